This design comes from an exercise in tuning for small area, a short achievable clock period and few clock cycles per item on the open sky130 flow, not from production work.
Where RTL was checked, it was by simulation tests only, not by an equivalence proof against the original.
Runs are listed by start time; runs that overlapped did not see each other's results, and the first one shown may already differ from the original design.
The series may have gaps, and a smaller design here may also do less where the tests do not look.
The RTL of runs 2 to 7, 11 to 14, 28, 29, 36, 39, 40 and 42 was laid out without a check of its function.

## flow/config.mk

```make
export PLATFORM = sky130hd
export DESIGN_NAME = top
export DESIGN_NICKNAME = top
export VERILOG_FILES = /design/flow/design.v
export SDC_FILE = /design/flow/constraint.sdc
export NUM_CORES = 4
export LEC_CHECK = 0
export CAP_MARGIN = 20
export CORE_MARGIN = 2
export CORE_UTILIZATION = 40
export SLEW_MARGIN = 20
```

## flow/constraint.sdc

```tcl
create_clock -name core_clock -period 6.0 [get_ports {clk}]
set_input_delay 1.2000 -clock core_clock [delete_from_list [all_inputs] [get_ports {clk}]]
set_output_delay 1.2000 -clock core_clock [all_outputs]
set_load 0.01 [all_outputs]
```

## flow/design.v

```verilog
module processor(
input   clk,
input   rst,
input   inst_valid,
input   [63:0] p_rdata,
output  reg [31:0] p_wdata,
output  reg done
    );
parameter IDLE = 0;
parameter INST = 1;
parameter ADD  = 2;
parameter SUB  = 3;
parameter MUL  = 4;
parameter TRAN = 5;
parameter DET  = 6;
parameter DONE = 7;
reg [2:0] state,n_state;
reg [4:0] inst;
reg  [6:0] A_0,A_1,A_2,A_3,B_0,B_1,B_2,B_3;
always@(posedge clk or posedge rst) begin
    if(rst) begin
        state <= 0;
    end
    else begin
        state <= n_state;
    end
end
always@(*) begin
    case(state)
    IDLE:begin
        n_state =(inst_valid == 1)? INST : IDLE; 
    end
    INST:begin
        case(inst)
            5'b00001:   n_state = ADD;
            5'b00010:   n_state = SUB;
            5'b00100:   n_state = MUL;
            5'b01000:   n_state = TRAN;
            5'b10000:   n_state = DET;
            default:     n_state = IDLE;
        endcase
    end
    ADD:begin
        n_state = DONE;
    end
    SUB:begin
        n_state = DONE;
    end
    MUL:begin
        n_state = DONE;
    end
    TRAN:begin
        n_state = DONE;
    end
    DET:begin
        n_state = DONE;
    end
    DONE:begin
        n_state = IDLE;
    end
    default:begin
        n_state = IDLE;
    end
    endcase
end
always@(posedge clk) begin
    case(state)
    IDLE:begin
         p_wdata <= 0;
         done    <= 0;
         inst <= (inst_valid == 1)? p_rdata[60:56] : 5'd0;
         A_0  <= (inst_valid == 1)? p_rdata[6:0] : 7'd0;
         A_1  <= (inst_valid == 1)? p_rdata[13:7] : 7'd0;
         A_2  <= (inst_valid == 1)? p_rdata[20:14] : 7'd0;
         A_3  <= (inst_valid == 1)? p_rdata[27:21] : 7'd0;
         B_0  <= (inst_valid == 1)? p_rdata[34:28] : 7'd0;
         B_1  <= (inst_valid == 1)? p_rdata[41:35] : 7'd0;
         B_2  <= (inst_valid == 1)? p_rdata[48:42] : 7'd0;
         B_3  <= (inst_valid == 1)? p_rdata[55:49] : 7'd0;
    end
    INST:begin
    end
    ADD:begin
        p_wdata[6:0]   <= A_0 + B_0;
        p_wdata[13:7]  <= A_1 + B_1;
        p_wdata[20:14] <= A_2 + B_2;
        p_wdata[27:21] <= A_3 + B_3;
        p_wdata[31:28] <= 4'd0;
        done <= 1;
    end
    SUB:begin
        p_wdata[6:0]   <= A_0 - B_0;
        p_wdata[13:7]  <= A_1 - B_1;
        p_wdata[20:14] <= A_2 - B_2;
        p_wdata[27:21] <= A_3 - B_3;
        p_wdata[31:28] <= 4'd0;
        done <= 1;
    end
    MUL:begin
        p_wdata[6:0]     <= (A_0 * B_0) + (A_1 * B_2);
        p_wdata[13:7]    <= (A_0 * B_1) + (A_1 * B_3);
        p_wdata[20:14]   <= (A_2 * B_0) + (A_3 * B_2);
        p_wdata[27:21]   <= (A_2 * B_1) + (A_3 * B_3);
        p_wdata[31:28] <= 4'd0;
        done <= 1;
    end
    TRAN:begin
        p_wdata[6:0]     <= A_0;
        p_wdata[13:7]    <= A_2;
        p_wdata[20:14]   <= A_1;
        p_wdata[27:21]   <= A_3; 
        p_wdata[31:28] <= 4'd0;
        done <= 1;
    end
    DET:begin
        p_wdata[6:0]     <= (A_0 * A_3) - (A_1 * A_2);
        p_wdata[31:6] <= 25'd0;
        done <= 1;
    end
    DONE:begin
        done <= 0;
    end
    default:begin
        p_wdata <= 0;
        done    <= 0;
    end
    endcase
end
endmodule
module controller(
input clk,
input rst,
input done,
input  [31:0] p_wdata,
input  [31:0] b_rdata,
output reg [31:0] b_wdata,
output [63:0] p_rdata,
output reg [31:0] addr,
output reg inst_valid,
output reg [3:0] we,
output reg en
    );
parameter bram_base_addr   = 32'h00000000;  
parameter result_base_addr   =  32'h00000000 ; 
parameter RESET_1     = 0;
parameter RESET_2     = 1;
parameter IDLE      = 2;
parameter R_BEGIN_1 = 3;
parameter R_BEGIN_2 = 4;
parameter READ_1    = 5;
parameter READ_2    = 6;
parameter READ_3    = 7;
parameter READ_4    = 8;
parameter WAIT      = 9;
parameter WRITE_1   = 10;
parameter WRITE_2   = 11;
reg [31:0] data1,data2;
reg start;
reg [3:0]  state,n_state;
reg [31:0] counter_r,counter_w;
reg [31:0] count,count_goal;
assign   p_rdata = {data2,data1};
always@(posedge clk or posedge rst) begin
    if(rst) begin
        state <= RESET_1;
    end
    else begin
        state <= n_state;
    end
end
always@(*) begin
    case(state)
        RESET_1:begin
            n_state = RESET_2;
        end
        RESET_2:begin
            n_state = (count == count_goal)? IDLE : RESET_2;
        end
        IDLE:begin
            n_state = (start)? READ_1 : R_BEGIN_1;
        end
        R_BEGIN_1:begin
             n_state = R_BEGIN_2;
        end
        R_BEGIN_2:begin
             n_state = IDLE;
        end
        READ_1:begin
            n_state = READ_2;
        end
        READ_2:begin
            n_state = READ_3;
        end
        READ_3:begin
            n_state = READ_4;
        end
        READ_4:begin
            n_state = WAIT;
        end
        WAIT:begin
            n_state = (done)? WRITE_1 : WAIT;
        end
        WRITE_1:begin
            n_state = WRITE_2;
        end
        WRITE_2:begin
            n_state = IDLE;
        end 
        default: begin
            n_state = IDLE;
        end 
    endcase
end
always@(posedge clk) begin
    case(state)
        RESET_1:begin
            inst_valid <= 0;
            counter_r    <= 32'd4;
            counter_w    <= 32'd40;
            addr       <= 0;
            we         <= 4'h0;
            en         <= 0;
            start      <= 0;
            data1      <= 0;
            data2      <= 0;
            count      <= 0;
            count_goal <=15; 
            b_wdata    <= 0;
        end 
        RESET_2:begin
            en         <= (count == count_goal)? 1:0;
            count      <= (count == count_goal)? 0 : count +1;
        end
        IDLE:begin
            addr <= (start)? bram_base_addr + counter_r : bram_base_addr;
            we   <= 0;
        end
        R_BEGIN_1:begin
             addr <= addr;
        end
        R_BEGIN_2:begin
              start <= (b_rdata[31] == 1)? 1:0;
        end
        READ_1:begin
            addr <= addr;
            counter_r <= counter_r + 32'd4;
        end
        READ_2:begin
            data1  <= b_rdata;
            addr <= bram_base_addr + counter_r;
        end
        READ_3:begin
            addr <= addr;
            counter_r <= counter_r + 32'd4;
        end
        READ_4:begin
            data2  <= b_rdata;
            counter_r <= counter_r + 32'd4;
        end
        WAIT:begin
            inst_valid <= 1;
            b_wdata    <= (done == 1)? p_wdata : 0;
        end
        WRITE_1:begin
            inst_valid <= 0;
            addr <= result_base_addr + counter_w;
            we   <= 4'hf;
        end
        WRITE_2:begin
            counter_w    <= counter_w + 32'd4;
            we   <= 4'hf;
            start <= 0;
        end 
        default: begin
            inst_valid <= 0;
            counter_r    <= 32'd4;
            counter_w    <= 32'd40;
            addr       <= 0;
            we         <= 4'h0;
            en         <= 0;
            start      <= 0;
            data1      <= 0;
            data2      <= 0;
            count      <= 0;
            count_goal <=15; 
            b_wdata    <= 0;
        end 
    endcase
end
endmodule
`timescale 1ns / 1ps
module top(
input clk,
input rst,
input  [31:0] b_rdata,
output [31:0] b_wdata,
output [31:0] addr,
output [3:0] we,
output en,
output rstout
    );
wire inst_valid;
wire [63:0] p_rdata;
wire [31:0] p_wdata;
wire done;
assign rstout = ~rst;
processor po(
        .clk(clk),
        .rst(rstout),
        .inst_valid(inst_valid),
        .p_rdata(p_rdata),
        .p_wdata(p_wdata),
        .done(done)
    );
controller co(
        .clk(clk),
        .rst(rstout),
        .done(done),
        .p_wdata(p_wdata),
        .b_rdata(b_rdata),
        .b_wdata(b_wdata),   
        .p_rdata(p_rdata),
        .addr(addr),
        .inst_valid(inst_valid),
        .we(we),
        .en(en)
    );
endmodule
```

## flow/run.sh

```bash
#!/bin/bash
# synth_recipe.tcl (not shown) runs the flow's synth.tcl, then flattens the netlist and writes it again
# the make line also repeats each setting of config.mk as NAME=value (left out here)
make -C /OpenROAD-flow-scripts/flow DESIGN_CONFIG=/design/flow/config.mk WORK_HOME=/design/flow/orfs CLKGATE_MAP_FILE= SYNTH_SCRIPT=/design/flow/synth_recipe.tcl finish
```

==> impl_metrics.ini, run 1 <==
[status]
status = no timing/DRC/antenna violations

[grt]
grt_use_met1 = 0.2732
grt.met3_usage = 0.03708
overflow = 0
busiest_layer = met2
grt_pass1_vias = 15760
met2_usage = 0.3349
grt_start_max_net_pins = 63
grt_util_all_layers = 0.2048
grt_pass1_wl_um = 89910
antenna_found_initial = 1

[yosys]
ys_seq_area_frac = 0.4192
syn-instance-count = 2093
synth_seq_cells = 312
synth_top_cell_by_area = edfxtp_1
async_reset_ff_frac = 0.02244
synth_area_per_cell_um2 = 10.64
ys.flop_type = edfxtp_1
synth_mux_area_frac = 0.006744
yosysWarnings = 2
synthAdderAreaFrac = 0.1823
synth_area_leaders = edfxtp_1 (41%), ha_1 (9.1%), fa_1 (9.1%)
netlist_area_um2 = 22260
synth_common_cells = edfxtp_1 (305), and2_1 (278), nand2_1 (171)
synth_edf_count = 305
synth_top_family_by_area = adder cells
yosys.cell_types.count = 59
yosys.area_share.simple = 0.1770
synth_compound_area_frac = 0.06755
synth.most_common_cell = edfxtp_1
synthXorXnorAreaFrac = 0.09880
synth_top_area_frac = 0.4114

[flow_run]
drv_cap = 0

[final_layout]
nNetsFinal = 2496
diodes = 0
drive_above_1_share = 0.06424
area_delta_synth_final_pct = 15.07
fill_cells = 5084
multi_input_area_um2 = 11970
seqCellArea_um2 = 9335

[critical_path]
reg2reg_slack_ps = 320
path_cells = and2_1 > fa_1 > inv_1 > fa_1 > inv_1 > fa_1 > inv_1 > fa_1 > inv_1 > fa_1 > fa_1 > ha_1 > o211ai_1 > a21oi_1 > xnor3_1 > xnor2_1 > nor3_1 > a221o_1
endpoint_kind = flop
critPathLaunchType = flop
worstPathRequired_ps = 6300
crit_path_top_delay_cell = fa_1
ff2ff_path_depth = 18
reg2reg_to = po.p_wdata[6]
r2r-start = po.B_0[3]
worstSetupStartpoint = po.B_0[3]
worstPathArrival_ps = 5980
cp_max_fo = 7
crit_path_frequent_cell = fa_1
crit_path_max_incr_delay_ps = 530
crit_type = reg -> reg

[routing]
drtPass1Iterations = 5
post-route-drc-count = 0
wl_um = 57470
ant_nets = 0
dr_total_vias = 15330
drt-initial-drc-count = 1117
wl_per_cell_um = 19.32
routed_via_density = 5.156

[timing]
fin_crit_sh = 0.9468
worst_pin_slew_ps = 1000
fmax_mhz = 176.0
layout_min_cycle_time_ps = 5681
rsz0062_at_grt = false
setup-violations-final = 0
finalMaxSlewViolations = 0
max_slew_margin = 0.3317
fin_skew_ps = 52.72
fin_tns_setup_ps = 0
finalHoldViolations = 0

[floorplanning]
die_w_um = 239.9
io_pins = 104
rows = 86
core-area_um2 = 55090
start_util = 0.4041
die_h_um = 239.9
die-area_um2 = 57560

[cts]
numCtsBuffers = 38
cts.path.max_buffers = 3
cts_setup_buffers = 0
cts_tree = yes
postCtsResizedCells = 0
clk_pin_slew_ps = 60
htreeDepth = 2
cts.sinks = 312
cts_hold_buf = 0
clock_latency_ps = 600
clockRootBuffer = clkbuf_16

[placement]
gp_congestion = 0.9222
numPortBuffers = 97
hpwl_um = 42900

[worst_hold_path]
worstHoldStart = po.p_wdata[18]
hold_path_depth = 1
hold_path.class = reg -> reg
whs_endpoint = co.b_wdata[18]
layer usage:
metal	routed length [um]	part of all wire
met1	25170	0.44
met4	1809	0.031
met5	0	0
met2	27150	0.47
met3	3342	0.058
stage by stage:
| step | setup slack, ps | util | cell area (um^2) | std cells | hold WS, ps |
|---|---|---|---|---|---|
| after floorplan | 299.6 | - | 22280 | 2098 | 496.7 |
| after global placement | 355.2 | 0.4419 | 24350 | 2907 | 506.4 |
| after detailed placement | 296.9 | 0.4420 | 24350 | 2907 | 507.0 |
| after CTS | 304.3 | 0.4650 | 25620 | 2974 | 494.5 |
| after global routing | 36.36 | 0.4650 | 25620 | 2974 | 524.1 |
| final | 319.0 | 0.4650 | 25620 | 2974 | 492.5 |
cell type report:
cell class | instances | area share
Clock buffer | 46 | 0.03829
Clock inverter | 21 | 0.01114
Inverter | 169 | 0.02476
Multi-Input combinational cell | 1513 | 0.4671
Sequential cell | 312 | 0.3644
Tap cell | 748 | 0.03653
Timing Repair Buffer | 165 | 0.05783
registers in the layout (all words and copies together), names as in the netlist, 28 cells and up:
name / cells
co.addr: 30
co.counter_w: 30
co.count: 32
co.counter_r: 30
po.p_wdata: 28
co.data1: 32
co.data2: 29
co.b_wdata: 28
placed cells by master (no fill, tap or decap), drive strengths merged, types with 17 or more instances in the layout:
| cell type | count |
|---|---|
| edfxtp | 305 |
| and2 | 278 |
| nand2 | 171 |
| inv | 170 |
| nor2 | 163 |
| ha | 162 |
| xnor2 | 146 |
| fa | 101 |
| clkdlybuf4s50 | 97 |
| xor2 | 82 |
| buf | 68 |
| a21oi | 65 |
| clkbuf | 46 |
| o21ai | 39 |
| nand3 | 33 |
| a22o | 32 |
| a21o | 25 |
| o22ai | 24 |
| and3 | 17 |
| or3 | 17 |
| nand4 | 17 |
cells by family (layout without fill, tap and decap cells):
kind of cell | after synthesis | in the layout
simple gates | 761 | 761
flops | 312 | 312
buf+inv | 273 | 401
fa+ha+maj | 264 | 264
xor+xnor | 237 | 237
compound gates | 230 | 230
mux | 15 | 15
other cells | 1 | 6
critical path, delay by kind of cell, from the launching register on:
family | cells | cell delay [ps]
XOR/XNOR | 2 | 560
AND/OR/NAND/NOR | 2 | 290
AO/OA/AOI/OAI | 3 | 550
flip-flops | 1 | 520
adder cells (fa/ha/maj) | 7 | 3290
buffers and inverters | 4 | 210
worst max path at each step:
stage                     cells past startpoint  slack, ps              to
after floorplan                              20        300  po.p_wdata[20]
after detailed placement                     19        300  po.p_wdata[13]
after CTS                                    18        300   po.p_wdata[6]
after global placement                       18        360   po.p_wdata[6]
final                                        18        320   po.p_wdata[6]
after global routing                         18         40   po.p_wdata[6]
Testbench counts, summed over its fixed seeds: cycles 20,160, items 960.
Power of run 1 is not shown: the default activity estimate is doubtful for this run.
==> run 2: changes to the inputs <==
==> flow/design.v (replaced) <==
module processor(
input   clk,
input   [31:0] b_rdata,
output  [31:0] b_wdata
    );
reg [31:0] w1;
always @(posedge clk) w1 <= b_rdata;
wire [63:0] p = {b_rdata, w1};
wire [6:0] a0 = p[6:0],   a1 = p[13:7],  a2 = p[20:14], a3 = p[27:21];
wire [6:0] b0 = p[34:28], b1 = p[41:35], b2 = p[48:42], b3 = p[55:49];
wire [4:0] op = p[60:56];
wire [6:0] m0 = a0 * b0 + a1 * b2;
wire [6:0] m1 = a0 * b1 + a1 * b3;
wire [6:0] m2 = a2 * b0 + a3 * b2;
wire [6:0] m3 = a2 * b1 + a3 * b3;
wire [6:0] d  = a0 * a3 - a1 * a2;
wire       sub = op[1];
wire [6:0] s0 = a0 + (b0 ^ {7{sub}}) + {6'd0, sub};
wire [6:0] s1 = a1 + (b1 ^ {7{sub}}) + {6'd0, sub};
wire [6:0] s2 = a2 + (b2 ^ {7{sub}}) + {6'd0, sub};
wire [6:0] s3 = a3 + (b3 ^ {7{sub}}) + {6'd0, sub};
wire as = op[0] | op[1];
assign b_wdata = ({32{as}}    & {4'd0, s3, s2, s1, s0})
               | ({32{op[2]}} & {4'd0, m3, m2, m1, m0})
               | ({32{op[3]}} & {4'd0, a3, a1, a2, a0})
               | ({32{op[4]}} & {26'd0, d[5:0]});
endmodule
module controller(
input clk,
input rst,                
input  [31:0] b_rdata,
output [31:0] addr,
output [3:0] we,
output en
    );
localparam F  = 2'd0;
localparam R1 = 2'd1;
localparam R2 = 2'd2;
localparam WR = 2'd3;
reg [1:0] ph;
reg [1:0] k;        
reg [3:0] widx;     
reg       wr;
reg [1:0] n_ph;
reg [1:0] n_k;
reg [3:0] n_widx;
always @(*) begin
    n_ph = ph;
    n_k  = k;
    case (ph)
        F:  n_ph = (k == 2'd3) ? F : R1;
        R1: n_ph = b_rdata[31] ? R2 : F;
        R2: n_ph = WR;
        WR: begin
            n_ph = F;
            n_k  = k + 2'd1;
        end
    endcase
    case (n_ph)
        F:  n_widx = 4'd0;
        R1: n_widx = {n_k, 2'b00} - {2'b00, n_k} + 4'd1;    
        R2: n_widx = {n_k, 2'b00} - {2'b00, n_k} + 4'd2;    
        default: n_widx = 4'd10 + {2'b00, n_k};
    endcase
end
always @(posedge clk or negedge rst) begin
    if (!rst) begin
        ph   <= F;
        k    <= 2'd0;
        widx <= 4'd0;
        wr   <= 1'b0;
    end else begin
        ph   <= n_ph;
        k    <= n_k;
        widx <= n_widx;
        wr   <= (n_ph == WR);
    end
end
assign en   = 1'b1;
assign we   = {4{wr}};
assign addr = {26'd0, widx, 2'b00};
endmodule
module top(
input clk,
input rst,
input  [31:0] b_rdata,
output [31:0] b_wdata,
output [31:0] addr,
output [3:0] we,
output en,
output rstout
    );
wire [31:0] p_rdata_d;
assign rstout = ~rst;
processor po(
        .clk(clk),
        .b_rdata(b_rdata),
        .b_wdata(b_wdata)
    );
controller co(
        .clk(clk),
        .rst(rst),
        .b_rdata(b_rdata),
        .addr(addr),
        .we(we),
        .en(en)
    );
endmodule
==> run 2 against run 1 <==
  * Now fails the layout checks on negative setup slack
  * Via count decreased by 46%
  * Non-clock buffer count grew 76
  * Fmax is 20% lower
  * First-iteration DRC count fell by 50%
  * Design area decreased by 49%
  * Sequential share of layout area is 30 points lower
  * Clock skew down 51 ps
  * Critical path depth grew 2
  * Sequential cell count shrank 271
  * Largest cell class unchanged
==> impl_metrics.ini, run 2 <==
[status]
status = finished with violations
failed_checks = negative setup slack

[yosys]
yosys.area_share.simple = 0.1502
netlist_area_um2 = 9839
yosys.cell_types.count = 44
synth_top_family_by_area = adder cells
synth_top_cell_by_area = fa_1
synth_mux_area_frac = 0.007375
ys.flop_type = dfxtp_1
synth.most_common_cell = inv_1
yosysWarnings = 2
synth_seq_cells = 41
synth_top_area_frac = 0.2035
synth_compound_area_frac = 0.07757
synth_area_leaders = fa_1 (20%), ha_1 (19%), xnor2_1 (12%)
async_reset_ff_frac = 0.2195
synth_area_per_cell_um2 = 8.497
synthXorXnorAreaFrac = 0.1676
synth_common_cells = inv_1 (166), ha_1 (148), nand2_1 (144)
synthAdderAreaFrac = 0.3917
syn-instance-count = 1158
synth_edf_count = 0
ys_seq_area_frac = 0.08800

[timing]
fin_skew_ps = 1.669
setup_slack_ps = -1106
max_slew_margin = 0.2664
finalHoldViolations = 0
fmax_mhz = 140.7
layout_min_cycle_time_ps = 7106
whs_ps = 589.2
fin_tns_setup_ps = -10170
finalMaxSlewViolations = 0
setup-violations-final = 12
rsz0062_at_grt = true
fin_crit_sh = 1.184
worst_pin_slew_ps = 1097

[worst_hold_path]
whs_endpoint = co.widx[2]
hold_path.class = reg -> reg
worstHoldStart = co.k[1]
hold_path_depth = 2

[cts]
htreeDepth = 2
clockRootBuffer = clkbuf_16
cts_tree = yes
clk_pin_slew_ps = 70
cts.path.max_buffers = 2
clock_latency_ps = 300
numCtsBuffers = 5
cts_hold_buf = 0
cts.sinks = 41

[final_layout]
nNetsFinal = 1625
multi_input_area_um2 = 8797
top_register = po.w1
seqCellArea_um2 = 865.8
fill_cells = 2257
largest_reg_flops = 32
utilization = 0.5382
area_delta_synth_final_pct = 32.64
drive_above_1_share = 0.2455
layout_common_cells = inv_1 (148), buf_4 (134), nand2_1 (130)
biggestRegsByFlops = po.w1 x32, co.widx x4
mostFrequentLayoutCell = inv_1

[critical_path]
worstPathArrival_ps = 5910
ff2ff_path_depth = 6
r2r-start = co.k[0]
critPathLaunchType = input port
crit_type = in -> out
cp_max_fo = 6
reg2reg_to = co.widx[2]
reg2reg_slack_ps = 4160
worstPathRequired_ps = 4800
endpoint_kind = output pin

[routing]
drt-initial-drc-count = 555
ant_nets = 0
drtPass1Iterations = 5
dr_total_vias = 8291
routed_via_density = 4.968
wl_per_cell_um = 18.85
post-route-drc-count = 0
wl_um = 31470

[floorplanning]
start_util = 0.4058
die_w_um = 160.8
core-area_um2 = 24250
rows = 57
io_pins = 104
die_h_um = 160.8
die-area_um2 = 25870

[grt]
grt_util_all_layers = 0.2438
grt_pass1_vias = 8523
grt_pass1_wl_um = 48270
overflow = 0
grt_start_max_net_pins = 23
antenna_found_initial = 1

[placement]
numPortBuffers = 70
dp_worst_setup_slack_ps = -1916
gp_congestion = 0.9319
hpwl_um = 25100

[flow_run]
drv_cap = 0
run 2: changes by cell type after synthesis, moves of 30 or more:
| cell | before | now |
|---|---|---|
| dfxtp_1 | 0 | 32 |
| and2_1 | 278 | 134 |
| xor2_1 | 82 | 52 |
| nor2_1 | 163 | 7 |
| clkbuf_1 | 83 | 34 |
| nand3_1 | 33 | 3 |
| a21oi_1 | 65 | 32 |
| a22o_1 | 32 | 1 |
| edfxtp_1 | 305 | 0 |
run 2: repair_timing:
action                                  CTS  global route
buffers inserted                         20            13
cloned                                    0             0
resized for setup                       207            76
pin swaps                                85            80
endpoints found under the setup margin   20            19
run 2: routing by layer:
layer / up-vias / track usage / routed length (um)
met2: 307 / 0.4038 / 14510
met5: - / 0 / 0
met3: 57 / 0.02686 / 2226
met4: 0 / 0.06615 / 950
li1: 3900 / - / -
met1: 4027 / 0.3385 / 13780
run 2: area by class of cell:
type,count,share of cell area
Antenna cell,1,0.0001917
Clock inverter,3,0.005273
Sequential cell,41,0.06634
Clock buffer,5,0.009587
Inverter,166,0.04774
Timing Repair Buffer,241,0.1658
Multi-Input combinational cell,888,0.6740
Tap cell,324,0.03106
run 2: cell families after synthesis:
kind of cell | Yosys count
DFF | 41
other | 2
adders and majority gates | 248
buffers and inverters | 260
and+or+nand+nor | 297
xor gates and xnor gates | 185
muxes | 7
AOI/OAI and AO/OA | 118
run 2: worst max-delay path by stage:
stage | from | to | slack, ps | cells after the start
after floorplan | b_rdata[7] | b_wdata[27] | -660 | 18
after global placement | b_rdata[5] | b_wdata[13] | -1910 | 21
after detailed placement | b_rdata[5] | b_wdata[13] | -1920 | 21
after CTS | b_rdata[5] | b_wdata[13] | -1110 | 20
after global routing | b_rdata[7] | b_wdata[13] | -1210 | 20
final | b_rdata[7] | b_wdata[13] | -1110 | 20
run 2: metrics by stage:
step,std cells,instance area [um^2]
after CTS,1666,12750
after floorplan,1189,10190
after global routing,1668,13050
final,1669,13050
after detailed placement,1640,12010
after global placement,1640,12010
run 2: critical path: stages:
cell,delay [ps]
buf_12,100
buf_6,100
nand2_2,50
fa_1,540
fa_1,430
fa_1,520
inv_2,50
fa_1,520
inv_1,50
fa_1,460
fa_1,510
inv_2,50
ha_4,260
inv_2,40
o21bai_4,120
a21oi_4,70
xnor2_2,150
xnor2_2,320
o221ai_2,170
buf_2,170
Power of run 2 is not shown: the default activity estimate is doubtful for this run.
--- run 3: outline of the changes from run 2 ---
flow/design.v: 108 -> 711 lines; modules unchanged: 2
  processor: edited, 27 -> 630 lines, shown in part
==> module processor, changes in run 3, first 36 of 636 lines <==
@@ -11,17 +11,620 @@
 wire [4:0] op = p[60:56];
-wire [6:0] m0 = a0 * b0 + a1 * b2;
-wire [6:0] m1 = a0 * b1 + a1 * b3;
-wire [6:0] m2 = a2 * b0 + a3 * b2;
-wire [6:0] m3 = a2 * b1 + a3 * b3;
-wire [6:0] d  = a0 * a3 - a1 * a2;
-wire       sub = op[1];
-wire [6:0] s0 = a0 + (b0 ^ {7{sub}}) + {6'd0, sub};
-wire [6:0] s1 = a1 + (b1 ^ {7{sub}}) + {6'd0, sub};
-wire [6:0] s2 = a2 + (b2 ^ {7{sub}}) + {6'd0, sub};
-wire [6:0] s3 = a3 + (b3 ^ {7{sub}}) + {6'd0, sub};
-wire as = op[0] | op[1];
-assign b_wdata = ({32{as}}    & {4'd0, s3, s2, s1, s0})
-               | ({32{op[2]}} & {4'd0, m3, m2, m1, m0})
-               | ({32{op[3]}} & {4'd0, a3, a1, a2, a0})
-               | ({32{op[4]}} & {26'd0, d[5:0]});
+wire is_add = op[0], is_sub = op[1], is_mul = op[2], is_tra = op[3], is_det = op[4];
+wire is_as = is_add | is_sub;
+wire [6:0] a0x3 = a0 + {a0[5:0], 1'b0};
+wire [6:0] a1x3 = a1 + {a1[5:0], 1'b0};
+wire [6:0] a2x3 = a2 + {a2[5:0], 1'b0};
+wire [6:0] a3x3 = a3 + {a3[5:0], 1'b0};
+wire [6:0] na2 = ~a2 + 7'd1;
+wire [6:0] d0a = is_det ? a3 : b0;
+wire [6:0] d0b = is_det ? na2 : b2;
+wire l0a0_1 = (((is_mul | is_det) & d0a[0] & ~d0a[1]) | is_as);
+wire l0a0_2 = (is_mul | is_det) & ~d0a[0] & d0a[1];
+wire l0a0_3 = (is_mul | is_det) & d0a[0] & d0a[1];
+wire l0a0_r0 = (l0a0_1 & a0[0]) | (l0a0_3 & a0x3[0]);
+wire l0a0_r1 = (l0a0_1 & a0[1]) | (l0a0_2 & a0[0]) | (l0a0_3 & a0x3[1]);
+wire l0a0_r2 = (l0a0_1 & a0[2]) | (l0a0_2 & a0[1]) | (l0a0_3 & a0x3[2]);
+wire l0a0_r3 = (l0a0_1 & a0[3]) | (l0a0_2 & a0[2]) | (l0a0_3 & a0x3[3]);
+wire l0a0_r4 = (l0a0_1 & a0[4]) | (l0a0_2 & a0[3]) | (l0a0_3 & a0x3[4]);
+wire l0a0_r5 = (l0a0_1 & a0[5]) | (l0a0_2 & a0[4]) | (l0a0_3 & a0x3[5]);
+wire l0a0_r6 = (l0a0_1 & a0[6]) | (l0a0_2 & a0[5]) | (l0a0_3 & a0x3[6]);
==> run 3 against run 2 <==
  * Still fails the layout checks on negative setup slack
  * Cell count is 5.4% lower
  * Register-to-register slack worse by 30 ps
  * Global-route usage is 1.5 points higher
  * Critical path depth is 3 lower
  * First-iteration DRC count is 42% higher
  * Die area is 13% lower
  * Core utilization is 2.7 points higher
  * Critical endpoint is now b_wdata[6]
==> impl_metrics.ini, run 3 <==
[yosys]
synth_area_leaders = fa_1 (15%), ha_1 (11%), xnor2_1 (7.6%)
yosysWarnings = 2
ys_seq_area_frac = 0.1016
syn-instance-count = 1058
netlist_area_um2 = 8524
synth_top_cell_by_area = fa_1
synth.most_common_cell = nand2_1
synth_area_per_cell_um2 = 8.057
synth_seq_cells = 41
ys.flop_type = dfxtp_1
synth_common_cells = nand2_1 (111), inv_1 (86), ha_1 (78)
async_reset_ff_frac = 0.2195
yosys.cell_types.count = 64
synth_top_area_frac = 0.1503
synth_edf_count = 0

[critical_path]
critPathLaunchType = input port
cp_max_fo = 4
worstPathRequired_ps = 4800
crit_type = in -> out
endpoint_kind = output pin
reg2reg_slack_ps = 4130
worstPathArrival_ps = 5410

[timing]
setup-violations-final = 4
fin_crit_sh = 1.102
max_slew_margin = 0.5851
fmax_mhz = 151.2
setup_slack_ps = -612.4
fin_skew_ps = 1.073
finalHoldViolations = 0
worst_pin_slew_ps = 615.9
rsz0062_at_grt = true
layout_min_cycle_time_ps = 6612
whs_ps = 539.5
finalMaxSlewViolations = 0

[final_layout]
diodes = 0
fill_cells = 1928
biggestRegsByFlops = po.w1 x32, co.widx x4
nNetsFinal = 1479
drive_above_1_share = 0.3252
mostFrequentLayoutCell = buf_4
area_delta_synth_final_pct = 39.01
largest_reg_flops = 32
layout_common_cells = buf_4 (217), nand2_1 (107), inv_1 (78)
top_register = po.w1

[floorplanning]
rows = 53
io_pins = 104
die_h_um = 150.0
start_util = 0.4068
die-area_um2 = 22500
core-area_um2 = 20960
die_w_um = 150.0

[grt]
grt_start_max_net_pins = 37
antenna_found_initial = 0
overflow = 0
grt_pass1_wl_um = 44620
grt_pass1_vias = 8227
grt_util_all_layers = 0.2590

[cts]
numCtsBuffers = 5
clockRootBuffer = clkbuf_16
htreeDepth = 2
cts.sinks = 41
cts.path.max_buffers = 2
cts_tree = yes
clk_pin_slew_ps = 80
clock_latency_ps = 300
cts_hold_buf = 0

[placement]
hpwl_um = 23090
numPortBuffers = 70
gp_congestion = 0.9483

[routing]
drt-initial-drc-count = 788
post-route-drc-count = 0
met2_length_um = 13750
wl_per_cell_um = 18.81
maxUsedRoutingLayer = met4
ant_nets = 0
wl_met3_um = 1984
wl_um = 29700
drtPass1Iterations = 7
dr_total_vias = 8553
routed_via_density = 5.417
wl_met1_um = 12930

[worst_hold_path]
hold_path.class = reg -> reg

[flow_run]
drv_cap = 0

[status]
status = finished with violations
failed_checks = negative setup slack
-- run 3: metrics by stage --
| stage | utilization | worst slack [ps] | setup TNS (ps) | cells | instance area (um^2) |
|---|---|---|---|---|---|
| 6_report | 0.5655 | -612.4 | -1422 | 1579 | 11850 |
| 3_5_place_dp | 0.5174 | -1258 | -12000 | 1540 | 10840 |
| 4_1_cts | 0.5475 | -759.5 | -1673 | 1568 | 11470 |
| 2_1_floorplan | - | -356.8 | -356.8 | 1089 | 8745 |
| 5_1_grt | 0.5655 | -808.4 | -2293 | 1579 | 11850 |
| 3_3_place_gp | 0.5174 | -1209 | -11020 | 1540 | 10840 |
-- run 3: cell families after synthesis --
kind of cell	Yosys count	share of synthesized area
mux	54	0.06781
other cells	2	0.0008810
xor+xnor	96	0.1036
buf+inv	199	0.1057
flops	41	0.1016
simple gates	265	0.1512
fa+ha+maj	142	0.2648
compound gates	259	0.2045
-- run 3: critical path: stages --
cell and delay (ps):
clkdlybuf4s15_1 250, mux2i_4 250, buf_6 130, and3b_1 180, o21ai_2 150, fa_1 460, fa_1 510, fa_2 410
xor2_2 150, xnor2_1 170, xnor2_1 110, xnor2_1 240, xnor2_2 150, xnor3_1 380, buf_4 150, a2111o_1 350
buf_2 140
-- run 3: metal layers --
| layer | up-vias | track usage |
|---|---|---|
| met2 | 370 | 0.4299 |
| met5 | - | 0 |
| li1 | 4050 | - |
| met3 | 60 | 0.02866 |
| met1 | 4073 | 0.3526 |
| met4 | 0 | 0.08208 |
-- run 3: path summary, 6_finish.rpt --
| check | start | depth (start not counted) | to |
|---|---|---|---|
| worst max register to register | co.k[0] | 6 | co.widx[1] |
| worst min register to register | co.k[1] | 1 | co.widx[1] |
| min in group asynchronous | rst | 1 | co.widx[3] |
| max in group asynchronous | rst | 1 | co.wr |
| worst max-delay path | b_rdata[14] | 17 | b_wdata[6] |
| worst min-delay path | co.k[1] | 1 | co.widx[1] |
-- run 3: area by class of cell --
| class | instances | area, um^2 | area share |
|---|---|---|---|
| Clock buffer | 5 | 125.1 | 0.01056 |
| Tap cell | 275 | 344.1 | 0.02904 |
| Sequential cell | 41 | 877.1 | 0.07402 |
| Inverter | 87 | 326.6 | 0.02756 |
| Timing Repair Buffer | 319 | 2728 | 0.2302 |
| Clock inverter | 3 | 28.78 | 0.002428 |
| Multi-Input combinational cell | 849 | 7421 | 0.6262 |
-- run 3: what timing repair did --
item | CTS | global route
pin swaps | 72 | 85
cloned | 2 | 0
resized for setup | 166 | 90
setup buffers | 20 | 12
setup endpoints to repair | 20 | 14
Power of run 3 is not shown: the default activity estimate is doubtful for this run.
==> run 4: changes to the inputs <==
==> flow/design.v (replaced) <==
module processor(
input   clk,
input   ld_a,
input   [3:0] l,
input   [31:0] b_rdata,
output  [31:0] b_wdata
    );
reg [31:0] w1;
always @(posedge clk) if (ld_a) w1 <= b_rdata;
wire [63:0] p = {b_rdata, w1};
wire [6:0] a0 = p[6:0],   a1 = p[13:7],  a2 = p[20:14], a3 = p[27:21];
wire [6:0] b0 = p[34:28], b1 = p[41:35], b2 = p[48:42], b3 = p[55:49];
wire [4:0] op = p[60:56];
wire is_add = op[0], is_sub = op[1], is_mul = op[2], is_tra = op[3], is_det = op[4];
wire is_as = is_add | is_sub;
wire sel01 = l[0] | l[1];
wire sel02 = l[0] | l[2];
wire det0 = is_det & l[0];
wire [6:0] ma = sel01 ? a0 : a2;
wire [6:0] mb = sel01 ? a1 : a3;
wire [6:0] max3 = ma + {ma[5:0], 1'b0};
wire [6:0] mbx3 = mb + {mb[5:0], 1'b0};
wire [6:0] na2 = ~a2 + 7'd1;
wire [6:0] da = det0 ? a3 : (sel02 ? b0 : b1);
wire [6:0] db = det0 ? na2 : (sel02 ? b2 : b3);
wire mulen = is_mul | det0;
wire adda = is_as & sel02;
wire addb = is_as & ~sel02;
wire [6:0] bl = ({7{l[0]}} & b0) | ({7{l[1]}} & b1) | ({7{l[2]}} & b2) | ({7{l[3]}} & b3);
wire [6:0] tl = ({7{l[0]}} & a0) | ({7{l[1]}} & a2) | ({7{l[2]}} & a1) | ({7{l[3]}} & a3);
wire [6:0] x = ({7{is_as}} & (bl ^ {7{is_sub}})) | ({7{is_tra}} & tl);
wire pa0_1 = ((mulen & da[0] & ~da[1]) | adda);
wire pa0_2 = mulen & ~da[0] & da[1];
wire pa0_3 = mulen & da[0] & da[1];
wire pa0_r0 = (pa0_1 & ma[0]) | (pa0_3 & max3[0]);
wire pa0_r1 = (pa0_1 & ma[1]) | (pa0_2 & ma[0]) | (pa0_3 & max3[1]);
wire pa0_r2 = (pa0_1 & ma[2]) | (pa0_2 & ma[1]) | (pa0_3 & max3[2]);
wire pa0_r3 = (pa0_1 & ma[3]) | (pa0_2 & ma[2]) | (pa0_3 & max3[3]);
wire pa0_r4 = (pa0_1 & ma[4]) | (pa0_2 & ma[3]) | (pa0_3 & max3[4]);
wire pa0_r5 = (pa0_1 & ma[5]) | (pa0_2 & ma[4]) | (pa0_3 & max3[5]);
wire pa0_r6 = (pa0_1 & ma[6]) | (pa0_2 & ma[5]) | (pa0_3 & max3[6]);
wire pa1_1 = (mulen & da[2] & ~da[3]);
wire pa1_2 = mulen & ~da[2] & da[3];
wire pa1_3 = mulen & da[2] & da[3];
wire pa1_r2 = (pa1_1 & ma[0]) | (pa1_3 & max3[0]);
wire pa1_r3 = (pa1_1 & ma[1]) | (pa1_2 & ma[0]) | (pa1_3 & max3[1]);
wire pa1_r4 = (pa1_1 & ma[2]) | (pa1_2 & ma[1]) | (pa1_3 & max3[2]);
wire pa1_r5 = (pa1_1 & ma[3]) | (pa1_2 & ma[2]) | (pa1_3 & max3[3]);
wire pa1_r6 = (pa1_1 & ma[4]) | (pa1_2 & ma[3]) | (pa1_3 & max3[4]);
wire pa2_1 = (mulen & da[4] & ~da[5]);
wire pa2_2 = mulen & ~da[4] & da[5];
wire pa2_3 = mulen & da[4] & da[5];
wire pa2_r4 = (pa2_1 & ma[0]) | (pa2_3 & max3[0]);
wire pa2_r5 = (pa2_1 & ma[1]) | (pa2_2 & ma[0]) | (pa2_3 & max3[1]);
wire pa2_r6 = (pa2_1 & ma[2]) | (pa2_2 & ma[1]) | (pa2_3 & max3[2]);
wire pa3_1 = (mulen & da[6] & ~1'b0);
wire pa3_2 = mulen & ~da[6] & 1'b0;
wire pa3_3 = mulen & da[6] & 1'b0;
wire pa3_r6 = (pa3_1 & ma[0]) | (pa3_3 & max3[0]);
wire pb0_1 = ((mulen & db[0] & ~db[1]) | addb);
wire pb0_2 = mulen & ~db[0] & db[1];
wire pb0_3 = mulen & db[0] & db[1];
wire pb0_r0 = (pb0_1 & mb[0]) | (pb0_3 & mbx3[0]);
wire pb0_r1 = (pb0_1 & mb[1]) | (pb0_2 & mb[0]) | (pb0_3 & mbx3[1]);
wire pb0_r2 = (pb0_1 & mb[2]) | (pb0_2 & mb[1]) | (pb0_3 & mbx3[2]);
wire pb0_r3 = (pb0_1 & mb[3]) | (pb0_2 & mb[2]) | (pb0_3 & mbx3[3]);
wire pb0_r4 = (pb0_1 & mb[4]) | (pb0_2 & mb[3]) | (pb0_3 & mbx3[4]);
wire pb0_r5 = (pb0_1 & mb[5]) | (pb0_2 & mb[4]) | (pb0_3 & mbx3[5]);
wire pb0_r6 = (pb0_1 & mb[6]) | (pb0_2 & mb[5]) | (pb0_3 & mbx3[6]);
wire pb1_1 = (mulen & db[2] & ~db[3]);
wire pb1_2 = mulen & ~db[2] & db[3];
wire pb1_3 = mulen & db[2] & db[3];
wire pb1_r2 = (pb1_1 & mb[0]) | (pb1_3 & mbx3[0]);
wire pb1_r3 = (pb1_1 & mb[1]) | (pb1_2 & mb[0]) | (pb1_3 & mbx3[1]);
wire pb1_r4 = (pb1_1 & mb[2]) | (pb1_2 & mb[1]) | (pb1_3 & mbx3[2]);
wire pb1_r5 = (pb1_1 & mb[3]) | (pb1_2 & mb[2]) | (pb1_3 & mbx3[3]);
wire pb1_r6 = (pb1_1 & mb[4]) | (pb1_2 & mb[3]) | (pb1_3 & mbx3[4]);
wire pb2_1 = (mulen & db[4] & ~db[5]);
wire pb2_2 = mulen & ~db[4] & db[5];
wire pb2_3 = mulen & db[4] & db[5];
wire pb2_r4 = (pb2_1 & mb[0]) | (pb2_3 & mbx3[0]);
wire pb2_r5 = (pb2_1 & mb[1]) | (pb2_2 & mb[0]) | (pb2_3 & mbx3[1]);
wire pb2_r6 = (pb2_1 & mb[2]) | (pb2_2 & mb[1]) | (pb2_3 & mbx3[2]);
wire pb3_1 = (mulen & db[6] & ~1'b0);
wire pb3_2 = mulen & ~db[6] & 1'b0;
wire pb3_3 = mulen & db[6] & 1'b0;
wire pb3_r6 = (pb3_1 & mb[0]) | (pb3_3 & mbx3[0]);
wire t_s1;
wire t_c2;
wire t_s3;
wire t_c4;
wire t_s5;
wire t_s6;
assign t_s1 = pa0_r4 ^ pa1_r4;
assign t_c2 = pa0_r4 & pa1_r4;
assign t_s3 = pa0_r5 ^ pa1_r5 ^ pa2_r5;
assign t_c4 = (pa0_r5 & pa1_r5) | (pa0_r5 & pa2_r5) | (pa1_r5 & pa2_r5);
assign t_s5 = pa0_r6 ^ pa1_r6 ^ pa2_r6;
assign t_s6 = pa3_r6 ^ pb0_r6 ^ pb1_r6;
reg [34:0] s1;
reg s1_det;
always @(posedge clk) begin
    s1 <= {t_s6, t_s5, t_c4, x[6], pb3_r6, pb2_r6, t_s3, t_c2, x[5], pb2_r5, pb1_r5, pb0_r5, t_s1, x[4], pb2_r4, pb1_r4, pb0_r4, pa2_r4, x[3], pb1_r3, pb0_r3, pa1_r3, pa0_r3, x[2], pb1_r2, pb0_r2, pa1_r2, pa0_r2, x[1], pb0_r1, pa0_r1, is_sub, x[0], pb0_r0, pa0_r0};
    s1_det <= det0;
end
wire u_s1;
wire u_c2;
wire u_s3;
wire u_c4;
wire u_s5;
wire u_c6;
wire u_s7;
wire u_c8;
wire u_s9;
wire u_c10;
wire u_s11;
wire u_c12;
wire u_s13;
wire u_s14;
wire u_s15;
wire u_c16;
wire u_s17;
wire u_c18;
wire u_s19;
wire u_c20;
wire u_s21;
wire u_c22;
wire u_s23;
wire u_c24;
wire u_s25;
wire u_c26;
wire u_s27;
wire u_s28;
wire u_c29;
wire u_s30;
wire u_c31;
wire u_s32;
wire u_c33;
wire u_s34;
wire u_c35;
wire u_s36;
wire u_c37;
wire u_s38;
wire u_c39;
wire u_s40;
assign u_s1 = s1[7] ^ s1[8];
assign u_c2 = s1[7] & s1[8];
assign u_s3 = s1[12] ^ s1[13] ^ s1[14];
assign u_c4 = (s1[12] & s1[13]) | (s1[12] & s1[14]) | (s1[13] & s1[14]);
assign u_s5 = s1[17] ^ s1[18] ^ s1[19];
assign u_c6 = (s1[17] & s1[18]) | (s1[17] & s1[19]) | (s1[18] & s1[19]);
assign u_s7 = s1[20] ^ s1[21];
assign u_c8 = s1[20] & s1[21];
assign u_s9 = s1[23] ^ s1[24] ^ s1[25];
assign u_c10 = (s1[23] & s1[24]) | (s1[23] & s1[25]) | (s1[24] & s1[25]);
assign u_s11 = s1[26] ^ s1[27] ^ s1[28];
assign u_c12 = (s1[26] & s1[27]) | (s1[26] & s1[28]) | (s1[27] & s1[28]);
assign u_s13 = s1[29] ^ s1[30] ^ s1[31];
assign u_s14 = s1[32] ^ s1[33] ^ s1[34];
assign u_s15 = s1[0] ^ s1[1];
assign u_c16 = s1[0] & s1[1];
assign u_s17 = s1[4] ^ s1[5];
assign u_c18 = s1[4] & s1[5];
assign u_s19 = s1[9] ^ s1[10] ^ s1[11];
assign u_c20 = (s1[9] & s1[10]) | (s1[9] & s1[11]) | (s1[10] & s1[11]);
assign u_s21 = s1[15] ^ s1[16] ^ u_c2;
assign u_c22 = (s1[15] & s1[16]) | (s1[15] & u_c2) | (s1[16] & u_c2);
assign u_s23 = s1[22] ^ u_c4 ^ u_s5;
assign u_c24 = (s1[22] & u_c4) | (s1[22] & u_s5) | (u_c4 & u_s5);
assign u_s25 = u_c6 ^ u_c8 ^ u_s9;
assign u_c26 = (u_c6 & u_c8) | (u_c6 & u_s9) | (u_c8 & u_s9);
assign u_s27 = u_c10 ^ u_c12 ^ u_s13;
assign u_s28 = s1[2] ^ s1[3];
assign u_c29 = s1[2] & s1[3];
assign u_s30 = s1[6] ^ u_c16 ^ u_s17;
assign u_c31 = (s1[6] & u_c16) | (s1[6] & u_s17) | (u_c16 & u_s17);
assign u_s32 = u_s1 ^ u_c18 ^ u_s19;
assign u_c33 = (u_s1 & u_c18) | (u_s1 & u_s19) | (u_c18 & u_s19);
assign u_s34 = u_s3 ^ u_c20 ^ u_s21;
assign u_c35 = (u_s3 & u_c20) | (u_s3 & u_s21) | (u_c20 & u_s21);
assign u_s36 = u_s7 ^ u_c22 ^ u_s23;
assign u_c37 = (u_s7 & u_c22) | (u_s7 & u_s23) | (u_c22 & u_s23);
assign u_s38 = u_s11 ^ u_c24 ^ u_s25;
assign u_c39 = (u_s11 & u_c24) | (u_s11 & u_s25) | (u_c24 & u_s25);
assign u_s40 = u_s14 ^ u_c26 ^ u_s27;
wire [6:0] ra = {u_c39, u_c37, u_c35, u_c33, u_c31, u_c29, u_s15};
wire [6:0] rb = {u_s40, u_s38, u_s36, u_s34, u_s32, u_s30, u_s28};
wire [6:0] r = ra + rb;
reg [27:0] res;
always @(posedge clk) res <= {r[6] & ~s1_det, r[5:0], res[27:7]};
assign b_wdata = {4'd0, res};
endmodule
module controller(
input clk,
input rst,                
input  [31:0] b_rdata,
output [31:0] addr,
output [3:0] we,
output en,
output ld_a,
output [3:0] l
    );
localparam F  = 4'd0;
localparam R1 = 4'd1;
localparam R2 = 4'd2;
localparam C0 = 4'd3;
localparam C1 = 4'd4;
localparam C2 = 4'd5;
localparam C3 = 4'd6;
localparam C4 = 4'd7;
localparam WR = 4'd8;
reg [3:0] ph;
reg [1:0] k;
always @(posedge clk or negedge rst) begin
    if (!rst) begin
        ph <= F;
        k  <= 2'd0;
    end else begin
        case (ph)
            F:  ph <= (k == 2'd3) ? F : R1;
            R1: ph <= b_rdata[31] ? R2 : F;
            WR: begin
                ph <= F;
                k  <= k + 2'd1;
            end
            default: ph <= ph + 4'd1;
        endcase
    end
end
wire [3:0] k3 = {k, 2'b00} - {2'b00, k};
reg  [3:0] widx;
always @(*) begin
    case (ph)
        F:  widx = 4'd0;
        R1: widx = k3 + 4'd1;
        R2: widx = k3 + 4'd2;
        default: widx = 4'd10 + {2'b00, k};
    endcase
end
assign en   = (ph == F) ? (k != 2'd3) : (ph == R1 || ph == R2 || ph == WR);
assign we   = {4{ph == WR}};
assign addr = {26'd0, widx, 2'b00};
assign ld_a = (ph == R2);
assign l    = {ph == C3, ph == C2, ph == C1, ph == C0};
endmodule
module top(
input clk,
input rst,
input  [31:0] b_rdata,
output [31:0] b_wdata,
output [31:0] addr,
output [3:0] we,
output en,
output rstout
    );
wire       ld_a;
wire [3:0] l;
assign rstout = ~rst;
processor po(
        .clk(clk),
        .ld_a(ld_a),
        .l(l),
        .b_rdata(b_rdata),
        .b_wdata(b_wdata)
    );
controller co(
        .clk(clk),
        .rst(rst),
        .b_rdata(b_rdata),
        .addr(addr),
        .we(we),
        .en(en),
        .ld_a(ld_a),
        .l(l)
    );
endmodule
==> run 4 against run 3 <==
  * Now clean on timing, DRC and antenna
  * Clock skew is 7.6 ps higher
  * Global-route usage is 4.3 points lower
  * Hold slack worse by 190 ps
  * Design area is 41% lower
  * Non-clock buffer count is 242 lower
  * First-iteration DRC count is 64% lower
  * Critical path type is now reg -> reg
  * Critical endpoint is now po.s1[34]
  * Highest routed layer unchanged
==> impl_metrics.ini, run 4 <==
[critical_path]
cp_max_fo = 13
worstPathRequired_ps = 6240
critPathLaunchType = flop
worstPathArrival_ps = 4720
crit_path_max_incr_delay_ps = 540
cpLargestDelayFamily = adder cells
crit_type = reg -> reg
path_cells = inv_1 > ha_1 > mux2_2 > nand2_1 > mux2i_1 > inv_1 > ha_1 > nor4bb_1 > nor4_1 > a32oi_1 > maj3_1 > a21oi_1 > xnor2_1 > a221oi_2 > xnor2_1
cp.buffers_inverters = 2
endpoint_kind = flop
crit_path_top_delay_cell = nand2_1

[grt]
grt_util_all_layers = 0.2159
antenna_found_initial = 0
grt_start_max_net_pins = 34
grt_pass1_vias = 4495
grt_pass1_wl_um = 26150
overflow = 0

[final_layout]
nNetsFinal = 763
top_register = po.s1
area_delta_synth_final_pct = 16.99
fill_cells = 1372
biggestRegsByFlops = po.s1 x35, po.w1 x32, po.res x28
layout_common_cells = clkdlybuf4s50_1 (71), dfxtp_1 (64), inv_1 (55)
utilization = 0.4825
mostFrequentLayoutCell = clkdlybuf4s50_1
largest_reg_flops = 35
drive_above_1_share = 0.04928
stdcell_area_um2 = 7039
diodes = 0

[routing]
drtPass1Iterations = 5
wl_um = 17210
dr_total_vias = 4830
ant_nets = 0
routed_via_density = 5.526
post-route-drc-count = 0
wl_per_cell_um = 19.70
drt-initial-drc-count = 283

[cts]
postCtsResizedCells = 0
cts.path.max_buffers = 2
cts_tree = yes
clockRootBuffer = clkbuf_16
numCtsBuffers = 9
clock_latency_ps = 360
cts_hold_buf = 0
clk_pin_slew_ps = 70
cts_setup_buffers = 0
htreeDepth = 3
cts.sinks = 102

[flow_run]
drv_cap = 0

[yosys]
synth_seq_cells = 102
ys.flop_type = dfxtp_1
synth.most_common_cell = dfxtp_1
yosys.cell_types.count = 70
synth_edf_count = 32
ys_seq_area_frac = 0.3976
synth_common_cells = dfxtp_1 (64), inv_1 (55), nand2_1 (48)
yosysWarnings = 2
synth_top_cell_by_area = dfxtp_1
synth_area_leaders = dfxtp_1 (21%), edfxtp_1 (16%), ha_1 (6.0%)
netlist_area_um2 = 6017
synth_top_area_frac = 0.2129
synth_area_per_cell_um2 = 9.627
syn-instance-count = 625
async_reset_ff_frac = 0.05882

[timing]
rsz0062_at_grt = false
fmax_mhz = 223.6
worst_pin_slew_ps = 836.1
fin_crit_sh = 0.7455
finalMaxSlewViolations = 0
max_slew_margin = 0.4423
layout_min_cycle_time_ps = 4473
whs_ps = 349.1
finalHoldViolations = 0
setup-violations-final = 0
fin_tns_setup_ps = 0
fin_skew_ps = 8.666

[floorplanning]
die_h_um = 126.7
start_util = 0.4124
core-area_um2 = 14590
die_w_um = 126.7
io_pins = 104
rows = 44
die-area_um2 = 16040

[placement]
numPortBuffers = 71
gp_congestion = 0.9744
hpwl_um = 13400
placedInstanceArea_um2 = 6759

[status]
status = no timing/DRC/antenna violations

[worst_hold_path]
hold_path.class = reg -> reg
==> run 4: changes by cell type after synthesis, moves of 20 or more <==
cell	change
nand2_1	-63
nor2b_1	-55
fa_1	-49
ha_1	-49
clkbuf_1	-48
xnor2_1	-47
a21oi_1	-35
dfxtp_1	+32
edfxtp_1	+32
inv_1	-31
o21ai_0	-29
mux2_2	-25
a222oi_1	-20
==> run 4: layer usage <==
metal | global-route usage | part of all wire
met1 | 0.2813 | 0.44
met2 | 0.3718 | 0.49
met5 | 0 | 0
met4 | 0.05495 | 0.013
met3 | 0.03838 | 0.056
==> run 4: stage by stage <==
stage / instances / setup WS, ps
floorplan: 656 / 2309
global placement: 858 / 1616
detailed placement: 858 / 1522
CTS: 874 / 1570
global route: 874 / 1149
finish: 874 / 1527
==> run 4: cell type report <==
type                    instances  area [um^2]  area share
clock buffers                   9        225.2     0.03199
clock inverters                 7        55.05    0.007821
flip-flops and latches        102         2392      0.3399
well taps                     184        230.2     0.03271
inverters                      58        217.7     0.03093
repair buffers                 77        755.7      0.1074
multi-input cells             437         3163      0.4493
==> run 4: final timing paths <==
kind	start	to	slack, ps	cells after the start
min reg2reg	po.res[17]	po.res[10]	350	0
max in group asynchronous	rst	co.ph[0]	4610	1
max reg2reg	co.ph[0]	po.s1[34]	1530	15
min	po.res[17]	po.res[10]	350	0
min in group asynchronous	rst	co.ph[3]	1120	1
max	co.ph[0]	po.s1[34]	1530	15
==> run 4: worst reg2reg max path: stages, from the launching register on <==
cell and delay, ps:
dfrtp_1 420, inv_1 80, ha_1 330, mux2_2 360, nand2_1 540, mux2i_1 540, inv_1 150, ha_1 280
nor4bb_1 160, nor4_1 200, a32oi_1 210, maj3_1 450, a21oi_1 180, xnor2_1 100, a221oi_2 250, xnor2_1 100
==> run 4: cell families after synthesis <==
kind of cell	count (synthesis)	share of synthesized area
AO/OA/AOI/OAI	167	0.1928
AND/OR/NAND/NOR	135	0.1096
buffers and inverters	117	0.09607
flip-flops	102	0.3976
adder cells (fa/ha/maj)	45	0.1119
XOR/XNOR	36	0.05240
multiplexers	22	0.03909
other	1	0.0006232
Power of run 4 is not shown: the default activity estimate is doubtful for this run.
==> run 5: changes to the inputs <==
--- a/flow/design.v
+++ b/flow/design.v
@@ -93,2 +93,16 @@
 wire t_s6;
+wire t_s7;
+wire t_c8;
+wire t_s9;
+wire t_c10;
+wire t_s11;
+wire t_c12;
+wire t_s13;
+wire t_c14;
+wire t_s15;
+wire t_c16;
+wire t_s17;
+wire t_c18;
+wire t_s19;
+wire t_s20;
 assign t_s1 = pa0_r4 ^ pa1_r4;
@@ -99,6 +113,20 @@
 assign t_s6 = pa3_r6 ^ pb0_r6 ^ pb1_r6;
-reg [34:0] s1;
+assign t_s7 = pa0_r2 ^ pa1_r2;
+assign t_c8 = pa0_r2 & pa1_r2;
+assign t_s9 = pa0_r3 ^ pa1_r3 ^ pb0_r3;
+assign t_c10 = (pa0_r3 & pa1_r3) | (pa0_r3 & pb0_r3) | (pa1_r3 & pb0_r3);
+assign t_s11 = pa2_r4 ^ pb0_r4 ^ pb1_r4;
+assign t_c12 = (pa2_r4 & pb0_r4) | (pa2_r4 & pb1_r4) | (pb0_r4 & pb1_r4);
+assign t_s13 = pb2_r4 ^ x[4];
+assign t_c14 = pb2_r4 & x[4];
+assign t_s15 = pb0_r5 ^ pb1_r5 ^ pb2_r5;
+assign t_c16 = (pb0_r5 & pb1_r5) | (pb0_r5 & pb2_r5) | (pb1_r5 & pb2_r5);
+assign t_s17 = x[5] ^ t_c2 ^ t_s3;
+assign t_c18 = (x[5] & t_c2) | (x[5] & t_s3) | (t_c2 & t_s3);
+assign t_s19 = pb2_r6 ^ pb3_r6 ^ x[6];
+assign t_s20 = t_c4 ^ t_s5 ^ t_s6;
+reg [26:0] s1;
 reg s1_det;
 always @(posedge clk) begin
-    s1 <= {t_s6, t_s5, t_c4, x[6], pb3_r6, pb2_r6, t_s3, t_c2, x[5], pb2_r5, pb1_r5, pb0_r5, t_s1, x[4], pb2_r4, pb1_r4, pb0_r4, pa2_r4, x[3], pb1_r3, pb0_r3, pa1_r3, pa0_r3, x[2], pb1_r2, pb0_r2, pa1_r2, pa0_r2, x[1], pb0_r1, pa0_r1, is_sub, x[0], pb0_r0, pa0_r0};
+    s1 <= {t_s20, t_s19, t_c18, t_c16, t_s17, t_s15, t_c14, t_c12, t_s13, t_s11, t_c10, t_s1, t_s9, t_c8, x[3], pb1_r3, t_s7, x[2], pb1_r2, pb0_r2, x[1], pb0_r1, pa0_r1, is_sub, x[0], pb0_r0, pa0_r0};
     s1_det <= det0;
@@ -119,70 +147,42 @@
 wire u_s14;
-wire u_s15;
-wire u_c16;
-wire u_s17;
-wire u_c18;
-wire u_s19;
-wire u_c20;
-wire u_s21;
-wire u_c22;
-wire u_s23;
-wire u_c24;
-wire u_s25;
-wire u_c26;
-wire u_s27;
-wire u_s28;
-wire u_c29;
-wire u_s30;
-wire u_c31;
-wire u_s32;
-wire u_c33;
-wire u_s34;
-wire u_c35;
-wire u_s36;
-wire u_c37;
-wire u_s38;
-wire u_c39;
-wire u_s40;
-assign u_s1 = s1[7] ^ s1[8];
-assign u_c2 = s1[7] & s1[8];
-assign u_s3 = s1[12] ^ s1[13] ^ s1[14];
-assign u_c4 = (s1[12] & s1[13]) | (s1[12] & s1[14]) | (s1[13] & s1[14]);
-assign u_s5 = s1[17] ^ s1[18] ^ s1[19];
-assign u_c6 = (s1[17] & s1[18]) | (s1[17] & s1[19]) | (s1[18] & s1[19]);
-assign u_s7 = s1[20] ^ s1[21];
-assign u_c8 = s1[20] & s1[21];
-assign u_s9 = s1[23] ^ s1[24] ^ s1[25];
-assign u_c10 = (s1[23] & s1[24]) | (s1[23] & s1[25]) | (s1[24] & s1[25]);
-assign u_s11 = s1[26] ^ s1[27] ^ s1[28];
-assign u_c12 = (s1[26] & s1[27]) | (s1[26] & s1[28]) | (s1[27] & s1[28]);
-assign u_s13 = s1[29] ^ s1[30] ^ s1[31];
-assign u_s14 = s1[32] ^ s1[33] ^ s1[34];
-assign u_s15 = s1[0] ^ s1[1];
-assign u_c16 = s1[0] & s1[1];
-assign u_s17 = s1[4] ^ s1[5];
-assign u_c18 = s1[4] & s1[5];
-assign u_s19 = s1[9] ^ s1[10] ^ s1[11];
-assign u_c20 = (s1[9] & s1[10]) | (s1[9] & s1[11]) | (s1[10] & s1[11]);
-assign u_s21 = s1[15] ^ s1[16] ^ u_c2;
-assign u_c22 = (s1[15] & s1[16]) | (s1[15] & u_c2) | (s1[16] & u_c2);
-assign u_s23 = s1[22] ^ u_c4 ^ u_s5;
-assign u_c24 = (s1[22] & u_c4) | (s1[22] & u_s5) | (u_c4 & u_s5);
-assign u_s25 = u_c6 ^ u_c8 ^ u_s9;
-assign u_c26 = (u_c6 & u_c8) | (u_c6 & u_s9) | (u_c8 & u_s9);
-assign u_s27 = u_c10 ^ u_c12 ^ u_s13;
-assign u_s28 = s1[2] ^ s1[3];
-assign u_c29 = s1[2] & s1[3];
-assign u_s30 = s1[6] ^ u_c16 ^ u_s17;
-assign u_c31 = (s1[6] & u_c16) | (s1[6] & u_s17) | (u_c16 & u_s17);
-assign u_s32 = u_s1 ^ u_c18 ^ u_s19;
-assign u_c33 = (u_s1 & u_c18) | (u_s1 & u_s19) | (u_c18 & u_s19);
-assign u_s34 = u_s3 ^ u_c20 ^ u_s21;
-assign u_c35 = (u_s3 & u_c20) | (u_s3 & u_s21) | (u_c20 & u_s21);
-assign u_s36 = u_s7 ^ u_c22 ^ u_s23;
-assign u_c37 = (u_s7 & u_c22) | (u_s7 & u_s23) | (u_c22 & u_s23);
-assign u_s38 = u_s11 ^ u_c24 ^ u_s25;
-assign u_c39 = (u_s11 & u_c24) | (u_s11 & u_s25) | (u_c24 & u_s25);
-assign u_s40 = u_s14 ^ u_c26 ^ u_s27;
-wire [6:0] ra = {u_c39, u_c37, u_c35, u_c33, u_c31, u_c29, u_s15};
-wire [6:0] rb = {u_s40, u_s38, u_s36, u_s34, u_s32, u_s30, u_s28};
+wire u_c15;
+wire u_s16;
+wire u_c17;
+wire u_s18;
+wire u_c19;
+wire u_s20;
+wire u_c21;
+wire u_s22;
+wire u_c23;
+wire u_s24;
+wire u_c25;
+wire u_s26;
+assign u_s1 = s1[0] ^ s1[1];
+assign u_c2 = s1[0] & s1[1];
+assign u_s3 = s1[4] ^ s1[5];
+assign u_c4 = s1[4] & s1[5];
+assign u_s5 = s1[7] ^ s1[8] ^ s1[9];
+assign u_c6 = (s1[7] & s1[8]) | (s1[7] & s1[9]) | (s1[8] & s1[9]);
+assign u_s7 = s1[11] ^ s1[12] ^ s1[13];
+assign u_c8 = (s1[11] & s1[12]) | (s1[11] & s1[13]) | (s1[12] & s1[13]);
+assign u_s9 = s1[15] ^ s1[16] ^ s1[17];
+assign u_c10 = (s1[15] & s1[16]) | (s1[15] & s1[17]) | (s1[16] & s1[17]);
+assign u_s11 = s1[19] ^ s1[20] ^ s1[21];
+assign u_c12 = (s1[19] & s1[20]) | (s1[19] & s1[21]) | (s1[20] & s1[21]);
+assign u_s13 = s1[23] ^ s1[24] ^ s1[25];
+assign u_s14 = s1[2] ^ s1[3];
+assign u_c15 = s1[2] & s1[3];
+assign u_s16 = s1[6] ^ u_c2 ^ u_s3;
+assign u_c17 = (s1[6] & u_c2) | (s1[6] & u_s3) | (u_c2 & u_s3);
+assign u_s18 = s1[10] ^ u_c4 ^ u_s5;
+assign u_c19 = (s1[10] & u_c4) | (s1[10] & u_s5) | (u_c4 & u_s5);
+assign u_s20 = s1[14] ^ u_c6 ^ u_s7;
+assign u_c21 = (s1[14] & u_c6) | (s1[14] & u_s7) | (u_c6 & u_s7);
+assign u_s22 = s1[18] ^ u_c8 ^ u_s9;
+assign u_c23 = (s1[18] & u_c8) | (s1[18] & u_s9) | (u_c8 & u_s9);
+assign u_s24 = s1[22] ^ u_c10 ^ u_s11;
+assign u_c25 = (s1[22] & u_c10) | (s1[22] & u_s11) | (u_c10 & u_s11);
+assign u_s26 = s1[26] ^ u_c12 ^ u_s13;
+wire [6:0] ra = {u_c25, u_c23, u_c21, u_c19, u_c17, u_c15, u_s1};
+wire [6:0] rb = {u_s26, u_s24, u_s22, u_s20, u_s18, u_s16, u_s14};
 wire [6:0] r = ra + rb;
==> run 5 against run 4 <==
  * Setup slack lost 460 ps
  * Largest cell class unchanged
  * Global-route usage shrank 1.5 points
  * Critical path depth grew 1
  * Sequential share of layout area shrank 1.5 points
  * Still clean on timing, DRC and antenna
  * Clock-buffer cell count grew 1
==> impl_metrics.ini, run 5 <==
[yosys]
synth_area_per_cell_um2 = 10.13
synth_top_cell_by_area = dfxtp_1
synth_edf_count = 32
yosysWarnings = 2
synth.most_common_cell = dfxtp_1
synth_seq_cells = 94
synth_top_area_frac = 0.1905
yosys.cell_types.count = 75
async_reset_ff_frac = 0.06383
netlist_area_um2 = 5884
synth_area_leaders = dfxtp_1 (19%), edfxtp_1 (16%), ha_1 (6.4%)
ys.flop_type = dfxtp_1
ys_seq_area_frac = 0.3793
syn-instance-count = 581
synth_common_cells = dfxtp_1 (56), inv_1 (44), nand2_1 (38)

[timing]
fmax_mhz = 202.9
fin_crit_sh = 0.8215
setup-violations-final = 0
worst_pin_slew_ps = 826.8
max_slew_margin = 0.4455
fin_skew_ps = 10.43
finalHoldViolations = 0
fin_tns_setup_ps = 0
rsz0062_at_grt = false
layout_min_cycle_time_ps = 4929
finalMaxSlewViolations = 0

[final_layout]
fill_cells = 1402
area_delta_synth_final_pct = 16.63
diodes = 0
nNetsFinal = 724
biggestRegsByFlops = po.w1 x32, po.res x28, po.s1 x27
layout_common_cells = clkdlybuf4s50_1 (71), dfxtp_1 (56), inv_1 (44)
mostFrequentLayoutCell = clkdlybuf4s50_1
drive_above_1_share = 0.07858
largest_reg_flops = 32
top_register = po.w1

[grt]
antenna_found_initial = 1
overflow = 0
grt_pass1_vias = 4354
grt_use_met1 = 0.2572
grt_util_all_layers = 0.2013
grt_start_max_net_pins = 26
busiest_layer = met2
grt_pass1_wl_um = 23990
met2_usage = 0.3270
grt.met3_usage = 0.04365

[cts]
clk_pin_slew_ps = 70
numCtsBuffers = 9
cts.path.max_buffers = 2
postCtsResizedCells = 0
htreeDepth = 3
cts_setup_buffers = 0
clock_latency_ps = 360
clockRootBuffer = clkbuf_16
cts_hold_buf = 0
cts_tree = yes
cts.sinks = 94

[status]
status = no timing/DRC/antenna violations

[placement]
gp_congestion = 0.8942
numPortBuffers = 71
hpwl_um = 12160

[critical_path]
worstPathArrival_ps = 5170
critPathLaunchType = flop
crit_type = reg -> reg
endpoint_kind = flop
cp_max_fo = 10
worstPathRequired_ps = 6240

[routing]
drt-initial-drc-count = 336
drtPass1Iterations = 5
dr_total_vias = 4500
wl_per_cell_um = 18.63
post-route-drc-count = 0
ant_nets = 0
routed_via_density = 5.402
wl_um = 15520

[floorplanning]
die-area_um2 = 15700
core-area_um2 = 14480
start_util = 0.4064
die_w_um = 125.3
die_h_um = 125.3
rows = 44
io_pins = 104

[flow_run]
drv_cap = 0

[worst_hold_path]
hold_path.class = reg -> reg
-- run 5: cells by family (layout without fill, tap and decap cells) --
family | after synthesis | after routing | synth area share
buffers and inverters | 101 | 138 | 0.09866
AO/OA/AOI/OAI | 156 | 156 | 0.1878
adder cells (fa/ha/maj) | 46 | 46 | 0.1182
other | 1 | 32 | 0.0006373
XOR/XNOR | 33 | 33 | 0.05507
AND/OR/NAND/NOR | 115 | 115 | 0.09718
flip-flops | 94 | 94 | 0.3793
multiplexers | 35 | 35 | 0.06315
-- run 5: final timing paths --
kind                       startpoint  slack, ps  cells past startpoint   endpoint
setup / recovery             co.ph[0]       1070                     16  po.s1[26]
setup reg to reg             co.ph[0]       1070                     16  po.s1[26]
hold / removal             po.res[15]        350                      0  po.res[8]
max in group asynchronous         rst       4660                      1   co.ph[3]
min in group asynchronous         rst       1090                      1   co.ph[2]
hold reg to reg            po.res[15]        350                      0  po.res[8]
-- run 5: metal layers --
| layer | routed length, um | vias up |
|---|---|---|
| met3 | 1006 | 31 |
| met1 | 6671 | 2145 |
| met4 | 510 | 0 |
| met2 | 7332 | 195 |
| li1 | - | 2129 |
| met5 | 0 | - |
-- run 5: per-stage QoR --
step / instance area [um^2] / worst slack (ps) / util / hold slack [ps] / instances
after detailed placement: 6575 / 1026 / 0.4541 / 336.5 / 817
after CTS: 6863 / 1119 / 0.4740 / 349.6 / 833
final: 6863 / 1071 / 0.4740 / 350.2 / 833
after floorplan: 6001 / 1864 / - / 367.4 / 612
after global placement: 6575 / 1142 / 0.4541 / 330.0 / 817
after global routing: 6863 / 701.6 / 0.4740 / 356.0 / 833
-- run 5: layout make-up --
type	count	area, um^2	area share
timing repair buffer	77	755.7	0.1101
inverter	45	168.9	0.02461
multi-input combinational	417	3188	0.4645
clock buffer	10	239.0	0.03482
clock inverter	6	48.80	0.007110
sequential	94	2232	0.3253
tap	184	230.2	0.03355
-- run 5: critical path, stage by stage (launching register included) --
cell,delay (ps)
dfrtp_1,420
inv_1,100
ha_1,330
nand2_1,110
a21oi_2,500
mux2i_1,710
inv_1,110
ha_1,230
ha_1,210
nor3_1,190
a21oi_1,110
o31ai_1,270
a21oi_1,130
fa_1,440
xnor2_1,180
xnor3_1,420
xnor3_1,330
Power of run 5 is not shown: the default activity estimate is doubtful for this run.
==> run 6: changes to the inputs <==
==> flow/design.v: back to that of run 4 <==
--- a/flow/config.mk
+++ b/flow/config.mk
@@ -7,2 +7,3 @@
 export LEC_CHECK = 0
+export ABC_CLOCK_PERIOD_IN_PS = 2800
 export CAP_MARGIN = 20
==> run 6 against run 5 <==
  * Synthesized cell count is 7.6% higher
  * Cell count is 4.9% higher
  * First-iteration DRC count shrank 16%
  * Core utilization increased by 0.85 points
  * Area after synthesis increased by 2.3%
  * Non-clock buffer count unchanged
  * Largest cell class unchanged
==> impl_metrics.ini, run 6 <==
[cts]
htreeDepth = 3
clockRootBuffer = clkbuf_16
cts_hold_buf = 0
cts_tree = yes
numCtsBuffers = 9
cts_setup_buffers = 0
clock_latency_ps = 360
postCtsResizedCells = 0
cts.sinks = 102
cts.path.max_buffers = 2
clk_pin_slew_ps = 70

[critical_path]
cp_max_fo = 13
cp.buffers_inverters = 2
endpoint_kind = flop
crit_path_max_incr_delay_ps = 540
worstPathRequired_ps = 6240
crit_path_top_delay_cell = nand2_1
cpLargestDelayFamily = adder cells
crit_type = reg -> reg
critPathLaunchType = flop
worstPathArrival_ps = 4720
path_cells = inv_1 > ha_1 > mux2_2 > nand2_1 > mux2i_1 > inv_1 > ha_1 > nor4bb_1 > nor4_1 > a32oi_1 > maj3_1 > a21oi_1 > xnor2_1 > a221oi_2 > xnor2_1

[final_layout]
fill_cells = 1372
multi_input_area_um2 = 3163
area_delta_synth_final_pct = 16.99
biggestRegsByFlops = po.s1 x35, po.w1 x32, po.res x28
mostFrequentLayoutCell = clkdlybuf4s50_1
drive_above_1_share = 0.04928
seqCellArea_um2 = 2392
layout_common_cells = clkdlybuf4s50_1 (71), dfxtp_1 (64), inv_1 (55)
largest_reg_flops = 35
nNetsFinal = 763
diodes = 0
top_register = po.s1

[floorplanning]
die_h_um = 126.7
start_util = 0.4124
rows = 44
die_w_um = 126.7
io_pins = 104
die-area_um2 = 16040
core-area_um2 = 14590

[timing]
max_slew_margin = 0.4423
fin_skew_ps = 8.666
setup-violations-final = 0
finalHoldViolations = 0
layout_min_cycle_time_ps = 4473
fmax_mhz = 223.6
worst_pin_slew_ps = 836.1
rsz0062_at_grt = false
finalMaxSlewViolations = 0
fin_crit_sh = 0.7455
fin_tns_setup_ps = 0

[yosys]
syn-instance-count = 625
ys_seq_area_frac = 0.3976
ys.flop_type = dfxtp_1
async_reset_ff_frac = 0.05882
yosys.cell_types.count = 70
synth_area_leaders = dfxtp_1 (21%), edfxtp_1 (16%), ha_1 (6.0%)
synth_edf_count = 32
synth_area_per_cell_um2 = 9.627
netlist_area_um2 = 6017
yosysWarnings = 2
synth_top_area_frac = 0.2129
synth_seq_cells = 102
synth_common_cells = dfxtp_1 (64), inv_1 (55), nand2_1 (48)
synth.most_common_cell = dfxtp_1
synth_top_cell_by_area = dfxtp_1

[grt]
grt_pass1_vias = 4495
grt_util_all_layers = 0.2159
overflow = 0
grt_pass1_wl_um = 26150
antenna_found_initial = 0
grt_start_max_net_pins = 34

[routing]
routed_via_density = 5.526
dr_total_vias = 4830
post-route-drc-count = 0
drt-initial-drc-count = 283
drtPass1Iterations = 5
ant_nets = 0
wl_per_cell_um = 19.70
wl_um = 17210

[flow_run]
drv_cap = 0

[placement]
hpwl_um = 13400
numPortBuffers = 71
gp_congestion = 0.9744

[worst_hold_path]
hold_path.class = reg -> reg

[status]
status = no timing/DRC/antenna violations
==> run 6: routing by layer <==
metal  wire length [um]  up-vias  track usage
met5                  0        -            0
met4                227        0      0.05495
met3                969       19      0.03838
met2               8467      201       0.3718
met1               7549     2330       0.2813
li1                   -     2280            -
==> run 6: path summary, 6_finish.rpt <==
path	startpoint	end	slack [ps]	cells after the start
setup reg to reg	co.ph[0]	po.s1[34]	1530	15
min in group asynchronous	rst	co.ph[3]	1120	1
max in group asynchronous	rst	co.ph[0]	4610	1
hold reg to reg	po.res[17]	po.res[10]	350	0
setup / recovery	co.ph[0]	po.s1[34]	1530	15
hold / removal	po.res[17]	po.res[10]	350	0
==> run 6: layout make-up <==
| class | count | area share |
|---|---|---|
| Clock inverter | 7 | 0.007821 |
| Multi-Input combinational cell | 437 | 0.4493 |
| Inverter | 58 | 0.03093 |
| Clock buffer | 9 | 0.03199 |
| Sequential cell | 102 | 0.3399 |
| Tap cell | 184 | 0.03271 |
| Timing Repair Buffer | 77 | 0.1074 |
==> run 6: cells by family after synthesis <==
kind of cell    share of synthesized area
xor+xnor                          0.05240
flops                              0.3976
mux                               0.03909
compound gates                     0.1928
fa+ha+maj                          0.1119
simple gates                       0.1096
other cells                     0.0006232
buf+inv                           0.09607
==> run 6: through the flow <==
| step | hold slack (ps) | cell area [um^2] | util | instances | setup slack [ps] |
|---|---|---|---|---|---|
| after detailed placement | 336.2 | 6759 | 0.4633 | 858 | 1522 |
| after CTS | 351.7 | 7039 | 0.4825 | 874 | 1570 |
| after global placement | 335.8 | 6759 | 0.4633 | 858 | 1616 |
| final | 349.1 | 7039 | 0.4825 | 874 | 1527 |
| after floorplan | 367.4 | 6133 | - | 656 | 2309 |
| after global routing | 358.6 | 7039 | 0.4825 | 874 | 1149 |
Power of run 6 is not shown: the default activity estimate is doubtful for this run.
==> run 7: changes to the inputs <==
--- a/flow/config.mk
+++ b/flow/config.mk
@@ -11,2 +11,3 @@
 export CORE_UTILIZATION = 40
+export SETUP_SLACK_MARGIN = 3.1
 export SLEW_MARGIN = 20
==> run 7 against run 6 <==
  * Sequential share of layout area down 5.2 points
  * Routed wire length grew 11%
  * Clock skew is 2.4 ps lower
  * Die area did not move
  * Core utilization up 8.9 points
  * Design area is 19% higher
  * Cell count up 9.4%
  * Via count up 10%
  * Critical path depth decreased by 1
  * Global-route usage rose by 1.4 points
  * Hold slack gained 2.0 ps
  * Critical path type unchanged
  * Setup slack better by 1000 ps
==> impl_metrics.ini, run 7 <==
[status]
status = no timing/DRC/antenna violations

[cts]
clock_latency_ps = 360
numCtsBuffers = 9
cts_tree = yes
clk_pin_slew_ps = 70
cts.sinks = 102
clockRootBuffer = clkbuf_16
htreeDepth = 3
cts.path.max_buffers = 2

[final_layout]
nNetsFinal = 845
layout_common_cells = buf_4 (78), dfxtp_1 (63), clkdlybuf4s50_1 (58)
fill_cells = 1215
top_register = po.s1
largest_reg_flops = 35
mostFrequentLayoutCell = buf_4
stdcell_area_um2 = 8343
drive_above_1_share = 0.2733
diodes = 0
instances_no_fill = 956
area_delta_synth_final_pct = 38.66
biggestRegsByFlops = po.s1 x35, po.w1 x32, po.res x28

[timing]
finalHoldViolations = 0
fin_crit_sh = 0.5724
fin_skew_ps = 6.216
layout_min_cycle_time_ps = 3435
max_slew_margin = 0.3662
setup_slack_ps = 2565
setup-violations-final = 0
fmax_mhz = 291.2
finalMaxSlewViolations = 0
worst_pin_slew_ps = 950.2
rsz0062_at_grt = true
fin_tns_setup_ps = 0

[grt]
grt_pass1_vias = 5014
grt_pass1_wl_um = 28000
antenna_found_initial = 0
overflow = 0
grt_start_max_net_pins = 19
grt_util_all_layers = 0.2298

[yosys]
yosys.cell_types.count = 70
ys.flop_type = dfxtp_1
synth_seq_cells = 102
synth_common_cells = dfxtp_1 (64), inv_1 (55), nand2_1 (48)
async_reset_ff_frac = 0.05882
synth_top_area_frac = 0.2129
synth_top_cell_by_area = dfxtp_1
netlist_area_um2 = 6017
synth.most_common_cell = dfxtp_1
synth_area_leaders = dfxtp_1 (21%), edfxtp_1 (16%), ha_1 (6.0%)
syn-instance-count = 625
ys_seq_area_frac = 0.3976
synth_area_per_cell_um2 = 9.627
synth_edf_count = 32
yosysWarnings = 2

[critical_path]
crit_type = reg -> reg
endpoint_kind = flop
worstPathRequired_ps = 6290
worstPathArrival_ps = 3720
cp_max_fo = 6
critPathLaunchType = flop

[placement]
placedInstanceArea_um2 = 6840
dp.cells = 857
hpwl_um = 13510
dp_worst_setup_slack_ps = 1713
gp_congestion = 0.9454
numPortBuffers = 71

[routing]
drt-initial-drc-count = 393
post-route-drc-count = 0
wl_per_cell_um = 19.93
ant_nets = 0
dr_total_vias = 5316
drtPass1Iterations = 4
routed_via_density = 5.561
wl_um = 19060

[floorplanning]
core-area_um2 = 14590
die_h_um = 126.7
io_pins = 104
start_util = 0.4124
rows = 44
die-area_um2 = 16040
die_w_um = 126.7

[flow_run]
drv_cap = 0

[worst_hold_path]
hold_path.class = reg -> reg
[run 7: cell counts after synthesis]
Identical to the previous run, type by type.
[run 7: repair_timing]
item / CTS / global route
cloned: 1 / 1
buffers inserted: 43 / 38
hold buffers: 0 / 0
gates resized for setup: 123 / 51
endpoints found under the setup margin: 32 / 19
pin swaps: 23 / 48
[run 7: critical path, stage by stage, from the launching register on]
cell and delay, ps:
dfrtp_2 450, inv_4 50, ha_4 180, mux2_4 300
nand2_8 130, mux2_4 330, ha_4 180, nor4bb_4 170
nor4_4 390, a32oi_4 130, maj3_2 350, a21oi_2 150
xnor2_1 90, a221oi_2 320, xnor2_1 150
[run 7: layout make-up]
class | count | area (um^2) | area share
inverters | 58 | 230.2 | 0.02759
flip-flops and latches | 102 | 2400 | 0.2876
well taps | 184 | 230.2 | 0.02759
repair buffers | 158 | 1378 | 0.1651
clock buffers | 10 | 239.0 | 0.02864
clock inverters | 6 | 80.08 | 0.009598
multi-input cells | 438 | 3786 | 0.4538
[run 7: final timing paths]
check / from / end / slack (ps) / depth (start not counted)
max reg2reg: co.ph[1] / po.s1[34] / 2570 / 14
min: po.res[10] / po.res[3] / 350 / 0
max in group asynchronous: rst / co.ph[3] / 5240 / 1
min in group asynchronous: rst / co.ph[2] / 630 / 1
min reg2reg: po.res[10] / po.res[3] / 350 / 0
max: co.ph[1] / po.s1[34] / 2570 / 14
[run 7: stage by stage]
stage	hold WS, ps	utilization
after floorplan	367.4	-
after global placement	337.0	0.4689
after detailed placement	337.8	0.4689
after CTS	353.1	0.5369
after global routing	361.3	0.5719
final	351.1	0.5719
[run 7: logic make-up after synthesis]
| kind of cell | Yosys count | share of synthesized area |
|---|---|---|
| AO/OA/AOI/OAI | 167 | 0.1928 |
| XOR/XNOR | 36 | 0.05240 |
| adder cells (fa/ha/maj) | 45 | 0.1119 |
| buffers and inverters | 117 | 0.09607 |
| flip-flops | 102 | 0.3976 |
| multiplexers | 22 | 0.03909 |
| other | 1 | 0.0006232 |
| AND/OR/NAND/NOR | 135 | 0.1096 |
[run 7: routing by layer]
metal | track usage | part of all wire | vias to the layer above
met4 | 0.09955 | 0.040 | 0
met1 | 0.2816 | 0.40 | 2516
met2 | 0.3838 | 0.48 | 293
li1 | - | - | 2456
met3 | 0.05778 | 0.076 | 51
met5 | 0 | 0 | -
Power of run 7 is not shown: the default activity estimate is doubtful for this run.
==> run 8: changes to the inputs <==
--- a/flow/design.v
+++ b/flow/design.v
@@ -202,44 +202,43 @@
     );
-localparam F  = 4'd0;
-localparam R1 = 4'd1;
-localparam R2 = 4'd2;
-localparam C0 = 4'd3;
-localparam C1 = 4'd4;
-localparam C2 = 4'd5;
-localparam C3 = 4'd6;
-localparam C4 = 4'd7;
-localparam WR = 4'd8;
-reg [3:0] ph;
+reg r1, r2, c0, c1, c2, c3, c4, wr;
 reg [1:0] k;
+wire f = ~(r1 | r2 | c0 | c1 | c2 | c3 | c4 | wr);
+wire done = k[1] & k[0];
 always @(posedge clk or negedge rst) begin
     if (!rst) begin
-        ph <= F;
+        r1 <= 1'b0;
+        r2 <= 1'b0;
+        c0 <= 1'b0;
+        c1 <= 1'b0;
+        c2 <= 1'b0;
+        c3 <= 1'b0;
+        c4 <= 1'b0;
+        wr <= 1'b0;
         k  <= 2'd0;
     end else begin
-        case (ph)
-            F:  ph <= (k == 2'd3) ? F : R1;
-            R1: ph <= b_rdata[31] ? R2 : F;
-            WR: begin
-                ph <= F;
-                k  <= k + 2'd1;
-            end
-            default: ph <= ph + 4'd1;
-        endcase
+        r1 <= f & ~done;
+        r2 <= r1 & b_rdata[31];
+        c0 <= r2;
+        c1 <= c0;
+        c2 <= c1;
+        c3 <= c2;
+        c4 <= c3;
+        wr <= c4;
+        if (wr) k <= k + 2'd1;
     end
 end
-wire [3:0] k3 = {k, 2'b00} - {2'b00, k};
-reg  [3:0] widx;
+reg [3:0] widx;
 always @(*) begin
-    case (ph)
-        F:  widx = 4'd0;
-        R1: widx = k3 + 4'd1;
-        R2: widx = k3 + 4'd2;
-        default: widx = 4'd10 + {2'b00, k};
+    case (k)
+        2'd0: widx = r1 ? 4'd1 : r2 ? 4'd2 : 4'd10;
+        2'd1: widx = r1 ? 4'd4 : r2 ? 4'd5 : 4'd11;
+        default: widx = r1 ? 4'd7 : r2 ? 4'd8 : 4'd12;
     endcase
+    if (f) widx = 4'd0;
 end
-assign en   = (ph == F) ? (k != 2'd3) : (ph == R1 || ph == R2 || ph == WR);
-assign we   = {4{ph == WR}};
+assign en   = (f & ~done) | r1 | r2 | wr;
+assign we   = {4{wr}};
 assign addr = {26'd0, widx, 2'b00};
-assign ld_a = (ph == R2);
-assign l    = {ph == C3, ph == C2, ph == C1, ph == C0};
+assign ld_a = r2;
+assign l    = {c3, c2, c1, c0};
 endmodule
--- a/flow/config.mk
+++ b/flow/config.mk
@@ -7,3 +7,2 @@
 export LEC_CHECK = 0
-export ABC_CLOCK_PERIOD_IN_PS = 2800
 export CAP_MARGIN = 20
@@ -11,3 +10,3 @@
 export CORE_UTILIZATION = 40
-export SETUP_SLACK_MARGIN = 3.1
+export SETUP_SLACK_MARGIN = 2.5
 export SLEW_MARGIN = 20
==> run 8 against run 7 <==
  * Via count is 19% lower
  * Synthesized cell count is 11% lower
  * Routed wire length is 24% lower
  * Sequential cell count is 4 higher
  * Global-route usage is 4.3 points lower
  * Critical path depth is 8 lower
  * Fmax hardly changed
  * Sequential share of layout area is 7.0 points higher
  * Area after synthesis is 2.8% lower
  * Setup slack hardly changed
  * Die area is 2.7% lower
==> impl_metrics.ini, run 8 <==
[critical_path]
worstPathArrival_ps = 2230
reg2reg_slack_ps = 2630
worstSetupStartpoint = co.c0
reg2reg_to = po.s1[34]
critPathLaunchType = flop
crit_type = reg -> out
worstPathRequired_ps = 4800
r2r-start = co.c0
cp_max_fo = 38
ff2ff_path_depth = 14
endpoint_kind = output pin
cp-endpoint = addr[5]

[final_layout]
area_delta_synth_final_pct = 19.10
biggestRegsByFlops = po.s1 x35, po.w1 x32, po.res x28
layout_common_cells = clkdlybuf4s50_1 (69), dfxtp_1 (64), inv_1 (50)
mostFrequentLayoutCell = clkdlybuf4s50_1
fill_cells = 1341
nNetsFinal = 706
utilization = 0.4831
diodes = 0
top_register = po.s1
largest_reg_flops = 35
drive_above_1_share = 0.08202
instances_no_fill = 818

[yosys]
netlist_area_um2 = 5851
ys_seq_area_frac = 0.4260
synth_top_area_frac = 0.2190
syn-instance-count = 557
synth.most_common_cell = dfxtp_1
synth_common_cells = dfxtp_1 (64), inv_1 (50), buf_4 (38)
synth_area_per_cell_um2 = 10.50
synth_seq_cells = 106
yosys.cell_types.count = 58
synth_top_cell_by_area = dfxtp_1
ys.flop_type = dfxtp_1
synth_edf_count = 32
synth_area_leaders = dfxtp_1 (22%), edfxtp_1 (16%), mux2i_1 (6.0%)
yosysWarnings = 2
async_reset_ff_frac = 0.09434

[placement]
hpwl_um = 11020
gp_congestion = 0.9030
numPortBuffers = 71
dp.cells = 795

[timing]
fin_skew_ps = 7.867
rsz0062_at_grt = true
layout_min_cycle_time_ps = 3434
finalMaxSlewViolations = 0
setup-violations-final = 0
fmax_mhz = 291.2
finalHoldViolations = 0
max_slew_margin = 0.5047
fin_tns_setup_ps = 0
worst_pin_slew_ps = 724.3
fin_crit_sh = 0.5724

[cts]
cts.path.max_buffers = 2
cts_tree = yes
htreeDepth = 3
clockRootBuffer = clkbuf_16
clock_latency_ps = 360
cts.sinks = 106
clk_pin_slew_ps = 70
numCtsBuffers = 9
cts_hold_buf = 0

[floorplanning]
io_pins = 104
die_w_um = 124.9
rows = 44
die_h_um = 124.9
core-area_um2 = 14420
start_util = 0.4056
die-area_um2 = 15610

[status]
status = no timing/DRC/antenna violations

[routing]
drt-initial-drc-count = 211
wl_um = 14440
dr_total_vias = 4287
wl_per_cell_um = 17.65
ant_nets = 0
post-route-drc-count = 0
routed_via_density = 5.241
drtPass1Iterations = 4

[grt]
overflow = 0
grt_start_max_net_pins = 39
grt_util_all_layers = 0.1867
antenna_found_initial = 0
grt_pass1_wl_um = 22650
grt_pass1_vias = 4170

[flow_run]
drv_cap = 0

[worst_hold_path]
hold_path.class = reg -> reg
-- run 8: cell count changes in the layout (fill, tap and decap cells not counted), sizes merged, moves of 7 or more --
cell           before  now
a21oi              34   26
mux2i              20   36
o22ai              11    4
mux2                2   11
inv                60   52
nand2              48   26
clkdlybuf4s50      58   69
buf                97   10
-- run 8: kinds of logic (layout without fill, tap and decap cells) --
family,Yosys count,after routing,synth area share
and+or+nand+nor,100,100,0.08319
adders and majority gates,43,43,0.1138
AOI/OAI and AO/OA,123,123,0.1444
buffers and inverters,102,148,0.09345
xor gates and xnor gates,35,35,0.05240
other,1,32,0.0006410
muxes,47,47,0.08619
DFF,106,106,0.4260
-- run 8: layer usage --
metal	up-vias	share of wire	wire length, um	track usage
li1	2043	-	-	-
met4	0	0.019	278	0.06209
met5	-	0	0	0
met3	20	0.049	713	0.04108
met1	2060	0.45	6566	0.2452
met2	164	0.48	6881	0.3079
-- run 8: layout make-up --
cell class	instances	area, um^2	share of cell area
sequential	106	2495	0.3581
clock buffer	11	252.7	0.03627
multi-input combinational	380	2945	0.4227
timing repair buffer	81	805.8	0.1156
clock inverter	5	47.55	0.006823
inverter	51	191.4	0.02747
tap	184	230.2	0.03304
-- run 8: worst min path at each step --
| stage | cells after the start | slack, ps | from | endpoint |
|---|---|---|---|---|
| final | 0 | 350 | po.res[13] | po.res[6] |
| after global routing | 0 | 360 | po.res[18] | po.res[11] |
| after CTS | 0 | 350 | po.res[13] | po.res[6] |
| after detailed placement | 0 | 340 | po.res[13] | po.res[6] |
| after global placement | 0 | 340 | po.res[25] | po.res[18] |
| after floorplan | 0 | 350 | co.c1 | co.c2 |
-- run 8: critical path: stages (launching register included) --
cell	delay, ps
dfrtp_1	360
buf_8	280
nor2_4	100
buf_4	160
and3_1	180
a211oi_1	220
clkdlybuf4s50_1	580
-- run 8: repair_timing --
| item | 4_1_cts | 5_1_grt |
|---|---|---|
| setup buffers | 6 | 1 |
| endpoints found under the setup margin | 17 | 9 |
| pin swaps | 1 | 1 |
| gates resized for setup | 8 | 5 |
-- run 8: per-stage QoR --
stage	instance area (um^2)	hold WS (ps)	worst slack, ps
final	6968	350.3	2566
after global routing	6968	360.7	2359
after CTS	6932	353.4	2505
after detailed placement	6575	339.6	1706
after global placement	6575	335.9	1808
after floorplan	5967	348.7	2893
Testbench counts for the RTL of run 8, summed over its fixed seeds: cycles 8,960, items 960.
Power of run 8 is not shown: the default activity estimate is doubtful for this run.
==> run 9: changes to the inputs <==
--- a/flow/config.mk
+++ b/flow/config.mk
@@ -10,3 +10,3 @@
 export CORE_UTILIZATION = 40
-export SETUP_SLACK_MARGIN = 2.5
+export SETUP_SLACK_MARGIN = 3.1
 export SLEW_MARGIN = 20
==> run 9 against run 8 <==
  * Critical path type is now reg -> reg
  * Clock skew increased by 0.83 ps
  * Highest routed layer unchanged
  * Critical path depth is 9 higher
  * Cell count grew 2.8%
==> impl_metrics.ini, run 9 <==
[final_layout]
stdcell_area_um2 = 7502
largest_reg_flops = 35
top_register = po.s1
layout_common_cells = dfxtp_1 (64), clkdlybuf4s50_1 (62), inv_1 (42)
mostFrequentLayoutCell = dfxtp_1
area_delta_synth_final_pct = 28.23
diodes = 0
nNetsFinal = 729
biggestRegsByFlops = po.s1 x35, po.w1 x32, po.res x28
drive_above_1_share = 0.1963

[yosys]
synth_seq_cells = 106
synth_common_cells = dfxtp_1 (64), inv_1 (50), buf_4 (38)
synth_area_per_cell_um2 = 10.50
yosysWarnings = 2
synth_area_leaders = dfxtp_1 (22%), edfxtp_1 (16%), mux2i_1 (6.0%)
async_reset_ff_frac = 0.09434
synth_top_cell_by_area = dfxtp_1
ys.flop_type = dfxtp_1
synth_top_area_frac = 0.2190
yosys.cell_types.count = 58
netlist_area_um2 = 5851
ys_seq_area_frac = 0.4260
synth_edf_count = 32
syn-instance-count = 557
synth.most_common_cell = dfxtp_1

[floorplanning]
die_h_um = 124.9
die-area_um2 = 15610
core-area_um2 = 14420
start_util = 0.4056
rows = 44
die_w_um = 124.9
io_pins = 104

[critical_path]
crit_path_top_delay_cell = fa_1
crit_type = reg -> reg
cpLargestDelayFamily = adder cells
path_cells = buf_12 > nor2_4 > buf_12 > buf_8 > mux2_4 > ha_4 > inv_2 > fa_2 > inv_2 > a21o_1 > a21oi_2 > xnor2_1 > nand2_1 > o221ai_2 > fa_1
worstPathArrival_ps = 3250
cp_max_fo = 6
worstPathRequired_ps = 6240
r2r-start = co.c0
reg2reg_slack_ps = 2980
endpoint_kind = flop
critPathLaunchType = flop
cp.buffers_inverters = 5
reg2reg_to = po.s1[28]
crit_path_max_incr_delay_ps = 490
ff2ff_path_depth = 15

[routing]
wl_met3_um = 1047
dr_total_vias = 4447
post-route-drc-count = 0
drtPass1Iterations = 4
wl_met1_um = 6440
wl_um = 15200
drt-initial-drc-count = 230
wl_per_cell_um = 18.08
ant_nets = 0
maxUsedRoutingLayer = met4
routed_via_density = 5.288
met2_length_um = 7386

[grt]
overflow = 0
grt_pass1_wl_um = 23360
grt_util_all_layers = 0.1938
grt_pass1_vias = 4322
antenna_found_initial = 0
grt_start_max_net_pins = 32

[cts]
clock_latency_ps = 360
cts.path.max_buffers = 2
clockRootBuffer = clkbuf_16
htreeDepth = 3
cts.sinks = 106
cts_hold_buf = 0
numCtsBuffers = 9
clk_pin_slew_ps = 70
cts_tree = yes

[timing]
fin_tns_setup_ps = 0
max_slew_margin = 0.5463
fmax_mhz = 331.6
finalMaxSlewViolations = 0
finalHoldViolations = 0
setup-violations-final = 0
fin_skew_ps = 8.698
layout_min_cycle_time_ps = 3016
fin_crit_sh = 0.5026
worst_pin_slew_ps = 663.4
rsz0062_at_grt = true

[worst_hold_path]
hold_path.class = reg -> reg
whs_endpoint = po.res[14]
hold_path_depth = 0
worstHoldStart = po.res[21]

[placement]
hpwl_um = 10890
numPortBuffers = 71
gp_congestion = 0.9475
placedInstanceArea_um2 = 6581

[flow_run]
drv_cap = 0

[status]
status = no timing/DRC/antenna violations
[run 9: cell counts after synthesis]
Identical to the previous run, type by type.
[run 9: final cells by class]
type                       instances  area (um^2)
sequential                       106         2502
fill                            1269         6922
multi-input combinational        380         3263
inverter                          51        195.2
tap                              184        230.2
clock inverter                     4        31.28
timing repair buffer             104         1022
clock buffer                      12        257.7
[run 9: through the flow]
step	util	setup slack (ps)	instances	hold WS [ps]
detailed placement	0.4563	1753	794	338.6
global placement	0.4563	1878	794	335.8
CTS	0.5039	2996	834	353.0
floorplan	-	3056	588	348.7
finish	0.5201	2984	841	349.9
global route	0.5201	2893	841	357.4
[run 9: kinds of logic (layout without fill, tap and decap cells)]
kind of cell	after synthesis	in the layout	share of synthesized area
flip-flops	106	106	0.4260
buffers and inverters	102	171	0.09345
XOR/XNOR	35	35	0.05240
multiplexers	47	47	0.08619
AO/OA/AOI/OAI	123	123	0.1444
AND/OR/NAND/NOR	100	100	0.08319
other	1	32	0.0006410
adder cells (fa/ha/maj)	43	43	0.1138
[run 9: what timing repair did]
action                                  in CTS  in global routing
pin swaps                                   11                 20
gates resized for setup                     69                 47
endpoints found under the setup margin      29                 17
buffers inserted                            23                  7
cloned                                       1                  0
[run 9: worst max-delay path by stage]
stage | startpoint | end | slack [ps] | cells past startpoint
final | co.c0 | po.s1[28] | 2980 | 15
after global routing | co.c0 | po.s1[28] | 2890 | 15
after CTS | b_rdata[3] | po.s1[28] | 3000 | 7
after detailed placement | b_rdata[28] | po.s1[28] | 1750 | 7
after global placement | b_rdata[28] | po.s1[28] | 1880 | 7
after floorplan | co.c1 | po.s1[28] | 3060 | 15
[run 9: metal layers]
layer | track usage | up-vias
met3 | 0.04750 | 26
met2 | 0.3269 | 190
met1 | 0.2427 | 2142
li1 | - | 2089
met4 | 0.07059 | 0
met5 | 0 | -
[run 9: worst reg2reg max path: stages, from the launching register on]
cell and delay [ps]:
dfrtp_1 410, buf_12 140, nor2_4 120, buf_12 150, buf_8 130, mux2_4 350
ha_4 180, inv_2 50, fa_2 240, inv_2 40, a21o_1 160, a21oi_2 170
xnor2_1 90, nand2_1 90, o221ai_2 100, fa_1 490
Power of run 9 is not shown: the default activity estimate is doubtful for this run.
==> run 10: changes to the inputs <==
==> flow/flow/run.sh (new file) <==
#!/bin/bash
set -e
export BUFFER_PORTS_ARGS="-buffer_cell sky130_fd_sc_hd__buf_2"
bash standard.sh > standard.log 2>&1
==> flow/standard.sh (new file) <==
#!/bin/bash
# synth_recipe.tcl (not shown) runs the flow's synth.tcl, then flattens the netlist and writes it again
# the make line also repeats each setting of config.mk as NAME=value (left out here)
make -C /OpenROAD-flow-scripts/flow DESIGN_CONFIG=/design/flow/config.mk WORK_HOME=/design/flow/orfs CLKGATE_MAP_FILE= SYNTH_SCRIPT=/design/flow/synth_recipe.tcl "${@:-finish}"
removed: flow/run.sh
==> run 10 against run 9 <==
  * Non-clock buffer count shrank 1
  * Die area unchanged
  * Register-to-register slack better by 200 ps
  * Design area down 4.5%
  * Largest cell class unchanged
  * Sequential share of layout area rose by 1.5 points
  * Synthesized cell count unchanged
  * First-iteration DRC count grew 2.2%
  * Clock skew fell by 0.91 ps
  * Hold slack worse by 2.6 ps
==> impl_metrics.ini, run 10 <==
[final_layout]
area_delta_synth_final_pct = 22.50
layout_common_cells = buf_2 (69), dfxtp_1 (62), inv_1 (42)
mostFrequentLayoutCell = buf_2
multi_input_area_um2 = 3219
fill_cells = 1349
drive_above_1_share = 0.2851
nNetsFinal = 728
diodes = 0
top_register = po.s1
biggestRegsByFlops = po.s1 x35, po.w1 x32, po.res x28
largest_reg_flops = 35
seqCellArea_um2 = 2501

[yosys]
netlist_area_um2 = 5851
synth_top_cell_by_area = dfxtp_1
synth_area_leaders = dfxtp_1 (22%), edfxtp_1 (16%), mux2i_1 (6.0%)
async_reset_ff_frac = 0.09434
ys_seq_area_frac = 0.4260
yosysWarnings = 2
synth_area_per_cell_um2 = 10.50
synth.most_common_cell = dfxtp_1
ys.flop_type = dfxtp_1
synth_seq_cells = 106
synth_edf_count = 32
syn-instance-count = 557
yosys.cell_types.count = 58
synth_common_cells = dfxtp_1 (64), inv_1 (50), buf_4 (38)
synth_top_area_frac = 0.2190

[critical_path]
ff2ff_path_depth = 14
cp-endpoint = addr[3]
crit_path_top_delay_cell = dfrtp_1
path_cells = buf_12 > nor2_4 > buf_12 > buf_12 > and3_4 > a211oi_2 > buf_2
r2r-start = co.c0
reg2reg_to = po.s1[28]
cp.buffers_inverters = 4
worstPathArrival_ps = 1720
worstSetupStartpoint = co.c0
cpLargestDelayFamily = buffers and inverters
reg2reg_slack_ps = 3180
crit_path_max_incr_delay_ps = 410
cp_max_fo = 5
crit_type = reg -> out
crit_path_frequent_cell = buf_12
critPathLaunchType = flop
worstPathRequired_ps = 4800
endpoint_kind = output pin
cp.depth = 7

[routing]
ant_nets = 0
wl_per_cell_um = 17.94
post-route-drc-count = 0
routed_via_density = 5.286
wl_um = 15070
dr_total_vias = 4440
drtPass1Iterations = 5
drt-initial-drc-count = 235

[timing]
fmax_mhz = 341.9
finalMaxSlewViolations = 0
fin_crit_sh = 0.4875
fin_skew_ps = 7.784
fin_tns_setup_ps = 0
max_slew_margin = 0.4455
setup-violations-final = 0
finalHoldViolations = 0
worst_pin_slew_ps = 810.7
layout_min_cycle_time_ps = 2925
rsz0062_at_grt = true

[floorplanning]
start_util = 0.4056
core-area_um2 = 14420
die-area_um2 = 15610
die_w_um = 124.9
io_pins = 104
die_h_um = 124.9
rows = 44

[cts]
cts.sinks = 106
htreeDepth = 3
clockRootBuffer = clkbuf_16
cts_tree = yes
clock_latency_ps = 360
cts.path.max_buffers = 2
numCtsBuffers = 9
cts_hold_buf = 0
clk_pin_slew_ps = 80

[grt]
overflow = 0
grt_pass1_vias = 4216
grt_start_max_net_pins = 33
grt_util_all_layers = 0.1913
grt_pass1_wl_um = 23120
antenna_found_initial = 0

[placement]
gp_congestion = 0.8405
hpwl_um = 10990
numPortBuffers = 71

[status]
status = no timing/DRC/antenna violations

[worst_hold_path]
hold_path.class = reg -> reg

[flow_run]
drv_cap = 0
==> run 10: changes by cell type in the layout (fill, tap and decap cells not counted), sizes merged <==
| cell | before | now |
|---|---|---|
| clkbuf | 13 | 9 |
| bufinv | 0 | 1 |
| clkdlybuf4s15 | 1 | 0 |
| dlymetal6s2s | 1 | 0 |
| buf | 38 | 102 |
| clkdlybuf4s50 | 62 | 0 |
| inv | 53 | 55 |
| clkinvlp | 2 | 1 |
| clkinv | 0 | 1 |
==> run 10: final cells by class <==
cell class              instances  area share
flip-flops and latches        106      0.3490
repair buffers                103     0.09637
clock inverters                 7     0.01432
well taps                     184     0.03212
multi-input cells             380      0.4492
clock buffers                   9     0.03142
inverters                      51     0.02758
==> run 10: kinds of logic (layout without fill, tap and decap cells) <==
kind of cell,after synthesis,count (layout),synth area share
buffers and inverters,102,170,0.09345
muxes,47,47,0.08619
and+or+nand+nor,100,100,0.08319
adders and majority gates,43,43,0.1138
AOI/OAI and AO/OA,123,123,0.1444
other,1,32,0.0006410
DFF,106,106,0.4260
xor gates and xnor gates,35,35,0.05240
==> run 10: how the worst min path moves through the flow <==
stage / startpoint / end / slack, ps / cells after the start
floorplan: co.c1 / co.c2 / 350 / 0
global route: po.res[19] / po.res[12] / 350 / 0
CTS: po.res[12] / po.res[5] / 350 / 0
finish: po.res[20] / po.res[13] / 350 / 0
detailed placement: po.res[20] / po.res[13] / 330 / 0
global placement: po.res[25] / po.res[18] / 330 / 0
==> run 10: worst reg2reg max path: stages (launching register included) <==
cell,delay (ps)
dfrtp_1,410
buf_12,140
nor2_4,140
buf_6,150
mux2_4,340
ha_4,180
inv_2,60
fa_2,210
inv_1,50
a21o_1,160
a21oi_2,130
xnor2_1,130
nand2_1,80
o221ai_2,80
fa_1,450
==> run 10: repair_timing <==
item,in CTS,in global routing
setup endpoints to repair,22,13
cloned,1,0
gates resized for setup,30,42
buffers inserted,13,15
pin swaps,8,24
==> run 10: metrics by stage <==
stage	instances	utilization	hold WS, ps	setup WS [ps]	cell area, um^2
2_1_floorplan	588	-	348.7	3056	5984
3_3_place_gp	795	0.4322	330.6	2456	6233
3_5_place_dp	795	0.4322	331.1	2338	6233
4_1_cts	825	0.4740	346.3	3050	6837
5_1_grt	840	0.4969	354.7	3003	7167
6_report	840	0.4969	347.4	3075	7167
==> run 10: per-layer routing <==
metal	wire, um	GRT usage
met1	6360	0.2464
met2	7109	0.3128
met3	1166	0.04878
met4	432	0.07124
met5	0	0
Power of run 10 is not shown: the default activity estimate is doubtful for this run.
==> run 11: changes to the inputs <==
--- a/flow/design.v
+++ b/flow/design.v
@@ -4,2 +4,3 @@
 input   [3:0] l,
+input   [3:0] wb,
 input   [31:0] b_rdata,
@@ -8,3 +9,12 @@
 reg [31:0] w1;
-always @(posedge clk) if (ld_a) w1 <= b_rdata;
+wire [6:0] rm;
+always @(posedge clk) begin
+    if (ld_a) w1 <= b_rdata;
+    else begin
+        if (wb[0]) w1[6:0]   <= rm;
+        if (wb[1]) w1[13:7]  <= rm;
+        if (wb[2]) w1[20:14] <= rm;
+        if (wb[3]) w1[27:21] <= rm;
+    end
+end
 wire [63:0] p = {b_rdata, w1};
@@ -188,5 +198,4 @@
 wire [6:0] r = ra + rb;
-reg [27:0] res;
-always @(posedge clk) res <= {r[6] & ~s1_det, r[5:0], res[27:7]};
-assign b_wdata = {4'd0, res};
+assign rm = {r[6] & ~s1_det, r[5:0]};
+assign b_wdata = {4'd0, w1[27:0]};
 endmodule
@@ -200,3 +209,4 @@
 output ld_a,
-output [3:0] l
+output [3:0] l,
+output [3:0] wb
     );
@@ -204,4 +214,19 @@
 reg [1:0] k;
-wire f = ~(r1 | r2 | c0 | c1 | c2 | c3 | c4 | wr);
+reg [3:0] widx;     
+reg       en_q, we_q;
+wire f    = ~(r1 | r2 | c0 | c1 | c2 | c3 | c4 | wr);
 wire done = k[1] & k[0];
+wire n_r1 = f & ~done;
+wire n_r2 = r1 & b_rdata[31];
+wire [1:0] n_k = wr ? k + 2'd1 : k;
+wire n_f  = ~(n_r1 | n_r2 | r2 | c0 | c1 | c2 | c3 | c4);
+reg [3:0] n_widx;
+always @(*) begin
+    case (k)
+        2'd0: n_widx = n_r1 ? 4'd1 : n_r2 ? 4'd2 : 4'd10;
+        2'd1: n_widx = n_r1 ? 4'd4 : n_r2 ? 4'd5 : 4'd11;
+        default: n_widx = n_r1 ? 4'd7 : n_r2 ? 4'd8 : 4'd12;
+    endcase
+    if (n_f) n_widx = 4'd0;
+end
 always @(posedge clk or negedge rst) begin
@@ -217,5 +242,8 @@
         k  <= 2'd0;
+        widx <= 4'd0;
+        en_q <= 1'b1;
+        we_q <= 1'b0;
     end else begin
-        r1 <= f & ~done;
-        r2 <= r1 & b_rdata[31];
+        r1 <= n_r1;
+        r2 <= n_r2;
         c0 <= r2;
@@ -226,16 +254,10 @@
         wr <= c4;
-        if (wr) k <= k + 2'd1;
+        k  <= n_k;
+        widx <= n_widx;
+        en_q <= (n_f & ~(n_k[1] & n_k[0])) | n_r1 | n_r2 | c4;
+        we_q <= c4;
     end
 end
-reg [3:0] widx;
-always @(*) begin
-    case (k)
-        2'd0: widx = r1 ? 4'd1 : r2 ? 4'd2 : 4'd10;
-        2'd1: widx = r1 ? 4'd4 : r2 ? 4'd5 : 4'd11;
-        default: widx = r1 ? 4'd7 : r2 ? 4'd8 : 4'd12;
-    endcase
-    if (f) widx = 4'd0;
-end
-assign en   = (f & ~done) | r1 | r2 | wr;
-assign we   = {4{wr}};
+assign en   = en_q;
+assign we   = {4{we_q}};
 assign addr = {26'd0, widx, 2'b00};
@@ -243,2 +265,3 @@
 assign l    = {c3, c2, c1, c0};
+assign wb   = {c4, c3, c2, c1};
 endmodule
@@ -256,2 +279,3 @@
 wire [3:0] l;
+wire [3:0] wb;
 assign rstout = ~rst;
@@ -261,2 +285,3 @@
         .l(l),
+        .wb(wb),
         .b_rdata(b_rdata),
@@ -272,3 +297,4 @@
         .ld_a(ld_a),
-        .l(l)
+        .l(l),
+        .wb(wb)
     );
==> run 11 against run 10 <==
  * Sequential cell count decreased by 23
  * Highest routed layer unchanged
  * Critical path depth increased by 5
  * Non-clock buffer count increased by 7
  * Fmax decreased by 11%
  * First-iteration DRC count increased by 31%
  * Cell count increased by 4.8%
  * Critical path type is now reg -> reg
  * Sequential share of layout area decreased by 5.6 points
==> impl_metrics.ini, run 11 <==
[grt]
antenna_found_initial = 0
grt_util_all_layers = 0.2378
grt_pass1_wl_um = 26930
overflow = 0
grt_pass1_vias = 4774
grt_start_max_net_pins = 45

[routing]
drtPass1Iterations = 5
post-route-drc-count = 0
dr_total_vias = 4819
met2_length_um = 8537
drt-initial-drc-count = 309
wl_per_cell_um = 20.20
wl_met3_um = 1117
ant_nets = 0
routed_via_density = 5.476
wl_met1_um = 7451
wl_um = 17780
maxUsedRoutingLayer = met4

[critical_path]
crit_path_max_incr_delay_ps = 560
cp_max_fo = 4
critPathLaunchType = flop
crit_path_top_delay_cell = fa_1
ff2ff_path_depth = 12
endpoint_kind = flop
cpLargestDelayFamily = adder cells
worstPathArrival_ps = 3490
path_cells = inv_2 > fa_1 > fa_1 > fa_1 > inv_2 > ha_4 > inv_2 > o21bai_1 > a21oi_2 > xnor2_2 > or3_4 > nand2_1
cp.depth = 12
crit_type = reg -> reg
cp.buffers_inverters = 3
worstPathRequired_ps = 6210
reg2reg_slack_ps = 2720

[final_layout]
instances_no_fill = 880
fill_cells = 1312
largest_reg_flops = 35
biggestRegsByFlops = po.s1 x35, po.w1 x32, co.widx x4
diodes = 0
mostFrequentLayoutCell = nand2_1
drive_above_1_share = 0.2971
layout_common_cells = nand2_1 (74), buf_2 (70), inv_1 (43)
area_delta_synth_final_pct = 21.89
nNetsFinal = 772
top_register = po.s1

[cts]
cts.sinks = 83
clock_latency_ps = 350
clk_pin_slew_ps = 70
clockRootBuffer = clkbuf_16
cts.path.max_buffers = 2
numCtsBuffers = 9
cts_tree = yes
htreeDepth = 3

[timing]
worst_pin_slew_ps = 648.7
max_slew_margin = 0.5675
fmax_mhz = 305.2
rsz0062_at_grt = true
layout_min_cycle_time_ps = 3276
fin_tns_setup_ps = 0
finalMaxSlewViolations = 0
fin_crit_sh = 0.5460
finalHoldViolations = 0
fin_skew_ps = 8.075
setup-violations-final = 0
whs_ps = 452.9

[yosys]
synth_seq_cells = 83
synth_common_cells = nand2_1 (81), inv_1 (51), buf_4 (37), mux2i_1 (37), dfxtp_1 (36)
ys.flop_type = dfxtp_1
synth_top_cell_by_area = edfxtp_1
yosys.area_share.simple = 0.1178
synth_top_family_by_area = compound AO/OA/AOI/OAI gates
synthAdderAreaFrac = 0.1152
synth_area_leaders = edfxtp_1 (17%), dfxtp_1 (12%), mux2i_1 (6.4%)
ys_seq_area_frac = 0.3562
synthXorXnorAreaFrac = 0.04851
yosys.cell_types.count = 64
yosysWarnings = 2
netlist_area_um2 = 5778
synth_mux_area_frac = 0.09809
async_reset_ff_frac = 0.1807
synth_area_per_cell_um2 = 9.614
synth_edf_count = 32
synth.most_common_cell = nand2_1
synth_top_area_frac = 0.1663
synth_compound_area_frac = 0.1568
syn-instance-count = 601

[flow_run]
drv_cap = 0

[placement]
dp.cells = 828
gp_congestion = 0.9334
hpwl_um = 13300
numPortBuffers = 71

[worst_hold_path]
hold_path_depth = 0
hold_path.class = reg -> reg

[floorplanning]
start_util = 0.4131
die_w_um = 124.2
core-area_um2 = 13990
rows = 43
die-area_um2 = 15420
io_pins = 104
die_h_um = 124.2

[status]
status = no timing/DRC/antenna violations
[run 11: final cells by class]
type | instances | area [um^2] | share of cell area
inverter | 54 | 210.2 | 0.02985
sequential | 83 | 2063 | 0.2929
timing repair buffer | 110 | 693.2 | 0.09842
clock buffer | 9 | 225.2 | 0.03198
tap | 180 | 225.2 | 0.03198
multi-input combinational | 437 | 3560 | 0.5054
clock inverter | 7 | 66.31 | 0.009416
[run 11: repair_timing]
| action | CTS | global route |
|---|---|---|
| pin swaps | 3 | 22 |
| endpoints found under the hold margin | 0 | 0 |
| gates resized for setup | 34 | 42 |
| hold buffers | 0 | 0 |
| setup endpoints to repair | 26 | 18 |
| setup buffers | 16 | 20 |
[run 11: routing by layer]
| layer | global-route usage | up-vias |
|---|---|---|
| met5 | 0 | - |
| met4 | 0.1117 | 0 |
| met3 | 0.04853 | 46 |
| met2 | 0.3774 | 196 |
| met1 | 0.3104 | 2361 |
| li1 | - | 2216 |
[run 11: worst reg2reg max path: stages, from the launching register on]
cell	delay, ps
dfxtp_2	330
inv_2	30
fa_1	560
fa_1	440
fa_1	520
inv_2	50
ha_4	260
inv_2	30
o21bai_1	170
a21oi_2	90
xnor2_2	150
or3_4	410
nand2_1	100
[run 11: through the flow]
stage          setup WS, ps  area, um^2  utilization
4_1_cts                2725        6675       0.4772
6_report               2724        7043       0.5035
3_3_place_gp           2495        6117       0.4373
2_1_floorplan          3002        5932            -
3_5_place_dp           2397        6117       0.4373
5_1_grt                2590        7043       0.5035
[run 11: final timing paths]
check | start | endpoint
worst min register to register | co.c4 | co.we_q
worst min-delay path | co.c4 | co.we_q
worst max register to register | po.s1[19] | po.w1[13]
min in group asynchronous | rst | co.widx[3]
max in group asynchronous | rst | co.en_q
worst max-delay path | po.s1[19] | po.w1[13]
[run 11: logic make-up (layout without fill, tap and decap cells)]
logic type / count (synthesis) / in the layout
and+or+nand+nor: 150 / 150
muxes: 50 / 50
other: 1 / 32
DFF: 83 / 83
buffers and inverters: 112 / 180
AOI/OAI and AO/OA: 130 / 130
adders and majority gates: 43 / 43
xor gates and xnor gates: 32 / 32
Power of run 11 is not shown: default switching activity piles up to over one toggle a cycle in this logic, so the estimate is an artifact.
==> run 12: changes to the inputs <==
--- a/flow/config.mk
+++ b/flow/config.mk
@@ -10,3 +10,3 @@
 export CORE_UTILIZATION = 40
-export SETUP_SLACK_MARGIN = 3.1
+export SETUP_SLACK_MARGIN = 3.4
 export SLEW_MARGIN = 20
==> run 12 against run 11 <==
  * Still clean
  * Clock-buffer cell count is the same
  * Sequential cell count is the same
  * Synthesized cell count unchanged
  * Area after synthesis stayed put
  * Register-to-register slack improved by 110 ps
  * Core utilization up 0.62 points
  * Design area grew 1.2%
  * Critical path type unchanged
==> impl_metrics.ini, run 12 <==
[timing]
rsz0062_at_grt = true
setup_slack_ps = 2833
fin_skew_ps = 7.145
finalHoldViolations = 0
setup-violations-final = 0
fmax_mhz = 315.8
fin_crit_sh = 0.5278
layout_min_cycle_time_ps = 3167
worst_pin_slew_ps = 655.7
max_slew_margin = 0.5629
fin_tns_setup_ps = 0
finalMaxSlewViolations = 0

[placement]
placedInstanceArea_um2 = 6202
dp.cells = 828
gp_congestion = 0.9279
hpwl_um = 13260
numPortBuffers = 71
dp_worst_setup_slack_ps = 2404

[routing]
ant_nets = 0
drtPass1Iterations = 5
wl_um = 17680
routed_via_density = 5.428
post-route-drc-count = 0
dr_total_vias = 4744
wl_per_cell_um = 20.23
drt-initial-drc-count = 336

[cts]
clock_latency_ps = 350
htreeDepth = 3
clk_pin_slew_ps = 70
clockRootBuffer = clkbuf_16
cts_tree = yes
cts.sinks = 83
cts_hold_buf = 0
numCtsBuffers = 9
cts.path.max_buffers = 2

[floorplanning]
rows = 43
die_h_um = 124.2
start_util = 0.4131
core-area_um2 = 13990
die_w_um = 124.2
io_pins = 104
die-area_um2 = 15420

[critical_path]
cpLargestDelayFamily = adder cells
cp_max_fo = 4
cp.buffers_inverters = 3
worstPathRequired_ps = 6220
path_cells = inv_2 > fa_1 > fa_1 > fa_1 > inv_2 > ha_4 > inv_2 > o21bai_2 > a21oi_2 > xnor2_1 > or3_4 > nand2_2
critPathLaunchType = flop
crit_type = reg -> reg
crit_path_max_incr_delay_ps = 540
endpoint_kind = flop
worstPathArrival_ps = 3390
crit_path_top_delay_cell = fa_1

[final_layout]
layout_common_cells = nand2_1 (76), buf_2 (68), inv_1 (41)
area_delta_synth_final_pct = 23.39
largest_reg_flops = 35
instances_no_fill = 874
top_register = po.s1
biggestRegsByFlops = po.s1 x35, po.w1 x32, co.widx x4
diodes = 0
stdcell_area_um2 = 7129
drive_above_1_share = 0.3112
nNetsFinal = 766
mostFrequentLayoutCell = nand2_1

[yosys]
yosys.cell_types.count = 64
ys.flop_type = dfxtp_1
synth_top_area_frac = 0.1663
netlist_area_um2 = 5778
syn-instance-count = 601
ys_seq_area_frac = 0.3562
synth.most_common_cell = nand2_1
synth_area_leaders = edfxtp_1 (17%), dfxtp_1 (12%), mux2i_1 (6.4%)
synth_area_per_cell_um2 = 9.614
synth_top_cell_by_area = edfxtp_1
yosysWarnings = 2
synth_edf_count = 32
synth_seq_cells = 83
synth_common_cells = nand2_1 (81), inv_1 (51), buf_4 (37), mux2i_1 (37), dfxtp_1 (36)
async_reset_ff_frac = 0.1807

[grt]
grt.met3_usage = 0.04899
grt_util_all_layers = 0.2392
grt_pass1_wl_um = 26560
antenna_found_initial = 0
grt_pass1_vias = 4575
met2_usage = 0.3726
overflow = 0
busiest_layer = met2
grt_start_max_net_pins = 45
grt_use_met1 = 0.3195

[status]
status = no timing/DRC/antenna violations

[worst_hold_path]
hold_path.class = reg -> reg

[flow_run]
drv_cap = 0
-- run 12: layout make-up --
class / count / area [um^2]
Tap cell: 180 / 225.2
Fill cell: 1287 / 6859
Clock buffer: 9 / 225.2
Multi-Input combinational cell: 437 / 3608
Timing Repair Buffer: 104 / 715.7
Sequential cell: 83 / 2063
Inverter: 54 / 210.2
Clock inverter: 7 / 81.33
-- run 12: layer usage --
| metal | part of all wire | vias up | wire length [um] |
|---|---|---|---|
| met3 | 0.064 | 33 | 1125 |
| li1 | - | 2213 | - |
| met2 | 0.48 | 205 | 8410 |
| met1 | 0.43 | 2293 | 7578 |
| met4 | 0.032 | 0 | 569 |
| met5 | 0 | - | 0 |
-- run 12: path summary, 6_finish.rpt --
kind / from / endpoint / slack [ps] / cells after the start
setup / recovery: po.s1[19] / po.w1[20] / 2830 / 12
hold / removal: co.c4 / co.we_q / 440 / 0
setup reg to reg: po.s1[19] / po.w1[20] / 2830 / 12
hold reg to reg: co.c4 / co.we_q / 440 / 0
max in group asynchronous: rst / co.en_q / 4950 / 2
min in group asynchronous: rst / co.widx[3] / 790 / 2
-- run 12: logic make-up after synthesis --
| kind of cell | after synthesis | synth area share |
|---|---|---|
| simple gates | 150 | 0.1178 |
| flops | 83 | 0.3562 |
| compound gates | 130 | 0.1568 |
| buf+inv | 112 | 0.1068 |
| xor+xnor | 32 | 0.04851 |
| fa+ha+maj | 43 | 0.1152 |
| mux | 50 | 0.09809 |
| other cells | 1 | 0.0006490 |
-- run 12: metrics by stage --
stage / utilization / hold slack (ps)
6_report: 0.5097 / 440.8
2_1_floorplan: - / 351.9
5_1_grt: 0.5097 / 464.2
3_3_place_gp: 0.4434 / 439.3
3_5_place_dp: 0.4434 / 434.8
4_1_cts: 0.5008 / 449.9
-- run 12: timing repair --
| action | 4_1_cts | 5_1_grt |
|---|---|---|
| endpoints found under the setup margin | 33 | 34 |
| resized for setup | 61 | 20 |
| setup buffers | 24 | 5 |
| pin swaps | 14 | 19 |
| cloned | 1 | 0 |
| endpoints found under the hold margin | 0 | 0 |
Power of run 12 is left out for the same reason.
==> run 13: changes to the inputs <==
--- a/flow/design.v
+++ b/flow/design.v
@@ -103,2 +103,16 @@
 wire t_s6;
+wire t_s7;
+wire t_c8;
+wire t_s9;
+wire t_c10;
+wire t_s11;
+wire t_c12;
+wire t_s13;
+wire t_c14;
+wire t_s15;
+wire t_c16;
+wire t_s17;
+wire t_c18;
+wire t_s19;
+wire t_s20;
 assign t_s1 = pa0_r4 ^ pa1_r4;
@@ -109,6 +123,20 @@
 assign t_s6 = pa3_r6 ^ pb0_r6 ^ pb1_r6;
-reg [34:0] s1;
+assign t_s7 = pa0_r2 ^ pa1_r2;
+assign t_c8 = pa0_r2 & pa1_r2;
+assign t_s9 = pa0_r3 ^ pa1_r3 ^ pb0_r3;
+assign t_c10 = (pa0_r3 & pa1_r3) | (pa0_r3 & pb0_r3) | (pa1_r3 & pb0_r3);
+assign t_s11 = pa2_r4 ^ pb0_r4 ^ pb1_r4;
+assign t_c12 = (pa2_r4 & pb0_r4) | (pa2_r4 & pb1_r4) | (pb0_r4 & pb1_r4);
+assign t_s13 = pb2_r4 ^ x[4];
+assign t_c14 = pb2_r4 & x[4];
+assign t_s15 = pb0_r5 ^ pb1_r5 ^ pb2_r5;
+assign t_c16 = (pb0_r5 & pb1_r5) | (pb0_r5 & pb2_r5) | (pb1_r5 & pb2_r5);
+assign t_s17 = x[5] ^ t_c2 ^ t_s3;
+assign t_c18 = (x[5] & t_c2) | (x[5] & t_s3) | (t_c2 & t_s3);
+assign t_s19 = pb2_r6 ^ pb3_r6 ^ x[6];
+assign t_s20 = t_c4 ^ t_s5 ^ t_s6;
+reg [26:0] s1;
 reg s1_det;
 always @(posedge clk) begin
-    s1 <= {t_s6, t_s5, t_c4, x[6], pb3_r6, pb2_r6, t_s3, t_c2, x[5], pb2_r5, pb1_r5, pb0_r5, t_s1, x[4], pb2_r4, pb1_r4, pb0_r4, pa2_r4, x[3], pb1_r3, pb0_r3, pa1_r3, pa0_r3, x[2], pb1_r2, pb0_r2, pa1_r2, pa0_r2, x[1], pb0_r1, pa0_r1, is_sub, x[0], pb0_r0, pa0_r0};
+    s1 <= {t_s20, t_s19, t_c18, t_c16, t_s17, t_s15, t_c14, t_c12, t_s13, t_s11, t_c10, t_s1, t_s9, t_c8, x[3], pb1_r3, t_s7, x[2], pb1_r2, pb0_r2, x[1], pb0_r1, pa0_r1, is_sub, x[0], pb0_r0, pa0_r0};
     s1_det <= det0;
@@ -129,70 +157,42 @@
 wire u_s14;
-wire u_s15;
-wire u_c16;
-wire u_s17;
-wire u_c18;
-wire u_s19;
-wire u_c20;
-wire u_s21;
-wire u_c22;
-wire u_s23;
-wire u_c24;
-wire u_s25;
-wire u_c26;
-wire u_s27;
-wire u_s28;
-wire u_c29;
-wire u_s30;
-wire u_c31;
-wire u_s32;
-wire u_c33;
-wire u_s34;
-wire u_c35;
-wire u_s36;
-wire u_c37;
-wire u_s38;
-wire u_c39;
-wire u_s40;
-assign u_s1 = s1[7] ^ s1[8];
-assign u_c2 = s1[7] & s1[8];
-assign u_s3 = s1[12] ^ s1[13] ^ s1[14];
-assign u_c4 = (s1[12] & s1[13]) | (s1[12] & s1[14]) | (s1[13] & s1[14]);
-assign u_s5 = s1[17] ^ s1[18] ^ s1[19];
-assign u_c6 = (s1[17] & s1[18]) | (s1[17] & s1[19]) | (s1[18] & s1[19]);
-assign u_s7 = s1[20] ^ s1[21];
-assign u_c8 = s1[20] & s1[21];
-assign u_s9 = s1[23] ^ s1[24] ^ s1[25];
-assign u_c10 = (s1[23] & s1[24]) | (s1[23] & s1[25]) | (s1[24] & s1[25]);
-assign u_s11 = s1[26] ^ s1[27] ^ s1[28];
-assign u_c12 = (s1[26] & s1[27]) | (s1[26] & s1[28]) | (s1[27] & s1[28]);
-assign u_s13 = s1[29] ^ s1[30] ^ s1[31];
-assign u_s14 = s1[32] ^ s1[33] ^ s1[34];
-assign u_s15 = s1[0] ^ s1[1];
-assign u_c16 = s1[0] & s1[1];
-assign u_s17 = s1[4] ^ s1[5];
-assign u_c18 = s1[4] & s1[5];
-assign u_s19 = s1[9] ^ s1[10] ^ s1[11];
-assign u_c20 = (s1[9] & s1[10]) | (s1[9] & s1[11]) | (s1[10] & s1[11]);
-assign u_s21 = s1[15] ^ s1[16] ^ u_c2;
-assign u_c22 = (s1[15] & s1[16]) | (s1[15] & u_c2) | (s1[16] & u_c2);
-assign u_s23 = s1[22] ^ u_c4 ^ u_s5;
-assign u_c24 = (s1[22] & u_c4) | (s1[22] & u_s5) | (u_c4 & u_s5);
-assign u_s25 = u_c6 ^ u_c8 ^ u_s9;
-assign u_c26 = (u_c6 & u_c8) | (u_c6 & u_s9) | (u_c8 & u_s9);
-assign u_s27 = u_c10 ^ u_c12 ^ u_s13;
-assign u_s28 = s1[2] ^ s1[3];
-assign u_c29 = s1[2] & s1[3];
-assign u_s30 = s1[6] ^ u_c16 ^ u_s17;
-assign u_c31 = (s1[6] & u_c16) | (s1[6] & u_s17) | (u_c16 & u_s17);
-assign u_s32 = u_s1 ^ u_c18 ^ u_s19;
-assign u_c33 = (u_s1 & u_c18) | (u_s1 & u_s19) | (u_c18 & u_s19);
-assign u_s34 = u_s3 ^ u_c20 ^ u_s21;
-assign u_c35 = (u_s3 & u_c20) | (u_s3 & u_s21) | (u_c20 & u_s21);
-assign u_s36 = u_s7 ^ u_c22 ^ u_s23;
-assign u_c37 = (u_s7 & u_c22) | (u_s7 & u_s23) | (u_c22 & u_s23);
-assign u_s38 = u_s11 ^ u_c24 ^ u_s25;
-assign u_c39 = (u_s11 & u_c24) | (u_s11 & u_s25) | (u_c24 & u_s25);
-assign u_s40 = u_s14 ^ u_c26 ^ u_s27;
-wire [6:0] ra = {u_c39, u_c37, u_c35, u_c33, u_c31, u_c29, u_s15};
-wire [6:0] rb = {u_s40, u_s38, u_s36, u_s34, u_s32, u_s30, u_s28};
+wire u_c15;
+wire u_s16;
+wire u_c17;
+wire u_s18;
+wire u_c19;
+wire u_s20;
+wire u_c21;
+wire u_s22;
+wire u_c23;
+wire u_s24;
+wire u_c25;
+wire u_s26;
+assign u_s1 = s1[0] ^ s1[1];
+assign u_c2 = s1[0] & s1[1];
+assign u_s3 = s1[4] ^ s1[5];
+assign u_c4 = s1[4] & s1[5];
+assign u_s5 = s1[7] ^ s1[8] ^ s1[9];
+assign u_c6 = (s1[7] & s1[8]) | (s1[7] & s1[9]) | (s1[8] & s1[9]);
+assign u_s7 = s1[11] ^ s1[12] ^ s1[13];
+assign u_c8 = (s1[11] & s1[12]) | (s1[11] & s1[13]) | (s1[12] & s1[13]);
+assign u_s9 = s1[15] ^ s1[16] ^ s1[17];
+assign u_c10 = (s1[15] & s1[16]) | (s1[15] & s1[17]) | (s1[16] & s1[17]);
+assign u_s11 = s1[19] ^ s1[20] ^ s1[21];
+assign u_c12 = (s1[19] & s1[20]) | (s1[19] & s1[21]) | (s1[20] & s1[21]);
+assign u_s13 = s1[23] ^ s1[24] ^ s1[25];
+assign u_s14 = s1[2] ^ s1[3];
+assign u_c15 = s1[2] & s1[3];
+assign u_s16 = s1[6] ^ u_c2 ^ u_s3;
+assign u_c17 = (s1[6] & u_c2) | (s1[6] & u_s3) | (u_c2 & u_s3);
+assign u_s18 = s1[10] ^ u_c4 ^ u_s5;
+assign u_c19 = (s1[10] & u_c4) | (s1[10] & u_s5) | (u_c4 & u_s5);
+assign u_s20 = s1[14] ^ u_c6 ^ u_s7;
+assign u_c21 = (s1[14] & u_c6) | (s1[14] & u_s7) | (u_c6 & u_s7);
+assign u_s22 = s1[18] ^ u_c8 ^ u_s9;
+assign u_c23 = (s1[18] & u_c8) | (s1[18] & u_s9) | (u_c8 & u_s9);
+assign u_s24 = s1[22] ^ u_c10 ^ u_s11;
+assign u_c25 = (s1[22] & u_c10) | (s1[22] & u_s11) | (u_c10 & u_s11);
+assign u_s26 = s1[26] ^ u_c12 ^ u_s13;
+wire [6:0] ra = {u_c25, u_c23, u_c21, u_c19, u_c17, u_c15, u_s1};
+wire [6:0] rb = {u_s26, u_s24, u_s22, u_s20, u_s18, u_s16, u_s14};
 wire [6:0] r = ra + rb;
--- a/flow/config.mk
+++ b/flow/config.mk
@@ -10,3 +10,3 @@
 export CORE_UTILIZATION = 40
-export SETUP_SLACK_MARGIN = 3.4
+export SETUP_SLACK_MARGIN = 3.1
 export SLEW_MARGIN = 20
==> run 13 against run 12 <==
  * Fmax down 9.9%
  * Routed wire length down 0.67%
  * Setup slack worse by 350 ps
  * Design area down 7.2%
  * Via count down 1.7%
  * Cell count down 3.5%
  * Die area down 3.4%
  * Register-to-register slack worse by 350 ps
  * Highest routed layer unchanged
  * Global-route usage up 0.42 points
  * Still clean on timing, DRC and antenna
  * Critical path depth up 1
==> impl_metrics.ini, run 13 <==
[timing]
layout_min_cycle_time_ps = 3513
fmax_mhz = 284.7
max_slew_margin = 0.5417
finalMaxSlewViolations = 0
fin_tns_setup_ps = 0
setup_slack_ps = 2487
worst_pin_slew_ps = 680.2
fin_crit_sh = 0.5855
finalHoldViolations = 0
setup-violations-final = 0
fin_skew_ps = 8.873
rsz0062_at_grt = true

[final_layout]
mostFrequentLayoutCell = nand2_1
largest_reg_flops = 32
instances_no_fill = 843
layout_common_cells = nand2_1 (79), buf_2 (69), inv_1 (35)
biggestRegsByFlops = po.w1 x32, po.s1 x27, co.widx x4
diodes = 0
drive_above_1_share = 0.2685
nNetsFinal = 735
top_register = po.w1
area_delta_synth_final_pct = 18.74

[cts]
cts.path.max_buffers = 2
clock_latency_ps = 350
clk_pin_slew_ps = 60
cts.sinks = 75
htreeDepth = 3
numCtsBuffers = 9
clockRootBuffer = clkbuf_16
cts_tree = yes

[grt]
overflow = 0
grt_start_max_net_pins = 44
grt_pass1_wl_um = 26680
grt_util_all_layers = 0.2433
grt_pass1_vias = 4524
antenna_found_initial = 0

[critical_path]
crit_path_max_incr_delay_ps = 510
endpoint_kind = flop
worstPathArrival_ps = 3740
worstPathRequired_ps = 6230
path_cells = buf_12 > nor2_8 > mux2i_4 > inv_2 > ha_4 > fa_2 > a21o_1 > a21oi_2 > xnor2_1 > a221oi_2 > fa_2 > inv_2 > fa_2
crit_type = reg -> reg
cp_max_fo = 7
crit_path_frequent_cell = fa_2
crit_path_top_delay_cell = fa_2
critPathLaunchType = flop
cp.buffers_inverters = 3
cpLargestDelayFamily = adder cells

[floorplanning]
die_h_um = 122.0
start_util = 0.4063
io_pins = 104
core-area_um2 = 13720
die-area_um2 = 14900
die_w_um = 122.0
rows = 43

[yosys]
synth_top_area_frac = 0.1724
yosysWarnings = 2
synth_area_per_cell_um2 = 9.611
netlist_area_um2 = 5574
ys_seq_area_frac = 0.3405
synth_seq_cells = 75
synth_area_leaders = edfxtp_1 (17%), dfxtp_1 (10%), mux2i_1 (7.4%)
synth_edf_count = 32
ys.flop_type = edfxtp_1
yosys.cell_types.count = 68
synth_common_cells = nand2_1 (81), inv_1 (41), mux2i_1 (41)
synth_top_cell_by_area = edfxtp_1
syn-instance-count = 580
synth.most_common_cell = nand2_1
async_reset_ff_frac = 0.2000

[routing]
dr_total_vias = 4662
post-route-drc-count = 0
ant_nets = 0
wl_um = 17570
routed_via_density = 5.530
drtPass1Iterations = 5
wl_per_cell_um = 20.84
drt-initial-drc-count = 406

[status]
status = no timing/DRC/antenna violations

[worst_hold_path]
hold_path.class = reg -> reg

[placement]
gp_congestion = 0.9834
numPortBuffers = 71
dp_worst_setup_slack_ps = 1944
dp.cells = 810
hpwl_um = 13300

[flow_run]
drv_cap = 0
[run 13: worst paths after layout]
kind | start | end | slack (ps) | depth (start not counted)
worst max-delay path | co.c0 | po.s1[22] | 2490 | 13
worst min register to register | co.c4 | co.we_q | 420 | 0
worst min-delay path | co.c4 | co.we_q | 420 | 0
min in group asynchronous | rst | co.widx[0] | 690 | 1
worst max register to register | co.c0 | po.s1[22] | 2490 | 13
max in group asynchronous | rst | co.en_q | 5060 | 1
[run 13: layout make-up]
class / instances / area, um^2
Fill cell: 1319 / 7101
Tap cell: 180 / 225.2
Timing Repair Buffer: 92 / 579.3
Inverter: 42 / 157.7
Multi-Input combinational cell: 438 / 3470
Sequential cell: 75 / 1906
Clock buffer: 9 / 225.2
Clock inverter: 7 / 56.30
[run 13: worst reg2reg max path, delay by kind of cell, from the launching register on]
| family | cells | cell delay (ps) |
|---|---|---|
| AOI/OAI and AO/OA | 3 | 640 |
| xor gates and xnor gates | 1 | 90 |
| adders and majority gates | 4 | 1430 |
| buffers and inverters | 3 | 300 |
| DFF | 1 | 410 |
| muxes | 1 | 300 |
| and+or+nand+nor | 1 | 210 |
[run 13: what timing repair did]
item | 4_1_cts | 5_1_grt
setup buffers | 13 | 3
setup endpoints to repair | 18 | 19
hold endpoints to repair | 0 | 0
hold buffers | 0 | 0
pin swaps | 14 | 12
cloned | 1 | 0
gates resized for setup | 24 | 7
[run 13: logic make-up (layout without fill, tap and decap cells)]
| group | count (synthesis) | in the layout | synth area share |
|---|---|---|---|
| xor gates and xnor gates | 33 | 33 | 0.05432 |
| AOI/OAI and AO/OA | 132 | 132 | 0.1679 |
| adders and majority gates | 43 | 43 | 0.1194 |
| buffers and inverters | 98 | 150 | 0.09585 |
| DFF | 75 | 75 | 0.3405 |
| muxes | 53 | 53 | 0.1030 |
| other | 1 | 32 | 0.0006728 |
| and+or+nand+nor | 145 | 145 | 0.1183 |
[run 13: metrics by stage]
step                hold slack (ps)  utilization  cell area [um^2]
floorplan                     351.9            -              5838
global placement              398.5       0.4409              6048
detailed placement            405.0       0.4409              6048
CTS                           425.8       0.4786              6566
global route                  448.6       0.4824              6619
finish                        424.5       0.4824              6619
[run 13: layer usage]
layer	GRT usage	part of all wire	up-vias
met5	0	0	-
met4	0.09195	0.033	0
met3	0.06882	0.062	33
met2	0.3781	0.46	175
met1	0.3220	0.44	2322
li1	-	-	2132
Power of run 13 is not shown: the default activity estimate is doubtful for this run.
==> run 14: changes to the inputs <==
--- a/flow/design.v
+++ b/flow/design.v
@@ -4,3 +4,2 @@
 input   [3:0] l,
-input   [3:0] wb,
 input   [31:0] b_rdata,
@@ -9,12 +8,3 @@
 reg [31:0] w1;
-wire [6:0] rm;
-always @(posedge clk) begin
-    if (ld_a) w1 <= b_rdata;
-    else begin
-        if (wb[0]) w1[6:0]   <= rm;
-        if (wb[1]) w1[13:7]  <= rm;
-        if (wb[2]) w1[20:14] <= rm;
-        if (wb[3]) w1[27:21] <= rm;
-    end
-end
+always @(posedge clk) if (ld_a) w1 <= b_rdata;
 wire [63:0] p = {b_rdata, w1};
@@ -103,16 +93,2 @@
 wire t_s6;
-wire t_s7;
-wire t_c8;
-wire t_s9;
-wire t_c10;
-wire t_s11;
-wire t_c12;
-wire t_s13;
-wire t_c14;
-wire t_s15;
-wire t_c16;
-wire t_s17;
-wire t_c18;
-wire t_s19;
-wire t_s20;
 assign t_s1 = pa0_r4 ^ pa1_r4;
@@ -123,20 +99,6 @@
 assign t_s6 = pa3_r6 ^ pb0_r6 ^ pb1_r6;
-assign t_s7 = pa0_r2 ^ pa1_r2;
-assign t_c8 = pa0_r2 & pa1_r2;
-assign t_s9 = pa0_r3 ^ pa1_r3 ^ pb0_r3;
-assign t_c10 = (pa0_r3 & pa1_r3) | (pa0_r3 & pb0_r3) | (pa1_r3 & pb0_r3);
-assign t_s11 = pa2_r4 ^ pb0_r4 ^ pb1_r4;
-assign t_c12 = (pa2_r4 & pb0_r4) | (pa2_r4 & pb1_r4) | (pb0_r4 & pb1_r4);
-assign t_s13 = pb2_r4 ^ x[4];
-assign t_c14 = pb2_r4 & x[4];
-assign t_s15 = pb0_r5 ^ pb1_r5 ^ pb2_r5;
-assign t_c16 = (pb0_r5 & pb1_r5) | (pb0_r5 & pb2_r5) | (pb1_r5 & pb2_r5);
-assign t_s17 = x[5] ^ t_c2 ^ t_s3;
-assign t_c18 = (x[5] & t_c2) | (x[5] & t_s3) | (t_c2 & t_s3);
-assign t_s19 = pb2_r6 ^ pb3_r6 ^ x[6];
-assign t_s20 = t_c4 ^ t_s5 ^ t_s6;
-reg [26:0] s1;
+reg [34:0] s1;
 reg s1_det;
 always @(posedge clk) begin
-    s1 <= {t_s20, t_s19, t_c18, t_c16, t_s17, t_s15, t_c14, t_c12, t_s13, t_s11, t_c10, t_s1, t_s9, t_c8, x[3], pb1_r3, t_s7, x[2], pb1_r2, pb0_r2, x[1], pb0_r1, pa0_r1, is_sub, x[0], pb0_r0, pa0_r0};
+    s1 <= {t_s6, t_s5, t_c4, x[6], pb3_r6, pb2_r6, t_s3, t_c2, x[5], pb2_r5, pb1_r5, pb0_r5, t_s1, x[4], pb2_r4, pb1_r4, pb0_r4, pa2_r4, x[3], pb1_r3, pb0_r3, pa1_r3, pa0_r3, x[2], pb1_r2, pb0_r2, pa1_r2, pa0_r2, x[1], pb0_r1, pa0_r1, is_sub, x[0], pb0_r0, pa0_r0};
     s1_det <= det0;
@@ -157,45 +119,74 @@
 wire u_s14;
-wire u_c15;
-wire u_s16;
-wire u_c17;
-wire u_s18;
-wire u_c19;
-wire u_s20;
-wire u_c21;
-wire u_s22;
-wire u_c23;
-wire u_s24;
-wire u_c25;
-wire u_s26;
-assign u_s1 = s1[0] ^ s1[1];
-assign u_c2 = s1[0] & s1[1];
-assign u_s3 = s1[4] ^ s1[5];
-assign u_c4 = s1[4] & s1[5];
-assign u_s5 = s1[7] ^ s1[8] ^ s1[9];
-assign u_c6 = (s1[7] & s1[8]) | (s1[7] & s1[9]) | (s1[8] & s1[9]);
-assign u_s7 = s1[11] ^ s1[12] ^ s1[13];
-assign u_c8 = (s1[11] & s1[12]) | (s1[11] & s1[13]) | (s1[12] & s1[13]);
-assign u_s9 = s1[15] ^ s1[16] ^ s1[17];
-assign u_c10 = (s1[15] & s1[16]) | (s1[15] & s1[17]) | (s1[16] & s1[17]);
-assign u_s11 = s1[19] ^ s1[20] ^ s1[21];
-assign u_c12 = (s1[19] & s1[20]) | (s1[19] & s1[21]) | (s1[20] & s1[21]);
-assign u_s13 = s1[23] ^ s1[24] ^ s1[25];
-assign u_s14 = s1[2] ^ s1[3];
-assign u_c15 = s1[2] & s1[3];
-assign u_s16 = s1[6] ^ u_c2 ^ u_s3;
-assign u_c17 = (s1[6] & u_c2) | (s1[6] & u_s3) | (u_c2 & u_s3);
-assign u_s18 = s1[10] ^ u_c4 ^ u_s5;
-assign u_c19 = (s1[10] & u_c4) | (s1[10] & u_s5) | (u_c4 & u_s5);
-assign u_s20 = s1[14] ^ u_c6 ^ u_s7;
-assign u_c21 = (s1[14] & u_c6) | (s1[14] & u_s7) | (u_c6 & u_s7);
-assign u_s22 = s1[18] ^ u_c8 ^ u_s9;
-assign u_c23 = (s1[18] & u_c8) | (s1[18] & u_s9) | (u_c8 & u_s9);
-assign u_s24 = s1[22] ^ u_c10 ^ u_s11;
-assign u_c25 = (s1[22] & u_c10) | (s1[22] & u_s11) | (u_c10 & u_s11);
-assign u_s26 = s1[26] ^ u_c12 ^ u_s13;
-wire [6:0] ra = {u_c25, u_c23, u_c21, u_c19, u_c17, u_c15, u_s1};
-wire [6:0] rb = {u_s26, u_s24, u_s22, u_s20, u_s18, u_s16, u_s14};
+wire u_s15;
+wire u_c16;
+wire u_s17;
+wire u_c18;
+wire u_s19;
+wire u_c20;
+wire u_s21;
+wire u_c22;
+wire u_s23;
+wire u_c24;
+wire u_s25;
+wire u_c26;
+wire u_s27;
+wire u_s28;
+wire u_c29;
+wire u_s30;
+wire u_c31;
+wire u_s32;
+wire u_c33;
+wire u_s34;
+wire u_c35;
+wire u_s36;
+wire u_c37;
+wire u_s38;
+wire u_c39;
+wire u_s40;
+assign u_s1 = s1[7] ^ s1[8];
+assign u_c2 = s1[7] & s1[8];
+assign u_s3 = s1[12] ^ s1[13] ^ s1[14];
+assign u_c4 = (s1[12] & s1[13]) | (s1[12] & s1[14]) | (s1[13] & s1[14]);
+assign u_s5 = s1[17] ^ s1[18] ^ s1[19];
+assign u_c6 = (s1[17] & s1[18]) | (s1[17] & s1[19]) | (s1[18] & s1[19]);
+assign u_s7 = s1[20] ^ s1[21];
+assign u_c8 = s1[20] & s1[21];
+assign u_s9 = s1[23] ^ s1[24] ^ s1[25];
+assign u_c10 = (s1[23] & s1[24]) | (s1[23] & s1[25]) | (s1[24] & s1[25]);
+assign u_s11 = s1[26] ^ s1[27] ^ s1[28];
+assign u_c12 = (s1[26] & s1[27]) | (s1[26] & s1[28]) | (s1[27] & s1[28]);
+assign u_s13 = s1[29] ^ s1[30] ^ s1[31];
+assign u_s14 = s1[32] ^ s1[33] ^ s1[34];
+assign u_s15 = s1[0] ^ s1[1];
+assign u_c16 = s1[0] & s1[1];
+assign u_s17 = s1[4] ^ s1[5];
+assign u_c18 = s1[4] & s1[5];
+assign u_s19 = s1[9] ^ s1[10] ^ s1[11];
+assign u_c20 = (s1[9] & s1[10]) | (s1[9] & s1[11]) | (s1[10] & s1[11]);
+assign u_s21 = s1[15] ^ s1[16] ^ u_c2;
+assign u_c22 = (s1[15] & s1[16]) | (s1[15] & u_c2) | (s1[16] & u_c2);
+assign u_s23 = s1[22] ^ u_c4 ^ u_s5;
+assign u_c24 = (s1[22] & u_c4) | (s1[22] & u_s5) | (u_c4 & u_s5);
+assign u_s25 = u_c6 ^ u_c8 ^ u_s9;
+assign u_c26 = (u_c6 & u_c8) | (u_c6 & u_s9) | (u_c8 & u_s9);
+assign u_s27 = u_c10 ^ u_c12 ^ u_s13;
+assign u_s28 = s1[2] ^ s1[3];
+assign u_c29 = s1[2] & s1[3];
+assign u_s30 = s1[6] ^ u_c16 ^ u_s17;
+assign u_c31 = (s1[6] & u_c16) | (s1[6] & u_s17) | (u_c16 & u_s17);
+assign u_s32 = u_s1 ^ u_c18 ^ u_s19;
+assign u_c33 = (u_s1 & u_c18) | (u_s1 & u_s19) | (u_c18 & u_s19);
+assign u_s34 = u_s3 ^ u_c20 ^ u_s21;
+assign u_c35 = (u_s3 & u_c20) | (u_s3 & u_s21) | (u_c20 & u_s21);
+assign u_s36 = u_s7 ^ u_c22 ^ u_s23;
+assign u_c37 = (u_s7 & u_c22) | (u_s7 & u_s23) | (u_c22 & u_s23);
+assign u_s38 = u_s11 ^ u_c24 ^ u_s25;
+assign u_c39 = (u_s11 & u_c24) | (u_s11 & u_s25) | (u_c24 & u_s25);
+assign u_s40 = u_s14 ^ u_c26 ^ u_s27;
+wire [6:0] ra = {u_c39, u_c37, u_c35, u_c33, u_c31, u_c29, u_s15};
+wire [6:0] rb = {u_s40, u_s38, u_s36, u_s34, u_s32, u_s30, u_s28};
 wire [6:0] r = ra + rb;
-assign rm = {r[6] & ~s1_det, r[5:0]};
-assign b_wdata = {4'd0, w1[27:0]};
+reg [27:0] res;
+always @(posedge clk) res <= {r[6] & ~s1_det, r[5:0], res[27:7]};
+assign b_wdata = {4'd0, res};
 endmodule
@@ -209,4 +200,3 @@
 output ld_a,
-output [3:0] l,
-output [3:0] wb
+output [3:0] l
     );
@@ -265,3 +255,2 @@
 assign l    = {c3, c2, c1, c0};
-assign wb   = {c4, c3, c2, c1};
 endmodule
@@ -279,3 +268,2 @@
 wire [3:0] l;
-wire [3:0] wb;
 assign rstout = ~rst;
@@ -285,3 +273,2 @@
         .l(l),
-        .wb(wb),
         .b_rdata(b_rdata),
@@ -297,4 +284,3 @@
         .ld_a(ld_a),
-        .l(l),
-        .wb(wb)
+        .l(l)
     );
==> run 14 against run 13 <==
  * Fmax is 19% higher
  * Largest cell class unchanged
  * Critical path type is now in -> reg
  * Global-route usage is 5.8 points lower
  * Clock skew is 1.4 ps higher
  * Critical endpoint is now po.s1[28]
  * Area after synthesis is 8.3% higher
  * Core utilization is 0.16 points higher
  * Design area is 7.1% higher
  * Sequential share of layout area is 8.2 points higher
  * Via count is 5.1% lower
==> impl_metrics.ini, run 14 <==
[floorplanning]
die_w_um = 126.9
start_util = 0.4123
io_pins = 104
die-area_um2 = 16090
core-area_um2 = 14640
rows = 44
die_h_um = 126.9

[routing]
routed_via_density = 5.362
drt-initial-drc-count = 352
wl_um = 14780
dr_total_vias = 4424
wl_per_cell_um = 17.91
drtPass1Iterations = 6
ant_nets = 0
post-route-drc-count = 0

[critical_path]
critPathLaunchType = input port
worstPathArrival_ps = 3180
reg2reg_to = po.s1[33]
crit_path_frequent_cell = nor2_1
worstPathRequired_ps = 6230
reg2reg_slack_ps = 3140
endpoint_kind = flop
ff2ff_path_depth = 12
path_cells = buf_4 > mux2i_1 > mux2_2 > nor2_1 > a211oi_1 > a31oi_1 > nor2_1 > fa_1
crit_path_max_incr_delay_ps = 440
cp.buffers_inverters = 1
crit_type = in -> reg
crit_path_top_delay_cell = fa_1
r2r-start = co.c1
cp_max_fo = 14
cpLargestDelayFamily = multiplexers

[cts]
htreeDepth = 3
clock_latency_ps = 360
cts.sinks = 111
numCtsBuffers = 9
cts_tree = yes
clockRootBuffer = clkbuf_16
clk_pin_slew_ps = 70
cts.path.max_buffers = 2

[final_layout]
layout_common_cells = buf_2 (69), dfxtp_1 (64), inv_1 (37), mux2i_1 (37)
seqCellArea_um2 = 2621
fill_cells = 1374
area_delta_synth_final_pct = 17.41
diodes = 0
multi_input_area_um2 = 3233
nNetsFinal = 713
mostFrequentLayoutCell = buf_2
drive_above_1_share = 0.2668
biggestRegsByFlops = po.s1 x35, po.w1 x32, po.res x28
top_register = po.s1
largest_reg_flops = 35

[yosys]
async_reset_ff_frac = 0.1351
syn-instance-count = 558
synthXorXnorAreaFrac = 0.04207
synth.most_common_cell = dfxtp_1
netlist_area_um2 = 6037
ys_seq_area_frac = 0.4338
synth_seq_cells = 111
synth_area_per_cell_um2 = 10.82
synth_top_cell_by_area = dfxtp_1
synth_common_cells = dfxtp_1 (64), mux2i_1 (46), inv_1 (44)
synth_compound_area_frac = 0.1366
synthAdderAreaFrac = 0.1103
ys.flop_type = dfxtp_1
synth_mux_area_frac = 0.1024
yosys.area_share.simple = 0.08394
yosys.cell_types.count = 60
synth_area_leaders = dfxtp_1 (21%), edfxtp_1 (16%), mux2i_1 (7.6%)
yosysWarnings = 2
synth_top_family_by_area = compound AO/OA/AOI/OAI gates
synth_top_area_frac = 0.2122
synth_edf_count = 32

[timing]
setup-violations-final = 0
layout_min_cycle_time_ps = 2951
max_slew_margin = 0.4190
finalMaxSlewViolations = 0
fmax_mhz = 338.8
fin_skew_ps = 10.30
finalHoldViolations = 0
worst_pin_slew_ps = 866.3
fin_tns_setup_ps = 0
rsz0062_at_grt = true
fin_crit_sh = 0.4919

[grt]
antenna_found_initial = 0
grt_pass1_vias = 4369
grt_start_max_net_pins = 35
grt_util_all_layers = 0.1852
grt_pass1_wl_um = 23150
overflow = 0

[worst_hold_path]
hold_path_depth = 0
whs_endpoint = po.res[16]
hold_path.class = reg -> reg
worstHoldStart = po.res[23]

[status]
status = no timing/DRC/antenna violations

[placement]
hpwl_um = 11190
numPortBuffers = 71
gp_congestion = 0.9319

[flow_run]
drv_cap = 0
[run 14: changes by cell type in the layout (fill, tap and decap cells not counted), moves of 4 or more]
cell	previous run	this run
a21o_1	6	2
a22oi_1	11	2
and3_1	1	6
dfxtp_1	26	64
nand2_1	79	30
nand2b_1	6	2
nor3_1	2	7
o21ai_0	28	16
o221ai_1	1	9
or2_2	4	0
[run 14: area by class of cell]
| type | count | area share |
|---|---|---|
| multi-input combinational | 380 | 0.4561 |
| clock buffer | 11 | 0.03725 |
| tap | 184 | 0.03248 |
| sequential | 111 | 0.3698 |
| clock inverter | 5 | 0.007237 |
| inverter | 44 | 0.02330 |
| timing repair buffer | 90 | 0.07379 |
[run 14: worst max-delay path by stage]
stage                start         to  slack [ps]  cells past startpoint
2_1_floorplan        co.c0  po.s1[33]        3030                     12
3_3_place_gp         co.c1  po.s1[24]        2280                      9
3_5_place_dp         co.c1  po.s1[24]        2250                      9
4_1_cts              co.c0  po.s1[24]        3070                     10
5_1_grt        b_rdata[28]  po.s1[28]        3020                      8
6_report       b_rdata[28]  po.s1[28]        3050                      8
[run 14: cell families after synthesis]
group,Yosys count
compound gates,114
xor+xnor,29
fa+ha+maj,43
buf+inv,98
flops,111
mux,59
other cells,1
simple gates,103
[run 14: per-layer routing]
layer | share of wire | track usage | routed length, um
met5 | 0 | 0 | 0
met4 | 0.027 | 0.05171 | 399
met3 | 0.063 | 0.04302 | 938
met2 | 0.47 | 0.3121 | 6874
met1 | 0.44 | 0.2396 | 6563
[run 14: stage by stage]
step	hold WS, ps	setup slack (ps)	utilization	cells	area [um^2]
floorplan	367.4	3027	-	589	6192
global placement	330.2	2281	0.4381	793	6416
detailed placement	329.8	2249	0.4381	793	6416
CTS	346.3	3067	0.4690	816	6868
global route	356.0	3016	0.4840	825	7088
finish	345.3	3049	0.4840	825	7088
[run 14: worst register-to-register path, stage by stage (launching register included)]
cell and delay (ps):
dfrtp_2 430, nor2_4 160, buf_8 160, mux2i_4 260, inv_2 70, ha_2 190
fa_2 450, or2_4 250, o22ai_2 170, a211oi_2 50, or3_1 300, mux2i_1 170
xnor2_1 90
[run 14: repair_timing]
| item | in CTS | in global routing |
|---|---|---|
| resized for setup | 19 | 33 |
| setup endpoints to repair | 17 | 9 |
| pin swaps | 1 | 9 |
| hold buffers | 0 | 0 |
| setup buffers | 7 | 9 |
Power of run 14 is not shown: the default activity estimate is doubtful for this run.
==> run 15: changes to the inputs <==
--- a/flow/design.v
+++ b/flow/design.v
@@ -4,2 +4,4 @@
 input   [3:0] l,
+input   sel01,
+input   sel02,
 input   [31:0] b_rdata,
@@ -15,5 +17,5 @@
 wire is_as = is_add | is_sub;
-wire sel01 = l[0] | l[1];
-wire sel02 = l[0] | l[2];
-wire det0 = is_det & l[0];
+reg det_r;
+always @(posedge clk) det_r <= b_rdata[28];
+wire det0 = det_r & l[0];
 wire [6:0] ma = sel01 ? a0 : a2;
@@ -190,3 +192,3 @@
 always @(posedge clk) res <= {r[6] & ~s1_det, r[5:0], res[27:7]};
-assign b_wdata = {4'd0, res};
+assign b_wdata = {4'd0, res[20:14], res[27:21], res[6:0], res[13:7]};
 endmodule
@@ -200,3 +202,5 @@
 output ld_a,
-output [3:0] l
+output [3:0] l,
+output sel01,
+output sel02
     );
@@ -206,2 +210,3 @@
 reg       en_q, we_q;
+reg       s01, s02;    
 wire f    = ~(r1 | r2 | c0 | c1 | c2 | c3 | c4 | wr);
@@ -235,2 +240,4 @@
         we_q <= 1'b0;
+        s01  <= 1'b0;
+        s02  <= 1'b0;
     end else begin
@@ -248,2 +255,4 @@
         we_q <= c4;
+        s01  <= r2 | c0;
+        s02  <= c0 | c2;
     end
@@ -254,3 +263,5 @@
 assign ld_a = r2;
-assign l    = {c3, c2, c1, c0};
+assign l    = {c2, c3, c0, c1};
+assign sel01 = s01;
+assign sel02 = s02;
 endmodule
@@ -268,2 +279,3 @@
 wire [3:0] l;
+wire       sel01, sel02;
 assign rstout = ~rst;
@@ -273,2 +285,4 @@
         .l(l),
+        .sel01(sel01),
+        .sel02(sel02),
         .b_rdata(b_rdata),
@@ -284,3 +298,5 @@
         .ld_a(ld_a),
-        .l(l)
+        .l(l),
+        .sel01(sel01),
+        .sel02(sel02)
     );
==> run 15 against run 14 <==
  * Hold slack got worse by 3.5 ps
  * Cell count fell by 1.3%
  * Clock skew increased by 1.5 ps
  * Area after synthesis shrank 1.4%
  * Critical path type is now reg -> reg
  * Clock-buffer cell count is 14 higher
  * Global-route usage shrank 0.87 points
  * First-iteration DRC count down 23%
  * Setup slack better by 190 ps
  * Die area is 1.4% lower
  * Sequential share of layout area grew 1.4 points
==> impl_metrics.ini, run 15 <==
[status]
status = no timing/DRC/antenna violations

[timing]
whs_ps = 341.8
finalHoldViolations = 0
setup_slack_ps = 3238
fmax_mhz = 362.1
worst_pin_slew_ps = 594.2
fin_tns_setup_ps = 0
setup-violations-final = 0
rsz0062_at_grt = false
fin_skew_ps = 11.83
layout_min_cycle_time_ps = 2762
finalMaxSlewViolations = 0
fin_crit_sh = 0.4603
max_slew_margin = 0.5997

[cts]
clk_pin_slew_ps = 50
cts_hold_buf = 0
htreeDepth = 4
cts.sinks = 114
cts.path.max_buffers = 2
clockRootBuffer = clkbuf_16
cts_tree = yes
clock_latency_ps = 420
numCtsBuffers = 17

[critical_path]
worstSetupStartpoint = po.w1[14]
cp-endpoint = po.s1[28]
crit_path_top_delay_cell = fa_1
reg2reg_slack_ps = 3240
path_cells = inv_1 > o21a_4 > inv_1 > ha_1 > fa_2 > a21o_1 > a21oi_1 > xnor2_1 > nand2_1 > o221ai_1 > fa_1
cp_max_fo = 7
endpoint_kind = flop
worstPathArrival_ps = 3050
crit_path_frequent_cell = inv_1
crit_path_max_incr_delay_ps = 510
reg2reg_to = po.s1[28]
ff2ff_path_depth = 11
critPathLaunchType = flop
worstPathRequired_ps = 6280
r2r-start = po.w1[14]
crit_type = reg -> reg

[final_layout]
mostFrequentLayoutCell = buf_2
fill_cells = 1357
largest_reg_flops = 35
nNetsFinal = 694
stdcell_area_um2 = 7019
layout_common_cells = buf_2 (70), dfxtp_1 (65), inv_1 (36)
diodes = 0
area_delta_synth_final_pct = 17.96
biggestRegsByFlops = po.s1 x35, po.w1 x32, po.res x28
drive_above_1_share = 0.2397
top_register = po.s1

[yosys]
synth_area_leaders = dfxtp_1 (22%), edfxtp_1 (16%), dfrtp_1 (6.7%)
ys_seq_area_frac = 0.4519
netlist_area_um2 = 5951
synth_area_per_cell_um2 = 11.04
synth_seq_cells = 114
synth_top_area_frac = 0.2187
yosys.cell_types.count = 62
synth.most_common_cell = dfxtp_1
syn-instance-count = 539
synth_edf_count = 32
async_reset_ff_frac = 0.1491
yosysWarnings = 2
synth_top_cell_by_area = dfxtp_1
ys.flop_type = dfxtp_1
synth_common_cells = dfxtp_1 (65), buf_4 (38), inv_1 (38)

[worst_hold_path]
hold_path.class = reg -> reg

[grt]
grt_start_max_net_pins = 35
busiest_layer = met2
overflow = 0
met2_usage = 0.2748
grt.met3_usage = 0.04843
grt_util_all_layers = 0.1766
grt_pass1_vias = 4086
grt_pass1_wl_um = 21530
grt_use_met1 = 0.2283
antenna_found_initial = 0

[floorplanning]
die-area_um2 = 15870
rows = 44
core-area_um2 = 14530
die_h_um = 126.0
io_pins = 104
die_w_um = 126.0
start_util = 0.4094

[routing]
wl_per_cell_um = 16.79
wl_um = 13670
dr_total_vias = 4228
routed_via_density = 5.194
drtPass1Iterations = 5
ant_nets = 0
drt-initial-drc-count = 270
post-route-drc-count = 0

[placement]
numPortBuffers = 71
dp_worst_setup_slack_ps = 2707
placedInstanceArea_um2 = 6300
hpwl_um = 10330
gp_congestion = 0.8847

[flow_run]
drv_cap = 0
-- run 15: changes by cell type after synthesis, moves of 4 or more --
cell and delta:
inv_1 -6, a21oi_1 -5, a22oi_1 +4, o221ai_1 -5, nor2_1 +6, and3_1 -5
mux2i_1 -13, nand3_1 +4, or3_1 -5
-- run 15: through the flow --
| step | std cells | util |
|---|---|---|
| floorplan | 570 | - |
| global route | 814 | 0.4830 |
| finish | 814 | 0.4830 |
| detailed placement | 777 | 0.4335 |
| global placement | 777 | 0.4335 |
| CTS | 809 | 0.4750 |
-- run 15: worst min path at each step --
stage | slack (ps) | end | depth (start not counted) | from
detailed placement | 330 | po.res[11] | 0 | po.res[18]
CTS | 340 | po.res[13] | 0 | po.res[20]
floorplan | 370 | po.res[27] | 1 | po.s1_det
global placement | 330 | po.res[0] | 0 | po.res[7]
finish | 340 | po.res[13] | 0 | po.res[20]
global route | 350 | po.res[3] | 0 | po.res[10]
-- run 15: cell families (layout without fill, tap and decap cells) --
logic type | count (synthesis) | in the layout | share of synthesized area
AND/OR/NAND/NOR | 101 | 101 | 0.08200
flip-flops | 114 | 114 | 0.4519
buffers and inverters | 88 | 148 | 0.08558
AO/OA/AOI/OAI | 113 | 113 | 0.1379
XOR/XNOR | 34 | 34 | 0.05004
adder cells (fa/ha/maj) | 43 | 43 | 0.1119
multiplexers | 45 | 45 | 0.08011
other | 1 | 32 | 0.0006302
-- run 15: layer usage --
| metal | vias up | wire length [um] |
|---|---|---|
| met5 | - | 0 |
| met4 | 0 | 479 |
| met3 | 40 | 972 |
| met2 | 188 | 6250 |
| met1 | 2003 | 5964 |
| li1 | 1997 | - |
-- run 15: cell type report --
type	instances	area [um^2]	area share
clock buffers	25	525.5	0.07487
clock inverters	7	70.07	0.009982
inverters	39	148.9	0.02121
multi-input cells	368	2927	0.4169
flip-flops and latches	114	2695	0.3840
well taps	184	230.2	0.03280
repair buffers	77	422.9	0.06025
-- run 15: what timing repair did --
action                     CTS  global route
pin swaps                    0             3
buffers inserted             0             5
cloned                       0             0
setup endpoints to repair    8             8
resized for setup            5            17
-- run 15: critical path, delay by kind of cell, from the launching register on --
| family | cells | cell delay [ps] |
|---|---|---|
| DFF | 1 | 490 |
| adders and majority gates | 3 | 1090 |
| and+or+nand+nor | 1 | 60 |
| AOI/OAI and AO/OA | 4 | 670 |
| xor gates and xnor gates | 1 | 80 |
| buffers and inverters | 2 | 240 |
Testbench counts for the RTL of run 15, summed over its fixed seeds: cycles 8,960, items 960.
Power of run 15 is not shown: the default activity estimate is doubtful for this run.
==> run 16: changes to the inputs <==
--- a/flow/config.mk
+++ b/flow/config.mk
@@ -10,3 +10,3 @@
 export CORE_UTILIZATION = 40
-export SETUP_SLACK_MARGIN = 3.1
+export SETUP_SLACK_MARGIN = 3.3
 export SLEW_MARGIN = 20
==> run 16 against run 15 <==
  * Hold slack improved by 1.2 ps
  * Critical path depth is the same
  * Die area unchanged
  * Cell count up 0.86%
  * Core utilization up 1.3 points
  * Sequential cell count unchanged
  * Highest routed layer unchanged
==> impl_metrics.ini, run 16 <==
[final_layout]
mostFrequentLayoutCell = buf_2
drive_above_1_share = 0.2732
instances_no_fill = 821
nNetsFinal = 701
layout_common_cells = buf_2 (70), dfxtp_1 (63), nor2_1 (33)
diodes = 0
utilization = 0.4956
biggestRegsByFlops = po.s1 x35, po.w1 x32, po.res x28
largest_reg_flops = 35
top_register = po.s1
area_delta_synth_final_pct = 21.05

[flow_run]
drv_cap = 0

[yosys]
synth_top_area_frac = 0.2187
synth_common_cells = dfxtp_1 (65), buf_4 (38), inv_1 (38)
ys_seq_area_frac = 0.4519
async_reset_ff_frac = 0.1491
synth_area_leaders = dfxtp_1 (22%), edfxtp_1 (16%), dfrtp_1 (6.7%)
yosysWarnings = 2
netlist_area_um2 = 5951
synth.most_common_cell = dfxtp_1
synth_area_per_cell_um2 = 11.04
syn-instance-count = 539
synth_top_cell_by_area = dfxtp_1
synth_seq_cells = 114
ys.flop_type = dfxtp_1
synth_edf_count = 32
yosys.cell_types.count = 62

[cts]
clock_latency_ps = 410
cts_tree = yes
cts_hold_buf = 0
clk_pin_slew_ps = 50
htreeDepth = 4
cts.sinks = 114
numCtsBuffers = 17
cts.path.max_buffers = 2
clockRootBuffer = clkbuf_16

[timing]
fin_crit_sh = 0.4593
fin_skew_ps = 8.707
worst_pin_slew_ps = 643.2
fmax_mhz = 362.9
fin_tns_setup_ps = 0
setup-violations-final = 0
max_slew_margin = 0.5712
rsz0062_at_grt = true
finalMaxSlewViolations = 0
finalHoldViolations = 0
setup_slack_ps = 3244
layout_min_cycle_time_ps = 2756

[routing]
drtPass1Iterations = 4
ant_nets = 0
drt-initial-drc-count = 295
routed_via_density = 5.129
dr_total_vias = 4211
post-route-drc-count = 0
wl_per_cell_um = 17.07
wl_um = 14020

[critical_path]
critPathLaunchType = flop
cp-endpoint = po.res[27]
worstSetupStartpoint = po.s1[17]
cp.buffers_inverters = 3
ff2ff_path_depth = 11
worstPathRequired_ps = 6300
cp.depth = 11
reg2reg_slack_ps = 3240
crit_path_frequent_cell = fa_1
crit_type = reg -> reg
cpLargestDelayFamily = adder cells
endpoint_kind = flop
worstPathArrival_ps = 3060
path_cells = fa_1 > fa_1 > inv_1 > fa_1 > inv_2 > ha_4 > inv_2 > o21bai_1 > a21oi_1 > xnor2_1 > nor2_1
reg2reg_to = po.res[27]
cp_max_fo = 2
crit_path_max_incr_delay_ps = 530
crit_path_top_delay_cell = fa_1
r2r-start = po.s1[17]

[grt]
grt_util_all_layers = 0.1816
overflow = 0
grt_pass1_vias = 4126
antenna_found_initial = 0
grt_start_max_net_pins = 35
grt_pass1_wl_um = 22070

[floorplanning]
die_h_um = 126.0
io_pins = 104
core-area_um2 = 14530
die_w_um = 126.0
rows = 44
die-area_um2 = 15870
start_util = 0.4094

[placement]
dp.cells = 777
numPortBuffers = 71
gp_congestion = 0.8901
hpwl_um = 10470
dp_worst_setup_slack_ps = 2757

[worst_hold_path]
hold_path.class = reg -> reg

[status]
status = no timing/DRC/antenna violations
-- run 16: worst min-delay path by stage --
stage | from | end | slack (ps) | cells past startpoint
final | po.res[20] | po.res[13] | 340 | 0
after CTS | po.res[20] | po.res[13] | 350 | 0
after global placement | po.res[7] | po.res[0] | 330 | 0
after detailed placement | po.res[19] | po.res[12] | 330 | 0
after floorplan | po.s1_det | po.res[27] | 370 | 1
after global routing | po.res[19] | po.res[12] | 350 | 0
-- run 16: kinds of logic (layout without fill, tap and decap cells) --
logic type,after synthesis,in the layout,share of synthesized area
and+or+nand+nor,101,101,0.08200
muxes,45,45,0.08011
xor gates and xnor gates,34,34,0.05004
AOI/OAI and AO/OA,113,113,0.1379
buffers and inverters,88,155,0.08558
other,1,32,0.0006302
adders and majority gates,43,43,0.1119
DFF,114,114,0.4519
-- run 16: metal layers --
metal | GRT usage | up-vias | part of all wire
li1 | - | 2008 | -
met1 | 0.2415 | 2019 | 0.45
met2 | 0.2770 | 157 | 0.47
met3 | 0.04970 | 27 | 0.058
met4 | 0.08274 | 0 | 0.027
met5 | 0 | - | 0
-- run 16: area by class of cell --
type	instances	area [um^2]
Tap cell	184	230.2
Multi-Input combinational cell	368	3002
Clock inverter	10	151.4
Inverter	39	151.4
Clock buffer	22	485.5
Timing Repair Buffer	84	483.0
Sequential cell	114	2700
Fill cell	1320	7331
-- run 16: repair_timing --
item                                   in CTS  in global routing
gates resized for setup                    20                 27
endpoints found under the hold margin       0                  0
setup endpoints to repair                  11                  8
buffers inserted                            5                  7
pin swaps                                   9                 12
-- run 16: through the flow --
| step | area, um^2 | hold slack [ps] |
|---|---|---|
| 3_3_place_gp | 6322 | 326.7 |
| 3_5_place_dp | 6322 | 329.8 |
| 5_1_grt | 7203 | 349.3 |
| 4_1_cts | 7063 | 347.3 |
| 6_report | 7203 | 343.0 |
| 2_1_floorplan | 6096 | 367.4 |
Power of run 16 is not shown: the default activity estimate is doubtful for this run.
==> run 17: changes to the inputs <==
==> flow/flow/run.sh (replaced) <==
#!/bin/bash
set -e
export BUFFER_PORTS_ARGS="-buffer_cell sky130_fd_sc_hd__buf_2"
export CTS_ARGS="-sink_clustering_enable -repair_clock_nets -dont_use_dummy_load -buf_list {sky130_fd_sc_hd__clkbuf_4 sky130_fd_sc_hd__clkbuf_8}"
bash standard.sh > standard.log 2>&1
--- a/flow/config.mk
+++ b/flow/config.mk
@@ -10,3 +10,3 @@
 export CORE_UTILIZATION = 40
-export SETUP_SLACK_MARGIN = 3.3
+export SETUP_SLACK_MARGIN = 2.9
 export SLEW_MARGIN = 20
==> run 17 against run 16 <==
  * Still clean on timing, DRC and antenna
  * Clock-buffer cell count is 5 lower
  * Die area stayed put
  * Sequential share of layout area is 3.6 points higher
  * First-iteration DRC count is 3.7% lower
  * Sequential cell count stayed put
  * Register-to-register slack worse by 180 ps
  * Fmax is 6.2% lower
  * Via count is 1.8% lower
  * Critical path type unchanged
==> impl_metrics.ini, run 17 <==
[status]
status = no timing/DRC/antenna violations

[cts]
cts.sinks = 114
htreeDepth = 4
clk_pin_slew_ps = 60
clock_latency_ps = 430
cts_tree = yes
clockRootBuffer = clkbuf_8
numCtsBuffers = 17
cts.path.max_buffers = 2

[yosys]
syn-instance-count = 539
synth_seq_cells = 114
netlist_area_um2 = 5951
synth_top_area_frac = 0.2187
yosys.cell_types.count = 62
ys.flop_type = dfxtp_1
synth_area_per_cell_um2 = 11.04
ys_seq_area_frac = 0.4519
synth.most_common_cell = dfxtp_1
yosysWarnings = 2
synth_top_cell_by_area = dfxtp_1
synth_area_leaders = dfxtp_1 (22%), edfxtp_1 (16%), dfrtp_1 (6.7%)
synth_edf_count = 32
synth_common_cells = dfxtp_1 (65), buf_4 (38), inv_1 (38)
async_reset_ff_frac = 0.1491

[routing]
drt-initial-drc-count = 284
wl_um = 13410
dr_total_vias = 4134
ant_nets = 0
wl_per_cell_um = 16.89
routed_via_density = 5.207
drtPass1Iterations = 6
post-route-drc-count = 0

[placement]
hpwl_um = 10330
dp_worst_setup_slack_ps = 2707
numPortBuffers = 71
gp_congestion = 0.8847

[critical_path]
crit_type = reg -> reg
critPathLaunchType = flop
cp_max_fo = 16
reg2reg_slack_ps = 3060
path_cells = mux2i_2 > inv_1 > fa_1 > a21o_1 > a21oi_1 > xnor2_1 > nand2_1 > o221ai_1 > fa_1
endpoint_kind = flop
worstPathRequired_ps = 6300
worstPathArrival_ps = 3240
crit_path_max_incr_delay_ps = 610
cpLargestDelayFamily = adder cells
cp.buffers_inverters = 1
crit_path_frequent_cell = fa_1
crit_path_top_delay_cell = dfrtp_2

[timing]
finalHoldViolations = 0
fin_tns_setup_ps = 0
layout_min_cycle_time_ps = 2939
max_slew_margin = 0.4354
fin_skew_ps = 27.47
worst_pin_slew_ps = 846.8
rsz0062_at_grt = false
fmax_mhz = 340.2
setup_slack_ps = 3061
finalMaxSlewViolations = 0
fin_crit_sh = 0.4899
setup-violations-final = 0

[grt]
grt_pass1_wl_um = 21340
overflow = 0
grt_pass1_vias = 4094
grt_util_all_layers = 0.1734
grt_start_max_net_pins = 35
antenna_found_initial = 0

[final_layout]
area_delta_synth_final_pct = 9.903
top_register = po.s1
nNetsFinal = 689
drive_above_1_share = 0.1984
diodes = 0
mostFrequentLayoutCell = buf_2
biggestRegsByFlops = po.s1 x35, po.w1 x32, po.res x28
fill_cells = 1404
layout_common_cells = buf_2 (71), dfxtp_1 (65), inv_1 (38)
largest_reg_flops = 35

[floorplanning]
start_util = 0.4094
die_h_um = 126.0
io_pins = 104
rows = 44
die-area_um2 = 15870
die_w_um = 126.0
core-area_um2 = 14530

[flow_run]
drv_cap = 0

[worst_hold_path]
hold_path.class = reg -> reg
==> run 17: cell counts after synthesis <==
Identical to the previous run, type by type.
==> run 17: kinds of logic after synthesis <==
group | synth area share
xor gates and xnor gates | 0.05004
DFF | 0.4519
other | 0.0006302
muxes | 0.08011
AOI/OAI and AO/OA | 0.1379
and+or+nand+nor | 0.08200
adders and majority gates | 0.1119
buffers and inverters | 0.08558
==> run 17: layout make-up <==
cell class                      count  area, um^2  area share
Clock buffer                       17       234.0     0.03578
Tap cell                          184       230.2     0.03520
Timing Repair Buffer               72       362.8     0.05548
Multi-Input combinational cell    368        2874      0.4394
Sequential cell                   114        2690      0.4113
Inverter                           39       148.9     0.02277
==> run 17: path summary, 6_finish.rpt <==
path	start	end	cells past startpoint
setup / recovery	co.s01	po.s1[28]	9
hold / removal	po.res[20]	po.res[13]	0
setup reg to reg	co.s01	po.s1[28]	9
hold reg to reg	po.res[20]	po.res[13]	0
max in group asynchronous	rst	co.en_q	1
min in group asynchronous	rst	co.c2	1
==> run 17: per-stage QoR <==
| stage | instances | instance area [um^2] | utilization | hold WS, ps |
|---|---|---|---|---|
| 2_1_floorplan | 570 | 6067 | - | 367.4 |
| 3_3_place_gp | 777 | 6300 | 0.4335 | 327.7 |
| 3_5_place_dp | 777 | 6300 | 0.4335 | 331.5 |
| 4_1_cts | 794 | 6535 | 0.4496 | 343.4 |
| 5_1_grt | 794 | 6540 | 0.4500 | 351.3 |
| 6_report | 794 | 6540 | 0.4500 | 342.3 |
==> run 17: timing repair <==
item | 4_1_cts | 5_1_grt
hold buffers | 0 | 0
setup endpoints to repair | 3 | 3
resized for setup | 1 | 3
setup buffers | 0 | 0
==> run 17: metal layers <==
layer | vias up | share of wire | wire [um] | GRT usage
li1 | 1966 | - | - | -
met1 | 1974 | 0.44 | 5898 | 0.2251
met2 | 168 | 0.46 | 6228 | 0.2736
met3 | 26 | 0.070 | 933 | 0.04885
met4 | 0 | 0.026 | 354 | 0.07111
met5 | - | 0 | 0 | 0
Power of run 17 is not shown: the default activity estimate is doubtful for this run.
==> run 18: changes to the inputs <==
--- a/flow/config.mk
+++ b/flow/config.mk
@@ -10,3 +10,3 @@
 export CORE_UTILIZATION = 40
-export SETUP_SLACK_MARGIN = 2.9
+export SETUP_SLACK_MARGIN = 3.1
 export SLEW_MARGIN = 20
==> run 18 against run 17 <==
  * Area after synthesis unchanged
  * Setup slack better by 130 ps
  * Sequential share of layout area down 0.49 points
  * Clock-buffer cell count unchanged
  * Register-to-register slack better by 130 ps
  * Design area up 1.4%
  * Fmax up 4.5%
  * First-iteration DRC count unchanged
  * Critical path type is now in -> out
  * Largest cell class unchanged
==> impl_metrics.ini, run 18 <==
[final_layout]
top_register = po.s1
fill_cells = 1394
mostFrequentLayoutCell = buf_2
largest_reg_flops = 35
nNetsFinal = 694
utilization = 0.4563
layout_common_cells = buf_2 (70), dfxtp_1 (65), inv_1 (37)
area_delta_synth_final_pct = 11.44
diodes = 0
drive_above_1_share = 0.2179
biggestRegsByFlops = po.s1 x35, po.w1 x32, po.res x28

[cts]
cts_hold_buf = 0
clock_latency_ps = 440
htreeDepth = 4
numCtsBuffers = 17
clk_pin_slew_ps = 50
cts.sinks = 114
cts.path.max_buffers = 2
cts_tree = yes
clockRootBuffer = clkbuf_8

[floorplanning]
die_w_um = 126.0
rows = 44
io_pins = 104
start_util = 0.4094
die-area_um2 = 15870
die_h_um = 126.0
core-area_um2 = 14530

[grt]
grt_start_max_net_pins = 35
grt_pass1_vias = 4094
grt_util_all_layers = 0.1734
antenna_found_initial = 0
overflow = 0
grt_pass1_wl_um = 21340

[timing]
fin_skew_ps = 28.80
whs_ps = 342.4
rsz0062_at_grt = true
fmax_mhz = 355.5
finalMaxSlewViolations = 0
layout_min_cycle_time_ps = 2813
fin_crit_sh = 0.4689
max_slew_margin = 0.5816
fin_tns_setup_ps = 0
finalHoldViolations = 0
setup-violations-final = 0
worst_pin_slew_ps = 621.0

[yosys]
ys.flop_type = dfxtp_1
synth_area_leaders = dfxtp_1 (22%), edfxtp_1 (16%), dfrtp_1 (6.7%)
synth_common_cells = dfxtp_1 (65), buf_4 (38), inv_1 (38)
ys_seq_area_frac = 0.4519
async_reset_ff_frac = 0.1491
synth_top_cell_by_area = dfxtp_1
synth_seq_cells = 114
synth_top_area_frac = 0.2187
synth_area_per_cell_um2 = 11.04
netlist_area_um2 = 5951
yosysWarnings = 2
synth_edf_count = 32
syn-instance-count = 539
yosys.cell_types.count = 62
synth.most_common_cell = dfxtp_1

[routing]
drt-initial-drc-count = 284
wl_um = 13520
drtPass1Iterations = 5
routed_via_density = 5.199
dr_total_vias = 4154
wl_per_cell_um = 16.92
ant_nets = 0
post-route-drc-count = 0

[critical_path]
critPathLaunchType = input port
cp_max_fo = 18
crit_type = in -> out
endpoint_kind = output pin
worstPathArrival_ps = 1610
worstPathRequired_ps = 4800

[placement]
hpwl_um = 10330
gp_congestion = 0.8847
numPortBuffers = 71

[status]
status = no timing/DRC/antenna violations

[worst_hold_path]
hold_path.class = reg -> reg

[flow_run]
drv_cap = 0
-- run 18: area by class of cell --
type,instances,area (um^2),share of cell area
Clock buffer,17,234.0,0.03528
Inverter,39,148.9,0.02245
Multi-Input combinational cell,368,2920,0.4404
Sequential cell,114,2695,0.4064
Tap cell,184,230.2,0.03472
Timing Repair Buffer,77,402.9,0.06075
-- run 18: timing repair --
action                     in CTS  in global routing
resized for setup               4                 13
pin swaps                       0                  3
buffers inserted                0                  5
setup endpoints to repair       8                  7
-- run 18: worst paths after layout --
check,end,startpoint,cells past startpoint,slack [ps]
max,rstout,rst,3,3190
min,po.res[13],po.res[20],0,340
max reg2reg,po.s1[28],co.s01,11,3190
min reg2reg,po.res[13],po.res[20],0,340
max in group asynchronous,co.en_q,rst,1,5120
min in group asynchronous,co.c2,rst,1,620
-- run 18: cells by family (layout without fill, tap and decap cells) --
logic type,count (synthesis),after routing,synth area share
compound gates,113,113,0.1379
xor+xnor,34,34,0.05004
fa+ha+maj,43,43,0.1119
buf+inv,88,133,0.08558
flops,114,114,0.4519
mux,45,45,0.08011
other cells,1,32,0.0006302
simple gates,101,101,0.08200
-- run 18: through the flow --
stage / instances / instance area [um^2] / setup WS [ps]
4_1_cts: 794 / 6541 / 3042
3_3_place_gp: 777 / 6300 / 2786
2_1_floorplan: 570 / 6067 / 3147
5_1_grt: 799 / 6631 / 3060
6_report: 799 / 6631 / 3187
3_5_place_dp: 777 / 6300 / 2707
-- run 18: metal layers --
layer / up-vias / part of all wire / wire length, um / track usage
met1: 1965 / 0.44 / 5916 / 0.2251
met4: 0 / 0.029 / 387 / 0.07111
met3: 32 / 0.072 / 978 / 0.04885
met2: 183 / 0.46 / 6239 / 0.2736
li1: 1974 / - / - / -
met5: - / 0 / 0 / 0
-- run 18: critical path, stage by stage --
cell and delay, ps:
buf_4 220, inv_1 60, buf_2 140
Power of run 18 is not shown: the default activity estimate is doubtful for this run.
==> run 19: changes to the inputs <==
==> flow/flow/run.sh (replaced) <==
#!/bin/bash
set -e
export BUFFER_PORTS_ARGS="-buffer_cell sky130_fd_sc_hd__buf_2"
export CTS_ARGS="-sink_clustering_enable -repair_clock_nets -dont_use_dummy_load -sink_clustering_size 40 -sink_clustering_max_diameter 80 -buf_list {sky130_fd_sc_hd__clkbuf_4 sky130_fd_sc_hd__clkbuf_8}"
bash standard.sh > standard.log 2>&1
==> run 19 against run 18 <==
  * Still clean on timing, DRC and antenna
  * Register-to-register slack about the same
  * First-iteration DRC count stayed put
  * Synthesized cell count did not move
  * Clock skew stayed put
  * Clock-buffer cell count stayed put
  * Via count is the same
  * Die area unchanged
  * Cell count stayed put
  * Setup slack unchanged
  * Sequential share of layout area is the same
  * Critical path depth is the same
  * Global-route usage stayed put
==> impl_metrics.ini, run 19 <==
[flow_run]
drv_cap = 0

[routing]
wl_met3_um = 978
ant_nets = 0
routed_via_density = 5.199
wl_um = 13520
met2_length_um = 6239
drtPass1Iterations = 5
post-route-drc-count = 0
maxUsedRoutingLayer = met4
dr_total_vias = 4154
wl_met1_um = 5916
wl_per_cell_um = 16.92
drt-initial-drc-count = 284

[yosys]
synth.most_common_cell = dfxtp_1
ys_seq_area_frac = 0.4519
synth_top_cell_by_area = dfxtp_1
synth_area_per_cell_um2 = 11.04
synth_area_leaders = dfxtp_1 (22%), edfxtp_1 (16%), dfrtp_1 (6.7%)
synth_top_area_frac = 0.2187
synth_seq_cells = 114
synth_edf_count = 32
yosys.cell_types.count = 62
syn-instance-count = 539
async_reset_ff_frac = 0.1491
synth_common_cells = dfxtp_1 (65), buf_4 (38), inv_1 (38)
yosysWarnings = 2
ys.flop_type = dfxtp_1
netlist_area_um2 = 5951

[cts]
numCtsBuffers = 17
htreeDepth = 4
clock_latency_ps = 440
clk_pin_slew_ps = 50
clockRootBuffer = clkbuf_8
cts_hold_buf = 0
cts_tree = yes
cts.path.max_buffers = 2
cts.sinks = 114

[worst_hold_path]
hold_path_depth = 0
whs_endpoint = po.res[13]
hold_path.class = reg -> reg
worstHoldStart = po.res[20]

[final_layout]
nNetsFinal = 694
layout_common_cells = buf_2 (70), dfxtp_1 (65), inv_1 (37)
fill_cells = 1394
top_register = po.s1
largest_reg_flops = 35
biggestRegsByFlops = po.s1 x35, po.w1 x32, po.res x28
mostFrequentLayoutCell = buf_2
diodes = 0
utilization = 0.4563
drive_above_1_share = 0.2179
area_delta_synth_final_pct = 11.44
instances_no_fill = 799

[floorplanning]
rows = 44
start_util = 0.4094
io_pins = 104
die_h_um = 126.0
die-area_um2 = 15870
core-area_um2 = 14530
die_w_um = 126.0

[timing]
max_slew_margin = 0.5816
fmax_mhz = 355.5
setup_slack_ps = 3187
fin_crit_sh = 0.4689
rsz0062_at_grt = true
worst_pin_slew_ps = 621.0
finalMaxSlewViolations = 0
fin_tns_setup_ps = 0
fin_skew_ps = 28.80
setup-violations-final = 0
finalHoldViolations = 0
layout_min_cycle_time_ps = 2813

[critical_path]
ff2ff_path_depth = 11
cp_max_fo = 18
crit_path_top_delay_cell = buf_4
cpLargestDelayFamily = buffers and inverters
cp.buffers_inverters = 3
path_cells = buf_4 > inv_1 > buf_2
worstPathArrival_ps = 1610
endpoint_kind = output pin
reg2reg_to = po.s1[28]
worstPathRequired_ps = 4800
crit_path_max_incr_delay_ps = 220
crit_type = in -> out
r2r-start = co.s01
reg2reg_slack_ps = 3190
critPathLaunchType = input port

[grt]
antenna_found_initial = 0
overflow = 0
grt_pass1_wl_um = 21340
grt_start_max_net_pins = 35
grt_pass1_vias = 4094
grt_util_all_layers = 0.1734

[placement]
dp_worst_setup_slack_ps = 2707
gp_congestion = 0.8847
numPortBuffers = 71
dp.cells = 777
hpwl_um = 10330

[status]
status = no timing/DRC/antenna violations
[run 19: cell counts after synthesis]
No cell type changed its count.
[run 19: worst max-delay path by stage]
stage          startpoint   endpoint  slack (ps)  cells past startpoint
2_1_floorplan      co.s01  po.s1[28]        3150                     11
3_3_place_gp       co.s01  po.s1[28]        2790                      9
3_5_place_dp       co.s01  po.s1[28]        2710                      9
4_1_cts            co.s01  po.s1[28]        3040                     11
5_1_grt            co.s01  po.s1[28]        3060                     11
6_report              rst     rstout        3190                      3
[run 19: layout make-up]
type                       instances  area (um^2)  area share
sequential                       114         2695      0.4064
clock buffer                      17        234.0     0.03528
tap                              184        230.2     0.03472
multi-input combinational        368         2920      0.4404
timing repair buffer              77        402.9     0.06075
inverter                          39        148.9     0.02245
[run 19: worst reg2reg max path, stage by stage, from the launching register on]
cell      delay (ps)
dfrtp_4          460
buf_4            210
o21a_4           190
inv_1             80
ha_1             210
fa_1             410
a21o_1           170
a21oi_1          180
xnor2_1           80
nand2_1           60
o221ai_1         130
fa_1             510
[run 19: cells by family after synthesis]
group | share of synthesized area
flip-flops | 0.4519
AO/OA/AOI/OAI | 0.1379
AND/OR/NAND/NOR | 0.08200
buffers and inverters | 0.08558
multiplexers | 0.08011
adder cells (fa/ha/maj) | 0.1119
XOR/XNOR | 0.05004
other | 0.0006302
[run 19: metal layers]
metal / GRT usage / up-vias
li1: - / 1974
met2: 0.2736 / 183
met5: 0 / -
met1: 0.2251 / 1965
met3: 0.04885 / 32
met4: 0.07111 / 0
[run 19: per-stage QoR]
step,hold slack [ps],area (um^2)
after floorplan,367.4,6067
after global placement,327.7,6300
after detailed placement,331.5,6300
after CTS,343.4,6541
after global routing,351.3,6631
final,342.4,6631
[run 19: timing repair]
action / 4_1_cts / 5_1_grt
resized for setup: 4 / 13
setup buffers: 0 / 5
endpoints found under the setup margin: 8 / 7
pin swaps: 0 / 3
Power of run 19 is not shown: the default activity estimate is doubtful for this run.
==> run 20: changes to the inputs <==
==> flow/flow/run.sh (replaced) <==
#!/bin/bash
set -e
export BUFFER_PORTS_ARGS="-buffer_cell sky130_fd_sc_hd__buf_2"
export CTS_ARGS="-sink_clustering_enable -repair_clock_nets -dont_use_dummy_load -sink_clustering_size 30 -sink_clustering_max_diameter 150 -sink_buffer_max_cap_derate 1.0 -buf_list {sky130_fd_sc_hd__clkbuf_8 sky130_fd_sc_hd__clkbuf_16}"
bash standard.sh > standard.log 2>&1
==> run 20 against run 19 <==
  * Critical path type unchanged
  * Critical path depth unchanged
  * Routed wire length increased by 1.0%
  * Still clean on timing, DRC and antenna
  * Global-route usage increased by 0.31 points
  * Largest cell class unchanged
  * Fmax decreased by 0.14%
  * Cell count unchanged
==> impl_metrics.ini, run 20 <==
[status]
status = no timing/DRC/antenna violations

[yosys]
synth.most_common_cell = dfxtp_1
ys.flop_type = dfxtp_1
synth_area_per_cell_um2 = 11.04
synth_seq_cells = 114
syn-instance-count = 539
synth_common_cells = dfxtp_1 (65), buf_4 (38), inv_1 (38)
synth_top_area_frac = 0.2187
synth_area_leaders = dfxtp_1 (22%), edfxtp_1 (16%), dfrtp_1 (6.7%)
yosysWarnings = 2
async_reset_ff_frac = 0.1491
yosys.cell_types.count = 62
synth_edf_count = 32
netlist_area_um2 = 5951
ys_seq_area_frac = 0.4519
synth_top_cell_by_area = dfxtp_1

[final_layout]
largest_reg_flops = 35
biggestRegsByFlops = po.s1 x35, po.w1 x32, po.res x28
drive_above_1_share = 0.2244
layout_common_cells = buf_2 (70), dfxtp_1 (65), inv_1 (35)
mostFrequentLayoutCell = buf_2
nNetsFinal = 694
diodes = 0
area_delta_synth_final_pct = 14.84
stdcell_area_um2 = 6834
top_register = po.s1

[critical_path]
crit_path_max_incr_delay_ps = 220
crit_path_top_delay_cell = buf_4
reg2reg_slack_ps = 3240
worstPathRequired_ps = 4800
cp-endpoint = rstout
cp_max_fo = 18
r2r-start = po.s1[19]
critPathLaunchType = input port
worstSetupStartpoint = rst
ff2ff_path_depth = 11
crit_type = in -> out
reg2reg_to = po.res[27]
endpoint_kind = output pin
worstPathArrival_ps = 1620
path_cells = buf_4 > inv_1 > buf_2

[cts]
numCtsBuffers = 17
cts_hold_buf = 0
htreeDepth = 4
clockRootBuffer = clkbuf_8
cts.sinks = 114
clk_pin_slew_ps = 40
clock_latency_ps = 530
cts.path.max_buffers = 2
cts_tree = yes

[worst_hold_path]
worstHoldStart = po.res[20]
hold_path.class = reg -> reg

[routing]
wl_um = 13660
drtPass1Iterations = 4
dr_total_vias = 4143
wl_per_cell_um = 17.10
ant_nets = 0
post-route-drc-count = 0
routed_via_density = 5.185
drt-initial-drc-count = 249

[timing]
setup_slack_ps = 3183
max_slew_margin = 0.5834
finalHoldViolations = 0
fmax_mhz = 355.0
fin_skew_ps = 20.33
worst_pin_slew_ps = 618.4
layout_min_cycle_time_ps = 2817
finalMaxSlewViolations = 0
fin_tns_setup_ps = 0
rsz0062_at_grt = false
fin_crit_sh = 0.4695
setup-violations-final = 0

[placement]
gp_congestion = 0.8847
dp_worst_setup_slack_ps = 2707
hpwl_um = 10330
placedInstanceArea_um2 = 6300
numPortBuffers = 71

[grt]
overflow = 0
grt_util_all_layers = 0.1764
grt_pass1_wl_um = 21550
antenna_found_initial = 0
grt_start_max_net_pins = 35
grt_pass1_vias = 4114

[floorplanning]
start_util = 0.4094
core-area_um2 = 14530
rows = 44
die_w_um = 126.0
io_pins = 104
die_h_um = 126.0
die-area_um2 = 15870

[flow_run]
drv_cap = 0
run 20: cell counts after synthesis:
No cell type changed its count.
run 20: cell type report:
cell class / count / area (um^2)
fill: 1374 / 7700
multi-input combinational: 368 / 2927
sequential: 114 / 2695
timing repair buffer: 77 / 419.2
clock buffer: 17 / 414.1
tap: 184 / 230.2
inverter: 39 / 148.9
run 20: kinds of logic (layout without fill, tap and decap cells):
| kind of cell | count (synthesis) | count (layout) | share of synthesized area |
|---|---|---|---|
| DFF | 114 | 114 | 0.4519 |
| AOI/OAI and AO/OA | 113 | 113 | 0.1379 |
| and+or+nand+nor | 101 | 101 | 0.08200 |
| buffers and inverters | 88 | 133 | 0.08558 |
| muxes | 45 | 45 | 0.08011 |
| adders and majority gates | 43 | 43 | 0.1119 |
| xor gates and xnor gates | 34 | 34 | 0.05004 |
| other | 1 | 32 | 0.0006302 |
run 20: metrics by stage:
stage	cells	util	hold WS, ps
floorplan	570	-	367.4
global placement	777	0.4335	327.7
detailed placement	777	0.4335	331.5
finish	799	0.4702	341.3
CTS	794	0.4625	343.8
global route	799	0.4702	350.3
run 20: per-layer routing:
layer,global-route usage,up-vias,part of all wire,wire length (um)
met5,0,-,0,0
met4,0.08468,0,0.031,430
met3,0.04885,30,0.067,918
met2,0.2758,177,0.46,6327
met1,0.2268,1956,0.44,5985
li1,-,1980,-,-
run 20: worst min-delay path by stage:
stage                     cells after the start          to  slack [ps]
after global routing                          0   po.res[3]         350
after floorplan                               1  po.res[27]         370
after CTS                                     0  po.res[13]         340
after global placement                        0   po.res[0]         330
after detailed placement                      0  po.res[11]         330
final                                         0  po.res[13]         340
run 20: what timing repair did:
item                                    CTS  global route
setup buffers                             0             5
endpoints found under the hold margin     0             0
pin swaps                                 0             3
endpoints found under the setup margin    8             7
resized for setup                         4            18
run 20: worst max-delay path: cells and delay by family:
kind	cells	cell delay [ps]
buf+inv	3	420
Power of run 20 is not shown: the default activity estimate is doubtful for this run.
==> run 21: changes to the inputs <==
==> flow/flow/run.sh (replaced) <==
#!/bin/bash
set -e
export BUFFER_PORTS_ARGS="-buffer_cell sky130_fd_sc_hd__buf_2"
export SKIP_REPAIR_TIE_FANOUT=1
export CTS_ARGS="-sink_clustering_enable -repair_clock_nets -dont_use_dummy_load -sink_clustering_size 40 -sink_clustering_max_diameter 80 -buf_list {sky130_fd_sc_hd__clkbuf_4 sky130_fd_sc_hd__clkbuf_8}"
bash standard.sh > standard.log 2>&1
==> run 21 against run 20 <==
  * Critical path depth stayed put
  * Cell count decreased by 3.6%
  * Setup slack better by 12 ps
  * Design area down 4.0%
  * Register-to-register slack got worse by 50 ps
  * Fmax rose by 0.43%
  * Highest routed layer unchanged
==> impl_metrics.ini, run 21 <==
[critical_path]
path_cells = buf_4 > inv_1 > buf_2
worstPathArrival_ps = 1610
critPathLaunchType = input port
crit_type = in -> out
worstPathRequired_ps = 4800
cp.buffers_inverters = 3
crit_path_max_incr_delay_ps = 210
endpoint_kind = output pin
cpLargestDelayFamily = buffers and inverters
crit_path_top_delay_cell = buf_4
cp_max_fo = 18

[placement]
gp_congestion = 0.8726
dp_worst_setup_slack_ps = 2722
numPortBuffers = 71
hpwl_um = 10160

[final_layout]
top_register = po.s1
mostFrequentLayoutCell = buf_2
area_delta_synth_final_pct = 10.26
nNetsFinal = 665
largest_reg_flops = 35
diodes = 0
drive_above_1_share = 0.2457
layout_common_cells = buf_2 (70), dfxtp_1 (64), nor2_1 (33)
utilization = 0.4514
biggestRegsByFlops = po.s1 x35, po.w1 x32, po.res x28

[yosys]
syn-instance-count = 539
synth_common_cells = dfxtp_1 (65), buf_4 (38), inv_1 (38)
synth_area_leaders = dfxtp_1 (22%), edfxtp_1 (16%), dfrtp_1 (6.7%)
synth_area_per_cell_um2 = 11.04
synth_top_cell_by_area = dfxtp_1
synth_edf_count = 32
ys_seq_area_frac = 0.4519
netlist_area_um2 = 5951
synth.most_common_cell = dfxtp_1
synth_seq_cells = 114
ys.flop_type = dfxtp_1
yosys.cell_types.count = 62
yosysWarnings = 2
synth_top_area_frac = 0.2187
async_reset_ff_frac = 0.1491

[grt]
grt_util_all_layers = 0.1706
grt_pass1_wl_um = 20930
antenna_found_initial = 0
grt_start_max_net_pins = 35
grt_pass1_vias = 3873
overflow = 0

[timing]
setup-violations-final = 0
layout_min_cycle_time_ps = 2805
fin_crit_sh = 0.4675
setup_slack_ps = 3195
finalMaxSlewViolations = 0
fin_tns_setup_ps = 0
max_slew_margin = 0.4825
worst_pin_slew_ps = 776.2
rsz0062_at_grt = true
finalHoldViolations = 0
whs_ps = 338.2
fmax_mhz = 356.5
fin_skew_ps = 29.47

[routing]
dr_total_vias = 4064
drtPass1Iterations = 7
wl_per_cell_um = 17.41
post-route-drc-count = 0
wl_um = 13400
routed_via_density = 5.278
ant_nets = 0
drt-initial-drc-count = 313

[flow_run]
drv_cap = 0

[cts]
htreeDepth = 4
numCtsBuffers = 17
clk_pin_slew_ps = 60
cts_tree = yes
cts.sinks = 114
cts.path.max_buffers = 2
clockRootBuffer = clkbuf_8
clock_latency_ps = 430

[floorplanning]
die-area_um2 = 15870
die_h_um = 126.0
io_pins = 104
start_util = 0.4094
core-area_um2 = 14530
die_w_um = 126.0
rows = 44

[worst_hold_path]
hold_path.class = reg -> reg

[status]
status = no timing/DRC/antenna violations
-- run 21: cell counts after synthesis --
Identical to the previous run, type by type.
-- run 21: layout make-up --
cell class	count	area (um^2)
fill	1383	7973
multi-input combinational	337	2819
sequential	114	2695
timing repair buffer	79	434.2
clock buffer	17	234.0
tap	184	230.2
inverter	39	148.9
-- run 21: timing repair --
item	4_1_cts	5_1_grt
setup buffers	0	7
resized for setup	6	22
pin swaps	3	9
endpoints found under the setup margin	8	6
hold buffers	0	0
-- run 21: logic make-up after synthesis --
kind of cell,after synthesis,share of synthesized area
other,1,0.0006302
adders and majority gates,43,0.1119
muxes,45,0.08011
DFF,114,0.4519
buffers and inverters,88,0.08558
xor gates and xnor gates,34,0.05004
and+or+nand+nor,101,0.08200
AOI/OAI and AO/OA,113,0.1379
-- run 21: per-stage QoR --
step | cells | cell area (um^2)
after floorplan | 539 | 5951
after global placement | 746 | 6183
after detailed placement | 746 | 6183
after CTS | 763 | 6430
after global routing | 770 | 6561
final | 770 | 6561
-- run 21: path summary, 6_finish.rpt --
| kind | cells past startpoint | from | slack (ps) | endpoint |
|---|---|---|---|---|
| hold reg to reg | 0 | po.res[17] | 340 | po.res[10] |
| hold / removal | 0 | po.res[17] | 340 | po.res[10] |
| setup reg to reg | 11 | po.s1[17] | 3190 | po.res[27] |
| min in group asynchronous | 1 | rst | 610 | co.c0 |
| setup / recovery | 3 | rst | 3190 | rstout |
| max in group asynchronous | 1 | rst | 5140 | co.en_q |
-- run 21: layer usage --
layer	vias up	track usage	part of all wire
met5	-	0	0
met4	0	0.05430	0.018
met3	17	0.04843	0.071
met2	151	0.2698	0.46
met1	1943	0.2275	0.45
li1	1953	-	-
Power of run 21 is not shown: the default activity estimate is doubtful for this run.
==> run 22: changes to the inputs <==
--- a/flow/design.v
+++ b/flow/design.v
@@ -3,5 +3,3 @@
 input   ld_a,
-input   [3:0] l,
-input   sel01,
-input   sel02,
+input   [3:0] c,         
 input   [31:0] b_rdata,
@@ -17,18 +15,26 @@
 wire is_as = is_add | is_sub;
-reg det_r;
-always @(posedge clk) det_r <= b_rdata[28];
-wire det0 = det_r & l[0];
-wire [6:0] ma = sel01 ? a0 : a2;
-wire [6:0] mb = sel01 ? a1 : a3;
+wire l3 = c[0], l0 = c[1], l1 = c[2], l2 = c[3];
+reg tra_r;    
+reg det0;     
+reg sa;       
+reg sb;       
+reg sd;       
+always @(posedge clk) begin
+    tra_r <= b_rdata[27];
+    det0  <= c[0] & b_rdata[28];
+    sa    <= c[0] | (c[1] & ~tra_r);
+    sb    <= c[0] | c[1] | (c[2] & tra_r);
+    sd    <= c[0] | c[2];
+end
+wire [6:0] ma = sa ? a0 : a2;    
+wire [6:0] mb = sb ? a1 : a3;    
 wire [6:0] max3 = ma + {ma[5:0], 1'b0};
 wire [6:0] mbx3 = mb + {mb[5:0], 1'b0};
-wire [6:0] na2 = ~a2 + 7'd1;
-wire [6:0] da = det0 ? a3 : (sel02 ? b0 : b1);
-wire [6:0] db = det0 ? na2 : (sel02 ? b2 : b3);
+wire [6:0] da = det0 ? a3 : (sd ? b0 : b1);
+wire [6:0] db = det0 ? ~a2 : (sd ? b2 : b3);
 wire mulen = is_mul | det0;
-wire adda = is_as & sel02;
-wire addb = is_as & ~sel02;
-wire [6:0] bl = ({7{l[0]}} & b0) | ({7{l[1]}} & b1) | ({7{l[2]}} & b2) | ({7{l[3]}} & b3);
-wire [6:0] tl = ({7{l[0]}} & a0) | ({7{l[1]}} & a2) | ({7{l[2]}} & a1) | ({7{l[3]}} & a3);
-wire [6:0] x = ({7{is_as}} & (bl ^ {7{is_sub}})) | ({7{is_tra}} & tl);
+wire adda = (is_as & (l0 | l2)) | (is_tra & (l0 | l1));
+wire addb = (is_as & (l1 | l3)) | (is_tra & (l2 | l3));
+wire [6:0] bl = ({7{l0}} & b0) | ({7{l1}} & b1) | ({7{l2}} & b2) | ({7{l3}} & b3);
+wire [6:0] x = ({7{is_as}} & (bl ^ {7{is_sub}})) | ({7{det0}} & a1);
 wire pa0_1 = ((mulen & da[0] & ~da[1]) | adda);
@@ -192,3 +198,3 @@
 always @(posedge clk) res <= {r[6] & ~s1_det, r[5:0], res[27:7]};
-assign b_wdata = {4'd0, res[20:14], res[27:21], res[6:0], res[13:7]};
+assign b_wdata = {4'd0, res[6:0], res[27:21], res[20:14], res[13:7]};
 endmodule
@@ -202,5 +208,3 @@
 output ld_a,
-output [3:0] l,
-output sel01,
-output sel02
+output [3:0] c
     );
@@ -210,3 +214,2 @@
 reg       en_q, we_q;
-reg       s01, s02;    
 wire f    = ~(r1 | r2 | c0 | c1 | c2 | c3 | c4 | wr);
@@ -240,4 +243,2 @@
         we_q <= 1'b0;
-        s01  <= 1'b0;
-        s02  <= 1'b0;
     end else begin
@@ -255,4 +256,2 @@
         we_q <= c4;
-        s01  <= r2 | c0;
-        s02  <= c0 | c2;
     end
@@ -263,5 +262,3 @@
 assign ld_a = r2;
-assign l    = {c2, c3, c0, c1};
-assign sel01 = s01;
-assign sel02 = s02;
+assign c    = {c3, c2, c1, c0};
 endmodule
@@ -278,4 +275,3 @@
 wire       ld_a;
-wire [3:0] l;
-wire       sel01, sel02;
+wire [3:0] c;
 assign rstout = ~rst;
@@ -284,5 +280,3 @@
         .ld_a(ld_a),
-        .l(l),
-        .sel01(sel01),
-        .sel02(sel02),
+        .c(c),
         .b_rdata(b_rdata),
@@ -298,5 +292,3 @@
         .ld_a(ld_a),
-        .l(l),
-        .sel01(sel01),
-        .sel02(sel02)
+        .c(c)
     );
--- a/flow/config.mk
+++ b/flow/config.mk
@@ -10,3 +10,3 @@
 export CORE_UTILIZATION = 40
-export SETUP_SLACK_MARGIN = 3.1
+export SETUP_SLACK_MARGIN = 3.0
 export SLEW_MARGIN = 20
==> run 22 against run 21 <==
  * Critical path type unchanged
  * Sequential cell count grew 2
  * Hold slack gained 1.8 ps
  * Largest cell class is now registers
  * Fmax shrank 3.4%
  * Non-clock buffer count shrank 2
  * Critical path depth is the same
  * Area after synthesis shrank 1.2%
  * Global-route usage grew 0.94 points
  * First-iteration DRC count shrank 32%
  * Setup slack lost 98 ps
==> impl_metrics.ini, run 22 <==
[final_layout]
nNetsFinal = 655
drive_above_1_share = 0.2253
fill_cells = 1393
stdcell_area_um2 = 6442
top_register = po.s1
area_delta_synth_final_pct = 9.577
diodes = 0
biggestRegsByFlops = po.s1 x35, po.w1 x32, po.res x28
mostFrequentLayoutCell = buf_2
layout_common_cells = buf_2 (71), dfxtp_1 (68), nand2_1 (38)
largest_reg_flops = 35

[critical_path]
cp_max_fo = 16
crit_type = in -> out
reg2reg_slack_ps = 3130
cp.depth = 3
r2r-start = po.sa
crit_path_max_incr_delay_ps = 290
worstPathArrival_ps = 1700
worstSetupStartpoint = rst
endpoint_kind = output pin
cp.buffers_inverters = 3
critPathLaunchType = input port
reg2reg_to = po.s1[33]
crit_path_top_delay_cell = buf_2
path_cells = buf_2 > inv_1 > buf_2
worstPathRequired_ps = 4800
cp-endpoint = rstout
cpLargestDelayFamily = buffers and inverters
ff2ff_path_depth = 9
crit_path_frequent_cell = buf_2

[yosys]
synth_top_cell_by_area = dfxtp_1
synth_area_leaders = dfxtp_1 (23%), edfxtp_1 (16%), dfrtp_1 (6.0%)
yosys.cell_types.count = 59
synth_edf_count = 32
netlist_area_um2 = 5879
synth_area_per_cell_um2 = 11.05
ys_seq_area_frac = 0.4624
synth_seq_cells = 116
synth_top_area_frac = 0.2349
ys.flop_type = dfxtp_1
synth.most_common_cell = dfxtp_1
syn-instance-count = 532
yosysWarnings = 2
async_reset_ff_frac = 0.1293
synth_common_cells = dfxtp_1 (69), nand2_1 (38), buf_4 (37)

[grt]
overflow = 0
grt_start_max_net_pins = 35
grt_pass1_wl_um = 21680
antenna_found_initial = 0
grt_util_all_layers = 0.1800
grt_pass1_vias = 4096

[timing]
finalMaxSlewViolations = 0
setup-violations-final = 0
worst_pin_slew_ps = 811.2
max_slew_margin = 0.4584
fin_skew_ps = 24.07
fin_crit_sh = 0.4839
finalHoldViolations = 0
layout_min_cycle_time_ps = 2903
fin_tns_setup_ps = 0
rsz0062_at_grt = false
fmax_mhz = 344.5

[placement]
hpwl_um = 10600
numPortBuffers = 71
gp_congestion = 0.8905
placedInstanceArea_um2 = 6140

[worst_hold_path]
hold_path_depth = 0
hold_path.class = reg -> reg

[routing]
dr_total_vias = 4069
routed_via_density = 5.347
post-route-drc-count = 0
drtPass1Iterations = 5
drt-initial-drc-count = 214
ant_nets = 0
wl_per_cell_um = 18.10
wl_um = 13770

[floorplanning]
start_util = 0.4076
die_w_um = 125.2
die-area_um2 = 15680
io_pins = 104
core-area_um2 = 14420
die_h_um = 125.2
rows = 44

[cts]
clk_pin_slew_ps = 50
cts_hold_buf = 0
numCtsBuffers = 17
clockRootBuffer = clkbuf_8
clock_latency_ps = 440
cts.path.max_buffers = 2
cts_tree = yes
htreeDepth = 4
cts.sinks = 116

[flow_run]
drv_cap = 0

[status]
status = no timing/DRC/antenna violations
## run 22: how the worst min path moves through the flow
stage                    start         end  slack (ps)
global placement    po.res[20]  po.res[13]         330
CTS                 po.res[24]  po.res[17]         340
detailed placement  po.res[19]  po.res[12]         330
floorplan                co.c3       co.c4         350
finish              po.res[19]  po.res[12]         340
global route        po.res[24]  po.res[17]         340
## run 22: kinds of logic after synthesis
kind of cell               Yosys count  share of synthesized area
buffers and inverters               85                    0.08087
xor gates and xnor gates            28                    0.04171
adders and majority gates           42                     0.1111
DFF                                116                     0.4624
muxes                               42                    0.07704
AOI/OAI and AO/OA                  117                     0.1436
and+or+nand+nor                    101                    0.08257
other                                1                  0.0006378
## run 22: layout make-up
cell class              count  area [um^2]  area share
multi-input cells         331         2720      0.4222
repair buffers             77        400.4     0.06215
clock buffers              17        234.0     0.03632
inverters                  36        135.1     0.02098
flip-flops and latches    116         2723      0.4226
well taps                 184        230.2     0.03574
## run 22: stage by stage
| stage | setup WS (ps) | util | hold slack (ps) | cells |
|---|---|---|---|---|
| finish | 3097 | 0.4467 | 340.1 | 761 |
| detailed placement | 2670 | 0.4257 | 335.0 | 740 |
| floorplan | 3082 | - | 351.9 | 532 |
| global route | 3011 | 0.4467 | 340.3 | 761 |
| global placement | 2746 | 0.4257 | 333.1 | 740 |
| CTS | 3018 | 0.4444 | 338.7 | 758 |
## run 22: what timing repair did
action	CTS	global route
setup buffers	1	3
pin swaps	0	1
cloned	0	0
setup endpoints to repair	3	4
hold endpoints to repair	0	0
resized for setup	6	4
## run 22: metal layers
layer,vias up,part of all wire,GRT usage
li1,1938,-,-
met1,1952,0.44,0.2261
met2,160,0.48,0.3027
met3,19,0.055,0.04835
met4,0,0.018,0.05752
met5,-,0,0
Testbench counts for the RTL of run 22, summed over its fixed seeds: cycles 8,960, items 960.
Power of run 22 is not shown: the default activity estimate is doubtful for this run.
==> run 23: changes to the inputs <==
--- a/flow/config.mk
+++ b/flow/config.mk
@@ -9,4 +9,5 @@
 export CORE_MARGIN = 2
-export CORE_UTILIZATION = 40
-export SETUP_SLACK_MARGIN = 3.0
+export CORE_UTILIZATION = 65
+export PLACE_DENSITY = 0.75
+export SETUP_SLACK_MARGIN = 3.1
 export SLEW_MARGIN = 20
==> run 23 against run 22 <==
  * Global-route usage increased by 10 points
  * Core utilization is 29 points higher
  * Register-to-register slack better by 40 ps
  * Area after synthesis is the same
  * Clock-buffer cell count did not move
  * Synthesized cell count unchanged
  * Non-clock buffer count grew 5
  * Via count is 4.0% higher
  * Design area grew 0.16%
  * Sequential share of layout area about the same
  * Critical path depth increased by 6
  * Clock skew is 2.6 ps higher
  * Highest routed layer unchanged
==> impl_metrics.ini, run 23 <==
[final_layout]
biggestRegsByFlops = po.s1 x35, po.w1 x32, po.res x28
largest_reg_flops = 35
top_register = po.s1
area_delta_synth_final_pct = 9.747
instances_no_fill = 690
mostFrequentLayoutCell = buf_2
nNetsFinal = 660
fill_cells = 637
stdcell_area_um2 = 6452
drive_above_1_share = 0.2509
layout_common_cells = buf_2 (70), dfxtp_1 (66), nand2_1 (38)
diodes = 0

[cts]
clk_pin_slew_ps = 70
cts_tree = yes
cts_hold_buf = 0
cts.sinks = 116
numCtsBuffers = 17
htreeDepth = 4
clock_latency_ps = 420
clockRootBuffer = clkbuf_8
cts.path.max_buffers = 2

[yosys]
netlist_area_um2 = 5879
synth_top_area_frac = 0.2349
synth_edf_count = 32
ys.flop_type = dfxtp_1
synth_common_cells = dfxtp_1 (69), nand2_1 (38), buf_4 (37)
synth_area_leaders = dfxtp_1 (23%), edfxtp_1 (16%), dfrtp_1 (6.0%)
async_reset_ff_frac = 0.1293
synth_top_cell_by_area = dfxtp_1
syn-instance-count = 532
yosysWarnings = 2
yosys.cell_types.count = 59
synth_seq_cells = 116
ys_seq_area_frac = 0.4624
synth_area_per_cell_um2 = 11.05
synth.most_common_cell = dfxtp_1

[timing]
setup_slack_ps = 3165
finalHoldViolations = 0
worst_pin_slew_ps = 769.4
layout_min_cycle_time_ps = 2835
fin_skew_ps = 26.71
fin_tns_setup_ps = 0
max_slew_margin = 0.4870
finalMaxSlewViolations = 0
rsz0062_at_grt = true
setup-violations-final = 0
fin_crit_sh = 0.4725
fmax_mhz = 352.8

[critical_path]
endpoint_kind = flop
crit_path_top_delay_cell = or4_4
reg2reg_slack_ps = 3170
cp_max_fo = 7
cpLargestDelayFamily = compound AO/OA/AOI/OAI gates
worstPathArrival_ps = 3160
cp.buffers_inverters = 1
crit_path_max_incr_delay_ps = 520
path_cells = buf_4 > mux2_2 > ha_1 > o21ai_0 > o21a_1 > or4_4 > a31o_1 > a32oi_1 > xnor2_1
crit_type = reg -> reg
worstPathRequired_ps = 6330
critPathLaunchType = flop

[placement]
gp_congestion = 0.9076
dp.cells = 664
hpwl_um = 10110
numPortBuffers = 71
dp_worst_setup_slack_ps = 2797
placedInstanceArea_um2 = 6052

[routing]
wl_um = 13520
maxUsedRoutingLayer = met4
wl_met1_um = 5626
routed_via_density = 6.132
wl_per_cell_um = 19.59
wl_met3_um = 897
dr_total_vias = 4231
drtPass1Iterations = 5
post-route-drc-count = 0
ant_nets = 0
drt-initial-drc-count = 290
met2_length_um = 6658

[floorplanning]
die_w_um = 99.11
die-area_um2 = 9822
die_h_um = 99.11
rows = 34
io_pins = 104
core-area_um2 = 8763
start_util = 0.6709

[grt]
grt_start_max_net_pins = 35
grt_util_all_layers = 0.2846
grt_pass1_vias = 4128
overflow = 0
antenna_found_initial = 0
grt_pass1_wl_um = 21250

[worst_hold_path]
hold_path.class = reg -> reg

[status]
status = no timing/DRC/antenna violations

[flow_run]
drv_cap = 0
-- run 23: final cells by class --
cell class                 count  area (um^2)  share of cell area
timing repair buffer          82        440.4             0.06826
inverter                      36        135.1             0.02094
sequential                   116         2725              0.4223
multi-input combinational    331         2783              0.4313
clock buffer                  17        234.0             0.03626
tap                          108        135.1             0.02094
-- run 23: repair_timing --
item | 4_1_cts | 5_1_grt
setup buffers | 3 | 6
gates resized for setup | 7 | 15
pin swaps | 2 | 11
hold endpoints to repair | 0 | 0
endpoints found under the setup margin | 6 | 4
-- run 23: per-layer routing --
metal,GRT usage,vias up
li1,-,1955
met1,0.3715,2033
met2,0.4714,215
met3,0.06465,28
met4,0.09800,0
met5,0,-
-- run 23: metrics by stage --
stage,utilization,hold slack [ps]
final,0.7363,331.0
after global routing,0.7363,341.6
after CTS,0.7230,333.0
after detailed placement,0.6906,331.8
after global placement,0.6906,327.0
after floorplan,-,351.9
-- run 23: logic make-up after synthesis --
kind of cell | count (synthesis) | share of synthesized area
AOI/OAI and AO/OA | 117 | 0.1436
DFF | 116 | 0.4624
and+or+nand+nor | 101 | 0.08257
buffers and inverters | 85 | 0.08087
adders and majority gates | 42 | 0.1111
muxes | 42 | 0.07704
xor gates and xnor gates | 28 | 0.04171
other | 1 | 0.0006378
-- run 23: final timing paths --
check	start	endpoint	cells past startpoint
max in group asynchronous	rst	co.en_q	1
min in group asynchronous	rst	co.r1	1
hold / removal	po.res[11]	po.res[4]	0
hold reg to reg	po.res[11]	po.res[4]	0
setup / recovery	po.sa	po.s1[33]	9
setup reg to reg	po.sa	po.s1[33]	9
-- run 23: worst reg2reg max path, cell delays in order, from the launching register on --
cell and delay, ps:
dfxtp_4 430, buf_4 150, mux2_2 420, ha_1 380, o21ai_0 140, o21a_1 210
or4_4 520, a31o_1 190, a32oi_1 190, xnor2_1 140
Power of run 23 is not shown: the default activity estimate is doubtful for this run.
==> run 24: changes to the inputs <==
--- a/flow/config.mk
+++ b/flow/config.mk
@@ -9,4 +9,4 @@
 export CORE_MARGIN = 2
-export CORE_UTILIZATION = 65
-export PLACE_DENSITY = 0.75
+export CORE_UTILIZATION = 80
+export PLACE_DENSITY = 0.88
 export SETUP_SLACK_MARGIN = 3.1
==> run 24 against run 23 <==
  * Critical endpoint is now po.res[27]
  * Sequential cell count unchanged
  * Global-route usage increased by 7.8 points
  * Clock-buffer cell count unchanged
  * Non-clock buffer count increased by 1
  * Still clean on timing, DRC and antenna
  * Setup slack got worse by 26 ps
  * Core utilization increased by 16 points
  * Routed wire length increased by 8.7%
  * Clock skew increased by 4.5 ps
  * Area after synthesis unchanged
==> impl_metrics.ini, run 24 <==
[yosys]
syn-instance-count = 532
async_reset_ff_frac = 0.1293
yosysWarnings = 2
synth_top_area_frac = 0.2349
synth_seq_cells = 116
synth_edf_count = 32
synth_common_cells = dfxtp_1 (69), nand2_1 (38), buf_4 (37)
synth.most_common_cell = dfxtp_1
ys.flop_type = dfxtp_1
yosys.cell_types.count = 59
synth_area_per_cell_um2 = 11.05
synth_top_cell_by_area = dfxtp_1
ys_seq_area_frac = 0.4624
netlist_area_um2 = 5879
synth_area_leaders = dfxtp_1 (23%), edfxtp_1 (16%), dfrtp_1 (6.0%)

[critical_path]
crit_path_max_incr_delay_ps = 510
crit_type = reg -> reg
cp_max_fo = 2
crit_path_top_delay_cell = fa_1
critPathLaunchType = flop
worstPathArrival_ps = 3170
worstPathRequired_ps = 6310
cp.buffers_inverters = 3
path_cells = fa_1 > fa_1 > inv_1 > fa_1 > inv_2 > ha_4 > inv_1 > o21bai_1 > a21oi_1 > xnor2_1 > nor2_1
endpoint_kind = flop
cpLargestDelayFamily = adder cells
crit_path_frequent_cell = fa_1

[timing]
setup_slack_ps = 3139
worst_pin_slew_ps = 763.8
setup-violations-final = 0
fin_tns_setup_ps = 0
finalHoldViolations = 0
fmax_mhz = 349.6
rsz0062_at_grt = true
fin_skew_ps = 31.24
layout_min_cycle_time_ps = 2861
fin_crit_sh = 0.4768
finalMaxSlewViolations = 0
max_slew_margin = 0.4901

[final_layout]
drive_above_1_share = 0.2436
mostFrequentLayoutCell = buf_2
fill_cells = 319
diodes = 0
stdcell_area_um2 = 6426
area_delta_synth_final_pct = 9.300
nNetsFinal = 661
largest_reg_flops = 35
layout_common_cells = buf_2 (70), dfxtp_1 (67), nand2_1 (38)
biggestRegsByFlops = po.s1 x35, po.w1 x32, po.res x28
top_register = po.s1

[floorplanning]
start_util = 0.8194
die_h_um = 89.73
rows = 31
die-area_um2 = 8051
die_w_um = 89.73
core-area_um2 = 7176
io_pins = 104

[placement]
gp_congestion = 0.9290
placedInstanceArea_um2 = 6041
hpwl_um = 10300
dp_worst_setup_slack_ps = 2749
numPortBuffers = 71

[grt]
antenna_found_initial = 0
grt_util_all_layers = 0.3623
grt_start_max_net_pins = 35
grt_pass1_vias = 4300
overflow = 0
grt_pass1_wl_um = 22340

[routing]
drtPass1Iterations = 8
drt-initial-drc-count = 460
post-route-drc-count = 0
wl_met1_um = 5360
wl_um = 14700
wl_per_cell_um = 21.55
maxUsedRoutingLayer = met4
dr_total_vias = 4470
routed_via_density = 6.554
wl_met3_um = 1501
met2_length_um = 7318
ant_nets = 0

[cts]
cts.sinks = 116
clk_pin_slew_ps = 80
clockRootBuffer = clkbuf_8
cts_hold_buf = 0
cts_tree = yes
htreeDepth = 4
numCtsBuffers = 17
clock_latency_ps = 440
cts.path.max_buffers = 2

[flow_run]
drv_cap = 0

[status]
status = no timing/DRC/antenna violations

[worst_hold_path]
hold_path.class = reg -> reg
-- run 24: worst register-to-register path: cells and delay by family (launching register included) --
| family | cells | cell delay [ps] |
|---|---|---|
| xor gates and xnor gates | 1 | 160 |
| and+or+nand+nor | 1 | 70 |
| adders and majority gates | 4 | 1750 |
| AOI/OAI and AO/OA | 2 | 300 |
| buffers and inverters | 3 | 140 |
| DFF | 1 | 320 |
-- run 24: logic make-up after synthesis --
family,synth area share
AO/OA/AOI/OAI,0.1436
flip-flops,0.4624
AND/OR/NAND/NOR,0.08257
buffers and inverters,0.08087
adder cells (fa/ha/maj),0.1111
multiplexers,0.07704
XOR/XNOR,0.04171
other,0.0006378
-- run 24: final timing paths --
| path | start | endpoint | slack (ps) | cells past startpoint |
|---|---|---|---|---|
| setup / recovery | po.s1[17] | po.res[27] | 3140 | 11 |
| setup reg to reg | po.s1[17] | po.res[27] | 3140 | 11 |
| max in group asynchronous | rst | co.en_q | 5140 | 1 |
| hold reg to reg | po.res[26] | po.res[19] | 320 | 0 |
| hold / removal | po.res[26] | po.res[19] | 320 | 0 |
| min in group asynchronous | rst | co.r1 | 620 | 1 |
-- run 24: final cells by class --
type	instances	area, um^2	share of cell area
flip-flops and latches	116	2724	0.4239
inverters	36	137.6	0.02142
well taps	99	123.9	0.01928
clock buffers	17	234.0	0.03641
multi-input cells	331	2759	0.4293
repair buffers	83	447.9	0.06970
-- run 24: stage by stage --
| stage | util | hold WS [ps] | cells |
|---|---|---|---|
| 6_report | 0.8956 | 323.8 | 682 |
| 5_1_grt | 0.8956 | 339.0 | 682 |
| 4_1_cts | 0.8811 | 332.8 | 673 |
| 3_5_place_dp | 0.8418 | 333.5 | 655 |
| 3_3_place_gp | 0.8418 | 326.4 | 655 |
| 2_1_floorplan | - | 351.9 | 532 |
-- run 24: timing repair --
action,CTS,global route
pin swaps,3,9
buffers inserted,1,9
resized for setup,8,9
endpoints found under the setup margin,7,3
cloned,0,0
-- run 24: per-layer routing --
metal | vias up | GRT usage
met5 | - | 0
met4 | 0 | 0.1397
met3 | 56 | 0.08634
met2 | 357 | 0.6162
met1 | 2106 | 0.4530
li1 | 1951 | -
Power of run 24 is not shown: the default activity estimate is doubtful for this run.
==> run 25: changes to the inputs <==
--- a/flow/config.mk
+++ b/flow/config.mk
@@ -9,4 +9,3 @@
 export CORE_MARGIN = 2
-export CORE_UTILIZATION = 80
-export PLACE_DENSITY = 0.88
+export CORE_UTILIZATION = 40
 export SETUP_SLACK_MARGIN = 3.1
==> run 25 against run 24 <==
  * Still clean on timing, DRC and antenna
  * Routed wire length is 7.1% lower
  * Design area rose by 1.2%
  * Non-clock buffer count down 5
  * Fmax up 2.5%
  * Critical path depth is 8 lower
  * Die area is 95% higher
  * Global-route usage down 18 points
  * Critical path type is now in -> out
  * Critical endpoint is now rstout
  * Largest cell class unchanged
==> impl_metrics.ini, run 25 <==
[status]
status = no timing/DRC/antenna violations

[cts]
numCtsBuffers = 17
clock_latency_ps = 430
cts_hold_buf = 0
cts.path.max_buffers = 2
htreeDepth = 4
clk_pin_slew_ps = 50
cts.sinks = 116
clockRootBuffer = clkbuf_8
cts_tree = yes

[floorplanning]
rows = 44
die_w_um = 125.2
die-area_um2 = 15680
io_pins = 104
die_h_um = 125.2
start_util = 0.4076
core-area_um2 = 14420

[critical_path]
critPathLaunchType = input port
endpoint_kind = output pin
crit_type = in -> out
worstPathRequired_ps = 4800
worstPathArrival_ps = 1590
cp_max_fo = 16

[grt]
overflow = 0
grt_util_all_layers = 0.1806
grt_pass1_wl_um = 21890
grt_pass1_vias = 4030
antenna_found_initial = 0
grt_start_max_net_pins = 35

[timing]
layout_min_cycle_time_ps = 2792
fin_skew_ps = 25.39
finalMaxSlewViolations = 0
max_slew_margin = 0.4881
worst_pin_slew_ps = 766.9
fin_crit_sh = 0.4653
rsz0062_at_grt = true
setup-violations-final = 0
fmax_mhz = 358.2
finalHoldViolations = 0
fin_tns_setup_ps = 0

[final_layout]
layout_common_cells = buf_2 (70), dfxtp_1 (68), nand2_1 (38)
mostFrequentLayoutCell = buf_2
stdcell_area_um2 = 6504
diodes = 0
largest_reg_flops = 35
biggestRegsByFlops = po.s1 x35, po.w1 x32, po.res x28
top_register = po.s1
drive_above_1_share = 0.2336
nNetsFinal = 656
area_delta_synth_final_pct = 10.62

[yosys]
netlist_area_um2 = 5879
ys_seq_area_frac = 0.4624
synth_top_cell_by_area = dfxtp_1
synthXorXnorAreaFrac = 0.04171
ys.flop_type = dfxtp_1
async_reset_ff_frac = 0.1293
yosys.cell_types.count = 59
synth_top_family_by_area = compound AO/OA/AOI/OAI gates
yosysWarnings = 2
synth.most_common_cell = dfxtp_1
synth_area_leaders = dfxtp_1 (23%), edfxtp_1 (16%), dfrtp_1 (6.0%)
synth_edf_count = 32
synth_top_area_frac = 0.2349
synth_compound_area_frac = 0.1436
synth_area_per_cell_um2 = 11.05
synthAdderAreaFrac = 0.1111
syn-instance-count = 532
yosys.area_share.simple = 0.08257
synth_mux_area_frac = 0.07704
synth_seq_cells = 116
synth_common_cells = dfxtp_1 (69), nand2_1 (38), buf_4 (37)

[placement]
gp_congestion = 0.9092
hpwl_um = 10450
placedInstanceArea_um2 = 6147
numPortBuffers = 71

[routing]
ant_nets = 0
dr_total_vias = 4038
routed_via_density = 5.299
drt-initial-drc-count = 257
wl_per_cell_um = 17.91
post-route-drc-count = 0
drtPass1Iterations = 5
wl_um = 13650

[flow_run]
drv_cap = 0

[worst_hold_path]
hold_path.class = reg -> reg
==> run 25: cell counts after synthesis <==
No cell type changed its count.
==> run 25: kinds of logic after synthesis <==
logic type,count (synthesis)
other,1
buffers and inverters,85
and+or+nand+nor,101
muxes,42
AOI/OAI and AO/OA,117
DFF,116
adders and majority gates,42
xor gates and xnor gates,28
==> run 25: worst paths after layout <==
kind | cells after the start | from | to | slack, ps
setup / recovery | 3 | rst | rstout | 3210
hold / removal | 0 | po.res[20] | po.res[13] | 340
setup reg to reg | 11 | po.sa | po.s1[28] | 3210
hold reg to reg | 0 | po.res[20] | po.res[13] | 340
max in group asynchronous | 1 | rst | co.en_q | 5160
min in group asynchronous | 1 | rst | co.k[0] | 600
==> run 25: worst max-delay path, cell delays in order <==
cell,delay [ps]
buf_4,200
inv_1,50
buf_2,130
==> run 25: layout make-up <==
| class | instances | area, um^2 |
|---|---|---|
| Fill cell | 1369 | 7920 |
| Sequential cell | 116 | 2723 |
| Multi-Input combinational cell | 331 | 2771 |
| Clock buffer | 17 | 234.0 |
| Timing Repair Buffer | 78 | 410.4 |
| Tap cell | 184 | 230.2 |
| Inverter | 36 | 135.1 |
==> run 25: routing by layer <==
metal	track usage	vias to the layer above	part of all wire
li1	-	1938	-
met1	0.2342	1930	0.44
met4	0.05163	0	0.018
met5	0	-	0
met2	0.2996	155	0.48
met3	0.04707	15	0.062
==> run 25: timing repair <==
action / CTS / global route
setup endpoints to repair: 6 / 5
setup buffers: 1 / 4
resized for setup: 7 / 7
pin swaps: 0 / 3
==> run 25: through the flow <==
| step | util | worst slack [ps] | hold WS (ps) | std cells |
|---|---|---|---|---|
| 2_1_floorplan | - | 3114 | 351.9 | 532 |
| 3_3_place_gp | 0.4262 | 2841 | 330.9 | 740 |
| 3_5_place_dp | 0.4262 | 2833 | 331.1 | 740 |
| 4_1_cts | 0.4448 | 3091 | 340.1 | 758 |
| 5_1_grt | 0.4509 | 3026 | 348.6 | 762 |
| 6_report | 0.4509 | 3208 | 338.6 | 762 |
Power of run 25 is not shown: the default activity estimate is doubtful for this run.
==> run 26: changes to the inputs <==
--- a/flow/design.v
+++ b/flow/design.v
@@ -210,23 +210,8 @@
     );
-reg r1, r2, c0, c1, c2, c3, c4, wr;
-reg [1:0] k;
-reg [3:0] widx;     
-reg       en_q, we_q;
-wire f    = ~(r1 | r2 | c0 | c1 | c2 | c3 | c4 | wr);
-wire done = k[1] & k[0];
-wire n_r1 = f & ~done;
-wire n_r2 = r1 & b_rdata[31];
-wire [1:0] n_k = wr ? k + 2'd1 : k;
-wire n_f  = ~(n_r1 | n_r2 | r2 | c0 | c1 | c2 | c3 | c4);
-reg [3:0] n_widx;
-always @(*) begin
-    case (k)
-        2'd0: n_widx = n_r1 ? 4'd1 : n_r2 ? 4'd2 : 4'd10;
-        2'd1: n_widx = n_r1 ? 4'd4 : n_r2 ? 4'd5 : 4'd11;
-        default: n_widx = n_r1 ? 4'd7 : n_r2 ? 4'd8 : 4'd12;
-    endcase
-    if (n_f) n_widx = 4'd0;
-end
+reg f, r1, r2, c0, c1, c2, c3, c4, wr;
+reg k0, k1, k2;            
+wire kd = ~(k0 | k1 | k2);
 always @(posedge clk or negedge rst) begin
     if (!rst) begin
+        f  <= 1'b1;
         r1 <= 1'b0;
@@ -239,9 +224,9 @@
         wr <= 1'b0;
-        k  <= 2'd0;
-        widx <= 4'd0;
-        en_q <= 1'b1;
-        we_q <= 1'b0;
+        k0 <= 1'b1;
+        k1 <= 1'b0;
+        k2 <= 1'b0;
     end else begin
-        r1 <= n_r1;
-        r2 <= n_r2;
+        f  <= (f & kd) | (r1 & ~b_rdata[31]) | wr;
+        r1 <= f & ~kd;
+        r2 <= r1 & b_rdata[31];
         c0 <= r2;
@@ -252,10 +237,16 @@
         wr <= c4;
-        k  <= n_k;
-        widx <= n_widx;
-        en_q <= (n_f & ~(n_k[1] & n_k[0])) | n_r1 | n_r2 | c4;
-        we_q <= c4;
+        if (wr) begin
+            k0 <= 1'b0;
+            k1 <= k0;
+            k2 <= k1;
+        end
     end
 end
-assign en   = en_q;
-assign we   = {4{we_q}};
+wire [3:0] widx;
+assign widx[0] = (r1 & (k0 | k2)) | ((r2 | wr) & k1);
+assign widx[1] = (r1 & k2) | (r2 & k0) | (wr & (k0 | k1));
+assign widx[2] = (r1 & (k1 | k2)) | (r2 & k1) | (wr & k2);
+assign widx[3] = (r2 & k2) | wr;
+assign en   = (f & ~kd) | r1 | r2 | wr;
+assign we   = {4{wr}};
 assign addr = {26'd0, widx, 2'b00};
==> run 26 against run 25 <==
  * Global-route usage is 0.49 points lower
  * Area after synthesis is 3.4% lower
  * Core utilization down 0.20 points
  * Clock skew fell by 4.9 ps
  * First-iteration DRC count grew 35%
==> impl_metrics.ini, run 26 <==
[yosys]
synth_area_per_cell_um2 = 10.97
synth_top_area_frac = 0.2431
ys_seq_area_frac = 0.4655
netlist_area_um2 = 5682
synth_area_leaders = dfxtp_1 (24%), edfxtp_1 (17%), fa_1 (6.0%)
synth.most_common_cell = dfxtp_1
async_reset_ff_frac = 0.1062
synth_seq_cells = 113
syn-instance-count = 518
yosysWarnings = 2
ys.flop_type = dfxtp_1
synth_top_cell_by_area = dfxtp_1
synth_edf_count = 32
synth_common_cells = dfxtp_1 (69), inv_1 (43), nand2_1 (39)
yosys.cell_types.count = 56

[floorplanning]
rows = 43
die-area_um2 = 15170
core-area_um2 = 13880
start_util = 0.4093
io_pins = 104
die_h_um = 123.2
die_w_um = 123.2

[routing]
drt-initial-drc-count = 346
met2_length_um = 5851
drtPass1Iterations = 5
post-route-drc-count = 0
routed_via_density = 5.231
maxUsedRoutingLayer = met4
wl_per_cell_um = 16.92
ant_nets = 0
wl_met3_um = 916
dr_total_vias = 3866
wl_um = 12500
wl_met1_um = 5477

[worst_hold_path]
hold_path.class = reg -> reg

[critical_path]
cp_max_fo = 13
worstPathRequired_ps = 4800
endpoint_kind = output pin
crit_type = reg -> out
critPathLaunchType = flop
reg2reg_slack_ps = 3200
worstPathArrival_ps = 1620

[final_layout]
layout_common_cells = buf_2 (70), dfxtp_1 (67), inv_1 (43)
biggestRegsByFlops = po.s1 x35, po.w1 x32, po.res x28
drive_above_1_share = 0.2451
largest_reg_flops = 35
area_delta_synth_final_pct = 9.668
top_register = po.s1
fill_cells = 1321
diodes = 0
nNetsFinal = 634
mostFrequentLayoutCell = buf_2

[timing]
setup-violations-final = 0
max_slew_margin = 0.3681
finalMaxSlewViolations = 0
fin_crit_sh = 0.4702
rsz0062_at_grt = true
fin_skew_ps = 20.48
worst_pin_slew_ps = 944.4
layout_min_cycle_time_ps = 2821
finalHoldViolations = 0
fin_tns_setup_ps = 0
fmax_mhz = 354.4

[grt]
grt_pass1_vias = 3846
grt_pass1_wl_um = 19620
antenna_found_initial = 0
grt_util_all_layers = 0.1758
overflow = 0
grt_start_max_net_pins = 40

[cts]
cts_tree = yes
clk_pin_slew_ps = 60
htreeDepth = 4
clockRootBuffer = clkbuf_8
cts.sinks = 113
numCtsBuffers = 17
clock_latency_ps = 420
cts.path.max_buffers = 2

[status]
status = no timing/DRC/antenna violations

[flow_run]
drv_cap = 0

[placement]
gp_congestion = 0.8481
numPortBuffers = 71
hpwl_um = 9574
## run 26: metal layers
layer | track usage | vias up
li1 | - | 1831
met2 | 0.2813 | 169
met3 | 0.04705 | 16
met4 | 0.07386 | 0
met5 | 0 | -
met1 | 0.2246 | 1850
## run 26: critical path, stage by stage (launching register included)
cell and delay (ps):
dfrtp_1 510, or4_1 550, buf_2 150
## run 26: final timing paths
path                                  from         end  cells after the start
worst min register to register  po.res[26]  po.res[19]                      0
worst min-delay path            po.res[26]  po.res[19]                      0
max in group asynchronous              rst        co.f                      1
worst max-delay path                 co.wr          en                      2
min in group asynchronous              rst       co.k1                      1
worst max register to register       po.sa   po.s1[28]                      8
## run 26: final cells by class
class	instances	area, um^2	area share
timing repair buffer	75	391.6	0.06285
multi-input combinational	311	2567	0.4120
clock buffer	17	234.0	0.03755
sequential	113	2651	0.4255
tap	180	225.2	0.03614
inverter	43	161.4	0.02590
## run 26: cell families (layout without fill, tap and decap cells)
logic type	after synthesis	in the layout	share of synthesized area
buf+inv	94	135	0.09029
simple gates	94	94	0.07598
compound gates	107	107	0.1350
other cells	1	1	0.0006600
fa+ha+maj	39	39	0.1083
mux	41	41	0.07950
xor+xnor	29	29	0.04470
flops	113	113	0.4655
## run 26: what timing repair did
item                                    CTS  global route
cloned                                    0             0
pin swaps                                 0             2
endpoints found under the setup margin    4             7
resized for setup                         5             8
buffers inserted                          1             1
hold endpoints to repair                  0             0
hold buffers                              0             0
## run 26: per-stage QoR
stage               std cells  cell area, um^2  setup WS, ps    util  hold WS [ps]
finish                    739             6231          3179  0.4489         332.5
global route              739             6231          3093  0.4489         342.9
global placement          720             5926          2940  0.4269         331.8
CTS                       738             6190          3115  0.4459         337.6
detailed placement        720             5926          2814  0.4269         333.7
floorplan                 518             5682          3203       -         331.2
Testbench counts for the RTL of run 26, summed over its fixed seeds: cycles 8,960, items 960.
Power of run 26 is not shown: the default activity estimate is doubtful for this run.
==> run 27: changes to the inputs <==
--- a/flow/flow/run.sh
+++ b/flow/flow/run.sh
@@ -2,3 +2,3 @@
 set -e
-export BUFFER_PORTS_ARGS="-buffer_cell sky130_fd_sc_hd__buf_2"
+export BUFFER_PORTS_ARGS="-buffer_cell sky130_fd_sc_hd__buf_1"
 export SKIP_REPAIR_TIE_FANOUT=1
==> run 27 against run 26 <==
  * Still clean
  * Via count is 0.26% higher
  * Setup slack worse by 9.1 ps
  * Critical path depth is 2 higher
  * Area after synthesis unchanged
  * Non-clock buffer count rose by 2
  * Die area unchanged
  * Routed wire length is 0.87% lower
==> impl_metrics.ini, run 27 <==
[cts]
clk_pin_slew_ps = 60
cts.path.max_buffers = 2
cts.sinks = 113
htreeDepth = 4
numCtsBuffers = 17
clockRootBuffer = clkbuf_8
cts_hold_buf = 0
clock_latency_ps = 430
cts_tree = yes

[yosys]
syn-instance-count = 518
async_reset_ff_frac = 0.1062
synth_common_cells = dfxtp_1 (69), inv_1 (43), nand2_1 (39)
synth_edf_count = 32
synth_area_per_cell_um2 = 10.97
netlist_area_um2 = 5682
synth_top_cell_by_area = dfxtp_1
yosys.cell_types.count = 56
synth_seq_cells = 113
synth.most_common_cell = dfxtp_1
synth_top_area_frac = 0.2431
ys.flop_type = dfxtp_1
ys_seq_area_frac = 0.4655
yosysWarnings = 2
synth_area_leaders = dfxtp_1 (24%), edfxtp_1 (17%), fa_1 (6.0%)

[timing]
fin_skew_ps = 26.91
fin_crit_sh = 0.4717
worst_pin_slew_ps = 1044
fin_tns_setup_ps = 0
setup-violations-final = 0
max_slew_margin = 0.3016
layout_min_cycle_time_ps = 2830
finalHoldViolations = 0
rsz0062_at_grt = true
finalMaxSlewViolations = 0
fmax_mhz = 353.3

[critical_path]
crit_type = reg -> out
worstSetupStartpoint = co.k0
crit_path_max_incr_delay_ps = 400
cp.buffers_inverters = 1
cp.depth = 4
endpoint_kind = output pin
ff2ff_path_depth = 11
critPathLaunchType = flop
reg2reg_slack_ps = 3230
path_cells = nor3_2 > nor2b_1 > or4_1 > buf_1
worstPathRequired_ps = 4800
reg2reg_to = po.s1[28]
cp_max_fo = 6
worstPathArrival_ps = 1630
cpLargestDelayFamily = simple AND/OR/NAND/NOR gates
r2r-start = po.sa
crit_path_top_delay_cell = dfstp_2
cp-endpoint = en

[routing]
wl_per_cell_um = 16.73
drt-initial-drc-count = 313
post-route-drc-count = 0
ant_nets = 0
drtPass1Iterations = 6
wl_um = 12400
dr_total_vias = 3876
routed_via_density = 5.231

[final_layout]
area_delta_synth_final_pct = 8.544
diodes = 0
mostFrequentLayoutCell = buf_1
top_register = po.s1
largest_reg_flops = 35
nNetsFinal = 636
drive_above_1_share = 0.1337
layout_common_cells = buf_1 (70), dfxtp_1 (65), inv_1 (40)
biggestRegsByFlops = po.s1 x35, po.w1 x32, po.res x28

[status]
status = no timing/DRC/antenna violations

[grt]
grt_pass1_wl_um = 20020
antenna_found_initial = 0
grt_start_max_net_pins = 40
grt_util_all_layers = 0.1790
overflow = 0
grt_pass1_vias = 3874

[floorplanning]
rows = 43
io_pins = 104
die_h_um = 123.2
core-area_um2 = 13880
die-area_um2 = 15170
start_util = 0.4093
die_w_um = 123.2

[placement]
numPortBuffers = 71
gp_congestion = 0.8590
hpwl_um = 9394

[flow_run]
drv_cap = 0

[worst_hold_path]
hold_path.class = reg -> reg
-- run 27: worst min path at each step --
| stage | slack [ps] | to | startpoint | cells past startpoint |
|---|---|---|---|---|
| detailed placement | 340 | po.res[16] | po.res[23] | 0 |
| global route | 350 | po.res[4] | po.res[11] | 0 |
| floorplan | 330 | co.wr | co.c4 | 0 |
| finish | 350 | po.res[16] | po.res[23] | 0 |
| global placement | 330 | co.wr | co.c4 | 0 |
| CTS | 350 | po.res[16] | po.res[23] | 0 |
-- run 27: layer usage --
metal  GRT usage  wire (um)
met1      0.2298       5575
met2      0.2881       5698
met3     0.05258        892
met4     0.06179        228
met5           0          0
-- run 27: layout make-up --
cell class	count	area [um^2]
multi-input combinational	311	2574
fill	1325	7714
inverter	43	161.4
timing repair buffer	77	319.1
clock buffer	17	234.0
tap	180	225.2
sequential	113	2654
-- run 27: logic make-up (layout without fill, tap and decap cells) --
group | after synthesis | count (layout) | share of synthesized area
buf+inv | 94 | 137 | 0.09029
mux | 41 | 41 | 0.07950
fa+ha+maj | 39 | 39 | 0.1083
other cells | 1 | 1 | 0.0006600
flops | 113 | 113 | 0.4655
compound gates | 107 | 107 | 0.1350
xor+xnor | 29 | 29 | 0.04470
simple gates | 94 | 94 | 0.07598
-- run 27: repair_timing --
item,in CTS,in global routing
gates resized for setup,5,15
pin swaps,0,8
endpoints found under the setup margin,6,8
setup buffers,1,3
-- run 27: metrics by stage --
step | cell area, um^2 | hold slack [ps] | instances | utilization | setup WS (ps)
4_1_cts | 6093 | 348.7 | 738 | 0.4390 | 3057
2_1_floorplan | 5682 | 331.2 | 518 | - | 3203
5_1_grt | 6167 | 354.4 | 741 | 0.4443 | 3078
6_report | 6167 | 345.5 | 741 | 0.4443 | 3170
3_5_place_dp | 5837 | 335.0 | 720 | 0.4205 | 2793
3_3_place_gp | 5837 | 332.4 | 720 | 0.4205 | 2856
Power of run 27 is not shown: the default activity estimate is doubtful for this run.
==> run 28: changes to the inputs <==
--- a/flow/design.v
+++ b/flow/design.v
@@ -37,3 +37,5 @@
 wire addb = (is_as & (l1 | l3)) | (is_tra & (l2 | l3));
-wire [6:0] bl = ({7{l0}} & b0) | ({7{l1}} & b1) | ({7{l2}} & b2) | ({7{l3}} & b3);
+reg sx;       
+always @(posedge clk) sx <= c[0] | c[1];
+wire [6:0] bl = sx ? da : db;
 wire [6:0] x = ({7{is_as}} & (bl ^ {7{is_sub}})) | ({7{det0}} & a1);
--- a/flow/config.mk
+++ b/flow/config.mk
@@ -10,3 +10,3 @@
 export CORE_UTILIZATION = 40
-export SETUP_SLACK_MARGIN = 3.1
+export SETUP_SLACK_MARGIN = 3.2
 export SLEW_MARGIN = 20
==> run 28 against run 27 <==
  * Clock skew is 5.4 ps lower
  * Design area is 2.0% higher
  * Synthesized cell count is 0.19% higher
  * Non-clock buffer count is 4 higher
  * Critical endpoint unchanged
==> impl_metrics.ini, run 28 <==
[status]
status = no timing/DRC/antenna violations

[yosys]
async_reset_ff_frac = 0.1053
synth_top_cell_by_area = dfxtp_1
netlist_area_um2 = 5707
synth_common_cells = dfxtp_1 (70), nand2_1 (47), inv_1 (42)
synth_area_leaders = dfxtp_1 (25%), edfxtp_1 (17%), fa_1 (6.0%)
ys.flop_type = dfxtp_1
synth_top_area_frac = 0.2456
yosys.cell_types.count = 62
yosysWarnings = 2
syn-instance-count = 519
synth_area_per_cell_um2 = 11.00
synth_seq_cells = 114
ys_seq_area_frac = 0.4670
synth_edf_count = 32
synth.most_common_cell = dfxtp_1

[routing]
post-route-drc-count = 0
ant_nets = 0
drtPass1Iterations = 6
wl_um = 12300
routed_via_density = 5.101
wl_per_cell_um = 16.42
drt-initial-drc-count = 268
dr_total_vias = 3821

[grt]
grt_util_all_layers = 0.1744
antenna_found_initial = 0
grt_pass1_wl_um = 19600
grt_start_max_net_pins = 39
grt_pass1_vias = 3808
overflow = 0

[timing]
finalHoldViolations = 0
rsz0062_at_grt = true
fin_tns_setup_ps = 0
max_slew_margin = 0.5695
finalMaxSlewViolations = 0
fmax_mhz = 350.2
worst_pin_slew_ps = 645.0
setup-violations-final = 0
whs_ps = 342.0
fin_crit_sh = 0.4759
fin_skew_ps = 21.47
layout_min_cycle_time_ps = 2856

[final_layout]
diodes = 0
top_register = po.s1
fill_cells = 1322
seqCellArea_um2 = 2675
mostFrequentLayoutCell = buf_1
layout_common_cells = buf_1 (67), dfxtp_1 (66), nand2_1 (47)
nNetsFinal = 644
biggestRegsByFlops = po.s1 x35, po.w1 x32, po.res x28
largest_reg_flops = 35
area_delta_synth_final_pct = 10.22
drive_above_1_share = 0.1634
multi_input_area_um2 = 2611

[cts]
clockRootBuffer = clkbuf_8
clk_pin_slew_ps = 60
cts.path.max_buffers = 2
htreeDepth = 4
cts_hold_buf = 0
cts_tree = yes
numCtsBuffers = 17
clock_latency_ps = 430
cts.sinks = 114

[floorplanning]
rows = 43
core-area_um2 = 13930
die_h_um = 123.4
die_w_um = 123.4
io_pins = 104
start_util = 0.4095
die-area_um2 = 15240

[critical_path]
path_cells = nor3_4 > nor2b_1 > or4_1 > clkbuf_2
critPathLaunchType = flop
cp-endpoint = en
worstSetupStartpoint = co.k1
reg2reg_to = po.s1[28]
crit_path_max_incr_delay_ps = 420
endpoint_kind = output pin
reg2reg_slack_ps = 3250
cp_max_fo = 2
worstPathArrival_ps = 1660
crit_path_top_delay_cell = dfrtp_2
worstPathRequired_ps = 4800
r2r-start = po.sa
crit_type = reg -> out
ff2ff_path_depth = 11

[flow_run]
drv_cap = 0

[placement]
numPortBuffers = 71
hpwl_um = 9309
gp_congestion = 0.9475

[worst_hold_path]
hold_path.class = reg -> reg
run 28: changes by cell type after synthesis, sizes merged, moves of 4 or more:
cell,delta
a21oi,-8
a221oi,-7
a22o,-7
clkbuf,-5
mux2,+4
nand2,+8
nor2b,-6
o21ai,+7
run 28: final cells by class:
class,instances,share of cell area
Multi-Input combinational cell,314,0.4152
Inverter,43,0.02566
Tap cell,180,0.03581
Clock buffer,17,0.03720
Sequential cell,114,0.4253
Timing Repair Buffer,81,0.06087
run 28: cells by family after synthesis:
kind of cell | share of synthesized area
DFF | 0.4670
adders and majority gates | 0.1079
xor gates and xnor gates | 0.04451
and+or+nand+nor | 0.08309
other | 0.0006571
muxes | 0.09230
buffers and inverters | 0.08945
AOI/OAI and AO/OA | 0.1151
run 28: how the worst min path moves through the flow:
stage	start	to	slack (ps)	cells after the start
floorplan	co.c4	co.wr	330	0
global placement	po.res[20]	po.res[13]	330	0
detailed placement	po.res[14]	po.res[7]	330	0
CTS	po.res[16]	po.res[9]	350	0
global route	po.res[16]	po.res[9]	350	0
finish	po.res[9]	po.res[2]	340	0
run 28: critical path: cells and delay by family, from the launching register on:
family                 cells  cell delay (ps)
buffers and inverters      1              140
flip-flops                 1              420
AND/OR/NAND/NOR            3              670
run 28: repair_timing:
item | 4_1_cts | 5_1_grt
setup endpoints to repair | 10 | 9
pin swaps | 3 | 10
gates resized for setup | 13 | 21
setup buffers | 2 | 5
cloned | 0 | 1
run 28: per-layer routing:
layer	part of all wire	GRT usage
met3	0.053	0.05074
met5	0	0
met1	0.47	0.2337
met2	0.46	0.2682
met4	0.022	0.06250
run 28: through the flow:
stage / cell area [um^2] / util / setup slack, ps / instances
floorplan: 5719 / - / 3202 / 519
global placement: 5877 / 0.4217 / 2748 / 724
detailed placement: 5877 / 0.4217 / 2702 / 724
CTS: 6173 / 0.4430 / 3118 / 743
global route: 6290 / 0.4514 / 3070 / 749
finish: 6290 / 0.4514 / 3144 / 749
Power of run 28 is not shown: the default activity estimate is doubtful for this run.
==> run 29: changes to the inputs <==
--- a/flow/config.mk
+++ b/flow/config.mk
@@ -10,3 +10,3 @@
 export CORE_UTILIZATION = 40
-export SETUP_SLACK_MARGIN = 3.2
+export SETUP_SLACK_MARGIN = 3.1
 export SLEW_MARGIN = 20
==> run 29 against run 28 <==
  * Global-route usage is essentially flat
  * Area after synthesis is the same
  * Sequential cell count is the same
  * Hold slack gained 5.1 ps
  * Core utilization shrank 0.57 points
  * Critical path type is now in -> reg
  * Critical endpoint is now po.s1[28]
==> impl_metrics.ini, run 29 <==
[status]
status = no timing/DRC/antenna violations

[routing]
wl_um = 12390
met2_length_um = 5880
drt-initial-drc-count = 253
ant_nets = 0
dr_total_vias = 3796
routed_via_density = 5.095
wl_met1_um = 5523
drtPass1Iterations = 5
post-route-drc-count = 0
maxUsedRoutingLayer = met4
wl_met3_um = 835
wl_per_cell_um = 16.62

[yosys]
synth_common_cells = dfxtp_1 (70), nand2_1 (47), inv_1 (42)
yosys.cell_types.count = 62
async_reset_ff_frac = 0.1053
ys.flop_type = dfxtp_1
netlist_area_um2 = 5707
synth_area_per_cell_um2 = 11.00
ys_seq_area_frac = 0.4670
synth.most_common_cell = dfxtp_1
yosysWarnings = 2
synth_area_leaders = dfxtp_1 (25%), edfxtp_1 (17%), fa_1 (6.0%)
synth_seq_cells = 114
syn-instance-count = 519
synth_top_area_frac = 0.2456
synth_top_cell_by_area = dfxtp_1
synth_edf_count = 32

[worst_hold_path]
hold_path_depth = 0
hold_path.class = reg -> reg
whs_endpoint = po.res[3]
worstHoldStart = po.res[10]

[timing]
fmax_mhz = 347.0
max_slew_margin = 0.3427
fin_crit_sh = 0.4804
rsz0062_at_grt = true
worst_pin_slew_ps = 982.2
fin_tns_setup_ps = 0
setup-violations-final = 0
fin_skew_ps = 24.57
finalMaxSlewViolations = 0
finalHoldViolations = 0
layout_min_cycle_time_ps = 2882

[cts]
cts.sinks = 114
numCtsBuffers = 17
htreeDepth = 4
cts.path.max_buffers = 2
cts_hold_buf = 0
clk_pin_slew_ps = 70
cts_tree = yes
clock_latency_ps = 430
clockRootBuffer = clkbuf_8

[final_layout]
nNetsFinal = 640
top_register = po.s1
largest_reg_flops = 35
mostFrequentLayoutCell = buf_1
layout_common_cells = buf_1 (69), dfxtp_1 (67), nand2_1 (47)
area_delta_synth_final_pct = 8.836
biggestRegsByFlops = po.s1 x35, po.w1 x32, po.res x28
fill_cells = 1343
drive_above_1_share = 0.1345
diodes = 0

[critical_path]
cpLargestDelayFamily = simple AND/OR/NAND/NOR gates
crit_type = in -> reg
critPathLaunchType = input port
reg2reg_slack_ps = 3190
cp_max_fo = 13
crit_path_top_delay_cell = nor2_1
reg2reg_to = po.s1[28]
worstPathRequired_ps = 6290
ff2ff_path_depth = 11
endpoint_kind = flop
worstPathArrival_ps = 3170
r2r-start = po.sa
cp.buffers_inverters = 1
path_cells = buf_1 > nor2_1 > nor3_1 > a221o_1 > fa_1
crit_path_max_incr_delay_ps = 750

[flow_run]
drv_cap = 0

[grt]
overflow = 0
grt_pass1_vias = 3774
grt_util_all_layers = 0.1743
antenna_found_initial = 0
grt_pass1_wl_um = 19620
grt_start_max_net_pins = 39

[floorplanning]
io_pins = 104
die_w_um = 123.4
die-area_um2 = 15240
core-area_um2 = 13930
start_util = 0.4095
rows = 43
die_h_um = 123.4

[placement]
gp_congestion = 0.9412
numPortBuffers = 71
hpwl_um = 9366
[run 29: worst max-delay path by stage]
stage / cells past startpoint / startpoint / slack, ps / to
6_report: 5 / b_rdata[26] / 3120 / po.s1[28]
5_1_grt: 5 / b_rdata[26] / 3040 / po.s1[28]
4_1_cts: 11 / po.sa / 3050 / po.s1[28]
3_5_place_dp: 5 / b_rdata[26] / 2680 / po.s1[28]
3_3_place_gp: 5 / b_rdata[26] / 2780 / po.s1[28]
2_1_floorplan: 13 / po.sa / 3150 / po.s1[28]
[run 29: cells by family (layout without fill, tap and decap cells)]
group,count (synthesis),in the layout,synth area share
other,1,1,0.0006571
adders and majority gates,39,39,0.1079
muxes,46,46,0.09230
xor gates and xnor gates,29,29,0.04451
buffers and inverters,91,137,0.08945
AOI/OAI and AO/OA,95,95,0.1151
DFF,114,114,0.4670
and+or+nand+nor,104,104,0.08309
[run 29: timing repair]
action,4_1_cts,5_1_grt
gates cloned,0,0
setup endpoints to repair,7,9
setup buffers,1,3
pin swaps,0,2
resized for setup,6,16
[run 29: layout make-up]
type | count | area (um^2) | share of cell area
clock buffers | 17 | 234.0 | 0.03767
inverters | 43 | 161.4 | 0.02599
multi-input cells | 314 | 2587 | 0.4166
flip-flops and latches | 114 | 2674 | 0.4305
well taps | 180 | 225.2 | 0.03626
repair buffers | 77 | 329.1 | 0.05298
[run 29: per-layer routing]
metal | vias to the layer above | GRT usage
li1 | 1830 | -
met1 | 1800 | 0.2269
met2 | 152 | 0.2802
met3 | 14 | 0.05166
met4 | 0 | 0.05256
met5 | - | 0
[run 29: through the flow]
| step | util | cell area [um^2] | instances | worst slack, ps | hold slack, ps |
|---|---|---|---|---|---|
| detailed placement | 0.4211 | 5868 | 724 | 2685 | 336.7 |
| CTS | 0.4402 | 6133 | 742 | 3050 | 347.5 |
| floorplan | - | 5710 | 519 | 3151 | 331.2 |
| finish | 0.4457 | 6211 | 745 | 3118 | 347.1 |
| global placement | 0.4211 | 5868 | 724 | 2780 | 332.8 |
| global route | 0.4457 | 6211 | 745 | 3042 | 353.8 |
Power of run 29 is not shown: the default activity estimate is doubtful for this run.
==> run 30: changes to the inputs <==
--- a/flow/design.v
+++ b/flow/design.v
@@ -37,5 +37,3 @@
 wire addb = (is_as & (l1 | l3)) | (is_tra & (l2 | l3));
-reg sx;       
-always @(posedge clk) sx <= c[0] | c[1];
-wire [6:0] bl = sx ? da : db;
+wire [6:0] bl = ({7{l0}} & b0) | ({7{l1}} & b1) | ({7{l2}} & b2) | ({7{l3}} & b3);
 wire [6:0] x = ({7{is_as}} & (bl ^ {7{is_sub}})) | ({7{det0}} & a1);
--- a/flow/config.mk
+++ b/flow/config.mk
@@ -7,2 +7,3 @@
 export LEC_CHECK = 0
+export ABC_AREA = 1
 export CAP_MARGIN = 20
==> run 30 against run 29 <==
  * Die area increased by 5.7%
  * Critical endpoint is now rstout
  * Fmax up 2.5%
  * Global-route usage increased by 1.4 points
  * Still clean on timing, DRC and antenna
  * Hold slack lost 7.7 ps
  * Clock skew shrank 10 ps
  * Via count increased by 20%
  * Design area up 4.4%
==> impl_metrics.ini, run 30 <==
[status]
status = no timing/DRC/antenna violations

[yosys]
ys.flop_type = dfxtp_1
synth_common_cells = nand2_1 (180), inv_1 (87), dfxtp_1 (69)
syn-instance-count = 682
yosys.cell_types.count = 49
synth_edf_count = 32
synth.most_common_cell = nand2_1
netlist_area_um2 = 6046
yosysWarnings = 2
synth_area_per_cell_um2 = 8.865
synth_top_cell_by_area = dfxtp_1
async_reset_ff_frac = 0.1062
synth_seq_cells = 113
ys_seq_area_frac = 0.4375
synth_area_leaders = dfxtp_1 (23%), edfxtp_1 (16%), nand2_1 (11%)
synth_top_area_frac = 0.2285

[floorplanning]
die-area_um2 = 16110
die_h_um = 126.9
rows = 44
io_pins = 104
die_w_um = 126.9
start_util = 0.4129
core-area_um2 = 14640

[critical_path]
worstPathRequired_ps = 4800
ff2ff_path_depth = 9
worstPathArrival_ps = 1610
critPathLaunchType = input port
crit_path_top_delay_cell = clkbuf_4
endpoint_kind = output pin
cp_max_fo = 13
crit_type = in -> out
worstSetupStartpoint = rst
r2r-start = po.s1[17]
path_cells = clkbuf_4 > inv_1 > buf_1
crit_path_max_incr_delay_ps = 190

[routing]
routed_via_density = 5.002
dr_total_vias = 4547
wl_um = 14220
drt-initial-drc-count = 226
wl_per_cell_um = 15.65
drtPass1Iterations = 5
ant_nets = 0
post-route-drc-count = 0

[timing]
max_slew_margin = 0.4367
finalMaxSlewViolations = 0
worst_pin_slew_ps = 839.3
fin_tns_setup_ps = 0
rsz0062_at_grt = true
fin_crit_sh = 0.4685
finalHoldViolations = 0
fin_skew_ps = 14.61
setup_slack_ps = 3189
setup-violations-final = 0
fmax_mhz = 355.7
layout_min_cycle_time_ps = 2811

[grt]
grt_pass1_vias = 4663
antenna_found_initial = 0
grt_util_all_layers = 0.1885
overflow = 0
grt_pass1_wl_um = 23390
grt_start_max_net_pins = 34

[cts]
cts.path.max_buffers = 2
clk_pin_slew_ps = 60
cts.sinks = 113
numCtsBuffers = 17
clock_latency_ps = 430
clockRootBuffer = clkbuf_8
htreeDepth = 4
cts_tree = yes

[worst_hold_path]
hold_path.class = reg -> reg
worstHoldStart = po.res[17]
hold_path_depth = 0

[final_layout]
biggestRegsByFlops = po.s1 x35, po.w1 x32, po.res x28
drive_above_1_share = 0.1228
mostFrequentLayoutCell = nand2_1
fill_cells = 1464
seqCellArea_um2 = 2651
nNetsFinal = 800
top_register = po.s1
multi_input_area_um2 = 2704
largest_reg_flops = 35
diodes = 0
area_delta_synth_final_pct = 7.243
layout_common_cells = nand2_1 (178), inv_1 (85), buf_1 (70)

[placement]
gp_congestion = 0.8987
hpwl_um = 11290
numPortBuffers = 71
dp_worst_setup_slack_ps = 2839

[flow_run]
drv_cap = 0
## run 30: changes by cell type in the layout (fill, tap and decap cells not counted), moves of 10 or more
cell | previous run | this run
nand3_1 | 1 | 41
nand2_2 | 0 | 14
nor2_1 | 26 | 16
xnor2_1 | 23 | 5
inv_1 | 41 | 85
o211ai_1 | 1 | 12
nand2_1 | 47 | 178
mux2i_1 | 16 | 0
mux2_2 | 21 | 0
## run 30: worst max-delay path, delay by kind of cell
kind	cells	cell delay [ps]
buf+inv	3	400
## run 30: area by class of cell
class                           instances  area share
Clock buffer                           17     0.03609
Inverter                               97     0.05731
Multi-Input combinational cell        424      0.4170
Sequential cell                       113      0.4089
Tap cell                              184     0.03551
Timing Repair Buffer                   74     0.04516
## run 30: layer usage
layer  share of wire  up-vias  track usage
li1                -     2249            -
met1            0.43     2079       0.2367
met2            0.48      194       0.3140
met3           0.073       25      0.05272
met4           0.023        0      0.06335
met5               0        -            0
## run 30: cell families after synthesis
kind of cell             synth area share
AO/OA/AOI/OAI                     0.09210
XOR/XNOR                          0.02463
adder cells (fa/ha/maj)            0.1018
buffers and inverters              0.1227
flip-flops                         0.4375
other                           0.0006203
AND/OR/NAND/NOR                    0.2206
## run 30: path summary, 6_finish.rpt
check / end / slack (ps)
setup / recovery: rstout / 3190
hold / removal: po.res[10] / 340
setup reg to reg: po.res[26] / 3220
hold reg to reg: po.res[10] / 340
max in group asynchronous: co.k0 / 5150
min in group asynchronous: co.r1 / 620
## run 30: repair_timing
item	CTS	global route
hold buffers	0	0
buffers inserted	0	1
endpoints found under the setup margin	4	5
resized for setup	2	14
cloned	0	0
pin swaps	1	9
## run 30: stage by stage
stage / hold WS [ps] / std cells / instance area, um^2 / util
floorplan: 331.2 / 682 / 6046 / -
global placement: 333.9 / 891 / 6187 / 0.4225
detailed placement: 335.8 / 891 / 6187 / 0.4225
CTS: 343.1 / 908 / 6424 / 0.4387
global route: 360.0 / 909 / 6484 / 0.4428
finish: 339.4 / 909 / 6484 / 0.4428
Testbench counts for the RTL of run 30, summed over its fixed seeds: cycles 8,960, items 960.
Power of run 30 is not shown: the default activity estimate is doubtful for this run.
==> run 31: changes to the inputs <==
--- a/flow/config.mk
+++ b/flow/config.mk
@@ -7,6 +7,5 @@
 export LEC_CHECK = 0
-export ABC_AREA = 1
 export CAP_MARGIN = 20
 export CORE_MARGIN = 2
-export CORE_UTILIZATION = 40
+export CORE_UTILIZATION = 30
 export SETUP_SLACK_MARGIN = 3.1
==> run 31 against run 30 <==
  * Core utilization decreased by 11 points
  * Critical path depth increased by 1
  * Die area increased by 24%
  * Sequential share of layout area increased by 1.5 points
  * Register-to-register slack got worse by 20 ps
  * Still clean
  * Area after synthesis decreased by 6.0%
  * Hold slack about the same
  * Synthesized cell count decreased by 24%
  * Design area decreased by 3.5%
  * Critical endpoint is now en
  * Via count decreased by 15%
  * Clock skew increased by 12 ps
==> impl_metrics.ini, run 31 <==
[yosys]
async_reset_ff_frac = 0.1062
ys.flop_type = dfxtp_1
synth_top_family_by_area = compound AO/OA/AOI/OAI gates
synth_edf_count = 32
ys_seq_area_frac = 0.4655
synth_mux_area_frac = 0.07950
synth.most_common_cell = dfxtp_1
syn-instance-count = 518
yosys.cell_types.count = 56
synthAdderAreaFrac = 0.1083
synth_common_cells = dfxtp_1 (69), inv_1 (43), nand2_1 (39)
synth_area_per_cell_um2 = 10.97
yosysWarnings = 2
synth_compound_area_frac = 0.1350
synth_area_leaders = dfxtp_1 (24%), edfxtp_1 (17%), fa_1 (6.0%)
synth_top_area_frac = 0.2431
yosys.area_share.simple = 0.07597
netlist_area_um2 = 5682
synth_seq_cells = 113
synth_top_cell_by_area = dfxtp_1
synthXorXnorAreaFrac = 0.04470

[final_layout]
utilization = 0.3357
diodes = 0
top_register = po.s1
biggestRegsByFlops = po.s1 x35, po.w1 x32, po.res x28
layout_common_cells = buf_1 (69), dfxtp_1 (66), inv_1 (40)
nNetsFinal = 637
mostFrequentLayoutCell = buf_1
largest_reg_flops = 35
drive_above_1_share = 0.1423
area_delta_synth_final_pct = 10.15

[timing]
fmax_mhz = 351.8
fin_crit_sh = 0.4738
fin_tns_setup_ps = 0
whs_ps = 339.1
rsz0062_at_grt = true
max_slew_margin = 0.6182
finalHoldViolations = 0
finalMaxSlewViolations = 0
worst_pin_slew_ps = 572.7
fin_skew_ps = 26.59
layout_min_cycle_time_ps = 2843
setup-violations-final = 0

[critical_path]
critPathLaunchType = flop
r2r-start = po.sa
crit_path_max_incr_delay_ps = 430
worstPathRequired_ps = 4800
endpoint_kind = output pin
cpLargestDelayFamily = simple AND/OR/NAND/NOR gates
crit_path_top_delay_cell = dfrtp_2
worstSetupStartpoint = co.k1
path_cells = nor3_4 > nor2b_2 > or4_1 > buf_2
worstPathArrival_ps = 1640
cp.buffers_inverters = 1
crit_type = reg -> out
cp_max_fo = 2

[floorplanning]
die-area_um2 = 20060
io_pins = 104
die_h_um = 141.6
rows = 50
start_util = 0.3048
core-area_um2 = 18640
die_w_um = 141.6

[status]
status = no timing/DRC/antenna violations

[routing]
wl_per_cell_um = 15.88
routed_via_density = 4.847
dr_total_vias = 3858
wl_um = 12640
drtPass1Iterations = 8
post-route-drc-count = 0
drt-initial-drc-count = 251
ant_nets = 0

[placement]
gp_congestion = 0.9370
hpwl_um = 9518
numPortBuffers = 71

[cts]
numCtsBuffers = 17
cts.path.max_buffers = 2
clockRootBuffer = clkbuf_8
cts_tree = yes
clk_pin_slew_ps = 70
htreeDepth = 4
cts.sinks = 113
clock_latency_ps = 430

[grt]
antenna_found_initial = 0
overflow = 0
grt_util_all_layers = 0.1292
grt_start_max_net_pins = 40
grt_pass1_wl_um = 19930
grt_pass1_vias = 3822

[worst_hold_path]
hold_path.class = reg -> reg
worstHoldStart = po.res[15]

[flow_run]
drv_cap = 0
-- run 31: cell count changes in the layout (fill, tap and decap cells not counted), sizes merged, moves of 8 or more --
cell / before / now
nand3: 50 / 1
o211ai: 13 / 2
o21ai: 30 / 22
nor2b: 0 / 15
mux2i: 0 / 21
nand2: 195 / 39
mux2: 0 / 20
xnor2: 5 / 23
a22oi: 2 / 11
inv: 96 / 43
-- run 31: routing by layer --
layer,GRT usage,up-vias,wire [um]
met4,0.04526,0,198
met1,0.1718,1823,5766
met2,0.2064,179,5834
li1,-,1836,-
met5,0,-,0
met3,0.03105,20,840
-- run 31: worst paths after layout --
check	endpoint	slack, ps	cells past startpoint
worst max-delay path	en	3160	4
worst min-delay path	po.res[8]	340	0
worst max register to register	po.s1[28]	3200	11
worst min register to register	po.res[8]	340	0
max in group asynchronous	co.f	5120	1
min in group asynchronous	co.k2	630	1
-- run 31: per-stage QoR --
| step | cells | cell area (um^2) | setup slack [ps] |
|---|---|---|---|
| 2_1_floorplan | 518 | 5682 | 3203 |
| 3_3_place_gp | 775 | 5912 | 2891 |
| 3_5_place_dp | 775 | 5912 | 2802 |
| 4_1_cts | 793 | 6170 | 3071 |
| 5_1_grt | 796 | 6259 | 3043 |
| 6_report | 796 | 6259 | 3157 |
-- run 31: cell type report --
class / count / area, um^2
tap: 234 / 292.8
fill: 1872 / 12380
multi-input combinational: 311 / 2589
sequential: 113 / 2654
inverter: 43 / 161.4
timing repair buffer: 78 / 327.8
clock buffer: 17 / 234.0
-- run 31: logic make-up after synthesis --
| group | count (synthesis) |
|---|---|
| compound gates | 107 |
| xor+xnor | 29 |
| fa+ha+maj | 39 |
| buf+inv | 94 |
| flops | 113 |
| mux | 41 |
| other cells | 1 |
| simple gates | 94 |
-- run 31: worst register-to-register path, stage by stage (launching register included) --
cell     delay (ps)
dfxtp_4         430
mux2i_4         310
inv_1           150
ha_1            250
inv_1            80
fa_1            210
inv_1            50
a21o_1          140
a21oi_1         180
xnor2_1         100
a221o_1         330
fa_1            460
-- run 31: repair_timing --
item | CTS | global route
pin swaps | 0 | 8
gates resized for setup | 6 | 19
setup buffers | 1 | 3
endpoints found under the setup margin | 5 | 7
hold buffers | 0 | 0
Power of run 31 is not shown: the default activity estimate is doubtful for this run.
==> run 32: changes to the inputs <==
--- a/flow/design.v
+++ b/flow/design.v
@@ -100,13 +100,39 @@
 wire t_s5;
-wire t_s6;
-assign t_s1 = pa0_r4 ^ pa1_r4;
-assign t_c2 = pa0_r4 & pa1_r4;
-assign t_s3 = pa0_r5 ^ pa1_r5 ^ pa2_r5;
-assign t_c4 = (pa0_r5 & pa1_r5) | (pa0_r5 & pa2_r5) | (pa1_r5 & pa2_r5);
-assign t_s5 = pa0_r6 ^ pa1_r6 ^ pa2_r6;
-assign t_s6 = pa3_r6 ^ pb0_r6 ^ pb1_r6;
-reg [34:0] s1;
+wire t_c6;
+wire t_s7;
+wire t_c8;
+wire t_s9;
+wire t_c10;
+wire t_s11;
+wire t_c12;
+wire t_s13;
+wire t_c14;
+wire t_s15;
+wire t_c16;
+wire t_s17;
+wire t_s18;
+wire t_s19;
+assign t_s1 = pa0_r0 ^ pb0_r0 ^ x[0];
+assign t_c2 = (pa0_r0 & pb0_r0) | (pa0_r0 & x[0]) | (pb0_r0 & x[0]);
+assign t_s3 = pa0_r1 ^ pb0_r1 ^ x[1];
+assign t_c4 = (pa0_r1 & pb0_r1) | (pa0_r1 & x[1]) | (pb0_r1 & x[1]);
+assign t_s5 = pa0_r2 ^ pa1_r2 ^ pb0_r2;
+assign t_c6 = (pa0_r2 & pa1_r2) | (pa0_r2 & pb0_r2) | (pa1_r2 & pb0_r2);
+assign t_s7 = pa0_r3 ^ pa1_r3 ^ pb0_r3;
+assign t_c8 = (pa0_r3 & pa1_r3) | (pa0_r3 & pb0_r3) | (pa1_r3 & pb0_r3);
+assign t_s9 = pa0_r4 ^ pa1_r4 ^ pa2_r4;
+assign t_c10 = (pa0_r4 & pa1_r4) | (pa0_r4 & pa2_r4) | (pa1_r4 & pa2_r4);
+assign t_s11 = pb0_r4 ^ pb1_r4 ^ pb2_r4;
+assign t_c12 = (pb0_r4 & pb1_r4) | (pb0_r4 & pb2_r4) | (pb1_r4 & pb2_r4);
+assign t_s13 = pa0_r5 ^ pa1_r5 ^ pa2_r5;
+assign t_c14 = (pa0_r5 & pa1_r5) | (pa0_r5 & pa2_r5) | (pa1_r5 & pa2_r5);
+assign t_s15 = pb0_r5 ^ pb1_r5 ^ pb2_r5;
+assign t_c16 = (pb0_r5 & pb1_r5) | (pb0_r5 & pb2_r5) | (pb1_r5 & pb2_r5);
+assign t_s17 = pa0_r6 ^ pa1_r6 ^ pa2_r6;
+assign t_s18 = pa3_r6 ^ pb0_r6 ^ pb1_r6;
+assign t_s19 = pb2_r6 ^ pb3_r6 ^ x[6];
+reg [25:0] s1;
 reg s1_det;
 always @(posedge clk) begin
-    s1 <= {t_s6, t_s5, t_c4, x[6], pb3_r6, pb2_r6, t_s3, t_c2, x[5], pb2_r5, pb1_r5, pb0_r5, t_s1, x[4], pb2_r4, pb1_r4, pb0_r4, pa2_r4, x[3], pb1_r3, pb0_r3, pa1_r3, pa0_r3, x[2], pb1_r2, pb0_r2, pa1_r2, pa0_r2, x[1], pb0_r1, pa0_r1, is_sub, x[0], pb0_r0, pa0_r0};
+    s1 <= {t_s19, t_s18, t_s17, t_c16, t_c14, t_s15, t_s13, t_c12, t_c10, x[5], t_s11, t_s9, t_c8, x[4], t_s7, t_c6, x[3], pb1_r3, t_s5, t_c4, x[2], pb1_r2, t_s3, t_c2, t_s1, is_sub};
     s1_det <= det0;
@@ -116,13 +142,13 @@
 wire u_s3;
-wire u_c4;
-wire u_s5;
-wire u_c6;
-wire u_s7;
-wire u_c8;
-wire u_s9;
-wire u_c10;
-wire u_s11;
-wire u_c12;
+wire u_s4;
+wire u_c5;
+wire u_s6;
+wire u_c7;
+wire u_s8;
+wire u_c9;
+wire u_s10;
+wire u_c11;
+wire u_s12;
 wire u_s13;
-wire u_s14;
+wire u_c14;
 wire u_s15;
@@ -134,63 +160,25 @@
 wire u_s21;
-wire u_c22;
-wire u_s23;
-wire u_c24;
-wire u_s25;
-wire u_c26;
-wire u_s27;
-wire u_s28;
-wire u_c29;
-wire u_s30;
-wire u_c31;
-wire u_s32;
-wire u_c33;
-wire u_s34;
-wire u_c35;
-wire u_s36;
-wire u_c37;
-wire u_s38;
-wire u_c39;
-wire u_s40;
-assign u_s1 = s1[7] ^ s1[8];
-assign u_c2 = s1[7] & s1[8];
-assign u_s3 = s1[12] ^ s1[13] ^ s1[14];
-assign u_c4 = (s1[12] & s1[13]) | (s1[12] & s1[14]) | (s1[13] & s1[14]);
-assign u_s5 = s1[17] ^ s1[18] ^ s1[19];
-assign u_c6 = (s1[17] & s1[18]) | (s1[17] & s1[19]) | (s1[18] & s1[19]);
-assign u_s7 = s1[20] ^ s1[21];
-assign u_c8 = s1[20] & s1[21];
-assign u_s9 = s1[23] ^ s1[24] ^ s1[25];
-assign u_c10 = (s1[23] & s1[24]) | (s1[23] & s1[25]) | (s1[24] & s1[25]);
-assign u_s11 = s1[26] ^ s1[27] ^ s1[28];
-assign u_c12 = (s1[26] & s1[27]) | (s1[26] & s1[28]) | (s1[27] & s1[28]);
-assign u_s13 = s1[29] ^ s1[30] ^ s1[31];
-assign u_s14 = s1[32] ^ s1[33] ^ s1[34];
-assign u_s15 = s1[0] ^ s1[1];
-assign u_c16 = s1[0] & s1[1];
-assign u_s17 = s1[4] ^ s1[5];
-assign u_c18 = s1[4] & s1[5];
-assign u_s19 = s1[9] ^ s1[10] ^ s1[11];
-assign u_c20 = (s1[9] & s1[10]) | (s1[9] & s1[11]) | (s1[10] & s1[11]);
-assign u_s21 = s1[15] ^ s1[16] ^ u_c2;
-assign u_c22 = (s1[15] & s1[16]) | (s1[15] & u_c2) | (s1[16] & u_c2);
-assign u_s23 = s1[22] ^ u_c4 ^ u_s5;
-assign u_c24 = (s1[22] & u_c4) | (s1[22] & u_s5) | (u_c4 & u_s5);
-assign u_s25 = u_c6 ^ u_c8 ^ u_s9;
-assign u_c26 = (u_c6 & u_c8) | (u_c6 & u_s9) | (u_c8 & u_s9);
-assign u_s27 = u_c10 ^ u_c12 ^ u_s13;
-assign u_s28 = s1[2] ^ s1[3];
-assign u_c29 = s1[2] & s1[3];
-assign u_s30 = s1[6] ^ u_c16 ^ u_s17;
-assign u_c31 = (s1[6] & u_c16) | (s1[6] & u_s17) | (u_c16 & u_s17);
-assign u_s32 = u_s1 ^ u_c18 ^ u_s19;
-assign u_c33 = (u_s1 & u_c18) | (u_s1 & u_s19) | (u_c18 & u_s19);
-assign u_s34 = u_s3 ^ u_c20 ^ u_s21;
-assign u_c35 = (u_s3 & u_c20) | (u_s3 & u_s21) | (u_c20 & u_s21);
-assign u_s36 = u_s7 ^ u_c22 ^ u_s23;
-assign u_c37 = (u_s7 & u_c22) | (u_s7 & u_s23) | (u_c22 & u_s23);
-assign u_s38 = u_s11 ^ u_c24 ^ u_s25;
-assign u_c39 = (u_s11 & u_c24) | (u_s11 & u_s25) | (u_c24 & u_s25);
-assign u_s40 = u_s14 ^ u_c26 ^ u_s27;
-wire [6:0] ra = {u_c39, u_c37, u_c35, u_c33, u_c31, u_c29, u_s15};
-wire [6:0] rb = {u_s40, u_s38, u_s36, u_s34, u_s32, u_s30, u_s28};
+assign u_s1 = s1[16] ^ s1[17];
+assign u_c2 = s1[16] & s1[17];
+assign u_s3 = s1[21] ^ s1[22] ^ s1[23];
+assign u_s4 = s1[4] ^ s1[5];
+assign u_c5 = s1[4] & s1[5];
+assign u_s6 = s1[8] ^ s1[9] ^ s1[10];
+assign u_c7 = (s1[8] & s1[9]) | (s1[8] & s1[10]) | (s1[9] & s1[10]);
+assign u_s8 = s1[12] ^ s1[13] ^ s1[14];
+assign u_c9 = (s1[12] & s1[13]) | (s1[12] & s1[14]) | (s1[13] & s1[14]);
+assign u_s10 = s1[18] ^ s1[19] ^ s1[20];
+assign u_c11 = (s1[18] & s1[19]) | (s1[18] & s1[20]) | (s1[19] & s1[20]);
+assign u_s12 = s1[24] ^ s1[25] ^ u_c2;
+assign u_s13 = s1[6] ^ s1[7];
+assign u_c14 = s1[6] & s1[7];
+assign u_s15 = s1[11] ^ u_c5 ^ u_s6;
+assign u_c16 = (s1[11] & u_c5) | (s1[11] & u_s6) | (u_c5 & u_s6);
+assign u_s17 = s1[15] ^ u_c7 ^ u_s8;
+assign u_c18 = (s1[15] & u_c7) | (s1[15] & u_s8) | (u_c7 & u_s8);
+assign u_s19 = u_s1 ^ u_c9 ^ u_s10;
+assign u_c20 = (u_s1 & u_c9) | (u_s1 & u_s10) | (u_c9 & u_s10);
+assign u_s21 = u_s3 ^ u_c11 ^ u_s12;
+wire [6:0] ra = {u_c20, u_c18, u_c16, u_c14, u_s4, s1[2], s1[0]};
+wire [6:0] rb = {u_s21, u_s19, u_s17, u_s15, u_s13, s1[3], s1[1]};
 wire [6:0] r = ra + rb;
--- a/flow/config.mk
+++ b/flow/config.mk
@@ -9,4 +9,4 @@
 export CORE_MARGIN = 2
-export CORE_UTILIZATION = 30
-export SETUP_SLACK_MARGIN = 3.1
+export CORE_UTILIZATION = 40
+export SETUP_SLACK_MARGIN = 3.2
 export SLEW_MARGIN = 20
==> run 32 against run 31 <==
  * First-iteration DRC count rose by 14%
  * Sequential share of layout area fell by 1.4 points
  * Hold slack improved by 2.8 ps
  * Clock skew rose by 10 ps
  * Register-to-register slack improved by 50 ps
==> impl_metrics.ini, run 32 <==
[worst_hold_path]
whs_endpoint = po.res[15]
hold_path.class = reg -> reg
worstHoldStart = po.res[22]
hold_path_depth = 0

[final_layout]
mostFrequentLayoutCell = buf_1
instances_no_fill = 732
diodes = 0
drive_above_1_share = 0.1601
area_delta_synth_final_pct = 12.11
largest_reg_flops = 32
top_register = po.w1
layout_common_cells = buf_1 (67), dfxtp_1 (57), inv_1 (38)
nNetsFinal = 628
biggestRegsByFlops = po.w1 x32, po.res x28, po.s1 x26
stdcell_area_um2 = 6045

[routing]
wl_per_cell_um = 17.45
post-route-drc-count = 0
dr_total_vias = 3800
drtPass1Iterations = 5
drt-initial-drc-count = 287
wl_um = 12770
routed_via_density = 5.191
ant_nets = 0

[floorplanning]
die_w_um = 120.1
core-area_um2 = 13190
io_pins = 104
rows = 42
die-area_um2 = 14420
start_util = 0.4087
die_h_um = 120.1

[grt]
grt_start_max_net_pins = 34
grt_pass1_wl_um = 20200
grt_pass1_vias = 3756
overflow = 0
grt_util_all_layers = 0.1838
antenna_found_initial = 0

[yosys]
yosys.cell_types.count = 53
synth_area_leaders = dfxtp_1 (22%), edfxtp_1 (18%), fa_1 (6.3%)
synthXorXnorAreaFrac = 0.04549
async_reset_ff_frac = 0.1154
yosysWarnings = 2
synth_edf_count = 32
synth_area_per_cell_um2 = 10.72
yosys.area_share.simple = 0.06823
synth_seq_cells = 104
syn-instance-count = 503
synthAdderAreaFrac = 0.1072
synth_common_cells = dfxtp_1 (60), inv_1 (41), nand2_1 (37)
ys.flop_type = dfxtp_1
ys_seq_area_frac = 0.4572
synth_compound_area_frac = 0.1453
synth_top_area_frac = 0.2228
netlist_area_um2 = 5391
synth_top_cell_by_area = dfxtp_1
synth_top_family_by_area = compound AO/OA/AOI/OAI gates
synth.most_common_cell = dfxtp_1
synth_mux_area_frac = 0.08262

[placement]
placedInstanceArea_um2 = 5568
numPortBuffers = 71
gp_congestion = 0.9400
dp.cells = 702
hpwl_um = 9451

[critical_path]
worstPathArrival_ps = 1630
reg2reg_slack_ps = 3250
endpoint_kind = output pin
ff2ff_path_depth = 11
cp_max_fo = 2
worstPathRequired_ps = 4800
critPathLaunchType = flop
r2r-start = po.sb
crit_type = reg -> out
reg2reg_to = po.s1[20]

[cts]
clockRootBuffer = clkbuf_8
clock_latency_ps = 380
numCtsBuffers = 9
cts_hold_buf = 0
cts.path.max_buffers = 2
htreeDepth = 3
cts_tree = yes
clk_pin_slew_ps = 90
cts.sinks = 104

[timing]
fmax_mhz = 353.6
layout_min_cycle_time_ps = 2828
max_slew_margin = 0.5498
finalHoldViolations = 0
fin_crit_sh = 0.4713
worst_pin_slew_ps = 672.7
fin_tns_setup_ps = 0
rsz0062_at_grt = true
setup-violations-final = 0
finalMaxSlewViolations = 0
fin_skew_ps = 36.66

[status]
status = no timing/DRC/antenna violations

[flow_run]
drv_cap = 0
==> run 32: changes by cell type after synthesis, sizes merged, moves of 4 or more <==
| cell | before | now |
|---|---|---|
| mux2 | 20 | 12 |
| a222oi | 4 | 0 |
| nor2b | 15 | 10 |
| o22ai | 1 | 11 |
| mux2i | 21 | 29 |
| dfxtp | 69 | 60 |
| a22oi | 11 | 15 |
| o21ai | 22 | 30 |
==> run 32: per-stage QoR <==
step                setup slack [ps]  hold slack (ps)    util
floorplan                       3192            331.2       -
global placement                2763            329.7  0.4221
detailed placement              2627            334.7  0.4221
CTS                             3179            346.9  0.4475
global route                    3118            353.1  0.4583
finish                          3172            341.8  0.4583
==> run 32: timing repair <==
item | in CTS | in global routing
setup endpoints to repair | 19 | 16
endpoints found under the hold margin | 0 | 0
pin swaps | 1 | 5
gates resized for setup | 26 | 26
buffers inserted | 12 | 8
cloned | 1 | 0
==> run 32: per-layer routing <==
layer / global-route usage / share of wire / up-vias
met5: 0 / 0 / -
met4: 0.06912 / 0.030 / 0
met3: 0.04278 / 0.061 / 30
met2: 0.2979 / 0.47 / 146
met1: 0.2388 / 0.44 / 1799
li1: - / - / 1825
==> run 32: worst max-delay path by stage <==
stage           endpoint  slack [ps]   startpoint  cells after the start
6_report              en        3170        co.k1                      4
5_1_grt               en        3120        co.k0                      4
4_1_cts               en        3180        co.k1                      4
3_5_place_dp   po.s1[15]        2630  b_rdata[10]                      7
3_3_place_gp   po.s1[15]        2760  b_rdata[10]                      7
2_1_floorplan  po.s1[20]        3190        po.sb                     11
==> run 32: area by class of cell <==
| cell class | count | area, um^2 |
|---|---|---|
| Inverter | 42 | 157.7 |
| Tap cell | 176 | 220.2 |
| Timing Repair Buffer | 94 | 488.0 |
| Clock buffer | 9 | 123.9 |
| Fill cell | 1264 | 7146 |
| Multi-Input combinational cell | 307 | 2577 |
| Sequential cell | 104 | 2477 |
==> run 32: critical path: stages (launching register included) <==
cell and delay [ps]:
dfrtp_2 440, nor3_4 200, nor2b_1 80, or4_1 390
buf_2 150
==> run 32: cell families after synthesis <==
logic type / Yosys count
XOR/XNOR: 28
flip-flops: 104
other: 1
AO/OA/AOI/OAI: 117
buffers and inverters: 92
multiplexers: 41
AND/OR/NAND/NOR: 84
adder cells (fa/ha/maj): 36
Testbench counts for the RTL of run 32, summed over its fixed seeds: cycles 8,960, items 960.
Power of run 32 is not shown: the default activity estimate is doubtful for this run.
==> run 33: changes to the inputs <==
--- a/flow/config.mk
+++ b/flow/config.mk
@@ -10,3 +10,3 @@
 export CORE_UTILIZATION = 40
-export SETUP_SLACK_MARGIN = 3.2
+export SETUP_SLACK_MARGIN = 3.1
 export SLEW_MARGIN = 20
==> run 33 against run 32 <==
  * Routed wire length decreased by 1.6%
  * First-iteration DRC count increased by 11%
  * Register-to-register slack got worse by 90 ps
  * Core utilization decreased by 1.3 points
  * Global-route usage decreased by 0.40 points
  * Non-clock buffer count decreased by 11
  * Design area decreased by 2.9%
  * Area after synthesis unchanged
  * Via count increased by 0.11%
  * Critical path type is now reg -> reg
  * Highest routed layer unchanged
==> impl_metrics.ini, run 33 <==
[timing]
fmax_mhz = 351.7
finalMaxSlewViolations = 0
fin_tns_setup_ps = 0
rsz0062_at_grt = true
fin_crit_sh = 0.4739
max_slew_margin = 0.4487
worst_pin_slew_ps = 823.7
fin_skew_ps = 23.13
layout_min_cycle_time_ps = 2843
finalHoldViolations = 0
setup-violations-final = 0

[yosys]
yosys.cell_types.count = 53
async_reset_ff_frac = 0.1154
ys_seq_area_frac = 0.4572
synth_mux_area_frac = 0.08262
synth_top_family_by_area = compound AO/OA/AOI/OAI gates
synthAdderAreaFrac = 0.1072
synth_seq_cells = 104
yosys.area_share.simple = 0.06823
netlist_area_um2 = 5391
ys.flop_type = dfxtp_1
synth_top_cell_by_area = dfxtp_1
synth_area_leaders = dfxtp_1 (22%), edfxtp_1 (18%), fa_1 (6.3%)
synth_compound_area_frac = 0.1453
syn-instance-count = 503
synth_top_area_frac = 0.2228
yosysWarnings = 2
synthXorXnorAreaFrac = 0.04549
synth_edf_count = 32
synth_common_cells = dfxtp_1 (60), inv_1 (41), nand2_1 (37)
synth.most_common_cell = dfxtp_1
synth_area_per_cell_um2 = 10.72

[cts]
htreeDepth = 3
cts.path.max_buffers = 2
clk_pin_slew_ps = 90
clockRootBuffer = clkbuf_8
numCtsBuffers = 9
cts_tree = yes
clock_latency_ps = 380
cts.sinks = 104
cts_hold_buf = 0

[final_layout]
drive_above_1_share = 0.1138
mostFrequentLayoutCell = buf_1
nNetsFinal = 617
utilization = 0.4449
largest_reg_flops = 32
seqCellArea_um2 = 2477
diodes = 0
top_register = po.w1
area_delta_synth_final_pct = 8.842
biggestRegsByFlops = po.w1 x32, po.res x28, po.s1 x26
layout_common_cells = buf_1 (69), dfxtp_1 (57), inv_1 (40)
fill_cells = 1273
multi_input_area_um2 = 2524

[placement]
numPortBuffers = 71
hpwl_um = 9700
gp_congestion = 0.8766

[floorplanning]
rows = 42
core-area_um2 = 13190
start_util = 0.4087
die_h_um = 120.1
die-area_um2 = 14420
die_w_um = 120.1
io_pins = 104

[worst_hold_path]
hold_path.class = reg -> reg
worstHoldStart = po.res[7]

[critical_path]
worstPathRequired_ps = 6310
crit_path_max_incr_delay_ps = 560
r2r-start = po.w1[24]
cp_max_fo = 4
critPathLaunchType = flop
worstPathArrival_ps = 3150
worstSetupStartpoint = po.w1[24]
crit_type = reg -> reg
endpoint_kind = flop
cpLargestDelayFamily = adder cells
crit_path_top_delay_cell = fa_1
cp.buffers_inverters = 1
path_cells = mux2i_1 > inv_1 > ha_1 > a21o_1 > a21oi_1 > xor2_1 > nand2_1 > o21ai_0 > o22ai_1 > fa_1

[grt]
grt_util_all_layers = 0.1798
antenna_found_initial = 0
grt_pass1_vias = 3713
grt_start_max_net_pins = 38
overflow = 0
grt_pass1_wl_um = 19690

[routing]
post-route-drc-count = 0
routed_via_density = 5.276
wl_um = 12560
dr_total_vias = 3804
drt-initial-drc-count = 318
ant_nets = 0
drtPass1Iterations = 5
wl_per_cell_um = 17.42

[status]
status = no timing/DRC/antenna violations

[flow_run]
drv_cap = 0
==> run 33: cell counts after synthesis <==
Identical to the previous run, type by type.
==> run 33: cell type report <==
cell class,count,share of cell area
multi-input combinational,307,0.4301
clock buffer,9,0.02111
tap,176,0.03753
inverter,42,0.02687
sequential,104,0.4222
timing repair buffer,83,0.06226
==> run 33: worst register-to-register path, stage by stage, from the launching register on <==
cell	delay, ps
edfxtp_1	490
mux2i_1	360
inv_1	170
ha_1	360
a21o_1	200
a21oi_1	190
xor2_1	170
nand2_1	70
o21ai_0	90
o22ai_1	120
fa_1	560
==> run 33: timing repair <==
| action | in CTS | in global routing |
|---|---|---|
| endpoints found under the setup margin | 15 | 13 |
| setup buffers | 1 | 9 |
| hold endpoints to repair | 0 | 0 |
| pin swaps | 0 | 1 |
| resized for setup | 12 | 20 |
==> run 33: layer usage <==
metal | share of wire | global-route usage | up-vias
li1 | - | - | 1795
met1 | 0.42 | 0.2288 | 1810
met5 | 0 | 0 | -
met4 | 0.021 | 0.05368 | 0
met3 | 0.076 | 0.04895 | 22
met2 | 0.48 | 0.2983 | 177
==> run 33: kinds of logic after synthesis <==
family	count (synthesis)
compound gates	117
flops	104
buf+inv	92
simple gates	84
mux	41
fa+ha+maj	36
xor+xnor	28
other cells	1
==> run 33: final timing paths <==
check                            end  slack (ps)  depth (start not counted)
hold reg to reg            po.res[0]         350                          0
min in group asynchronous      co.c0         680                          1
setup / recovery           po.s1[20]        3160                         10
hold / removal             po.res[0]         350                          0
setup reg to reg           po.s1[20]        3160                         10
max in group asynchronous      co.k0        5090                          1
==> run 33: per-stage QoR <==
stage / std cells / hold slack, ps / setup slack, ps / cell area, um^2
floorplan: 503 / 331.2 / 3136 / 5395
global placement: 702 / 330.0 / 2600 / 5552
detailed placement: 702 / 336.3 / 2567 / 5552
CTS: 712 / 352.9 / 3013 / 5718
global route: 721 / 358.6 / 3031 / 5868
finish: 721 / 349.3 / 3157 / 5868
Power of run 33 is not shown: the default activity estimate is doubtful for this run.
==> run 34: changes to the inputs <==
--- a/flow/config.mk
+++ b/flow/config.mk
@@ -10,3 +10,3 @@
 export CORE_UTILIZATION = 40
-export SETUP_SLACK_MARGIN = 3.1
+export SETUP_SLACK_MARGIN = 3.15
 export SLEW_MARGIN = 20
==> run 34 against run 33 <==
  * Clock skew up 3.6 ps
  * Highest routed layer unchanged
  * Largest cell class unchanged
  * Critical path depth down 7
  * Non-clock buffer count increased by 10
==> impl_metrics.ini, run 34 <==
[status]
status = no timing/DRC/antenna violations

[yosys]
synthXorXnorAreaFrac = 0.04549
synth_area_per_cell_um2 = 10.72
synth_top_cell_by_area = dfxtp_1
synth_edf_count = 32
synth_mux_area_frac = 0.08262
synth_top_area_frac = 0.2228
yosys.cell_types.count = 53
ys_seq_area_frac = 0.4572
synth_area_leaders = dfxtp_1 (22%), edfxtp_1 (18%), fa_1 (6.3%)
synth.most_common_cell = dfxtp_1
synth_common_cells = dfxtp_1 (60), inv_1 (41), nand2_1 (37)
synthAdderAreaFrac = 0.1072
netlist_area_um2 = 5391
yosysWarnings = 2
synth_seq_cells = 104
async_reset_ff_frac = 0.1154
synth_compound_area_frac = 0.1453
synth_top_family_by_area = compound AO/OA/AOI/OAI gates
yosys.area_share.simple = 0.06823
ys.flop_type = dfxtp_1
syn-instance-count = 503

[critical_path]
worstPathArrival_ps = 1630
endpoint_kind = output pin
cp_max_fo = 2
crit_path_max_incr_delay_ps = 510
crit_type = reg -> out
path_cells = buf_12 > or4_1 > buf_2
critPathLaunchType = flop
reg2reg_slack_ps = 3210
crit_path_top_delay_cell = dfrtp_4
worstPathRequired_ps = 4800

[flow_run]
drv_cap = 0

[final_layout]
diodes = 0
top_register = po.w1
nNetsFinal = 627
fill_cells = 1260
area_delta_synth_final_pct = 11.46
largest_reg_flops = 32
layout_common_cells = buf_1 (69), dfxtp_1 (57), inv_1 (38)
mostFrequentLayoutCell = buf_1
biggestRegsByFlops = po.w1 x32, po.res x28, po.s1 x26
drive_above_1_share = 0.1477

[cts]
clockRootBuffer = clkbuf_8
clock_latency_ps = 370
cts_tree = yes
clk_pin_slew_ps = 100
htreeDepth = 3
cts.sinks = 104
cts_hold_buf = 0
numCtsBuffers = 9
cts.path.max_buffers = 2

[timing]
finalHoldViolations = 0
finalMaxSlewViolations = 0
fin_tns_setup_ps = 0
fin_crit_sh = 0.4713
setup-violations-final = 0
setup_slack_ps = 3172
layout_min_cycle_time_ps = 2828
fin_skew_ps = 26.74
fmax_mhz = 353.6
rsz0062_at_grt = true
max_slew_margin = 0.6484
worst_pin_slew_ps = 523.9

[grt]
grt_util_all_layers = 0.1849
grt_use_met1 = 0.2474
busiest_layer = met2
grt.met3_usage = 0.03850
overflow = 0
met2_usage = 0.3047
grt_start_max_net_pins = 34
antenna_found_initial = 0
grt_pass1_wl_um = 20230
grt_pass1_vias = 3766

[placement]
numPortBuffers = 71
dp_worst_setup_slack_ps = 2574
gp_congestion = 0.8774
hpwl_um = 9698

[routing]
dr_total_vias = 3813
post-route-drc-count = 0
wl_um = 12810
ant_nets = 0
drtPass1Iterations = 4
routed_via_density = 5.216
wl_per_cell_um = 17.52
drt-initial-drc-count = 265

[floorplanning]
core-area_um2 = 13190
rows = 42
die_w_um = 120.1
io_pins = 104
die-area_um2 = 14420
die_h_um = 120.1
start_util = 0.4087

[worst_hold_path]
hold_path.class = reg -> reg
[run 34: cell counts after synthesis]
Identical to the previous run, type by type.
[run 34: per-stage QoR]
stage / cell area (um^2) / hold WS, ps / instances / utilization
after CTS: 5888 / 352.7 / 722 / 0.4464
after global routing: 6010 / 347.6 / 731 / 0.4556
after floorplan: 5406 / 331.2 / 503 / -
final: 6010 / 346.3 / 731 / 0.4556
after global placement: 5560 / 332.3 / 702 / 0.4216
after detailed placement: 5560 / 334.4 / 702 / 0.4216
[run 34: critical path: cells and delay by family (launching register included)]
| kind | cells | cell delay, ps |
|---|---|---|
| flops | 1 | 510 |
| buf+inv | 2 | 280 |
| simple gates | 1 | 460 |
[run 34: final cells by class]
class                   instances  area (um^2)  share of cell area
clock buffers                   9        123.9             0.02061
inverters                      42        157.7             0.02623
multi-input cells             307         2550              0.4243
flip-flops and latches        104         2480              0.4127
well taps                     176        220.2             0.03664
repair buffers                 93        478.0             0.07953
[run 34: final timing paths]
kind	depth (start not counted)	from	to
max in group asynchronous	1	rst	co.k0
max reg2reg	10	po.w1[24]	po.s1[20]
min in group asynchronous	1	rst	co.c2
max	3	co.r2	en
min	0	po.res[18]	po.res[11]
min reg2reg	0	po.res[18]	po.res[11]
[run 34: what timing repair did]
action | 4_1_cts | 5_1_grt
setup buffers | 10 | 9
pin swaps | 0 | 2
gates cloned | 1 | 0
endpoints found under the hold margin | 0 | 0
endpoints found under the setup margin | 18 | 18
resized for setup | 30 | 19
[run 34: routing by layer]
layer  wire length, um  share of wire
met1              5632           0.44
met2              6306           0.49
met3               688          0.054
met4               181          0.014
met5                 0              0
[run 34: cell families (layout without fill, tap and decap cells)]
kind of cell / Yosys count / after routing
other: 1 / 1
xor gates and xnor gates: 28 / 28
muxes: 41 / 41
buffers and inverters: 92 / 144
adders and majority gates: 36 / 36
DFF: 104 / 104
and+or+nand+nor: 84 / 84
AOI/OAI and AO/OA: 117 / 117
Power of run 34 is not shown: the default activity estimate is doubtful for this run.
==> run 35: changes to the inputs <==
--- a/flow/config.mk
+++ b/flow/config.mk
@@ -10,3 +10,3 @@
 export CORE_UTILIZATION = 40
-export SETUP_SLACK_MARGIN = 3.15
+export SETUP_SLACK_MARGIN = 3.05
 export SLEW_MARGIN = 20
==> run 35 against run 34 <==
  * Sequential share of layout area up 0.98 points
  * Die area unchanged
  * Core utilization down 1.1 points
  * Non-clock buffer count decreased by 12
  * Routed wire length is 2.9% lower
  * Synthesized cell count unchanged
  * Clock-buffer cell count did not move
  * Largest cell class unchanged
==> impl_metrics.ini, run 35 <==
[floorplanning]
die_h_um = 120.1
core-area_um2 = 13190
rows = 42
die_w_um = 120.1
start_util = 0.4087
die-area_um2 = 14420
io_pins = 104

[critical_path]
crit_path_frequent_cell = mux2_2
cpLargestDelayFamily = multiplexers
crit_path_max_incr_delay_ps = 430
crit_type = in -> reg
path_cells = buf_1 > mux2_2 > o21ai_1 > mux2_2 > a22oi_1 > nor2_1 > fa_1
worstPathArrival_ps = 3130
crit_path_top_delay_cell = fa_1
endpoint_kind = flop
worstPathRequired_ps = 6230
cp.buffers_inverters = 1
cp_max_fo = 5
critPathLaunchType = input port

[timing]
whs_ps = 341.0
rsz0062_at_grt = false
fin_skew_ps = 26.77
fin_tns_setup_ps = 0
finalMaxSlewViolations = 0
setup-violations-final = 0
layout_min_cycle_time_ps = 2903
fmax_mhz = 344.5
fin_crit_sh = 0.4838
worst_pin_slew_ps = 809.7
finalHoldViolations = 0
max_slew_margin = 0.4545
setup_slack_ps = 3097

[grt]
grt_pass1_wl_um = 19670
overflow = 0
grt_start_max_net_pins = 38
grt_pass1_vias = 3638
grt_util_all_layers = 0.1785
antenna_found_initial = 0

[cts]
numCtsBuffers = 9
clk_pin_slew_ps = 80
clockRootBuffer = clkbuf_8
clock_latency_ps = 370
cts_tree = yes
htreeDepth = 3
cts.sinks = 104
cts.path.max_buffers = 2

[yosys]
synth_seq_cells = 104
synth_edf_count = 32
async_reset_ff_frac = 0.1154
netlist_area_um2 = 5391
syn-instance-count = 503
synth_top_area_frac = 0.2228
yosysWarnings = 2
synth_common_cells = dfxtp_1 (60), inv_1 (41), nand2_1 (37)
ys_seq_area_frac = 0.4572
synth.most_common_cell = dfxtp_1
ys.flop_type = dfxtp_1
synth_area_leaders = dfxtp_1 (22%), edfxtp_1 (18%), fa_1 (6.3%)
synth_top_cell_by_area = dfxtp_1
synth_area_per_cell_um2 = 10.72
yosys.cell_types.count = 53

[placement]
numPortBuffers = 71
dp_worst_setup_slack_ps = 2623
hpwl_um = 9522
gp_congestion = 0.9207

[final_layout]
nNetsFinal = 615
layout_common_cells = buf_1 (69), dfxtp_1 (57), inv_1 (40)
fill_cells = 1278
utilization = 0.4441
area_delta_synth_final_pct = 8.656
mostFrequentLayoutCell = buf_1
top_register = po.w1
seqCellArea_um2 = 2475
diodes = 0
largest_reg_flops = 32
multi_input_area_um2 = 2537
biggestRegsByFlops = po.w1 x32, po.res x28, po.s1 x26
drive_above_1_share = 0.1123

[status]
status = no timing/DRC/antenna violations

[routing]
wl_um = 12440
drtPass1Iterations = 4
drt-initial-drc-count = 277
routed_via_density = 5.143
wl_per_cell_um = 17.30
dr_total_vias = 3698
post-route-drc-count = 0
ant_nets = 0

[worst_hold_path]
hold_path.class = reg -> reg

[flow_run]
drv_cap = 0
==> run 35: cell counts after synthesis <==
Identical to the previous run, type by type.
==> run 35: worst paths after layout <==
check                           slack (ps)         from  cells past startpoint         end
worst min register to register         340   po.res[25]                      0  po.res[18]
worst min-delay path                   340   po.res[25]                      0  po.res[18]
worst max-delay path                  3100  b_rdata[14]                      7   po.s1[20]
max in group asynchronous             5030          rst                      1       co.k0
min in group asynchronous              700          rst                      1       co.r2
worst max register to register        3200        po.sb                     10   po.s1[20]
==> run 35: metrics by stage <==
step	instances	area, um^2
after CTS	711	5715
after global routing	719	5858
after global placement	702	5548
after floorplan	503	5391
after detailed placement	702	5548
final	719	5858
==> run 35: worst register-to-register path: stages, from the launching register on <==
cell and delay, ps:
dfxtp_4 420, mux2_4 370, ha_1 240, fa_2 360, a21o_1 180, a21oi_2 150
xor2_1 170, nand2_1 60, o21ai_0 100, o22ai_1 140, fa_1 500
==> run 35: area by class of cell <==
cell class / instances / area share
Timing Repair Buffer: 81 / 0.05874
Sequential cell: 104 / 0.4225
Inverter: 42 / 0.02691
Tap cell: 176 / 0.03759
Multi-Input combinational cell: 307 / 0.4331
Clock buffer: 9 / 0.02114
==> run 35: repair_timing <==
action	in CTS	in global routing
hold buffers	0	0
pin swaps	0	0
endpoints found under the setup margin	14	12
gates resized for setup	13	20
setup buffers	0	8
==> run 35: cell families after synthesis <==
logic type	Yosys count	share of synthesized area
adders and majority gates	36	0.1072
DFF	104	0.4572
buffers and inverters	92	0.09329
muxes	41	0.08262
other	1	0.0006955
xor gates and xnor gates	28	0.04549
AOI/OAI and AO/OA	117	0.1453
and+or+nand+nor	84	0.06823
==> run 35: per-layer routing <==
metal | up-vias | part of all wire | GRT usage
met5 | - | 0 | 0
met4 | 0 | 0.018 | 0.06471
met3 | 13 | 0.064 | 0.03802
met2 | 126 | 0.49 | 0.2901
met1 | 1764 | 0.43 | 0.2348
li1 | 1795 | - | -
Power of run 35 is not shown: the default activity estimate is doubtful for this run.
==> run 36: changes to the inputs <==
--- a/flow/design.v
+++ b/flow/design.v
@@ -14,8 +14,7 @@
 wire is_add = op[0], is_sub = op[1], is_mul = op[2], is_tra = op[3], is_det = op[4];
-wire is_as = is_add | is_sub;
 wire l3 = c[0], l0 = c[1], l1 = c[2], l2 = c[3];
 reg tra_r;    
+reg det_r;    
 reg det0;     
 reg sa;       
-reg sb;       
 reg sd;       
@@ -23,9 +22,9 @@
     tra_r <= b_rdata[27];
+    det_r <= b_rdata[28];
     det0  <= c[0] & b_rdata[28];
-    sa    <= c[0] | (c[1] & ~tra_r);
-    sb    <= c[0] | c[1] | (c[2] & tra_r);
+    sa    <= c[0] | c[1];
     sd    <= c[0] | c[2];
 end
-wire [6:0] ma = sa ? a0 : a2;    
-wire [6:0] mb = sb ? a1 : a3;    
+wire [6:0] ma = sa ? a0 : a2;
+wire [6:0] mb = sa ? a1 : a3;
 wire [6:0] max3 = ma + {ma[5:0], 1'b0};
@@ -35,7 +34,4 @@
 wire mulen = is_mul | det0;
-wire adda = (is_as & (l0 | l2)) | (is_tra & (l0 | l1));
-wire addb = (is_as & (l1 | l3)) | (is_tra & (l2 | l3));
-wire [6:0] bl = ({7{l0}} & b0) | ({7{l1}} & b1) | ({7{l2}} & b2) | ({7{l3}} & b3);
-wire [6:0] x = ({7{is_as}} & (bl ^ {7{is_sub}})) | ({7{det0}} & a1);
-wire pa0_1 = ((mulen & da[0] & ~da[1]) | adda);
+wire [6:0] x = {7{det0}} & a1;
+wire pa0_1 = (mulen & da[0] & ~da[1]);
 wire pa0_2 = mulen & ~da[0] & da[1];
@@ -67,3 +63,3 @@
 wire pa3_r6 = (pa3_1 & ma[0]) | (pa3_3 & max3[0]);
-wire pb0_1 = ((mulen & db[0] & ~db[1]) | addb);
+wire pb0_1 = (mulen & db[0] & ~db[1]);
 wire pb0_2 = mulen & ~db[0] & db[1];
@@ -133,6 +129,6 @@
 assign t_s19 = pb2_r6 ^ pb3_r6 ^ x[6];
-reg [25:0] s1;
+reg [24:0] s1;
 reg s1_det;
 always @(posedge clk) begin
-    s1 <= {t_s19, t_s18, t_s17, t_c16, t_c14, t_s15, t_s13, t_c12, t_c10, x[5], t_s11, t_s9, t_c8, x[4], t_s7, t_c6, x[3], pb1_r3, t_s5, t_c4, x[2], pb1_r2, t_s3, t_c2, t_s1, is_sub};
+    s1 <= {t_s19, t_s18, t_s17, t_c16, t_c14, t_s15, t_s13, t_c12, t_c10, x[5], t_s11, t_s9, t_c8, x[4], t_s7, t_c6, x[3], pb1_r3, t_s5, t_c4, x[2], pb1_r2, t_s3, t_c2, t_s1};
     s1_det <= det0;
@@ -160,20 +156,20 @@
 wire u_s21;
-assign u_s1 = s1[16] ^ s1[17];
-assign u_c2 = s1[16] & s1[17];
-assign u_s3 = s1[21] ^ s1[22] ^ s1[23];
-assign u_s4 = s1[4] ^ s1[5];
-assign u_c5 = s1[4] & s1[5];
-assign u_s6 = s1[8] ^ s1[9] ^ s1[10];
-assign u_c7 = (s1[8] & s1[9]) | (s1[8] & s1[10]) | (s1[9] & s1[10]);
-assign u_s8 = s1[12] ^ s1[13] ^ s1[14];
-assign u_c9 = (s1[12] & s1[13]) | (s1[12] & s1[14]) | (s1[13] & s1[14]);
-assign u_s10 = s1[18] ^ s1[19] ^ s1[20];
-assign u_c11 = (s1[18] & s1[19]) | (s1[18] & s1[20]) | (s1[19] & s1[20]);
-assign u_s12 = s1[24] ^ s1[25] ^ u_c2;
-assign u_s13 = s1[6] ^ s1[7];
-assign u_c14 = s1[6] & s1[7];
-assign u_s15 = s1[11] ^ u_c5 ^ u_s6;
-assign u_c16 = (s1[11] & u_c5) | (s1[11] & u_s6) | (u_c5 & u_s6);
-assign u_s17 = s1[15] ^ u_c7 ^ u_s8;
-assign u_c18 = (s1[15] & u_c7) | (s1[15] & u_s8) | (u_c7 & u_s8);
+assign u_s1 = s1[15] ^ s1[16];
+assign u_c2 = s1[15] & s1[16];
+assign u_s3 = s1[20] ^ s1[21] ^ s1[22];
+assign u_s4 = s1[3] ^ s1[4];
+assign u_c5 = s1[3] & s1[4];
+assign u_s6 = s1[7] ^ s1[8] ^ s1[9];
+assign u_c7 = (s1[7] & s1[8]) | (s1[7] & s1[9]) | (s1[8] & s1[9]);
+assign u_s8 = s1[11] ^ s1[12] ^ s1[13];
+assign u_c9 = (s1[11] & s1[12]) | (s1[11] & s1[13]) | (s1[12] & s1[13]);
+assign u_s10 = s1[17] ^ s1[18] ^ s1[19];
+assign u_c11 = (s1[17] & s1[18]) | (s1[17] & s1[19]) | (s1[18] & s1[19]);
+assign u_s12 = s1[23] ^ s1[24] ^ u_c2;
+assign u_s13 = s1[5] ^ s1[6];
+assign u_c14 = s1[5] & s1[6];
+assign u_s15 = s1[10] ^ u_c5 ^ u_s6;
+assign u_c16 = (s1[10] & u_c5) | (s1[10] & u_s6) | (u_c5 & u_s6);
+assign u_s17 = s1[14] ^ u_c7 ^ u_s8;
+assign u_c18 = (s1[14] & u_c7) | (s1[14] & u_s8) | (u_c7 & u_s8);
 assign u_s19 = u_s1 ^ u_c9 ^ u_s10;
@@ -181,8 +177,17 @@
 assign u_s21 = u_s3 ^ u_c11 ^ u_s12;
-wire [6:0] ra = {u_c20, u_c18, u_c16, u_c14, u_s4, s1[2], s1[0]};
-wire [6:0] rb = {u_s21, u_s19, u_s17, u_s15, u_s13, s1[3], s1[1]};
+wire [6:0] ra = {u_c20, u_c18, u_c16, u_c14, u_s4, s1[1], s1[0]};
+wire [6:0] rb = {u_s21, u_s19, u_s17, u_s15, u_s13, s1[2], 1'b0};
 wire [6:0] r = ra + rb;
 reg [27:0] res;
-always @(posedge clk) res <= {r[6] & ~s1_det, r[5:0], res[27:7]};
-assign b_wdata = {4'd0, res[6:0], res[27:21], res[20:14], res[13:7]};
+wire [6:0] f0 = a0 + (b0 ^ {7{is_sub}}) + {6'd0, is_sub};
+wire [6:0] f1 = a1 + (b1 ^ {7{is_sub}}) + {6'd0, is_sub};
+wire [6:0] f2 = a2 + (b2 ^ {7{is_sub}}) + {6'd0, is_sub};
+wire [6:0] f3 = a3 + (b3 ^ {7{is_sub}}) + {6'd0, is_sub};
+always @(posedge clk)
+    if (c[0]) res <= {f2, f1, f0, f3};
+    else      res <= {r[6] & ~s1_det, r[5:0], res[27:7]};
+wire [31:0] w_all = {4'd0, res[6:0], res[27:21], res[20:14], res[13:7]};
+wire [31:0] w_det = {26'd0, res[26:21]};
+wire [31:0] w_tra = {4'd0, a3, a1, a2, a0};
+assign b_wdata = tra_r ? w_tra : (det_r ? w_det : w_all);
 endmodule
@@ -220,7 +225,7 @@
         c0 <= r2;
-        c1 <= c0;
+        c1 <= c0 & ~(b_rdata[24] | b_rdata[25] | b_rdata[27]);
         c2 <= c1;
-        c3 <= c2;
+        c3 <= c2 & ~b_rdata[28];
         c4 <= c3;
-        wr <= c4;
+        wr <= c4 | (c0 & (b_rdata[24] | b_rdata[25] | b_rdata[27])) | (c2 & b_rdata[28]);
         if (wr) begin
--- a/flow/config.mk
+++ b/flow/config.mk
@@ -10,3 +10,3 @@
 export CORE_UTILIZATION = 40
-export SETUP_SLACK_MARGIN = 3.05
+export SETUP_SLACK_MARGIN = 3.1
 export SLEW_MARGIN = 20
==> run 36 against run 35 <==
  * Still clean on timing, DRC and antenna
  * Global-route usage is 3.5 points higher
  * Cell count is 35% higher
  * Die area is 28% higher
  * First-iteration DRC count is 74% higher
  * Core utilization is 0.95 points higher
  * Critical path depth stayed put
  * Hold slack better by 54 ps
  * Clock skew is 6.1 ps higher
  * Fmax is 1.7% higher
  * Via count is 42% higher
  * Sequential share of layout area is 11 points lower
  * Critical path type unchanged
  * Critical endpoint is now po.s1[14]
  * Largest cell class unchanged
==> impl_metrics.ini, run 36 <==
[grt]
overflow = 0
antenna_found_initial = 0
grt_pass1_wl_um = 29330
grt_util_all_layers = 0.2131
grt_pass1_vias = 5178
grt_start_max_net_pins = 46

[placement]
gp_congestion = 0.8982
numPortBuffers = 71
hpwl_um = 14200

[yosys]
async_reset_ff_frac = 0.1165
synth_seq_cells = 103
ys_seq_area_frac = 0.3525
synth_top_area_frac = 0.1703
synth_top_cell_by_area = dfxtp_1
yosys.cell_types.count = 61
synth_area_leaders = dfxtp_1 (17%), edfxtp_1 (14%), ha_1 (6.9%)
synth_area_per_cell_um2 = 10.01
synth_edf_count = 32
synth.most_common_cell = dfxtp_1
synth_common_cells = dfxtp_1 (59), inv_1 (48), a21oi_1 (44)
syn-instance-count = 693
ys.flop_type = dfxtp_1
yosysWarnings = 2
netlist_area_um2 = 6937

[cts]
clock_latency_ps = 400
clockRootBuffer = clkbuf_8
cts_tree = yes
numCtsBuffers = 9
cts_hold_buf = 0
cts.sinks = 103
clk_pin_slew_ps = 80
htreeDepth = 3
cts.path.max_buffers = 2

[final_layout]
top_register = po.w1
largest_reg_flops = 32
nNetsFinal = 839
drive_above_1_share = 0.1855
area_delta_synth_final_pct = 11.92
mostFrequentLayoutCell = buf_1
layout_common_cells = buf_1 (66), dfxtp_1 (56), inv_1 (43), xnor2_1 (43)
diodes = 0
biggestRegsByFlops = po.w1 x32, po.res x28, po.s1 x25
fill_cells = 1636

[critical_path]
crit_path_max_incr_delay_ps = 430
crit_type = in -> reg
endpoint_kind = flop
cpLargestDelayFamily = multiplexers
critPathLaunchType = input port
cp.buffers_inverters = 1
crit_path_top_delay_cell = fa_1
cp_max_fo = 13
worstPathArrival_ps = 3110
worstPathRequired_ps = 6260
path_cells = buf_1 > mux2i_1 > mux2i_4 > nor2b_1 > nand2_1 > o22ai_1 > fa_1

[routing]
wl_met3_um = 1477
dr_total_vias = 5259
post-route-drc-count = 0
drtPass1Iterations = 5
routed_via_density = 5.427
maxUsedRoutingLayer = met4
ant_nets = 0
drt-initial-drc-count = 482
met2_length_um = 8842
wl_met1_um = 8578
wl_per_cell_um = 19.86
wl_um = 19250

[floorplanning]
die_h_um = 135.7
core-area_um2 = 17120
die-area_um2 = 18410
io_pins = 104
die_w_um = 135.7
start_util = 0.4053
rows = 48

[worst_hold_path]
hold_path.class = reg -> reg

[timing]
fmax_mhz = 350.2
max_slew_margin = 0.3705
fin_tns_setup_ps = 0
layout_min_cycle_time_ps = 2855
rsz0062_at_grt = true
worst_pin_slew_ps = 940.8
fin_skew_ps = 32.85
setup-violations-final = 0
finalHoldViolations = 0
fin_crit_sh = 0.4759
finalMaxSlewViolations = 0

[flow_run]
drv_cap = 0

[status]
status = no timing/DRC/antenna violations
==> run 36: cell types whose count changed in the layout (fill, tap and decap cells not counted), moves of 16 or more <==
cell,previous run,this run
mux2_2,7,27
xnor2_1,20,43
ha_1,19,36
buf_4,10,27
a21oi_1,18,34
xor2_1,8,29
==> run 36: per-stage QoR <==
stage / utilization / cell area, um^2 / instances / setup WS (ps) / hold WS (ps)
6_report: 0.4536 / 7764 / 969 / 3145 / 394.6
5_1_grt: 0.4536 / 7764 / 969 / 3042 / 420.9
4_1_cts: 0.4400 / 7531 / 953 / 3049 / 396.5
3_5_place_dp: 0.4186 / 7166 / 932 / 2130 / 349.6
3_3_place_gp: 0.4186 / 7166 / 932 / 2225 / 339.3
2_1_floorplan: - / 7042 / 693 / 2851 / 331.2
==> run 36: final timing paths <==
kind                              from         to  slack [ps]  cells past startpoint
min in group asynchronous          rst      co.c3         640                      1
min reg2reg                      co.c1      co.c2         390                      0
max in group asynchronous          rst      co.k0        5120                      1
min                              co.c1      co.c2         390                      0
max                        b_rdata[11]  po.s1[14]        3140                      7
max reg2reg                      po.sa  po.s1[19]        3200                     13
==> run 36: routing by layer <==
layer  track usage  up-vias
li1              -     2466
met1        0.2922     2549
met2        0.3406      219
met3       0.04602       25
met4       0.05845        0
met5             0        -
==> run 36: area by class of cell <==
class / instances / area (um^2) / share of cell area
well taps: 225 / 281.5 / 0.03626
inverters: 49 / 186.4 / 0.02401
clock buffers: 9 / 123.9 / 0.01595
repair buffers: 104 / 578.1 / 0.07446
flip-flops and latches: 103 / 2454 / 0.3160
multi-input cells: 479 / 4140 / 0.5333
==> run 36: kinds of logic (layout without fill, tap and decap cells) <==
family                   after synthesis  in the layout  synth area share
buffers and inverters                111            162           0.08568
adder cells (fa/ha/maj)               59             59            0.1291
other                                  1              1         0.0005406
AND/OR/NAND/NOR                      124            124           0.08496
XOR/XNOR                              74             74           0.09343
AO/OA/AOI/OAI                        156            156            0.1495
flip-flops                           103            103            0.3525
multiplexers                          65             65            0.1043
==> run 36: repair_timing <==
| action | in CTS | in global routing |
|---|---|---|
| endpoints found under the setup margin | 54 | 20 |
| resized for setup | 35 | 32 |
| cloned | 0 | 1 |
| setup buffers | 12 | 15 |
| pin swaps | 1 | 6 |
Power of run 36 is not shown: the default activity estimate is doubtful for this run.
==> run 37: changes to the inputs <==
--- a/flow/design.v
+++ b/flow/design.v
@@ -14,2 +14,3 @@
 wire is_add = op[0], is_sub = op[1], is_mul = op[2], is_tra = op[3], is_det = op[4];
+wire is_as = is_add | is_sub;
 wire l3 = c[0], l0 = c[1], l1 = c[2], l2 = c[3];
@@ -34,4 +35,7 @@
 wire mulen = is_mul | det0;
-wire [6:0] x = {7{det0}} & a1;
-wire pa0_1 = (mulen & da[0] & ~da[1]);
+wire adda = is_as & (l0 | l2);
+wire addb = is_as & (l1 | l3);
+wire [6:0] bl = ({7{l0}} & b0) | ({7{l1}} & b1) | ({7{l2}} & b2) | ({7{l3}} & b3);
+wire [6:0] x = ({7{is_as}} & (bl ^ {7{is_sub}})) | ({7{det0}} & a1);
+wire pa0_1 = ((mulen & da[0] & ~da[1]) | adda);
 wire pa0_2 = mulen & ~da[0] & da[1];
@@ -63,3 +67,3 @@
 wire pa3_r6 = (pa3_1 & ma[0]) | (pa3_3 & max3[0]);
-wire pb0_1 = (mulen & db[0] & ~db[1]);
+wire pb0_1 = ((mulen & db[0] & ~db[1]) | addb);
 wire pb0_2 = mulen & ~db[0] & db[1];
@@ -129,6 +133,6 @@
 assign t_s19 = pb2_r6 ^ pb3_r6 ^ x[6];
-reg [24:0] s1;
+reg [25:0] s1;
 reg s1_det;
 always @(posedge clk) begin
-    s1 <= {t_s19, t_s18, t_s17, t_c16, t_c14, t_s15, t_s13, t_c12, t_c10, x[5], t_s11, t_s9, t_c8, x[4], t_s7, t_c6, x[3], pb1_r3, t_s5, t_c4, x[2], pb1_r2, t_s3, t_c2, t_s1};
+    s1 <= {t_s19, t_s18, t_s17, t_c16, t_c14, t_s15, t_s13, t_c12, t_c10, x[5], t_s11, t_s9, t_c8, x[4], t_s7, t_c6, x[3], pb1_r3, t_s5, t_c4, x[2], pb1_r2, t_s3, t_c2, t_s1, is_sub};
     s1_det <= det0;
@@ -156,20 +160,20 @@
 wire u_s21;
-assign u_s1 = s1[15] ^ s1[16];
-assign u_c2 = s1[15] & s1[16];
-assign u_s3 = s1[20] ^ s1[21] ^ s1[22];
-assign u_s4 = s1[3] ^ s1[4];
-assign u_c5 = s1[3] & s1[4];
-assign u_s6 = s1[7] ^ s1[8] ^ s1[9];
-assign u_c7 = (s1[7] & s1[8]) | (s1[7] & s1[9]) | (s1[8] & s1[9]);
-assign u_s8 = s1[11] ^ s1[12] ^ s1[13];
-assign u_c9 = (s1[11] & s1[12]) | (s1[11] & s1[13]) | (s1[12] & s1[13]);
-assign u_s10 = s1[17] ^ s1[18] ^ s1[19];
-assign u_c11 = (s1[17] & s1[18]) | (s1[17] & s1[19]) | (s1[18] & s1[19]);
-assign u_s12 = s1[23] ^ s1[24] ^ u_c2;
-assign u_s13 = s1[5] ^ s1[6];
-assign u_c14 = s1[5] & s1[6];
-assign u_s15 = s1[10] ^ u_c5 ^ u_s6;
-assign u_c16 = (s1[10] & u_c5) | (s1[10] & u_s6) | (u_c5 & u_s6);
-assign u_s17 = s1[14] ^ u_c7 ^ u_s8;
-assign u_c18 = (s1[14] & u_c7) | (s1[14] & u_s8) | (u_c7 & u_s8);
+assign u_s1 = s1[16] ^ s1[17];
+assign u_c2 = s1[16] & s1[17];
+assign u_s3 = s1[21] ^ s1[22] ^ s1[23];
+assign u_s4 = s1[4] ^ s1[5];
+assign u_c5 = s1[4] & s1[5];
+assign u_s6 = s1[8] ^ s1[9] ^ s1[10];
+assign u_c7 = (s1[8] & s1[9]) | (s1[8] & s1[10]) | (s1[9] & s1[10]);
+assign u_s8 = s1[12] ^ s1[13] ^ s1[14];
+assign u_c9 = (s1[12] & s1[13]) | (s1[12] & s1[14]) | (s1[13] & s1[14]);
+assign u_s10 = s1[18] ^ s1[19] ^ s1[20];
+assign u_c11 = (s1[18] & s1[19]) | (s1[18] & s1[20]) | (s1[19] & s1[20]);
+assign u_s12 = s1[24] ^ s1[25] ^ u_c2;
+assign u_s13 = s1[6] ^ s1[7];
+assign u_c14 = s1[6] & s1[7];
+assign u_s15 = s1[11] ^ u_c5 ^ u_s6;
+assign u_c16 = (s1[11] & u_c5) | (s1[11] & u_s6) | (u_c5 & u_s6);
+assign u_s17 = s1[15] ^ u_c7 ^ u_s8;
+assign u_c18 = (s1[15] & u_c7) | (s1[15] & u_s8) | (u_c7 & u_s8);
 assign u_s19 = u_s1 ^ u_c9 ^ u_s10;
@@ -177,13 +181,7 @@
 assign u_s21 = u_s3 ^ u_c11 ^ u_s12;
-wire [6:0] ra = {u_c20, u_c18, u_c16, u_c14, u_s4, s1[1], s1[0]};
-wire [6:0] rb = {u_s21, u_s19, u_s17, u_s15, u_s13, s1[2], 1'b0};
+wire [6:0] ra = {u_c20, u_c18, u_c16, u_c14, u_s4, s1[2], s1[0]};
+wire [6:0] rb = {u_s21, u_s19, u_s17, u_s15, u_s13, s1[3], s1[1]};
 wire [6:0] r = ra + rb;
 reg [27:0] res;
-wire [6:0] f0 = a0 + (b0 ^ {7{is_sub}}) + {6'd0, is_sub};
-wire [6:0] f1 = a1 + (b1 ^ {7{is_sub}}) + {6'd0, is_sub};
-wire [6:0] f2 = a2 + (b2 ^ {7{is_sub}}) + {6'd0, is_sub};
-wire [6:0] f3 = a3 + (b3 ^ {7{is_sub}}) + {6'd0, is_sub};
-always @(posedge clk)
-    if (c[0]) res <= {f2, f1, f0, f3};
-    else      res <= {r[6] & ~s1_det, r[5:0], res[27:7]};
+always @(posedge clk) res <= {r[6] & ~s1_det, r[5:0], res[27:7]};
 wire [31:0] w_all = {4'd0, res[6:0], res[27:21], res[20:14], res[13:7]};
@@ -225,3 +223,3 @@
         c0 <= r2;
-        c1 <= c0 & ~(b_rdata[24] | b_rdata[25] | b_rdata[27]);
+        c1 <= c0 & ~b_rdata[27];
         c2 <= c1;
@@ -229,3 +227,3 @@
         c4 <= c3;
-        wr <= c4 | (c0 & (b_rdata[24] | b_rdata[25] | b_rdata[27])) | (c2 & b_rdata[28]);
+        wr <= c4 | (c0 & b_rdata[27]) | (c2 & b_rdata[28]);
         if (wr) begin
==> run 37 against run 36 <==
  * Still clean on timing, DRC and antenna
  * Area after synthesis shrank 17%
  * Hold slack got worse by 42 ps
  * Fmax increased by 0.29%
  * Clock skew decreased by 1.2 ps
  * First-iteration DRC count shrank 29%
  * Clock-buffer cell count unchanged
  * Global-route usage shrank 1.1 points
  * Synthesized cell count fell by 22%
  * Via count shrank 20%
==> impl_metrics.ini, run 37 <==
[timing]
layout_min_cycle_time_ps = 2847
max_slew_margin = 0.4326
finalHoldViolations = 0
finalMaxSlewViolations = 0
fin_tns_setup_ps = 0
worst_pin_slew_ps = 848.0
fmax_mhz = 351.3
fin_skew_ps = 31.69
fin_crit_sh = 0.4745
setup-violations-final = 0
rsz0062_at_grt = true

[cts]
cts.sinks = 104
htreeDepth = 3
clock_latency_ps = 400
cts_hold_buf = 0
clockRootBuffer = clkbuf_8
clk_pin_slew_ps = 110
cts.path.max_buffers = 2
numCtsBuffers = 9
cts_tree = yes

[yosys]
async_reset_ff_frac = 0.1154
synth_area_leaders = dfxtp_1 (21%), edfxtp_1 (17%), fa_1 (5.9%)
synth_top_family_by_area = compound AO/OA/AOI/OAI gates
synth_common_cells = dfxtp_1 (60), nand2_1 (45), inv_1 (40)
yosysWarnings = 2
yosys.area_share.simple = 0.08018
synth_edf_count = 32
netlist_area_um2 = 5789
synth_top_area_frac = 0.2075
yosys.cell_types.count = 61
synth_top_cell_by_area = dfxtp_1
ys_seq_area_frac = 0.4258
ys.flop_type = dfxtp_1
synth_mux_area_frac = 0.09077
synthAdderAreaFrac = 0.09985
synth_area_per_cell_um2 = 10.64
synth_seq_cells = 104
synthXorXnorAreaFrac = 0.04539
synth_compound_area_frac = 0.1675
syn-instance-count = 544
synth.most_common_cell = dfxtp_1

[critical_path]
endpoint_kind = output pin
crit_path_max_incr_delay_ps = 420
critPathLaunchType = flop
cp_max_fo = 6
crit_path_top_delay_cell = dfstp_2
crit_type = reg -> out
worstPathRequired_ps = 4800
worstPathArrival_ps = 1650
path_cells = nor3_4 > nor2b_1 > or4_1 > buf_1

[grt]
overflow = 0
grt_util_all_layers = 0.2019
antenna_found_initial = 0
grt_pass1_vias = 4070
grt_pass1_wl_um = 23870
grt_start_max_net_pins = 38

[routing]
wl_um = 15530
drtPass1Iterations = 7
ant_nets = 0
dr_total_vias = 4214
post-route-drc-count = 0
routed_via_density = 5.480
drt-initial-drc-count = 341
wl_per_cell_um = 20.19

[final_layout]
fill_cells = 1389
area_delta_synth_final_pct = 9.812
layout_common_cells = buf_1 (70), dfxtp_1 (56), nand2_1 (45)
nNetsFinal = 661
largest_reg_flops = 32
biggestRegsByFlops = po.w1 x32, po.res x28, po.s1 x26
drive_above_1_share = 0.1494
diodes = 0
top_register = po.w1
mostFrequentLayoutCell = buf_1

[status]
status = no timing/DRC/antenna violations

[placement]
gp_congestion = 0.9301
numPortBuffers = 71
hpwl_um = 11810

[floorplanning]
die_h_um = 124.3
die-area_um2 = 15450
rows = 43
core-area_um2 = 13990
io_pins = 104
die_w_um = 124.3
start_util = 0.4139

[worst_hold_path]
hold_path.class = reg -> reg

[flow_run]
drv_cap = 0
-- run 37: final cells by class --
type,instances,area (um^2),area share
Clock buffer,9,123.9,0.01948
Inverter,41,153.9,0.02421
Multi-Input combinational cell,343,2942,0.4627
Sequential cell,104,2477,0.3897
Tap cell,180,225.2,0.03543
Timing Repair Buffer,92,435.4,0.06849
-- run 37: timing repair --
action                                  CTS  global route
setup buffers                             8            10
resized for setup                        15            25
pin swaps                                 0             7
endpoints found under the setup margin   47            35
-- run 37: cell families after synthesis --
family	count (synthesis)
multiplexers	46
XOR/XNOR	30
other	1
AO/OA/AOI/OAI	132
buffers and inverters	97
flip-flops	104
AND/OR/NAND/NOR	98
adder cells (fa/ha/maj)	36
-- run 37: stage by stage --
stage | utilization | instance area (um^2) | instances | worst slack [ps] | hold slack [ps]
floorplan | - | 5811 | 544 | 3106 | 330.1
global placement | 0.4253 | 5949 | 742 | 2524 | 335.0
detailed placement | 0.4253 | 5949 | 742 | 2434 | 339.5
CTS | 0.4411 | 6171 | 759 | 3046 | 355.8
global route | 0.4545 | 6357 | 769 | 3001 | 358.5
finish | 0.4545 | 6357 | 769 | 3153 | 353.1
-- run 37: path summary, 6_finish.rpt --
kind                       slack, ps         to        from  depth (start not counted)
max                             3150         en       co.k0                          4
min                              350  po.res[5]  po.res[12]                          0
max reg2reg                     3190  po.s1[15]       po.sa                          9
min reg2reg                      350  po.res[5]  po.res[12]                          0
max in group asynchronous       5110      co.k0         rst                          1
min in group asynchronous        650      co.r2         rst                          1
-- run 37: worst max-delay path, delay by kind of cell (launching register included) --
family / cells / cell delay, ps
and+or+nand+nor: 3 / 680
DFF: 1 / 420
buffers and inverters: 1 / 140
-- run 37: routing by layer --
layer | vias up | track usage | share of wire
met5 | - | 0 | 0
met4 | 0 | 0.04825 | 0.011
met3 | 19 | 0.04596 | 0.064
met2 | 158 | 0.3137 | 0.46
met1 | 2045 | 0.2868 | 0.47
li1 | 1992 | - | -
Testbench counts for the RTL of run 37, summed over its fixed seeds: cycles 7,850, items 960.
Power of run 37 is not shown: the default activity estimate is doubtful for this run.
==> run 38: changes to the inputs <==
--- a/flow/design.v
+++ b/flow/design.v
@@ -14,3 +14,2 @@
 wire is_add = op[0], is_sub = op[1], is_mul = op[2], is_tra = op[3], is_det = op[4];
-wire is_as = is_add | is_sub;
 wire l3 = c[0], l0 = c[1], l1 = c[2], l2 = c[3];
@@ -32,10 +31,7 @@
 wire [6:0] mbx3 = mb + {mb[5:0], 1'b0};
+wire [6:0] na2 = 7'd0 - a2;
 wire [6:0] da = det0 ? a3 : (sd ? b0 : b1);
-wire [6:0] db = det0 ? ~a2 : (sd ? b2 : b3);
+wire [6:0] db = det0 ? na2 : (sd ? b2 : b3);
 wire mulen = is_mul | det0;
-wire adda = is_as & (l0 | l2);
-wire addb = is_as & (l1 | l3);
-wire [6:0] bl = ({7{l0}} & b0) | ({7{l1}} & b1) | ({7{l2}} & b2) | ({7{l3}} & b3);
-wire [6:0] x = ({7{is_as}} & (bl ^ {7{is_sub}})) | ({7{det0}} & a1);
-wire pa0_1 = ((mulen & da[0] & ~da[1]) | adda);
+wire pa0_1 = (mulen & da[0] & ~da[1]);
 wire pa0_2 = mulen & ~da[0] & da[1];
@@ -67,3 +63,3 @@
 wire pa3_r6 = (pa3_1 & ma[0]) | (pa3_3 & max3[0]);
-wire pb0_1 = ((mulen & db[0] & ~db[1]) | addb);
+wire pb0_1 = (mulen & db[0] & ~db[1]);
 wire pb0_2 = mulen & ~db[0] & db[1];
@@ -108,31 +104,21 @@
 wire t_s13;
-wire t_c14;
-wire t_s15;
-wire t_c16;
-wire t_s17;
-wire t_s18;
-wire t_s19;
-assign t_s1 = pa0_r0 ^ pb0_r0 ^ x[0];
-assign t_c2 = (pa0_r0 & pb0_r0) | (pa0_r0 & x[0]) | (pb0_r0 & x[0]);
-assign t_s3 = pa0_r1 ^ pb0_r1 ^ x[1];
-assign t_c4 = (pa0_r1 & pb0_r1) | (pa0_r1 & x[1]) | (pb0_r1 & x[1]);
-assign t_s5 = pa0_r2 ^ pa1_r2 ^ pb0_r2;
-assign t_c6 = (pa0_r2 & pa1_r2) | (pa0_r2 & pb0_r2) | (pa1_r2 & pb0_r2);
-assign t_s7 = pa0_r3 ^ pa1_r3 ^ pb0_r3;
-assign t_c8 = (pa0_r3 & pa1_r3) | (pa0_r3 & pb0_r3) | (pa1_r3 & pb0_r3);
-assign t_s9 = pa0_r4 ^ pa1_r4 ^ pa2_r4;
-assign t_c10 = (pa0_r4 & pa1_r4) | (pa0_r4 & pa2_r4) | (pa1_r4 & pa2_r4);
-assign t_s11 = pb0_r4 ^ pb1_r4 ^ pb2_r4;
-assign t_c12 = (pb0_r4 & pb1_r4) | (pb0_r4 & pb2_r4) | (pb1_r4 & pb2_r4);
-assign t_s13 = pa0_r5 ^ pa1_r5 ^ pa2_r5;
-assign t_c14 = (pa0_r5 & pa1_r5) | (pa0_r5 & pa2_r5) | (pa1_r5 & pa2_r5);
-assign t_s15 = pb0_r5 ^ pb1_r5 ^ pb2_r5;
-assign t_c16 = (pb0_r5 & pb1_r5) | (pb0_r5 & pb2_r5) | (pb1_r5 & pb2_r5);
-assign t_s17 = pa0_r6 ^ pa1_r6 ^ pa2_r6;
-assign t_s18 = pa3_r6 ^ pb0_r6 ^ pb1_r6;
-assign t_s19 = pb2_r6 ^ pb3_r6 ^ x[6];
-reg [25:0] s1;
+wire t_s14;
+assign t_s1 = pa0_r2 ^ pa1_r2 ^ pb0_r2;
+assign t_c2 = (pa0_r2 & pa1_r2) | (pa0_r2 & pb0_r2) | (pa1_r2 & pb0_r2);
+assign t_s3 = pa0_r3 ^ pa1_r3 ^ pb0_r3;
+assign t_c4 = (pa0_r3 & pa1_r3) | (pa0_r3 & pb0_r3) | (pa1_r3 & pb0_r3);
+assign t_s5 = pa0_r4 ^ pa1_r4 ^ pa2_r4;
+assign t_c6 = (pa0_r4 & pa1_r4) | (pa0_r4 & pa2_r4) | (pa1_r4 & pa2_r4);
+assign t_s7 = pb0_r4 ^ pb1_r4 ^ pb2_r4;
+assign t_c8 = (pb0_r4 & pb1_r4) | (pb0_r4 & pb2_r4) | (pb1_r4 & pb2_r4);
+assign t_s9 = pa0_r5 ^ pa1_r5 ^ pa2_r5;
+assign t_c10 = (pa0_r5 & pa1_r5) | (pa0_r5 & pa2_r5) | (pa1_r5 & pa2_r5);
+assign t_s11 = pb0_r5 ^ pb1_r5 ^ pb2_r5;
+assign t_c12 = (pb0_r5 & pb1_r5) | (pb0_r5 & pb2_r5) | (pb1_r5 & pb2_r5);
+assign t_s13 = pa0_r6 ^ pa1_r6 ^ pa2_r6;
+assign t_s14 = pa3_r6 ^ pb0_r6 ^ pb1_r6;
+reg [21:0] s1;
 reg s1_det;
 always @(posedge clk) begin
-    s1 <= {t_s19, t_s18, t_s17, t_c16, t_c14, t_s15, t_s13, t_c12, t_c10, x[5], t_s11, t_s9, t_c8, x[4], t_s7, t_c6, x[3], pb1_r3, t_s5, t_c4, x[2], pb1_r2, t_s3, t_c2, t_s1, is_sub};
+    s1 <= {t_s14, t_s13, t_c12, t_c10, pb3_r6, pb2_r6, t_s11, t_s9, t_c8, t_c6, t_s7, t_s5, t_c4, t_s3, t_c2, pb1_r3, t_s1, pb1_r2, pb0_r1, pa0_r1, pb0_r0, pa0_r0};
     s1_det <= det0;
@@ -140,48 +126,34 @@
 wire u_s1;
-wire u_c2;
-wire u_s3;
+wire u_s2;
+wire u_c3;
 wire u_s4;
-wire u_c5;
-wire u_s6;
-wire u_c7;
-wire u_s8;
-wire u_c9;
-wire u_s10;
-wire u_c11;
-wire u_s12;
-wire u_s13;
-wire u_c14;
-wire u_s15;
-wire u_c16;
-wire u_s17;
-wire u_c18;
-wire u_s19;
-wire u_c20;
-wire u_s21;
-assign u_s1 = s1[16] ^ s1[17];
-assign u_c2 = s1[16] & s1[17];
-assign u_s3 = s1[21] ^ s1[22] ^ s1[23];
-assign u_s4 = s1[4] ^ s1[5];
-assign u_c5 = s1[4] & s1[5];
-assign u_s6 = s1[8] ^ s1[9] ^ s1[10];
-assign u_c7 = (s1[8] & s1[9]) | (s1[8] & s1[10]) | (s1[9] & s1[10]);
-assign u_s8 = s1[12] ^ s1[13] ^ s1[14];
-assign u_c9 = (s1[12] & s1[13]) | (s1[12] & s1[14]) | (s1[13] & s1[14]);
-assign u_s10 = s1[18] ^ s1[19] ^ s1[20];
-assign u_c11 = (s1[18] & s1[19]) | (s1[18] & s1[20]) | (s1[19] & s1[20]);
-assign u_s12 = s1[24] ^ s1[25] ^ u_c2;
-assign u_s13 = s1[6] ^ s1[7];
-assign u_c14 = s1[6] & s1[7];
-assign u_s15 = s1[11] ^ u_c5 ^ u_s6;
-assign u_c16 = (s1[11] & u_c5) | (s1[11] & u_s6) | (u_c5 & u_s6);
-assign u_s17 = s1[15] ^ u_c7 ^ u_s8;
-assign u_c18 = (s1[15] & u_c7) | (s1[15] & u_s8) | (u_c7 & u_s8);
-assign u_s19 = u_s1 ^ u_c9 ^ u_s10;
-assign u_c20 = (u_s1 & u_c9) | (u_s1 & u_s10) | (u_c9 & u_s10);
-assign u_s21 = u_s3 ^ u_c11 ^ u_s12;
-wire [6:0] ra = {u_c20, u_c18, u_c16, u_c14, u_s4, s1[2], s1[0]};
-wire [6:0] rb = {u_s21, u_s19, u_s17, u_s15, u_s13, s1[3], s1[1]};
+wire u_s5;
+wire u_c6;
+wire u_s7;
+wire u_c8;
+wire u_s9;
+wire u_c10;
+wire u_s11;
+assign u_s1 = s1[16] ^ s1[17] ^ s1[18];
+assign u_s2 = s1[12] ^ s1[13];
+assign u_c3 = s1[12] & s1[13];
+assign u_s4 = s1[19] ^ s1[20] ^ s1[21];
+assign u_s5 = s1[6] ^ s1[7];
+assign u_c6 = s1[6] & s1[7];
+assign u_s7 = s1[9] ^ s1[10] ^ s1[11];
+assign u_c8 = (s1[9] & s1[10]) | (s1[9] & s1[11]) | (s1[10] & s1[11]);
+assign u_s9 = s1[14] ^ s1[15] ^ u_s2;
+assign u_c10 = (s1[14] & s1[15]) | (s1[14] & u_s2) | (s1[15] & u_s2);
+assign u_s11 = u_s1 ^ u_c3 ^ u_s4;
+wire [6:0] ra = {u_c10, u_c8, u_c6, s1[8], s1[4], s1[2], s1[0]};
+wire [6:0] rb = {u_s11, u_s9, u_s7, u_s5, s1[5], s1[3], s1[1]};
 wire [6:0] r = ra + rb;
 reg [27:0] res;
-always @(posedge clk) res <= {r[6] & ~s1_det, r[5:0], res[27:7]};
+wire [6:0] f0 = a0 + (b0 ^ {7{is_sub}}) + {6'd0, is_sub};
+wire [6:0] f1 = a1 + (b1 ^ {7{is_sub}}) + {6'd0, is_sub};
+wire [6:0] f2 = a2 + (b2 ^ {7{is_sub}}) + {6'd0, is_sub};
+wire [6:0] f3 = a3 + (b3 ^ {7{is_sub}}) + {6'd0, is_sub};
+always @(posedge clk)
+    if (c[0]) res <= {f2, f1, f0, f3};
+    else      res <= {r[6] & ~s1_det, r[5:0], res[27:7]};
 wire [31:0] w_all = {4'd0, res[6:0], res[27:21], res[20:14], res[13:7]};
@@ -223,3 +195,3 @@
         c0 <= r2;
-        c1 <= c0 & ~b_rdata[27];
+        c1 <= c0 & ~(b_rdata[24] | b_rdata[25] | b_rdata[27]);
         c2 <= c1;
@@ -227,3 +199,3 @@
         c4 <= c3;
-        wr <= c4 | (c0 & b_rdata[27]) | (c2 & b_rdata[28]);
+        wr <= c4 | (c0 & (b_rdata[24] | b_rdata[25] | b_rdata[27])) | (c2 & b_rdata[28]);
         if (wr) begin
==> run 38 against run 37 <==
  * Still clean
  * Sequential cell count shrank 4
  * Cell count grew 24%
  * Register-to-register slack worse by 90 ps
  * Critical path type is now reg -> reg
==> impl_metrics.ini, run 38 <==
[yosys]
synth_top_area_frac = 0.1656
yosysWarnings = 2
synth_edf_count = 32
yosys.cell_types.count = 57
ys.flop_type = dfxtp_1
synth_top_cell_by_area = dfxtp_1
synth.most_common_cell = dfxtp_1
synth_area_per_cell_um2 = 9.855
synth_seq_cells = 100
synth_area_leaders = dfxtp_1 (17%), edfxtp_1 (14%), ha_1 (7.2%)
syn-instance-count = 687
netlist_area_um2 = 6770
synth_common_cells = dfxtp_1 (56), a21oi_1 (51), inv_1 (47), xnor2_1 (47), nor2_1 (43)
async_reset_ff_frac = 0.1200
ys_seq_area_frac = 0.3522

[critical_path]
worstPathRequired_ps = 6250
cp.buffers_inverters = 2
reg2reg_to = po.s1[14]
crit_path_max_incr_delay_ps = 430
crit_path_top_delay_cell = fa_1
crit_path_frequent_cell = a21oi_2
r2r-start = po.sa
cp.depth = 13
cpLargestDelayFamily = adder cells
cp-endpoint = po.s1[14]
critPathLaunchType = flop
worstSetupStartpoint = po.sa
worstPathArrival_ps = 3150
endpoint_kind = flop
reg2reg_slack_ps = 3100
cp_max_fo = 6
ff2ff_path_depth = 13
path_cells = buf_4 > nand2_1 > o21a_4 > inv_1 > ha_4 > fa_2 > a21o_1 > a21oi_2 > xnor2_1 > nor2_1 > a211o_1 > a21oi_2 > fa_1
crit_type = reg -> reg

[grt]
grt_pass1_vias = 5070
antenna_found_initial = 0
grt_util_all_layers = 0.2079
grt_pass1_wl_um = 28030
overflow = 0
grt_start_max_net_pins = 40

[timing]
fmax_mhz = 344.6
setup_slack_ps = 3098
layout_min_cycle_time_ps = 2902
finalHoldViolations = 0
worst_pin_slew_ps = 570.7
setup-violations-final = 0
rsz0062_at_grt = true
finalMaxSlewViolations = 0
max_slew_margin = 0.6087
fin_tns_setup_ps = 0
fin_skew_ps = 37.45
fin_crit_sh = 0.4836

[final_layout]
mostFrequentLayoutCell = buf_1
nNetsFinal = 823
layout_common_cells = buf_1 (67), dfxtp_1 (52), xnor2_1 (47)
biggestRegsByFlops = po.w1 x32, po.res x28, po.s1 x22
drive_above_1_share = 0.1719
diodes = 0
top_register = po.w1
area_delta_synth_final_pct = 10.94
largest_reg_flops = 32

[cts]
numCtsBuffers = 9
cts_tree = yes
cts_hold_buf = 0
clk_pin_slew_ps = 100
htreeDepth = 3
clock_latency_ps = 400
cts.path.max_buffers = 2
clockRootBuffer = clkbuf_8
cts.sinks = 100

[routing]
post-route-drc-count = 0
dr_total_vias = 5188
routed_via_density = 5.444
wl_per_cell_um = 19.63
wl_um = 18710
ant_nets = 0
drt-initial-drc-count = 495
drtPass1Iterations = 5

[floorplanning]
core-area_um2 = 16580
die_w_um = 134.1
io_pins = 104
start_util = 0.4083
rows = 47
die_h_um = 134.1
die-area_um2 = 17980

[placement]
gp_congestion = 0.9010
numPortBuffers = 71
hpwl_um = 13890
dp_worst_setup_slack_ps = 2232

[flow_run]
drv_cap = 0

[worst_hold_path]
hold_path.class = reg -> reg
worstHoldStart = co.c3

[status]
status = no timing/DRC/antenna violations
## run 38: worst register-to-register path, cell delays in order (launching register included)
cell     delay [ps]
dfxtp_4         360
buf_4           170
nand2_1          90
o21a_4          160
inv_1            90
ha_4            170
fa_2            350
a21o_1          170
a21oi_2         130
xnor2_1         140
nor2_1           70
a211o_1         250
a21oi_2         180
fa_1            430
## run 38: metal layers
metal	vias to the layer above	GRT usage	part of all wire
met2	200	0.3308	0.46
li1	2434	-	-
met4	0	0.08713	0.031
met1	2517	0.2740	0.44
met5	-	0	0
met3	37	0.04686	0.066
## run 38: layout make-up
type	instances	area [um^2]
fill	1616	9072
multi-input combinational	475	4000
tap	220	275.3
timing repair buffer	101	531.8
inverter	48	185.2
sequential	100	2395
clock buffer	9	123.9
## run 38: worst min-delay path by stage
stage | endpoint | slack, ps | depth (start not counted)
after floorplan | po.s1_det | 330 | 0
final | co.c4 | 350 | 0
after global placement | co.c4 | 330 | 0
after global routing | co.c4 | 340 | 0
after CTS | co.c4 | 350 | 0
after detailed placement | co.c4 | 350 | 0
## run 38: metrics by stage
| step | cells | hold WS, ps | utilization | cell area (um^2) |
|---|---|---|---|---|
| 4_1_cts | 934 | 347.9 | 0.4370 | 7247 |
| 2_1_floorplan | 687 | 325.8 | - | 6878 |
| 6_report | 953 | 352.0 | 0.4529 | 7511 |
| 3_3_place_gp | 918 | 333.5 | 0.4220 | 6998 |
| 5_1_grt | 953 | 343.5 | 0.4529 | 7511 |
| 3_5_place_dp | 918 | 346.5 | 0.4220 | 6998 |
## run 38: logic make-up (layout without fill, tap and decap cells)
logic type | count (synthesis) | count (layout) | synth area share
XOR/XNOR | 83 | 83 | 0.1074
adder cells (fa/ha/maj) | 54 | 54 | 0.1164
AND/OR/NAND/NOR | 109 | 109 | 0.07134
multiplexers | 66 | 66 | 0.1061
other | 1 | 1 | 0.0005539
flip-flops | 100 | 100 | 0.3522
AO/OA/AOI/OAI | 162 | 162 | 0.1586
buffers and inverters | 112 | 158 | 0.08741
## run 38: timing repair
| item | in CTS | in global routing |
|---|---|---|
| resized for setup | 23 | 33 |
| pin swaps | 0 | 7 |
| setup buffers | 7 | 19 |
| setup endpoints to repair | 53 | 37 |
Testbench counts for the RTL of run 38, summed over its fixed seeds: cycles 6,266, items 960.
Power of run 38 is not shown: the default activity estimate is doubtful for this run.
==> run 39: changes to the inputs <==
--- a/flow/design.v
+++ b/flow/design.v
@@ -15,3 +15,2 @@
 wire l3 = c[0], l0 = c[1], l1 = c[2], l2 = c[3];
-reg tra_r;    
 reg det_r;    
@@ -21,3 +20,2 @@
 always @(posedge clk) begin
-    tra_r <= b_rdata[27];
     det_r <= b_rdata[28];
@@ -161,3 +159,3 @@
 wire [31:0] w_tra = {4'd0, a3, a1, a2, a0};
-assign b_wdata = tra_r ? w_tra : (det_r ? w_det : w_all);
+assign b_wdata = c[0] ? w_tra : (det_r ? w_det : w_all);
 endmodule
@@ -176,2 +174,3 @@
 wire kd = ~(k0 | k1 | k2);
+wire wrt = wr | (c0 & b_rdata[27]);    
 always @(posedge clk or negedge rst) begin
@@ -191,3 +190,3 @@
     end else begin
-        f  <= (f & kd) | (r1 & ~b_rdata[31]) | wr;
+        f  <= (f & kd) | (r1 & ~b_rdata[31]) | wr | (c0 & b_rdata[27]);
         r1 <= f & ~kd;
@@ -199,4 +198,4 @@
         c4 <= c3;
-        wr <= c4 | (c0 & (b_rdata[24] | b_rdata[25] | b_rdata[27])) | (c2 & b_rdata[28]);
-        if (wr) begin
+        wr <= c4 | (c0 & (b_rdata[24] | b_rdata[25])) | (c2 & b_rdata[28]);
+        if (wrt) begin
             k0 <= 1'b0;
@@ -208,8 +207,9 @@
 wire [3:0] widx;
-assign widx[0] = (r1 & (k0 | k2)) | ((r2 | wr) & k1);
-assign widx[1] = (r1 & k2) | (r2 & k0) | (wr & (k0 | k1));
-assign widx[2] = (r1 & (k1 | k2)) | (r2 & k1) | (wr & k2);
-assign widx[3] = (r2 & k2) | wr;
-assign en   = (f & ~kd) | r1 | r2 | wr;
-assign we   = {4{wr}};
+wire wc = wr | c0;
+assign widx[0] = (r1 & (k0 | k2)) | ((r2 | wc) & k1);
+assign widx[1] = (r1 & k2) | (r2 & k0) | (wc & (k0 | k1));
+assign widx[2] = (r1 & (k1 | k2)) | (r2 & k1) | (wc & k2);
+assign widx[3] = (r2 & k2) | wc;
+assign en   = (f & ~kd) | r1 | r2 | wrt;
+assign we   = {4{wrt}};
 assign addr = {26'd0, widx, 2'b00};
==> run 39 against run 38 <==
  * Still clean
  * Synthesized cell count increased by 4.9%
  * Design area increased by 6.5%
  * Sequential cell count decreased by 1
  * Sequential share of layout area decreased by 2.2 points
  * Clock-buffer cell count unchanged
  * First-iteration DRC count decreased by 3.8%
  * Die area decreased by 0.52%
  * Fmax decreased by 11%
  * Critical path depth decreased by 8
  * Non-clock buffer count increased by 16
  * Clock skew increased by 1.5 ps
  * Critical endpoint is now en
  * Largest cell class unchanged
==> impl_metrics.ini, run 39 <==
[routing]
met2_length_um = 8845
routed_via_density = 5.427
wl_per_cell_um = 19.55
dr_total_vias = 5465
drtPass1Iterations = 5
wl_met3_um = 1618
drt-initial-drc-count = 476
wl_met1_um = 8870
post-route-drc-count = 0
wl_um = 19690
maxUsedRoutingLayer = met4
ant_nets = 0

[yosys]
synth_area_per_cell_um2 = 9.340
synth_top_area_frac = 0.1635
netlist_area_um2 = 6734
yosysWarnings = 2
syn-instance-count = 721
synth.most_common_cell = nand2_1
ys_seq_area_frac = 0.3512
synth_common_cells = nand2_1 (68), dfxtp_1 (55), a21oi_1 (54)
synth_edf_count = 32
synth_seq_cells = 99
async_reset_ff_frac = 0.1212
yosys.cell_types.count = 57
ys.flop_type = dfxtp_1
synth_area_leaders = dfxtp_1 (16%), edfxtp_1 (14%), ha_1 (7.2%)
synth_top_cell_by_area = dfxtp_1

[timing]
fin_tns_setup_ps = 0
worst_pin_slew_ps = 671.6
setup_slack_ps = 2752
max_slew_margin = 0.5522
setup-violations-final = 0
fin_crit_sh = 0.5414
rsz0062_at_grt = true
finalMaxSlewViolations = 0
layout_min_cycle_time_ps = 3248
finalHoldViolations = 0
fmax_mhz = 307.9
fin_skew_ps = 38.99

[worst_hold_path]
hold_path.class = reg -> reg

[floorplanning]
start_util = 0.4075
core-area_um2 = 16520
rows = 47
die_w_um = 133.8
die_h_um = 133.8
die-area_um2 = 17890
io_pins = 104

[final_layout]
diodes = 0
layout_common_cells = nand2_1 (54), dfxtp_1 (51), a21oi_1 (47)
area_delta_synth_final_pct = 18.80
nNetsFinal = 877
mostFrequentLayoutCell = nand2_1
stdcell_area_um2 = 8000
top_register = po.w1
drive_above_1_share = 0.2300
largest_reg_flops = 32
instances_no_fill = 1007
biggestRegsByFlops = po.w1 x32, po.res x28, po.s1 x22

[placement]
placedInstanceArea_um2 = 6957
hpwl_um = 13870
gp_congestion = 0.9432
numPortBuffers = 71
dp_worst_setup_slack_ps = 2348
dp.cells = 955

[grt]
antenna_found_initial = 1
overflow = 0
grt_util_all_layers = 0.2170
grt_pass1_wl_um = 29190
grt_start_max_net_pins = 33
grt_pass1_vias = 5181

[cts]
cts.sinks = 99
cts.path.max_buffers = 2
htreeDepth = 3
cts_hold_buf = 0
numCtsBuffers = 9
cts_tree = yes
clk_pin_slew_ps = 110
clock_latency_ps = 400
clockRootBuffer = clkbuf_8

[critical_path]
worstPathRequired_ps = 4800
worstPathArrival_ps = 2050
cp_max_fo = 2
crit_type = in -> out
endpoint_kind = output pin
critPathLaunchType = input port

[flow_run]
drv_cap = 0

[status]
status = no timing/DRC/antenna violations
==> run 39: changes by cell type in the layout (fill, tap and decap cells not counted), sizes merged, moves of 9 or more <==
cell   change
nand2     +32
a22o      -15
mux2      -13
o21ai     +29
buf        +9
a22oi      -9
==> run 39: logic make-up (layout without fill, tap and decap cells) <==
kind of cell             count (synthesis)  count (layout)  share of synthesized area
AO/OA/AOI/OAI                          174             174                     0.1561
flip-flops                              99              99                     0.3512
buffers and inverters                  106             172                    0.08380
multiplexers                            56              56                    0.08881
adder cells (fa/ha/maj)                 54              54                     0.1171
XOR/XNOR                                82              82                     0.1067
other                                    1               1                  0.0005569
AND/OR/NAND/NOR                        149             149                    0.09588
==> run 39: layout make-up <==
type,instances,area [um^2]
clock buffer,9,123.9
fill,1569,8524
inverter,45,175.2
multi-input combinational,516,4156
sequential,99,2377
tap,220,275.3
timing repair buffer,117,887.1
timing repair inverter,1,5.005
==> run 39: final timing paths <==
kind | slack, ps | endpoint | cells past startpoint | from
max | 2750 | en | 5 | b_rdata[27]
min | 370 | co.c4 | 0 | co.c3
min reg2reg | 370 | co.c4 | 0 | co.c3
max reg2reg | 3170 | po.s1[14] | 12 | po.sa
max in group asynchronous | 5120 | co.f | 1 | rst
min in group asynchronous | 640 | co.k2 | 1 | rst
==> run 39: worst max-delay path, cell delays in order <==
cell and delay [ps]:
buf_8 100, a21oi_4 140, inv_2 60, or4_4 420
buf_6 140
==> run 39: repair_timing <==
item	in CTS	in global routing
gates cloned	4	2
pin swaps	1	9
resized for setup	52	121
endpoints found under the setup margin	64	44
buffers inserted	16	21
==> run 39: metal layers <==
| metal | global-route usage | vias to the layer above |
|---|---|---|
| met5 | 0 | - |
| met4 | 0.05733 | 0 |
| met3 | 0.04642 | 28 |
| met2 | 0.3359 | 225 |
| met1 | 0.3080 | 2638 |
| li1 | - | 2574 |
==> run 39: per-stage QoR <==
stage / hold slack (ps) / utilization
after floorplan: 325.8 / -
after global placement: 333.8 / 0.4210
after detailed placement: 342.7 / 0.4210
after CTS: 369.5 / 0.4505
after global routing: 384.2 / 0.4841
final: 367.9 / 0.4841
Power of run 39 is not shown: the default activity estimate is doubtful for this run.
==> run 40: changes to the inputs <==
--- a/flow/design.v
+++ b/flow/design.v
@@ -15,2 +15,3 @@
 wire l3 = c[0], l0 = c[1], l1 = c[2], l2 = c[3];
+reg tra_r;    
 reg det_r;    
@@ -20,2 +21,3 @@
 always @(posedge clk) begin
+    tra_r <= b_rdata[27];
     det_r <= b_rdata[28];
@@ -32,6 +34,5 @@
 wire [6:0] db = det0 ? na2 : (sd ? b2 : b3);
-wire mulen = is_mul | det0;
-wire pa0_1 = (mulen & da[0] & ~da[1]);
-wire pa0_2 = mulen & ~da[0] & da[1];
-wire pa0_3 = mulen & da[0] & da[1];
+wire pa0_1 = (da[0] & ~da[1]);
+wire pa0_2 = ~da[0] & da[1];
+wire pa0_3 = da[0] & da[1];
 wire pa0_r0 = (pa0_1 & ma[0]) | (pa0_3 & max3[0]);
@@ -43,5 +44,5 @@
 wire pa0_r6 = (pa0_1 & ma[6]) | (pa0_2 & ma[5]) | (pa0_3 & max3[6]);
-wire pa1_1 = (mulen & da[2] & ~da[3]);
-wire pa1_2 = mulen & ~da[2] & da[3];
-wire pa1_3 = mulen & da[2] & da[3];
+wire pa1_1 = (da[2] & ~da[3]);
+wire pa1_2 = ~da[2] & da[3];
+wire pa1_3 = da[2] & da[3];
 wire pa1_r2 = (pa1_1 & ma[0]) | (pa1_3 & max3[0]);
@@ -51,5 +52,5 @@
 wire pa1_r6 = (pa1_1 & ma[4]) | (pa1_2 & ma[3]) | (pa1_3 & max3[4]);
-wire pa2_1 = (mulen & da[4] & ~da[5]);
-wire pa2_2 = mulen & ~da[4] & da[5];
-wire pa2_3 = mulen & da[4] & da[5];
+wire pa2_1 = (da[4] & ~da[5]);
+wire pa2_2 = ~da[4] & da[5];
+wire pa2_3 = da[4] & da[5];
 wire pa2_r4 = (pa2_1 & ma[0]) | (pa2_3 & max3[0]);
@@ -57,9 +58,9 @@
 wire pa2_r6 = (pa2_1 & ma[2]) | (pa2_2 & ma[1]) | (pa2_3 & max3[2]);
-wire pa3_1 = (mulen & da[6] & ~1'b0);
-wire pa3_2 = mulen & ~da[6] & 1'b0;
-wire pa3_3 = mulen & da[6] & 1'b0;
+wire pa3_1 = (da[6] & ~1'b0);
+wire pa3_2 = ~da[6] & 1'b0;
+wire pa3_3 = da[6] & 1'b0;
 wire pa3_r6 = (pa3_1 & ma[0]) | (pa3_3 & max3[0]);
-wire pb0_1 = (mulen & db[0] & ~db[1]);
-wire pb0_2 = mulen & ~db[0] & db[1];
-wire pb0_3 = mulen & db[0] & db[1];
+wire pb0_1 = (db[0] & ~db[1]);
+wire pb0_2 = ~db[0] & db[1];
+wire pb0_3 = db[0] & db[1];
 wire pb0_r0 = (pb0_1 & mb[0]) | (pb0_3 & mbx3[0]);
@@ -71,5 +72,5 @@
 wire pb0_r6 = (pb0_1 & mb[6]) | (pb0_2 & mb[5]) | (pb0_3 & mbx3[6]);
-wire pb1_1 = (mulen & db[2] & ~db[3]);
-wire pb1_2 = mulen & ~db[2] & db[3];
-wire pb1_3 = mulen & db[2] & db[3];
+wire pb1_1 = (db[2] & ~db[3]);
+wire pb1_2 = ~db[2] & db[3];
+wire pb1_3 = db[2] & db[3];
 wire pb1_r2 = (pb1_1 & mb[0]) | (pb1_3 & mbx3[0]);
@@ -79,5 +80,5 @@
 wire pb1_r6 = (pb1_1 & mb[4]) | (pb1_2 & mb[3]) | (pb1_3 & mbx3[4]);
-wire pb2_1 = (mulen & db[4] & ~db[5]);
-wire pb2_2 = mulen & ~db[4] & db[5];
-wire pb2_3 = mulen & db[4] & db[5];
+wire pb2_1 = (db[4] & ~db[5]);
+wire pb2_2 = ~db[4] & db[5];
+wire pb2_3 = db[4] & db[5];
 wire pb2_r4 = (pb2_1 & mb[0]) | (pb2_3 & mbx3[0]);
@@ -85,5 +86,5 @@
 wire pb2_r6 = (pb2_1 & mb[2]) | (pb2_2 & mb[1]) | (pb2_3 & mbx3[2]);
-wire pb3_1 = (mulen & db[6] & ~1'b0);
-wire pb3_2 = mulen & ~db[6] & 1'b0;
-wire pb3_3 = mulen & db[6] & 1'b0;
+wire pb3_1 = (db[6] & ~1'b0);
+wire pb3_2 = ~db[6] & 1'b0;
+wire pb3_3 = db[6] & 1'b0;
 wire pb3_r6 = (pb3_1 & mb[0]) | (pb3_3 & mbx3[0]);
@@ -159,3 +160,3 @@
 wire [31:0] w_tra = {4'd0, a3, a1, a2, a0};
-assign b_wdata = c[0] ? w_tra : (det_r ? w_det : w_all);
+assign b_wdata = tra_r ? w_tra : (det_r ? w_det : w_all);
 endmodule
@@ -174,3 +175,2 @@
 wire kd = ~(k0 | k1 | k2);
-wire wrt = wr | (c0 & b_rdata[27]);    
 always @(posedge clk or negedge rst) begin
@@ -190,3 +190,3 @@
     end else begin
-        f  <= (f & kd) | (r1 & ~b_rdata[31]) | wr | (c0 & b_rdata[27]);
+        f  <= (f & kd) | (r1 & ~b_rdata[31]) | wr;
         r1 <= f & ~kd;
@@ -198,4 +198,4 @@
         c4 <= c3;
-        wr <= c4 | (c0 & (b_rdata[24] | b_rdata[25])) | (c2 & b_rdata[28]);
-        if (wrt) begin
+        wr <= c4 | (c0 & (b_rdata[24] | b_rdata[25] | b_rdata[27])) | (c2 & b_rdata[28]);
+        if (wr) begin
             k0 <= 1'b0;
@@ -207,9 +207,8 @@
 wire [3:0] widx;
-wire wc = wr | c0;
-assign widx[0] = (r1 & (k0 | k2)) | ((r2 | wc) & k1);
-assign widx[1] = (r1 & k2) | (r2 & k0) | (wc & (k0 | k1));
-assign widx[2] = (r1 & (k1 | k2)) | (r2 & k1) | (wc & k2);
-assign widx[3] = (r2 & k2) | wc;
-assign en   = (f & ~kd) | r1 | r2 | wrt;
-assign we   = {4{wrt}};
+assign widx[0] = (r1 & (k0 | k2)) | ((r2 | wr) & k1);
+assign widx[1] = (r1 & k2) | (r2 & k0) | (wr & (k0 | k1));
+assign widx[2] = (r1 & (k1 | k2)) | (r2 & k1) | (wr & k2);
+assign widx[3] = (r2 & k2) | wr;
+assign en   = (f & ~kd) | r1 | r2 | wr;
+assign we   = {4{wr}};
 assign addr = {26'd0, widx, 2'b00};
==> run 40 against run 39 <==
  * Routed wire length is 4.1% lower
  * Critical path depth grew 7
  * Core utilization shrank 2.9 points
  * Die area rose by 2.1%
  * Still clean
  * Area after synthesis increased by 2.2%
  * Cell count decreased by 3.3%
==> impl_metrics.ini, run 40 <==
[yosys]
synth_top_cell_by_area = dfxtp_1
synth_area_per_cell_um2 = 9.648
yosysWarnings = 2
ys.flop_type = dfxtp_1
yosys.cell_types.count = 67
synth_common_cells = dfxtp_1 (56), nand2_1 (49), nor2_1 (49)
synth_top_area_frac = 0.1630
ys_seq_area_frac = 0.3467
syn-instance-count = 713
synth_edf_count = 32
async_reset_ff_frac = 0.1200
synth.most_common_cell = dfxtp_1
netlist_area_um2 = 6879
synth_area_leaders = dfxtp_1 (16%), edfxtp_1 (14%), ha_1 (7.1%)
synth_seq_cells = 100

[cts]
htreeDepth = 3
cts.sinks = 100
cts_hold_buf = 0
clock_latency_ps = 400
cts_tree = yes
numCtsBuffers = 9
clk_pin_slew_ps = 110
cts.path.max_buffers = 2
clockRootBuffer = clkbuf_8

[floorplanning]
rows = 47
core-area_um2 = 16700
die-area_um2 = 18260
start_util = 0.4119
die_w_um = 135.1
io_pins = 104
die_h_um = 135.1

[grt]
met2_usage = 0.3407
grt_start_max_net_pins = 38
antenna_found_initial = 0
grt_util_all_layers = 0.2062
grt.met3_usage = 0.05312
busiest_layer = met2
grt_use_met1 = 0.2643
grt_pass1_vias = 5295
grt_pass1_wl_um = 28410
overflow = 0

[final_layout]
fill_cells = 1593
drive_above_1_share = 0.1618
stdcell_area_um2 = 7599
area_delta_synth_final_pct = 10.46
layout_common_cells = buf_1 (66), dfxtp_1 (52), nand2_1 (49)
diodes = 0
largest_reg_flops = 32
biggestRegsByFlops = po.w1 x32, po.res x28, po.s1 x22
mostFrequentLayoutCell = buf_1
nNetsFinal = 844
top_register = po.w1

[placement]
numPortBuffers = 71
hpwl_um = 14450
placedInstanceArea_um2 = 7048
dp_worst_setup_slack_ps = 2225
gp_congestion = 0.9299

[timing]
setup_slack_ps = 3119
finalHoldViolations = 0
fin_tns_setup_ps = 0
layout_min_cycle_time_ps = 2881
worst_pin_slew_ps = 651.6
max_slew_margin = 0.5656
setup-violations-final = 0
fmax_mhz = 347.0
rsz0062_at_grt = true
fin_skew_ps = 40.17
finalMaxSlewViolations = 0
fin_crit_sh = 0.4802
whs_ps = 370.6

[critical_path]
crit_type = reg -> reg
cp_max_fo = 7
crit_path_top_delay_cell = fa_2
cpLargestDelayFamily = adder cells
path_cells = buf_4 > nand2_1 > o21a_4 > inv_2 > ha_2 > fa_2 > a21o_1 > a21oi_2 > xnor2_1 > o21ai_1 > o22ai_2 > fa_2
cp.depth = 12
worstPathRequired_ps = 6310
crit_path_max_incr_delay_ps = 590
endpoint_kind = flop
ff2ff_path_depth = 12
reg2reg_slack_ps = 3120
reg2reg_to = po.s1[14]
worstPathArrival_ps = 3190
r2r-start = po.sa
cp.buffers_inverters = 2
critPathLaunchType = flop
crit_path_frequent_cell = fa_2

[flow_run]
drv_cap = 0

[routing]
routed_via_density = 5.581
post-route-drc-count = 0
ant_nets = 0
drt-initial-drc-count = 348
wl_per_cell_um = 19.38
drtPass1Iterations = 4
wl_um = 18880
dr_total_vias = 5436

[status]
status = no timing/DRC/antenna violations

[worst_hold_path]
hold_path.class = reg -> reg
whs_endpoint = co.c4
worstHoldStart = co.c3
hold_path_depth = 0
==> run 40: cell count changes after synthesis, moves of 5 or more <==
cell	change
a21oi_1	-23
nand2_1	-19
a22o_1	+14
o21ai_0	-9
o22ai_1	+9
nand2b_1	+8
xor2_1	-8
o21bai_1	-7
xnor2_1	-7
clkbuf_1	+5
nor2_1	+5
==> run 40: metrics by stage <==
| stage | std cells | utilization |
|---|---|---|
| global placement | 943 | 0.4220 |
| detailed placement | 943 | 0.4220 |
| floorplan | 713 | - |
| finish | 974 | 0.4550 |
| global route | 974 | 0.4550 |
| CTS | 963 | 0.4438 |
==> run 40: logic make-up after synthesis <==
kind of cell,after synthesis,share of synthesized area
AO/OA/AOI/OAI,168,0.1630
other,1,0.0005451
adder cells (fa/ha/maj),54,0.1146
AND/OR/NAND/NOR,156,0.1124
buffers and inverters,112,0.08730
flip-flops,100,0.3467
XOR/XNOR,67,0.08530
multiplexers,55,0.09021
==> run 40: layout make-up <==
| class | count | area (um^2) | area share |
|---|---|---|---|
| clock buffer | 9 | 123.9 | 0.01630 |
| inverter | 47 | 176.4 | 0.02322 |
| multi-input combinational | 501 | 4111 | 0.5411 |
| sequential | 100 | 2397 | 0.3155 |
| tap | 220 | 275.3 | 0.03623 |
| timing repair buffer | 97 | 514.2 | 0.06768 |
==> run 40: how the worst max path moves through the flow <==
stage                startpoint         end  slack (ps)
floorplan           b_rdata[25]  po.res[13]        2900
global placement    b_rdata[25]  po.res[13]        2370
detailed placement  b_rdata[25]  po.res[13]        2230
CTS                   po.w1[14]   po.s1[14]        3060
global route              po.sa   po.s1[14]        3010
finish                    po.sa   po.s1[14]        3120
==> run 40: repair_timing <==
action                     CTS  global route
gates resized for setup     37            33
gates cloned                 0             0
pin swaps                    2             6
setup buffers               11            11
setup endpoints to repair   46            36
==> run 40: layer usage <==
metal / share of wire / vias up
li1: - / 2540
met5: 0 / -
met1: 0.43 / 2663
met4: 0.023 / 0
met2: 0.47 / 201
met3: 0.077 / 32
==> run 40: worst register-to-register path, stage by stage, from the launching register on <==
cell     delay, ps
dfxtp_4        410
buf_4          190
nand2_1        100
o21a_4         170
inv_2           70
ha_2           200
fa_2           350
a21o_1         180
a21oi_2        140
xnor2_1         80
o21ai_1        180
o22ai_2        120
fa_2           600
Power of run 40 is not shown: the default activity estimate is doubtful for this run.
==> run 41: changes to the inputs <==
--- a/flow/design.v
+++ b/flow/design.v
@@ -119,6 +119,4 @@
 reg [21:0] s1;
-reg s1_det;
 always @(posedge clk) begin
     s1 <= {t_s14, t_s13, t_c12, t_c10, pb3_r6, pb2_r6, t_s11, t_s9, t_c8, t_c6, t_s7, t_s5, t_c4, t_s3, t_c2, pb1_r3, t_s1, pb1_r2, pb0_r1, pa0_r1, pb0_r0, pa0_r0};
-    s1_det <= det0;
 end
@@ -156,3 +154,3 @@
     if (c[0]) res <= {f2, f1, f0, f3};
-    else      res <= {r[6] & ~s1_det, r[5:0], res[27:7]};
+    else      res <= {r, res[27:7]};
 wire [31:0] w_all = {4'd0, res[6:0], res[27:21], res[20:14], res[13:7]};
==> run 41 against run 40 <==
  * Area after synthesis fell by 0.71%
  * Hold slack got worse by 12 ps
  * Die area fell by 0.69%
  * Cell count rose by 1.2%
  * First-iteration DRC count rose by 1.4%
  * Critical path type is now reg -> out
  * Critical endpoint is now en
==> impl_metrics.ini, run 41 <==
[timing]
fin_skew_ps = 22.80
setup-violations-final = 0
worst_pin_slew_ps = 1053
finalMaxSlewViolations = 0
whs_ps = 358.9
finalHoldViolations = 0
fmax_mhz = 354.5
rsz0062_at_grt = true
setup_slack_ps = 3179
fin_tns_setup_ps = 0
max_slew_margin = 0.2972
fin_crit_sh = 0.4701
layout_min_cycle_time_ps = 2821

[yosys]
synth_mux_area_frac = 0.08958
synthXorXnorAreaFrac = 0.08976
synth_edf_count = 32
ys_seq_area_frac = 0.3462
synth_area_per_cell_um2 = 9.460
syn-instance-count = 722
synth_top_family_by_area = compound AO/OA/AOI/OAI gates
synth_top_cell_by_area = dfxtp_1
synth_top_area_frac = 0.1612
yosys.cell_types.count = 66
synth_area_leaders = dfxtp_1 (16%), edfxtp_1 (14%), ha_1 (7.1%)
yosysWarnings = 2
synth_compound_area_frac = 0.1555
synthAdderAreaFrac = 0.1154
yosys.area_share.simple = 0.1160
synth.most_common_cell = nand2_1
synth_common_cells = nand2_1 (64), dfxtp_1 (55), o21ai_0 (49)
ys.flop_type = dfxtp_1
async_reset_ff_frac = 0.1212
netlist_area_um2 = 6830
synth_seq_cells = 99

[flow_run]
drv_cap = 0

[placement]
numPortBuffers = 71
gp_congestion = 0.9862
hpwl_um = 14180
dp.cells = 951
dp_worst_setup_slack_ps = 2272

[floorplanning]
rows = 47
core-area_um2 = 16640
start_util = 0.4104
die_h_um = 134.7
die_w_um = 134.7
io_pins = 104
die-area_um2 = 18140

[cts]
clockRootBuffer = clkbuf_8
cts.path.max_buffers = 2
cts.sinks = 99
clk_pin_slew_ps = 90
cts_hold_buf = 0
numCtsBuffers = 9
htreeDepth = 3
cts_tree = yes
clock_latency_ps = 380

[grt]
overflow = 0
grt_pass1_vias = 5061
grt_start_max_net_pins = 52
antenna_found_initial = 0
grt_pass1_wl_um = 28530
grt_util_all_layers = 0.2088

[final_layout]
instances_no_fill = 986
layout_common_cells = buf_1 (66), nand2_1 (64), dfxtp_1 (53)
top_register = po.w1
mostFrequentLayoutCell = buf_1
drive_above_1_share = 0.1358
nNetsFinal = 856
seqCellArea_um2 = 2372
largest_reg_flops = 32
multi_input_area_um2 = 4065
fill_cells = 1607
area_delta_synth_final_pct = 10.55
biggestRegsByFlops = po.w1 x32, po.res x28, po.s1 x22
diodes = 0

[routing]
post-route-drc-count = 0
wl_um = 18700
dr_total_vias = 5227
ant_nets = 0
routed_via_density = 5.301
drt-initial-drc-count = 353
wl_per_cell_um = 18.96
drtPass1Iterations = 4

[worst_hold_path]
hold_path.class = reg -> reg

[critical_path]
crit_path_max_incr_delay_ps = 430
critPathLaunchType = flop
cp_max_fo = 3
path_cells = nor3_2 > nor2b_1 > or4_1 > buf_1
worstPathRequired_ps = 4800
worstPathArrival_ps = 1620
crit_path_top_delay_cell = dfrtp_2
cpLargestDelayFamily = simple AND/OR/NAND/NOR gates
cp.buffers_inverters = 1
endpoint_kind = output pin
crit_type = reg -> out

[status]
status = no timing/DRC/antenna violations
-- run 41: path summary, 6_finish.rpt --
path,from,end,slack [ps],depth (start not counted)
worst max-delay path,co.k1,en,3180,4
worst min-delay path,co.c3,co.c4,360,0
worst max register to register,po.sa,po.s1[14],3180,12
worst min register to register,co.c3,co.c4,360,0
max in group asynchronous,rst,co.k0,5110,1
min in group asynchronous,rst,co.r2,660,1
-- run 41: area by class of cell --
type / instances / share of cell area
Tap cell: 220 / 0.03645
Multi-Input combinational cell: 512 / 0.5384
Sequential cell: 99 / 0.3142
Inverter: 45 / 0.02237
Clock buffer: 9 / 0.01640
Timing Repair Buffer: 101 / 0.07225
-- run 41: per-layer routing --
metal	track usage	wire length [um]	part of all wire
met4	0.07427	425	0.023
met5	0	0	0
met2	0.3246	8469	0.45
met3	0.03979	1299	0.069
met1	0.2906	8503	0.45
-- run 41: timing repair --
action,4_1_cts,5_1_grt
pin swaps,2,2
gates resized for setup,21,33
setup endpoints to repair,57,24
cloned,0,1
buffers inserted,12,13
-- run 41: logic make-up (layout without fill, tap and decap cells) --
family / count (synthesis) / after routing
multiplexers: 59 / 59
other: 1 / 1
flip-flops: 99 / 99
buffers and inverters: 111 / 155
adder cells (fa/ha/maj): 54 / 54
AND/OR/NAND/NOR: 164 / 164
AO/OA/AOI/OAI: 164 / 164
XOR/XNOR: 70 / 70
-- run 41: worst register-to-register path: stages (launching register included) --
cell and delay [ps]:
dfxtp_4 380, buf_2 170, nand2_1 110, a21boi_4 220, inv_2 80, ha_2 200, fa_1 400, a21o_1 190
a21oi_2 150, xnor2_1 80, o21ai_1 140, o22ai_2 100, fa_1 490
-- run 41: metrics by stage --
stage / utilization / cell area [um^2]
2_1_floorplan: - / 6898
3_3_place_gp: 0.4209 / 7005
3_5_place_dp: 0.4209 / 7005
4_1_cts: 0.4395 / 7315
5_1_grt: 0.4537 / 7551
6_report: 0.4537 / 7551
Testbench counts for the RTL of run 41, summed over its fixed seeds: cycles 6,266, items 960.
Power of run 41 is not shown: the default activity estimate is doubtful for this run.
==> run 42: changes to the inputs <==
--- a/flow/design.v
+++ b/flow/design.v
@@ -17,3 +17,2 @@
 reg det_r;    
-reg det0;     
 reg sa;       
@@ -23,3 +22,2 @@
     det_r <= b_rdata[28];
-    det0  <= c[0] & b_rdata[28];
     sa    <= c[0] | c[1];
@@ -31,5 +29,6 @@
 wire [6:0] mbx3 = mb + {mb[5:0], 1'b0};
-wire [6:0] na2 = 7'd0 - a2;
-wire [6:0] da = det0 ? a3 : (sd ? b0 : b1);
-wire [6:0] db = det0 ? na2 : (sd ? b2 : b3);
+wire dsel = c[0] & is_det;
+wire [6:0] na1 = 7'd0 - a1;
+wire [6:0] da = dsel ? na1 : (sd ? b0 : b1);
+wire [6:0] db = dsel ? a0 : (sd ? b2 : b3);
 wire pa0_1 = (da[0] & ~da[1]);
@@ -193,6 +192,6 @@
         c1 <= c0 & ~(b_rdata[24] | b_rdata[25] | b_rdata[27]);
-        c2 <= c1;
-        c3 <= c2 & ~b_rdata[28];
+        c2 <= c1 & ~b_rdata[28];
+        c3 <= c2;
         c4 <= c3;
-        wr <= c4 | (c0 & (b_rdata[24] | b_rdata[25] | b_rdata[27])) | (c2 & b_rdata[28]);
+        wr <= c4 | (c0 & (b_rdata[24] | b_rdata[25] | b_rdata[27])) | (c1 & b_rdata[28]);
         if (wr) begin
==> run 42 against run 41 <==
  * Highest routed layer unchanged
  * Routed wire length grew 1.4%
  * Cell count down 0.81%
  * Still clean on timing, DRC and antenna
  * Clock-buffer cell count stayed put
  * Hold slack better by 16 ps
  * Sequential cell count fell by 1
  * Critical path type is now in -> reg
==> impl_metrics.ini, run 42 <==
[timing]
whs_ps = 375.1
finalMaxSlewViolations = 0
layout_min_cycle_time_ps = 2929
setup-violations-final = 0
fin_crit_sh = 0.4881
fmax_mhz = 341.5
fin_tns_setup_ps = 0
rsz0062_at_grt = true
worst_pin_slew_ps = 501.4
fin_skew_ps = 40.03
finalHoldViolations = 0
max_slew_margin = 0.6562

[worst_hold_path]
hold_path.class = reg -> reg

[yosys]
synth_seq_cells = 98
ys_seq_area_frac = 0.3528
synth_edf_count = 32
yosys.cell_types.count = 51
synth_area_per_cell_um2 = 9.522
synth_top_cell_by_area = dfxtp_1
async_reset_ff_frac = 0.1224
synth.most_common_cell = dfxtp_1
synth_top_area_frac = 0.1627
ys.flop_type = dfxtp_1
syn-instance-count = 698
yosysWarnings = 2
synth_area_leaders = dfxtp_1 (16%), edfxtp_1 (14%), ha_1 (7.3%)
netlist_area_um2 = 6646
synth_common_cells = dfxtp_1 (54), nand2_1 (49), inv_1 (48)

[placement]
numPortBuffers = 71
placedInstanceArea_um2 = 6925
hpwl_um = 13830
gp_congestion = 0.9027

[floorplanning]
start_util = 0.4051
die_w_um = 132.9
io_pins = 104
die-area_um2 = 17660
die_h_um = 132.9
core-area_um2 = 16410
rows = 47

[final_layout]
top_register = po.w1
area_delta_synth_final_pct = 14.68
diodes = 0
stdcell_area_um2 = 7622
seqCellArea_um2 = 2359
biggestRegsByFlops = po.w1 x32, po.res x28, po.s1 x22
layout_common_cells = buf_1 (68), dfxtp_1 (51), nand2_1 (48)
nNetsFinal = 848
fill_cells = 1521
multi_input_area_um2 = 4048
drive_above_1_share = 0.1979
largest_reg_flops = 32
utilization = 0.4646
mostFrequentLayoutCell = buf_1

[cts]
cts.path.max_buffers = 2
clk_pin_slew_ps = 110
cts_tree = yes
numCtsBuffers = 9
cts.sinks = 98
clockRootBuffer = clkbuf_8
clock_latency_ps = 400
htreeDepth = 3

[critical_path]
worstPathRequired_ps = 6250
cp_max_fo = 14
endpoint_kind = flop
critPathLaunchType = input port
worstPathArrival_ps = 3180
crit_type = in -> reg

[flow_run]
drv_cap = 0

[status]
status = no timing/DRC/antenna violations

[routing]
dr_total_vias = 5296
ant_nets = 0
routed_via_density = 5.415
drt-initial-drc-count = 415
drtPass1Iterations = 5
wl_per_cell_um = 19.39
post-route-drc-count = 0
wl_um = 18960

[grt]
grt_start_max_net_pins = 52
grt_util_all_layers = 0.2185
grt_pass1_wl_um = 29470
overflow = 0
antenna_found_initial = 0
grt_pass1_vias = 5256
run 42: per-stage QoR:
stage / instances / setup WS, ps
4_1_cts: 952 / 2950
2_1_floorplan: 698 / 3014
6_report: 978 / 3072
3_5_place_dp: 930 / 2057
3_3_place_gp: 930 / 2174
5_1_grt: 978 / 3026
run 42: final timing paths:
check                             from   endpoint  slack, ps  depth (start not counted)
max                        b_rdata[28]  po.s1[14]       3070                          8
min                              co.c3      co.c4        380                          0
max reg2reg                   po.w1[8]  po.s1[14]       3110                          7
min reg2reg                      co.c3      co.c4        380                          0
max in group asynchronous          rst      co.k0       5120                          1
min in group asynchronous          rst      co.k1        640                          1
run 42: metal layers:
layer	GRT usage	up-vias	share of wire
li1	-	2484	-
met1	0.2865	2548	0.43
met2	0.3440	210	0.45
met3	0.05134	54	0.075
met4	0.09797	0	0.037
met5	0	-	0
run 42: final cells by class:
type	instances	area share
clock buffers	9	0.01625
well taps	220	0.03611
multi-input cells	490	0.5310
repair buffers	113	0.08322
inverters	48	0.02397
flip-flops and latches	98	0.3094
run 42: logic make-up after synthesis:
| group | count (synthesis) | share of synthesized area |
|---|---|---|
| simple gates | 133 | 0.09262 |
| buf+inv | 110 | 0.08396 |
| xor+xnor | 77 | 0.1015 |
| flops | 98 | 0.3528 |
| other cells | 1 | 0.0005642 |
| fa+ha+maj | 54 | 0.1186 |
| compound gates | 157 | 0.1425 |
| mux | 68 | 0.1075 |
run 42: what timing repair did:
| action | in CTS | in global routing |
|---|---|---|
| setup endpoints to repair | 62 | 32 |
| pin swaps | 1 | 17 |
| gates cloned | 0 | 0 |
| hold buffers | 0 | 0 |
| setup buffers | 13 | 26 |
| resized for setup | 27 | 49 |
run 42: critical path: stages:
cell and delay, ps:
buf_1 230, and2_4 340, buf_4 180, nor2_1 40, a31o_2 250, mux2i_1 130
o21ai_0 330, fa_1 480
Power of run 42 is not shown: the default activity estimate is doubtful for this run.
==> run 43: changes to the inputs <==
--- a/flow/design.v
+++ b/flow/design.v
@@ -29,6 +29,5 @@
 wire [6:0] mbx3 = mb + {mb[5:0], 1'b0};
-wire dsel = c[0] & is_det;
 wire [6:0] na1 = 7'd0 - a1;
-wire [6:0] da = dsel ? na1 : (sd ? b0 : b1);
-wire [6:0] db = dsel ? a0 : (sd ? b2 : b3);
+wire [6:0] da = sd ? b0 : (is_det ? na1 : b1);
+wire [6:0] db = sd ? b2 : (is_det ? a0 : b3);
 wire pa0_1 = (da[0] & ~da[1]);
==> run 43 against run 42 <==
  * Hold slack got worse by 20 ps
  * Sequential cell count unchanged
  * Clock skew is 15 ps lower
  * Still clean
  * Via count is 2.6% lower
  * Sequential share of layout area increased by 0.23 points
  * Design area decreased by 0.74%
  * Non-clock buffer count did not move
  * Area after synthesis about the same
  * Clock-buffer cell count is the same
==> impl_metrics.ini, run 43 <==
[placement]
gp_congestion = 0.9073
numPortBuffers = 71
hpwl_um = 13500

[cts]
clockRootBuffer = clkbuf_8
cts.sinks = 98
cts.path.max_buffers = 2
htreeDepth = 3
clk_pin_slew_ps = 90
clock_latency_ps = 380
numCtsBuffers = 9
cts_tree = yes
cts_hold_buf = 0

[critical_path]
crit_path_max_incr_delay_ps = 490
endpoint_kind = flop
worstPathArrival_ps = 3100
ff2ff_path_depth = 10
critPathLaunchType = input port
crit_type = in -> reg
cp_max_fo = 21
worstPathRequired_ps = 6220
path_cells = buf_1 > buf_6 > mux2i_1 > nor2_1 > a21oi_4 > nand2b_2 > o22ai_1 > fa_1
crit_path_top_delay_cell = fa_1

[grt]
grt_start_max_net_pins = 39
grt_pass1_vias = 5077
grt_pass1_wl_um = 28260
overflow = 0
grt_util_all_layers = 0.2105
antenna_found_initial = 0

[floorplanning]
start_util = 0.4052
die-area_um2 = 17670
io_pins = 104
die_h_um = 132.9
rows = 47
die_w_um = 132.9
core-area_um2 = 16410

[yosys]
async_reset_ff_frac = 0.1224
synth.most_common_cell = dfxtp_1
synth_area_leaders = dfxtp_1 (16%), edfxtp_1 (14%), ha_1 (7.3%)
ys_seq_area_frac = 0.3527
synth_top_area_frac = 0.1626
synth_top_cell_by_area = dfxtp_1
yosys.cell_types.count = 50
synth_common_cells = dfxtp_1 (54), a21oi_1 (51), nand2_1 (49)
yosysWarnings = 2
netlist_area_um2 = 6649
synth_edf_count = 32
synth_seq_cells = 98
ys.flop_type = dfxtp_1
synth_area_per_cell_um2 = 9.706
syn-instance-count = 685

[routing]
ant_nets = 0
routed_via_density = 5.335
wl_um = 18550
dr_total_vias = 5159
wl_per_cell_um = 19.19
drtPass1Iterations = 5
drt-initial-drc-count = 348
post-route-drc-count = 0

[timing]
finalMaxSlewViolations = 0
fmax_mhz = 348.0
max_slew_margin = 0.6419
finalHoldViolations = 0
layout_min_cycle_time_ps = 2874
fin_crit_sh = 0.4790
fin_skew_ps = 25.47
setup-violations-final = 0
fin_tns_setup_ps = 0
rsz0062_at_grt = true
worst_pin_slew_ps = 537.1

[final_layout]
diodes = 0
drive_above_1_share = 0.1807
top_register = po.w1
biggestRegsByFlops = po.w1 x32, po.res x28, po.s1 x22
mostFrequentLayoutCell = buf_1
layout_common_cells = buf_1 (66), dfxtp_1 (51), nand2_1 (49)
largest_reg_flops = 32
area_delta_synth_final_pct = 13.79
nNetsFinal = 837

[worst_hold_path]
hold_path_depth = 0
hold_path.class = reg -> reg

[flow_run]
drv_cap = 0

[status]
status = no timing/DRC/antenna violations
==> run 43: changes by cell type in the layout (fill, tap and decap cells not counted), sizes merged, moves of 3 or more <==
| cell | change |
|---|---|
| nor2 | -4 |
| xnor2 | +3 |
| nand3 | -3 |
| nor3 | -3 |
| o21ai | -3 |
| a22oi | -3 |
| a21oi | +5 |
| inv | -3 |
| nor3b | +3 |
| o22ai | +3 |
==> run 43: final cells by class <==
| class | count | area (um^2) |
|---|---|---|
| Fill cell | 1563 | 8841 |
| Multi-Input combinational cell | 482 | 3995 |
| Sequential cell | 98 | 2359 |
| Timing Repair Buffer | 113 | 644.4 |
| Tap cell | 220 | 275.3 |
| Inverter | 45 | 168.9 |
| Clock buffer | 9 | 123.9 |
==> run 43: repair_timing <==
item / 4_1_cts / 5_1_grt
gates cloned: 0 / 1
buffers inserted: 9 / 27
resized for setup: 28 / 32
setup endpoints to repair: 55 / 27
pin swaps: 0 / 3
==> run 43: cells by family after synthesis <==
logic type | after synthesis | synth area share
other cells | 1 | 0.0005640
xor+xnor | 80 | 0.1054
flops | 98 | 0.3527
fa+ha+maj | 54 | 0.1186
compound gates | 156 | 0.1436
buf+inv | 106 | 0.08374
mux | 67 | 0.1080
simple gates | 123 | 0.08751
==> run 43: worst paths after layout <==
path,start,to,slack (ps)
setup / recovery,b_rdata[28],po.s1[5],3130
min in group asynchronous,rst,co.c1,670
max in group asynchronous,rst,co.f,5090
hold / removal,co.c3,co.c4,350
hold reg to reg,co.c3,co.c4,350
setup reg to reg,po.w1[8],po.s1[14],3150
==> run 43: routing by layer <==
layer / wire, um / GRT usage / vias to the layer above / part of all wire
met2: 8761 / 0.3411 / 179 / 0.47
met4: 362 / 0.05257 / 0 / 0.020
met5: 0 / 0 / - / 0
met3: 1267 / 0.04943 / 25 / 0.068
li1: - / - / 2443 / -
met1: 8160 / 0.2846 / 2512 / 0.44
==> run 43: metrics by stage <==
stage                     instances  cell area (um^2)  hold WS [ps]  worst slack [ps]  utilization
after global routing            967              7566         366.2              3025       0.4611
after floorplan                 685              6817         331.2              3007            -
after detailed placement        921              6928         335.5              2300       0.4223
after CTS                       939              7246         357.1              3001       0.4416
after global placement          921              6928         340.3              2341       0.4223
final                           967              7566         354.9              3126       0.4611
==> run 43: worst max-delay path: cells and delay by family <==
| kind | cells | cell delay, ps |
|---|---|---|
| AO/OA/AOI/OAI | 2 | 350 |
| AND/OR/NAND/NOR | 2 | 570 |
| buffers and inverters | 2 | 340 |
| adder cells (fa/ha/maj) | 1 | 490 |
| multiplexers | 1 | 130 |
Testbench counts for the RTL of run 43, summed over its fixed seeds: cycles 6,067, items 960.
Power of run 43 is not shown: the default activity estimate is doubtful for this run.
==> run 44: changes to the inputs <==
--- a/flow/flow/run.sh
+++ b/flow/flow/run.sh
@@ -2,3 +2,3 @@
 set -e
-export BUFFER_PORTS_ARGS="-buffer_cell sky130_fd_sc_hd__buf_1"
+export BUFFER_PORTS_ARGS="-buffer_cell sky130_fd_sc_hd__buf_2"
 export SKIP_REPAIR_TIE_FANOUT=1
==> run 44 against run 43 <==
  * Via count is 0.72% lower
  * Setup slack improved by 38 ps
  * Still clean on timing, DRC and antenna
  * Sequential cell count is the same
==> impl_metrics.ini, run 44 <==
[timing]
worst_pin_slew_ps = 508.1
finalHoldViolations = 0
rsz0062_at_grt = true
fin_tns_setup_ps = 0
fin_skew_ps = 27.48
max_slew_margin = 0.6516
setup-violations-final = 0
finalMaxSlewViolations = 0
layout_min_cycle_time_ps = 2836
fmax_mhz = 352.6
whs_ps = 366.6
fin_crit_sh = 0.4727
setup_slack_ps = 3164

[status]
status = no timing/DRC/antenna violations

[cts]
numCtsBuffers = 9
clk_pin_slew_ps = 80
cts_tree = yes
cts.sinks = 98
clockRootBuffer = clkbuf_8
clock_latency_ps = 380
htreeDepth = 3
cts.path.max_buffers = 2

[floorplanning]
die_w_um = 132.9
die-area_um2 = 17670
rows = 47
die_h_um = 132.9
start_util = 0.4052
io_pins = 104
core-area_um2 = 16410

[critical_path]
worstPathRequired_ps = 4800
path_cells = buf_12 > or4_1 > buf_2
critPathLaunchType = flop
endpoint_kind = output pin
crit_path_top_delay_cell = dfrtp_4
cp_max_fo = 2
crit_type = reg -> out
crit_path_max_incr_delay_ps = 510
worstPathArrival_ps = 1640

[routing]
drtPass1Iterations = 6
routed_via_density = 5.335
dr_total_vias = 5122
wl_um = 18490
wl_per_cell_um = 19.26
drt-initial-drc-count = 457
ant_nets = 0
post-route-drc-count = 0

[final_layout]
nNetsFinal = 830
fill_cells = 1576
drive_above_1_share = 0.2527
layout_common_cells = buf_2 (68), dfxtp_1 (52), nand2_1 (49)
top_register = po.w1
stdcell_area_um2 = 7584
seqCellArea_um2 = 2357
largest_reg_flops = 32
biggestRegsByFlops = po.w1 x32, po.res x28, po.s1 x22
multi_input_area_um2 = 3943
mostFrequentLayoutCell = buf_2
area_delta_synth_final_pct = 14.06
diodes = 0

[yosys]
synth_seq_cells = 98
synth_common_cells = dfxtp_1 (54), a21oi_1 (51), nand2_1 (49)
synth_area_leaders = dfxtp_1 (16%), edfxtp_1 (14%), ha_1 (7.3%)
yosys.cell_types.count = 50
yosysWarnings = 2
netlist_area_um2 = 6649
syn-instance-count = 685
ys.flop_type = dfxtp_1
async_reset_ff_frac = 0.1224
synth_top_cell_by_area = dfxtp_1
synth.most_common_cell = dfxtp_1
ys_seq_area_frac = 0.3527
synth_area_per_cell_um2 = 9.706
synth_edf_count = 32
synth_top_area_frac = 0.1626

[placement]
hpwl_um = 13600
placedInstanceArea_um2 = 7000
dp_worst_setup_slack_ps = 2351
numPortBuffers = 71
gp_congestion = 0.9225

[worst_hold_path]
hold_path.class = reg -> reg

[grt]
grt_util_all_layers = 0.2134
grt_pass1_vias = 5016
antenna_found_initial = 0
overflow = 0
grt_pass1_wl_um = 28480
grt_start_max_net_pins = 52

[flow_run]
drv_cap = 0
## run 44: logic make-up after synthesis
family / after synthesis / share of synthesized area
other: 1 / 0.0005640
and+or+nand+nor: 123 / 0.08751
adders and majority gates: 54 / 0.1186
xor gates and xnor gates: 80 / 0.1054
buffers and inverters: 106 / 0.08374
muxes: 67 / 0.1080
DFF: 98 / 0.3527
AOI/OAI and AO/OA: 156 / 0.1436
## run 44: path summary, 6_finish.rpt
check / startpoint / to / slack (ps) / depth (start not counted)
max: co.r2 / en / 3160 / 3
min: co.c3 / co.c4 / 370 / 0
max reg2reg: po.w1[8] / po.s1[14] / 3190 / 10
min reg2reg: co.c3 / co.c4 / 370 / 0
max in group asynchronous: rst / co.f / 5090 / 1
min in group asynchronous: rst / co.k1 / 680 / 1
## run 44: timing repair
action | 4_1_cts | 5_1_grt
setup buffers | 10 | 21
hold buffers | 0 | 0
resized for setup | 21 | 25
setup endpoints to repair | 57 | 27
pin swaps | 1 | 1
cloned | 1 | 0
## run 44: routing by layer
| metal | share of wire | track usage |
|---|---|---|
| met5 | 0 | 0 |
| met1 | 0.44 | 0.2903 |
| met2 | 0.47 | 0.3431 |
| met3 | 0.060 | 0.03410 |
| met4 | 0.027 | 0.07945 |
## run 44: metrics by stage
| stage | cells | util |
|---|---|---|
| detailed placement | 919 | 0.4267 |
| global placement | 919 | 0.4267 |
| CTS | 939 | 0.4455 |
| global route | 960 | 0.4622 |
| finish | 960 | 0.4622 |
| floorplan | 685 | - |
## run 44: cell type report
| cell class | instances | area share |
|---|---|---|
| Timing Repair Buffer | 107 | 0.09437 |
| Tap cell | 220 | 0.03630 |
| Inverter | 45 | 0.02227 |
| Multi-Input combinational cell | 481 | 0.5199 |
| Clock buffer | 9 | 0.01633 |
| Sequential cell | 98 | 0.3108 |
## run 44: critical path, delay by kind of cell (launching register included)
kind / cells / cell delay, ps
DFF: 1 / 510
and+or+nand+nor: 1 / 460
buffers and inverters: 2 / 290
Power of run 44 is not shown: the default activity estimate is doubtful for this run.

port drivers added, routing unchanged:
Ports are ideal in the flow. The routed layouts listed here were re-timed in OpenROAD. Step 1 assumes that a clkbuf_16 drives the clock port and a buf_2 every other input. Step 2 moves the port delays by t, midway between the first and last clock arrival at a register: inputs arrive t later, outputs are due t later. That takes back most of the time a late clock gives input paths. Three values: no drivers, after step 1, after step 2; two values: the first two.
run | t (ns) | setup WS [ns] | worst setup path at the end | worst register clock-pin slew, ns | pins driven straight from the clock port
run 1 | 0.631 | 0.319 / 0.319 / 0.319 | register to register | 0.08 / 0.08 | 1
run 2 | 0.333 | -1.106 / -1.170 / -1.170 | input to output | 0.08 / 0.08 | 1
run 3 | 0.340 | -0.612 / -0.673 / -0.673 | input to output | 0.08 / 0.08 | 1
run 4 | 0.398 | 1.527 / 1.527 / 1.457 | input to register | 0.08 / 0.08 | 1
run 5 | 0.396 | 1.071 / 1.071 / 1.031 | input to register | 0.07 / 0.07 | 1
run 6 | 0.398 | 1.527 / 1.527 / 1.457 | input to register | 0.08 / 0.08 | 1
run 7 | 0.394 | 2.565 / 2.565 / 2.514 | input to register | 0.07 / 0.07 | 1
run 8 | 0.393 | 2.566 / 2.524 / 2.198 | input to register | 0.07 / 0.07 | 1
run 9 | 0.397 | 2.984 / 2.984 / 2.610 | input to register | 0.07 / 0.07 | 1
run 10 | 0.397 | 3.075 / 3.034 / 2.797 | input to register | 0.08 / 0.08 | 1
run 11 | 0.381 | 2.724 / 2.724 / 2.595 | input to register | 0.07 / 0.07 | 1
run 12 | 0.392 | 2.833 / 2.833 / 2.821 | input to register | 0.07 / 0.07 | 1
run 13 | 0.388 | 2.487 / 2.487 / 2.197 | input to register | 0.06 / 0.06 | 1
run 14 | 0.393 | 3.049 / 3.066 / 2.673 | input to register | 0.08 / 0.08 | 1
run 15 | 0.452 | 3.238 / 3.209 / 2.957 | input to register | 0.05 / 0.05 | 1
run 16 | 0.449 | 3.244 / 3.244 / 2.957 | input to register | 0.06 / 0.06 | 1
run 17 | 0.458 | 3.061 / 3.044 / 2.916 | input to register | 0.07 / 0.07 | 1
run 18 | 0.459 | 3.187 / 3.163 / 2.933 | input to register | 0.07 / 0.07 | 1
run 19 | 0.459 | 3.187 / 3.163 / 2.933 | input to register | 0.07 / 0.07 | 1
run 20 | 0.552 | 3.183 / 3.159 / 2.967 | input to register | 0.06 / 0.06 | 1
run 21 | 0.451 | 3.195 / 3.172 / 2.972 | input to register | 0.07 / 0.07 | 1
run 22 | 0.462 | 3.097 / 3.076 / 2.815 | input to register | 0.07 / 0.07 | 1
run 23 | 0.441 | 3.165 / 3.165 / 2.873 | input to register | 0.07 / 0.07 | 1
run 24 | 0.455 | 3.139 / 3.139 / 2.866 | input to register | 0.08 / 0.08 | 1
run 25 | 0.454 | 3.208 / 3.185 / 2.862 | input to register | 0.08 / 0.08 | 1
run 26 | 0.444 | 3.179 / 3.143 / 2.810 | input to register | 0.07 / 0.07 | 1
run 27 | 0.451 | 3.170 / 3.135 / 2.807 | input to register | 0.07 / 0.07 | 1
run 28 | 0.461 | 3.144 / 3.108 / 2.846 | input to register | 0.07 / 0.07 | 1
run 29 | 0.449 | 3.118 / 3.114 / 2.666 | input to register | 0.07 / 0.07 | 1
run 30 | 0.463 | 3.189 / 3.169 / 3.053 | input to register | 0.07 / 0.07 | 1
run 31 | 0.450 | 3.157 / 3.121 / 2.791 | input to register | 0.07 / 0.07 | 1
run 32 | 0.398 | 3.172 / 3.136 / 2.854 | input to register | 0.11 / 0.11 | 1
run 33 | 0.408 | 3.157 / 3.157 / 2.769 | input to register | 0.10 / 0.10 | 1
run 34 | 0.396 | 3.172 / 3.136 / 2.817 | input to register | 0.10 / 0.10 | 1
run 35 | 0.391 | 3.097 / 3.113 / 2.722 | input to register | 0.10 / 0.10 | 1
run 36 | 0.425 | 3.145 / 3.112 / 2.715 | input to register | 0.11 / 0.11 | 1
run 37 | 0.416 | 3.153 / 3.117 / 2.786 | input to register | 0.11 / 0.11 | 1
run 38 | 0.415 | 3.098 / 3.098 / 2.759 | input to register | 0.11 / 0.11 | 1
run 39 | 0.422 | 2.752 / 2.714 / 2.714 | input to output | 0.11 / 0.11 | 1
run 40 | 0.419 | 3.119 / 3.100 / 2.711 | input to register | 0.11 / 0.11 | 1
run 41 | 0.409 | 3.179 / 3.142 / 2.767 | input to register | 0.09 / 0.09 | 1
run 42 | 0.414 | 3.072 / 3.088 / 2.674 | input to register | 0.11 / 0.11 | 1
run 43 | 0.402 | 3.126 / 3.115 / 2.733 | input to register | 0.10 / 0.10 | 1
run 44 | 0.409 | 3.164 / 3.123 / 2.824 | input to register | 0.10 / 0.10 | 1
The setup slack of run 29, which loses most, moves by -0.004 ns with the drivers and by -0.452 ns with both steps.
